This design comes from an exercise in tuning for small area on the open sky130 flow, not from production work. Where RTL was checked, it was by simulation tests only, not by an equivalence proof against the original. The runs stand in the order in which they began. Some may have run side by side, so a run need not build on the results above it, and the first need not be the original design. The series may have gaps, and a smaller design here may also do less where the tests do not look. For runs 3 to 11, 18 to 21, 31, 32, 41, 49, 52, 59, 61, 62 and 66, only the layout was checked, not whether the RTL still works. Power figures rest on the tool's default switching activity, not on a simulated workload.

==> flow/design.v <==
module spi_interface(
    output reg mosi,
    input miso,
    input clk,
    input rst,
    output reg              RX_valid,                
    output reg [7:0]        output_shift_register,   
    input               TX_valid,                    
    input [7:0]         input_shift_register
);
reg [2:0] meta_data_count;
reg [5:0] prefix_count;
reg [7:0] data_count;
reg [7:0]    SPI_to_FIB_metadata;
reg [63:0]   SPI_to_FIB_prefix;
reg [255:0]  SPI_to_FIB_data;
reg isInterestPacket;
localparam HIGH = 1;
localparam LOW = 0;
reg [2:0] receiving_state;
reg [2:0] prefix_byte_count;
reg [4:0] data_byte_count;
localparam idle = 0, INTERFACE_to_SPI_meta_state = 1, INTERFACE_to_SPI_prefix_state = 2, INTERFACE_to_SPI_packet_state = 3, SPI_to_FIB_meta_state = 4, SPI_to_FIB_prefix_state = 5, SPI_to_FIB_data_state = 6;
always@(posedge clk, posedge rst) begin
    if (rst) begin
        RX_valid <= 0;
        receiving_state <= idle;
        SPI_to_FIB_metadata <= 8'd0;
        SPI_to_FIB_prefix <= 64'd0;
        SPI_to_FIB_data <= 255'd0;
        prefix_byte_count <= 0;
        data_byte_count <= 0;
        output_shift_register <= 0;
    end
    else begin
        case (receiving_state)
            idle: begin
                RX_valid <= 0;
                SPI_to_FIB_metadata <= 0;
                SPI_to_FIB_prefix <= 0;
                SPI_to_FIB_data <= 0;
                meta_data_count <= 7;
                prefix_count <= 63;
                data_count <= 255;
                prefix_byte_count <= 7;
                data_byte_count <= 31;
                if (!miso) begin
                    receiving_state <= INTERFACE_to_SPI_meta_state;
                end
            end 
            INTERFACE_to_SPI_meta_state: begin
                if (meta_data_count == 6) begin
                    if (miso) begin
                        isInterestPacket <= HIGH;
                    end
                    else begin
                        isInterestPacket <= LOW;
                    end
                    SPI_to_FIB_metadata[meta_data_count] <= miso;
                    meta_data_count <= meta_data_count - 1;
                end
                else if (meta_data_count > 0) begin
                    SPI_to_FIB_metadata[meta_data_count] <= miso;
                end
                else if (meta_data_count == 0) begin
                    SPI_to_FIB_metadata[meta_data_count] <= miso;
                    receiving_state <= INTERFACE_to_SPI_prefix_state;
                end
                meta_data_count <= meta_data_count - 1;
            end
            INTERFACE_to_SPI_prefix_state: begin
                if (prefix_count == 0) begin
                    if (isInterestPacket) begin
                        RX_valid <= HIGH;
                        receiving_state <= SPI_to_FIB_meta_state;
                    end
                    else begin
                        receiving_state <= INTERFACE_to_SPI_packet_state;
                    end    
                end
                SPI_to_FIB_prefix[prefix_count] <= miso; 
                prefix_count <= prefix_count - 1;
            end
            INTERFACE_to_SPI_packet_state: begin
                if (data_count == 0) begin
                    RX_valid <= HIGH;
                    receiving_state <= SPI_to_FIB_meta_state;
                end
                SPI_to_FIB_data[data_count] <= miso;
                data_count <= data_count - 1;
            end
            SPI_to_FIB_meta_state: begin
                output_shift_register <= SPI_to_FIB_metadata;
                receiving_state <= SPI_to_FIB_prefix_state;
            end
            SPI_to_FIB_prefix_state: begin
                if (prefix_byte_count == 0) begin
                    if (isInterestPacket) begin
                        receiving_state <= idle;
                    end
                    else begin
                        receiving_state <= SPI_to_FIB_data_state;
                    end
                end
                output_shift_register <= SPI_to_FIB_prefix[63:56];
				SPI_to_FIB_prefix <= SPI_to_FIB_prefix << 8;
                prefix_byte_count <= prefix_byte_count - 1;
            end
            SPI_to_FIB_data_state: begin
                if (data_byte_count == 0) begin
                    receiving_state <= idle;
                end
                output_shift_register <= SPI_to_FIB_data[255:248];
				SPI_to_FIB_data <= SPI_to_FIB_data << 8;
                data_byte_count <= data_byte_count - 1;
            end
            default: begin
                receiving_state <= idle;
            end
        endcase
    end
end
reg [2:0] meta_data_input_count;
reg [5:0] prefix_input_count;
reg [7:0] data_input_count;
reg transferring_data_packet;
reg [7:0]    FIB_to_SPI_metadata;
reg [63:0]   FIB_to_SPI_prefix;
reg [255:0]  FIB_to_SPI_data;
parameter FIB_to_SPI_meta_state = 1, FIB_to_SPI_prefix_state = 2, FIB_to_SPI_data_state = 3, SPI_to_INTERFACE_meta = 4, SPI_to_INTERFACE_prefix = 5, SPI_to_INTERFACE_data = 6;
reg [2:0] transmitting_state;
always@(posedge clk, posedge rst)
    if (rst) begin
        transmitting_state <= idle;
        meta_data_input_count <= 0;
        prefix_input_count <= 0;
        data_input_count <= 0;
        mosi <= HIGH;
        transferring_data_packet <= LOW;
        FIB_to_SPI_metadata <= 0;
        FIB_to_SPI_data <= 0;
        FIB_to_SPI_prefix <= 0;
    end
    else begin
        case (transmitting_state)
            idle: begin
				meta_data_input_count <= 1;
                prefix_input_count <= 8;
                data_input_count <= 32;
                transferring_data_packet <= LOW;  
                if (TX_valid) begin
                    mosi <= LOW;
                    transmitting_state <= FIB_to_SPI_meta_state;
                end
                else begin
                    mosi <= HIGH;
                end
            end
			FIB_to_SPI_meta_state: begin
				if(meta_data_input_count > 0) begin
				FIB_to_SPI_metadata <= input_shift_register;
				meta_data_input_count <= meta_data_input_count - 1;
				end
				if(meta_data_input_count == 1) begin
				transmitting_state <= FIB_to_SPI_prefix_state;
				meta_data_input_count <= 7;
				end
			end
			FIB_to_SPI_prefix_state: begin
				if(prefix_input_count > 0) begin
					FIB_to_SPI_prefix <= (FIB_to_SPI_prefix << 8) + input_shift_register;
					prefix_input_count <= prefix_input_count - 1;
				end
				if(prefix_input_count == 1) begin
					transmitting_state <= FIB_to_SPI_data_state;
                	prefix_input_count <= 63;
				end
			end
			FIB_to_SPI_data_state: begin
				if(data_input_count > 0) begin
					FIB_to_SPI_data <= (FIB_to_SPI_data << 8) + input_shift_register;	
					data_input_count <= data_input_count - 1;			
				end
				if(data_input_count == 1) begin
					transmitting_state <= SPI_to_INTERFACE_meta;
                 	data_input_count <= 255;
				end
			end 
            SPI_to_INTERFACE_meta: begin
                if (meta_data_input_count == 0) begin
                    transmitting_state <= SPI_to_INTERFACE_prefix;
                end 
                else if (meta_data_input_count == 6) begin
                    transferring_data_packet <= !FIB_to_SPI_metadata[meta_data_input_count];  
                end
                mosi <= FIB_to_SPI_metadata[meta_data_input_count];
                meta_data_input_count <= meta_data_input_count - 1;
            end
            SPI_to_INTERFACE_prefix: begin
                if (prefix_input_count == 0) begin
                    if (transferring_data_packet) begin
                        transmitting_state <= SPI_to_INTERFACE_data;
                    end
                    else begin
                        transmitting_state <= idle;
                    end
                end
                mosi <= FIB_to_SPI_prefix[prefix_input_count];
                prefix_input_count <= prefix_input_count - 1;
            end
            SPI_to_INTERFACE_data: begin
                if (data_input_count == 0) begin
                    transmitting_state <= idle;
                end
                mosi <= FIB_to_SPI_data[data_input_count];
                data_input_count <= data_input_count - 1;
            end
        endcase
    end
endmodule
==> flow/run.sh <==
#!/bin/bash
# synth_recipe.tcl (not shown) runs the flow's synth.tcl, then flattens the netlist and writes it again
# the make line also repeats each setting of config.mk as NAME=value (left out here)
make -C /OpenROAD-flow-scripts/flow DESIGN_CONFIG=/design/flow/config.mk WORK_HOME=/design/flow/orfs CLKGATE_MAP_FILE= SYNTH_SCRIPT=/design/flow/synth_recipe.tcl finish
==> flow/config.mk <==
export PLATFORM = sky130hd
export DESIGN_NAME = spi_interface
export DESIGN_NICKNAME = spi_interface
export VERILOG_FILES = /design/flow/design.v
export SDC_FILE = /design/flow/constraint.sdc
export NUM_CORES = 8
export LEC_CHECK = 0
export CAP_MARGIN = 20
export CORE_MARGIN = 2
export CORE_UTILIZATION = 40
export SLEW_MARGIN = 20
==> flow/constraint.sdc <==
create_clock -name core_clock -period 5.0 [get_ports {clk}]
set_input_delay 1.0000 -clock core_clock [delete_from_list [all_inputs] [get_ports {clk}]]
set_output_delay 1.0000 -clock core_clock [all_outputs]
set_load 0.01 [all_outputs]
==> impl_metrics.py, run 1 <==
metrics = {
    "floorplanning": {
        "start_util": 0.403,
        "pin_count": 22,
        "die-area_um2": 92800,
        "fp.dieW_um": 305,
        "die_h_um": 305,
        "rows": 110,
        "coreArea_um2": 89700,
    },
    "finish": {
        "nNetsFinal": 3245,
        "regArea_um2": 18000,
        "fill_cells": 8313,
        "final_cell_mix": "dfrtp_1 (694), nand2_1 (399), mux2_2 (341), a21oi_1 (240), o21ai_0 (202)",
        "final_common_cell": "dfrtp_1",
        "multiInputGateArea_um2": 17000,
        "drive_above_1_share": 0.208,
        "diodes": 0,
        "area_growth_pct": 11.7,
    },
    "synth": {
        "synth_cell_types": 85,
        "synth_flop_cell": "dfrtp_1",
        "synthAdderAreaFrac": 0.00962,
        "synth.cell_area_um2": 36100,
        "synth_nets": 3332,
        "yosysSeqAreaShare": 0.498,
        "synth-seq-cells": 716,
        "netlist_instances": 3293,
        "yosys-mux-area-fraction": 0.171,
        "synth_enable_flop_cells": 18,
        "avgSynthCellArea_um2": 11.0,
        "synth_top_family_by_area": "compound AO/OA/AOI/OAI gates",
        "async_reset_ff_frac": 0.975,
        "synth_xor_area_frac": 0.00315,
        "synth_compound_area_frac": 0.189,
        "yosys.area_share.simple": 0.0946,
        "yosysWarningCount": 1,
    },
    "worst_setup_path": {
        "path_cells": "inv_1, ha_1, nand2b_1, o31a_1, nor4_4, nand2_1, o21ai_0, a21oi_1, a221o_1",
        "reg2regPathDepth": 9,
        "cp_slowest_stage_delay_ns": 0.75,
        "cp_slowest_cell": "nand2_1",
        "path_max_fanout": 25,
        "cp.arrival_ns": 4.46,
        "start_kind": "flop",
        "cp-end-kind": "flop",
        "worstSetupPathType": "flop to flop",
        "cp_data_required_time_ns": 5.51,
    },
    "sta": {
        "skew_ns": 0.0477,
        "worst_pin_slew_ns": 1.12,
        "slew-limit-headroom": 0.247,
        "fin_crit_sh": 0.791,
        "tns_ns": 0,
        "rsz0062_at_grt": "no",
        "whs_ns": 0.474,
        "finalSetupViolations": 0,
        "maxSlewViolCount": 0,
        "post-route-min-period_ns": 3.95,
        "layout_setup_ws_ns": 1.05,
        "fmax_mhz": 253,
        "finalHoldViolations": 0,
    },
    "outcome": {
        "status": "complete, no violations",
    },
    "global_routing": {
        "grtUsageTotal": 0.204,
        "grt_remaining_overflow": 0,
        "grt_pass1_vias": 26344,
        "antenna_found_initial": 0,
        "grt_max_degree": 246,
        "grt_pass1_wl_mm": 155,
    },
    "detailed_routing": {
        "vias": 26908,
        "drt_pass1_iterations": 5,
        "drtAntennaViolNets": 0,
        "drt_iter0_markers": 2420,
        "drc_errors": 0,
        "vias_per_cell": 6.05,
        "wirelength_mm": 95.4,
        "routedWlPerCell_um": 21.4,
    },
    "clock_network": {
        "cts_hold_buf": 0,
        "cts_setup_buffers": 0,
        "cts.repair.resized": 0,
        "numCtsBuffers": 83,
        "clkSlewWorstSetupHoldPaths_ns": 0.06,
        "cts_tree": "done",
        "worstSkewPairLatency_ns": 0.66,
        "clk_path_buf_depth": 3,
        "cts-root-buf": "clkbuf_16",
        "cts.sinks": 716,
        "htreeDepth": 3,
    },
    "pwr": {
        "peakVddDrop_mv": 0.515,
        "p_leak_nw": 17.5,
        "power_density_nw_per_um2": 468,
    },
    "placed_design": {
        "dp.final_hpwl_mm": 57.8,
        "preCtsSetupSlack_ns": 1.13,
        "io_buffers": 21,
        "gp_congestion": 0.866,
    },
    "flow_run": {
        "cap_viol_max_count": 0,
    },
    "min_path": {
        "min_path_cells": 2,
        "hold_path.class": "flop to flop",
    },
}
synth_stat cells, types with 7 or more instances:
| master | instances | area share |
|---|---|---|
| buf_2 | 37 | 0.0051 |
| nor4_1 | 10 | 0.0017 |
| a2bb2oi_1 | 12 | 0.0029 |
| dfrtp_1 | 697 | 0.48 |
| a32o_1 | 15 | 0.0042 |
| mux2i_1 | 51 | 0.014 |
| nor3_2 | 9 | 0.0025 |
| and3_1 | 12 | 0.0021 |
| nand3_1 | 50 | 0.0069 |
| nand4_1 | 7 | 0.0012 |
| nor2_1 | 128 | 0.013 |
| o21ai_1 | 42 | 0.0058 |
| a31oi_1 | 17 | 0.0029 |
| nand2_1 | 400 | 0.042 |
| mux2_2 | 341 | 0.11 |
| o31ai_1 | 10 | 0.0021 |
| clkbuf_1 | 188 | 0.020 |
| o211ai_1 | 85 | 0.018 |
| a32oi_1 | 21 | 0.0051 |
| nor3_1 | 42 | 0.0058 |
| o21a_1 | 11 | 0.0023 |
| o22ai_1 | 23 | 0.0040 |
| inv_1 | 29 | 0.0030 |
| o21ai_0 | 202 | 0.028 |
| and2_1 | 19 | 0.0033 |
| a21oi_1 | 241 | 0.033 |
| mux4_2 | 81 | 0.050 |
| a221oi_1 | 19 | 0.0046 |
| buf_4 | 9 | 0.0019 |
| a22oi_1 | 125 | 0.026 |
| nor2b_1 | 15 | 0.0026 |
| a211oi_1 | 16 | 0.0033 |
| ha_1 | 27 | 0.0093 |
| buf_1 | 22 | 0.0023 |
| a221o_1 | 127 | 0.035 |
| nand2b_1 | 12 | 0.0021 |
| edfxtp_1 | 18 | 0.015 |
| xor2_1 | 7 | 0.0017 |
where the power goes:
part / total, mW / internal [mW] / switching, mW
logic: 5.09 / 2.12 / 2.96
clock network: 6.34 / 3.79 / 2.55
registers: 7.49 / 6.57 / 0.912
sequential cells by signal (all words and copies together), names as in the netlist, 3 cells and up:
name / count
SPI_to_FIB_metadata: 8
data_input_count: 8
SPI_to_FIB_data: 256
prefix_byte_count: 3
prefix_count: 6
receiving_state: 3
data_count: 8
SPI_to_FIB_prefix: 64
FIB_to_SPI_prefix: 64
transmitting_state: 3
output_shift_register: 8
meta_data_input_count: 3
meta_data_count: 3
prefix_input_count: 6
FIB_to_SPI_metadata: 8
data_byte_count: 5
FIB_to_SPI_data: 256
kinds of logic after synthesis:
group	Yosys count
buf+inv	296
mux	474
fa+ha+maj	28
compound gates	1015
simple gates	751
xor+xnor	13
flops	716
final timing paths:
| check | startpoint | to | slack, ns |
|---|---|---|---|
| max reg2reg | data_count[0] | SPI_to_FIB_data[133] | 1.05 |
| max in group asynchronous | rst | FIB_to_SPI_data[21] | 2.75 |
| max | data_count[0] | SPI_to_FIB_data[133] | 1.05 |
| min reg2reg | SPI_to_FIB_prefix[55] | SPI_to_FIB_prefix[63] | 0.47 |
| min in group asynchronous | rst | SPI_to_FIB_data[132] | 1.00 |
| min | SPI_to_FIB_prefix[55] | SPI_to_FIB_prefix[63] | 0.47 |
worst max-delay path: cells and delay by family (launching register included):
kind / cells / cell delay [ns]
fa+ha+maj: 1 / 0.24
simple gates: 3 / 1.56
flops: 1 / 0.53
compound gates: 4 / 1.25
buf+inv: 1 / 0.17
per-stage QoR:
stage	area (um^2)	power [mW]	instances	util
floorplan	36100	11.2	3293	-
global placement	37500	12.6	4296	0.418
detailed placement	37500	12.7	4296	0.418
CTS	40300	19.1	4449	0.449
global route	40400	19.9	4450	0.450
finish	40400	18.9	4450	0.450
metal layers:
layer	part of all wire	up-vias	GRT usage
met5	0	-	0
met4	0.027	0	0.0638
met3	0.050	173	0.0284
met2	0.45	777	0.305
met1	0.47	13695	0.306
li1	-	12263	-
area by class of cell:
class | count | area share
flip-flops and latches | 716 | 0.446
multi-input cells | 2281 | 0.421
clock buffers | 119 | 0.0608
well taps | 1176 | 0.0365
repair buffers | 90 | 0.0224
clock inverters | 34 | 0.00992
inverters | 34 | 0.00325
==> run 2, diff against run 1 <==
==> flow/design.v (replaced) <==
module spi_interface(
    output reg          mosi,
    input               miso,
    input               clk,
    input               rst,
    output reg          RX_valid,
    output reg [7:0]    output_shift_register,
    input               TX_valid,
    input [7:0]         input_shift_register
);
localparam IDLE = 2'd0, MOVE_IN = 2'd1, MOVE_OUT = 2'd2;
reg [1:0] r_st;
reg [2:0] r_bit;
reg [5:0] r_byte;
reg       r_int;
reg [6:0] r_des;                                
wire r_idle = (r_st == IDLE);
wire r_in   = (r_st == MOVE_IN);
wire r_out  = (r_st == MOVE_OUT);
wire r_lo   = (r_byte < 6'd9);                  
wire r_end  = (r_byte == 6'd40) | (r_int & (r_byte == 6'd8));
wire r_last = r_in & (r_bit == 3'd7) & r_end;
wire r_en_a = r_out | (r_in & (r_bit == 3'd7) & r_lo);
wire r_en_b = r_out | (r_in & (r_bit == 3'd7) & ~r_lo);
wire r_out_next = (r_out & ~r_end) | r_last;
reg  r_en_a_n, r_en_b_n;
always @(posedge clk or posedge rst) begin
    if (rst) begin
        r_en_a_n <= 1'b1;
        r_en_b_n <= 1'b1;
    end else begin
        r_en_a_n <= ~(r_out_next | (r_in & (r_bit == 3'd6) & r_lo));
        r_en_b_n <= ~(r_out_next | (r_in & (r_bit == 3'd6) & ~r_lo));
    end
end
always @(posedge clk)
    r_des <= {r_des[5:0], miso};
reg [71:0]  ra;
reg [255:0] rb;
wire [7:0] ra_in = r_out ? rb[7:0] : {r_des, miso};
wire [79:0]  ra_src = {ra_in, ra};
wire [263:0] rb_src = {r_des, miso, rb};
genvar i;
generate
    for (i = 0; i < 72; i = i + 1) begin : rag
        always @(posedge clk)
            ra[i] <= ~((ra_src[i+8] | r_en_a_n) & (ra[i] | r_en_a));
    end
    for (i = 0; i < 256; i = i + 1) begin : rbg
        always @(posedge clk)
            rb[i] <= ~((rb_src[i+8] | r_en_b_n) & (rb[i] | r_en_b));
    end
endgenerate
always @(posedge clk) begin
    if (r_in & (r_byte == 6'd0) & (r_bit == 3'd1))
        r_int <= miso;
end
always @(posedge clk or posedge rst) begin
    if (rst) begin
        r_st <= IDLE;
        RX_valid <= 1'b0;
        output_shift_register <= 8'd0;
    end else begin
        RX_valid <= r_last | r_out;
        if (r_out)
            output_shift_register <= ra[7:0] ^ {8{~r_byte[0]}};
        case (r_st)
            IDLE:     if (!miso) r_st <= MOVE_IN;
            MOVE_IN:  if (r_last) r_st <= MOVE_OUT;
            MOVE_OUT: if (r_end) r_st <= IDLE;
            default:  r_st <= IDLE;
        endcase
    end
end
always @(posedge clk) begin
    if (r_idle | r_last | (r_out & r_end)) begin
        r_bit <= 3'd0;
        r_byte <= 6'd0;
    end else if (r_in) begin
        r_bit <= r_bit + 3'd1;
        if (r_bit == 3'd7)
            r_byte <= r_byte + 6'd1;
    end else begin
        r_byte <= r_byte + 6'd1;
    end
end
reg [1:0] t_st;
reg [2:0] t_bit;
reg [5:0] t_byte;
reg       t_int;
wire t_idle = (t_st == IDLE);
wire t_in   = (t_st == MOVE_IN);
wire t_out  = (t_st == MOVE_OUT);
wire t_in_end = (t_byte == 6'd40);
wire t_end  = (t_bit == 3'd7) & ((t_byte == 6'd40) | (t_int & (t_byte == 6'd8)));
wire t_en = t_in | (t_out & (t_bit == 3'd7));
reg  t_en_n;
always @(posedge clk or posedge rst) begin
    if (rst)
        t_en_n <= 1'b1;
    else
        t_en_n <= ~((t_idle & TX_valid) | (t_in & ~t_in_end) | (t_out & (t_bit == 3'd6)));
end
reg [327:0] tl;
wire [335:0] tl_src = {input_shift_register, tl};
generate
    for (i = 0; i < 328; i = i + 1) begin : tg
        always @(posedge clk)
            tl[i] <= ~((tl_src[i+8] | t_en_n) & (tl[i] | t_en));
    end
endgenerate
wire t_bitval = tl[7 - t_bit] ^ ~(t_bit[0] ^ t_byte[0]);
always @(posedge clk) begin
    if (t_in & (t_byte == 6'd0))
        t_int <= input_shift_register[6];
end
always @(posedge clk or posedge rst) begin
    if (rst) begin
        t_st <= IDLE;
        mosi <= 1'b1;
    end else begin
        case (t_st)
            IDLE: begin
                mosi <= ~TX_valid;
                if (TX_valid) t_st <= MOVE_IN;
            end
            MOVE_IN: begin
                mosi <= 1'b0;
                if (t_in_end) t_st <= MOVE_OUT;
            end
            MOVE_OUT: begin
                mosi <= t_bitval;
                if (t_end) t_st <= IDLE;
            end
            default: begin
                mosi <= 1'b1;
                t_st <= IDLE;
            end
        endcase
    end
end
always @(posedge clk) begin
    if (t_idle | (t_in & t_in_end) | (t_out & t_end)) begin
        t_bit <= 3'd0;
        t_byte <= 6'd0;
    end else if (t_in) begin
        t_byte <= t_byte + 6'd1;
    end else begin
        t_bit <= t_bit + 3'd1;
        if (t_bit == 3'd7)
            t_byte <= t_byte + 6'd1;
    end
end
endmodule
==> impl_metrics.py, run 2 <==
metrics = {
    "outcome": {
        "status": "complete, no violations",
    },
    "global_routing": {
        "grt_util_met2": 0.183,
        "busiest_layer": "met2",
        "use_met3": 0.0282,
        "grt_pass1_wl_mm": 54.0,
        "grt_max_degree": 193,
        "grt_util_met1": 0.155,
    },
    "detailed_routing": {
        "wl_met3_mm": 1.00,
        "top_layer_used": "met4",
        "vias_per_cell": 5.26,
        "drt_pass1_iterations": 4,
        "drtAntennaViolNets": 0,
        "drt_iter0_markers": 753,
        "met1Wirelength_mm": 15.8,
        "vias": 12308,
    },
    "clock_network": {
        "clk_path_buf_depth": 3,
        "cts_setup_buffers": 0,
        "numCtsBuffers": 67,
        "cts_hold_buf": 0,
        "cts.sinks": 700,
        "htreeDepth": 3,
    },
    "worst_setup_path": {
        "cp-end-kind": "flop",
        "r2r_slack_ns": 1.90,
        "reg2regPathDepth": 7,
        "cp-endpoint": "rb[131]",
        "path_cells": "inv_1, ha_1, nand2b_1, a211oi_2, o21ai_4, buf_12, o22ai_1",
        "cp_data_required_time_ns": 5.42,
        "start_kind": "flop",
        "cp_top_family": "compound AO/OA/AOI/OAI gates",
        "path_buf_inv": 2,
        "rr_endpoint": "rb[131]",
        "worstSetupPathType": "flop to flop",
    },
    "floorplanning": {
        "rows": 82,
        "start_util": 0.404,
        "pin_count": 22,
        "die_h_um": 229,
    },
    "synth": {
        "yosys.area.top_type": "dfxtp_1",
        "synth.cell_area_um2": 20200,
        "synth_compound_area_frac": 0.218,
        "synth_enable_flop_cells": 2,
        "synthAdderAreaFrac": 0.00743,
        "yosys.area_share.simple": 0.0145,
        "synth_cell_types": 43,
        "synth_flop_cell": "dfxtp_1",
        "avgSynthCellArea_um2": 12.1,
        "synth_xor_area_frac": 0.00953,
        "synth_common_cells": "dfxtp_1 (681), o22ai_1 (656), clkbuf_1 (73)",
        "yosysSeqAreaShare": 0.699,
        "ys_top_cells_by_area": "dfxtp_1 (67%), o22ai_1 (20%), buf_6 (1.9%)",
        "synth.most_common_cell": "dfxtp_1",
        "synth_top_area_share": 0.674,
        "yosysWarningCount": 1,
    },
    "finish": {
        "nNetsFinal": 1639,
        "drive_above_1_share": 0.0828,
        "largest-register": "tl",
        "final_common_cell": "dfxtp_1",
        "area_growth_pct": 12.3,
        "diodes": 0,
    },
    "placed_design": {
        "io_buffers": 21,
    },
    "pwr": {
        "power_density_nw_per_um2": 761,
        "peakVddDrop_mv": 0.244,
        "p_clk_mw": 4.80,
        "p_leak_nw": 8.51,
        "power_frac_clock": 0.278,
        "internal_power_mw": 12.5,
        "p_switching_mw": 4.77,
    },
    "sta": {
        "post-route-min-period_ns": 3.10,
        "rsz0062_at_grt": "no",
        "skew_ns": 0.0192,
        "slew-limit-headroom": 0.329,
        "fmax_mhz": 323,
    },
}
## run 2: per-stage QoR
stage	cells	setup WS (ns)	area (um^2)	power [mW]	hold slack, ns
after floorplan	1665	3.20	20200	11.9	0.346
after global placement	2218	2.03	20600	12.3	0.359
after detailed placement	2218	1.93	20600	12.6	0.354
after CTS	2338	1.93	22700	17.5	0.364
after global routing	2338	1.63	22700	18.4	0.377
final	2338	1.90	22700	17.3	0.364
## run 2: how the worst min path moves through the flow
stage,end,depth (start not counted),start,slack (ns)
6_report,r_des[4],0,r_des[3],0.36
5_1_grt,r_des[3],0,r_des[2],0.38
4_1_cts,r_des[4],0,r_des[3],0.36
3_5_place_dp,r_des[4],0,r_des[3],0.35
3_3_place_gp,r_des[4],0,r_des[3],0.36
2_1_floorplan,r_des[1],0,r_des[0],0.35
## run 2: final cells by class
| class | count | area, um^2 | share of cell area |
|---|---|---|---|
| clock inverter | 22 | 183 | 0.00805 |
| multi-input combinational | 805 | 5190 | 0.229 |
| clock buffer | 98 | 1970 | 0.0866 |
| tap | 672 | 841 | 0.0370 |
| sequential | 700 | 14100 | 0.623 |
| timing repair buffer | 33 | 363 | 0.0160 |
| inverter | 8 | 30.0 | 0.00132 |
## run 2: kinds of logic (layout without fill, tap and decap cells)
kind of cell | after synthesis | count (layout)
AOI/OAI and AO/OA | 698 | 698
xor gates and xnor gates | 22 | 22
adders and majority gates | 12 | 12
buffers and inverters | 160 | 161
DFF | 700 | 700
muxes | 11 | 11
and+or+nand+nor | 62 | 62
==> run 3, diff against run 2 <==
==> flow/design.v (replaced) <==
module spi_interface(
    output reg          mosi,
    input               miso,
    input               clk,
    input               rst,
    output reg          RX_valid,
    output reg [7:0]    output_shift_register,
    input               TX_valid,
    input [7:0]         input_shift_register
);
genvar i;
reg       r_in, r_in_n;                         
reg       r_out;                                
reg [2:0] r_bit;
reg [5:0] r_byte;
reg       r_int;                                
wire r_end  = (r_byte == 6'd40) | (r_int & (r_byte == 6'd8));
wire r_last = r_in & (r_bit == 3'd7) & r_end;
wire r_in_next = r_in ? ~r_last : (~r_out & ~miso);
reg [327:0] rs;
wire [328:0] rs_ser  = {miso, rs};              
wire [335:0] rs_byte = {8'hff, rs};             
generate
    for (i = 0; i < 328; i = i + 1) begin : rsg
        always @(posedge clk)
            rs[i] <= ~((rs_ser[i+1] | r_in_n) & (rs_byte[i+8] | r_in));
    end
endgenerate
wire [7:0] r_tap;
generate
    for (i = 0; i < 8; i = i + 1) begin : rtap
        assign r_tap[7-i] = (r_int ? rs[256+i] : rs[i]) ^ r_byte[0] ^ (i % 2);
    end
endgenerate
always @(posedge clk) begin
    if (r_in & (r_byte == 6'd0) & (r_bit == 3'd1))
        r_int <= miso;
end
always @(posedge clk or posedge rst) begin
    if (rst) begin
        r_in <= 1'b0;
        r_in_n <= 1'b1;
        r_out <= 1'b0;
        RX_valid <= 1'b0;
        output_shift_register <= 8'd0;
    end else begin
        r_in <= r_in_next;
        r_in_n <= ~r_in_next;
        r_out <= r_last | (r_out & ~r_end);
        RX_valid <= r_last | r_out;
        if (r_out)
            output_shift_register <= r_tap;
    end
end
always @(posedge clk) begin
    if (~(r_in | r_out) | r_last | (r_out & r_end)) begin
        r_bit <= 3'd0;
        r_byte <= 6'd0;
    end else if (r_in) begin
        r_bit <= r_bit + 3'd1;
        if (r_bit == 3'd7)
            r_byte <= r_byte + 6'd1;
    end else begin
        r_byte <= r_byte + 6'd1;
    end
end
reg       t_in, t_in_n;                         
reg       t_out;                                
reg [2:0] t_bit;
reg [5:0] t_byte;
reg       t_int;                                
wire t_in_end = (t_byte == 6'd40);
wire t_end  = (t_bit == 3'd7) & ((t_byte == 6'd40) | (t_int & (t_byte == 6'd8)));
wire t_in_next = t_in ? ~t_in_end : (~t_out & TX_valid);
reg [327:0] ts;
wire [328:0] ts_ser  = {1'b1, ts};
wire [335:0] ts_byte;
generate
    for (i = 0; i < 8; i = i + 1) begin : tin
        assign ts_byte[328+i] = input_shift_register[7-i];
    end
endgenerate
assign ts_byte[327:0] = ts;
generate
    for (i = 0; i < 328; i = i + 1) begin : tsg
        always @(posedge clk)
            ts[i] <= ~((ts_ser[i+1] | t_in) & (ts_byte[i+8] | t_in_n));
    end
endgenerate
always @(posedge clk) begin
    if (t_in & (t_byte == 6'd0))
        t_int <= input_shift_register[6];
end
always @(posedge clk or posedge rst) begin
    if (rst) begin
        t_in <= 1'b0;
        t_in_n <= 1'b1;
        t_out <= 1'b0;
        mosi <= 1'b1;
    end else begin
        t_in <= t_in_next;
        t_in_n <= ~t_in_next;
        t_out <= (t_in & t_in_end) | (t_out & ~t_end);
        if (t_out)
            mosi <= ts[0] ^ ~(t_bit[0] ^ t_byte[0]);
        else
            mosi <= ~(t_in | TX_valid);
    end
end
always @(posedge clk) begin
    if (~(t_in | t_out) | (t_in & t_in_end) | (t_out & t_end)) begin
        t_bit <= 3'd0;
        t_byte <= 6'd0;
    end else if (t_in) begin
        t_byte <= t_byte + 6'd1;
    end else begin
        t_bit <= t_bit + 3'd1;
        if (t_bit == 3'd7)
            t_byte <= t_byte + 6'd1;
    end
end
endmodule
==> impl_metrics.py, run 3 <==
metrics = {
    "pwr": {
        "power_density_nw_per_um2": 825,
        "power_mw": 18.7,
        "peakVddDrop_mv": 0.393,
        "p_leak_nw": 8.59,
    },
    "finish": {
        "diodes": 0,
        "fin_area_um2": 22700,
        "nNetsFinal": 1610,
        "area_growth_pct": 15.5,
        "final_common_cell": "dfxtp_1",
        "drive_above_1_share": 0.0845,
    },
    "synth": {
        "synth_xor_area_frac": 0.00846,
        "synth_flop_cell": "dfxtp_1",
        "yosysSeqAreaShare": 0.709,
        "yosys.area_share.simple": 0.0151,
        "synth_common_cells": "dfxtp_1 (674), o22ai_1 (647), buf_2 (81)",
        "synth_nets": 1658,
        "yosys.area.top_type": "dfxtp_1",
        "synthAdderAreaFrac": 0.00572,
        "synth_compound_area_frac": 0.217,
        "ys_top_cells_by_area": "dfxtp_1 (69%), o22ai_1 (21%), buf_2 (2.1%)",
        "netlist_instances": 1637,
        "synth.cell_area_um2": 19700,
        "yosysWarningCount": 1,
        "synth_cell_types": 43,
        "synth_enable_flop_cells": 2,
        "synth.most_common_cell": "dfxtp_1",
        "avgSynthCellArea_um2": 12.0,
    },
    "detailed_routing": {
        "drtAntennaViolNets": 0,
        "top_layer_used": "met4",
        "drt_iter0_markers": 885,
        "wl_met3_um": 979,
        "vias_per_cell": 5.28,
        "vias": 12189,
        "met1Wirelength_mm": 17.6,
        "drt_pass1_iterations": 4,
    },
    "clock_network": {
        "cts_setup_buffers": 0,
        "numCtsBuffers": 70,
        "cts.sinks": 692,
        "clk_path_buf_depth": 3,
        "htreeDepth": 3,
        "cts_hold_buf": 0,
    },
    "worst_setup_path": {
        "cp-end-kind": "output pin",
        "path_cells": "clkdlybuf4s50_1",
        "worstSetupPathType": "flop to output pin",
        "cp.arrival_ns": 1.63,
        "path_buf_inv": 1,
        "start_kind": "flop",
        "reg2regPathDepth": 2,
        "cp_top_family": "buffers and inverters",
        "cp_data_required_time_ns": 4.00,
    },
    "floorplanning": {
        "coreArea_um2": 48700,
        "start_util": 0.404,
        "pin_count": 22,
        "rows": 81,
        "die_h_um": 226,
    },
    "global_routing": {
        "grt_pass1_wl_mm": 57.1,
        "grt_util_met1": 0.194,
        "antenna_found_initial": 0,
        "grt_util_met2": 0.190,
        "grt_max_degree": 191,
    },
    "placed_design": {
        "io_buffers": 21,
        "dpl_cell_area_um2": 20200,
    },
    "sta": {
        "rsz0062_at_grt": "no",
        "post-route-min-period_ns": 2.63,
        "worst_pin_slew_ns": 0.953,
        "whs_ns": 0.402,
        "slew-limit-headroom": 0.365,
        "fmax_mhz": 381,
        "skew_ns": 0.0246,
    },
    "outcome": {
        "status": "complete, no violations",
    },
    "min_path": {
        "min_path_cells": 1,
    },
}
## run 3: changes by cell type after synthesis, sizes merged, moves of 4 or more
cell	before	now
xor2	15	7
mux2	8	4
o21ai	18	7
nand2	21	9
nor2	21	34
dfxtp	681	674
clkbuf	73	55
mux2i	1	12
nand2b	5	1
xnor2	7	12
buf	79	97
o22ai	658	648
## run 3: worst paths after layout
check / from / end / slack [ns]
max: mosi / mosi / 2.37
min: rs[323] / rs[322] / 0.40
max reg2reg: t_in_n / ts[182] / 2.75
min reg2reg: rs[323] / rs[322] / 0.40
max in group asynchronous: rst / t_in / 3.53
min in group asynchronous: rst / output_shift_register[6] / 0.86
## run 3: worst reg2reg max path: stages (launching register included)
cell	delay [ns]
dfstp_4	1.20
buf_12	0.61
o22ai_1	0.28
## run 3: per-stage QoR
step	std cells	utilization	worst slack, ns
2_1_floorplan	1637	-	3.48
3_3_place_gp	2180	0.414	2.67
3_5_place_dp	2180	0.414	2.64
4_1_cts	2307	0.465	2.33
5_1_grt	2308	0.466	2.32
6_report	2308	0.466	2.37
## run 3: report_power, final
| group | internal [mW] | switching (mW) | total (mW) |
|---|---|---|---|
| sequential | 8.44 | 1.76 | 10.2 |
| clock | 3.31 | 2.15 | 5.46 |
| combinational | 1.70 | 1.37 | 3.07 |
## run 3: layout make-up
type | count | area [um^2] | share of cell area
Timing Repair Buffer | 32 | 375 | 0.0165
Sequential cell | 692 | 14000 | 0.615
Clock inverter | 27 | 452 | 0.0199
Tap cell | 664 | 831 | 0.0366
Clock buffer | 100 | 2050 | 0.0901
Multi-Input combinational cell | 785 | 5010 | 0.220
Inverter | 8 | 30.0 | 0.00132
==> run 4, diff against run 3 <==
--- a/flow/config.mk
+++ b/flow/config.mk
@@ -10,2 +10,5 @@
 export CORE_UTILIZATION = 40
+export CTS_BUF_LIST = sky130_fd_sc_hd__clkbuf_8
+export CTS_CLUSTER_DIAMETER = 60
+export CTS_CLUSTER_SIZE = 20
 export SLEW_MARGIN = 20
==> impl_metrics.py, run 4 <==
metrics = {
    "worst_setup_path": {
        "start_kind": "flop",
        "cp-endpoint": "mosi",
        "cp-end-kind": "output pin",
        "r2r_slack_ns": 2.74,
        "reg2regPathDepth": 2,
        "rr_endpoint": "ts[182]",
        "timing.rr.start": "t_in_n",
        "path_cells": "clkdlybuf4s50_1",
        "cp_top_family": "flip-flops",
        "cp_data_required_time_ns": 4.00,
        "cp.arrival_ns": 1.69,
        "path_buf_inv": 1,
        "worstSetupPathType": "flop to output pin",
    },
    "sta": {
        "fmax_mhz": 371,
        "post-route-min-period_ns": 2.69,
        "rsz0062_at_grt": "no",
        "slew-limit-headroom": 0.376,
        "skew_ns": 0.0389,
        "layout_setup_ws_ns": 2.31,
        "worst_pin_slew_ns": 0.936,
    },
    "detailed_routing": {
        "vias": 11950,
        "drt_iter0_markers": 829,
        "drt_pass1_iterations": 4,
        "vias_per_cell": 5.32,
        "drtAntennaViolNets": 0,
    },
    "outcome": {
        "status": "complete, no violations",
    },
    "pwr": {
        "power_leader": "sequential cells",
        "peakVddDrop_mv": 0.340,
        "combinationalPower_mw": 3.04,
        "swShare": 0.300,
        "internal_power_mw": 11.2,
        "power_frac_clock": 0.170,
        "power_density_nw_per_um2": 757,
        "p_leak_nw": 7.82,
        "combPwrFrac": 0.191,
        "p_clk_mw": 2.72,
    },
    "synth": {
        "synth_flop_cell": "dfxtp_1",
        "synth.most_common_cell": "dfxtp_1",
        "ys_top_cells_by_area": "dfxtp_1 (69%), o22ai_1 (21%), buf_2 (2.1%)",
        "synth_enable_flop_cells": 2,
        "synth.cell_area_um2": 19700,
        "yosysSeqAreaShare": 0.709,
        "synth_common_cells": "dfxtp_1 (674), o22ai_1 (647), buf_2 (81)",
        "yosys.area.top_type": "dfxtp_1",
        "synth_nets": 1658,
        "yosysWarningCount": 1,
        "synth_cell_types": 43,
        "netlist_instances": 1637,
    },
    "finish": {
        "drive_above_1_share": 0.0550,
        "final_common_cell": "dfxtp_1",
        "regArea_um2": 14000,
        "nNetsFinal": 1584,
        "multiInputGateArea_um2": 5010,
        "area_growth_pct": 7.05,
        "finish.utilization": 0.432,
    },
    "global_routing": {
        "grt_max_degree": 191,
        "antenna_found_initial": 1,
    },
    "floorplanning": {
        "rows": 81,
        "pin_count": 22,
        "start_util": 0.404,
        "coreArea_um2": 48700,
        "die_h_um": 226,
    },
    "clock_network": {
        "clk_path_buf_depth": 3,
        "cts.sinks": 692,
        "cts_hold_buf": 0,
        "cts_setup_buffers": 0,
        "numCtsBuffers": 44,
    },
    "placed_design": {
        "preCtsSetupSlack_ns": 2.64,
    },
    "min_path": {
        "min_path_cells": 1,
        "holdCritStartpoint": "rs[323]",
        "hold_end": "rs[322]",
    },
}
run 4: cell counts after synthesis:
Identical to the previous run, type by type.
run 4: through the flow:
stage | area, um^2 | power [mW] | std cells | hold slack (ns)
2_1_floorplan | 19700 | 12.4 | 1637 | 0.386
3_3_place_gp | 20200 | 13.2 | 2180 | 0.397
3_5_place_dp | 20200 | 13.4 | 2180 | 0.402
4_1_cts | 21000 | 16.1 | 2245 | 0.406
5_1_grt | 21100 | 17.0 | 2247 | 0.435
6_report | 21100 | 15.9 | 2247 | 0.404
run 4: layer usage:
metal / track usage / share of wire / up-vias
met5: 0 / 0 / -
met4: 0.0404 / 0.022 / 0
met3: 0.0243 / 0.025 / 50
met2: 0.185 / 0.43 / 84
met1: 0.192 / 0.53 / 5694
li1: - / - / 6122
run 4: area by class of cell:
type                            count  area share
Sequential cell                   692       0.663
Clock buffer                       49      0.0320
Inverter                            8     0.00143
Multi-Input combinational cell    785       0.238
Timing Repair Buffer               32      0.0175
Tap cell                          664      0.0394
Clock inverter                     16     0.00832
Antenna cell                        1    0.000119
run 4: cells by family after synthesis:
| family | count (synthesis) | share of synthesized area |
|---|---|---|
| adders and majority gates | 9 | 0.00572 |
| and+or+nand+nor | 62 | 0.0151 |
| DFF | 692 | 0.709 |
| buffers and inverters | 160 | 0.0361 |
| muxes | 16 | 0.00839 |
| xor gates and xnor gates | 19 | 0.00846 |
| AOI/OAI and AO/OA | 679 | 0.217 |
run 4: worst register-to-register path, stage by stage, from the launching register on:
cell	delay (ns)
dfstp_4	1.25
buf_12	0.55
o22ai_1	0.33
==> run 5, diff against run 4 <==
--- a/flow/config.mk
+++ b/flow/config.mk
@@ -10,5 +10,5 @@
 export CORE_UTILIZATION = 40
-export CTS_BUF_LIST = sky130_fd_sc_hd__clkbuf_8
-export CTS_CLUSTER_DIAMETER = 60
-export CTS_CLUSTER_SIZE = 20
+export CTS_BUF_LIST = sky130_fd_sc_hd__clkbuf_4
+export CTS_CLUSTER_DIAMETER = 40
+export CTS_CLUSTER_SIZE = 12
 export SLEW_MARGIN = 20
==> impl_metrics.py, run 5 <==
metrics = {
    "pwr": {
        "internal_power_mw": 11.6,
        "combPwrFrac": 0.184,
        "power_frac_clock": 0.202,
        "swShare": 0.301,
        "power_density_nw_per_um2": 773,
        "peakVddDrop_mv": 0.361,
        "p_leak_nw": 8.04,
    },
    "synth": {
        "netlist_instances": 1637,
        "yosys.area.top_type": "dfxtp_1",
        "synth_nets": 1658,
        "synth.most_common_cell": "dfxtp_1",
        "synth.cell_area_um2": 19700,
        "ys_top_cells_by_area": "dfxtp_1 (69%), o22ai_1 (21%), buf_2 (2.1%)",
        "yosysWarningCount": 1,
        "yosysSeqAreaShare": 0.709,
        "synth_common_cells": "dfxtp_1 (674), o22ai_1 (647), buf_2 (81)",
        "synth_enable_flop_cells": 2,
        "synth_flop_cell": "dfxtp_1",
        "synth_top_area_share": 0.686,
        "synth_cell_types": 43,
    },
    "sta": {
        "tns_ns": 0,
        "fmax_mhz": 350,
        "whs_ns": 0.411,
        "rsz0062_at_grt": "no",
        "worst_pin_slew_ns": 0.960,
        "slew-limit-headroom": 0.360,
        "layout_setup_ws_ns": 2.14,
        "post-route-min-period_ns": 2.86,
        "skew_ns": 0.0508,
    },
    "finish": {
        "area_growth_pct": 8.99,
        "drive_above_1_share": 0.0947,
        "regArea_um2": 14000,
        "biggestRegsByFlops": "rs x328, ts x328, output_shift_register x8",
        "multiInputGateArea_um2": 5010,
        "final_common_cell": "dfxtp_1",
        "nNetsFinal": 1622,
    },
    "worst_setup_path": {
        "path_buf_inv": 1,
        "cp_top_family": "flip-flops",
        "cp_slowest_stage_delay_ns": 0.53,
        "timing.rr.start": "t_in_n",
        "start_kind": "flop",
        "worstSetupPathType": "flop to output pin",
        "cp-end-kind": "output pin",
        "path_cells": "clkdlybuf4s50_1",
        "cp_data_required_time_ns": 4.00,
        "r2r_slack_ns": 2.68,
        "cp.arrival_ns": 1.86,
    },
    "detailed_routing": {
        "vias_per_cell": 5.28,
        "vias": 12257,
        "drt_iter0_markers": 849,
        "drt_pass1_iterations": 4,
        "drtAntennaViolNets": 0,
    },
    "floorplanning": {
        "coreArea_um2": 48700,
        "rows": 81,
        "start_util": 0.404,
        "pin_count": 22,
        "die_h_um": 226,
    },
    "clock_network": {
        "numCtsBuffers": 82,
        "htreeDepth": 3,
        "cts_setup_buffers": 0,
        "cts_hold_buf": 0,
        "worstSkewPairLatency_ns": 0.84,
        "cts.sinks": 692,
        "clk_path_buf_depth": 3,
        "cts-root-buf": "clkbuf_4",
    },
    "global_routing": {
        "grtUsageTotal": 0.133,
        "antenna_found_initial": 2,
        "grt_max_degree": 191,
    },
    "placed_design": {
        "preCtsSetupSlack_ns": 2.64,
    },
    "min_path": {
        "holdCritStartpoint": "rs[323]",
    },
    "outcome": {
        "status": "complete, no violations",
    },
}
## run 5: cell counts after synthesis
No cell type changed its count.
## run 5: layout make-up
class,count,share of cell area
Multi-Input combinational cell,785,0.234
Antenna cell,2,0.000233
Tap cell,664,0.0387
Clock buffer,93,0.0326
Clock inverter,47,0.0248
Inverter,8,0.00140
Timing Repair Buffer,32,0.0172
Sequential cell,692,0.652
## run 5: power by group through the flow
stage	Combinational [mW]	Sequential (mW)	Clock, mW
detailed placement	3.00	10.3	0
global placement	2.89	10.4	0
global route	3.45	10.6	3.70
CTS	3.03	10.2	3.47
floorplan	2.73	9.62	0
finish	3.04	10.2	3.34
## run 5: worst paths after layout
kind,endpoint,cells past startpoint
setup reg to reg,ts[182],2
hold reg to reg,rs[322],1
max in group asynchronous,t_in,2
setup / recovery,mosi,1
hold / removal,rs[322],1
min in group asynchronous,r_in,2
## run 5: kinds of logic after synthesis
logic type | Yosys count | share of synthesized area
compound gates | 679 | 0.217
xor+xnor | 19 | 0.00846
fa+ha+maj | 9 | 0.00572
buf+inv | 160 | 0.0361
flops | 692 | 0.709
mux | 16 | 0.00839
simple gates | 62 | 0.0151
## run 5: layer usage
layer / part of all wire / GRT usage
met1: 0.52 / 0.193
met3: 0.037 / 0.0308
met5: 0 / 0
met2: 0.42 / 0.187
met4: 0.022 / 0.0600
## run 5: stage by stage
step	total power [mW]	cells	utilization	area, um^2
after CTS	16.7	2320	0.439	21400
final	16.6	2323	0.440	21400
after detailed placement	13.4	2180	0.414	20200
after floorplan	12.4	1637	-	19700
after global placement	13.2	2180	0.414	20200
after global routing	17.7	2323	0.440	21400
==> run 6, diff against run 5 <==
--- a/flow/config.mk
+++ b/flow/config.mk
@@ -10,5 +10,3 @@
 export CORE_UTILIZATION = 40
-export CTS_BUF_LIST = sky130_fd_sc_hd__clkbuf_4
-export CTS_CLUSTER_DIAMETER = 40
-export CTS_CLUSTER_SIZE = 12
+export CTS_BUF_LIST = sky130_fd_sc_hd__clkbuf_4 sky130_fd_sc_hd__clkbuf_8
 export SLEW_MARGIN = 20
==> impl_metrics.py, run 6 <==
metrics = {
    "clock_network": {
        "cts.sinks": 692,
        "worstSkewPairLatency_ns": 0.70,
        "numCtsBuffers": 106,
        "cts.repair.resized": 0,
        "cts-root-buf": "clkbuf_8",
        "cts_setup_buffers": 0,
        "htreeDepth": 3,
        "clk_path_buf_depth": 3,
    },
    "finish": {
        "finish.utilization": 0.464,
        "final_common_cell": "dfxtp_1",
        "drive_above_1_share": 0.124,
        "area_growth_pct": 15.0,
        "nNetsFinal": 1646,
    },
    "outcome": {
        "status": "complete, no violations",
    },
    "detailed_routing": {
        "top_layer_used": "met4",
        "met2_length_mm": 14.7,
        "drt_iter0_markers": 812,
        "vias_per_cell": 5.22,
        "drt_pass1_iterations": 4,
        "met1Wirelength_mm": 17.8,
        "drtAntennaViolNets": 0,
    },
    "pwr": {
        "combinationalPower_mw": 3.06,
        "power_density_nw_per_um2": 813,
        "internal_power_mw": 13.2,
        "power_leader": "sequential cells",
        "power_frac_clock": 0.279,
        "peakVddDrop_mv": 0.451,
    },
    "sta": {
        "skew_ns": 0.0398,
        "fmax_mhz": 368,
        "rsz0062_at_grt": "no",
        "tns_ns": 0,
        "post-route-min-period_ns": 2.72,
        "slew-limit-headroom": 0.365,
        "worst_pin_slew_ns": 0.952,
    },
    "worst_setup_path": {
        "start_kind": "flop",
        "path_buf_inv": 1,
        "cp_data_required_time_ns": 4.00,
        "cp.arrival_ns": 1.72,
        "reg2regPathDepth": 2,
        "cp_top_family": "buffers and inverters",
        "r2r_slack_ns": 2.75,
        "worstSetupPathType": "flop to output pin",
        "crit_cells": 1,
        "path_cells": "clkdlybuf4s50_1",
        "cp_slowest_stage_delay_ns": 0.52,
        "timing.rr.start": "t_in_n",
    },
    "global_routing": {
        "busiest_layer": "met1",
        "antenna_found_initial": 1,
        "grt_pass1_vias": 11951,
        "use_met3": 0.0337,
        "grtUsageTotal": 0.135,
        "grt_util_met2": 0.190,
        "grt_max_degree": 191,
        "grt_util_met1": 0.194,
    },
    "synth": {
        "yosys.area.top_type": "dfxtp_1",
        "synth.most_common_cell": "dfxtp_1",
        "synth_top_area_share": 0.686,
        "synth_cell_types": 43,
        "synth_flop_cell": "dfxtp_1",
        "yosysWarningCount": 1,
        "synth_common_cells": "dfxtp_1 (674), o22ai_1 (647), buf_2 (81)",
        "synth_nets": 1658,
        "netlist_instances": 1637,
        "synth_enable_flop_cells": 2,
        "yosysSeqAreaShare": 0.709,
        "ys_top_cells_by_area": "dfxtp_1 (69%), o22ai_1 (21%), buf_2 (2.1%)",
    },
    "floorplanning": {
        "die_h_um": 226,
        "rows": 81,
        "pin_count": 22,
        "start_util": 0.404,
    },
    "min_path": {
        "min_path_cells": 1,
    },
}
-- run 6: worst min path at each step --
stage	start	endpoint	slack, ns
6_report	rs[323]	rs[322]	0.40
5_1_grt	rs[323]	rs[322]	0.42
4_1_cts	rs[323]	rs[322]	0.40
3_5_place_dp	rs[327]	rs[326]	0.40
3_3_place_gp	rs[323]	rs[322]	0.40
2_1_floorplan	rs[321]	rs[320]	0.39
-- run 6: layout make-up --
cell class                      instances  area, um^2
Fill cell                            4467       26100
Timing Repair Buffer                   32         375
Clock buffer                          163        2070
Inverter                                8        30.0
Clock inverter                         23         345
Sequential cell                       692       14000
Multi-Input combinational cell        785        5010
Tap cell                              664         831
Antenna cell                            1        2.50
-- run 6: cell families after synthesis --
| kind of cell | Yosys count | share of synthesized area |
|---|---|---|
| simple gates | 62 | 0.0151 |
| flops | 692 | 0.709 |
| mux | 16 | 0.00839 |
| buf+inv | 160 | 0.0361 |
| compound gates | 679 | 0.217 |
| fa+ha+maj | 9 | 0.00572 |
| xor+xnor | 19 | 0.00846 |
-- run 6: worst register-to-register path, delay by kind of cell, from the launching register on --
kind / cells / cell delay [ns]
flip-flops: 1 / 1.23
AO/OA/AOI/OAI: 1 / 0.26
buffers and inverters: 1 / 0.61
-- run 6: stage by stage --
step,power [mW],setup slack [ns],hold slack (ns),std cells,area [um^2]
after floorplan,12.4,3.48,0.386,1637,19700
after global placement,13.2,2.67,0.397,2180,20200
after detailed placement,13.4,2.64,0.402,2180,20200
after CTS,18.6,2.20,0.405,2366,22600
after global routing,19.6,2.20,0.421,2368,22600
final,18.4,2.28,0.399,2368,22600
==> run 7, diff against run 6 <==
--- a/flow/config.mk
+++ b/flow/config.mk
@@ -7,6 +7,8 @@
 export LEC_CHECK = 0
-export CAP_MARGIN = 20
+export CAP_MARGIN = 0
 export CORE_MARGIN = 2
 export CORE_UTILIZATION = 40
-export CTS_BUF_LIST = sky130_fd_sc_hd__clkbuf_4 sky130_fd_sc_hd__clkbuf_8
-export SLEW_MARGIN = 20
+export CTS_BUF_LIST = sky130_fd_sc_hd__clkbuf_8
+export CTS_CLUSTER_DIAMETER = 60
+export CTS_CLUSTER_SIZE = 20
+export SLEW_MARGIN = 0
==> impl_metrics.py, run 7 <==
metrics = {
    "clock_network": {
        "worstSkewPairLatency_ns": 0.64,
        "cts_setup_buffers": 0,
        "clk_path_buf_depth": 3,
        "cts.sinks": 692,
        "cts.repair.resized": 0,
        "htreeDepth": 2,
        "numCtsBuffers": 44,
        "cts-root-buf": "clkbuf_8",
    },
    "placed_design": {
        "gp_congestion": 0.693,
        "dp.cells": 2180,
        "preCtsSetupSlack_ns": 2.64,
        "dpl_cell_area_um2": 20200,
    },
    "pwr": {
        "power_mw": 15.9,
        "power_density_nw_per_um2": 757,
        "peakVddDrop_mv": 0.340,
        "power_frac_clock": 0.171,
        "internal_power_mw": 11.1,
    },
    "detailed_routing": {
        "drt_iter0_markers": 881,
        "wirelength_mm": 33.0,
        "routedWlPerCell_um": 14.7,
        "drtAntennaViolNets": 0,
        "drt_pass1_iterations": 4,
        "vias_per_cell": 5.32,
    },
    "synth": {
        "synth_common_cells": "dfxtp_1 (674), o22ai_1 (647), buf_2 (81)",
        "yosys-mux-area-fraction": 0.00839,
        "yosys.area_share.simple": 0.0151,
        "synth_flop_cell": "dfxtp_1",
        "yosysSeqAreaShare": 0.709,
        "synth_cell_types": 43,
        "synth_nets": 1658,
        "synth_top_area_share": 0.686,
        "synth.most_common_cell": "dfxtp_1",
        "ys_top_cells_by_area": "dfxtp_1 (69%), o22ai_1 (21%), buf_2 (2.1%)",
        "synth_compound_area_frac": 0.217,
        "yosys.area.top_type": "dfxtp_1",
        "synth_enable_flop_cells": 2,
        "synth_top_family_by_area": "compound AO/OA/AOI/OAI gates",
        "netlist_instances": 1637,
        "synth_xor_area_frac": 0.00846,
    },
    "worst_setup_path": {
        "cp.arrival_ns": 1.69,
        "cp_slowest_stage_delay_ns": 0.53,
        "path_cells": "clkdlybuf4s50_1",
        "worstSetupPathType": "flop to output pin",
        "path_buf_inv": 1,
        "start_kind": "flop",
        "cp_data_required_time_ns": 4.00,
        "cp_top_family": "flip-flops",
    },
    "global_routing": {
        "grt_pass1_vias": 11307,
        "grt_max_degree": 191,
        "antenna_found_initial": 1,
        "grtUsageTotal": 0.128,
    },
    "finish": {
        "final_common_cell": "dfxtp_1",
        "fin_area_um2": 21000,
        "finish.utilization": 0.432,
        "nNetsFinal": 1583,
        "instances_no_fill": 2246,
        "area_growth_pct": 6.94,
        "drive_above_1_share": 0.0544,
    },
    "sta": {
        "skew_ns": 0.0389,
        "tns_ns": 0,
        "rsz0062_at_grt": "no",
        "fmax_mhz": 371,
        "post-route-min-period_ns": 2.69,
        "worst_pin_slew_ns": 1.16,
        "layout_setup_ws_ns": 2.31,
    },
    "floorplanning": {
        "die_h_um": 226,
        "rows": 81,
        "die-area_um2": 51000,
        "pin_count": 22,
        "start_util": 0.404,
    },
    "outcome": {
        "status": "complete, no violations",
    },
}
## run 7: cell counts after synthesis
Identical to the previous run, type by type.
## run 7: worst paths after layout
| path | cells after the start | slack, ns | startpoint | to |
|---|---|---|---|---|
| max | 1 | 2.31 | mosi | mosi |
| max in group asynchronous | 2 | 3.61 | rst | t_in |
| min in group asynchronous | 2 | 0.79 | rst | output_shift_register[4] |
| min | 1 | 0.40 | rs[323] | rs[322] |
| max reg2reg | 2 | 2.62 | r_in_n | rs[44] |
| min reg2reg | 1 | 0.40 | rs[323] | rs[322] |
## run 7: kinds of logic (layout without fill, tap and decap cells)
logic type / Yosys count / after routing
flops: 692 / 692
compound gates: 679 / 679
buf+inv: 160 / 104
simple gates: 62 / 62
xor+xnor: 19 / 19
mux: 16 / 16
fa+ha+maj: 9 / 9
other cells: 0 / 1
## run 7: power groups by stage
stage | Sequential, mW | Clock [mW] | Combinational (mW)
after floorplan | 9.62 | 0 | 2.73
after global placement | 10.4 | 0 | 2.89
after detailed placement | 10.3 | 0 | 3.00
after CTS | 10.2 | 2.83 | 3.02
after global routing | 10.6 | 3.01 | 3.40
final | 10.2 | 2.72 | 2.99
## run 7: per-layer routing
layer | part of all wire | global-route usage | vias up
li1 | - | - | 6112
met1 | 0.53 | 0.192 | 5702
met2 | 0.42 | 0.185 | 97
met3 | 0.026 | 0.0243 | 47
met4 | 0.021 | 0.0404 | 0
met5 | 0 | 0 | -
## run 7: final cells by class
class | count | area [um^2]
multi-input combinational | 785 | 5010
antenna | 1 | 2.50
clock buffer | 49 | 674
fill | 4598 | 27700
clock inverter | 16 | 175
sequential | 692 | 14000
inverter | 8 | 30.0
tap | 664 | 831
timing repair buffer | 31 | 348
==> run 8, diff against run 7 <==
--- a/flow/config.mk
+++ b/flow/config.mk
@@ -7,5 +7,5 @@
 export LEC_CHECK = 0
-export CAP_MARGIN = 0
+export CAP_MARGIN = 20
 export CORE_MARGIN = 2
-export CORE_UTILIZATION = 40
+export CORE_UTILIZATION = 65
 export CTS_BUF_LIST = sky130_fd_sc_hd__clkbuf_8
@@ -13,2 +13,2 @@
 export CTS_CLUSTER_SIZE = 20
-export SLEW_MARGIN = 0
+export SLEW_MARGIN = 20
==> impl_metrics.py, run 8 <==
metrics = {
    "outcome": {
        "status": "complete, no violations",
    },
    "global_routing": {
        "busiest_layer": "met2",
        "grt_max_degree": 220,
        "grt_util_met1": 0.294,
        "grt_util_met2": 0.298,
        "use_met3": 0.0301,
        "antenna_found_initial": 0,
        "grt_pass1_vias": 10983,
        "grtUsageTotal": 0.195,
    },
    "sta": {
        "tns_ns": 0,
        "maxSlewViolCount": 0,
        "rsz0062_at_grt": "no",
        "fmax_mhz": 376,
        "post-route-min-period_ns": 2.66,
        "layout_setup_ws_ns": 2.34,
        "skew_ns": 0.0264,
        "worst_pin_slew_ns": 0.931,
    },
    "synth": {
        "yosys.area.top_type": "dfxtp_1",
        "yosysSeqAreaShare": 0.709,
        "netlist_instances": 1637,
        "synth_enable_flop_cells": 2,
        "ys_top_cells_by_area": "dfxtp_1 (69%), o22ai_1 (21%), buf_2 (2.1%)",
        "synth_common_cells": "dfxtp_1 (674), o22ai_1 (647), buf_2 (81)",
        "synth_nets": 1658,
        "synth_top_area_share": 0.686,
    },
    "detailed_routing": {
        "drt_pass1_iterations": 5,
        "met1Wirelength_mm": 16.4,
        "vias_per_cell": 6.11,
        "drt_iter0_markers": 743,
        "wirelength_mm": 31.8,
        "top_layer_used": "met4",
        "routedWlPerCell_um": 16.2,
    },
    "finish": {
        "nNetsFinal": 1579,
        "diodes": 0,
        "fill_cells": 2189,
        "final_common_cell": "dfxtp_1",
    },
    "placed_design": {
        "dp.final_hpwl_mm": 18.1,
        "gp_congestion": 0.711,
    },
    "worst_setup_path": {
        "crit_cells": 1,
        "cp_data_required_time_ns": 4.00,
        "cp_slowest_stage_delay_ns": 0.55,
        "worstSetupPathType": "flop to output pin",
        "timing.rr.start": "r_in_n",
        "path_buf_inv": 1,
        "cp_top_family": "flip-flops",
        "rr_endpoint": "rs[38]",
        "cp.arrival_ns": 1.66,
        "start_kind": "flop",
        "reg2regPathDepth": 2,
    },
    "min_path": {
        "holdCritStartpoint": "rs[324]",
        "hold_end": "rs[323]",
        "min_path_cells": 1,
    },
    "pwr": {
        "power_density_nw_per_um2": 761,
        "p_clk_mw": 2.38,
        "peakVddDrop_mv": 0.461,
        "seq_power_mw": 10.2,
        "combinationalPower_mw": 3.02,
        "power_leader": "sequential cells",
        "power_frac_clock": 0.152,
    },
    "clock_network": {
        "cts-root-buf": "clkbuf_8",
        "htreeDepth": 2,
        "cts.repair.resized": 0,
        "cts_setup_buffers": 0,
        "numCtsBuffers": 41,
        "cts.sinks": 692,
        "clk_path_buf_depth": 3,
    },
    "floorplanning": {
        "pin_count": 22,
        "die_h_um": 178,
        "rows": 63,
        "die-area_um2": 31700,
        "start_util": 0.662,
    },
}
run 8: cell types whose count changed in the layout (fill, tap and decap cells not counted):
| cell | change |
|---|---|
| clkbuf_8 | -5 |
| inv_6 | -3 |
| bufinv_16 | -2 |
| clkinv_4 | -2 |
| buf_12 | -1 |
| clkinv_2 | -1 |
| clkinv_8 | -1 |
| clkinvlp_4 | +1 |
| diode_2 | -1 |
| inv_1 | +1 |
run 8: how the worst max path moves through the flow:
| stage | startpoint | to |
|---|---|---|
| floorplan | mosi | mosi |
| global placement | r_in_n | rs[246] |
| detailed placement | r_in_n | rs[38] |
| CTS | mosi | mosi |
| global route | mosi | mosi |
| finish | mosi | mosi |
run 8: logic make-up after synthesis:
| kind of cell | synth area share |
|---|---|
| AOI/OAI and AO/OA | 0.217 |
| xor gates and xnor gates | 0.00846 |
| adders and majority gates | 0.00572 |
| buffers and inverters | 0.0361 |
| DFF | 0.709 |
| muxes | 0.00839 |
| and+or+nand+nor | 0.0151 |
run 8: per-stage QoR:
step | instance area (um^2) | std cells | util | total power, mW
2_1_floorplan | 19700 | 1637 | - | 12.4
3_3_place_gp | 19800 | 1905 | 0.667 | 13.2
3_5_place_dp | 19800 | 1905 | 0.667 | 13.3
4_1_cts | 20500 | 1958 | 0.690 | 15.7
5_1_grt | 20500 | 1958 | 0.690 | 16.6
6_report | 20500 | 1958 | 0.690 | 15.6
run 8: final cells by class:
type,count,area (um^2),share of cell area
sequential,692,14000,0.682
tap,390,488,0.0238
clock inverter,9,61.3,0.00299
inverter,8,30.0,0.00147
clock buffer,44,606,0.0296
multi-input combinational,785,5010,0.244
timing repair buffer,30,328,0.0160
==> run 9, diff against run 8 <==
--- a/flow/config.mk
+++ b/flow/config.mk
@@ -9,6 +9,6 @@
 export CORE_MARGIN = 2
-export CORE_UTILIZATION = 65
-export CTS_BUF_LIST = sky130_fd_sc_hd__clkbuf_8
+export CORE_UTILIZATION = 40
+export CTS_BUF_LIST = sky130_fd_sc_hd__clkbuf_16
 export CTS_CLUSTER_DIAMETER = 60
-export CTS_CLUSTER_SIZE = 20
+export CTS_CLUSTER_SIZE = 40
 export SLEW_MARGIN = 20
==> impl_metrics.py, run 9 <==
metrics = {
    "detailed_routing": {
        "drt_pass1_iterations": 5,
        "routedWlPerCell_um": 14.6,
        "wirelength_mm": 32.8,
        "drt_iter0_markers": 946,
        "vias_per_cell": 5.33,
    },
    "worst_setup_path": {
        "cp_data_required_time_ns": 4.00,
        "cp-endpoint": "mosi",
        "cp.arrival_ns": 1.60,
        "reg2regPathDepth": 2,
        "start_kind": "flop",
        "cp_slowest_stage_delay_ns": 0.52,
        "worstSetupPathType": "flop to output pin",
        "rr_endpoint": "ts[182]",
        "path_buf_inv": 1,
        "cp_top_family": "flip-flops",
        "timing.rr.start": "t_in_n",
        "crit_cells": 1,
        "critPathLaunch": "mosi",
    },
    "clock_network": {
        "cts.repair.resized": 0,
        "htreeDepth": 2,
        "clk_path_buf_depth": 3,
        "cts_setup_buffers": 0,
        "numCtsBuffers": 35,
        "cts.sinks": 692,
        "cts-root-buf": "clkbuf_16",
    },
    "sta": {
        "worst_pin_slew_ns": 0.944,
        "fmax_mhz": 385,
        "tns_ns": 0,
        "rsz0062_at_grt": "no",
        "maxSlewViolCount": 0,
        "skew_ns": 0.0542,
        "post-route-min-period_ns": 2.60,
    },
    "synth": {
        "synth_nets": 1658,
        "netlist_instances": 1637,
        "yosysSeqAreaShare": 0.709,
        "synth_top_area_share": 0.686,
        "yosys.area.top_type": "dfxtp_1",
        "ys_top_cells_by_area": "dfxtp_1 (69%), o22ai_1 (21%), buf_2 (2.1%)",
        "synth_common_cells": "dfxtp_1 (674), o22ai_1 (647), buf_2 (81)",
        "synth_enable_flop_cells": 2,
    },
    "finish": {
        "multiInputGateArea_um2": 5010,
        "multi_input_gates": 785,
        "fill_cells": 4546,
        "regArea_um2": 14000,
        "buffers_excl_clock": 32,
        "multi_input_area_share": 0.232,
        "clockBufferCount": 36,
        "diodes": 0,
        "nFlopsAndLatches": 692,
        "instances_no_fill": 2245,
        "sh_seq_area": 0.648,
        "inverters_excl_clock": 8,
        "finish.utilization": 0.442,
        "nNetsFinal": 1575,
        "clk_share": 0.0620,
    },
    "floorplanning": {
        "rows": 81,
        "n_tap_cell": 664,
        "start_util": 0.404,
        "pin_count": 22,
        "die-area_um2": 51000,
        "die_h_um": 226,
    },
    "placed_design": {
        "dp.cells": 2180,
        "dp.final_hpwl_mm": 18.4,
        "gp_congestion": 0.693,
    },
    "pwr": {
        "power_frac_clock": 0.212,
        "power_density_nw_per_um2": 779,
        "peakVddDrop_mv": 0.451,
    },
    "global_routing": {
        "grtUsageTotal": 0.128,
        "grt_pass1_vias": 11197,
        "antenna_found_initial": 0,
    },
    "outcome": {
        "status": "complete, no violations",
    },
}
run 9: cell counts after synthesis:
No cell type changed its count.
run 9: cell families after synthesis:
kind of cell / count (synthesis) / synth area share
adders and majority gates: 9 / 0.00572
AOI/OAI and AO/OA: 679 / 0.217
and+or+nand+nor: 62 / 0.0151
DFF: 692 / 0.709
xor gates and xnor gates: 19 / 0.00846
muxes: 16 / 0.00839
buffers and inverters: 160 / 0.0361
run 9: stage by stage:
stage / instance area (um^2) / hold WS [ns] / total power, mW / setup slack [ns]
after floorplan: 19700 / 0.386 / 12.4 / 3.48
after global placement: 20200 / 0.397 / 13.2 / 2.67
after detailed placement: 20200 / 0.402 / 13.4 / 2.64
after CTS: 21500 / 0.398 / 16.9 / 2.36
after global routing: 21600 / 0.411 / 17.9 / 2.34
final: 21600 / 0.391 / 16.8 / 2.40
run 9: power by group through the flow:
stage	clock, mW	combinational [mW]	sequential (mW)
2_1_floorplan	0	2.73	9.62
3_3_place_gp	0	2.89	10.4
3_5_place_dp	0	3.00	10.3
4_1_cts	3.67	3.02	10.2
5_1_grt	3.85	3.47	10.6
6_report	3.56	3.05	10.2
run 9: worst min path at each step:
stage               cells after the start       to  startpoint
floorplan                               1  rs[320]     rs[321]
global placement                        1  rs[322]     rs[323]
detailed placement                      1  rs[326]     rs[327]
CTS                                     1  rs[325]     rs[326]
global route                            1  rs[325]     rs[326]
finish                                  1  rs[325]     rs[326]
run 9: per-layer routing:
layer / global-route usage / vias to the layer above / wire length, um
met1: 0.192 / 5702 / 17100
met3: 0.0245 / 46 / 937
li1: - / 6127 / -
met2: 0.184 / 94 / 14100
met4: 0.0391 / 0 / 704
met5: 0 / - / 0
==> run 10, diff against run 9 <==
==> flow/flow/run.sh (new file) <==
#!/bin/bash
set -euo pipefail
export CTS_ARGS="-sink_clustering_enable -repair_clock_nets -sink_clustering_size 20 -sink_clustering_max_diameter 60 -buf_list sky130_fd_sc_hd__clkbuf_8 -dont_use_dummy_load"
bash standard.sh > standard.log 2>&1
==> flow/standard.sh (new file) <==
#!/bin/bash
# synth_recipe.tcl (not shown) runs the flow's synth.tcl, then flattens the netlist and writes it again
# the make line also repeats each setting of config.mk as NAME=value (left out here)
make -C /OpenROAD-flow-scripts/flow DESIGN_CONFIG=/design/flow/config.mk WORK_HOME=/design/flow/orfs CLKGATE_MAP_FILE= SYNTH_SCRIPT=/design/flow/synth_recipe.tcl "${@:-finish}"
--- a/flow/config.mk
+++ b/flow/config.mk
@@ -9,6 +9,6 @@
 export CORE_MARGIN = 2
-export CORE_UTILIZATION = 40
-export CTS_BUF_LIST = sky130_fd_sc_hd__clkbuf_16
+export CORE_UTILIZATION = 65
+export CTS_BUF_LIST = sky130_fd_sc_hd__clkbuf_8
 export CTS_CLUSTER_DIAMETER = 60
-export CTS_CLUSTER_SIZE = 40
+export CTS_CLUSTER_SIZE = 20
 export SLEW_MARGIN = 20
removed: flow/run.sh
==> impl_metrics.py, run 10 <==
metrics = {
    "outcome": {
        "status": "complete, no violations",
    },
    "global_routing": {
        "grtUsageTotal": 0.195,
        "grt_pass1_vias": 10978,
        "antenna_found_initial": 0,
    },
    "synth": {
        "netlist_instances": 1637,
        "synth_cell_types": 43,
        "synth_common_cells": "dfxtp_1 (674), o22ai_1 (647), buf_2 (81)",
        "yosysSeqAreaShare": 0.709,
        "yosys.area.top_type": "dfxtp_1",
        "synth_nets": 1658,
        "ys_top_cells_by_area": "dfxtp_1 (69%), o22ai_1 (21%), buf_2 (2.1%)",
        "synth_top_area_share": 0.686,
        "synth_enable_flop_cells": 2,
    },
    "detailed_routing": {
        "drt_pass1_iterations": 5,
        "routedWlPerCell_um": 16.4,
        "vias_per_cell": 6.13,
        "vias": 11931,
        "drtAntennaViolNets": 0,
        "wirelength_mm": 31.8,
        "drt_iter0_markers": 678,
    },
    "floorplanning": {
        "fp.dieW_um": 178,
        "die-area_um2": 31700,
        "start_util": 0.662,
        "pin_count": 22,
        "rows": 63,
        "die_h_um": 178,
    },
    "placed_design": {
        "preCtsSetupSlack_ns": 2.82,
        "gp_congestion": 0.711,
        "dp.cells": 1905,
        "dpl_cell_area_um2": 19800,
        "dp.final_hpwl_mm": 18.1,
    },
    "pwr": {
        "power_frac_clock": 0.146,
        "pwr-share-seq": 0.659,
        "peakVddDrop_mv": 0.461,
        "p_switching_mw": 4.61,
        "power_mw": 15.5,
        "power_density_nw_per_um2": 758,
    },
    "sta": {
        "finalHoldViolations": 0,
        "layout_setup_ws_ns": 2.36,
        "rsz0062_at_grt": "no",
        "skew_ns": 0.0449,
        "maxSlewViolCount": 0,
        "slew-limit-headroom": 0.360,
        "whs_ns": 0.390,
        "post-route-min-period_ns": 2.64,
        "worst_pin_slew_ns": 0.960,
        "fmax_mhz": 378,
        "tns_ns": 0,
    },
    "worst_setup_path": {
        "cp_top_family": "flip-flops",
        "path_buf_inv": 1,
        "cp-end-kind": "output pin",
        "cp.arrival_ns": 1.64,
        "worstSetupPathType": "flop to output pin",
        "cp_slowest_stage_delay_ns": 0.55,
        "cp_data_required_time_ns": 4.00,
        "start_kind": "flop",
    },
    "clock_network": {
        "cts_setup_buffers": 0,
        "worstSkewPairLatency_ns": 0.58,
        "clk_path_buf_depth": 3,
        "cts.repair.resized": 0,
        "numCtsBuffers": 41,
        "cts.sinks": 692,
        "cts-root-buf": "clkbuf_8",
        "htreeDepth": 2,
    },
    "finish": {
        "nNetsFinal": 1579,
        "diodes": 0,
        "biggestRegsByFlops": "rs x328, ts x328, output_shift_register x8",
        "fin_area_um2": 20400,
        "finish.utilization": 0.686,
        "instances_no_fill": 1946,
    },
    "min_path": {
        "hold_path.class": "flop to flop",
    },
}
## run 10: cell families after synthesis
group	share of synthesized area
AOI/OAI and AO/OA	0.217
xor gates and xnor gates	0.00846
adders and majority gates	0.00572
buffers and inverters	0.0361
DFF	0.709
muxes	0.00839
and+or+nand+nor	0.0151
## run 10: worst register-to-register path: stages (launching register included)
cell and delay (ns):
dfstp_4 1.13, buf_4 0.69, o22ai_1 0.25
## run 10: worst paths after layout
| path | slack (ns) | endpoint | from | depth (start not counted) |
|---|---|---|---|---|
| worst min-delay path | 0.39 | rs[326] | rs[327] | 1 |
| worst min register to register | 0.39 | rs[326] | rs[327] | 1 |
| max in group asynchronous | 3.65 | t_in | rst | 2 |
| worst max-delay path | 2.36 | mosi | mosi | 1 |
| worst max register to register | 2.74 | rs[38] | r_in_n | 2 |
| min in group asynchronous | 0.82 | output_shift_register[2] | rst | 2 |
## run 10: area by class of cell
class / instances / area, um^2
clock buffer: 41 / 564
fill: 2202 / 9330
multi-input combinational: 785 / 5010
timing repair buffer: 30 / 328
sequential: 692 / 14000
inverter: 8 / 30.0
tap: 390 / 488
## run 10: per-layer routing
layer,GRT usage,vias to the layer above,part of all wire
li1,-,6097,-
met3,0.0322,43,0.026
met2,0.299,89,0.45
met5,0,-,0
met4,0.0423,0,0.014
met1,0.292,5702,0.51
## run 10: power by group through the flow
stage | clock network [mW] | registers (mW) | logic, mW
after floorplan | 0 | 9.62 | 2.73
after global placement | 0 | 10.3 | 2.90
after detailed placement | 0 | 10.3 | 3.03
after CTS | 2.33 | 10.2 | 3.05
after global routing | 2.53 | 10.5 | 3.41
final | 2.25 | 10.2 | 3.02
==> run 11, diff against run 10 <==
==> flow/flow/run.sh (replaced) <==
#!/bin/bash
set -euo pipefail
export CTS_ARGS="-sink_clustering_enable -repair_clock_nets -sink_clustering_size 20 -sink_clustering_max_diameter 60 -buf_list sky130_fd_sc_hd__clkbuf_8 -dont_use_dummy_load -tree_buf sky130_fd_sc_hd__clkbuf_4 -root_buf sky130_fd_sc_hd__clkbuf_8"
bash standard.sh > standard.log 2>&1
==> impl_metrics.py, run 11 <==
metrics = {
    "worst_setup_path": {
        "worstSetupPathType": "flop to output pin",
        "cp.arrival_ns": 1.64,
        "cp_top_family": "flip-flops",
        "critPathLaunch": "mosi",
        "cp-end-kind": "output pin",
        "start_kind": "flop",
        "path_cells": "clkdlybuf4s50_1",
        "crit_cells": 1,
        "timing.rr.start": "r_in_n",
        "cp_slowest_stage_delay_ns": 0.55,
        "reg2regPathDepth": 2,
    },
    "synth": {
        "synthAdderAreaFrac": 0.00572,
        "synth_top_area_share": 0.686,
        "netlist_instances": 1637,
        "synth_xor_area_frac": 0.00846,
        "yosys.area.top_type": "dfxtp_1",
        "yosysSeqAreaShare": 0.709,
        "yosys-mux-area-fraction": 0.00839,
        "synth_common_cells": "dfxtp_1 (674), o22ai_1 (647), buf_2 (81)",
        "synth_compound_area_frac": 0.217,
        "synth_enable_flop_cells": 2,
        "synth_cell_types": 43,
        "synth_top_family_by_area": "compound AO/OA/AOI/OAI gates",
        "ys_top_cells_by_area": "dfxtp_1 (69%), o22ai_1 (21%), buf_2 (2.1%)",
        "yosys.area_share.simple": 0.0151,
    },
    "sta": {
        "slew-limit-headroom": 0.360,
        "worst_pin_slew_ns": 0.960,
        "whs_ns": 0.390,
        "finalHoldViolations": 0,
        "fmax_mhz": 378,
        "maxSlewViolCount": 0,
        "rsz0062_at_grt": "no",
        "tns_ns": 0,
        "skew_ns": 0.0449,
        "post-route-min-period_ns": 2.64,
        "layout_setup_ws_ns": 2.36,
    },
    "placed_design": {
        "dp.final_hpwl_mm": 18.1,
        "preCtsSetupSlack_ns": 2.82,
    },
    "clock_network": {
        "cts.sinks": 692,
        "clk_path_buf_depth": 3,
        "cts-root-buf": "clkbuf_8",
        "cts.repair.resized": 0,
        "htreeDepth": 2,
        "numCtsBuffers": 41,
        "cts_setup_buffers": 0,
    },
    "global_routing": {
        "grtUsageTotal": 0.195,
        "grt_util_met2": 0.299,
        "grt_util_met1": 0.292,
        "antenna_found_initial": 0,
        "use_met3": 0.0322,
        "grt_pass1_vias": 10978,
        "busiest_layer": "met2",
    },
    "outcome": {
        "status": "complete, no violations",
    },
    "detailed_routing": {
        "wirelength_mm": 31.8,
        "routedWlPerCell_um": 16.4,
        "drt_pass1_iterations": 5,
        "drtAntennaViolNets": 0,
        "vias": 11931,
    },
    "floorplanning": {
        "fp.dieW_um": 178,
        "die_h_um": 178,
        "rows": 63,
        "pin_count": 22,
        "die-area_um2": 31700,
        "start_util": 0.662,
    },
    "pwr": {
        "peakVddDrop_mv": 0.461,
        "power_mw": 15.5,
    },
    "finish": {
        "area_growth_pct": 3.64,
        "nNetsFinal": 1579,
    },
    "min_path": {
        "hold_path.class": "flop to flop",
        "min_path_cells": 1,
        "holdCritStartpoint": "rs[327]",
    },
}
[run 11: cell counts after synthesis]
Identical to the previous run, type by type.
[run 11: area by class of cell]
type / count / area [um^2]
Multi-Input combinational cell: 785 / 5010
Timing Repair Buffer: 30 / 328
Tap cell: 390 / 488
Fill cell: 2202 / 9330
Sequential cell: 692 / 14000
Clock buffer: 41 / 564
Inverter: 8 / 30.0
[run 11: path summary, 6_finish.rpt]
path,slack (ns),endpoint
setup reg to reg,2.74,rs[38]
setup / recovery,2.36,mosi
hold / removal,0.39,rs[326]
max in group asynchronous,3.65,t_in
min in group asynchronous,0.82,output_shift_register[2]
hold reg to reg,0.39,rs[326]
[run 11: stage by stage]
step | std cells | util | instance area (um^2)
6_report | 1946 | 0.686 | 20400
5_1_grt | 1946 | 0.686 | 20400
4_1_cts | 1946 | 0.686 | 20400
3_5_place_dp | 1905 | 0.667 | 19800
3_3_place_gp | 1905 | 0.667 | 19800
2_1_floorplan | 1637 | - | 19700
[run 11: per-layer routing]
layer / vias up / wire, um
li1: 6097 / -
met1: 5702 / 16300
met2: 89 / 14300
met3: 43 / 824
met4: 0 / 445
met5: - / 0
[run 11: cell families after synthesis]
| group | after synthesis |
|---|---|
| AND/OR/NAND/NOR | 62 |
| multiplexers | 16 |
| adder cells (fa/ha/maj) | 9 |
| flip-flops | 692 |
| XOR/XNOR | 19 |
| buffers and inverters | 160 |
| AO/OA/AOI/OAI | 679 |
[run 11: where the power goes]
| group | switching, mW | internal (mW) |
|---|---|---|
| logic | 1.34 | 1.69 |
| clock network | 1.50 | 0.745 |
| registers | 1.77 | 8.42 |
==> run 12, diff against run 11 <==
==> flow/design.v (replaced) <==
module spi_interface(
    output reg          mosi,
    input               miso,
    input               clk,
    input               rst,
    output reg          RX_valid,
    output reg [7:0]    output_shift_register,
    input               TX_valid,
    input [7:0]         input_shift_register
);
genvar j, p;
reg       r_in;                                 
reg       r_out;                                
reg [2:0] r_bit;
reg [3:0] r_q;                                  
reg [1:0] r_m;
reg       r_int;                                
reg [6:0] r_des;                                
wire r_k8   = (r_q == 4'd2) & (r_m == 2'd2);
wire r_k40  = (r_q == 4'd13) & (r_m == 2'd1);
wire r_end  = r_k40 | (r_int & r_k8);
wire r_last = r_in & (r_bit == 3'd7) & r_end;
wire r_lo   = (r_q < 4'd7);                     
wire r_ins  = r_in & (r_bit == 3'd7);
wire [7:0] r_byte = {r_des, miso};              
reg [20:0] ra [0:7];
reg [20:0] rb [0:7];
wire [7:0] r_tap;
generate
    for (j = 0; j < 8; j = j + 1) begin : rl
        always @(posedge clk) begin
            ra[j] <= {(r_ins & r_lo)  ? r_byte[7-j] : ra[j][0], ra[j][20:1]};
            rb[j] <= {(r_ins & ~r_lo) ? r_byte[7-j] : rb[j][0], rb[j][20:1]};
        end
        reg t;
        always @(*) begin
            if (r_lo) begin
                if (r_int)
                    case (r_m)
                        2'd0: t = ra[j][19];
                        2'd1: t = ra[j][5];
                        default: t = ra[j][12];
                    endcase
                else
                    case (r_m)
                        2'd0: t = ra[j][15];
                        2'd1: t = ra[j][1];
                        default: t = ra[j][8];
                    endcase
            end else begin
                case (r_m)
                    2'd0: t = rb[j][15];
                    2'd1: t = rb[j][1];
                    default: t = rb[j][8];
                endcase
            end
        end
        assign r_tap[7-j] = t;
    end
endgenerate
always @(posedge clk)
    r_des <= {r_des[5:0], miso};
always @(posedge clk) begin
    if (r_in & (r_q == 4'd0) & (r_m == 2'd0) & (r_bit == 3'd1))
        r_int <= miso;
end
always @(posedge clk or posedge rst) begin
    if (rst) begin
        r_in <= 1'b0;
        r_out <= 1'b0;
        RX_valid <= 1'b0;
        output_shift_register <= 8'd0;
    end else begin
        r_in <= r_in ? ~r_last : (~r_out & ~miso);
        r_out <= r_last | (r_out & ~r_end);
        RX_valid <= r_last | r_out;
        if (r_out)
            output_shift_register <= r_tap;
    end
end
wire r_inc = r_out | r_ins;
always @(posedge clk) begin
    if (~(r_in | r_out) | r_last | (r_out & r_end)) begin
        r_bit <= 3'd0;
        r_q <= 4'd0;
        r_m <= 2'd0;
    end else begin
        if (r_in)
            r_bit <= r_bit + 3'd1;
        if (r_inc) begin
            if (r_m == 2'd2) begin
                r_m <= 2'd0;
                r_q <= r_q + 4'd1;
            end else begin
                r_m <= r_m + 2'd1;
            end
        end
    end
end
reg       t_in;                                 
reg       t_out;                                
reg [2:0] t_bit;
reg [2:0] t_q;                                  
reg [2:0] t_m;
reg       t_int;                                
wire t_k8   = (t_q == 3'd1) & (t_m == 3'd2);
wire t_k40  = (t_q == 3'd6) & (t_m == 3'd4);
wire t_end  = (t_bit == 3'd7) & (t_k40 | (t_int & t_k8));
reg [41:0] tr [0:7];
reg t_tap;
generate
    for (j = 0; j < 8; j = j + 1) begin : tl
        always @(posedge clk)
            tr[j] <= {t_in ? input_shift_register[7-j] : tr[j][0], tr[j][41:1]};
    end
endgenerate
integer jj, mm;
always @(*) begin
    t_tap = 1'b0;
    for (jj = 0; jj < 8; jj = jj + 1)
        for (mm = 0; mm < 6; mm = mm + 1)
            if (t_bit == jj && t_m == mm)
                t_tap = tr[jj][(1 - jj - 7 * mm + 84) % 42];
end
always @(posedge clk) begin
    if (t_in & (t_q == 3'd0) & (t_m == 3'd0))
        t_int <= input_shift_register[6];
end
always @(posedge clk or posedge rst) begin
    if (rst) begin
        t_in <= 1'b0;
        t_out <= 1'b0;
        mosi <= 1'b1;
    end else begin
        t_in <= t_in ? ~t_k40 : (~t_out & TX_valid);
        t_out <= (t_in & t_k40) | (t_out & ~t_end);
        if (t_out)
            mosi <= t_tap;
        else
            mosi <= ~(t_in | TX_valid);
    end
end
wire t_inc = t_in | (t_bit == 3'd7);
always @(posedge clk) begin
    if (~(t_in | t_out) | (t_in & t_k40) | (t_out & t_end)) begin
        t_bit <= 3'd0;
        t_q <= 3'd0;
        t_m <= 3'd0;
    end else begin
        if (t_out)
            t_bit <= t_bit + 3'd1;
        if (t_inc) begin
            if (t_m == 3'd5) begin
                t_m <= 3'd0;
                t_q <= t_q + 3'd1;
            end else begin
                t_m <= t_m + 3'd1;
            end
        end
    end
end
endmodule
==> flow/run.sh (new file) <==
#!/bin/bash
# synth_recipe.tcl (not shown) runs the flow's synth.tcl, then flattens the netlist and writes it again
# the make line also repeats each setting of config.mk as NAME=value (left out here)
make -C /OpenROAD-flow-scripts/flow DESIGN_CONFIG=/design/flow/config.mk WORK_HOME=/design/flow/orfs CLKGATE_MAP_FILE= SYNTH_SCRIPT=/design/flow/synth_recipe.tcl finish
--- a/flow/config.mk
+++ b/flow/config.mk
@@ -9,6 +9,3 @@
 export CORE_MARGIN = 2
-export CORE_UTILIZATION = 65
-export CTS_BUF_LIST = sky130_fd_sc_hd__clkbuf_8
-export CTS_CLUSTER_DIAMETER = 60
-export CTS_CLUSTER_SIZE = 20
+export CORE_UTILIZATION = 40
 export SLEW_MARGIN = 20
removed: flow/flow/run.sh
removed: flow/standard.sh
==> impl_metrics.py, run 12 <==
metrics = {
    "outcome": {
        "status": "complete, no violations",
    },
    "synth": {
        "yosysSeqAreaShare": 0.845,
        "netlist_instances": 1088,
        "ys_top_cells_by_area": "dfxtp_1 (82%), dfrtp_1 (1.9%), mux2_2 (1.7%)",
        "synth_common_cells": "dfxtp_1 (697), nor2_1 (62), a21oi_1 (49)",
        "synth_cell_types": 71,
        "synth_enable_flop_cells": 2,
        "synth_top_area_share": 0.820,
        "yosys.area.top_type": "dfxtp_1",
    },
    "detailed_routing": {
        "wl_met3_mm": 1.09,
        "wirelength_mm": 25.2,
        "routedWlPerCell_um": 14.5,
        "drtAntennaViolNets": 0,
        "met1Wirelength_mm": 12.6,
        "top_layer_used": "met4",
        "drt_pass1_iterations": 4,
        "met2_length_mm": 10.8,
    },
    "finish": {
        "instances_no_fill": 1740,
        "fill_cells": 3623,
        "multiInputGateArea_um2": 2410,
        "nNetsFinal": 1181,
        "fin_area_um2": 19900,
        "regArea_um2": 14400,
        "area_growth_pct": 17.1,
    },
    "floorplanning": {
        "rows": 75,
        "die-area_um2": 44200,
        "die_h_um": 210,
        "pin_count": 22,
        "fp.dieW_um": 210,
        "start_util": 0.405,
    },
    "sta": {
        "tns_ns": 0,
        "rsz0062_at_grt": "no",
        "finalSetupViolations": 0,
        "worst_pin_slew_ns": 0.910,
        "maxSlewViolCount": 0,
        "skew_ns": 0.0217,
        "fmax_mhz": 318,
        "slew-limit-headroom": 0.393,
        "post-route-min-period_ns": 3.15,
    },
    "worst_setup_path": {
        "r2r_slack_ns": 1.85,
        "start_kind": "flop",
        "worstSetupPathType": "flop to flop",
        "path_cells": "and2_1, ha_1, or2_2, a2111oi_1, a211oi_1, o211ai_2, a21oi_1, o21ai_1, a211o_1",
        "rr_endpoint": "mosi",
        "cp.arrival_ns": 3.66,
        "cp-end-kind": "flop",
        "timing.rr.start": "t_m[1]",
        "cp_slowest_stage_delay_ns": 0.92,
        "reg2regPathDepth": 9,
        "critPathLaunch": "t_m[1]",
        "cp-endpoint": "mosi",
    },
    "global_routing": {
        "grt_util_met2": 0.180,
        "grtUsageTotal": 0.117,
        "use_met3": 0.0298,
        "grt_pass1_vias": 7588,
        "busiest_layer": "met2",
        "antenna_found_initial": 0,
        "grt_util_met1": 0.160,
    },
    "clock_network": {
        "clk_path_buf_depth": 3,
        "cts.repair.resized": 0,
        "cts_setup_buffers": 0,
        "cts-root-buf": "clkbuf_16",
        "numCtsBuffers": 61,
        "htreeDepth": 2,
        "worstSkewPairLatency_ns": 0.60,
    },
    "min_path": {
        "hold_path.class": "flop to flop",
        "hold_end": "tr[4][13]",
        "min_path_cells": 0,
        "holdCritStartpoint": "tr[4][14]",
    },
    "pwr": {
        "peakVddDrop_mv": 0.319,
    },
    "placed_design": {
        "dp.cells": 1627,
    },
}
[run 12: cell count changes after synthesis, moves of 23 or more]
cell,change
buf_2,-73
nor2_1,+28
o22ai_1,-644
dfxtp_1,+23
clkbuf_1,-44
a21oi_1,+38
[run 12: where the power goes]
| group | internal [mW] | leakage, nW | switching [mW] |
|---|---|---|---|
| Sequential | 6.31 | 5.94 | 0.259 |
| Combinational | 0.255 | 1.14 | 0.225 |
| Clock | 2.84 | 1.04 | 1.97 |
[run 12: per-stage QoR]
step                       util  setup WS [ns]  power (mW)  hold slack, ns
after CTS                 0.475           1.93        12.0           0.313
after global placement    0.424           2.02        7.16           0.310
final                     0.475           1.85        11.9           0.311
after detailed placement  0.424           1.94        7.18           0.312
after floorplan               -           2.68        6.93           0.310
after global routing      0.475           1.71        12.4           0.323
[run 12: final cells by class]
type / instances / area share
multi-input combinational: 328 / 0.121
clock inverter: 23 / 0.0160
sequential: 713 / 0.721
timing repair buffer: 28 / 0.0132
inverter: 19 / 0.00358
clock buffer: 90 / 0.0912
tap: 539 / 0.0338
[run 12: cells by family after synthesis]
group | count (synthesis) | share of synthesized area
xor gates and xnor gates | 8 | 0.00412
DFF | 713 | 0.845
AOI/OAI and AO/OA | 110 | 0.0428
muxes | 56 | 0.0410
and+or+nand+nor | 136 | 0.0408
buffers and inverters | 47 | 0.0134
adders and majority gates | 18 | 0.0132
[run 12: critical path: cells and delay by family (launching register included)]
kind | cells | cell delay (ns)
DFF | 1 | 0.92
AOI/OAI and AO/OA | 6 | 1.04
adders and majority gates | 1 | 0.62
and+or+nand+nor | 2 | 0.48
==> run 13, diff against run 12 <==
--- a/flow/config.mk
+++ b/flow/config.mk
@@ -9,3 +9,6 @@
 export CORE_MARGIN = 2
-export CORE_UTILIZATION = 40
+export CORE_UTILIZATION = 65
+export CTS_BUF_LIST = sky130_fd_sc_hd__clkbuf_8
+export CTS_CLUSTER_DIAMETER = 60
+export CTS_CLUSTER_SIZE = 20
 export SLEW_MARGIN = 20
==> impl_metrics.py, run 13 <==
metrics = {
    "pwr": {
        "seq_power_mw": 6.55,
        "pwr-share-seq": 0.684,
        "combinationalPower_mw": 0.485,
        "internal_power_mw": 7.52,
        "swShare": 0.215,
        "power_mw": 9.59,
        "combPwrFrac": 0.051,
        "p_switching_mw": 2.07,
        "p_clk_mw": 2.55,
        "power_leader": "sequential cells",
        "power_frac_clock": 0.266,
        "peakVddDrop_mv": 0.398,
    },
    "sta": {
        "skew_ns": 0.0228,
        "fmax_mhz": 323,
        "slew-limit-headroom": 0.357,
        "finalSetupViolations": 0,
        "post-route-min-period_ns": 3.09,
        "maxSlewViolCount": 0,
        "worst_pin_slew_ns": 0.961,
        "whs_ns": 0.315,
        "rsz0062_at_grt": "no",
    },
    "outcome": {
        "status": "complete, no violations",
    },
    "floorplanning": {
        "die-area_um2": 27500,
        "die_h_um": 166,
        "start_util": 0.658,
        "pin_count": 22,
        "fp.dieW_um": 166,
    },
    "worst_setup_path": {
        "worstSetupPathType": "flop to flop",
        "reg2regPathDepth": 9,
        "start_kind": "flop",
        "cp-end-kind": "flop",
        "timing.rr.start": "t_m[1]",
        "cp.arrival_ns": 3.58,
        "r2r_slack_ns": 1.91,
    },
    "synth": {
        "synth_nets": 1118,
        "synth_cell_types": 71,
        "synth_enable_flop_cells": 2,
        "ys_top_cells_by_area": "dfxtp_1 (82%), dfrtp_1 (1.9%), mux2_2 (1.7%)",
        "netlist_instances": 1088,
        "yosysSeqAreaShare": 0.845,
        "yosys.area.top_type": "dfxtp_1",
        "synth_top_area_share": 0.820,
    },
    "clock_network": {
        "htreeDepth": 2,
        "cts.repair.resized": 0,
        "clk_path_buf_depth": 3,
        "worstSkewPairLatency_ns": 0.58,
        "cts_setup_buffers": 0,
        "cts.sinks": 713,
        "cts_tree": "done",
        "numCtsBuffers": 44,
    },
    "detailed_routing": {
        "routedWlPerCell_um": 16.3,
        "drtAntennaViolNets": 0,
        "met1Wirelength_mm": 11.7,
        "met2_length_mm": 10.7,
        "wirelength_mm": 24.0,
        "wl_met3_um": 805,
        "drt_pass1_iterations": 5,
    },
    "global_routing": {
        "busiest_layer": "met2",
        "antenna_found_initial": 0,
        "grt_max_degree": 35,
        "grt_util_met1": 0.252,
        "use_met3": 0.0296,
        "grtUsageTotal": 0.178,
    },
    "finish": {
        "fin_area_um2": 18300,
        "area_growth_pct": 7.47,
    },
    "min_path": {
        "hold_path.class": "flop to flop",
        "holdCritStartpoint": "tr[7][12]",
        "min_path_cells": 0,
        "hold_end": "tr[7][11]",
    },
    "placed_design": {
        "preCtsSetupSlack_ns": 1.76,
    },
    "flow_run": {
        "cap_viol_max_count": 0,
    },
}
[run 13: area by class of cell]
type / instances / area [um^2]
fillers: 1717 / 7560
repair buffers: 26 / 248
inverters: 19 / 71.3
clock inverters: 10 / 140
multi-input cells: 328 / 2410
clock buffers: 45 / 619
flip-flops and latches: 713 / 14400
well taps: 335 / 419
[run 13: how the worst max path moves through the flow]
stage | from | endpoint | slack, ns | cells after the start
after global placement | t_m[0] | mosi | 1.80 | 9
after floorplan | t_m[0] | mosi | 2.68 | 12
after CTS | t_m[0] | mosi | 1.70 | 9
after global routing | t_m[1] | mosi | 1.59 | 9
after detailed placement | t_m[0] | mosi | 1.76 | 9
final | t_m[1] | mosi | 1.91 | 9
[run 13: per-stage QoR]
step | instances | util
after floorplan | 1088 | -
after global placement | 1421 | 0.678
after detailed placement | 1421 | 0.678
after CTS | 1476 | 0.707
after global routing | 1476 | 0.707
final | 1476 | 0.707
[run 13: kinds of logic after synthesis]
| family | after synthesis | share of synthesized area |
|---|---|---|
| XOR/XNOR | 8 | 0.00412 |
| AO/OA/AOI/OAI | 110 | 0.0428 |
| multiplexers | 56 | 0.0410 |
| adder cells (fa/ha/maj) | 18 | 0.0132 |
| AND/OR/NAND/NOR | 136 | 0.0408 |
| buffers and inverters | 47 | 0.0134 |
| flip-flops | 713 | 0.845 |
[run 13: critical path: stages, from the launching register on]
cell and delay, ns:
dfxtp_1 0.92, and2_1 0.23, ha_1 0.60, or2_2 0.24, a2111oi_1 0.05, a211oi_1 0.35, o211ai_2 0.12, a21oi_1 0.14
o21ai_1 0.09, a211o_1 0.26
==> run 14, diff against run 13 <==
==> flow/flow/run.sh (new file) <==
#!/bin/bash
# The standard layout, with our own clock tree synthesis options.
set -euo pipefail
export CTS_ARGS="-sink_clustering_enable -repair_clock_nets -sink_clustering_size 20 -sink_clustering_max_diameter 60 -buf_list sky130_fd_sc_hd__clkbuf_8 -dont_use_dummy_load"

bash standard.sh > standard.log 2>&1
==> flow/standard.sh (new file) <==
#!/bin/bash
# synth_recipe.tcl (not shown) runs the flow's synth.tcl, then flattens the netlist and writes it again
# the make line also repeats each setting of config.mk as NAME=value (left out here)
make -C /OpenROAD-flow-scripts/flow DESIGN_CONFIG=/design/flow/config.mk WORK_HOME=/design/flow/orfs CLKGATE_MAP_FILE= SYNTH_SCRIPT=/design/flow/synth_recipe.tcl "${@:-finish}"
--- a/flow/config.mk
+++ b/flow/config.mk
@@ -10,5 +10,2 @@
 export CORE_UTILIZATION = 65
-export CTS_BUF_LIST = sky130_fd_sc_hd__clkbuf_8
-export CTS_CLUSTER_DIAMETER = 60
-export CTS_CLUSTER_SIZE = 20
 export SLEW_MARGIN = 20
removed: flow/run.sh
==> impl_metrics.py, run 14 <==
metrics = {
    "worst_setup_path": {
        "cp_slowest_stage_delay_ns": 0.91,
        "cp-end-kind": "flop",
        "cp_top_family": "compound AO/OA/AOI/OAI gates",
        "cp.arrival_ns": 3.57,
        "rr_endpoint": "mosi",
        "crit_cells": 9,
        "worstSetupPathType": "flop to flop",
        "timing.rr.start": "t_m[1]",
        "cp_slowest_cell": "dfxtp_1",
        "path_cells": "and2_1, ha_1, or2_2, a2111oi_1, a211oi_1, o211ai_2, a21oi_1, o21ai_1, a211o_1",
        "start_kind": "flop",
        "reg2regPathDepth": 9,
        "cp-endpoint": "mosi",
        "r2r_slack_ns": 1.87,
        "path_buf_inv": 0,
        "critPathLaunch": "t_m[1]",
    },
    "detailed_routing": {
        "drtAntennaViolNets": 0,
        "drc_errors": 0,
        "drt_pass1_iterations": 5,
        "wirelength_mm": 24.0,
        "routedWlPerCell_um": 16.4,
    },
    "sta": {
        "post-route-min-period_ns": 3.13,
        "rsz0062_at_grt": "no",
        "fmax_mhz": 319,
        "skew_ns": 0.0676,
        "worst_pin_slew_ns": 0.965,
        "fin_crit_sh": 0.626,
        "slew-limit-headroom": 0.354,
        "maxSlewViolCount": 0,
        "finalSetupViolations": 0,
    },
    "global_routing": {
        "grtUsageTotal": 0.178,
        "grt_pass1_wl_mm": 38.4,
        "antenna_found_initial": 0,
        "grt_max_degree": 35,
    },
    "synth": {
        "yosysSeqAreaShare": 0.845,
        "ys_top_cells_by_area": "dfxtp_1 (82%), dfrtp_1 (1.9%), mux2_2 (1.7%)",
        "netlist_instances": 1088,
        "synth.cell_area_um2": 17000,
        "synth_nets": 1118,
        "synth_cell_types": 71,
        "synth-seq-cells": 713,
        "synth_top_area_share": 0.820,
        "yosysWarningCount": 4,
        "yosys.area.top_type": "dfxtp_1",
        "synth_enable_flop_cells": 2,
    },
    "outcome": {
        "status": "complete, no violations",
    },
    "floorplanning": {
        "die-area_um2": 27500,
        "pin_count": 22,
        "die_h_um": 166,
        "fp.dieW_um": 166,
        "start_util": 0.658,
    },
    "flow_run": {
        "cap_viol_max_count": 0,
    },
    "finish": {
        "area_growth_pct": 6.57,
        "final_cell_mix": "dfxtp_1 (696), nor2_1 (62), a21oi_1 (49), clkbuf_8 (44), mux2_2 (25)",
        "largest-register": "tr",
        "biggestRegsByFlops": "tr x336, ra x168, rb x168",
        "finish.utilization": 0.702,
    },
    "min_path": {
        "holdCritStartpoint": "tr[7][12]",
        "hold_path.class": "flop to flop",
        "min_path_cells": 0,
        "hold_end": "tr[7][11]",
    },
    "clock_network": {
        "cts_tree": "done",
        "htreeDepth": 2,
        "cts_setup_buffers": 0,
        "cts.repair.resized": 0,
        "worstSkewPairLatency_ns": 0.58,
        "clk_path_buf_depth": 3,
        "numCtsBuffers": 44,
        "cts.sinks": 713,
    },
    "pwr": {
        "power_mw": 9.33,
        "peakVddDrop_mv": 0.398,
    },
}
run 14: layout make-up:
| class | instances | area [um^2] |
|---|---|---|
| sequential | 713 | 14400 |
| fill | 1742 | 7710 |
| tap | 335 | 419 |
| multi-input combinational | 328 | 2410 |
| inverter | 19 | 71.3 |
| timing repair buffer | 26 | 248 |
| clock buffer | 44 | 606 |
run 14: per-layer routing:
layer  up-vias  GRT usage  wire length (um)
met1      3424      0.252             11700
li1       3620          -                 -
met3        56     0.0298               879
met5         -          0                 0
met2       157      0.278             10700
met4         0     0.0730               759
run 14: cell families after synthesis:
kind of cell,after synthesis,synth area share
AOI/OAI and AO/OA,110,0.0428
xor gates and xnor gates,8,0.00412
adders and majority gates,18,0.0132
buffers and inverters,47,0.0134
DFF,713,0.845
muxes,56,0.0410
and+or+nand+nor,136,0.0408
run 14: power breakdown:
group | internal (mW) | switching [mW] | leakage (nW) | total [mW]
Clock | 0.796 | 1.50 | 0.316 | 2.29
Sequential | 6.31 | 0.249 | 5.94 | 6.55
Combinational | 0.255 | 0.230 | 1.13 | 0.485
Total | 7.36 | 1.97 | 7.39 | 9.33
run 14: through the flow:
| step | instances | hold WS, ns | worst slack (ns) | area, um^2 |
|---|---|---|---|---|
| after floorplan | 1088 | 0.310 | 2.68 | 17000 |
| after global placement | 1421 | 0.309 | 1.80 | 17500 |
| after detailed placement | 1421 | 0.312 | 1.76 | 17500 |
| after CTS | 1465 | 0.251 | 1.66 | 18100 |
| after global routing | 1465 | 0.249 | 1.56 | 18100 |
| final | 1465 | 0.250 | 1.87 | 18100 |
==> run 15, diff against run 14 <==
--- a/flow/flow/run.sh
+++ b/flow/flow/run.sh
@@ -4,3 +4,3 @@
 export CTS_ARGS="-sink_clustering_enable -repair_clock_nets -sink_clustering_size 20 -sink_clustering_max_diameter 60 -buf_list sky130_fd_sc_hd__clkbuf_8 -dont_use_dummy_load"
-
+export BUFFER_PORTS_ARGS="-buffer_cell sky130_fd_sc_hd__buf_1"
 bash standard.sh > standard.log 2>&1
==> impl_metrics.py, run 15 <==
metrics = {
    "finish": {
        "area_growth_pct": 5.75,
        "final_cell_mix": "dfxtp_1 (697), nor2_1 (62), a21oi_1 (49), clkbuf_8 (43), mux2_2 (25)",
        "fill_cells": 1777,
        "biggestRegsByFlops": "tr x336, ra x168, rb x168",
        "largest-register": "tr",
    },
    "global_routing": {
        "antenna_found_initial": 0,
        "grt_pass1_wl_mm": 38.3,
        "grt_util_met1": 0.252,
        "grt_util_met2": 0.274,
        "grtUsageTotal": 0.177,
        "busiest_layer": "met2",
        "use_met3": 0.0293,
    },
    "worst_setup_path": {
        "worstSetupPathType": "flop to flop",
        "r2r_slack_ns": 2.01,
        "cp_slowest_cell": "dfxtp_1",
        "start_kind": "flop",
        "timing.rr.start": "t_m[1]",
        "reg2regPathDepth": 9,
        "cp-endpoint": "mosi",
        "cp_slowest_stage_delay_ns": 0.88,
        "rr_endpoint": "mosi",
        "cp.arrival_ns": 3.50,
    },
    "synth": {
        "synth_nets": 1118,
        "netlist_instances": 1088,
        "synth_top_area_share": 0.820,
        "ys_top_cells_by_area": "dfxtp_1 (82%), dfrtp_1 (1.9%), mux2_2 (1.7%)",
        "synth_cell_types": 71,
        "synth_enable_flop_cells": 2,
        "yosysSeqAreaShare": 0.845,
        "synth-seq-cells": 713,
        "yosysWarningCount": 4,
        "yosys.area.top_type": "dfxtp_1",
    },
    "detailed_routing": {
        "top_layer_used": "met4",
        "drt_pass1_iterations": 4,
        "drtAntennaViolNets": 0,
        "met2_length_mm": 10.2,
        "drc_errors": 0,
        "vias_per_cell": 4.88,
        "routedWlPerCell_um": 16.2,
        "met1Wirelength_mm": 11.9,
        "wl_met3_um": 858,
        "wirelength_mm": 23.8,
    },
    "sta": {
        "layout_setup_ws_ns": 2.01,
        "skew_ns": 0.0627,
        "rsz0062_at_grt": "no",
        "maxSlewViolCount": 0,
        "fin_crit_sh": 0.598,
        "finalSetupViolations": 0,
        "fmax_mhz": 334,
    },
    "placed_design": {
        "preCtsSetupSlack_ns": 1.98,
    },
    "clock_network": {
        "numCtsBuffers": 43,
        "worstSkewPairLatency_ns": 0.58,
        "htreeDepth": 2,
        "cts_tree": "done",
        "clk_path_buf_depth": 3,
        "cts.repair.resized": 0,
        "cts.sinks": 713,
    },
    "floorplanning": {
        "die-area_um2": 27500,
        "fp.dieW_um": 166,
        "die_h_um": 166,
        "start_util": 0.658,
    },
    "min_path": {
        "min_path_cells": 0,
        "holdCritStartpoint": "tr[4][20]",
        "hold_path.class": "flop to flop",
    },
    "pwr": {
        "pwr-share-seq": 0.705,
        "internal_power_mw": 7.30,
        "p_leak_nw": 7.33,
        "peakVddDrop_mv": 0.443,
        "power_frac_clock": 0.245,
        "p_switching_mw": 1.97,
    },
    "outcome": {
        "status": "complete, no violations",
    },
}
[run 15: cell counts after synthesis]
No cell type changed its count.
[run 15: logic make-up after synthesis]
group	synth area share
AND/OR/NAND/NOR	0.0408
adder cells (fa/ha/maj)	0.0132
multiplexers	0.0410
XOR/XNOR	0.00412
flip-flops	0.845
AO/OA/AOI/OAI	0.0428
buffers and inverters	0.0134
[run 15: stage by stage]
stage          hold WS (ns)  instance area [um^2]  total power, mW   util  cells
2_1_floorplan         0.310                 17000             6.93      -   1088
3_3_place_gp          0.310                 17400             7.11  0.673   1422
3_5_place_dp          0.312                 17400             7.14  0.673   1422
4_1_cts               0.252                 18000             9.38  0.696   1465
5_1_grt               0.250                 18000             9.68  0.696   1465
6_report              0.248                 18000             9.27  0.696   1465
[run 15: area by class of cell]
type | count | area (um^2) | share of cell area
clock buffer | 43 | 592 | 0.0329
inverter | 19 | 71.3 | 0.00397
tap | 335 | 419 | 0.0233
timing repair buffer | 27 | 124 | 0.00689
multi-input combinational | 328 | 2410 | 0.134
sequential | 713 | 14400 | 0.799
[run 15: worst max-delay path: cells and delay by family, from the launching register on]
family	cells	cell delay, ns
simple gates	2	0.47
fa+ha+maj	1	0.61
compound gates	6	1.01
flops	1	0.88
[run 15: power by group through the flow]
stage	logic [mW]	registers [mW]	clock network, mW
3_3_place_gp	0.467	6.65	0
3_5_place_dp	0.475	6.67	0
2_1_floorplan	0.358	6.57	0
4_1_cts	0.477	6.55	2.35
6_report	0.467	6.53	2.27
5_1_grt	0.530	6.61	2.55
==> run 16, diff against run 15 <==
==> flow/flow/run.sh (replaced) <==
#!/bin/bash
# The standard layout, with our own clock tree synthesis options.
set -euo pipefail
export CTS_ARGS="-sink_clustering_enable -repair_clock_nets -sink_clustering_size 40 -sink_clustering_max_diameter 60 -buf_list sky130_fd_sc_hd__clkbuf_16 -dont_use_dummy_load"
export BUFFER_PORTS_ARGS="-buffer_cell sky130_fd_sc_hd__buf_1"
bash standard.sh > standard.log 2>&1
==> impl_metrics.py, run 16 <==
metrics = {
    "global_routing": {
        "grt_pass1_wl_mm": 38.7,
        "grtUsageTotal": 0.178,
        "antenna_found_initial": 0,
    },
    "finish": {
        "area_growth_pct": 6.83,
        "fill_cells": 1746,
        "fin_area_um2": 18200,
        "largest-register": "tr",
        "biggestRegsByFlops": "tr x336, ra x168, rb x168",
    },
    "sta": {
        "whs_ns": 0.253,
        "rsz0062_at_grt": "no",
        "finalSetupViolations": 0,
        "fin_crit_sh": 0.607,
        "layout_setup_ws_ns": 1.97,
        "fmax_mhz": 330,
        "maxSlewViolCount": 0,
        "post-route-min-period_ns": 3.03,
    },
    "pwr": {
        "power_frac_clock": 0.272,
        "p_switching_mw": 2.00,
        "seq_power_mw": 6.54,
        "combinationalPower_mw": 0.467,
        "pwr-share-seq": 0.679,
        "p_clk_mw": 2.62,
        "internal_power_mw": 7.63,
        "peakVddDrop_mv": 0.534,
        "power_leader": "sequential cells",
        "power_mw": 9.63,
        "p_leak_nw": 7.40,
    },
    "synth": {
        "synth_nets": 1118,
        "ys_top_cells_by_area": "dfxtp_1 (82%), dfrtp_1 (1.9%), mux2_2 (1.7%)",
        "synth_top_area_share": 0.820,
        "synth_compound_area_frac": 0.0428,
        "synthAdderAreaFrac": 0.0132,
        "synth_xor_area_frac": 0.00412,
        "yosys.area_share.simple": 0.0408,
        "synth_enable_flop_cells": 2,
        "yosys-mux-area-fraction": 0.0410,
        "yosys.area.top_type": "dfxtp_1",
        "synth_top_family_by_area": "compound AO/OA/AOI/OAI gates",
        "netlist_instances": 1088,
        "yosysWarningCount": 4,
        "synth-seq-cells": 713,
        "synth_cell_types": 71,
        "async_reset_ff_frac": 0.0196,
    },
    "min_path": {
        "holdCritStartpoint": "tr[1][25]",
        "min_path_cells": 0,
        "hold_path.class": "flop to flop",
    },
    "detailed_routing": {
        "drc_errors": 0,
        "drtAntennaViolNets": 0,
        "wirelength_mm": 24.0,
        "routedWlPerCell_um": 16.5,
        "vias_per_cell": 4.90,
    },
    "placed_design": {
        "dpl_cell_area_um2": 17400,
        "preCtsSetupSlack_ns": 1.98,
    },
    "clock_network": {
        "worstSkewPairLatency_ns": 0.60,
        "cts_tree": "done",
        "clk_path_buf_depth": 3,
        "htreeDepth": 1,
        "numCtsBuffers": 31,
        "cts.sinks": 713,
    },
    "floorplanning": {
        "die_h_um": 166,
        "fp.dieW_um": 166,
        "die-area_um2": 27500,
        "start_util": 0.658,
        "pin_count": 22,
    },
    "worst_setup_path": {
        "r2r_slack_ns": 1.97,
        "cp.arrival_ns": 3.52,
        "worstSetupPathType": "flop to flop",
        "rr_endpoint": "mosi",
        "timing.rr.start": "t_m[1]",
        "start_kind": "flop",
    },
    "outcome": {
        "status": "complete, no violations",
    },
}
-- run 16: layout make-up --
class	count	area (um^2)	share of cell area
Clock buffer	31	776	0.0427
Inverter	19	71.3	0.00393
Multi-Input combinational cell	328	2410	0.133
Sequential cell	713	14400	0.791
Tap cell	335	419	0.0231
Timing Repair Buffer	27	124	0.00682
-- run 16: stage by stage --
stage	utilization	cells
2_1_floorplan	-	1088
3_3_place_gp	0.673	1422
3_5_place_dp	0.673	1422
4_1_cts	0.703	1453
5_1_grt	0.703	1453
6_report	0.703	1453
-- run 16: layer usage --
metal / global-route usage / wire length, um / part of all wire / up-vias
li1: - / - / - / 3622
met1: 0.259 / 12000 / 0.50 / 3341
met2: 0.279 / 10500 / 0.44 / 103
met3: 0.0257 / 735 / 0.031 / 53
met4: 0.0624 / 793 / 0.033 / 0
met5: 0 / 0 / 0 / -
-- run 16: worst max-delay path by stage --
stage / start / end / cells past startpoint
2_1_floorplan: t_m[0] / mosi / 12
3_3_place_gp: t_m[1] / mosi / 9
3_5_place_dp: t_m[1] / mosi / 9
4_1_cts: t_m[1] / mosi / 9
5_1_grt: t_m[1] / mosi / 9
6_report: t_m[1] / mosi / 9
-- run 16: cell families after synthesis --
family | after synthesis
AND/OR/NAND/NOR | 136
buffers and inverters | 47
adder cells (fa/ha/maj) | 18
XOR/XNOR | 8
AO/OA/AOI/OAI | 110
flip-flops | 713
multiplexers | 56
-- run 16: worst max-delay path, cell delays in order, from the launching register on --
cell       delay, ns
dfxtp_1         0.89
and2_1          0.23
ha_1            0.60
or2_2           0.24
a2111oi_1       0.05
a211oi_1        0.33
o211ai_2        0.13
a21oi_1         0.15
o21ai_1         0.09
a211o_1         0.27
==> run 17, diff against run 16 <==
==> flow/flow/run.sh (replaced) <==
#!/bin/bash
# The standard layout, with our own clock tree synthesis options.
set -euo pipefail
export CTS_ARGS="-sink_clustering_enable -repair_clock_nets -sink_clustering_size 20 -sink_clustering_max_diameter 60 -buf_list sky130_fd_sc_hd__clkbuf_8 -dont_use_dummy_load"
export BUFFER_PORTS_ARGS="-buffer_cell sky130_fd_sc_hd__buf_1"
bash standard.sh > standard.log 2>&1
--- a/flow/config.mk
+++ b/flow/config.mk
@@ -9,3 +9,4 @@
 export CORE_MARGIN = 2
-export CORE_UTILIZATION = 65
+export CORE_UTILIZATION = 80
+export PLACE_DENSITY = 0.85
 export SLEW_MARGIN = 20
==> impl_metrics.py, run 17 <==
metrics = {
    "sta": {
        "fin_crit_sh": 0.642,
        "whs_ns": 0.314,
        "rsz0062_at_grt": "no",
        "finalSetupViolations": 0,
        "maxSlewViolCount": 0,
        "layout_setup_ws_ns": 1.79,
        "post-route-min-period_ns": 3.21,
        "fmax_mhz": 311,
    },
    "global_routing": {
        "grtUsageTotal": 0.298,
        "grt_pass1_wl_mm": 48.9,
        "antenna_found_initial": 0,
    },
    "synth": {
        "yosysWarningCount": 4,
        "async_reset_ff_frac": 0.0196,
        "ys_top_cells_by_area": "dfxtp_1 (82%), dfrtp_1 (1.9%), mux2_2 (1.7%)",
        "synth_enable_flop_cells": 2,
        "synth-seq-cells": 713,
        "synth_common_cells": "dfxtp_1 (697), nor2_1 (62), a21oi_1 (49)",
        "yosys.area.top_type": "dfxtp_1",
        "synth_flop_cell": "dfxtp_1",
        "synth_nets": 1118,
        "synth_cell_types": 71,
        "netlist_instances": 1088,
        "synth_top_area_share": 0.820,
        "yosysSeqAreaShare": 0.845,
    },
    "placed_design": {
        "io_buffers": 21,
        "preCtsSetupSlack_ns": 1.88,
        "dpl_cell_area_um2": 17300,
    },
    "finish": {
        "fin_area_um2": 17900,
        "final_cell_mix": "dfxtp_1 (696), nor2_1 (62), a21oi_1 (49), clkbuf_8 (41), mux2_2 (25)",
        "largest-register": "tr",
        "biggestRegsByFlops": "tr x336, ra x168, rb x168",
        "diodes": 0,
        "area_growth_pct": 5.11,
        "drive_above_1_share": 0.0852,
        "fill_cells": 870,
    },
    "pwr": {
        "p_switching_mw": 2.20,
        "power_frac_clock": 0.240,
        "internal_power_mw": 7.29,
        "peakVddDrop_mv": 0.379,
        "p_leak_nw": 7.31,
        "pwr-share-seq": 0.701,
    },
    "floorplanning": {
        "die_h_um": 150,
        "start_util": 0.812,
        "pin_count": 22,
        "die-area_um2": 22400,
        "fp.dieW_um": 150,
    },
    "worst_setup_path": {
        "worstSetupPathType": "flop to flop",
        "cp-end-kind": "flop",
        "critPathLaunch": "t_m[2]",
        "rr_endpoint": "mosi",
        "start_kind": "flop",
        "cp.arrival_ns": 3.74,
        "cp-endpoint": "mosi",
        "r2r_slack_ns": 1.79,
        "timing.rr.start": "t_m[2]",
    },
    "detailed_routing": {
        "vias_per_cell": 5.64,
        "drtAntennaViolNets": 0,
        "routedWlPerCell_um": 22.8,
        "wirelength_mm": 31.9,
        "drt_pass1_iterations": 5,
    },
    "clock_network": {
        "numCtsBuffers": 41,
        "clk_path_buf_depth": 3,
        "cts_hold_buf": 0,
        "cts_tree": "done",
        "cts.sinks": 713,
        "htreeDepth": 2,
        "worstSkewPairLatency_ns": 0.59,
    },
    "outcome": {
        "status": "complete, no violations",
    },
    "flow_run": {
        "cap_viol_max_count": 0,
    },
    "min_path": {
        "min_path_cells": 0,
        "hold_path.class": "flop to flop",
    },
}
## run 17: cell counts after synthesis
Identical to the previous run, type by type.
## run 17: final cells by class
class | count | area, um^2 | share of cell area
Tap cell | 275 | 344 | 0.0192
Inverter | 19 | 71.3 | 0.00399
Sequential cell | 713 | 14400 | 0.804
Clock buffer | 41 | 564 | 0.0316
Timing Repair Buffer | 26 | 116 | 0.00651
Multi-Input combinational cell | 328 | 2410 | 0.135
## run 17: logic make-up after synthesis
kind of cell,share of synthesized area
xor+xnor,0.00412
flops,0.845
fa+ha+maj,0.0132
mux,0.0410
compound gates,0.0428
buf+inv,0.0134
simple gates,0.0408
## run 17: metrics by stage
stage	power (mW)	std cells	utilization
finish	9.49	1402	0.853
global route	9.76	1402	0.853
CTS	9.50	1402	0.853
detailed placement	7.24	1361	0.826
global placement	7.10	1361	0.826
floorplan	6.93	1088	-
## run 17: power groups by stage
stage,combinational [mW],clock (mW),sequential [mW]
floorplan,0.358,0,6.57
global placement,0.443,0,6.66
detailed placement,0.509,0,6.73
CTS,0.550,2.31,6.64
global route,0.578,2.50,6.69
finish,0.556,2.28,6.65
## run 17: metal layers
layer / track usage / part of all wire / vias up
li1: - / - / 3619
met1: 0.363 / 0.39 / 3811
met2: 0.504 / 0.49 / 341
met3: 0.0497 / 0.052 / 132
met4: 0.172 / 0.060 / 0
met5: 0 / 0 / -
## run 17: critical path, stage by stage, from the launching register on
cell       delay [ns]
dfxtp_1          0.88
inv_1            0.28
ha_1             0.53
or2_2            0.40
a2111oi_1        0.33
a211oi_1         0.16
o211ai_2         0.18
a21oi_1          0.11
o21ai_1          0.15
a211o_1          0.15
==> run 18, diff against run 17 <==
--- a/flow/design.v
+++ b/flow/design.v
@@ -104,6 +104,5 @@
 reg [2:0] t_m;
-reg       t_int;                                
 wire t_k8   = (t_q == 3'd1) & (t_m == 3'd2);
 wire t_k40  = (t_q == 3'd6) & (t_m == 3'd4);
-wire t_end  = (t_bit == 3'd7) & (t_k40 | (t_int & t_k8));
+wire t_end  = (t_bit == 3'd7) & (t_k40 | (tr[1][14] & t_k8));
 reg [41:0] tr [0:7];
@@ -123,6 +122,2 @@
                 t_tap = tr[jj][(1 - jj - 7 * mm + 84) % 42];
-end
-always @(posedge clk) begin
-    if (t_in & (t_q == 3'd0) & (t_m == 3'd0))
-        t_int <= input_shift_register[6];
 end
--- a/flow/config.mk
+++ b/flow/config.mk
@@ -9,4 +9,3 @@
 export CORE_MARGIN = 2
-export CORE_UTILIZATION = 80
-export PLACE_DENSITY = 0.85
+export CORE_UTILIZATION = 65
 export SLEW_MARGIN = 20
==> impl_metrics.py, run 18 <==
metrics = {
    "outcome": {
        "status": "complete, no violations",
    },
    "placed_design": {
        "dpl_cell_area_um2": 17300,
        "gp_congestion": 0.874,
        "io_buffers": 21,
    },
    "synth": {
        "synth_nets": 1109,
        "synth_common_cells": "dfxtp_1 (697), nor2_1 (65), a21oi_1 (42)",
        "synth-seq-cells": 712,
        "yosysSeqAreaShare": 0.850,
        "synth_cell_types": 64,
        "synth_enable_flop_cells": 1,
        "synth_top_area_share": 0.827,
        "ys_top_cells_by_area": "dfxtp_1 (83%), dfrtp_1 (1.9%), mux2_2 (1.8%)",
        "yosys.area.top_type": "dfxtp_1",
        "async_reset_ff_frac": 0.0197,
        "yosysWarningCount": 4,
        "synth_flop_cell": "dfxtp_1",
    },
    "clock_network": {
        "clkSlewWorstSetupHoldPaths_ns": 0.11,
        "cts.sinks": 712,
        "cts_tree": "done",
        "cts_hold_buf": 0,
        "htreeDepth": 2,
        "numCtsBuffers": 43,
        "cts-root-buf": "clkbuf_8",
        "clk_path_buf_depth": 3,
        "worstSkewPairLatency_ns": 0.58,
    },
    "pwr": {
        "power_mw": 9.20,
        "peakVddDrop_mv": 0.372,
        "p_leak_nw": 7.27,
    },
    "sta": {
        "maxSlewViolCount": 0,
        "finalSetupViolations": 0,
        "post-route-min-period_ns": 2.82,
        "fmax_mhz": 355,
        "fin_crit_sh": 0.564,
        "rsz0062_at_grt": "no",
    },
    "global_routing": {
        "antenna_found_initial": 0,
        "grt_pass1_wl_mm": 36.9,
        "grtUsageTotal": 0.179,
    },
    "finish": {
        "fill_cells": 1711,
        "area_growth_pct": 5.91,
        "biggestRegsByFlops": "tr x336, ra x168, rb x168",
        "regArea_um2": 14300,
        "fin_area_um2": 17900,
        "multiInputGateArea_um2": 2340,
        "largest-register": "tr",
        "final_cell_mix": "dfxtp_1 (697), nor2_1 (65), clkbuf_8 (43), a21oi_1 (42), mux2_2 (27)",
        "diodes": 0,
        "largest_reg_flops": 336,
        "drive_above_1_share": 0.0818,
    },
    "worst_setup_path": {
        "rr_endpoint": "mosi",
        "timing.rr.start": "t_m[2]",
        "r2r_slack_ns": 2.18,
        "cp.arrival_ns": 3.33,
        "critPathLaunch": "t_m[2]",
        "start_kind": "flop",
        "cp-end-kind": "flop",
        "worstSetupPathType": "flop to flop",
        "cp-endpoint": "mosi",
    },
    "detailed_routing": {
        "drtAntennaViolNets": 0,
        "vias_per_cell": 4.88,
        "drt_pass1_iterations": 4,
        "wirelength_mm": 23.5,
        "routedWlPerCell_um": 16.1,
    },
    "min_path": {
        "min_path_cells": 0,
        "hold_end": "tr[5][34]",
        "hold_path.class": "flop to flop",
    },
    "floorplanning": {
        "start_util": 0.666,
        "die_h_um": 165,
        "die-area_um2": 27200,
        "fp.dieW_um": 165,
        "pin_count": 22,
    },
    "flow_run": {
        "cap_viol_max_count": 0,
    },
}
-- run 18: critical path, cell delays in order (launching register included) --
cell and delay, ns:
dfxtp_1 0.79, inv_1 0.16, ha_1 0.42, inv_1 0.28, o211ai_1 0.13, o311a_1 0.35
a31oi_1 0.21, nor3_1 0.09, nor3b_1 0.19, a22o_1 0.16
-- run 18: final cells by class --
class	instances	area share
multi-input combinational	327	0.131
sequential	712	0.803
inverter	16	0.00336
tap	330	0.0231
clock buffer	43	0.0331
timing repair buffer	27	0.00694
-- run 18: kinds of logic after synthesis --
group,Yosys count,synth area share
flip-flops,712,0.850
buffers and inverters,41,0.0114
adder cells (fa/ha/maj),17,0.0126
multiplexers,58,0.0424
XOR/XNOR,8,0.00416
AO/OA/AOI/OAI,109,0.0424
AND/OR/NAND/NOR,135,0.0370
-- run 18: report_power, final --
part	leakage [nW]	total (mW)	internal, mW	switching [mW]
clock network	0.309	2.27	0.779	1.50
logic	1.04	0.441	0.216	0.225
registers	5.92	6.49	6.26	0.230
-- run 18: stage by stage --
step                      worst slack [ns]  instances
after detailed placement              2.22       1412
after floorplan                       2.80       1080
after global routing                  1.97       1455
final                                 2.18       1455
after global placement                2.31       1412
after CTS                             2.23       1455
-- run 18: per-layer routing --
layer	wire length (um)	GRT usage	part of all wire
met1	11800	0.254	0.50
met2	9990	0.273	0.43
met3	843	0.0332	0.036
met4	816	0.0751	0.035
met5	0	0	0
==> run 19, diff against run 18 <==
--- a/flow/config.mk
+++ b/flow/config.mk
@@ -9,3 +9,4 @@
 export CORE_MARGIN = 2
-export CORE_UTILIZATION = 65
+export CORE_UTILIZATION = 80
+export PLACE_DENSITY = 0.85
 export SLEW_MARGIN = 20
==> impl_metrics.py, run 19 <==
metrics = {
    "outcome": {
        "status": "complete, no violations",
    },
    "finish": {
        "regArea_um2": 14300,
        "multiInputGateArea_um2": 2340,
        "diodes": 0,
        "fin_area_um2": 17800,
        "drive_above_1_share": 0.0801,
        "largest_reg_flops": 336,
        "final_cell_mix": "dfxtp_1 (697), nor2_1 (65), a21oi_1 (42), clkbuf_8 (41), mux2_2 (27)",
        "largest-register": "tr",
        "area_growth_pct": 5.34,
        "biggestRegsByFlops": "tr x336, ra x168, rb x168",
        "fill_cells": 838,
    },
    "pwr": {
        "combPwrFrac": 0.056,
        "power_leader": "sequential cells",
        "power_mw": 9.40,
        "power_frac_clock": 0.244,
        "p_leak_nw": 7.26,
        "internal_power_mw": 7.23,
        "p_clk_mw": 2.30,
        "seq_power_mw": 6.58,
        "swShare": 0.231,
        "combinationalPower_mw": 0.526,
    },
    "worst_setup_path": {
        "cp_slowest_stage_delay_ns": 0.80,
        "path_buf_inv": 2,
        "cp_common_cell": "inv_1",
        "cp-end-kind": "flop",
        "start_kind": "flop",
        "path_cells": "inv_1, ha_1, inv_1, o211ai_1, o311a_1, a31oi_1, nor3_1, nor3b_1, a22o_1",
        "cp.arrival_ns": 3.35,
        "worstSetupPathType": "flop to flop",
    },
    "clock_network": {
        "worstSkewPairLatency_ns": 0.60,
        "clk_path_buf_depth": 3,
        "htreeDepth": 2,
        "cts-root-buf": "clkbuf_8",
        "cts_hold_buf": 0,
        "cts.sinks": 712,
        "cts_tree": "done",
        "clkSlewWorstSetupHoldPaths_ns": 0.12,
    },
    "synth": {
        "synth_top_area_share": 0.827,
        "synth_enable_flop_cells": 1,
        "synth-seq-cells": 712,
        "synth_nets": 1109,
        "yosysWarningCount": 4,
        "yosysSeqAreaShare": 0.850,
        "yosys.area.top_type": "dfxtp_1",
        "async_reset_ff_frac": 0.0197,
    },
    "placed_design": {
        "gp_congestion": 0.885,
        "preCtsSetupSlack_ns": 2.26,
        "dpl_cell_area_um2": 17200,
        "io_buffers": 21,
    },
    "sta": {
        "fin_crit_sh": 0.569,
        "finalSetupViolations": 0,
        "rsz0062_at_grt": "no",
        "layout_setup_ws_ns": 2.16,
        "fmax_mhz": 352,
        "maxSlewViolCount": 0,
    },
    "floorplanning": {
        "die-area_um2": 22300,
        "start_util": 0.810,
        "pin_count": 22,
    },
    "detailed_routing": {
        "met2_length_mm": 15.6,
        "wl_met3_mm": 1.60,
        "met1Wirelength_mm": 12.4,
        "drtAntennaViolNets": 0,
        "routedWlPerCell_um": 22.2,
        "drt_pass1_iterations": 5,
        "wirelength_mm": 31.0,
        "vias_per_cell": 5.59,
    },
    "global_routing": {
        "antenna_found_initial": 0,
        "grt_pass1_wl_mm": 47.7,
    },
    "min_path": {
        "hold_path.class": "flop to flop",
    },
    "flow_run": {
        "cap_viol_max_count": 0,
    },
}
-- run 19: cell counts after synthesis --
No cell type changed its count.
-- run 19: per-layer routing --
metal,track usage,vias to the layer above
met1,0.356,3783
met3,0.0514,115
met4,0.143,0
met2,0.502,314
met5,0,-
li1,-,3605
-- run 19: cells by family (layout without fill, tap and decap cells) --
logic type | after synthesis | count (layout) | synth area share
xor gates and xnor gates | 8 | 8 | 0.00416
muxes | 58 | 58 | 0.0424
and+or+nand+nor | 135 | 135 | 0.0370
adders and majority gates | 17 | 17 | 0.0126
buffers and inverters | 41 | 84 | 0.0114
AOI/OAI and AO/OA | 109 | 109 | 0.0424
DFF | 712 | 712 | 0.850
-- run 19: cell type report --
cell class	instances	area share
clock buffer	41	0.0318
sequential	712	0.807
multi-input combinational	327	0.132
timing repair buffer	27	0.00697
inverter	16	0.00338
tap	275	0.0194
-- run 19: stage by stage --
stage	std cells	utilization
2_1_floorplan	1080	-
3_3_place_gp	1357	0.826
3_5_place_dp	1357	0.826
4_1_cts	1398	0.853
5_1_grt	1398	0.853
6_report	1398	0.853
-- run 19: worst paths after layout --
check / startpoint / end / slack [ns] / cells past startpoint
min reg2reg: tr[4][29] / tr[4][28] / 0.30 / 0
min: tr[4][29] / tr[4][28] / 0.30 / 0
min in group asynchronous: rst / output_shift_register[4] / 0.50 / 2
max reg2reg: t_m[2] / mosi / 2.16 / 9
max: t_m[2] / mosi / 2.16 / 9
max in group asynchronous: rst / t_out / 3.98 / 2
==> run 20, diff against run 19 <==
==> flow/flow/run.sh (replaced) <==
#!/bin/bash
# The standard layout, with our own clock tree synthesis options.
set -euo pipefail
export CTS_ARGS="-sink_clustering_enable -repair_clock_nets -sink_clustering_size 35 -sink_clustering_max_diameter 60 -buf_list sky130_fd_sc_hd__buf_12 -dont_use_dummy_load"
export BUFFER_PORTS_ARGS="-buffer_cell sky130_fd_sc_hd__buf_1"
bash standard.sh > standard.log 2>&1
--- a/flow/config.mk
+++ b/flow/config.mk
@@ -9,4 +9,3 @@
 export CORE_MARGIN = 2
-export CORE_UTILIZATION = 80
-export PLACE_DENSITY = 0.85
+export CORE_UTILIZATION = 65
 export SLEW_MARGIN = 20
==> impl_metrics.py, run 20 <==
metrics = {
    "outcome": {
        "status": "complete, no violations",
    },
    "placed_design": {
        "io_buffers": 21,
        "dpl_cell_area_um2": 17300,
        "preCtsSetupSlack_ns": 2.22,
        "gp_congestion": 0.874,
        "dp.cells": 1412,
    },
    "sta": {
        "fin_crit_sh": 0.569,
        "maxSlewViolCount": 0,
        "fmax_mhz": 352,
        "tns_ns": 0,
        "rsz0062_at_grt": "no",
        "finalSetupViolations": 0,
        "layout_setup_ws_ns": 2.16,
    },
    "pwr": {
        "power_frac_clock": 0.280,
        "pwr-share-seq": 0.674,
        "internal_power_mw": 7.61,
        "combPwrFrac": 0.046,
        "swShare": 0.211,
        "power_mw": 9.64,
    },
    "detailed_routing": {
        "drtAntennaViolNets": 0,
        "vias_per_cell": 4.91,
        "wirelength_mm": 23.8,
        "routedWlPerCell_um": 16.4,
    },
    "finish": {
        "largest-register": "tr",
        "diodes": 0,
        "drive_above_1_share": 0.0760,
        "instances_no_fill": 1448,
        "finish.utilization": 0.710,
        "fill_cells": 1684,
        "final_cell_mix": "dfxtp_1 (697), nor2_1 (65), a21oi_1 (42), buf_12 (36), mux2_2 (27)",
        "largest_reg_flops": 336,
        "biggestRegsByFlops": "tr x336, ra x168, rb x168",
        "multiInputGateArea_um2": 2340,
        "area_growth_pct": 6.68,
        "fin_area_um2": 18000,
        "regArea_um2": 14300,
    },
    "clock_network": {
        "clk_path_buf_depth": 3,
        "cts_tree": "done",
        "worstSkewPairLatency_ns": 0.49,
        "cts-root-buf": "buf_12",
        "cts.sinks": 712,
        "cts_hold_buf": 0,
        "htreeDepth": 2,
        "clkSlewWorstSetupHoldPaths_ns": 0.10,
    },
    "synth": {
        "synth_nets": 1109,
        "synth-seq-cells": 712,
        "yosys.area.top_type": "dfxtp_1",
        "yosysSeqAreaShare": 0.850,
        "synth_enable_flop_cells": 1,
        "yosysWarningCount": 4,
        "synth_top_area_share": 0.827,
        "async_reset_ff_frac": 0.0197,
    },
    "min_path": {
        "holdCritStartpoint": "tr[5][15]",
        "min_path_cells": 0,
        "hold_path.class": "flop to flop",
        "hold_end": "tr[5][14]",
    },
    "worst_setup_path": {
        "cp_slowest_stage_delay_ns": 0.79,
        "cp-end-kind": "flop",
        "path_buf_inv": 2,
        "cp_common_cell": "inv_1",
        "start_kind": "flop",
        "r2r_slack_ns": 2.16,
        "worstSetupPathType": "flop to flop",
        "path_cells": "inv_1, ha_1, inv_1, o211ai_1, o311a_1, a31oi_1, nor3_1, nor3b_1, a22o_1",
        "reg2regPathDepth": 9,
        "cp.arrival_ns": 3.23,
    },
    "floorplanning": {
        "die-area_um2": 27200,
        "start_util": 0.666,
        "pin_count": 22,
    },
    "global_routing": {
        "antenna_found_initial": 0,
        "grt_pass1_wl_mm": 37.1,
    },
}
-- run 20: power by group through the flow --
stage	clock network, mW	registers (mW)	logic (mW)
6_report	2.70	6.50	0.440
2_1_floorplan	0	6.52	0.352
4_1_cts	2.79	6.51	0.449
3_5_place_dp	0	6.62	0.446
3_3_place_gp	0	6.61	0.438
5_1_grt	2.97	6.56	0.495
-- run 20: per-layer routing --
layer,vias to the layer above,global-route usage,routed length [um]
met5,-,0,0
met4,0,0.0672,733
met3,52,0.0312,771
met2,107,0.283,10500
met1,3346,0.253,11800
li1,3611,-,-
-- run 20: worst max path at each step --
stage | from | end | slack, ns | cells after the start
after floorplan | t_m[2] | mosi | 2.80 | 12
after global placement | t_m[2] | mosi | 2.31 | 9
after detailed placement | t_m[2] | mosi | 2.22 | 9
after CTS | t_m[2] | mosi | 2.21 | 9
after global routing | t_m[2] | mosi | 1.96 | 9
final | t_m[2] | mosi | 2.16 | 9
-- run 20: cell type report --
| type | instances | area share |
|---|---|---|
| sequential | 712 | 0.797 |
| clock buffer | 36 | 0.0401 |
| tap | 330 | 0.0230 |
| timing repair buffer | 27 | 0.00689 |
| multi-input combinational | 327 | 0.130 |
| inverter | 16 | 0.00334 |
-- run 20: logic make-up (layout without fill, tap and decap cells) --
logic type,count (synthesis),count (layout),synth area share
AND/OR/NAND/NOR,135,135,0.0370
AO/OA/AOI/OAI,109,109,0.0424
XOR/XNOR,8,8,0.00416
buffers and inverters,41,79,0.0114
multiplexers,58,58,0.0424
adder cells (fa/ha/maj),17,17,0.0126
flip-flops,712,712,0.850
==> run 21, diff against run 20 <==
==> flow/flow/run.sh (replaced) <==
#!/bin/bash
# The standard layout, with our own clock tree synthesis options.
set -euo pipefail
export CTS_ARGS="-sink_clustering_enable -repair_clock_nets -sink_clustering_size 25 -sink_clustering_max_diameter 60 -buf_list sky130_fd_sc_hd__buf_8 -dont_use_dummy_load"
export BUFFER_PORTS_ARGS="-buffer_cell sky130_fd_sc_hd__buf_1"
bash standard.sh > standard.log 2>&1
==> impl_metrics.py, run 21 <==
metrics = {
    "finish": {
        "clk_share": 0.0304,
        "finish.utilization": 0.703,
        "sh_seq_area": 0.805,
        "largest_class": "flip-flops and latches",
        "multi_input_area_share": 0.131,
        "regArea_um2": 14300,
        "final_cell_mix": "dfxtp_1 (697), nor2_1 (65), a21oi_1 (42), buf_8 (36), mux2_2 (27)",
        "diodes": 0,
        "area_growth_pct": 5.61,
        "clockBufferCount": 36,
        "biggestRegsByFlops": "tr x336, ra x168, rb x168",
        "multiInputGateArea_um2": 2340,
        "drive_above_1_share": 0.0760,
        "nFlopsAndLatches": 712,
        "fill_cells": 1717,
        "final-nonclk-buf-share": 0.00696,
        "largest-register": "tr",
        "buffers_excl_clock": 27,
        "inverters_excl_clock": 16,
        "largest_reg_flops": 336,
        "fin_area_um2": 17800,
        "instances_no_fill": 1448,
    },
    "synth": {
        "synth_top_area_share": 0.827,
        "synth_enable_flop_cells": 1,
        "yosys.area.top_type": "dfxtp_1",
        "yosysWarningCount": 4,
        "synth_nets": 1109,
        "synth-seq-cells": 712,
    },
    "floorplanning": {
        "pin_count": 22,
        "start_util": 0.666,
        "n_tap_cell": 330,
        "die-area_um2": 27200,
    },
    "worst_setup_path": {
        "cp.arrival_ns": 3.23,
        "cp_data_required_time_ns": 5.44,
        "worstSetupPathType": "flop to flop",
        "start_kind": "flop",
        "cp-end-kind": "flop",
    },
    "clock_network": {
        "cts-root-buf": "buf_8",
        "cts.sinks": 712,
        "htreeDepth": 2,
        "cts_tree": "done",
        "clkSlewWorstSetupHoldPaths_ns": 0.12,
        "clk_path_buf_depth": 3,
        "worstSkewPairLatency_ns": 0.51,
        "cts_hold_buf": 0,
    },
    "sta": {
        "fin_crit_sh": 0.558,
        "worst_pin_slew_ns": 0.935,
        "post-route-min-period_ns": 2.79,
        "maxSlewViolCount": 0,
        "tns_ns": 0,
        "rsz0062_at_grt": "no",
        "finalSetupViolations": 0,
        "fmax_mhz": 358,
    },
    "global_routing": {
        "antenna_found_initial": 0,
        "grt_util_met1": 0.252,
        "grt_pass1_vias": 6869,
        "grt_pass1_wl_mm": 36.4,
        "busiest_layer": "met2",
        "grt_util_met2": 0.269,
    },
    "detailed_routing": {
        "drtAntennaViolNets": 0,
        "routedWlPerCell_um": 16.2,
        "vias_per_cell": 4.88,
        "wirelength_mm": 23.5,
    },
    "min_path": {
        "hold_path.class": "flop to flop",
    },
    "placed_design": {
        "dp.cells": 1412,
        "io_buffers": 21,
        "dpl_cell_area_um2": 17300,
        "gp_congestion": 0.874,
    },
    "outcome": {
        "status": "complete, no violations",
    },
    "flow_run": {
        "cap_viol_max_count": 0,
    },
    "pwr": {
        "p_leak_nw": 7.23,
    },
}
==> run 21: per-layer routing <==
metal / part of all wire / up-vias
met1: 0.51 / 3311
met3: 0.036 / 48
met4: 0.030 / 0
met5: 0 / -
li1: - / 3602
met2: 0.43 / 103
==> run 21: stage by stage <==
step,power [mW],setup WS [ns]
finish,9.26,2.21
global route,9.62,2.01
CTS,9.34,2.25
detailed placement,7.07,2.22
global placement,7.05,2.31
floorplan,6.87,2.80
==> run 21: cell families after synthesis <==
kind of cell               share of synthesized area
and+or+nand+nor                               0.0370
DFF                                            0.850
xor gates and xnor gates                     0.00416
buffers and inverters                         0.0114
muxes                                         0.0424
adders and majority gates                     0.0126
AOI/OAI and AO/OA                             0.0424
==> run 21: worst max-delay path, stage by stage, from the launching register on <==
cell and delay (ns):
dfxtp_1 0.81, inv_1 0.16, ha_1 0.43, inv_1 0.28
o211ai_1 0.13, o311a_1 0.35, a31oi_1 0.20, nor3_1 0.09
nor3b_1 0.19, a22o_1 0.16
==> run 21: worst paths after layout <==
| path | start | end | slack (ns) | cells after the start |
|---|---|---|---|---|
| setup / recovery | t_m[2] | mosi | 2.21 | 9 |
| hold / removal | tr[5][27] | tr[5][26] | 0.27 | 0 |
| setup reg to reg | t_m[2] | mosi | 2.21 | 9 |
| hold reg to reg | tr[5][27] | tr[5][26] | 0.27 | 0 |
| max in group asynchronous | rst | t_in | 3.87 | 2 |
| min in group asynchronous | rst | r_in | 0.60 | 2 |
==> run 21: where the power goes <==
| part | switching (mW) | leakage, nW | internal, mW |
|---|---|---|---|
| combinational | 0.225 | 1.04 | 0.216 |
| sequential | 0.232 | 5.92 | 6.26 |
| clock | 1.54 | 0.267 | 0.788 |
==> run 22, diff against run 21 <==
--- a/flow/design.v
+++ b/flow/design.v
@@ -24,2 +24,6 @@
 wire r_ins  = r_in & (r_bit == 3'd7);
+wire r_ins_a   = r_ins & r_lo & ~r_int;
+wire r_ins_b   = r_ins & ~r_lo;
+wire r_ins_int = r_ins & r_int;
+wire r_use_a   = r_lo & ~r_int;                 
 wire [7:0] r_byte = {r_des, miso};              
@@ -31,4 +35,5 @@
         always @(posedge clk) begin
-            ra[j] <= {(r_ins & r_lo)  ? r_byte[7-j] : ra[j][0], ra[j][20:1]};
-            rb[j] <= {(r_ins & ~r_lo) ? r_byte[7-j] : rb[j][0], rb[j][20:1]};
+            ra[j] <= {r_ins_a ? r_byte[7-j] : ra[j][0], ra[j][20:1]};
+            rb[j] <= {r_ins_b ? r_byte[7-j] : rb[j][0], rb[j][20:18],
+                      r_ins_int ? r_byte[7-j] : rb[j][17], rb[j][16:1]};
         end
@@ -36,22 +41,7 @@
         always @(*) begin
-            if (r_lo) begin
-                if (r_int)
-                    case (r_m)
-                        2'd0: t = ra[j][19];
-                        2'd1: t = ra[j][5];
-                        default: t = ra[j][12];
-                    endcase
-                else
-                    case (r_m)
-                        2'd0: t = ra[j][15];
-                        2'd1: t = ra[j][1];
-                        default: t = ra[j][8];
-                    endcase
-            end else begin
-                case (r_m)
-                    2'd0: t = rb[j][15];
-                    2'd1: t = rb[j][1];
-                    default: t = rb[j][8];
-                endcase
-            end
+            case (r_m)
+                2'd0: t = r_use_a ? ra[j][15] : rb[j][15];
+                2'd1: t = r_use_a ? ra[j][1]  : rb[j][1];
+                default: t = r_use_a ? ra[j][8] : rb[j][8];
+            endcase
         end
@@ -102,16 +92,18 @@
 reg [2:0] t_bit;
-reg [2:0] t_q;                                  
-reg [2:0] t_m;
-wire t_k8   = (t_q == 3'd1) & (t_m == 3'd2);
-wire t_k40  = (t_q == 3'd6) & (t_m == 3'd4);
-wire t_end  = (t_bit == 3'd7) & (t_k40 | (tr[1][14] & t_k8));
+reg [3:0] t_q;                                  
+reg [1:0] t_m;
+wire t_k8   = (t_q == 4'd2) & (t_m == 2'd2);
+wire t_k40  = (t_q == 4'd13) & (t_m == 2'd1);
 reg [41:0] tr [0:7];
-reg t_tap;
 generate
     for (j = 0; j < 8; j = j + 1) begin : tl
+        wire d = input_shift_register[7-j];
         always @(posedge clk)
-            tr[j] <= {t_in ? input_shift_register[7-j] : tr[j][0], tr[j][41:1]};
+            tr[j] <= {(t_in & (t_m == 2'd2)) ? d : tr[j][0], tr[j][41:36],
+                      (t_in & (t_m == 2'd1)) ? d : tr[j][35], tr[j][34:29],
+                      (t_in & (t_m == 2'd0)) ? d : tr[j][28], tr[j][27:1]};
     end
 endgenerate
-integer jj, mm;
+reg t_tap;
+integer jj;
 always @(*) begin
@@ -119,6 +111,6 @@
     for (jj = 0; jj < 8; jj = jj + 1)
-        for (mm = 0; mm < 6; mm = mm + 1)
-            if (t_bit == jj && t_m == mm)
-                t_tap = tr[jj][(1 - jj - 7 * mm + 84) % 42];
+        if (t_bit == jj)
+            t_tap = t_q[0] ? tr[jj][8 - jj] : tr[jj][29 - jj];
 end
+wire t_end  = (t_bit == 3'd7) & (t_k40 | (tr[1][0] & t_k8));
 always @(posedge clk or posedge rst) begin
@@ -141,4 +133,4 @@
         t_bit <= 3'd0;
-        t_q <= 3'd0;
-        t_m <= 3'd0;
+        t_q <= 4'd0;
+        t_m <= 2'd0;
     end else begin
@@ -147,7 +139,7 @@
         if (t_inc) begin
-            if (t_m == 3'd5) begin
-                t_m <= 3'd0;
-                t_q <= t_q + 3'd1;
+            if (t_m == 2'd2) begin
+                t_m <= 2'd0;
+                t_q <= t_q + 4'd1;
             end else begin
-                t_m <= t_m + 3'd1;
+                t_m <= t_m + 2'd1;
             end
==> flow/flow/run.sh (replaced) <==
#!/bin/bash
# The standard layout, with our own clock tree synthesis options.
set -euo pipefail
export CTS_ARGS="-sink_clustering_enable -repair_clock_nets -sink_clustering_size 20 -sink_clustering_max_diameter 60 -buf_list sky130_fd_sc_hd__clkbuf_8 -dont_use_dummy_load"
export BUFFER_PORTS_ARGS="-buffer_cell sky130_fd_sc_hd__buf_1"
bash standard.sh > standard.log 2>&1
==> impl_metrics.py, run 22 <==
metrics = {
    "outcome": {
        "status": "complete, no violations",
    },
    "synth": {
        "synth_xor_area_frac": 0.00427,
        "yosys-mux-area-fraction": 0.0622,
        "yosys.area_share.simple": 0.0238,
        "yosys.area.top_type": "dfxtp_1",
        "synth_enable_flop_cells": 1,
        "yosysWarningCount": 4,
        "synth-seq-cells": 712,
        "synth_top_family_by_area": "multiplexers",
        "synth_cell_types": 48,
        "synth_compound_area_frac": 0.0150,
        "synth_nets": 987,
        "synth_top_area_share": 0.851,
    },
    "clock_network": {
        "cts-root-buf": "clkbuf_8",
        "cts_tree": "done",
        "numCtsBuffers": 41,
        "cts_hold_buf": 0,
        "cts.sinks": 712,
        "clk_path_buf_depth": 3,
        "htreeDepth": 2,
        "worstSkewPairLatency_ns": 0.56,
        "clkSlewWorstSetupHoldPaths_ns": 0.11,
    },
    "global_routing": {
        "antenna_found_initial": 0,
        "grt_pass1_vias": 6503,
        "busiest_layer": "met2",
        "use_met3": 0.0334,
        "grt_pass1_wl_mm": 33.8,
        "grt_util_met2": 0.251,
    },
    "pwr": {
        "power_frac_clock": 0.245,
        "internal_power_mw": 7.20,
        "pwr-share-seq": 0.719,
        "p_leak_nw": 7.14,
        "peakVddDrop_mv": 0.359,
        "swShare": 0.208,
    },
    "floorplanning": {
        "start_util": 0.657,
        "fp.dieW_um": 163,
        "die-area_um2": 26500,
        "pin_count": 22,
    },
    "finish": {
        "fin_area_um2": 17400,
        "largest_reg_flops": 336,
        "drive_above_1_share": 0.107,
        "largest-register": "tr",
        "area_growth_pct": 5.96,
        "final_cell_mix": "dfxtp_1 (697), mux2_2 (58), clkbuf_8 (41), nor2_1 (31), buf_1 (21)",
        "diodes": 0,
        "biggestRegsByFlops": "tr x336, ra x168, rb x168",
    },
    "sta": {
        "layout_setup_ws_ns": 2.55,
        "maxSlewViolCount": 0,
        "post-route-min-period_ns": 2.45,
        "slew-limit-headroom": 0.395,
        "tns_ns": 0,
        "worst_pin_slew_ns": 0.903,
        "rsz0062_at_grt": "no",
        "finalHoldViolations": 0,
        "finalSetupViolations": 0,
        "fin_crit_sh": 0.489,
    },
    "worst_setup_path": {
        "worstSetupPathType": "flop to flop",
        "start_kind": "flop",
        "cp_data_required_time_ns": 5.43,
        "cp-end-kind": "flop",
        "cp.arrival_ns": 2.88,
    },
    "placed_design": {
        "gp_congestion": 0.791,
        "preCtsSetupSlack_ns": 2.25,
        "io_buffers": 21,
        "dpl_cell_area_um2": 16800,
    },
    "flow_run": {
        "cap_viol_max_count": 0,
    },
    "detailed_routing": {
        "routedWlPerCell_um": 15.6,
        "wirelength_mm": 20.9,
        "drtAntennaViolNets": 0,
        "vias_per_cell": 4.77,
    },
    "min_path": {
        "hold_path.class": "flop to flop",
    },
}
-- run 22: area by class of cell --
class / count / area (um^2)
clock buffers: 41 / 564
fillers: 1680 / 7590
inverters: 12 / 45.0
multi-input cells: 219 / 1930
flip-flops and latches: 712 / 14300
well taps: 330 / 413
repair buffers: 22 / 90.1
-- run 22: per-layer routing --
metal,share of wire,wire length (um)
met1,0.49,10300
met2,0.44,9190
met3,0.038,801
met4,0.030,626
met5,0,0
-- run 22: stage by stage --
stage	total power, mW	hold WS, ns	cells	util
after global placement	6.96	0.310	1294	0.673
after global routing	9.47	0.319	1336	0.696
after floorplan	6.81	0.310	959	-
after detailed placement	6.99	0.312	1294	0.673
after CTS	9.19	0.316	1335	0.695
final	9.09	0.321	1336	0.696
-- run 22: final timing paths --
kind                       startpoint                    endpoint  slack, ns  cells after the start
setup reg to reg               r_q[0]                   ra[0][20]       2.55                      5
max in group asynchronous         rst  asynchronous set/reset pin       3.92                      2
setup / recovery               r_q[0]                   ra[0][20]       2.55                      5
hold / removal               rb[5][9]                    rb[5][8]       0.32                      0
min in group asynchronous         rst                       t_out       0.56                      2
hold reg to reg              rb[5][9]                    rb[5][8]       0.32                      0
-- run 22: critical path: stages, from the launching register on --
cell      delay, ns
dfxtp_1        0.39
ha_1           0.28
a211oi_4       0.51
buf_6          0.26
and3_1         0.48
mux2_2         0.39
-- run 22: power groups by stage --
stage,registers (mW),logic [mW],clock network [mW]
global route,6.60,0.363,2.50
detailed placement,6.66,0.327,0
CTS,6.55,0.330,2.32
global placement,6.65,0.308,0
floorplan,6.53,0.275,0
finish,6.53,0.327,2.23
==> run 23, diff against run 22 <==
==> flow/flow/run.sh (replaced) <==
#!/bin/bash
# The standard layout, with our own clock tree synthesis options.
set -euo pipefail
export CTS_ARGS="-sink_clustering_enable -repair_clock_nets -sink_clustering_size 22 -sink_clustering_max_diameter 50 -buf_list sky130_fd_sc_hd__clkbuf_8 -dont_use_dummy_load"
export BUFFER_PORTS_ARGS="-buffer_cell sky130_fd_sc_hd__buf_1"
bash standard.sh > standard.log 2>&1
==> impl_metrics.py, run 23 <==
metrics = {
    "finish": {
        "fin_area_um2": 17400,
        "largest_reg_flops": 336,
        "area_growth_pct": 6.04,
        "final_cell_mix": "dfxtp_1 (697), mux2_2 (58), clkbuf_8 (42), nor2_1 (31), buf_1 (21)",
        "instances_no_fill": 1337,
        "finish.utilization": 0.696,
        "drive_above_1_share": 0.108,
        "biggestRegsByFlops": "tr x336, ra x168, rb x168",
        "diodes": 0,
    },
    "worst_setup_path": {
        "path_cells": "ha_1, a211oi_4, buf_6, mux4_1, mux2i_1, a21oi_1",
        "reg2regPathDepth": 6,
        "cp.arrival_ns": 2.82,
        "path_buf_inv": 1,
        "cp_top_family": "multiplexers",
        "cp_data_required_time_ns": 5.41,
        "worstSetupPathType": "flop to flop",
        "cp-end-kind": "flop",
        "cp_slowest_cell": "mux4_1",
        "critPathLaunch": "r_q[0]",
        "cp_slowest_stage_delay_ns": 0.57,
    },
    "sta": {
        "worst_pin_slew_ns": 0.915,
        "finalHoldViolations": 0,
        "slew-limit-headroom": 0.386,
        "finalSetupViolations": 0,
        "post-route-min-period_ns": 2.41,
        "maxSlewViolCount": 0,
        "fin_crit_sh": 0.482,
        "rsz0062_at_grt": "no",
        "whs_ns": 0.285,
        "tns_ns": 0,
    },
    "min_path": {
        "hold_path.class": "flop to flop",
        "holdCritStartpoint": "rb[5][9]",
        "min_path_cells": 0,
    },
    "clock_network": {
        "cts-root-buf": "clkbuf_8",
        "cts_tree": "done",
        "clkSlewWorstSetupHoldPaths_ns": 0.12,
        "cts.sinks": 712,
        "worstSkewPairLatency_ns": 0.58,
        "numCtsBuffers": 42,
        "cts_hold_buf": 0,
    },
    "placed_design": {
        "gp_congestion": 0.791,
        "dpl_cell_area_um2": 16800,
        "dp.cells": 1294,
        "io_buffers": 21,
    },
    "pwr": {
        "power_frac_clock": 0.246,
        "internal_power_mw": 7.22,
        "p_leak_nw": 7.15,
        "power_leader": "sequential cells",
        "p_clk_mw": 2.24,
        "swShare": 0.207,
        "pwr-share-seq": 0.718,
        "peakVddDrop_mv": 0.362,
    },
    "global_routing": {
        "antenna_found_initial": 0,
        "grt_pass1_vias": 6450,
    },
    "synth": {
        "synth_cell_types": 48,
        "synth_top_family_by_area": "multiplexers",
        "synth_nets": 987,
        "synth_compound_area_frac": 0.0150,
        "synth-seq-cells": 712,
        "yosys-mux-area-fraction": 0.0622,
        "synth_enable_flop_cells": 1,
        "yosysWarningCount": 4,
    },
    "outcome": {
        "status": "complete, no violations",
    },
    "detailed_routing": {
        "top_layer_used": "met4",
        "routedWlPerCell_um": 15.5,
        "met2_length_mm": 9.06,
        "wl_met3_um": 908,
        "drtAntennaViolNets": 0,
        "met1Wirelength_mm": 10.2,
    },
    "floorplanning": {
        "fp.dieW_um": 163,
        "pin_count": 22,
    },
}
[run 23: changes by cell type in the layout (fill, tap and decap cells not counted)]
cell | previous run | this run
clkbuf_8 | 41 | 42
[run 23: layer usage]
layer,vias to the layer above,GRT usage
met5,-,0
met2,113,0.247
met1,3018,0.232
met3,52,0.0339
met4,0,0.0628
li1,3170,-
[run 23: layout make-up]
type	instances	area, um^2	share of cell area
clock buffers	42	578	0.0332
inverters	12	45.0	0.00259
flip-flops and latches	712	14300	0.824
multi-input cells	219	1930	0.111
repair buffers	22	90.1	0.00518
well taps	330	413	0.0237
[run 23: cell families (layout without fill, tap and decap cells)]
| group | after synthesis | in the layout |
|---|---|---|
| buffers and inverters | 28 | 76 |
| xor gates and xnor gates | 8 | 8 |
| AOI/OAI and AO/OA | 36 | 36 |
| adders and majority gates | 16 | 16 |
| muxes | 82 | 82 |
| DFF | 712 | 712 |
| and+or+nand+nor | 77 | 77 |
[run 23: path summary, 6_finish.rpt]
kind	endpoint	slack (ns)
max	output_shift_register[6]	2.59
min	rb[5][8]	0.28
max reg2reg	output_shift_register[6]	2.59
min reg2reg	rb[5][8]	0.28
max in group asynchronous	r_in	3.90
min in group asynchronous	output_shift_register[3]	0.54
[run 23: worst register-to-register path, stage by stage, from the launching register on]
cell and delay, ns:
dfxtp_1 0.39, ha_1 0.29, a211oi_4 0.51, buf_6 0.25
mux4_1 0.58, mux2i_1 0.17, a21oi_1 0.09
==> run 24, diff against run 23 <==
==> flow/flow/run.sh (replaced) <==
#!/bin/bash
# The standard layout, with our own clock tree synthesis options.
set -euo pipefail
export CTS_ARGS="-sink_clustering_enable -repair_clock_nets -sink_clustering_size 18 -sink_clustering_max_diameter 50 -buf_list sky130_fd_sc_hd__buf_6 -dont_use_dummy_load"
export BUFFER_PORTS_ARGS="-buffer_cell sky130_fd_sc_hd__buf_1"
bash standard.sh > standard.log 2>&1
==> impl_metrics.py, run 24 <==
metrics = {
    "global_routing": {
        "grt_util_met2": 0.249,
        "grt_util_met1": 0.233,
        "antenna_found_initial": 0,
        "use_met3": 0.0318,
        "grt_pass1_vias": 6560,
        "busiest_layer": "met2",
    },
    "pwr": {
        "internal_power_mw": 7.17,
        "power_frac_clock": 0.246,
        "peakVddDrop_mv": 0.297,
        "pwr-share-seq": 0.718,
        "p_leak_nw": 7.13,
        "swShare": 0.211,
    },
    "worst_setup_path": {
        "cp-endpoint": "ra[0][20]",
        "rr_endpoint": "ra[0][20]",
        "cp-end-kind": "flop",
        "r2r_slack_ns": 2.53,
        "critPathLaunch": "r_q[0]",
        "worstSetupPathType": "flop to flop",
        "cp.arrival_ns": 2.83,
        "reg2regPathDepth": 5,
    },
    "finish": {
        "fin_area_um2": 17300,
        "area_growth_pct": 5.68,
        "final-nonclk-buf-share": 0.00520,
        "clk_share": 0.0299,
        "multiInputGateArea_um2": 1930,
        "multi_input_area_share": 0.111,
        "regArea_um2": 14300,
        "final_cell_mix": "dfxtp_1 (697), mux2_2 (58), buf_6 (47), nor2_1 (31), buf_1 (21)",
        "clockBufferCount": 46,
        "largest_class": "flip-flops and latches",
        "buffers_excl_clock": 22,
        "sh_seq_area": 0.827,
        "diodes": 0,
        "biggestRegsByFlops": "tr x336, ra x168, rb x168",
        "drive_above_1_share": 0.112,
        "nFlopsAndLatches": 712,
    },
    "synth": {
        "synth_enable_flop_cells": 1,
        "synth_common_cells": "dfxtp_1 (697), mux2_2 (58), nor2_1 (31)",
        "yosysWarningCount": 4,
        "synth-seq-cells": 712,
        "synth_cell_types": 48,
        "avgSynthCellArea_um2": 17.1,
        "synth_nets": 987,
    },
    "detailed_routing": {
        "met2_length_mm": 9.09,
        "drtAntennaViolNets": 0,
        "routedWlPerCell_um": 15.5,
        "wl_met3_um": 775,
        "top_layer_used": "met4",
    },
    "floorplanning": {
        "fp.dieW_um": 163,
        "pin_count": 22,
        "n_tap_cell": 330,
    },
    "sta": {
        "rsz0062_at_grt": "no",
        "maxSlewViolCount": 0,
        "worst_pin_slew_ns": 0.918,
        "fin_crit_sh": 0.494,
        "slew-limit-headroom": 0.385,
        "tns_ns": 0,
        "finalHoldViolations": 0,
        "finalSetupViolations": 0,
        "post-route-min-period_ns": 2.47,
    },
    "outcome": {
        "status": "complete, no violations",
    },
    "placed_design": {
        "io_buffers": 21,
        "gp_congestion": 0.791,
        "dpl_cell_area_um2": 16800,
    },
    "clock_network": {
        "numCtsBuffers": 46,
        "worstSkewPairLatency_ns": 0.54,
        "clk_path_buf_depth": 3,
        "cts-root-buf": "buf_6",
        "cts_hold_buf": 0,
        "cts.sinks": 712,
        "cts_tree": "done",
    },
}
==> run 24: stage by stage <==
stage,setup WS [ns],util,total power [mW],std cells,hold WS [ns]
after CTS,2.18,0.694,9.20,1340,0.280
after detailed placement,2.25,0.673,6.99,1294,0.312
after global routing,2.41,0.694,9.48,1341,0.270
final,2.53,0.694,9.09,1341,0.275
after floorplan,2.96,-,6.81,959,0.310
after global placement,2.37,0.673,6.96,1294,0.310
==> run 24: kinds of logic after synthesis <==
group	share of synthesized area
xor+xnor	0.00427
simple gates	0.0238
fa+ha+maj	0.0122
compound gates	0.0150
flops	0.874
mux	0.0622
buf+inv	0.00824
==> run 24: power by group through the flow <==
| stage | Sequential, mW | Clock, mW | Combinational (mW) |
|---|---|---|---|
| after global placement | 6.65 | 0 | 0.308 |
| after detailed placement | 6.66 | 0 | 0.327 |
| after CTS | 6.55 | 2.32 | 0.331 |
| final | 6.53 | 2.23 | 0.328 |
| after global routing | 6.60 | 2.52 | 0.364 |
| after floorplan | 6.53 | 0 | 0.275 |
==> run 24: worst max-delay path: stages (launching register included) <==
cell and delay (ns):
dfxtp_1 0.38, ha_1 0.28, a211oi_4 0.51, buf_6 0.26, and3_1 0.48, mux2_2 0.39
==> run 24: worst min-delay path by stage <==
stage / to / cells after the start / from / slack [ns]
detailed placement: ra[6][3] / 0 / ra[6][4] / 0.31
floorplan: ra[0][10] / 0 / ra[0][11] / 0.31
CTS: tr[3][39] / 0 / tr[3][40] / 0.28
global route: tr[3][39] / 0 / tr[3][40] / 0.27
global placement: tr[0][33] / 0 / tr[0][34] / 0.31
finish: tr[3][39] / 0 / tr[3][40] / 0.27
==> run 25, diff against run 24 <==
==> flow/flow/run.sh (replaced) <==
#!/bin/bash
# The standard layout, with our own clock tree synthesis options.
set -euo pipefail
export CTS_ARGS="-sink_clustering_enable -repair_clock_nets -sink_clustering_size 22 -sink_clustering_max_diameter 60 -buf_list sky130_fd_sc_hd__buf_8 -dont_use_dummy_load"
export BUFFER_PORTS_ARGS="-buffer_cell sky130_fd_sc_hd__buf_1"
bash standard.sh > standard.log 2>&1
==> impl_metrics.py, run 25 <==
metrics = {
    "outcome": {
        "status": "complete, no violations",
    },
    "worst_setup_path": {
        "cp_slowest_stage_delay_ns": 0.50,
        "cp.arrival_ns": 2.83,
        "r2r_slack_ns": 2.57,
        "worstSetupPathType": "flop to flop",
        "cp_slowest_cell": "a211oi_4",
        "cp-end-kind": "flop",
        "path_buf_inv": 1,
        "cp_top_family": "compound AO/OA/AOI/OAI gates",
    },
    "sta": {
        "layout_setup_ws_ns": 2.57,
        "slew-limit-headroom": 0.388,
        "finalHoldViolations": 0,
        "worst_pin_slew_ns": 0.912,
        "rsz0062_at_grt": "no",
        "post-route-min-period_ns": 2.43,
        "maxSlewViolCount": 0,
        "tns_ns": 0,
        "whs_ns": 0.272,
        "fin_crit_sh": 0.485,
    },
    "synth": {
        "synth_common_cells": "dfxtp_1 (697), mux2_2 (58), nor2_1 (31)",
        "synth_enable_flop_cells": 1,
        "yosysWarningCount": 4,
        "synth_nets": 987,
        "avgSynthCellArea_um2": 17.1,
        "synth_cell_types": 48,
        "synth-seq-cells": 712,
    },
    "finish": {
        "largest_reg_flops": 336,
        "final_cell_mix": "dfxtp_1 (697), mux2_2 (58), buf_8 (39), nor2_1 (31), buf_1 (21)",
        "clockBufferCount": 39,
        "drive_above_1_share": 0.106,
        "finish.utilization": 0.697,
        "largest_class": "flip-flops and latches",
        "multiInputGateArea_um2": 1930,
        "instances_no_fill": 1334,
        "fin_area_um2": 17400,
        "regArea_um2": 14300,
        "biggestRegsByFlops": "tr x336, ra x168, rb x168",
        "clk_share": 0.0337,
        "area_growth_pct": 6.09,
        "nNetsFinal": 1034,
        "multi_input_area_share": 0.111,
        "final-nonclk-buf-share": 0.00518,
        "buffers_excl_clock": 22,
    },
    "pwr": {
        "internal_power_mw": 7.31,
        "power_frac_clock": 0.259,
        "swShare": 0.211,
        "p_leak_nw": 7.14,
        "peakVddDrop_mv": 0.345,
        "power_mw": 9.26,
        "pwr-share-seq": 0.705,
    },
    "global_routing": {
        "antenna_found_initial": 0,
        "grt_pass1_vias": 6483,
    },
    "floorplanning": {
        "pin_count": 22,
        "die-area_um2": 26500,
        "n_tap_cell": 330,
        "fp.dieW_um": 163,
    },
    "placed_design": {
        "dp.cells": 1294,
        "preCtsSetupSlack_ns": 2.25,
        "dpl_cell_area_um2": 16800,
        "gp_congestion": 0.791,
    },
    "clock_network": {
        "cts-root-buf": "buf_8",
        "numCtsBuffers": 39,
        "clkSlewWorstSetupHoldPaths_ns": 0.11,
        "clk_path_buf_depth": 3,
        "worstSkewPairLatency_ns": 0.50,
        "cts.sinks": 712,
        "cts_tree": "done",
        "cts_hold_buf": 0,
    },
    "detailed_routing": {
        "drt_pass1_iterations": 4,
        "drtAntennaViolNets": 0,
        "routedWlPerCell_um": 15.5,
    },
}
-- run 25: cell count changes in the layout (fill, tap and decap cells not counted) --
cell	delta
buf_6	-46
buf_8	+39
-- run 25: final timing paths --
path                            startpoint                         end  cells after the start
worst min register to register   tr[6][16]                   tr[6][15]                      0
max in group asynchronous              rst  asynchronous set/reset pin                      2
worst max register to register      r_q[0]                   ra[1][20]                      5
worst min-delay path             tr[6][16]                   tr[6][15]                      0
min in group asynchronous              rst                        t_in                      2
worst max-delay path                r_q[0]                   ra[1][20]                      5
-- run 25: layer usage --
| metal | share of wire | GRT usage | vias up |
|---|---|---|---|
| met5 | 0 | 0 | - |
| met2 | 0.44 | 0.250 | 104 |
| met1 | 0.49 | 0.232 | 3032 |
| li1 | - | - | 3168 |
| met4 | 0.027 | 0.0591 | 0 |
| met3 | 0.040 | 0.0331 | 50 |
-- run 25: cells by family (layout without fill, tap and decap cells) --
group / after synthesis / after routing / synth area share
flip-flops: 712 / 712 / 0.874
multiplexers: 82 / 82 / 0.0622
AND/OR/NAND/NOR: 77 / 77 / 0.0238
AO/OA/AOI/OAI: 36 / 36 / 0.0150
buffers and inverters: 28 / 73 / 0.00824
adder cells (fa/ha/maj): 16 / 16 / 0.0122
XOR/XNOR: 8 / 8 / 0.00427
-- run 25: power by group through the flow --
stage                     Combinational [mW]  Clock [mW]  Sequential [mW]
final                                  0.327        2.40             6.53
after global routing                   0.363        2.68             6.60
after floorplan                        0.275           0             6.53
after CTS                              0.330        2.50             6.55
after global placement                 0.308           0             6.65
after detailed placement               0.327           0             6.66
==> run 26, diff against run 25 <==
==> flow/flow/run.sh (replaced) <==
#!/bin/bash
# The standard layout, with our own clock tree synthesis options.
set -euo pipefail
export CTS_ARGS="-sink_clustering_enable -repair_clock_nets -sink_clustering_size 30 -sink_clustering_max_diameter 60 -buf_list sky130_fd_sc_hd__buf_12 -dont_use_dummy_load"
export BUFFER_PORTS_ARGS="-buffer_cell sky130_fd_sc_hd__buf_1"
bash standard.sh > standard.log 2>&1
==> impl_metrics.py, run 26 <==
metrics = {
    "synth": {
        "synth_enable_flop_cells": 1,
        "synth_cell_types": 48,
        "async_reset_ff_frac": 0.0197,
        "synth_nets": 987,
        "synth_common_cells": "dfxtp_1 (697), mux2_2 (58), nor2_1 (31)",
        "avgSynthCellArea_um2": 17.1,
        "synth.cell_area_um2": 16400,
        "yosysWarningCount": 4,
        "synth_top_area_share": 0.851,
        "synth-seq-cells": 712,
        "yosysSeqAreaShare": 0.874,
    },
    "clock_network": {
        "clkSlewWorstSetupHoldPaths_ns": 0.11,
        "cts-root-buf": "buf_12",
        "cts.sinks": 712,
        "cts_tree": "done",
        "htreeDepth": 2,
        "worstSkewPairLatency_ns": 0.48,
        "cts_hold_buf": 0,
        "clk_path_buf_depth": 3,
        "numCtsBuffers": 35,
    },
    "floorplanning": {
        "die-area_um2": 26500,
        "die_h_um": 163,
        "fp.dieW_um": 163,
        "pin_count": 22,
    },
    "detailed_routing": {
        "drt_iter0_markers": 405,
        "drt_pass1_iterations": 6,
        "routedWlPerCell_um": 15.7,
        "drtAntennaViolNets": 0,
    },
    "pwr": {
        "p_leak_nw": 7.18,
        "power_mw": 9.54,
        "peakVddDrop_mv": 0.349,
    },
    "finish": {
        "instances_no_fill": 1330,
        "final_cell_mix": "dfxtp_1 (697), mux2_2 (58), buf_12 (35), nor2_1 (31), buf_1 (21)",
        "nNetsFinal": 1030,
        "drive_above_1_share": 0.102,
        "regArea_um2": 14300,
        "multiInputGateArea_um2": 1930,
        "largest_reg_flops": 336,
        "biggestRegsByFlops": "tr x336, ra x168, rb x168",
        "finish.utilization": 0.701,
        "area_growth_pct": 6.79,
        "fin_area_um2": 17500,
    },
    "placed_design": {
        "gp_congestion": 0.791,
        "dpl_cell_area_um2": 16800,
        "dp.cells": 1294,
        "preCtsSetupSlack_ns": 2.25,
    },
    "worst_setup_path": {
        "path_max_fanout": 11,
        "cp_slowest_stage_delay_ns": 0.51,
        "cp.arrival_ns": 2.80,
        "worstSetupPathType": "flop to flop",
        "cp-end-kind": "flop",
        "cp_slowest_cell": "a211oi_4",
        "start_kind": "flop",
    },
    "sta": {
        "slew-limit-headroom": 0.365,
        "rsz0062_at_grt": "no",
        "maxSlewViolCount": 0,
        "post-route-min-period_ns": 2.47,
        "worst_pin_slew_ns": 0.947,
        "finalHoldViolations": 0,
        "fin_crit_sh": 0.493,
        "layout_setup_ws_ns": 2.53,
        "fmax_mhz": 405,
        "finalSetupViolations": 0,
        "tns_ns": 0,
        "whs_ns": 0.259,
    },
    "outcome": {
        "status": "complete, no violations",
    },
    "global_routing": {
        "grt_pass1_vias": 6451,
        "antenna_found_initial": 0,
        "grt_remaining_overflow": 0,
    },
    "flow_run": {
        "cap_viol_max_count": 0,
    },
    "min_path": {
        "hold_path.class": "flop to flop",
    },
}
[run 26: path summary, 6_finish.rpt]
check	from	to	slack, ns	cells past startpoint
max in group asynchronous	rst	r_in	3.82	2
setup reg to reg	r_q[0]	ra[0][20]	2.53	5
min in group asynchronous	rst	t_in	0.63	2
setup / recovery	r_q[0]	ra[0][20]	2.53	5
hold reg to reg	tr[6][33]	tr[6][32]	0.26	0
hold / removal	tr[6][33]	tr[6][32]	0.26	0
[run 26: final cells by class]
class | instances | area share
Tap cell | 330 | 0.0236
Clock buffer | 35 | 0.0400
Timing Repair Buffer | 22 | 0.00515
Sequential cell | 712 | 0.819
Multi-Input combinational cell | 219 | 0.110
Inverter | 12 | 0.00257
[run 26: where the power goes]
part | switching (mW) | internal, mW | total [mW] | leakage (nW)
sequential | 0.255 | 6.28 | 6.54 | 5.89
combinational | 0.149 | 0.179 | 0.328 | 0.961
clock | 1.58 | 1.10 | 2.67 | 0.329
[run 26: per-layer routing]
metal | track usage | wire length, um
met3 | 0.0306 | 677
met4 | 0.0583 | 552
met5 | 0 | 0
met2 | 0.251 | 9240
met1 | 0.235 | 10400
[run 26: critical path, delay by kind of cell, from the launching register on]
family | cells | cell delay (ns)
compound gates | 1 | 0.51
fa+ha+maj | 1 | 0.28
buf+inv | 1 | 0.25
flops | 1 | 0.39
mux | 1 | 0.39
simple gates | 1 | 0.49
[run 26: logic make-up after synthesis]
kind of cell,count (synthesis),synth area share
buf+inv,28,0.00824
fa+ha+maj,16,0.0122
compound gates,36,0.0150
flops,712,0.874
mux,82,0.0622
xor+xnor,8,0.00427
simple gates,77,0.0238
==> run 27, diff against run 26 <==
==> flow/flow/run.sh (replaced) <==
#!/bin/bash
# The standard layout, with our own clock tree synthesis options.
set -euo pipefail
export CTS_ARGS="-sink_clustering_enable -repair_clock_nets -sink_clustering_size 18 -sink_clustering_max_diameter 50 -buf_list sky130_fd_sc_hd__buf_6 -dont_use_dummy_load"
export BUFFER_PORTS_ARGS="-buffer_cell sky130_fd_sc_hd__buf_1"
bash standard.sh > standard.log 2>&1
--- a/flow/config.mk
+++ b/flow/config.mk
@@ -9,3 +9,3 @@
 export CORE_MARGIN = 2
-export CORE_UTILIZATION = 65
+export CORE_UTILIZATION = 70
 export SLEW_MARGIN = 20
==> impl_metrics.py, run 27 <==
metrics = {
    "flow_run": {
        "cap_viol_max_count": 0,
    },
    "detailed_routing": {
        "top_layer_used": "met4",
        "drtAntennaViolNets": 0,
        "met1Wirelength_mm": 10.2,
        "met2_length_mm": 9.13,
        "routedWlPerCell_um": 15.6,
        "drt_pass1_iterations": 4,
        "wl_met3_um": 833,
    },
    "outcome": {
        "status": "complete, no violations",
    },
    "clock_network": {
        "htreeDepth": 2,
        "cts_tree": "done",
        "clkSlewWorstSetupHoldPaths_ns": 0.11,
        "cts_hold_buf": 0,
        "worstSkewPairLatency_ns": 0.53,
        "numCtsBuffers": 46,
        "cts.sinks": 712,
    },
    "finish": {
        "multiInputGateArea_um2": 1930,
        "largest_reg_flops": 336,
        "final_cell_mix": "dfxtp_1 (697), mux2_2 (58), buf_6 (47), nor2_1 (31), buf_1 (21)",
        "nNetsFinal": 1041,
        "regArea_um2": 14300,
        "area_growth_pct": 5.59,
        "instances_no_fill": 1330,
    },
    "sta": {
        "post-route-min-period_ns": 2.48,
        "finalSetupViolations": 0,
        "finalHoldViolations": 0,
        "worst_pin_slew_ns": 0.908,
        "slew-limit-headroom": 0.392,
        "layout_setup_ws_ns": 2.52,
        "tns_ns": 0,
        "rsz0062_at_grt": "no",
        "maxSlewViolCount": 0,
        "whs_ns": 0.301,
        "fmax_mhz": 403,
    },
    "worst_setup_path": {
        "cp-end-kind": "flop",
        "critPathLaunch": "r_q[0]",
        "rr_endpoint": "output_shift_register[0]",
        "r2r_slack_ns": 2.52,
        "cp-endpoint": "output_shift_register[0]",
        "cp_slowest_cell": "a211oi_4",
        "reg2regPathDepth": 6,
        "cp.arrival_ns": 2.84,
        "worstSetupPathType": "flop to flop",
        "start_kind": "flop",
        "timing.rr.start": "r_q[0]",
        "path_max_fanout": 10,
    },
    "floorplanning": {
        "die-area_um2": 24700,
        "die_h_um": 157,
        "pin_count": 22,
    },
    "synth": {
        "async_reset_ff_frac": 0.0197,
        "synth.cell_area_um2": 16400,
        "avgSynthCellArea_um2": 17.1,
        "yosysSeqAreaShare": 0.874,
        "synth_top_area_share": 0.851,
        "synth_common_cells": "dfxtp_1 (697), mux2_2 (58), nor2_1 (31)",
        "synth_nets": 987,
        "yosysWarningCount": 4,
        "synth_enable_flop_cells": 1,
        "synth_cell_types": 48,
    },
    "min_path": {
        "holdCritStartpoint": "ra[0][5]",
        "min_path_cells": 0,
        "hold_path.class": "flop to flop",
        "hold_end": "ra[0][4]",
    },
    "placed_design": {
        "preCtsSetupSlack_ns": 2.28,
        "dpl_cell_area_um2": 16800,
        "dp.cells": 1283,
        "dp.final_hpwl_mm": 12.5,
    },
    "pwr": {
        "p_leak_nw": 7.13,
        "power_mw": 9.10,
    },
    "global_routing": {
        "antenna_found_initial": 0,
        "grt_remaining_overflow": 0,
    },
}
-- run 27: layout make-up --
| type | count | share of cell area |
|---|---|---|
| multi-input combinational | 219 | 0.111 |
| tap | 319 | 0.0231 |
| timing repair buffer | 22 | 0.00520 |
| sequential | 712 | 0.828 |
| clock buffer | 46 | 0.0299 |
| inverter | 12 | 0.00260 |
-- run 27: power by group --
group	internal [mW]	switching [mW]	leakage, nW
clock	0.715	1.52	0.278
combinational	0.181	0.153	0.961
sequential	6.28	0.254	5.89
total	7.17	1.92	7.13
-- run 27: kinds of logic (layout without fill, tap and decap cells) --
| group | count (synthesis) | after routing | synth area share |
|---|---|---|---|
| buf+inv | 28 | 80 | 0.00824 |
| simple gates | 77 | 77 | 0.0238 |
| compound gates | 36 | 36 | 0.0150 |
| xor+xnor | 8 | 8 | 0.00427 |
| flops | 712 | 712 | 0.874 |
| fa+ha+maj | 16 | 16 | 0.0122 |
| mux | 82 | 82 | 0.0622 |
-- run 27: worst max-delay path: cells and delay by family (launching register included) --
kind	cells	cell delay, ns
AOI/OAI and AO/OA	2	0.69
muxes	2	0.71
adders and majority gates	1	0.29
buffers and inverters	1	0.25
DFF	1	0.39
-- run 27: metal layers --
| metal | global-route usage | vias up |
|---|---|---|
| met5 | 0 | - |
| met4 | 0.0693 | 0 |
| met3 | 0.0383 | 48 |
| met2 | 0.269 | 112 |
| met1 | 0.245 | 3027 |
| li1 | - | 3189 |
==> run 28, diff against run 27 <==
==> flow/flow/run.sh (replaced) <==
#!/bin/bash
# The standard layout, with our own clock tree synthesis options.
set -euo pipefail
export CTS_ARGS="-sink_clustering_enable -repair_clock_nets -sink_clustering_size 16 -sink_clustering_max_diameter 40 -buf_list sky130_fd_sc_hd__buf_6 -dont_use_dummy_load"
export BUFFER_PORTS_ARGS="-buffer_cell sky130_fd_sc_hd__buf_1"
bash standard.sh > standard.log 2>&1
--- a/flow/config.mk
+++ b/flow/config.mk
@@ -9,3 +9,3 @@
 export CORE_MARGIN = 2
-export CORE_UTILIZATION = 70
+export CORE_UTILIZATION = 65
 export SLEW_MARGIN = 20
==> impl_metrics.py, run 28 <==
metrics = {
    "outcome": {
        "status": "complete, no violations",
    },
    "worst_setup_path": {
        "start_kind": "flop",
        "cp_slowest_cell": "a211oi_4",
        "reg2regPathDepth": 5,
        "timing.rr.start": "r_q[0]",
        "rr_endpoint": "ra[0][20]",
        "cp_top_family": "compound AO/OA/AOI/OAI gates",
        "cp-end-kind": "flop",
        "path_buf_inv": 1,
        "path_max_fanout": 11,
        "critPathLaunch": "r_q[0]",
        "r2r_slack_ns": 2.61,
        "worstSetupPathType": "flop to flop",
        "path_cells": "ha_1, a211oi_4, buf_6, and3_1, mux2_2",
    },
    "sta": {
        "finalSetupViolations": 0,
        "tns_ns": 0,
        "finalHoldViolations": 0,
        "skew_ns": 0.0343,
        "fmax_mhz": 419,
        "worst_pin_slew_ns": 0.928,
        "rsz0062_at_grt": "no",
        "whs_ns": 0.306,
        "maxSlewViolCount": 0,
        "slew-limit-headroom": 0.378,
        "post-route-min-period_ns": 2.39,
    },
    "synth": {
        "synth_xor_area_frac": 0.00427,
        "synth_common_cells": "dfxtp_1 (697), mux2_2 (58), nor2_1 (31)",
        "avgSynthCellArea_um2": 17.1,
        "yosysWarningCount": 4,
        "synth_top_family_by_area": "multiplexers",
        "async_reset_ff_frac": 0.0197,
        "yosys-mux-area-fraction": 0.0622,
        "yosys.area_share.simple": 0.0238,
        "synth_cell_types": 48,
        "yosysSeqAreaShare": 0.874,
        "synthAdderAreaFrac": 0.0122,
        "synth_nets": 987,
        "synth_compound_area_frac": 0.0150,
        "synth_enable_flop_cells": 1,
    },
    "placed_design": {
        "io_buffers": 21,
        "dp.final_hpwl_mm": 12.2,
    },
    "min_path": {
        "holdCritStartpoint": "rb[4][18]",
        "hold_end": "rb[4][17]",
        "hold_path.class": "flop to flop",
        "min_path_cells": 0,
    },
    "pwr": {
        "p_leak_nw": 7.17,
    },
    "detailed_routing": {
        "vias": 6444,
        "routedWlPerCell_um": 15.5,
        "drt_pass1_iterations": 4,
        "drtAntennaViolNets": 0,
    },
    "finish": {
        "area_growth_pct": 6.16,
        "final_cell_mix": "dfxtp_1 (697), mux2_2 (58), buf_6 (54), nor2_1 (31), buf_1 (21)",
        "regArea_um2": 14300,
        "multiInputGateArea_um2": 1930,
        "nNetsFinal": 1048,
        "largest_reg_flops": 336,
    },
    "clock_network": {
        "cts_tree": "done",
        "clkSlewWorstSetupHoldPaths_ns": 0.10,
        "htreeDepth": 2,
        "worstSkewPairLatency_ns": 0.55,
        "cts_hold_buf": 0,
        "cts.sinks": 712,
        "numCtsBuffers": 53,
    },
    "flow_run": {
        "cap_viol_max_count": 0,
    },
    "floorplanning": {
        "die-area_um2": 26500,
        "rows": 58,
        "pin_count": 22,
        "die_h_um": 163,
    },
    "global_routing": {
        "grt_remaining_overflow": 0,
        "antenna_found_initial": 0,
        "grt_pass1_vias": 6635,
    },
}
==> run 28: cell counts after synthesis <==
Identical to the previous run, type by type.
==> run 28: cell families after synthesis <==
kind of cell / after synthesis
xor+xnor: 8
compound gates: 36
simple gates: 77
fa+ha+maj: 16
mux: 82
buf+inv: 28
flops: 712
==> run 28: how the worst max path moves through the flow <==
stage,slack [ns],to,cells after the start
after detailed placement,2.25,ra[1][20],4
after floorplan,2.96,output_shift_register[7],6
after global placement,2.37,ra[0][20],4
after global routing,2.49,ra[0][20],5
final,2.61,ra[0][20],5
after CTS,2.25,ra[0][20],4
==> run 28: cell type report <==
cell class                      instances  share of cell area
Sequential cell                       712               0.824
Multi-Input combinational cell        219               0.111
Clock buffer                           53              0.0343
Tap cell                              330              0.0237
Timing Repair Buffer                   22             0.00518
Inverter                               12             0.00259
==> run 28: per-layer routing <==
layer / vias to the layer above / GRT usage / share of wire / wire length (um)
met1: 3058 / 0.232 / 0.49 / 10300
met2: 117 / 0.252 / 0.44 / 9100
li1: 3206 / - / - / -
met5: - / 0 / 0 / 0
met3: 63 / 0.0359 / 0.040 / 838
met4: 0 / 0.0660 / 0.032 / 668
==> run 28: where the power goes <==
group          total [mW]  internal, mW  switching, mW
logic               0.326         0.179          0.147
clock network        2.37         0.816           1.55
registers            6.54          6.28          0.255
total                9.23          7.28           1.95
==> run 28: metrics by stage <==
stage	util	instance area [um^2]	cells	total power [mW]	setup WS [ns]
floorplan	-	16400	959	6.81	2.96
global placement	0.673	16800	1294	6.96	2.37
detailed placement	0.673	16800	1294	6.99	2.25
CTS	0.697	17400	1347	9.34	2.25
global route	0.697	17400	1348	9.62	2.49
finish	0.697	17400	1348	9.23	2.61
==> run 29, diff against run 28 <==
==> flow/flow/run.sh (replaced) <==
#!/bin/bash
# The standard layout, with our own clock tree synthesis options.
set -euo pipefail
export CTS_ARGS="-sink_clustering_enable -repair_clock_nets -sink_clustering_size 18 -sink_clustering_max_diameter 50 -buf_list sky130_fd_sc_hd__buf_6 -dont_use_dummy_load"
export BUFFER_PORTS_ARGS="-buffer_cell sky130_fd_sc_hd__buf_1"
bash standard.sh > standard.log 2>&1
--- a/flow/config.mk
+++ b/flow/config.mk
@@ -10,2 +10,4 @@
 export CORE_UTILIZATION = 65
+export GPL_ROUTABILITY_DRIVEN = 0
+export GPL_TIMING_DRIVEN = 0
 export SLEW_MARGIN = 20
==> impl_metrics.py, run 29 <==
metrics = {
    "worst_setup_path": {
        "path_max_fanout": 10,
        "start_kind": "flop",
        "critPathLaunch": "r_q[0]",
        "cp-endpoint": "ra[3][20]",
        "reg2regPathDepth": 6,
        "crit_cells": 6,
        "timing.rr.start": "r_q[0]",
        "path_cells": "ha_1, a211oi_4, buf_6, and3_1, buf_4, mux2_2",
        "path_buf_inv": 2,
        "cp_top_family": "compound AO/OA/AOI/OAI gates",
        "cp_slowest_cell": "a211oi_4",
        "cp-end-kind": "flop",
        "worstSetupPathType": "flop to flop",
    },
    "finish": {
        "regArea_um2": 14300,
        "final_cell_mix": "dfxtp_1 (697), mux2_2 (58), buf_6 (49), nor2_1 (31), buf_1 (22)",
        "fin_area_um2": 17400,
        "instances_no_fill": 1356,
        "area_growth_pct": 6.16,
        "multiInputGateArea_um2": 1930,
        "largest_reg_flops": 336,
        "finish.utilization": 0.697,
        "nNetsFinal": 1056,
    },
    "detailed_routing": {
        "drt_pass1_iterations": 4,
        "vias": 6423,
        "routedWlPerCell_um": 15.5,
        "drt_iter0_markers": 422,
    },
    "clock_network": {
        "cts_tree": "done",
        "clkSlewWorstSetupHoldPaths_ns": 0.11,
        "htreeDepth": 2,
        "numCtsBuffers": 46,
        "cts.sinks": 712,
        "worstSkewPairLatency_ns": 0.52,
        "cts_hold_buf": 0,
    },
    "min_path": {
        "holdCritStartpoint": "rb[0][14]",
        "min_path_cells": 0,
        "hold_end": "rb[0][13]",
    },
    "placed_design": {
        "dp.cells": 1310,
        "io_buffers": 21,
        "dp.final_hpwl_mm": 12.4,
        "dpl_cell_area_um2": 16900,
        "preCtsSetupSlack_ns": 2.41,
    },
    "pwr": {
        "swShare": 0.212,
        "power_frac_clock": 0.246,
        "pwr-share-seq": 0.710,
        "p_leak_nw": 7.16,
        "combPwrFrac": 0.044,
        "internal_power_mw": 7.18,
    },
    "synth": {
        "synth_cell_types": 48,
        "avgSynthCellArea_um2": 17.1,
        "yosysSeqAreaShare": 0.874,
        "synth_common_cells": "dfxtp_1 (697), mux2_2 (58), nor2_1 (31)",
        "async_reset_ff_frac": 0.0197,
        "synth_enable_flop_cells": 1,
    },
    "sta": {
        "rsz0062_at_grt": "no",
        "slew-limit-headroom": 0.277,
        "fmax_mhz": 394,
        "finalSetupViolations": 0,
        "whs_ns": 0.312,
        "post-route-min-period_ns": 2.54,
        "finalHoldViolations": 0,
        "layout_setup_ws_ns": 2.46,
        "maxSlewViolCount": 0,
        "tns_ns": 0,
    },
    "outcome": {
        "status": "complete, no violations",
    },
    "global_routing": {
        "grt_remaining_overflow": 0,
        "grt_pass1_vias": 6764,
        "grt_pass1_wl_mm": 34.1,
        "antenna_found_initial": 0,
    },
    "floorplanning": {
        "pin_count": 22,
        "die-area_um2": 26500,
    },
    "flow_run": {
        "cap_viol_max_count": 0,
    },
}
[run 29: routing by layer]
layer	routed length (um)	vias to the layer above	part of all wire	global-route usage
met2	9520	126	0.45	0.265
met3	941	48	0.045	0.0313
met5	0	-	0	0
met4	629	0	0.030	0.0688
li1	-	3221	-	-
met1	9940	3028	0.47	0.224
[run 29: cell type report]
cell class	instances	area share
multi-input cells	219	0.111
flip-flops and latches	712	0.824
plain buffers	16	0.00518
clock buffers	46	0.0298
repair buffers	21	0.00453
inverters	12	0.00259
well taps	330	0.0237
[run 29: kinds of logic (layout without fill, tap and decap cells)]
| kind of cell | count (synthesis) | after routing | synth area share |
|---|---|---|---|
| AO/OA/AOI/OAI | 36 | 36 | 0.0150 |
| XOR/XNOR | 8 | 8 | 0.00427 |
| adder cells (fa/ha/maj) | 16 | 16 | 0.0122 |
| buffers and inverters | 28 | 95 | 0.00824 |
| flip-flops | 712 | 712 | 0.874 |
| multiplexers | 82 | 82 | 0.0622 |
| AND/OR/NAND/NOR | 77 | 77 | 0.0238 |
[run 29: worst register-to-register path: stages, from the launching register on]
cell and delay, ns:
dfxtp_1 0.38, ha_1 0.28, a211oi_4 0.70, buf_6 0.30, and3_1 0.19, buf_4 0.20
mux2_2 0.37
[run 29: power by group through the flow]
| stage | registers [mW] | logic, mW | clock network, mW |
|---|---|---|---|
| after floorplan | 6.53 | 0.275 | 0 |
| after global placement | 6.58 | 0.382 | 0 |
| after detailed placement | 6.61 | 0.403 | 0 |
| final | 6.47 | 0.400 | 2.24 |
| after global routing | 6.54 | 0.440 | 2.54 |
| after CTS | 6.49 | 0.406 | 2.32 |
==> run 30, diff against run 29 <==
--- a/flow/config.mk
+++ b/flow/config.mk
@@ -9,5 +9,4 @@
 export CORE_MARGIN = 2
-export CORE_UTILIZATION = 65
-export GPL_ROUTABILITY_DRIVEN = 0
-export GPL_TIMING_DRIVEN = 0
+export CORE_UTILIZATION = 75
+export PLACE_DENSITY = 0.8
 export SLEW_MARGIN = 20
==> impl_metrics.py, run 30 <==
metrics = {
    "clock_network": {
        "cts_hold_buf": 0,
        "worstSkewPairLatency_ns": 0.54,
        "clkSlewWorstSetupHoldPaths_ns": 0.11,
        "numCtsBuffers": 45,
        "htreeDepth": 2,
        "cts.sinks": 712,
        "cts_tree": "done",
    },
    "worst_setup_path": {
        "path_buf_inv": 1,
        "path_max_fanout": 11,
        "timing.rr.start": "r_q[0]",
        "path_cells": "ha_1, a211oi_4, buf_6, mux4_1, mux2i_1, a21oi_1",
        "cp_top_family": "multiplexers",
        "cp-end-kind": "flop",
        "start_kind": "flop",
        "critPathLaunch": "r_q[0]",
        "worstSetupPathType": "flop to flop",
        "cp_slowest_cell": "mux4_1",
    },
    "detailed_routing": {
        "wl_met3_um": 767,
        "drtAntennaViolNets": 0,
        "routedWlPerCell_um": 16.3,
        "met2_length_mm": 9.25,
        "drt_iter0_markers": 242,
        "top_layer_used": "met4",
        "vias": 6356,
        "met1Wirelength_mm": 10.5,
    },
    "pwr": {
        "pwr-share-seq": 0.720,
        "p_leak_nw": 7.12,
        "internal_power_mw": 7.16,
        "swShare": 0.211,
        "power_frac_clock": 0.244,
        "peakVddDrop_mv": 0.361,
    },
    "placed_design": {
        "dp.final_hpwl_mm": 12.8,
        "dp.cells": 1244,
        "io_buffers": 21,
        "preCtsSetupSlack_ns": 2.35,
        "dpl_cell_area_um2": 16700,
    },
    "sta": {
        "slew-limit-headroom": 0.385,
        "maxSlewViolCount": 0,
        "tns_ns": 0,
        "fmax_mhz": 436,
        "layout_setup_ws_ns": 2.70,
        "post-route-min-period_ns": 2.30,
        "finalHoldViolations": 0,
        "rsz0062_at_grt": "no",
        "finalSetupViolations": 0,
    },
    "finish": {
        "largest_reg_flops": 336,
        "instances_no_fill": 1290,
        "area_growth_pct": 5.23,
        "nNetsFinal": 1040,
        "final_cell_mix": "dfxtp_1 (697), mux2_2 (58), buf_6 (46), nor2_1 (31), buf_1 (21)",
        "regArea_um2": 14300,
        "fin_area_um2": 17300,
        "multiInputGateArea_um2": 1930,
    },
    "global_routing": {
        "grt_pass1_wl_mm": 33.9,
        "grt_util_met1": 0.273,
        "busiest_layer": "met2",
        "grt_pass1_vias": 6617,
        "use_met3": 0.0351,
        "grt_remaining_overflow": 0,
        "antenna_found_initial": 0,
    },
    "synth": {
        "ys_top_cells_by_area": "dfxtp_1 (85%), mux2_2 (4.0%), dfrtp_1 (2.0%)",
        "avgSynthCellArea_um2": 17.1,
        "synth_common_cells": "dfxtp_1 (697), mux2_2 (58), nor2_1 (31)",
        "synth_enable_flop_cells": 1,
        "yosysSeqAreaShare": 0.874,
        "async_reset_ff_frac": 0.0197,
    },
    "flow_run": {
        "cap_viol_max_count": 0,
    },
    "outcome": {
        "status": "complete, no violations",
    },
    "min_path": {
        "holdCritStartpoint": "rb[5][3]",
    },
    "floorplanning": {
        "pin_count": 22,
        "die-area_um2": 23100,
    },
}
run 30: cell counts after synthesis:
Identical to the previous run, type by type.
run 30: kinds of logic after synthesis:
group                      share of synthesized area
DFF                                            0.874
muxes                                         0.0622
and+or+nand+nor                               0.0238
AOI/OAI and AO/OA                             0.0150
buffers and inverters                        0.00824
adders and majority gates                     0.0122
xor gates and xnor gates                     0.00427
run 30: final cells by class:
cell class | instances | share of cell area
Multi-Input combinational cell | 219 | 0.112
Timing Repair Buffer | 22 | 0.00522
Inverter | 12 | 0.00261
Clock buffer | 45 | 0.0294
Tap cell | 280 | 0.0203
Sequential cell | 712 | 0.831
run 30: path summary, 6_finish.rpt:
path | end | slack, ns | depth (start not counted)
max in group asynchronous | asynchronous set/reset pin | 3.87 | 2
worst max-delay path | output_shift_register[6] | 2.70 | 6
min in group asynchronous | t_out | 0.58 | 2
worst max register to register | output_shift_register[6] | 2.70 | 6
worst min-delay path | rb[5][2] | 0.30 | 0
worst min register to register | rb[5][2] | 0.30 | 0
run 30: stage by stage:
step,hold slack (ns),util
detailed placement,0.312,0.774
CTS,0.299,0.797
floorplan,0.310,-
global placement,0.310,0.774
finish,0.301,0.798
global route,0.302,0.798
run 30: power by group through the flow:
| stage | registers, mW | clock network (mW) | logic [mW] |
|---|---|---|---|
| final | 6.54 | 2.21 | 0.326 |
| after global routing | 6.60 | 2.45 | 0.364 |
| after CTS | 6.55 | 2.26 | 0.328 |
| after detailed placement | 6.67 | 0 | 0.326 |
| after global placement | 6.64 | 0 | 0.310 |
| after floorplan | 6.53 | 0 | 0.275 |
==> run 31, diff against run 30 <==
--- a/flow/design.v
+++ b/flow/design.v
@@ -17,3 +17,2 @@
 reg       r_int;                                
-reg [6:0] r_des;                                
 wire r_k8   = (r_q == 4'd2) & (r_m == 2'd2);
@@ -24,7 +23,2 @@
 wire r_ins  = r_in & (r_bit == 3'd7);
-wire r_ins_a   = r_ins & r_lo & ~r_int;
-wire r_ins_b   = r_ins & ~r_lo;
-wire r_ins_int = r_ins & r_int;
-wire r_use_a   = r_lo & ~r_int;                 
-wire [7:0] r_byte = {r_des, miso};              
 reg [20:0] ra [0:7];
@@ -34,6 +28,6 @@
     for (j = 0; j < 8; j = j + 1) begin : rl
+        wire ins = r_in & (r_bit == j);
         always @(posedge clk) begin
-            ra[j] <= {r_ins_a ? r_byte[7-j] : ra[j][0], ra[j][20:1]};
-            rb[j] <= {r_ins_b ? r_byte[7-j] : rb[j][0], rb[j][20:18],
-                      r_ins_int ? r_byte[7-j] : rb[j][17], rb[j][16:1]};
+            ra[j] <= {(ins & r_lo)  ? miso : ra[j][0], ra[j][20:1]};
+            rb[j] <= {(ins & ~r_lo) ? miso : rb[j][0], rb[j][20:1]};
         end
@@ -41,7 +35,22 @@
         always @(*) begin
-            case (r_m)
-                2'd0: t = r_use_a ? ra[j][15] : rb[j][15];
-                2'd1: t = r_use_a ? ra[j][1]  : rb[j][1];
-                default: t = r_use_a ? ra[j][8] : rb[j][8];
-            endcase
+            if (r_lo) begin
+                if (r_int)
+                    case (r_m)
+                        2'd0: t = ra[j][(j + 12) % 21];
+                        2'd1: t = ra[j][(j + 19) % 21];
+                        default: t = ra[j][(j + 26) % 21];
+                    endcase
+                else
+                    case (r_m)
+                        2'd0: t = ra[j][(j + 8) % 21];
+                        2'd1: t = ra[j][(j + 15) % 21];
+                        default: t = ra[j][(j + 22) % 21];
+                    endcase
+            end else begin
+                case (r_m)
+                    2'd0: t = rb[j][(j + 8) % 21];
+                    2'd1: t = rb[j][(j + 15) % 21];
+                    default: t = rb[j][(j + 22) % 21];
+                endcase
+            end
         end
@@ -50,4 +59,2 @@
 endgenerate
-always @(posedge clk)
-    r_des <= {r_des[5:0], miso};
 always @(posedge clk) begin
@@ -92,18 +99,16 @@
 reg [2:0] t_bit;
-reg [3:0] t_q;                                  
-reg [1:0] t_m;
-wire t_k8   = (t_q == 4'd2) & (t_m == 2'd2);
-wire t_k40  = (t_q == 4'd13) & (t_m == 2'd1);
+reg [2:0] t_q;                                  
+reg [2:0] t_m;
+wire t_k8   = (t_q == 3'd1) & (t_m == 3'd2);
+wire t_k40  = (t_q == 3'd6) & (t_m == 3'd4);
+wire t_end  = (t_bit == 3'd7) & (t_k40 | (tr[1][14] & t_k8));
 reg [41:0] tr [0:7];
+reg t_tap;
 generate
     for (j = 0; j < 8; j = j + 1) begin : tl
-        wire d = input_shift_register[7-j];
         always @(posedge clk)
-            tr[j] <= {(t_in & (t_m == 2'd2)) ? d : tr[j][0], tr[j][41:36],
-                      (t_in & (t_m == 2'd1)) ? d : tr[j][35], tr[j][34:29],
-                      (t_in & (t_m == 2'd0)) ? d : tr[j][28], tr[j][27:1]};
+            tr[j] <= {t_in ? input_shift_register[7-j] : tr[j][0], tr[j][41:1]};
     end
 endgenerate
-reg t_tap;
-integer jj;
+integer jj, mm;
 always @(*) begin
@@ -111,6 +116,6 @@
     for (jj = 0; jj < 8; jj = jj + 1)
-        if (t_bit == jj)
-            t_tap = t_q[0] ? tr[jj][8 - jj] : tr[jj][29 - jj];
+        for (mm = 0; mm < 6; mm = mm + 1)
+            if (t_bit == jj && t_m == mm)
+                t_tap = tr[jj][(1 - jj - 7 * mm + 84) % 42];
 end
-wire t_end  = (t_bit == 3'd7) & (t_k40 | (tr[1][0] & t_k8));
 always @(posedge clk or posedge rst) begin
@@ -133,4 +138,4 @@
         t_bit <= 3'd0;
-        t_q <= 4'd0;
-        t_m <= 2'd0;
+        t_q <= 3'd0;
+        t_m <= 3'd0;
     end else begin
@@ -139,7 +144,7 @@
         if (t_inc) begin
-            if (t_m == 2'd2) begin
-                t_m <= 2'd0;
-                t_q <= t_q + 4'd1;
+            if (t_m == 3'd5) begin
+                t_m <= 3'd0;
+                t_q <= t_q + 3'd1;
             end else begin
-                t_m <= t_m + 2'd1;
+                t_m <= t_m + 3'd1;
             end
--- a/flow/config.mk
+++ b/flow/config.mk
@@ -7,2 +7,3 @@
 export LEC_CHECK = 0
+export ABC_AREA = 1
 export CAP_MARGIN = 20
==> impl_metrics.py, run 31 <==
metrics = {
    "floorplanning": {
        "die-area_um2": 23600,
        "pin_count": 22,
    },
    "synth": {
        "synth_nets": 1280,
        "yosysSeqAreaShare": 0.846,
        "synth_compound_area_frac": 0.0400,
        "synth_xor_area_frac": 0.00157,
        "synthAdderAreaFrac": 0.0149,
        "ys_top_cells_by_area": "dfxtp_1 (82%), nand2_1 (4.1%), dfrtp_1 (1.9%)",
        "async_reset_ff_frac": 0.0199,
        "synth_common_cells": "dfxtp_1 (690), nand2_1 (183), nor2_1 (77)",
        "synth_top_family_by_area": "simple AND/OR/NAND/NOR gates",
        "avgSynthCellArea_um2": 13.4,
        "yosys.area_share.simple": 0.0772,
        "synth_enable_flop_cells": 1,
    },
    "clock_network": {
        "cts_tree": "done",
        "numCtsBuffers": 46,
        "cts.sinks": 705,
        "worstSkewPairLatency_ns": 0.53,
        "cts_hold_buf": 0,
        "cts_setup_buffers": 0,
    },
    "finish": {
        "final_cell_mix": "dfxtp_1 (690), nand2_1 (183), nor2_1 (75), a21oi_1 (57), inv_1 (53)",
        "regArea_um2": 14200,
        "largest_reg_flops": 336,
        "area_growth_pct": 5.30,
        "finish.utilization": 0.807,
        "multiInputGateArea_um2": 2260,
    },
    "worst_setup_path": {
        "cp_slowest_cell": "dfxtp_1",
        "timing.rr.start": "t_m[1]",
        "path_max_fanout": 9,
        "r2r_slack_ns": 1.11,
        "path_buf_inv": 2,
        "start_kind": "flop",
        "cp-endpoint": "mosi",
        "reg2regPathDepth": 56,
        "cp-end-kind": "flop",
        "rr_endpoint": "mosi",
        "crit_cells": 56,
        "worstSetupPathType": "flop to flop",
    },
    "flow_run": {
        "cap_viol_max_count": 0,
    },
    "global_routing": {
        "grt_pass1_vias": 8206,
        "busiest_layer": "met2",
        "grt_remaining_overflow": 0,
        "grt_pass1_wl_mm": 43.1,
        "grt_util_met1": 0.348,
        "antenna_found_initial": 0,
    },
    "pwr": {
        "seq_power_mw": 6.09,
        "peakVddDrop_mv": 0.349,
        "pwr-share-seq": 0.673,
        "combinationalPower_mw": 0.723,
        "internal_power_mw": 6.89,
        "swShare": 0.239,
        "power_leader": "sequential cells",
        "p_leak_nw": 7.49,
    },
    "detailed_routing": {
        "wl_met3_mm": 1.19,
        "drtAntennaViolNets": 0,
        "drt_iter0_markers": 688,
        "routedWlPerCell_um": 17.7,
        "met2_length_mm": 12.7,
        "vias": 8235,
        "top_layer_used": "met4",
    },
    "sta": {
        "finalSetupViolations": 0,
        "finalHoldViolations": 0,
        "fmax_mhz": 257,
        "layout_setup_ws_ns": 1.11,
        "slew-limit-headroom": 0.288,
        "post-route-min-period_ns": 3.89,
        "tns_ns": 0,
    },
    "outcome": {
        "status": "complete, no violations",
    },
    "placed_design": {
        "io_buffers": 21,
        "preCtsSetupSlack_ns": 1.21,
        "dp.final_hpwl_mm": 17.5,
    },
}
==> run 31: cell count changes after synthesis, moves of 8 or more <==
cell / previous run / this run
nor2_1: 31 / 77
a21oi_1: 16 / 57
a221oi_1: 0 / 9
nand3_1: 3 / 37
inv_1: 12 / 54
a211o_1: 0 / 8
a31oi_1: 1 / 19
mux2i_1: 16 / 0
inv_2: 0 / 10
nand2_1: 7 / 183
mux2_2: 58 / 1
clkbuf_1: 8 / 20
==> run 31: worst min path at each step <==
stage	cells past startpoint	from	endpoint	slack, ns
final	0	tr[6][6]	tr[6][5]	0.25
after global routing	0	rb[5][12]	rb[5][11]	0.26
after detailed placement	0	ra[5][11]	ra[5][10]	0.31
after floorplan	0	ra[0][11]	ra[0][10]	0.31
after global placement	0	tr[4][23]	tr[4][22]	0.31
after CTS	0	tr[6][6]	tr[6][5]	0.26
==> run 31: stage by stage <==
| stage | hold slack, ns | instances | area, um^2 |
|---|---|---|---|
| after global placement | 0.310 | 1530 | 17200 |
| after detailed placement | 0.312 | 1530 | 17200 |
| final | 0.253 | 1576 | 17700 |
| after floorplan | 0.310 | 1248 | 16800 |
| after global routing | 0.255 | 1576 | 17700 |
| after CTS | 0.259 | 1576 | 17700 |
==> run 31: area by class of cell <==
| type | count | area share |
|---|---|---|
| Tap cell | 280 | 0.0198 |
| Inverter | 64 | 0.0136 |
| Clock buffer | 46 | 0.0293 |
| Timing Repair Buffer | 25 | 0.00616 |
| Multi-Input combinational cell | 456 | 0.128 |
| Sequential cell | 705 | 0.803 |
==> run 32, diff against run 31 <==
--- a/flow/design.v
+++ b/flow/design.v
@@ -17,2 +17,3 @@
 reg       r_int;                                
+reg [6:0] r_des;                                
 wire r_k8   = (r_q == 4'd2) & (r_m == 2'd2);
@@ -23,2 +24,3 @@
 wire r_ins  = r_in & (r_bit == 3'd7);
+wire [7:0] r_byte = {r_des, miso};              
 reg [20:0] ra [0:7];
@@ -28,6 +30,5 @@
     for (j = 0; j < 8; j = j + 1) begin : rl
-        wire ins = r_in & (r_bit == j);
         always @(posedge clk) begin
-            ra[j] <= {(ins & r_lo)  ? miso : ra[j][0], ra[j][20:1]};
-            rb[j] <= {(ins & ~r_lo) ? miso : rb[j][0], rb[j][20:1]};
+            ra[j] <= {(r_ins & r_lo)  ? r_byte[7-j] : ra[j][0], ra[j][20:1]};
+            rb[j] <= {(r_ins & ~r_lo) ? r_byte[7-j] : rb[j][0], rb[j][20:1]};
         end
@@ -38,5 +39,5 @@
                     case (r_m)
-                        2'd0: t = ra[j][(j + 12) % 21];
-                        2'd1: t = ra[j][(j + 19) % 21];
-                        default: t = ra[j][(j + 26) % 21];
+                        2'd0: t = ra[j][19];
+                        2'd1: t = ra[j][5];
+                        default: t = ra[j][12];
                     endcase
@@ -44,5 +45,5 @@
                     case (r_m)
-                        2'd0: t = ra[j][(j + 8) % 21];
-                        2'd1: t = ra[j][(j + 15) % 21];
-                        default: t = ra[j][(j + 22) % 21];
+                        2'd0: t = ra[j][15];
+                        2'd1: t = ra[j][1];
+                        default: t = ra[j][8];
                     endcase
@@ -50,5 +51,5 @@
                 case (r_m)
-                    2'd0: t = rb[j][(j + 8) % 21];
-                    2'd1: t = rb[j][(j + 15) % 21];
-                    default: t = rb[j][(j + 22) % 21];
+                    2'd0: t = rb[j][15];
+                    2'd1: t = rb[j][1];
+                    default: t = rb[j][8];
                 endcase
@@ -59,2 +60,4 @@
 endgenerate
+always @(posedge clk)
+    r_des <= {r_des[5:0], miso};
 always @(posedge clk) begin
==> impl_metrics.py, run 32 <==
metrics = {
    "floorplanning": {
        "pin_count": 22,
        "n_tap_cell": 280,
        "die-area_um2": 23700,
    },
    "finish": {
        "area_growth_pct": 5.45,
        "largest_reg_flops": 336,
        "regArea_um2": 14300,
        "fin_area_um2": 17800,
        "clk_share": 0.0298,
        "inverters_excl_clock": 70,
        "multi_input_gates": 454,
        "multiInputGateArea_um2": 2180,
        "largest_class": "flip-flops and latches",
        "final-nonclk-buf-share": 0.00613,
        "finish.utilization": 0.809,
        "nFlopsAndLatches": 712,
        "clockBufferCount": 47,
        "buffers_excl_clock": 25,
        "largest-register": "tr",
        "final_cell_mix": "dfxtp_1 (697), nand2_1 (223), nor2_1 (73), inv_1 (63), buf_6 (47)",
    },
    "pwr": {
        "seq_power_mw": 6.17,
        "internal_power_mw": 6.98,
        "swShare": 0.240,
        "combinationalPower_mw": 0.727,
        "power_leader": "sequential cells",
    },
    "flow_run": {
        "cap_viol_max_count": 0,
    },
    "clock_network": {
        "cts_tree": "done",
        "clk_path_buf_depth": 3,
        "worstSkewPairLatency_ns": 0.54,
        "cts_setup_buffers": 0,
        "numCtsBuffers": 47,
        "cts_hold_buf": 0,
    },
    "worst_setup_path": {
        "timing.rr.start": "t_m[1]",
        "path_buf_inv": 3,
        "cp-end-kind": "flop",
        "cp_slowest_cell": "dfxtp_1",
        "cp.arrival_ns": 4.36,
        "r2r_slack_ns": 1.08,
        "rr_endpoint": "mosi",
        "path_max_fanout": 9,
        "reg2regPathDepth": 58,
    },
    "sta": {
        "finalHoldViolations": 0,
        "tns_ns": 0,
        "layout_setup_ws_ns": 1.08,
        "whs_ns": 0.288,
        "post-route-min-period_ns": 3.92,
        "slew-limit-headroom": 0.409,
        "fmax_mhz": 255,
        "finalSetupViolations": 0,
        "worst_pin_slew_ns": 0.886,
    },
    "min_path": {
        "min_path_cells": 0,
        "hold_end": "tr[0][13]",
        "holdCritStartpoint": "tr[0][14]",
    },
    "placed_design": {
        "dpl_cell_area_um2": 17200,
        "dp.cells": 1541,
        "preCtsSetupSlack_ns": 1.13,
    },
    "detailed_routing": {
        "drtAntennaViolNets": 0,
        "vias": 8064,
        "drt_iter0_markers": 489,
        "routedWlPerCell_um": 16.9,
    },
    "global_routing": {
        "grt_pass1_wl_mm": 42.2,
        "antenna_found_initial": 0,
        "grt_remaining_overflow": 0,
        "grt_pass1_vias": 8314,
    },
    "synth": {
        "synth.most_common_cell": "dfxtp_1",
        "async_reset_ff_frac": 0.0197,
        "avgSynthCellArea_um2": 13.4,
        "synth_nets": 1284,
        "synth_enable_flop_cells": 1,
        "yosysSeqAreaShare": 0.851,
        "ys_top_cells_by_area": "dfxtp_1 (83%), nand2_1 (5.0%), dfrtp_1 (1.9%)",
    },
    "outcome": {
        "status": "complete, no violations",
    },
}
[run 32: cell count changes in the layout (fill, tap and decap cells not counted), sizes merged, moves of 5 or more]
| cell | previous run | this run |
|---|---|---|
| nand2 | 184 | 223 |
| o211ai | 0 | 8 |
| a31o | 0 | 12 |
| nand3 | 37 | 27 |
| dfxtp | 690 | 697 |
| a31oi | 19 | 8 |
| a211o | 8 | 0 |
| a21oi | 57 | 22 |
| nand4 | 4 | 9 |
| a221oi | 9 | 0 |
| o21ai | 11 | 23 |
[run 32: kinds of logic (layout without fill, tap and decap cells)]
kind of cell | count (synthesis) | in the layout | synth area share
AOI/OAI and AO/OA | 83 | 83 | 0.0304
xor gates and xnor gates | 4 | 4 | 0.00208
adders and majority gates | 17 | 17 | 0.0126
buffers and inverters | 89 | 142 | 0.0200
DFF | 712 | 712 | 0.851
muxes | 1 | 1 | 0.000668
and+or+nand+nor | 349 | 349 | 0.0835
[run 32: layer usage]
layer	share of wire	up-vias	GRT usage
li1	-	4009	-
met1	0.45	3821	0.300
met2	0.48	161	0.396
met3	0.033	73	0.0375
met4	0.034	0	0.0912
met5	0	-	0
[run 32: worst max path at each step]
stage | from | slack, ns | depth (start not counted) | endpoint
after floorplan | t_m[1] | 1.75 | 59 | mosi
after global placement | t_m[1] | 1.20 | 58 | mosi
after detailed placement | t_m[1] | 1.13 | 58 | mosi
after CTS | t_m[1] | 1.11 | 58 | mosi
after global routing | t_m[1] | 0.55 | 58 | mosi
final | t_m[1] | 1.08 | 58 | mosi
==> run 33, diff against run 32 <==
==> flow/design.v: back to that of run 22 <==
==> impl_metrics.py, run 33 <==
metrics = {
    "outcome": {
        "status": "complete, no violations",
    },
    "synth": {
        "synth_top_area_share": 0.856,
        "ys_top_cells_by_area": "dfxtp_1 (86%), nand2_1 (2.1%), dfrtp_1 (2.0%)",
        "synth.most_common_cell": "dfxtp_1",
        "synth_nets": 1131,
        "synth_cell_types": 39,
        "avgSynthCellArea_um2": 14.8,
        "synth_enable_flop_cells": 1,
        "async_reset_ff_frac": 0.0197,
    },
    "floorplanning": {
        "pin_count": 22,
        "rows": 53,
        "die-area_um2": 22900,
    },
    "worst_setup_path": {
        "rr_endpoint": "ra[5][20]",
        "r2r_slack_ns": 3.06,
        "cp_top_family": "flip-flops",
        "cp.arrival_ns": 1.18,
        "timing.rr.start": "r_q[0]",
        "reg2regPathDepth": 7,
        "path_buf_inv": 1,
        "critPathLaunch": "mosi",
        "cp_slowest_cell": "dfstp_2",
        "path_max_fanout": 1,
        "cp-end-kind": "output pin",
        "start_kind": "flop",
    },
    "clock_network": {
        "cts_setup_buffers": 0,
        "cts_tree": "done",
        "cts_hold_buf": 0,
        "cts-root-buf": "buf_6",
        "worstSkewPairLatency_ns": 0.52,
        "numCtsBuffers": 45,
        "clk_path_buf_depth": 3,
    },
    "detailed_routing": {
        "wirelength_mm": 21.7,
        "wl_met3_um": 927,
        "met1Wirelength_mm": 10.6,
        "vias": 7028,
        "top_layer_used": "met4",
        "drtAntennaViolNets": 0,
        "routedWlPerCell_um": 15.2,
        "drt_iter0_markers": 379,
        "met2_length_mm": 9.77,
    },
    "sta": {
        "finalSetupViolations": 0,
        "whs_ns": 0.293,
        "slew-limit-headroom": 0.471,
        "finalHoldViolations": 0,
        "fmax_mhz": 459,
        "post-route-min-period_ns": 2.18,
        "worst_pin_slew_ns": 0.793,
        "fin_crit_sh": 0.436,
        "tns_ns": 0,
    },
    "pwr": {
        "internal_power_mw": 7.81,
        "power_frac_clock": 0.220,
        "swShare": 0.218,
    },
    "finish": {
        "largest_reg_flops": 336,
        "regArea_um2": 14300,
        "area_growth_pct": 5.21,
        "largest-register": "tr",
        "multiInputGateArea_um2": 1680,
        "finish.utilization": 0.810,
        "final_cell_mix": "dfxtp_1 (697), nand2_1 (90), nor2_1 (64), o21ai_0 (64), inv_1 (46)",
        "biggestRegsByFlops": "tr x336, ra x168, rb x168",
    },
    "global_routing": {
        "busiest_layer": "met2",
        "use_met3": 0.0419,
        "grt_util_met1": 0.279,
        "grt_util_met2": 0.307,
        "grt_remaining_overflow": 0,
        "grt_pass1_vias": 7005,
        "antenna_found_initial": 2,
    },
    "min_path": {
        "hold_end": "rb[7][13]",
        "min_path_cells": 0,
        "holdCritStartpoint": "rb[7][14]",
    },
    "flow_run": {
        "cap_viol_max_count": 0,
    },
}
[run 33: logic make-up after synthesis]
group / after synthesis / share of synthesized area
adder cells (fa/ha/maj): 16 / 0.0123
buffers and inverters: 65 / 0.0171
AO/OA/AOI/OAI: 123 / 0.0426
AND/OR/NAND/NOR: 182 / 0.0455
flip-flops: 712 / 0.880
XOR/XNOR: 5 / 0.00269
[run 33: final cells by class]
cell class              count  share of cell area
flip-flops and latches    712               0.836
multi-input cells         326              0.0980
clock buffers              45              0.0296
well taps                 275              0.0201
inverters                  51              0.0114
repair buffers             21             0.00460
diodes                      1            0.000146
[run 33: per-stage QoR]
step | worst slack (ns) | area, um^2 | instances
finish | 2.82 | 17100 | 1431
global route | 2.75 | 17100 | 1430
CTS | 2.77 | 17100 | 1430
detailed placement | 3.12 | 16600 | 1385
global placement | 3.25 | 16600 | 1385
floorplan | 3.46 | 16300 | 1103
[run 33: worst max-delay path by stage]
stage	endpoint	depth (start not counted)
after floorplan	r_q[3]	10
after global placement	ra[1][20]	7
after detailed placement	ra[1][20]	7
after CTS	mosi	1
after global routing	mosi	1
final	mosi	1
[run 33: power by group through the flow]
stage | sequential (mW) | combinational (mW) | clock [mW]
3_3_place_gp | 7.45 | 0.373 | 0
4_1_cts | 7.42 | 0.397 | 2.28
2_1_floorplan | 7.31 | 0.298 | 0
3_5_place_dp | 7.53 | 0.391 | 0
6_report | 7.40 | 0.394 | 2.20
5_1_grt | 7.52 | 0.467 | 2.46
==> run 34, diff against run 33 <==
==> flow/flow/run.sh (replaced) <==
#!/bin/bash
# The standard layout, with our own clock tree synthesis options.
set -euo pipefail
export CTS_ARGS="-sink_clustering_enable -repair_clock_nets -sink_clustering_size 20 -sink_clustering_max_diameter 40 -buf_list sky130_fd_sc_hd__buf_6 -dont_use_dummy_load"
export BUFFER_PORTS_ARGS="-buffer_cell sky130_fd_sc_hd__buf_1"
bash standard.sh > standard.log 2>&1
==> impl_metrics.py, run 34 <==
metrics = {
    "clock_network": {
        "cts_hold_buf": 0,
        "worstSkewPairLatency_ns": 0.54,
        "cts-root-buf": "buf_6",
    },
    "synth": {
        "async_reset_ff_frac": 0.0197,
        "ys_top_cells_by_area": "dfxtp_1 (86%), nand2_1 (2.1%), dfrtp_1 (2.0%)",
        "synth.most_common_cell": "dfxtp_1",
        "yosys.area_share.simple": 0.0455,
        "synth.cell_area_um2": 16300,
        "synth_xor_area_frac": 0.00269,
        "synth_top_area_share": 0.856,
        "yosys-mux-area-fraction": 0,
        "synth_nets": 1131,
        "synth_cell_types": 39,
        "synth_top_family_by_area": "simple AND/OR/NAND/NOR gates",
        "synth_enable_flop_cells": 1,
        "avgSynthCellArea_um2": 14.8,
    },
    "global_routing": {
        "grt_util_met1": 0.277,
        "antenna_found_initial": 1,
        "use_met3": 0.0431,
        "busiest_layer": "met2",
        "grt_remaining_overflow": 0,
        "grt_pass1_vias": 7022,
    },
    "detailed_routing": {
        "wirelength_mm": 21.9,
        "vias": 7068,
        "top_layer_used": "met4",
        "routedWlPerCell_um": 15.3,
        "drt_iter0_markers": 345,
        "wl_met3_um": 970,
        "drtAntennaViolNets": 0,
        "met1Wirelength_mm": 10.5,
        "met2_length_mm": 9.98,
    },
    "outcome": {
        "status": "complete, no violations",
    },
    "worst_setup_path": {
        "cp-endpoint": "mosi",
        "rr_endpoint": "ra[5][20]",
        "cp_top_family": "flip-flops",
        "cp-end-kind": "output pin",
        "critPathLaunch": "mosi",
        "path_max_fanout": 1,
        "start_kind": "flop",
        "timing.rr.start": "r_q[0]",
        "path_buf_inv": 1,
        "crit_cells": 1,
        "cp.arrival_ns": 1.21,
        "reg2regPathDepth": 7,
        "r2r_slack_ns": 3.05,
    },
    "finish": {
        "regArea_um2": 14300,
        "largest-register": "tr",
        "instances_no_fill": 1435,
        "largest_reg_flops": 336,
        "biggestRegsByFlops": "tr x336, ra x168, rb x168",
        "multiInputGateArea_um2": 1680,
        "finish.utilization": 0.812,
        "final_cell_mix": "dfxtp_1 (697), nand2_1 (90), nor2_1 (64), o21ai_0 (64), buf_6 (48)",
        "area_growth_pct": 5.43,
    },
    "sta": {
        "slew-limit-headroom": 0.470,
        "worst_pin_slew_ns": 0.794,
        "finalSetupViolations": 0,
        "tns_ns": 0,
        "fin_crit_sh": 0.441,
        "post-route-min-period_ns": 2.21,
        "whs_ns": 0.294,
        "rsz0062_at_grt": "no",
    },
    "floorplanning": {
        "die-area_um2": 22900,
        "coreArea_um2": 21200,
        "rows": 53,
        "pin_count": 22,
    },
    "pwr": {
        "swShare": 0.218,
        "power_frac_clock": 0.225,
    },
    "placed_design": {
        "gp_congestion": 0.767,
        "dp.cells": 1385,
    },
    "flow_run": {
        "cap_viol_max_count": 0,
    },
}
==> run 34: cell type report <==
type                       count  area share
antenna                        2    0.000291
timing repair buffer          21     0.00459
sequential                   712       0.834
inverter                      51      0.0114
clock buffer                  48      0.0315
multi-input combinational    326      0.0978
tap                          275      0.0200
==> run 34: worst min-delay path by stage <==
stage / start / endpoint / slack [ns] / depth (start not counted)
2_1_floorplan: ra[0][11] / ra[0][10] / 0.31 / 0
3_3_place_gp: tr[2][23] / tr[2][22] / 0.31 / 0
3_5_place_dp: ra[0][10] / ra[0][9] / 0.31 / 0
4_1_cts: ra[3][20] / ra[3][19] / 0.30 / 0
5_1_grt: tr[0][31] / tr[0][30] / 0.29 / 0
6_report: ra[3][20] / ra[3][19] / 0.29 / 0
==> run 34: cell families (layout without fill, tap and decap cells) <==
family          Yosys count  after routing
flops                   712            712
xor+xnor                  5              5
compound gates          123            123
simple gates            182            182
other cells               0              2
fa+ha+maj                16             16
buf+inv                  65            120
==> run 34: metrics by stage <==
| step | area (um^2) | worst slack (ns) | power, mW |
|---|---|---|---|
| 2_1_floorplan | 16300 | 3.46 | 7.61 |
| 3_3_place_gp | 16600 | 3.25 | 7.82 |
| 6_report | 17200 | 2.79 | 10.1 |
| 3_5_place_dp | 16600 | 3.12 | 7.92 |
| 5_1_grt | 17200 | 2.73 | 10.5 |
| 4_1_cts | 17200 | 2.76 | 10.1 |
==> run 34: power groups by stage <==
stage	clock network (mW)	registers (mW)	logic, mW
floorplan	0	7.31	0.298
finish	2.26	7.40	0.392
detailed placement	0	7.53	0.391
global placement	0	7.45	0.373
CTS	2.33	7.42	0.395
global route	2.52	7.52	0.465
==> run 35, diff against run 34 <==
==> flow/flow/run.sh (replaced) <==
#!/bin/bash
# The standard layout, with our own clock tree synthesis options.
set -euo pipefail
export CTS_ARGS="-sink_clustering_enable -repair_clock_nets -sink_clustering_size 22 -sink_clustering_max_diameter 40 -buf_list sky130_fd_sc_hd__clkbuf_8 -dont_use_dummy_load"
export BUFFER_PORTS_ARGS="-buffer_cell sky130_fd_sc_hd__buf_1"
bash standard.sh > standard.log 2>&1
==> impl_metrics.py, run 35 <==
metrics = {
    "clock_network": {
        "worstSkewPairLatency_ns": 0.60,
        "cts-root-buf": "clkbuf_8",
        "cts_hold_buf": 0,
    },
    "worst_setup_path": {
        "critPathLaunch": "mosi",
        "path_max_fanout": 1,
        "r2r_slack_ns": 3.04,
        "start_kind": "flop",
        "cp-end-kind": "output pin",
        "cp.arrival_ns": 1.22,
        "timing.rr.start": "r_q[1]",
        "cp_top_family": "flip-flops",
        "path_buf_inv": 1,
    },
    "finish": {
        "clk_share": 0.0382,
        "final-nonclk-buf-share": 0.00456,
        "area_growth_pct": 6.20,
        "clockBufferCount": 48,
        "largest_reg_flops": 336,
        "finish.utilization": 0.818,
        "buffers_excl_clock": 21,
        "multi_input_area_share": 0.0971,
        "final_cell_mix": "dfxtp_1 (697), nand2_1 (90), nor2_1 (64), o21ai_0 (64), clkbuf_8 (48)",
        "regArea_um2": 14300,
        "inverters_excl_clock": 51,
        "largest-register": "tr",
        "multi_input_gates": 326,
        "biggestRegsByFlops": "tr x336, ra x168, rb x168",
        "nFlopsAndLatches": 712,
        "multiInputGateArea_um2": 1680,
        "drive_above_1_share": 0.0579,
        "nNetsFinal": 1188,
        "diodes": 4,
    },
    "sta": {
        "finalSetupViolations": 0,
        "post-route-min-period_ns": 2.22,
        "fin_crit_sh": 0.444,
        "layout_setup_ws_ns": 2.78,
        "worst_pin_slew_ns": 0.787,
        "tns_ns": 0,
        "slew-limit-headroom": 0.475,
    },
    "synth": {
        "synth_cell_types": 39,
        "netlist_instances": 1103,
        "synth_top_area_share": 0.856,
        "synth.most_common_cell": "dfxtp_1",
        "synth.cell_area_um2": 16300,
        "ys_top_cells_by_area": "dfxtp_1 (86%), nand2_1 (2.1%), dfrtp_1 (2.0%)",
        "async_reset_ff_frac": 0.0197,
    },
    "floorplanning": {
        "die-area_um2": 22900,
        "coreArea_um2": 21200,
        "rows": 53,
        "n_tap_cell": 275,
        "die_h_um": 151,
    },
    "pwr": {
        "power_density_nw_per_um2": 588,
        "power_mw": 10.2,
    },
    "detailed_routing": {
        "wirelength_mm": 22.4,
        "vias": 7118,
        "top_layer_used": "met4",
        "routedWlPerCell_um": 15.6,
        "wl_met3_um": 947,
        "drtAntennaViolNets": 0,
        "met2_length_mm": 10.1,
        "drt_iter0_markers": 358,
        "met1Wirelength_mm": 10.7,
    },
    "global_routing": {
        "grt_pass1_vias": 7069,
        "grt_max_degree": 26,
        "grt_remaining_overflow": 0,
        "antenna_found_initial": 1,
    },
    "outcome": {
        "status": "complete, no violations",
    },
    "placed_design": {
        "preCtsSetupSlack_ns": 3.12,
        "gp_congestion": 0.767,
        "io_buffers": 21,
    },
    "flow_run": {
        "cap_viol_max_count": 0,
    },
    "min_path": {
        "holdCritStartpoint": "tr[1][6]",
    },
}
run 35: cell counts after synthesis:
Identical to the previous run, type by type.
run 35: power by group:
part | total [mW] | leakage, nW | switching (mW) | internal [mW]
registers | 7.41 | 5.96 | 0.421 | 6.98
clock network | 2.38 | 0.345 | 1.52 | 0.864
logic | 0.393 | 0.906 | 0.265 | 0.127
run 35: final timing paths:
check                                                 to  depth (start not counted)
worst max-delay path                                mosi                          1
max in group asynchronous       output_shift_register[6]                          2
worst min register to register                  tr[1][5]                          0
worst max register to register                 ra[5][20]                          7
worst min-delay path                            tr[1][5]                          0
min in group asynchronous       output_shift_register[3]                          2
run 35: metal layers:
| layer | track usage | vias up |
|---|---|---|
| met5 | 0 | - |
| met2 | 0.321 | 153 |
| met1 | 0.282 | 3351 |
| li1 | - | 3559 |
| met4 | 0.0790 | 0 |
| met3 | 0.0386 | 55 |
run 35: logic make-up after synthesis:
logic type,Yosys count,share of synthesized area
xor+xnor,5,0.00269
buf+inv,65,0.0171
flops,712,0.880
simple gates,182,0.0455
fa+ha+maj,16,0.0123
compound gates,123,0.0426
run 35: per-stage QoR:
step | hold WS, ns | std cells | area (um^2)
after global placement | 0.310 | 1385 | 16600
final | 0.258 | 1437 | 17300
after global routing | 0.250 | 1433 | 17300
after floorplan | 0.310 | 1103 | 16300
after detailed placement | 0.312 | 1385 | 16600
after CTS | 0.249 | 1433 | 17300
==> run 36, diff against run 35 <==
==> flow/flow/run.sh (replaced) <==
#!/bin/bash
# The standard layout, with our own clock tree synthesis options.
set -euo pipefail
export CTS_ARGS="-sink_clustering_enable -repair_clock_nets -sink_clustering_size 19 -sink_clustering_max_diameter 50 -buf_list sky130_fd_sc_hd__buf_6 -dont_use_dummy_load"
export BUFFER_PORTS_ARGS="-buffer_cell sky130_fd_sc_hd__buf_1"
bash standard.sh > standard.log 2>&1
==> impl_metrics.py, run 36 <==
metrics = {
    "outcome": {
        "status": "complete, no violations",
    },
    "worst_setup_path": {
        "r2r_slack_ns": 3.07,
        "timing.rr.start": "r_q[0]",
        "cp-end-kind": "output pin",
        "start_kind": "flop",
        "path_buf_inv": 1,
        "reg2regPathDepth": 7,
        "rr_endpoint": "ra[5][20]",
        "cp.arrival_ns": 1.21,
        "cp_top_family": "flip-flops",
        "path_max_fanout": 1,
    },
    "floorplanning": {
        "pin_count": 22,
        "die_h_um": 151,
        "coreArea_um2": 21200,
        "rows": 53,
        "die-area_um2": 22900,
    },
    "detailed_routing": {
        "vias": 6984,
        "drt_iter0_markers": 362,
        "wirelength_mm": 21.7,
        "routedWlPerCell_um": 15.2,
        "drtAntennaViolNets": 0,
        "vias_per_cell": 4.89,
    },
    "finish": {
        "largest_reg_flops": 336,
        "final_cell_mix": "dfxtp_1 (697), nand2_1 (90), nor2_1 (64), o21ai_0 (64), inv_1 (46)",
        "drive_above_1_share": 0.0538,
        "fin_area_um2": 17100,
        "area_growth_pct": 5.05,
        "largest-register": "tr",
        "diodes": 0,
        "finish.utilization": 0.809,
        "nNetsFinal": 1183,
        "instances_no_fill": 1428,
        "final_common_cell": "dfxtp_1",
        "biggestRegsByFlops": "tr x336, ra x168, rb x168",
    },
    "flow_run": {
        "cap_viol_max_count": 0,
    },
    "global_routing": {
        "grt_pass1_vias": 6949,
        "grt_max_degree": 26,
        "grt_remaining_overflow": 0,
        "antenna_found_initial": 1,
    },
    "synth": {
        "synth_top_area_share": 0.856,
        "synth.cell_area_um2": 16300,
        "async_reset_ff_frac": 0.0197,
        "synth.most_common_cell": "dfxtp_1",
        "netlist_instances": 1103,
        "synth_cell_types": 39,
        "ys_top_cells_by_area": "dfxtp_1 (86%), nand2_1 (2.1%), dfrtp_1 (2.0%)",
        "synth_enable_flop_cells": 1,
    },
    "placed_design": {
        "preCtsSetupSlack_ns": 3.12,
        "gp_congestion": 0.767,
        "dp.cells": 1385,
        "dpl_cell_area_um2": 16600,
        "io_buffers": 21,
    },
    "min_path": {
        "min_path_cells": 0,
        "holdCritStartpoint": "tr[0][25]",
        "hold_end": "tr[0][24]",
    },
    "sta": {
        "post-route-min-period_ns": 2.21,
        "layout_setup_ws_ns": 2.79,
        "skew_ns": 0.0338,
        "finalSetupViolations": 0,
        "fin_crit_sh": 0.442,
        "slew-limit-headroom": 0.469,
        "whs_ns": 0.305,
        "worst_pin_slew_ns": 0.796,
        "tns_ns": 0,
    },
    "clock_network": {
        "cts_hold_buf": 0,
        "numCtsBuffers": 43,
        "worstSkewPairLatency_ns": 0.51,
        "cts-root-buf": "buf_6",
    },
    "pwr": {
        "power_density_nw_per_um2": 582,
        "power_mw": 9.96,
        "peakVddDrop_mv": 0.421,
    },
}
[run 36: cell count changes in the layout (fill, tap and decap cells not counted)]
| cell | change |
|---|---|
| diode_2 | -4 |
| clkbuf_8 | -48 |
| buf_6 | +43 |
[run 36: cells by family after synthesis]
family	synth area share
compound gates	0.0426
xor+xnor	0.00269
fa+ha+maj	0.0123
buf+inv	0.0171
flops	0.880
simple gates	0.0455
[run 36: worst max path at each step]
stage | start | endpoint | cells after the start
global placement | r_q[0] | ra[1][20] | 7
global route | mosi | mosi | 1
detailed placement | r_q[0] | ra[1][20] | 7
floorplan | r_bit[0] | r_q[3] | 10
finish | mosi | mosi | 1
CTS | mosi | mosi | 1
[run 36: final cells by class]
type	count	area [um^2]	share of cell area
Clock buffer	43	484	0.0283
Tap cell	275	344	0.0201
Timing Repair Buffer	21	78.8	0.00460
Sequential cell	712	14300	0.837
Multi-Input combinational cell	326	1680	0.0982
Inverter	51	195	0.0114
[run 36: layer usage]
| metal | up-vias | global-route usage | part of all wire |
|---|---|---|---|
| li1 | 3546 | - | - |
| met1 | 3259 | 0.279 | 0.49 |
| met2 | 130 | 0.307 | 0.45 |
| met3 | 49 | 0.0392 | 0.044 |
| met4 | 0 | 0.0738 | 0.024 |
| met5 | - | 0 | 0 |
[run 36: power by group]
part           switching [mW]  internal, mW
Sequential              0.413          6.98
Clock                    1.50         0.671
Combinational           0.266         0.127
==> run 37, diff against run 36 <==
==> flow/flow/run.sh (replaced) <==
#!/bin/bash
# The standard layout, with our own clock tree synthesis options.
set -euo pipefail
export CTS_ARGS="-sink_clustering_enable -repair_clock_nets -sink_clustering_size 12 -sink_clustering_max_diameter 40 -buf_list sky130_fd_sc_hd__buf_4 -dont_use_dummy_load"
export BUFFER_PORTS_ARGS="-buffer_cell sky130_fd_sc_hd__buf_1"
bash standard.sh > standard.log 2>&1
==> impl_metrics.py, run 37 <==
metrics = {
    "finish": {
        "area_growth_pct": 5.34,
        "final_cell_mix": "dfxtp_1 (697), nand2_1 (90), buf_4 (70), nor2_1 (64), o21ai_0 (64)",
        "largest_reg_flops": 336,
        "final_common_cell": "dfxtp_1",
        "biggestRegsByFlops": "tr x336, ra x168, rb x168",
        "instances_no_fill": 1457,
        "drive_above_1_share": 0.0754,
        "finish.utilization": 0.811,
        "nNetsFinal": 1210,
        "largest-register": "tr",
        "fin_area_um2": 17200,
    },
    "placed_design": {
        "io_buffers": 21,
        "dpl_cell_area_um2": 16600,
        "preCtsSetupSlack_ns": 3.12,
        "dp.cells": 1385,
        "gp_congestion": 0.767,
    },
    "pwr": {
        "p_leak_nw": 7.20,
        "power_density_nw_per_um2": 584,
        "peakVddDrop_mv": 0.417,
        "power_mw": 10.0,
    },
    "outcome": {
        "status": "complete, no violations",
    },
    "synth": {
        "synth_enable_flop_cells": 1,
        "synth.cell_area_um2": 16300,
        "async_reset_ff_frac": 0.0197,
        "yosys.area.top_type": "dfxtp_1",
        "synth_top_area_share": 0.856,
        "ys_top_cells_by_area": "dfxtp_1 (86%), nand2_1 (2.1%), dfrtp_1 (2.0%)",
        "netlist_instances": 1103,
        "synth_cell_types": 39,
        "synth.most_common_cell": "dfxtp_1",
    },
    "floorplanning": {
        "rows": 53,
        "coreArea_um2": 21200,
        "pin_count": 22,
        "die-area_um2": 22900,
        "die_h_um": 151,
    },
    "worst_setup_path": {
        "start_kind": "flop",
        "path_max_fanout": 1,
        "cp_top_family": "flip-flops",
        "cp-end-kind": "output pin",
        "path_buf_inv": 1,
    },
    "clock_network": {
        "numCtsBuffers": 70,
        "worstSkewPairLatency_ns": 0.60,
        "cts-root-buf": "buf_4",
        "cts_hold_buf": 0,
    },
    "sta": {
        "slew-limit-headroom": 0.473,
        "fin_crit_sh": 0.449,
        "tns_ns": 0,
        "maxSlewViolCount": 0,
        "finalSetupViolations": 0,
        "whs_ns": 0.282,
        "worst_pin_slew_ns": 0.789,
        "post-route-min-period_ns": 2.25,
        "layout_setup_ws_ns": 2.75,
        "skew_ns": 0.0615,
    },
    "detailed_routing": {
        "wirelength_mm": 22.1,
        "drt_pass1_iterations": 4,
        "top_layer_used": "met4",
        "drtAntennaViolNets": 0,
        "drt_iter0_markers": 394,
        "wl_met3_um": 968,
        "met1Wirelength_mm": 10.6,
        "met2_length_mm": 10.0,
        "routedWlPerCell_um": 15.2,
        "vias": 7154,
        "vias_per_cell": 4.91,
    },
    "global_routing": {
        "grt_remaining_overflow": 0,
        "antenna_found_initial": 2,
        "grt_pass1_wl_mm": 35.2,
        "grt_pass1_vias": 7205,
        "grt_max_degree": 26,
    },
    "flow_run": {
        "cap_viol_max_count": 0,
    },
}
[run 37: cell types whose count changed in the layout (fill, tap and decap cells not counted), sizes merged]
cell   before  now
diode       0    2
buf        64   91
[run 37: area by class of cell]
class	instances	area [um^2]	area share
antenna	2	5.00	0.000292
clock buffer	70	526	0.0306
inverter	51	195	0.0114
multi-input combinational	326	1680	0.0979
sequential	712	14300	0.835
tap	275	344	0.0200
timing repair buffer	21	78.8	0.00459
[run 37: path summary, 6_finish.rpt]
check | startpoint | end | slack [ns] | depth (start not counted)
max | mosi | mosi | 2.75 | 1
min | tr[1][17] | tr[1][16] | 0.28 | 0
max reg2reg | r_q[0] | ra[1][20] | 3.05 | 7
min reg2reg | tr[1][17] | tr[1][16] | 0.28 | 0
max in group asynchronous | rst | t_out | 3.90 | 2
min in group asynchronous | rst | output_shift_register[5] | 0.56 | 2
[run 37: where the power goes]
part | leakage, nW | internal [mW] | switching [mW]
logic | 0.906 | 0.127 | 0.265
registers | 5.96 | 6.98 | 0.413
clock network | 0.336 | 0.715 | 1.51
total | 7.20 | 7.83 | 2.19
[run 37: layer usage]
metal	vias up	global-route usage
met4	0	0.0850
met1	3370	0.278
met5	-	0
met3	52	0.0554
li1	3589	-
met2	143	0.313
[run 37: kinds of logic (layout without fill, tap and decap cells)]
logic type / after synthesis / count (layout) / share of synthesized area
other: 0 / 2 / 0
AOI/OAI and AO/OA: 123 / 123 / 0.0426
and+or+nand+nor: 182 / 182 / 0.0455
xor gates and xnor gates: 5 / 5 / 0.00269
adders and majority gates: 16 / 16 / 0.0123
DFF: 712 / 712 / 0.880
buffers and inverters: 65 / 142 / 0.0171
==> run 38, diff against run 37 <==
==> flow/flow/run.sh (replaced) <==
#!/bin/bash
# The standard layout, with our own clock tree synthesis options.
set -euo pipefail
export CTS_ARGS="-sink_clustering_enable -repair_clock_nets -sink_clustering_size 18 -sink_clustering_max_diameter 50 -buf_list sky130_fd_sc_hd__buf_6 -dont_use_dummy_load -root_buf sky130_fd_sc_hd__buf_8"
export BUFFER_PORTS_ARGS="-buffer_cell sky130_fd_sc_hd__buf_1"
bash standard.sh > standard.log 2>&1
==> impl_metrics.py, run 38 <==
metrics = {
    "outcome": {
        "status": "complete, no violations",
    },
    "sta": {
        "skew_ns": 0.0323,
        "maxSlewViolCount": 0,
        "slew-limit-headroom": 0.476,
        "post-route-min-period_ns": 2.16,
        "finalSetupViolations": 0,
        "fin_crit_sh": 0.433,
        "layout_setup_ws_ns": 2.84,
        "tns_ns": 0,
        "worst_pin_slew_ns": 0.785,
        "whs_ns": 0.305,
    },
    "finish": {
        "biggestRegsByFlops": "tr x336, ra x168, rb x168",
        "largest-register": "tr",
        "drive_above_1_share": 0.0554,
        "fin_area_um2": 17200,
        "final_common_cell": "dfxtp_1",
        "final_cell_mix": "dfxtp_1 (697), nand2_1 (90), nor2_1 (64), o21ai_0 (64), inv_1 (46)",
        "instances_no_fill": 1431,
        "largest_reg_flops": 336,
        "multiInputGateArea_um2": 1680,
        "finish.utilization": 0.811,
        "nNetsFinal": 1185,
        "regArea_um2": 14300,
    },
    "detailed_routing": {
        "routedWlPerCell_um": 15.4,
        "vias": 7058,
        "wirelength_mm": 22.0,
        "drt_iter0_markers": 364,
        "drt_pass1_iterations": 5,
        "vias_per_cell": 4.93,
        "drtAntennaViolNets": 0,
    },
    "floorplanning": {
        "coreArea_um2": 21200,
        "die_h_um": 151,
        "die-area_um2": 22900,
        "rows": 53,
        "pin_count": 22,
    },
    "clock_network": {
        "cts-root-buf": "buf_8",
        "cts_hold_buf": 0,
        "numCtsBuffers": 45,
        "cts.sinks": 712,
        "worstSkewPairLatency_ns": 0.50,
        "htreeDepth": 2,
    },
    "global_routing": {
        "grt_max_degree": 26,
        "grt_pass1_wl_mm": 35.1,
        "antenna_found_initial": 2,
        "grt_pass1_vias": 7115,
        "grt_remaining_overflow": 0,
    },
    "synth": {
        "yosys.area.top_type": "dfxtp_1",
        "synth.most_common_cell": "dfxtp_1",
        "synth_enable_flop_cells": 1,
        "synth-seq-cells": 712,
        "synth_cell_types": 39,
        "async_reset_ff_frac": 0.0197,
        "synth.cell_area_um2": 16300,
        "ys_top_cells_by_area": "dfxtp_1 (86%), nand2_1 (2.1%), dfrtp_1 (2.0%)",
        "netlist_instances": 1103,
        "synth_top_area_share": 0.856,
    },
    "placed_design": {
        "preCtsSetupSlack_ns": 3.12,
        "dpl_cell_area_um2": 16600,
        "dp.cells": 1385,
        "gp_congestion": 0.767,
        "io_buffers": 21,
    },
    "pwr": {
        "power_density_nw_per_um2": 586,
        "power_mw": 10.1,
        "peakVddDrop_mv": 0.452,
    },
    "worst_setup_path": {
        "path_max_fanout": 1,
        "cp_slowest_stage_delay_ns": 0.54,
        "path_buf_inv": 1,
        "cp-end-kind": "output pin",
        "cp_top_family": "flip-flops",
        "cp_slowest_cell": "dfstp_2",
        "start_kind": "flop",
    },
}
==> run 38: per-layer routing <==
layer	vias to the layer above	GRT usage	routed length [um]
met5	-	0	0
met4	0	0.0738	510
met3	45	0.0440	941
met2	126	0.317	9980
met1	3336	0.278	10600
li1	3551	-	-
==> run 38: logic make-up (layout without fill, tap and decap cells) <==
group                      count (synthesis)  after routing  synth area share
DFF                                      712            712             0.880
and+or+nand+nor                          182            182            0.0455
other                                      0              1                 0
xor gates and xnor gates                   5              5           0.00269
AOI/OAI and AO/OA                        123            123            0.0426
buffers and inverters                     65            117            0.0171
adders and majority gates                 16             16            0.0123
==> run 38: worst register-to-register path, stage by stage, from the launching register on <==
cell	delay, ns
dfxtp_1	0.36
ha_1	0.26
a21oi_4	0.20
nand2_4	0.20
inv_4	0.29
nand2_2	0.26
nand2_1	0.14
o21ai_0	0.09
==> run 38: final cells by class <==
cell class              instances  share of cell area
diodes                          1            0.000146
clock buffers                  45              0.0306
inverters                      51              0.0114
multi-input cells             326              0.0979
flip-flops and latches        712               0.835
well taps                     275              0.0200
repair buffers                 21             0.00459
==> run 38: path summary, 6_finish.rpt <==
path                       slack, ns      start  cells past startpoint         to
max in group asynchronous       3.84        rst                      2      t_out
setup / recovery                2.84       mosi                      1       mosi
hold / removal                  0.30  rb[7][14]                      0  rb[7][13]
min in group asynchronous       0.66        rst                      2       r_in
setup reg to reg                3.09     r_q[0]                      7  ra[5][20]
hold reg to reg                 0.30  rb[7][14]                      0  rb[7][13]
==> run 38: report_power, final <==
group,switching [mW],internal [mW]
clock network,1.52,0.734
logic,0.272,0.129
registers,0.419,6.98
total,2.21,7.85
==> run 39, diff against run 38 <==
==> flow/flow/run.sh (replaced) <==
#!/bin/bash
# The standard layout, with our own clock tree synthesis options.
set -euo pipefail
export CTS_ARGS="-sink_clustering_enable -repair_clock_nets -sink_clustering_size 14 -sink_clustering_max_diameter 30 -buf_list sky130_fd_sc_hd__buf_4 -dont_use_dummy_load"
export BUFFER_PORTS_ARGS="-buffer_cell sky130_fd_sc_hd__buf_1"
bash standard.sh > standard.log 2>&1
==> impl_metrics.py, run 39 <==
metrics = {
    "sta": {
        "maxSlewViolCount": 0,
        "tns_ns": 0,
        "layout_setup_ws_ns": 2.75,
        "finalSetupViolations": 0,
        "worst_pin_slew_ns": 0.777,
        "whs_ns": 0.269,
        "fin_crit_sh": 0.449,
        "slew-limit-headroom": 0.482,
    },
    "finish": {
        "finish.utilization": 0.813,
        "drive_above_1_share": 0.0785,
        "instances_no_fill": 1460,
        "largest_reg_flops": 336,
        "fin_area_um2": 17200,
        "biggestRegsByFlops": "tr x336, ra x168, rb x168",
        "final_common_cell": "dfxtp_1",
        "nNetsFinal": 1214,
    },
    "worst_setup_path": {
        "critPathLaunch": "mosi",
        "cp-end-kind": "output pin",
        "start_kind": "flop",
        "cp_slowest_cell": "dfstp_2",
        "path_max_fanout": 1,
        "cp_slowest_stage_delay_ns": 0.54,
        "timing.rr.start": "r_q[0]",
    },
    "pwr": {
        "internal_power_mw": 7.87,
        "p_switching_mw": 2.19,
        "power_mw": 10.1,
        "power_frac_clock": 0.225,
        "combPwrFrac": 0.039,
        "pwr-share-seq": 0.736,
        "power_density_nw_per_um2": 585,
    },
    "synth": {
        "synth.cell_area_um2": 16300,
        "netlist_instances": 1103,
        "synth_enable_flop_cells": 1,
        "synth-seq-cells": 712,
        "yosys.area.top_type": "dfxtp_1",
        "ys_top_cells_by_area": "dfxtp_1 (86%), nand2_1 (2.1%), dfrtp_1 (2.0%)",
        "synth_cell_types": 39,
    },
    "placed_design": {
        "gp_congestion": 0.767,
        "dp.cells": 1385,
        "preCtsSetupSlack_ns": 3.12,
        "dpl_cell_area_um2": 16600,
    },
    "detailed_routing": {
        "wl_met3_mm": 1.08,
        "drt_pass1_iterations": 5,
        "met2_length_mm": 9.93,
        "routedWlPerCell_um": 15.1,
        "vias": 7129,
        "drtAntennaViolNets": 0,
        "met1Wirelength_mm": 10.5,
        "vias_per_cell": 4.88,
        "top_layer_used": "met4",
    },
    "global_routing": {
        "grt_util_met2": 0.309,
        "grt_pass1_vias": 7235,
        "busiest_layer": "met2",
        "grt_max_degree": 26,
        "grt_remaining_overflow": 0,
        "grt_util_met1": 0.274,
        "grt_pass1_wl_mm": 34.8,
        "use_met3": 0.0593,
    },
    "min_path": {
        "holdCritStartpoint": "ra[0][5]",
    },
    "floorplanning": {
        "pin_count": 22,
        "die_h_um": 151,
        "die-area_um2": 22900,
        "rows": 53,
        "coreArea_um2": 21200,
    },
    "clock_network": {
        "cts.sinks": 712,
        "worstSkewPairLatency_ns": 0.62,
        "numCtsBuffers": 74,
        "htreeDepth": 3,
        "cts-root-buf": "buf_4",
        "cts_hold_buf": 0,
    },
    "outcome": {
        "status": "complete, no violations",
    },
}
==> run 39: worst paths after layout <==
path                                            endpoint  slack [ns]  cells past startpoint
worst max-delay path                                mosi        2.75                      1
worst min-delay path                            ra[0][4]        0.27                      0
worst max register to register                 ra[5][20]        3.06                      7
worst min register to register                  ra[0][4]        0.27                      0
max in group asynchronous       output_shift_register[6]        3.93                      2
min in group asynchronous       output_shift_register[4]        0.54                      2
==> run 39: power groups by stage <==
stage / logic (mW) / registers [mW] / clock network, mW
after floorplan: 0.298 / 7.31 / 0
final: 0.394 / 7.40 / 2.27
after detailed placement: 0.391 / 7.53 / 0
after CTS: 0.397 / 7.42 / 2.34
after global routing: 0.467 / 7.52 / 2.54
after global placement: 0.373 / 7.45 / 0
==> run 39: logic make-up (layout without fill, tap and decap cells) <==
kind of cell / Yosys count / in the layout / synth area share
AO/OA/AOI/OAI: 123 / 123 / 0.0426
XOR/XNOR: 5 / 5 / 0.00269
flip-flops: 712 / 712 / 0.880
buffers and inverters: 65 / 146 / 0.0171
other: 0 / 1 / 0
AND/OR/NAND/NOR: 182 / 182 / 0.0455
adder cells (fa/ha/maj): 16 / 16 / 0.0123
==> run 39: layout make-up <==
| type | count | area, um^2 | area share |
|---|---|---|---|
| multi-input combinational | 326 | 1680 | 0.0977 |
| tap | 275 | 344 | 0.0200 |
| timing repair buffer | 21 | 78.8 | 0.00459 |
| inverter | 51 | 195 | 0.0114 |
| clock buffer | 74 | 556 | 0.0323 |
| sequential | 712 | 14300 | 0.834 |
| antenna | 1 | 2.50 | 0.000146 |
==> run 40, diff against run 39 <==
==> flow/flow/run.sh (replaced) <==
#!/bin/bash
# The standard layout, with our own clock tree synthesis options.
set -euo pipefail
export CTS_ARGS="-sink_clustering_enable -repair_clock_nets -sink_clustering_size 13 -sink_clustering_max_diameter 40 -buf_list sky130_fd_sc_hd__buf_4 -dont_use_dummy_load"
export BUFFER_PORTS_ARGS="-buffer_cell sky130_fd_sc_hd__buf_1"
bash standard.sh > standard.log 2>&1
==> impl_metrics.py, run 40 <==
metrics = {
    "outcome": {
        "status": "complete, no violations",
    },
    "global_routing": {
        "grt_pass1_wl_mm": 34.6,
        "busiest_layer": "met2",
        "grtUsageTotal": 0.199,
        "use_met3": 0.0452,
        "grt_util_met2": 0.309,
        "grt_util_met1": 0.276,
        "grt_remaining_overflow": 0,
        "grt_max_degree": 26,
        "grt_pass1_vias": 7167,
    },
    "clock_network": {
        "clkSlewWorstSetupHoldPaths_ns": 0.11,
        "cts-root-buf": "buf_4",
        "numCtsBuffers": 61,
        "htreeDepth": 2,
        "cts_hold_buf": 0,
        "cts.sinks": 712,
        "worstSkewPairLatency_ns": 0.63,
    },
    "synth": {
        "netlist_instances": 1103,
        "ys_top_cells_by_area": "dfxtp_1 (86%), nand2_1 (2.1%), dfrtp_1 (2.0%)",
        "synth_cell_types": 39,
        "synth-seq-cells": 712,
        "synth_enable_flop_cells": 1,
        "yosys.area.top_type": "dfxtp_1",
    },
    "detailed_routing": {
        "met2_length_mm": 9.89,
        "vias": 7129,
        "drt_pass1_iterations": 4,
        "met1Wirelength_mm": 10.6,
        "routedWlPerCell_um": 15.1,
        "top_layer_used": "met4",
        "wl_met3_um": 942,
        "vias_per_cell": 4.91,
        "wirelength_mm": 21.9,
        "drtAntennaViolNets": 0,
    },
    "worst_setup_path": {
        "reg2regPathDepth": 7,
        "start_kind": "flop",
        "cp_slowest_stage_delay_ns": 0.55,
        "cp_slowest_cell": "dfstp_2",
        "rr_endpoint": "ra[1][20]",
        "path_max_fanout": 1,
        "r2r_slack_ns": 3.09,
    },
    "finish": {
        "final_common_cell": "dfxtp_1",
        "drive_above_1_share": 0.0683,
        "biggestRegsByFlops": "tr x336, ra x168, rb x168",
        "nNetsFinal": 1201,
        "largest_reg_flops": 336,
    },
    "sta": {
        "whs_ns": 0.287,
        "maxSlewViolCount": 0,
        "slew-limit-headroom": 0.473,
        "finalSetupViolations": 0,
        "fin_crit_sh": 0.459,
        "layout_setup_ws_ns": 2.70,
        "worst_pin_slew_ns": 0.790,
        "tns_ns": 0,
    },
    "pwr": {
        "internal_power_mw": 7.73,
        "combPwrFrac": 0.040,
        "power_frac_clock": 0.212,
        "p_clk_mw": 2.10,
        "power_density_nw_per_um2": 578,
        "power_leader": "sequential cells",
        "seq_power_mw": 7.40,
        "p_switching_mw": 2.16,
        "pwr-share-seq": 0.748,
    },
    "min_path": {
        "holdCritStartpoint": "rb[7][14]",
        "hold_end": "rb[7][13]",
        "min_path_cells": 0,
    },
    "floorplanning": {
        "pin_count": 22,
        "die-area_um2": 22900,
        "die_h_um": 151,
        "rows": 53,
    },
    "placed_design": {
        "gp_congestion": 0.767,
        "preCtsSetupSlack_ns": 3.12,
    },
}
-- run 40: cell counts after synthesis --
No cell type changed its count.
-- run 40: logic make-up after synthesis --
| group | count (synthesis) | share of synthesized area |
|---|---|---|
| adder cells (fa/ha/maj) | 16 | 0.0123 |
| buffers and inverters | 65 | 0.0171 |
| AO/OA/AOI/OAI | 123 | 0.0426 |
| AND/OR/NAND/NOR | 182 | 0.0455 |
| XOR/XNOR | 5 | 0.00269 |
| flip-flops | 712 | 0.880 |
-- run 40: layout make-up --
| class | count | area (um^2) |
|---|---|---|
| timing repair buffer | 21 | 78.8 |
| fill | 1122 | 4050 |
| tap | 275 | 344 |
| multi-input combinational | 326 | 1680 |
| inverter | 51 | 195 |
| clock buffer | 61 | 458 |
| antenna | 5 | 12.5 |
| sequential | 712 | 14300 |
-- run 40: worst max path at each step --
stage,from,endpoint,slack [ns],cells past startpoint
floorplan,r_bit[0],r_q[3],3.46,10
global placement,r_q[0],ra[1][20],3.25,7
detailed placement,r_q[0],ra[1][20],3.12,7
CTS,mosi,mosi,2.64,1
global route,mosi,mosi,2.61,1
finish,mosi,mosi,2.70,1
-- run 40: through the flow --
step | instances | utilization | power [mW] | area (um^2)
4_1_cts | 1446 | 0.808 | 9.98 | 17100
6_report | 1451 | 0.809 | 9.89 | 17100
5_1_grt | 1447 | 0.808 | 10.3 | 17100
3_5_place_dp | 1385 | 0.786 | 7.92 | 16600
2_1_floorplan | 1103 | - | 7.61 | 16300
3_3_place_gp | 1385 | 0.786 | 7.82 | 16600
==> run 41, diff against run 40 <==
--- a/flow/design.v
+++ b/flow/design.v
@@ -22,11 +22,6 @@
 wire r_last = r_in & (r_bit == 3'd7) & r_end;
-wire r_lo   = (r_q < 4'd7);                     
 wire r_ins  = r_in & (r_bit == 3'd7);
-wire r_ins_a   = r_ins & r_lo & ~r_int;
-wire r_ins_b   = r_ins & ~r_lo;
-wire r_ins_int = r_ins & r_int;
-wire r_use_a   = r_lo & ~r_int;                 
+wire r_odd  = r_q[0] ^ r_m[0];                  
 wire [7:0] r_byte = {r_des, miso};              
-reg [20:0] ra [0:7];
-reg [20:0] rb [0:7];
+reg [41:0] rr [0:7];
 wire [7:0] r_tap;
@@ -34,7 +29,5 @@
     for (j = 0; j < 8; j = j + 1) begin : rl
-        always @(posedge clk) begin
-            ra[j] <= {r_ins_a ? r_byte[7-j] : ra[j][0], ra[j][20:1]};
-            rb[j] <= {r_ins_b ? r_byte[7-j] : rb[j][0], rb[j][20:18],
-                      r_ins_int ? r_byte[7-j] : rb[j][17], rb[j][16:1]};
-        end
+        always @(posedge clk)
+            rr[j] <= {(r_ins & ~r_odd) ? r_byte[7-j] : rr[j][0], rr[j][41:22],
+                      (r_ins &  r_odd) ? r_byte[7-j] : rr[j][21], rr[j][20:1]};
         reg t;
@@ -42,5 +35,5 @@
             case (r_m)
-                2'd0: t = r_use_a ? ra[j][15] : rb[j][15];
-                2'd1: t = r_use_a ? ra[j][1]  : rb[j][1];
-                default: t = r_use_a ? ra[j][8] : rb[j][8];
+                2'd0: t = r_int ? rr[j][19] : rr[j][15];
+                2'd1: t = r_int ? rr[j][5]  : rr[j][1];
+                default: t = r_int ? rr[j][33] : rr[j][29];
             endcase
==> impl_metrics.py, run 41 <==
metrics = {
    "outcome": {
        "status": "complete, no violations",
    },
    "detailed_routing": {
        "routedWlPerCell_um": 14.9,
        "vias_per_cell": 4.81,
        "drtAntennaViolNets": 0,
        "wirelength_mm": 21.4,
        "drt_pass1_iterations": 5,
    },
    "global_routing": {
        "grtUsageTotal": 0.199,
        "grt_pass1_wl_mm": 34.7,
        "grt_pass1_vias": 7225,
        "grt_max_degree": 23,
    },
    "floorplanning": {
        "rows": 53,
        "die_h_um": 151,
        "pin_count": 22,
    },
    "worst_setup_path": {
        "cp_slowest_stage_delay_ns": 0.55,
        "reg2regPathDepth": 4,
        "path_max_fanout": 1,
        "crit_cells": 1,
        "start_kind": "flop",
        "cp_slowest_cell": "dfstp_2",
        "worstSetupPathType": "flop to output pin",
    },
    "clock_network": {
        "cts-root-buf": "buf_4",
        "clk_path_buf_depth": 3,
        "numCtsBuffers": 66,
        "cts.sinks": 712,
        "htreeDepth": 3,
        "clkSlewWorstSetupHoldPaths_ns": 0.11,
        "cts_hold_buf": 0,
        "worstSkewPairLatency_ns": 0.58,
    },
    "sta": {
        "finalSetupViolations": 0,
        "layout_setup_ws_ns": 2.74,
        "tns_ns": 0,
        "fin_crit_sh": 0.452,
        "whs_ns": 0.277,
        "slew-limit-headroom": 0.513,
        "worst_pin_slew_ns": 0.730,
    },
    "finish": {
        "finish.utilization": 0.807,
        "final_cell_mix": "dfxtp_1 (697), nand2_1 (92), buf_4 (66), nor2_1 (62), inv_1 (51)",
        "fill_cells": 1192,
        "instances_no_fill": 1436,
        "biggestRegsByFlops": "rr x336, tr x336, output_shift_register x8",
        "fin_area_um2": 17100,
        "final_common_cell": "dfxtp_1",
        "multiInputGateArea_um2": 1610,
        "drive_above_1_share": 0.0716,
    },
    "pwr": {
        "internal_power_mw": 7.79,
        "power_frac_clock": 0.218,
        "power_mw": 9.97,
        "p_leak_nw": 7.19,
        "p_switching_mw": 2.17,
        "pwr-share-seq": 0.741,
        "seq_power_mw": 7.38,
        "p_clk_mw": 2.18,
        "combPwrFrac": 0.041,
        "power_leader": "sequential cells",
        "swShare": 0.218,
        "power_density_nw_per_um2": 584,
    },
    "placed_design": {
        "dpl_cell_area_um2": 16600,
        "gp_congestion": 0.841,
        "dp.cells": 1369,
        "preCtsSetupSlack_ns": 3.05,
    },
    "synth": {
        "synth_enable_flop_cells": 1,
        "avgSynthCellArea_um2": 14.9,
        "netlist_instances": 1089,
        "synth-seq-cells": 712,
        "synth_top_area_share": 0.860,
        "synth_cell_types": 38,
        "ys_top_cells_by_area": "dfxtp_1 (86%), nand2_1 (2.1%), dfrtp_1 (2.0%)",
        "synth.most_common_cell": "dfxtp_1",
        "yosys.area.top_type": "dfxtp_1",
        "synth_common_cells": "dfxtp_1 (697), nand2_1 (92), nor2_1 (62)",
    },
    "min_path": {
        "min_path_cells": 0,
    },
}
run 41: cell types whose count changed after synthesis, sizes merged, moves of 4 or more:
cell / before / now
a21oi: 25 / 16
a22oi: 1 / 9
inv: 50 / 54
o211ai: 0 / 4
o21ai: 78 / 58
o22ai: 9 / 4
run 41: worst reg2reg max path: stages, from the launching register on:
cell and delay (ns):
edfxtp_1 0.81, inv_1 0.47, o21ai_0 0.27, o211ai_1 0.14, o22a_1 0.21
run 41: logic make-up after synthesis:
group	after synthesis	share of synthesized area
XOR/XNOR	8	0.00432
adder cells (fa/ha/maj)	16	0.0123
AO/OA/AOI/OAI	100	0.0364
buffers and inverters	71	0.0176
flip-flops	712	0.883
AND/OR/NAND/NOR	180	0.0448
multiplexers	2	0.00131
run 41: final cells by class:
class,count,area share
Multi-Input combinational cell,306,0.0943
Timing Repair Buffer,21,0.00462
Inverter,55,0.0121
Clock buffer,66,0.0290
Sequential cell,712,0.840
Tap cell,275,0.0202
Antenna cell,1,0.000147
run 41: path summary, 6_finish.rpt:
| check | startpoint | end | slack, ns |
|---|---|---|---|
| setup reg to reg | r_int | output_shift_register[5] | 2.98 |
| min in group asynchronous | rst | output_shift_register[7] | 0.51 |
| setup / recovery | mosi | mosi | 2.74 |
| max in group asynchronous | rst | output_shift_register[3] | 4.00 |
| hold / removal | rr[6][20] | rr[6][19] | 0.28 |
| hold reg to reg | rr[6][20] | rr[6][19] | 0.28 |
run 41: metal layers:
layer	up-vias	track usage	share of wire
li1	3508	-	-
met1	3201	0.263	0.48
met2	137	0.320	0.45
met3	57	0.0440	0.037
met4	0	0.0855	0.031
met5	-	0	0
==> run 42, diff against run 41 <==
--- a/flow/design.v
+++ b/flow/design.v
@@ -17,3 +17,2 @@
 reg       r_int;                                
-reg [6:0] r_des;                                
 wire r_k8   = (r_q == 4'd2) & (r_m == 2'd2);
@@ -22,5 +21,3 @@
 wire r_last = r_in & (r_bit == 3'd7) & r_end;
-wire r_ins  = r_in & (r_bit == 3'd7);
 wire r_odd  = r_q[0] ^ r_m[0];                  
-wire [7:0] r_byte = {r_des, miso};              
 reg [41:0] rr [0:7];
@@ -29,5 +26,6 @@
     for (j = 0; j < 8; j = j + 1) begin : rl
+        wire here = r_in & (r_bit == j);
         always @(posedge clk)
-            rr[j] <= {(r_ins & ~r_odd) ? r_byte[7-j] : rr[j][0], rr[j][41:22],
-                      (r_ins &  r_odd) ? r_byte[7-j] : rr[j][21], rr[j][20:1]};
+            rr[j] <= {(here & ~r_odd) ? miso : rr[j][0], rr[j][41:22],
+                      (here &  r_odd) ? miso : rr[j][21], rr[j][20:1]};
         reg t;
@@ -35,5 +33,5 @@
             case (r_m)
-                2'd0: t = r_int ? rr[j][19] : rr[j][15];
-                2'd1: t = r_int ? rr[j][5]  : rr[j][1];
-                default: t = r_int ? rr[j][33] : rr[j][29];
+                2'd0: t = r_int ? rr[j][(12 + j) % 42] : rr[j][(8 + j) % 42];
+                2'd1: t = r_int ? rr[j][(40 + j) % 42] : rr[j][(36 + j) % 42];
+                default: t = r_int ? rr[j][(26 + j) % 42] : rr[j][(22 + j) % 42];
             endcase
@@ -43,4 +41,2 @@
 endgenerate
-always @(posedge clk)
-    r_des <= {r_des[5:0], miso};
 always @(posedge clk) begin
@@ -63,3 +59,3 @@
 end
-wire r_inc = r_out | r_ins;
+wire r_inc = r_out | (r_in & (r_bit == 3'd7));
 always @(posedge clk) begin
==> impl_metrics.py, run 42 <==
metrics = {
    "pwr": {
        "power_frac_clock": 0.214,
        "p_switching_mw": 2.15,
        "pwr-share-seq": 0.747,
        "power_density_nw_per_um2": 578,
        "p_clk_mw": 2.10,
        "internal_power_mw": 7.67,
        "p_leak_nw": 7.13,
        "seq_power_mw": 7.34,
        "power_mw": 9.82,
        "combPwrFrac": 0.039,
        "power_leader": "sequential cells",
        "swShare": 0.219,
    },
    "floorplanning": {
        "rows": 53,
        "die_h_um": 151,
        "pin_count": 22,
    },
    "worst_setup_path": {
        "cp-end-kind": "output pin",
        "cp_slowest_cell": "dfstp_2",
        "path_max_fanout": 1,
        "cp_data_required_time_ns": 4.00,
        "start_kind": "flop",
        "cp_slowest_stage_delay_ns": 0.53,
        "worstSetupPathType": "flop to output pin",
    },
    "outcome": {
        "status": "complete, no violations",
    },
    "finish": {
        "instances_no_fill": 1430,
        "biggestRegsByFlops": "rr x336, tr x336, output_shift_register x8",
        "fin_area_um2": 17000,
        "final_common_cell": "dfxtp_1",
        "drive_above_1_share": 0.0685,
        "finish.utilization": 0.805,
        "final_cell_mix": "dfxtp_1 (690), nand2_1 (84), buf_4 (61), nor2_1 (59), inv_1 (45)",
        "fill_cells": 1151,
    },
    "detailed_routing": {
        "routedWlPerCell_um": 15.4,
        "vias_per_cell": 4.93,
        "wirelength_mm": 22.1,
    },
    "sta": {
        "finalHoldViolations": 0,
        "whs_ns": 0.310,
        "fin_crit_sh": 0.461,
        "tns_ns": 0,
        "layout_setup_ws_ns": 2.70,
        "worst_pin_slew_ns": 0.772,
        "slew-limit-headroom": 0.485,
        "finalSetupViolations": 0,
    },
    "clock_network": {
        "cts.repair.resized": 0,
        "htreeDepth": 2,
        "cts.sinks": 705,
        "worstSkewPairLatency_ns": 0.64,
        "numCtsBuffers": 61,
        "clkSlewWorstSetupHoldPaths_ns": 0.11,
        "cts_tree": "done",
        "clk_path_buf_depth": 3,
        "cts_hold_buf": 0,
        "cts-root-buf": "buf_4",
    },
    "synth": {
        "synth-seq-cells": 705,
        "avgSynthCellArea_um2": 14.9,
        "yosys.area.top_type": "dfxtp_1",
        "synth_cell_types": 35,
        "synth.most_common_cell": "dfxtp_1",
        "synth_enable_flop_cells": 1,
        "synth_common_cells": "dfxtp_1 (690), nand2_1 (84), nor2_1 (59)",
        "ys_top_cells_by_area": "dfxtp_1 (85%), dfrtp_1 (2.0%), nand2_1 (1.9%)",
        "netlist_instances": 1088,
        "synth_top_area_share": 0.853,
    },
    "placed_design": {
        "dp.cells": 1368,
        "gp_congestion": 0.809,
        "preCtsSetupSlack_ns": 3.08,
        "dp.final_hpwl_mm": 13.9,
        "dpl_cell_area_um2": 16500,
    },
    "global_routing": {
        "grtUsageTotal": 0.202,
        "grt_pass1_vias": 6990,
        "grt_pass1_wl_mm": 34.8,
        "grt_max_degree": 20,
    },
}
[run 42: changes by cell type after synthesis, moves of 6 or more]
cell,delta
dfxtp_1,-7
o21ai_1,-15
inv_1,-6
a31oi_1,+13
a21oi_1,+17
nand2_1,-8
[run 42: final timing paths]
kind	endpoint	slack (ns)	cells after the start	startpoint
worst max-delay path	mosi	2.70	1	mosi
worst min-delay path	tr[1][16]	0.31	0	tr[1][17]
worst min register to register	tr[1][16]	0.31	0	tr[1][17]
max in group asynchronous	output_shift_register[4]	4.17	2	rst
min in group asynchronous	RX_valid	0.41	2	rst
worst max register to register	t_q[1]	3.02	7	t_q[0]
[run 42: final cells by class]
type                    instances  area, um^2  area share
flip-flops and latches        705       14200       0.836
multi-input cells             316        1710       0.101
clock buffers                  61         458      0.0270
well taps                     275         344      0.0203
inverters                      51         191      0.0113
repair buffers                 21        78.8     0.00464
diodes                          1        2.50    0.000147
[run 42: cells by family (layout without fill, tap and decap cells)]
family	after synthesis	count (layout)	share of synthesized area
buffers and inverters	67	133	0.0178
adders and majority gates	19	19	0.0147
AOI/OAI and AO/OA	120	120	0.0445
other	0	1	0
xor gates and xnor gates	4	4	0.00216
and+or+nand+nor	173	173	0.0445
DFF	705	705	0.876
[run 42: per-layer routing]
layer / vias up / wire (um) / global-route usage / share of wire
met5: - / 0 / 0 / 0
met4: 0 / 556 / 0.0813 / 0.025
met3: 53 / 1110 / 0.0473 / 0.050
met2: 150 / 9830 / 0.311 / 0.44
met1: 3314 / 10600 / 0.282 / 0.48
li1: 3540 / - / - / -
==> run 43, diff against run 42 <==
==> flow/flow/run.sh (replaced) <==
#!/bin/bash
# The standard layout, with our own clock tree synthesis options.
set -euo pipefail
export CTS_ARGS="-sink_clustering_enable -repair_clock_nets -sink_clustering_size 12 -sink_clustering_max_diameter 35 -buf_list sky130_fd_sc_hd__buf_4 -dont_use_dummy_load"
export BUFFER_PORTS_ARGS="-buffer_cell sky130_fd_sc_hd__buf_1"
bash standard.sh > standard.log 2>&1
==> impl_metrics.py, run 43 <==
metrics = {
    "sta": {
        "finalHoldViolations": 0,
        "tns_ns": 0,
        "finalSetupViolations": 0,
        "whs_ns": 0.290,
        "worst_pin_slew_ns": 0.805,
        "rsz0062_at_grt": "no",
        "slew-limit-headroom": 0.463,
        "fin_crit_sh": 0.450,
    },
    "synth": {
        "yosys-mux-area-fraction": 0,
        "yosysWarningCount": 3,
        "netlist_instances": 1088,
        "yosys.area_share.simple": 0.0445,
        "avgSynthCellArea_um2": 14.9,
        "synth_top_family_by_area": "compound AO/OA/AOI/OAI gates",
        "synth-seq-cells": 705,
        "synth_top_area_share": 0.853,
        "synthAdderAreaFrac": 0.0147,
        "synth_enable_flop_cells": 1,
        "ys_top_cells_by_area": "dfxtp_1 (85%), dfrtp_1 (2.0%), nand2_1 (1.9%)",
        "synth_cell_types": 35,
        "async_reset_ff_frac": 0.0199,
        "synth.most_common_cell": "dfxtp_1",
        "yosys.area.top_type": "dfxtp_1",
        "synth_common_cells": "dfxtp_1 (690), nand2_1 (84), nor2_1 (59)",
        "synth_xor_area_frac": 0.00216,
    },
    "clock_network": {
        "numCtsBuffers": 70,
        "clk_path_buf_depth": 3,
        "htreeDepth": 3,
        "cts_hold_buf": 0,
        "cts.repair.resized": 0,
        "cts.sinks": 705,
        "worstSkewPairLatency_ns": 0.59,
        "clkSlewWorstSetupHoldPaths_ns": 0.11,
        "cts_tree": "done",
        "cts-root-buf": "buf_4",
    },
    "pwr": {
        "p_leak_nw": 7.17,
        "power_mw": 9.96,
        "power_density_nw_per_um2": 584,
    },
    "outcome": {
        "status": "complete, no violations",
    },
    "worst_setup_path": {
        "timing.rr.start": "t_q[0]",
        "rr_endpoint": "t_q[1]",
        "cp_data_required_time_ns": 4.00,
        "path_max_fanout": 1,
        "cp_slowest_stage_delay_ns": 0.53,
        "reg2regPathDepth": 7,
        "worstSetupPathType": "flop to output pin",
        "cp-end-kind": "output pin",
        "r2r_slack_ns": 2.98,
        "path_cells": "buf_1",
        "cp_slowest_cell": "dfstp_2",
        "start_kind": "flop",
    },
    "finish": {
        "biggestRegsByFlops": "rr x336, tr x336, output_shift_register x8",
        "nNetsFinal": 1196,
        "final_common_cell": "dfxtp_1",
        "final_cell_mix": "dfxtp_1 (690), nand2_1 (84), buf_4 (70), nor2_1 (59), inv_1 (45)",
    },
    "detailed_routing": {
        "drt_iter0_markers": 318,
        "wirelength_mm": 22.5,
        "routedWlPerCell_um": 15.7,
        "vias_per_cell": 4.94,
    },
    "min_path": {
        "min_path_cells": 0,
        "hold_end": "rr[6][16]",
        "holdCritStartpoint": "rr[6][17]",
    },
    "global_routing": {
        "grt_remaining_overflow": 0,
        "grt_pass1_vias": 7150,
        "grt_pass1_wl_mm": 35.6,
        "grtUsageTotal": 0.208,
        "grt_max_degree": 20,
    },
    "floorplanning": {
        "rows": 53,
        "pin_count": 22,
    },
    "placed_design": {
        "gp_congestion": 0.809,
        "dp.final_hpwl_mm": 13.9,
    },
}
## run 43: cell counts after synthesis
Identical to the previous run, type by type.
## run 43: per-layer routing
| layer | part of all wire | vias to the layer above | GRT usage |
|---|---|---|---|
| met5 | 0.00058 | - | 0 |
| met4 | 0.036 | 2 | 0.0958 |
| met3 | 0.044 | 77 | 0.0569 |
| met2 | 0.44 | 146 | 0.317 |
| met1 | 0.48 | 3329 | 0.284 |
| li1 | - | 3561 | - |
## run 43: how the worst max path moves through the flow
stage           endpoint  depth (start not counted)
5_1_grt             mosi                          1
2_1_floorplan  rr[0][20]                          3
3_3_place_gp    t_bit[0]                          7
6_report            mosi                          1
3_5_place_dp      t_q[1]                          7
4_1_cts             mosi                          1
## run 43: metrics by stage
| stage | std cells | area [um^2] | setup WS (ns) | utilization |
|---|---|---|---|---|
| 2_1_floorplan | 1088 | 16200 | 3.37 | - |
| 3_3_place_gp | 1368 | 16500 | 3.12 | 0.784 |
| 3_5_place_dp | 1368 | 16500 | 3.08 | 0.784 |
| 4_1_cts | 1438 | 17000 | 2.68 | 0.808 |
| 5_1_grt | 1439 | 17100 | 2.66 | 0.809 |
| 6_report | 1439 | 17100 | 2.75 | 0.809 |
## run 43: cell type report
class | instances | area (um^2)
antenna | 1 | 2.50
clock buffer | 70 | 526
fill | 1137 | 4040
inverter | 51 | 191
multi-input combinational | 316 | 1710
sequential | 705 | 14200
tap | 275 | 344
timing repair buffer | 21 | 78.8
## run 43: power by group
group          leakage [nW]  total, mW  internal [mW]  switching (mW)
clock network         0.336       2.23          0.715            1.51
logic                 0.916      0.392          0.127           0.266
registers              5.92       7.34           6.93           0.414
total                  7.17       9.96           7.77            2.19
==> run 44, diff against run 43 <==
==> flow/flow/run.sh (replaced) <==
#!/bin/bash
# The standard layout, with our own clock tree synthesis options.
set -euo pipefail
export CTS_ARGS="-sink_clustering_enable -repair_clock_nets -sink_clustering_size 13 -sink_clustering_max_diameter 40 -buf_list sky130_fd_sc_hd__clkbuf_4 -dont_use_dummy_load"
export BUFFER_PORTS_ARGS="-buffer_cell sky130_fd_sc_hd__buf_1"
bash standard.sh > standard.log 2>&1
==> impl_metrics.py, run 44 <==
metrics = {
    "clock_network": {
        "htreeDepth": 2,
        "cts_hold_buf": 0,
        "numCtsBuffers": 61,
        "cts.sinks": 705,
        "clk_path_buf_depth": 3,
        "cts.repair.resized": 0,
        "cts-root-buf": "clkbuf_4",
        "clkSlewWorstSetupHoldPaths_ns": 0.12,
        "worstSkewPairLatency_ns": 0.74,
        "cts_tree": "done",
    },
    "finish": {
        "fill_cells": 1151,
        "biggestRegsByFlops": "rr x336, tr x336, output_shift_register x8",
        "regArea_um2": 14200,
        "final_cell_mix": "dfxtp_1 (690), nand2_1 (84), clkbuf_4 (61), nor2_1 (59), inv_1 (45)",
        "instances_no_fill": 1430,
        "nNetsFinal": 1187,
        "final_common_cell": "dfxtp_1",
        "fin_area_um2": 17000,
        "multiInputGateArea_um2": 1710,
    },
    "detailed_routing": {
        "routedWlPerCell_um": 15.4,
        "vias_per_cell": 4.94,
        "drt_iter0_markers": 372,
        "wirelength_mm": 22.0,
    },
    "synth": {
        "ys_top_cells_by_area": "dfxtp_1 (85%), dfrtp_1 (2.0%), nand2_1 (1.9%)",
        "synth_common_cells": "dfxtp_1 (690), nand2_1 (84), nor2_1 (59)",
        "synth_top_area_share": 0.853,
        "avgSynthCellArea_um2": 14.9,
        "netlist_instances": 1088,
        "async_reset_ff_frac": 0.0199,
        "synth_enable_flop_cells": 1,
        "yosysWarningCount": 3,
        "synth_cell_types": 35,
        "synth-seq-cells": 705,
        "yosys.area.top_type": "dfxtp_1",
    },
    "pwr": {
        "p_leak_nw": 7.11,
        "power_frac_clock": 0.208,
        "power_leader": "sequential cells",
        "combPwrFrac": 0.040,
        "p_switching_mw": 2.14,
        "p_clk_mw": 2.03,
        "swShare": 0.219,
        "pwr-share-seq": 0.752,
        "combinationalPower_mw": 0.386,
        "seq_power_mw": 7.33,
        "internal_power_mw": 7.61,
    },
    "sta": {
        "layout_setup_ws_ns": 2.59,
        "worst_pin_slew_ns": 0.777,
        "slew-limit-headroom": 0.481,
        "fin_crit_sh": 0.482,
        "tns_ns": 0,
        "finalSetupViolations": 0,
        "finalHoldViolations": 0,
    },
    "worst_setup_path": {
        "worstSetupPathType": "flop to output pin",
        "start_kind": "flop",
        "path_cells": "buf_1",
        "cp-end-kind": "output pin",
        "cp_slowest_cell": "dfstp_2",
        "cp_slowest_stage_delay_ns": 0.53,
        "cp_data_required_time_ns": 4.00,
    },
    "placed_design": {
        "preCtsSetupSlack_ns": 3.08,
        "dpl_cell_area_um2": 16500,
        "dp.final_hpwl_mm": 13.9,
        "dp.cells": 1368,
    },
    "global_routing": {
        "grt_max_degree": 20,
        "grt_pass1_vias": 7009,
        "grtUsageTotal": 0.202,
        "grt_pass1_wl_mm": 34.9,
        "grt_remaining_overflow": 0,
    },
    "floorplanning": {
        "pin_count": 22,
        "rows": 53,
    },
    "outcome": {
        "status": "complete, no violations",
    },
}
-- run 44: cell counts after synthesis --
No cell type changed its count.
-- run 44: layout make-up --
class | count | area share
multi-input combinational | 316 | 0.101
inverter | 51 | 0.0113
clock buffer | 61 | 0.0270
timing repair buffer | 21 | 0.00464
sequential | 705 | 0.836
tap | 275 | 0.0203
antenna | 1 | 0.000147
-- run 44: path summary, 6_finish.rpt --
kind | slack [ns] | depth (start not counted) | from | endpoint
worst max-delay path | 2.59 | 1 | mosi | mosi
worst min-delay path | 0.31 | 2 | rst | t_out
worst max register to register | 3.03 | 7 | t_q[0] | t_q[1]
worst min register to register | 0.31 | 0 | tr[1][17] | tr[1][16]
max in group asynchronous | 4.26 | 2 | rst | output_shift_register[4]
min in group core_clock | 0.31 | 0 | tr[1][17] | tr[1][16]
-- run 44: metal layers --
layer,vias up,global-route usage,share of wire
met3,57,0.0473,0.051
met2,145,0.310,0.44
met5,-,0,0
met1,3297,0.283,0.48
li1,3566,-,-
met4,0,0.0827,0.027
-- run 44: kinds of logic after synthesis --
kind of cell	Yosys count	share of synthesized area
xor+xnor	4	0.00216
buf+inv	67	0.0178
flops	705	0.876
fa+ha+maj	19	0.0147
simple gates	173	0.0445
compound gates	120	0.0445
-- run 44: stage by stage --
stage / power, mW / utilization / hold slack [ns]
finish: 9.75 / 0.805 / 0.308
global route: 10.2 / 0.805 / 0.308
CTS: 9.85 / 0.805 / 0.290
detailed placement: 7.86 / 0.784 / 0.312
global placement: 7.76 / 0.784 / 0.310
floorplan: 7.55 / - / 0.310
==> run 45, diff against run 44 <==
==> flow/flow/run.sh (replaced) <==
#!/bin/bash
# The standard layout, with our own clock tree synthesis options.
set -euo pipefail
export CTS_ARGS="-sink_clustering_enable -repair_clock_nets -sink_clustering_size 13 -sink_clustering_max_diameter 40 -buf_list sky130_fd_sc_hd__buf_4 -dont_use_dummy_load"
export BUFFER_PORTS_ARGS="-buffer_cell sky130_fd_sc_hd__buf_1"
bash standard.sh > standard.log 2>&1
--- a/flow/config.mk
+++ b/flow/config.mk
@@ -10,4 +10,4 @@
 export CORE_MARGIN = 2
-export CORE_UTILIZATION = 75
-export PLACE_DENSITY = 0.8
+export CORE_UTILIZATION = 85
+export PLACE_DENSITY = 0.9
 export SLEW_MARGIN = 20
==> impl_metrics.py, run 45 <==
metrics = {
    "outcome": {
        "status": "aborted with a tool error",
        "lastStage": "detailed placement (3_5_place_dp)",
        "tool.error": "[ERROR DPL-0033] detailed placement checks failed during check placement.",
    },
    "placed_design": {
        "dp.final_hpwl_mm": 22.4,
        "gp_congestion": 0.860,
        "io_buffers": 21,
    },
    "synth": {
        "yosys.area.top_type": "dfxtp_1",
        "synth_top_area_share": 0.853,
        "synth.most_common_cell": "dfxtp_1",
        "synth_cell_types": 35,
        "yosysWarningCount": 3,
        "ys_top_cells_by_area": "dfxtp_1 (85%), dfrtp_1 (2.0%), nand2_1 (1.9%)",
        "synth_common_cells": "dfxtp_1 (690), nand2_1 (84), nor2_1 (59)",
        "yosysSeqAreaShare": 0.876,
        "avgSynthCellArea_um2": 14.9,
        "synth_nets": 1119,
        "synth_enable_flop_cells": 1,
        "synth_flop_cell": "dfxtp_1",
        "netlist_instances": 1088,
        "synth.cell_area_um2": 16200,
        "synth-seq-cells": 705,
        "async_reset_ff_frac": 0.0199,
    },
    "floorplanning": {
        "rows": 50,
        "die_h_um": 142,
        "start_util": 0.866,
        "fp.dieW_um": 142,
        "pin_count": 22,
    },
}
-- run 45: cell counts after synthesis --
Identical to the previous run, type by type.
-- run 45: worst max-delay path by stage --
stage          cells past startpoint   endpoint  slack, ns  startpoint
2_1_floorplan                      3  rr[0][20]       3.37        miso
3_3_place_gp                       7     t_m[0]       3.16      t_q[0]
-- run 45: cell families after synthesis --
| logic type | count (synthesis) | synth area share |
|---|---|---|
| adders and majority gates | 19 | 0.0147 |
| AOI/OAI and AO/OA | 120 | 0.0445 |
| buffers and inverters | 67 | 0.0178 |
| DFF | 705 | 0.876 |
| and+or+nand+nor | 173 | 0.0445 |
| xor gates and xnor gates | 4 | 0.00216 |
-- run 45: power by group through the flow --
stage	logic, mW	registers (mW)	clock network, mW
floorplan	0.293	7.25	0
global placement	0.364	7.39	0
==> run 46, diff against run 45 <==
==> flow/flow/run.sh (replaced) <==
#!/bin/bash
# The standard layout, with our own clock tree synthesis options.
set -euo pipefail
export CTS_ARGS="-sink_clustering_enable -repair_clock_nets -sink_clustering_size 18 -sink_clustering_max_diameter 50 -buf_list sky130_fd_sc_hd__buf_6 -dont_use_dummy_load"
export BUFFER_PORTS_ARGS="-buffer_cell sky130_fd_sc_hd__buf_1"
bash standard.sh > standard.log 2>&1
--- a/flow/config.mk
+++ b/flow/config.mk
@@ -10,4 +10,4 @@
 export CORE_MARGIN = 2
-export CORE_UTILIZATION = 85
-export PLACE_DENSITY = 0.9
+export CORE_UTILIZATION = 75
+export PLACE_DENSITY = 0.8
 export SLEW_MARGIN = 20
==> impl_metrics.py, run 46 <==
metrics = {
    "synth": {
        "synth_enable_flop_cells": 1,
        "synth.cell_area_um2": 16200,
        "synth_nets": 1119,
        "ys_top_cells_by_area": "dfxtp_1 (85%), dfrtp_1 (2.0%), nand2_1 (1.9%)",
        "yosys.area.top_type": "dfxtp_1",
        "yosysSeqAreaShare": 0.876,
        "synth_cell_types": 35,
        "async_reset_ff_frac": 0.0199,
        "synth_top_area_share": 0.853,
        "synth_flop_cell": "dfxtp_1",
        "synth.most_common_cell": "dfxtp_1",
        "yosysWarningCount": 3,
        "avgSynthCellArea_um2": 14.9,
        "synth-seq-cells": 705,
        "synth_common_cells": "dfxtp_1 (690), nand2_1 (84), nor2_1 (59)",
        "netlist_instances": 1088,
    },
    "finish": {
        "area_growth_pct": 5.14,
        "biggestRegsByFlops": "rr x336, tr x336, output_shift_register x8",
        "fin_area_um2": 17000,
        "finish.utilization": 0.808,
        "diodes": 0,
        "drive_above_1_share": 0.0554,
        "fill_cells": 1128,
    },
    "clock_network": {
        "cts_tree": "done",
        "cts.repair.resized": 0,
        "cts.sinks": 705,
        "worstSkewPairLatency_ns": 0.53,
        "clk_path_buf_depth": 3,
        "cts_setup_buffers": 0,
        "cts-root-buf": "buf_6",
    },
    "worst_setup_path": {
        "critPathLaunch": "mosi",
        "cp_slowest_stage_delay_ns": 0.53,
        "rr_endpoint": "t_q[1]",
        "timing.rr.start": "t_q[0]",
        "crit_cells": 1,
        "start_kind": "flop",
        "cp_slowest_cell": "dfstp_2",
        "cp-endpoint": "mosi",
        "r2r_slack_ns": 2.96,
        "reg2regPathDepth": 7,
    },
    "floorplanning": {
        "fp.dieW_um": 151,
        "start_util": 0.768,
        "rows": 53,
        "pin_count": 22,
        "die_h_um": 151,
    },
    "sta": {
        "tns_ns": 0,
        "finalHoldViolations": 0,
        "rsz0062_at_grt": "no",
        "fmax_mhz": 457,
        "worst_pin_slew_ns": 0.809,
    },
    "placed_design": {
        "io_buffers": 21,
        "dpl_cell_area_um2": 16500,
        "dp.final_hpwl_mm": 13.9,
        "gp_congestion": 0.809,
    },
    "pwr": {
        "p_clk_mw": 2.20,
        "power_frac_clock": 0.221,
        "swShare": 0.220,
        "power_density_nw_per_um2": 583,
        "seq_power_mw": 7.34,
    },
    "detailed_routing": {
        "drt_iter0_markers": 292,
        "routedWlPerCell_um": 15.7,
        "wirelength_mm": 22.2,
        "drtAntennaViolNets": 0,
        "drc_errors": 0,
    },
    "flow_run": {
        "cap_viol_max_count": 0,
    },
    "global_routing": {
        "grtUsageTotal": 0.203,
        "grt_remaining_overflow": 0,
        "grt_max_degree": 20,
        "antenna_found_initial": 1,
        "grt_pass1_wl_mm": 34.9,
    },
    "outcome": {
        "status": "complete, no violations",
    },
}
## run 46: worst min path at each step
stage	cells past startpoint	startpoint	to	slack [ns]
3_3_place_gp	0	rr[4][31]	rr[4][30]	0.31
2_1_floorplan	0	rr[0][1]	rr[0][0]	0.31
3_5_place_dp	0	rr[0][39]	rr[0][38]	0.31
4_1_cts	0	rr[0][4]	rr[0][3]	0.30
6_report	0	rr[0][4]	rr[0][3]	0.30
5_1_grt	0	rr[0][4]	rr[0][3]	0.30
## run 46: per-layer routing
| layer | GRT usage | vias to the layer above | part of all wire |
|---|---|---|---|
| met5 | 0 | - | 0 |
| met4 | 0.0780 | 0 | 0.027 |
| met3 | 0.0413 | 52 | 0.044 |
| met2 | 0.315 | 135 | 0.45 |
| met1 | 0.286 | 3280 | 0.48 |
| li1 | - | 3530 | - |
## run 46: stage by stage
stage,power [mW],hold slack [ns],instances
floorplan,7.55,0.310,1088
global placement,7.76,0.310,1368
detailed placement,7.86,0.312,1368
CTS,10.0,0.299,1413
global route,10.4,0.301,1413
finish,9.94,0.300,1413
## run 46: layout make-up
| type | instances | area, um^2 | share of cell area |
|---|---|---|---|
| flip-flops and latches | 705 | 14200 | 0.834 |
| multi-input cells | 316 | 1710 | 0.101 |
| clock buffers | 45 | 507 | 0.0298 |
| well taps | 275 | 344 | 0.0202 |
| inverters | 51 | 191 | 0.0112 |
| repair buffers | 21 | 78.8 | 0.00463 |
## run 46: cell families after synthesis
| logic type | synth area share |
|---|---|
| adder cells (fa/ha/maj) | 0.0147 |
| XOR/XNOR | 0.00216 |
| AND/OR/NAND/NOR | 0.0445 |
| AO/OA/AOI/OAI | 0.0445 |
| buffers and inverters | 0.0178 |
| flip-flops | 0.876 |
==> run 47, diff against run 46 <==
--- a/flow/design.v
+++ b/flow/design.v
@@ -11,5 +11,19 @@
 genvar j, p;
+function is_jc8;
+    input [3:0] c;
+    input integer n;
+    case (n)
+        0: is_jc8 = ~c[0] & ~c[3];
+        1: is_jc8 =  c[0] & ~c[1];
+        2: is_jc8 =  c[1] & ~c[2];
+        3: is_jc8 =  c[2] & ~c[3];
+        4: is_jc8 =  c[3] &  c[0];
+        5: is_jc8 = ~c[0] &  c[1];
+        6: is_jc8 = ~c[1] &  c[2];
+        default: is_jc8 = ~c[2] & c[3];
+    endcase
+endfunction
 reg       r_in;                                 
 reg       r_out;                                
-reg [2:0] r_bit;
+reg [3:0] r_bit;                                
 reg [3:0] r_q;                                  
@@ -20,3 +34,3 @@
 wire r_end  = r_k40 | (r_int & r_k8);
-wire r_last = r_in & (r_bit == 3'd7) & r_end;
+wire r_last = r_in & is_jc8(r_bit, 7) & r_end;
 wire r_odd  = r_q[0] ^ r_m[0];                  
@@ -26,3 +40,3 @@
     for (j = 0; j < 8; j = j + 1) begin : rl
-        wire here = r_in & (r_bit == j);
+        wire here = r_in & is_jc8(r_bit, j);
         always @(posedge clk)
@@ -42,3 +56,3 @@
 always @(posedge clk) begin
-    if (r_in & (r_q == 4'd0) & (r_m == 2'd0) & (r_bit == 3'd1))
+    if (r_in & (r_q == 4'd0) & (r_m == 2'd0) & is_jc8(r_bit, 1))
         r_int <= miso;
@@ -59,6 +73,6 @@
 end
-wire r_inc = r_out | (r_in & (r_bit == 3'd7));
+wire r_inc = r_out | (r_in & is_jc8(r_bit, 7));
 always @(posedge clk) begin
     if (~(r_in | r_out) | r_last | (r_out & r_end)) begin
-        r_bit <= 3'd0;
+        r_bit <= 4'd0;
         r_q <= 4'd0;
@@ -67,3 +81,3 @@
         if (r_in)
-            r_bit <= r_bit + 3'd1;
+            r_bit <= {r_bit[2:0], ~r_bit[3]};
         if (r_inc) begin
==> flow/flow/run.sh (replaced) <==
#!/bin/bash
# The standard layout, with our own clock tree synthesis options.
set -euo pipefail
export CTS_ARGS="-sink_clustering_enable -repair_clock_nets -sink_clustering_size 13 -sink_clustering_max_diameter 40 -buf_list sky130_fd_sc_hd__buf_4 -dont_use_dummy_load"
export BUFFER_PORTS_ARGS="-buffer_cell sky130_fd_sc_hd__buf_1"
bash standard.sh > standard.log 2>&1
==> impl_metrics.py, run 47 <==
metrics = {
    "synth": {
        "synth.cell_area_um2": 16100,
        "synth_enable_flop_cells": 1,
        "synth_nets": 1100,
        "synth_top_area_share": 0.859,
        "async_reset_ff_frac": 0.0198,
        "yosysWarningCount": 3,
        "yosys.area.top_type": "dfxtp_1",
        "synth_cell_types": 37,
        "synth_flop_cell": "dfxtp_1",
        "synth-seq-cells": 706,
        "yosysSeqAreaShare": 0.883,
        "synth.most_common_cell": "dfxtp_1",
        "ys_top_cells_by_area": "dfxtp_1 (86%), dfrtp_1 (2.0%), nand2_1 (1.8%)",
        "synth_common_cells": "dfxtp_1 (691), nand2_1 (79), nor2_1 (61)",
        "avgSynthCellArea_um2": 15.0,
    },
    "detailed_routing": {
        "drt_iter0_markers": 347,
        "wirelength_mm": 21.7,
        "routedWlPerCell_um": 15.3,
        "drtAntennaViolNets": 0,
        "drc_errors": 0,
        "drt_pass1_iterations": 6,
        "vias": 7025,
    },
    "worst_setup_path": {
        "rr_endpoint": "r_q[2]",
        "timing.rr.start": "r_m[1]",
        "path_cells": "buf_1",
        "r2r_slack_ns": 2.86,
        "critPathLaunch": "mosi",
        "cp_slowest_stage_delay_ns": 0.55,
        "crit_cells": 1,
        "start_kind": "flop",
        "reg2regPathDepth": 6,
        "cp_slowest_cell": "dfstp_2",
        "cp-endpoint": "mosi",
    },
    "global_routing": {
        "grt_pass1_wl_mm": 35.1,
        "grt_max_degree": 21,
        "grt_remaining_overflow": 0,
        "antenna_found_initial": 1,
    },
    "floorplanning": {
        "fp.dieW_um": 151,
        "rows": 53,
        "die_h_um": 151,
    },
    "clock_network": {
        "cts_tree": "done",
        "cts_setup_buffers": 0,
        "worstSkewPairLatency_ns": 0.63,
        "cts.repair.resized": 0,
        "cts.sinks": 706,
        "clk_path_buf_depth": 3,
        "cts-root-buf": "buf_4",
    },
    "sta": {
        "fmax_mhz": 431,
        "worst_pin_slew_ns": 0.854,
        "tns_ns": 0,
        "whs_ns": 0.290,
        "finalHoldViolations": 0,
        "rsz0062_at_grt": "no",
        "post-route-min-period_ns": 2.32,
    },
    "min_path": {
        "hold_path.class": "flop to flop",
        "holdCritStartpoint": "rr[4][22]",
    },
    "pwr": {
        "power_density_nw_per_um2": 580,
        "power_frac_clock": 0.212,
        "swShare": 0.217,
        "power_mw": 9.82,
    },
    "placed_design": {
        "dpl_cell_area_um2": 16500,
        "io_buffers": 21,
        "dp.cells": 1356,
    },
    "outcome": {
        "status": "complete, no violations",
    },
    "finish": {
        "instances_no_fill": 1419,
        "drive_above_1_share": 0.0648,
        "finish.utilization": 0.805,
        "fin_area_um2": 16900,
        "biggestRegsByFlops": "rr x336, tr x336, output_shift_register x8",
        "fill_cells": 1099,
    },
    "flow_run": {
        "cap_viol_max_count": 0,
    },
}
-- run 47: power groups by stage --
stage	logic, mW	registers, mW	clock network (mW)
2_1_floorplan	0.339	7.26	0
5_1_grt	0.476	7.45	2.37
3_5_place_dp	0.410	7.46	0
6_report	0.409	7.33	2.08
3_3_place_gp	0.397	7.40	0
4_1_cts	0.416	7.36	2.15
-- run 47: cells by family after synthesis --
group,count (synthesis),share of synthesized area
AOI/OAI and AO/OA,121,0.0454
xor gates and xnor gates,6,0.00373
buffers and inverters,63,0.0152
muxes,2,0.00132
adders and majority gates,13,0.0101
DFF,706,0.883
and+or+nand+nor,164,0.0411
-- run 47: area by class of cell --
cell class / instances / area, um^2 / share of cell area
multi-input combinational: 306 / 1640 / 0.0969
antenna: 2 / 5.00 / 0.000296
inverter: 48 / 180 / 0.0106
timing repair buffer: 21 / 78.8 / 0.00466
clock buffer: 61 / 458 / 0.0271
sequential: 706 / 14200 / 0.840
tap: 275 / 344 / 0.0203
-- run 47: per-layer routing --
metal  up-vias  part of all wire  GRT usage  routed length, um
li1       3514                 -          -                  -
met1      3303              0.47      0.278              10200
met2       157              0.47      0.321              10200
met3        51             0.040     0.0430                864
met4         0             0.023     0.0769                507
met5         -                 0          0                  0
-- run 47: worst min path at each step --
stage / end / slack [ns] / depth (start not counted)
after global routing: rr[4][21] / 0.27 / 0
after CTS: rr[4][21] / 0.28 / 0
final: rr[4][21] / 0.29 / 0
after global placement: rr[6][33] / 0.31 / 0
after detailed placement: tr[3][11] / 0.31 / 0
after floorplan: rr[0][0] / 0.31 / 0
==> run 48, diff against run 47 <==
==> flow/flow/run.sh (replaced) <==
#!/bin/bash
# The standard layout, with our own clock tree synthesis options.
set -euo pipefail
export CTS_ARGS="-sink_clustering_enable -repair_clock_nets -sink_clustering_size 18 -sink_clustering_max_diameter 50 -buf_list sky130_fd_sc_hd__buf_6 -dont_use_dummy_load"
export BUFFER_PORTS_ARGS="-buffer_cell sky130_fd_sc_hd__buf_1"
bash standard.sh > standard.log 2>&1
==> impl_metrics.py, run 48 <==
metrics = {
    "global_routing": {
        "use_met3": 0.0373,
        "grt_max_degree": 21,
        "busiest_layer": "met2",
        "grt_util_met2": 0.326,
        "antenna_found_initial": 1,
        "grt_remaining_overflow": 0,
        "grt_pass1_wl_mm": 34.9,
    },
    "synth": {
        "synth_top_family_by_area": "compound AO/OA/AOI/OAI gates",
        "synth-seq-cells": 706,
        "synth_enable_flop_cells": 1,
        "synth_flop_cell": "dfxtp_1",
        "synth_compound_area_frac": 0.0454,
        "avgSynthCellArea_um2": 15.0,
        "yosysSeqAreaShare": 0.883,
        "synthAdderAreaFrac": 0.0101,
        "synth_nets": 1100,
        "ys_top_cells_by_area": "dfxtp_1 (86%), dfrtp_1 (2.0%), nand2_1 (1.8%)",
        "yosys.area_share.simple": 0.0411,
        "async_reset_ff_frac": 0.0198,
        "synth_top_area_share": 0.859,
        "synth_xor_area_frac": 0.00373,
        "synth.most_common_cell": "dfxtp_1",
        "synth_common_cells": "dfxtp_1 (691), nand2_1 (79), nor2_1 (61)",
        "yosysWarningCount": 3,
        "synth_cell_types": 37,
        "synth.cell_area_um2": 16100,
        "yosys.area.top_type": "dfxtp_1",
    },
    "finish": {
        "finish.utilization": 0.807,
        "fill_cells": 1072,
        "drive_above_1_share": 0.0515,
        "diodes": 0,
        "biggestRegsByFlops": "rr x336, tr x336, output_shift_register x8",
    },
    "clock_network": {
        "cts.sinks": 706,
        "worstSkewPairLatency_ns": 0.52,
        "cts_setup_buffers": 0,
        "cts_tree": "done",
        "clk_path_buf_depth": 3,
        "cts-root-buf": "buf_6",
        "cts.repair.resized": 0,
    },
    "detailed_routing": {
        "drt_pass1_iterations": 5,
        "wirelength_mm": 22.0,
        "met2_length_mm": 10.2,
        "drt_iter0_markers": 351,
        "routedWlPerCell_um": 15.7,
        "met1Wirelength_mm": 10.2,
        "vias": 6992,
        "drtAntennaViolNets": 0,
        "wl_met3_mm": 1.08,
    },
    "worst_setup_path": {
        "path_cells": "buf_1",
        "r2r_slack_ns": 2.87,
        "reg2regPathDepth": 6,
        "rr_endpoint": "output_shift_register[1]",
        "start_kind": "flop",
        "cp_slowest_cell": "dfstp_2",
        "crit_cells": 1,
        "path_buf_inv": 1,
        "cp-endpoint": "mosi",
        "cp_slowest_stage_delay_ns": 0.55,
    },
    "min_path": {
        "hold_path.class": "flop to flop",
    },
    "outcome": {
        "status": "complete, no violations",
    },
    "sta": {
        "tns_ns": 0,
        "finalHoldViolations": 0,
        "worst_pin_slew_ns": 0.878,
        "post-route-min-period_ns": 2.19,
        "fmax_mhz": 456,
    },
    "floorplanning": {
        "rows": 53,
        "die_h_um": 151,
        "fp.dieW_um": 151,
    },
    "flow_run": {
        "cap_viol_max_count": 0,
    },
    "pwr": {
        "peakVddDrop_mv": 0.537,
    },
    "placed_design": {
        "io_buffers": 21,
    },
}
-- run 48: through the flow --
step	cells	instance area, um^2	total power, mW	hold WS, ns	setup slack [ns]
detailed placement	1356	16500	7.87	0.312	2.85
finish	1401	17000	9.94	0.294	2.81
global route	1401	17000	10.4	0.294	2.70
CTS	1401	17000	10.0	0.298	2.76
global placement	1356	16500	7.79	0.310	2.99
floorplan	1075	16100	7.59	0.310	3.41
-- run 48: report_power, final --
group,total (mW),internal [mW],switching [mW]
clock network,2.19,0.700,1.49
registers,7.34,6.93,0.408
logic,0.418,0.141,0.277
-- run 48: cell type report --
cell class | instances | area (um^2) | share of cell area
repair buffers | 21 | 78.8 | 0.00465
flip-flops and latches | 706 | 14200 | 0.838
clock buffers | 45 | 507 | 0.0299
well taps | 275 | 344 | 0.0203
inverters | 48 | 180 | 0.0106
multi-input cells | 306 | 1640 | 0.0966
-- run 48: cells by family (layout without fill, tap and decap cells) --
kind of cell | after synthesis | after routing
xor gates and xnor gates | 6 | 6
adders and majority gates | 13 | 13
AOI/OAI and AO/OA | 121 | 121
and+or+nand+nor | 164 | 164
buffers and inverters | 63 | 114
muxes | 2 | 2
DFF | 706 | 706
-- run 48: worst min-delay path by stage --
stage	from	slack [ns]	end	cells past startpoint
after floorplan	rr[0][1]	0.31	rr[0][0]	0
after global placement	rr[6][34]	0.31	rr[6][33]	0
after detailed placement	tr[3][12]	0.31	tr[3][11]	0
after CTS	rr[5][35]	0.30	rr[5][34]	0
after global routing	tr[1][15]	0.29	tr[1][14]	0
final	tr[1][15]	0.29	tr[1][14]	0
==> run 49, diff against run 48 <==
--- a/flow/design.v
+++ b/flow/design.v
@@ -26,4 +26,4 @@
 reg       r_in;                                 
-reg       r_out;                                
 reg [3:0] r_bit;                                
+wire      r_out = RX_valid & r_bit[0];
 reg [3:0] r_q;                                  
@@ -62,3 +62,2 @@
         r_in <= 1'b0;
-        r_out <= 1'b0;
         RX_valid <= 1'b0;
@@ -67,3 +66,2 @@
         r_in <= r_in ? ~r_last : (~r_out & ~miso);
-        r_out <= r_last | (r_out & ~r_end);
         RX_valid <= r_last | r_out;
@@ -75,4 +73,7 @@
 always @(posedge clk) begin
+    if (r_in)
+        r_bit <= r_last ? 4'b0001 : {r_bit[2:0], ~r_bit[3]};
+    else if (~r_out | r_end)
+        r_bit <= 4'b0000;
     if (~(r_in | r_out) | r_last | (r_out & r_end)) begin
-        r_bit <= 4'd0;
         r_q <= 4'd0;
@@ -80,4 +81,2 @@
     end else begin
-        if (r_in)
-            r_bit <= {r_bit[2:0], ~r_bit[3]};
         if (r_inc) begin
@@ -94,3 +93,3 @@
 reg       t_out;                                
-reg [2:0] t_bit;
+reg [3:0] t_bit;                                
 reg [3:0] t_q;                                  
@@ -114,6 +113,6 @@
     for (jj = 0; jj < 8; jj = jj + 1)
-        if (t_bit == jj)
+        if (is_jc8(t_bit, jj))
             t_tap = t_q[0] ? tr[jj][8 - jj] : tr[jj][29 - jj];
 end
-wire t_end  = (t_bit == 3'd7) & (t_k40 | (tr[1][0] & t_k8));
+wire t_end  = is_jc8(t_bit, 7) & (t_k40 | (tr[1][0] & t_k8));
 always @(posedge clk or posedge rst) begin
@@ -132,6 +131,6 @@
 end
-wire t_inc = t_in | (t_bit == 3'd7);
+wire t_inc = t_in | is_jc8(t_bit, 7);
 always @(posedge clk) begin
     if (~(t_in | t_out) | (t_in & t_k40) | (t_out & t_end)) begin
-        t_bit <= 3'd0;
+        t_bit <= 4'd0;
         t_q <= 4'd0;
@@ -140,3 +139,3 @@
         if (t_out)
-            t_bit <= t_bit + 3'd1;
+            t_bit <= {t_bit[2:0], ~t_bit[3]};
         if (t_inc) begin
==> flow/flow/run.sh (replaced) <==
#!/bin/bash
# The standard layout, with our own clock tree synthesis options.
set -euo pipefail
export CTS_ARGS="-sink_clustering_enable -repair_clock_nets -dont_use_dummy_load -sink_clustering_size 13 -sink_clustering_max_diameter 35 -buf_list sky130_fd_sc_hd__buf_4"
export BUFFER_PORTS_ARGS="-buffer_cell sky130_fd_sc_hd__buf_1"
bash standard.sh > standard.log 2>&1
==> impl_metrics.py, run 49 <==
metrics = {
    "detailed_routing": {
        "wl_met3_um": 892,
        "drt_pass1_iterations": 5,
        "wirelength_mm": 21.7,
        "routedWlPerCell_um": 15.1,
        "vias": 7075,
        "met2_length_mm": 9.58,
        "drtAntennaViolNets": 0,
        "met1Wirelength_mm": 10.7,
        "drt_iter0_markers": 444,
    },
    "finish": {
        "fin_area_um2": 16900,
        "finish.utilization": 0.806,
        "biggestRegsByFlops": "rr x336, tr x336, output_shift_register x8",
        "drive_above_1_share": 0.0714,
        "instances_no_fill": 1438,
        "fill_cells": 1109,
    },
    "clock_network": {
        "cts.sinks": 706,
        "cts_setup_buffers": 0,
        "clkSlewWorstSetupHoldPaths_ns": 0.12,
        "cts.repair.resized": 0,
        "clk_path_buf_depth": 3,
        "cts-root-buf": "buf_4",
        "cts_tree": "done",
        "worstSkewPairLatency_ns": 0.59,
    },
    "global_routing": {
        "grt_remaining_overflow": 0,
        "busiest_layer": "met2",
        "grt_pass1_wl_mm": 34.1,
        "antenna_found_initial": 2,
        "use_met3": 0.0512,
        "grt_util_met2": 0.299,
        "grt_max_degree": 28,
    },
    "sta": {
        "whs_ns": 0.282,
        "worst_pin_slew_ns": 0.882,
        "tns_ns": 0,
        "finalHoldViolations": 0,
        "skew_ns": 0.0521,
        "fmax_mhz": 441,
        "layout_setup_ws_ns": 2.73,
    },
    "synth": {
        "synth_top_family_by_area": "simple AND/OR/NAND/NOR gates",
        "synth.most_common_cell": "dfxtp_1",
        "async_reset_ff_frac": 0.0184,
        "yosys.area_share.simple": 0.0479,
        "yosysWarningCount": 3,
        "synth_xor_area_frac": 0.00373,
        "synth_enable_flop_cells": 5,
        "synth_compound_area_frac": 0.0402,
        "synth_cell_types": 38,
        "synth.cell_area_um2": 16100,
        "synth_nets": 1108,
        "ys_top_cells_by_area": "dfxtp_1 (86%), nor2_1 (1.9%), dfrtp_1 (1.9%)",
        "synth-seq-cells": 706,
        "synth_flop_cell": "dfxtp_1",
        "yosys.area.top_type": "dfxtp_1",
        "yosysSeqAreaShare": 0.885,
        "synth_top_area_share": 0.856,
    },
    "placed_design": {
        "dpl_cell_area_um2": 16400,
        "io_buffers": 21,
        "preCtsSetupSlack_ns": 2.81,
    },
    "min_path": {
        "hold_path.class": "flop to flop",
    },
    "worst_setup_path": {
        "cp_slowest_stage_delay_ns": 0.95,
        "start_kind": "flop",
        "path_buf_inv": 1,
        "cp_slowest_cell": "edfxtp_1",
        "path_cells": "inv_1, nor2_1, nor2_1, o21ai_0, o21ai_0, o22a_1",
    },
    "pwr": {
        "peakVddDrop_mv": 0.414,
        "power_mw": 9.96,
    },
    "flow_run": {
        "cap_viol_max_count": 0,
    },
    "floorplanning": {
        "coreArea_um2": 21000,
        "rows": 53,
        "fp.dieW_um": 151,
        "die_h_um": 151,
    },
    "outcome": {
        "status": "complete, no violations",
    },
}
## run 49: cell count changes after synthesis, moves of 7 or more
cell,change
nor2_1,+22
o21ai_0,+17
a22oi_1,-13
a21oi_1,-7
## run 49: kinds of logic after synthesis
| logic type | after synthesis |
|---|---|
| AOI/OAI and AO/OA | 114 |
| xor gates and xnor gates | 6 |
| adders and majority gates | 7 |
| buffers and inverters | 65 |
| DFF | 706 |
| and+or+nand+nor | 191 |
## run 49: worst paths after layout
check | startpoint | end | slack, ns | cells after the start
max in group asynchronous | rst | output_shift_register[6] | 4.04 | 2
hold reg to reg | tr[2][38] | tr[2][37] | 0.28 | 0
setup reg to reg | r_int | output_shift_register[7] | 2.73 | 6
min in group asynchronous | rst | output_shift_register[4] | 0.48 | 2
setup / recovery | r_int | output_shift_register[7] | 2.73 | 6
hold / removal | tr[2][38] | tr[2][37] | 0.28 | 0
## run 49: worst reg2reg max path: stages, from the launching register on
cell	delay [ns]
edfxtp_1	0.95
inv_1	0.59
nor2_1	0.22
nor2_1	0.05
o21ai_0	0.07
o21ai_0	0.11
o22a_1	0.16
## run 49: cell type report
cell class | count | area (um^2) | share of cell area
well taps | 275 | 344 | 0.0203
flip-flops and latches | 706 | 14200 | 0.842
repair buffers | 22 | 86.3 | 0.00510
diodes | 1 | 2.50 | 0.000148
clock buffers | 66 | 495 | 0.0293
multi-input cells | 318 | 1570 | 0.0924
inverters | 50 | 190 | 0.0112
## run 49: power breakdown
group / total (mW) / switching (mW) / internal (mW)
Sequential: 7.36 / 0.410 / 6.95
Clock: 2.17 / 1.49 / 0.676
Combinational: 0.432 / 0.283 / 0.148
==> run 50, diff against run 49 <==
--- a/flow/design.v
+++ b/flow/design.v
@@ -93,3 +93,3 @@
 reg       t_out;                                
-reg [3:0] t_bit;                                
+reg [2:0] t_bit;
 reg [3:0] t_q;                                  
@@ -113,6 +113,6 @@
     for (jj = 0; jj < 8; jj = jj + 1)
-        if (is_jc8(t_bit, jj))
+        if (t_bit == jj)
             t_tap = t_q[0] ? tr[jj][8 - jj] : tr[jj][29 - jj];
 end
-wire t_end  = is_jc8(t_bit, 7) & (t_k40 | (tr[1][0] & t_k8));
+wire t_end  = (t_bit == 3'd7) & (t_k40 | (tr[1][0] & t_k8));
 always @(posedge clk or posedge rst) begin
@@ -131,6 +131,6 @@
 end
-wire t_inc = t_in | is_jc8(t_bit, 7);
+wire t_inc = t_in | (t_bit == 3'd7);
 always @(posedge clk) begin
     if (~(t_in | t_out) | (t_in & t_k40) | (t_out & t_end)) begin
-        t_bit <= 4'd0;
+        t_bit <= 3'd0;
         t_q <= 4'd0;
@@ -139,3 +139,3 @@
         if (t_out)
-            t_bit <= {t_bit[2:0], ~t_bit[3]};
+            t_bit <= t_bit + 3'd1;
         if (t_inc) begin
==> impl_metrics.py, run 50 <==
metrics = {
    "flow_run": {
        "cap_viol_max_count": 0,
    },
    "sta": {
        "worst_pin_slew_ns": 0.722,
        "rsz0062_at_grt": "no",
        "layout_setup_ws_ns": 2.65,
        "fmax_mhz": 426,
        "whs_ns": 0.308,
        "tns_ns": 0,
        "skew_ns": 0.0374,
        "finalHoldViolations": 0,
    },
    "outcome": {
        "status": "complete, no violations",
    },
    "synth": {
        "yosysSeqAreaShare": 0.885,
        "synth.most_common_cell": "dfxtp_1",
        "synth-seq-cells": 705,
        "synth_top_area_share": 0.855,
        "synth_enable_flop_cells": 5,
        "synth_flop_cell": "dfxtp_1",
        "synth.cell_area_um2": 16100,
        "synth_cell_types": 38,
        "async_reset_ff_frac": 0.0184,
        "ys_top_cells_by_area": "dfxtp_1 (86%), dfrtp_1 (1.9%), nand2_1 (1.7%)",
        "yosysWarningCount": 3,
        "yosys.area.top_type": "dfxtp_1",
        "synth_common_cells": "dfxtp_1 (687), nand2_1 (74), nor2_1 (69)",
    },
    "detailed_routing": {
        "drt_pass1_iterations": 5,
        "wirelength_mm": 22.3,
        "drt_iter0_markers": 408,
        "routedWlPerCell_um": 15.7,
        "vias": 7028,
    },
    "min_path": {
        "hold_path.class": "flop to flop",
    },
    "finish": {
        "nNetsFinal": 1170,
        "instances_no_fill": 1421,
        "biggestRegsByFlops": "rr x336, tr x336, output_shift_register x8",
        "finish.utilization": 0.805,
        "final_common_cell": "dfxtp_1",
        "fill_cells": 1116,
        "multiInputGateArea_um2": 1620,
        "regArea_um2": 14200,
        "fin_area_um2": 16900,
        "drive_above_1_share": 0.0674,
    },
    "pwr": {
        "power_mw": 11.8,
        "pwr-share-seq": 0.748,
        "power_frac_clock": 0.177,
        "internal_power_mw": 8.90,
        "peakVddDrop_mv": 0.453,
        "combPwrFrac": 0.074,
        "p_switching_mw": 2.86,
    },
    "worst_setup_path": {
        "cp_slowest_cell": "dfstp_2",
        "cp_slowest_stage_delay_ns": 0.55,
        "start_kind": "flop",
        "path_max_fanout": 1,
        "path_cells": "buf_1",
    },
    "clock_network": {
        "clk_path_buf_depth": 3,
        "cts_tree": "done",
        "cts.repair.resized": 0,
        "cts.sinks": 705,
        "clkSlewWorstSetupHoldPaths_ns": 0.12,
        "worstSkewPairLatency_ns": 0.63,
        "cts-root-buf": "buf_4",
        "htreeDepth": 2,
        "cts_setup_buffers": 0,
    },
    "global_routing": {
        "antenna_found_initial": 3,
        "grt_remaining_overflow": 0,
        "grt_max_degree": 23,
        "grt_pass1_wl_mm": 35.8,
    },
    "floorplanning": {
        "die_h_um": 150,
        "fp.dieW_um": 150,
        "rows": 53,
        "coreArea_um2": 21000,
    },
    "placed_design": {
        "io_buffers": 21,
        "dpl_cell_area_um2": 16500,
        "preCtsSetupSlack_ns": 3.10,
    },
}
[run 50: final cells by class]
type | count | area share
flip-flops and latches | 705 | 0.841
inverters | 46 | 0.0103
multi-input cells | 309 | 0.0956
clock buffers | 61 | 0.0271
repair buffers | 22 | 0.00510
diodes | 3 | 0.000444
well taps | 275 | 0.0203
[run 50: cells by family after synthesis]
kind of cell               share of synthesized area
adders and majority gates                     0.0101
DFF                                            0.885
and+or+nand+nor                               0.0433
xor gates and xnor gates                     0.00319
AOI/OAI and AO/OA                             0.0440
buffers and inverters                         0.0146
[run 50: worst paths after layout]
check / cells past startpoint / end / slack, ns / startpoint
worst max-delay path: 1 / mosi / 2.65 / mosi
worst min register to register: 0 / rr[6][30] / 0.31 / rr[6][31]
min in group asynchronous: 2 / t_out / 0.47 / rst
worst max register to register: 4 / output_shift_register[3] / 3.04 / r_int
max in group asynchronous: 2 / output_shift_register[1] / 4.04 / rst
worst min-delay path: 0 / rr[6][30] / 0.31 / rr[6][31]
[run 50: power by group through the flow]
| stage | clock network [mW] | logic (mW) | registers [mW] |
|---|---|---|---|
| floorplan | 0 | 0.676 | 8.50 |
| global placement | 0 | 0.816 | 8.81 |
| detailed placement | 0 | 0.864 | 8.92 |
| CTS | 2.16 | 0.871 | 8.84 |
| global route | 2.36 | 1.00 | 9.02 |
| finish | 2.08 | 0.874 | 8.80 |
[run 50: routing by layer]
metal	share of wire	wire length (um)	global-route usage	up-vias
met5	0	0	0	-
met4	0.027	613	0.0802	0
met3	0.047	1050	0.0461	52
met2	0.46	10300	0.339	159
met1	0.46	10300	0.272	3292
li1	-	-	-	3525
==> run 51, diff against run 50 <==
--- a/flow/design.v
+++ b/flow/design.v
@@ -37,3 +37,7 @@
 reg [41:0] rr [0:7];
-wire [7:0] r_tap;
+wire miso_n = ~miso;
+wire [7:0] r_next;                              
+wire [5:0] r_sel = {6{r_out}} & {r_int & (r_m == 2'd2), ~r_int & (r_m == 2'd2),
+                                 r_int & (r_m == 2'd1), ~r_int & (r_m == 2'd1),
+                                 r_int & (r_m == 2'd0), ~r_int & (r_m == 2'd0)};
 generate
@@ -41,14 +45,13 @@
         wire here = r_in & is_jc8(r_bit, j);
+        wire in_even, in_odd;                   
+        spi_interface_ins ins_even (.dn(miso_n), .sn(~(here & ~r_odd)), .fb(rr[j][0]),  .y(in_even));
+        spi_interface_ins ins_odd  (.dn(miso_n), .sn(~(here &  r_odd)), .fb(rr[j][21]), .y(in_odd));
         always @(posedge clk)
-            rr[j] <= {(here & ~r_odd) ? miso : rr[j][0], rr[j][41:22],
-                      (here &  r_odd) ? miso : rr[j][21], rr[j][20:1]};
-        reg t;
-        always @(*) begin
-            case (r_m)
-                2'd0: t = r_int ? rr[j][(12 + j) % 42] : rr[j][(8 + j) % 42];
-                2'd1: t = r_int ? rr[j][(40 + j) % 42] : rr[j][(36 + j) % 42];
-                default: t = r_int ? rr[j][(26 + j) % 42] : rr[j][(22 + j) % 42];
-            endcase
-        end
-        assign r_tap[7-j] = t;
+            rr[j] <= {in_even, rr[j][41:22], in_odd, rr[j][20:1]};
+        spi_interface_pick7 pick (
+            .t({rr[j][(26 + j) % 42], rr[j][(22 + j) % 42],
+                rr[j][(40 + j) % 42], rr[j][(36 + j) % 42],
+                rr[j][(12 + j) % 42], rr[j][(8 + j) % 42]}),
+            .s(r_sel), .q(output_shift_register[7-j]), .h(~r_out),
+            .y(r_next[7-j]));
     end
@@ -67,4 +70,3 @@
         RX_valid <= r_last | r_out;
-        if (r_out)
-            output_shift_register <= r_tap;
+        output_shift_register <= r_next;
     end
@@ -73,6 +75,4 @@
 always @(posedge clk) begin
-    if (r_in)
-        r_bit <= r_last ? 4'b0001 : {r_bit[2:0], ~r_bit[3]};
-    else if (~r_out | r_end)
-        r_bit <= 4'b0000;
+    r_bit[3:1] <= (r_in & ~r_last) ? r_bit[2:0] : 3'b000;
+    r_bit[0]   <= r_in ? (r_last | ~r_bit[3]) : (r_out & ~r_end);
     if (~(r_in | r_out) | r_last | (r_out & r_end)) begin
@@ -99,19 +99,30 @@
 reg [41:0] tr [0:7];
+wire [2:0] t_sn = ~({3{t_in}} & {t_m == 2'd2, t_m == 2'd1, t_m == 2'd0});
 generate
     for (j = 0; j < 8; j = j + 1) begin : tl
-        wire d = input_shift_register[7-j];
+        wire dn = ~input_shift_register[7-j];
+        wire in2, in1, in0;                     
+        spi_interface_ins ins2 (.dn(dn), .sn(t_sn[2]), .fb(tr[j][0]),  .y(in2));
+        spi_interface_ins ins1 (.dn(dn), .sn(t_sn[1]), .fb(tr[j][35]), .y(in1));
+        spi_interface_ins ins0 (.dn(dn), .sn(t_sn[0]), .fb(tr[j][28]), .y(in0));
         always @(posedge clk)
-            tr[j] <= {(t_in & (t_m == 2'd2)) ? d : tr[j][0], tr[j][41:36],
-                      (t_in & (t_m == 2'd1)) ? d : tr[j][35], tr[j][34:29],
-                      (t_in & (t_m == 2'd0)) ? d : tr[j][28], tr[j][27:1]};
+            tr[j] <= {in2, tr[j][41:36], in1, tr[j][34:29], in0, tr[j][27:1]};
     end
 endgenerate
-reg t_tap;
-integer jj;
-always @(*) begin
-    t_tap = 1'b0;
-    for (jj = 0; jj < 8; jj = jj + 1)
-        if (t_bit == jj)
-            t_tap = t_q[0] ? tr[jj][8 - jj] : tr[jj][29 - jj];
-end
+wire [15:0] t_taps;
+generate
+    for (j = 0; j < 8; j = j + 1) begin : ttap
+        assign t_taps[2*j]   = tr[j][29 - j];
+        assign t_taps[2*j+1] = tr[j][8 - j];
+    end
+endgenerate
+wire [3:0] t_sel = {t_bit, t_q[0]};
+wire [3:0] t_m4;
+wire t_tap;
+generate
+    for (j = 0; j < 4; j = j + 1) begin : tm
+        spi_interface_mux4 m (.a(t_taps[4*j +: 4]), .s(t_sel[1:0]), .y(t_m4[j]));
+    end
+endgenerate
+spi_interface_mux4 tm4 (.a(t_m4), .s(t_sel[3:2]), .y(t_tap));
 wire t_end  = (t_bit == 3'd7) & (t_k40 | (tr[1][0] & t_k8));
@@ -151 +162,33 @@
 endmodule
+module spi_interface_ins(
+    input  dn,
+    input  sn,
+    input  fb,
+    output y
+);
+wire b;
+spi_interface_nand2 g0 (.a(sn), .b(fb), .y(b));
+spi_interface_o21ai g1 (.a1(dn), .a2(sn), .b1(b), .y(y));
+endmodule
+module spi_interface_nand2(input a, b, output y);
+assign y = ~(a & b);
+endmodule
+module spi_interface_o21ai(input a1, a2, b1, output y);
+assign y = ~((a1 | a2) & b1);
+endmodule
+module spi_interface_mux4(
+    input [3:0] a,
+    input [1:0] s,
+    output      y
+);
+assign y = a[s];
+endmodule
+module spi_interface_pick7(
+    input [5:0] t,
+    input [5:0] s,
+    input       q,
+    input       h,
+    output      y
+);
+assign y = (|(t & s)) | (q & h);
+endmodule
--- a/flow/config.mk
+++ b/flow/config.mk
@@ -7,3 +7,3 @@
 export LEC_CHECK = 0
-export ABC_AREA = 1
+export ABC_AREA = 0
 export CAP_MARGIN = 20
@@ -13 +13,2 @@
 export SLEW_MARGIN = 20
+export SYNTH_HIERARCHICAL = 1
==> impl_metrics.py, run 51 <==
metrics = {
    "global_routing": {
        "antenna_found_initial": 1,
        "grt_remaining_overflow": 0,
        "grt_pass1_wl_mm": 35.2,
        "grt_max_degree": 18,
    },
    "synth": {
        "yosys-mux-area-fraction": 0.00902,
        "ys_top_cells_by_area": "dfxtp_1 (88%), dfrtp_1 (1.9%), nand2_1 (1.5%)",
        "yosysWarningCount": 11,
        "synth.most_common_cell": "dfxtp_1",
        "synth_flop_cell": "dfxtp_1",
        "synth_compound_area_frac": 0.0362,
        "synth_common_cells": "dfxtp_1 (691), nand2_1 (63), o21ai_1 (40)",
        "synth_cell_types": 48,
        "synth_top_family_by_area": "simple AND/OR/NAND/NOR gates",
        "synthAdderAreaFrac": 0.00712,
        "yosysSeqAreaShare": 0.898,
        "synth.cell_area_um2": 15800,
        "synth_top_area_share": 0.875,
        "synth_enable_flop_cells": 1,
        "yosys.area.top_type": "dfxtp_1",
        "synth-seq-cells": 705,
        "synth_xor_area_frac": 0.00499,
        "yosys.area_share.simple": 0.0383,
    },
    "placed_design": {
        "preCtsSetupSlack_ns": 2.94,
        "dp.final_hpwl_mm": 13.7,
        "io_buffers": 21,
    },
    "clock_network": {
        "cts.repair.resized": 0,
        "clkSlewWorstSetupHoldPaths_ns": 0.10,
        "cts.sinks": 705,
        "htreeDepth": 3,
        "cts_tree": "done",
        "cts-root-buf": "buf_4",
        "worstSkewPairLatency_ns": 0.60,
        "clk_path_buf_depth": 3,
    },
    "worst_setup_path": {
        "crit_cells": 1,
        "reg2regPathDepth": 5,
        "cp_data_required_time_ns": 4.00,
        "r2r_slack_ns": 2.94,
        "cp_slowest_stage_delay_ns": 0.56,
        "path_max_fanout": 1,
        "path_cells": "buf_1",
        "start_kind": "flop",
        "cp_slowest_cell": "dfstp_2",
    },
    "sta": {
        "rsz0062_at_grt": "no",
        "finalHoldViolations": 0,
        "layout_setup_ws_ns": 2.73,
        "skew_ns": 0.0460,
        "tns_ns": 0,
        "worst_pin_slew_ns": 1.09,
        "fmax_mhz": 440,
    },
    "finish": {
        "regArea_um2": 14200,
        "drive_above_1_share": 0.0795,
        "final_common_cell": "dfxtp_1",
        "multiInputGateArea_um2": 1520,
        "fill_cells": 1127,
        "biggestRegsByFlops": "rr x336, tr x336, output_shift_register x8",
        "nNetsFinal": 1080,
        "finish.utilization": 0.803,
    },
    "min_path": {
        "hold_path.class": "flop to flop",
        "min_path_cells": 0,
    },
    "floorplanning": {
        "rows": 53,
        "fp.dieW_um": 149,
        "die_h_um": 149,
        "coreArea_um2": 20800,
    },
    "detailed_routing": {
        "wirelength_mm": 22.4,
        "drt_pass1_iterations": 5,
        "drt_iter0_markers": 426,
        "vias": 6641,
        "routedWlPerCell_um": 16.8,
    },
    "flow_run": {
        "cap_viol_max_count": 0,
    },
    "outcome": {
        "status": "complete, no violations",
    },
    "pwr": {
        "power_mw": 9.34,
    },
}
==> run 51: stage by stage <==
stage	hold slack, ns	std cells	instance area, um^2
floorplan	0.310	973	15800
global placement	0.310	1266	16200
detailed placement	0.312	1266	16200
CTS	0.281	1332	16700
global route	0.279	1333	16700
finish	0.279	1333	16700
==> run 51: logic make-up after synthesis <==
family | Yosys count
flip-flops | 705
XOR/XNOR | 9
AND/OR/NAND/NOR | 131
multiplexers | 8
adder cells (fa/ha/maj) | 9
AO/OA/AOI/OAI | 86
buffers and inverters | 25
==> run 51: per-layer routing <==
metal	vias up	global-route usage	wire [um]
met5	-	0	0
met4	0	0.0986	681
met3	57	0.0453	936
met2	165	0.331	10600
met1	3136	0.284	10200
li1	3283	-	-
==> run 51: cell type report <==
cell class | count | area share
clock buffers | 66 | 0.0296
repair buffers | 23 | 0.00561
diodes | 1 | 0.000150
inverters | 20 | 0.00464
flip-flops and latches | 705 | 0.849
multi-input cells | 243 | 0.0907
well taps | 275 | 0.0206
==> run 51: path summary, 6_finish.rpt <==
| check | endpoint | start |
|---|---|---|
| min | tr[7][29] | tr[7][30] |
| max | mosi | mosi |
| max reg2reg | output_shift_register[3] | r_bit[0] |
| min in group asynchronous | r_in | rst |
| max in group asynchronous | mosi | rst |
| min reg2reg | tr[7][29] | tr[7][30] |
==> run 51: power breakdown <==
part,internal [mW],leakage [nW],switching (mW),total [mW]
sequential,6.50,5.87,0.343,6.85
combinational,0.109,0.699,0.199,0.307
clock,0.676,0.317,1.51,2.18
total,7.29,6.88,2.05,9.34
==> run 52, diff against run 51 <==
--- a/flow/design.v
+++ b/flow/design.v
@@ -75,4 +75,6 @@
 always @(posedge clk) begin
-    r_bit[3:1] <= (r_in & ~r_last) ? r_bit[2:0] : 3'b000;
-    r_bit[0]   <= r_in ? (r_last | ~r_bit[3]) : (r_out & ~r_end);
+    if (r_in)
+        r_bit <= r_last ? 4'b0001 : {r_bit[2:0], ~r_bit[3]};
+    else if (~r_out | r_end)
+        r_bit <= 4'b0000;
     if (~(r_in | r_out) | r_last | (r_out & r_end)) begin
@@ -111,18 +113,10 @@
 endgenerate
-wire [15:0] t_taps;
-generate
-    for (j = 0; j < 8; j = j + 1) begin : ttap
-        assign t_taps[2*j]   = tr[j][29 - j];
-        assign t_taps[2*j+1] = tr[j][8 - j];
-    end
-endgenerate
-wire [3:0] t_sel = {t_bit, t_q[0]};
-wire [3:0] t_m4;
-wire t_tap;
-generate
-    for (j = 0; j < 4; j = j + 1) begin : tm
-        spi_interface_mux4 m (.a(t_taps[4*j +: 4]), .s(t_sel[1:0]), .y(t_m4[j]));
-    end
-endgenerate
-spi_interface_mux4 tm4 (.a(t_m4), .s(t_sel[3:2]), .y(t_tap));
+reg t_tap;
+integer jj;
+always @(*) begin
+    t_tap = 1'b0;
+    for (jj = 0; jj < 8; jj = jj + 1)
+        if (t_bit == jj)
+            t_tap = t_q[0] ? tr[jj][8 - jj] : tr[jj][29 - jj];
+end
 wire t_end  = (t_bit == 3'd7) & (t_k40 | (tr[1][0] & t_k8));
@@ -178,9 +172,2 @@
 endmodule
-module spi_interface_mux4(
-    input [3:0] a,
-    input [1:0] s,
-    output      y
-);
-assign y = a[s];
-endmodule
 module spi_interface_pick7(
==> impl_metrics.py, run 52 <==
metrics = {
    "outcome": {
        "status": "complete, no violations",
    },
    "finish": {
        "final_common_cell": "dfxtp_1",
        "regArea_um2": 14200,
        "fill_cells": 1117,
        "nNetsFinal": 1108,
        "biggestRegsByFlops": "rr x336, tr x336, output_shift_register x8",
        "finish.utilization": 0.805,
        "multiInputGateArea_um2": 1610,
        "drive_above_1_share": 0.0759,
        "fin_area_um2": 16900,
    },
    "detailed_routing": {
        "vias": 6793,
        "drt_iter0_markers": 391,
        "routedWlPerCell_um": 16.8,
    },
    "sta": {
        "skew_ns": 0.0542,
        "rsz0062_at_grt": "no",
        "worst_pin_slew_ns": 1.02,
        "fmax_mhz": 420,
        "layout_setup_ws_ns": 2.62,
    },
    "pwr": {
        "pwr-share-seq": 0.734,
        "internal_power_mw": 7.23,
        "p_clk_mw": 2.17,
        "combPwrFrac": 0.032,
        "combinationalPower_mw": 0.294,
        "power_mw": 9.25,
        "p_switching_mw": 2.02,
        "power_frac_clock": 0.234,
        "swShare": 0.219,
    },
    "clock_network": {
        "cts-root-buf": "buf_4",
        "worstSkewPairLatency_ns": 0.59,
        "cts_tree": "done",
        "cts.repair.resized": 0,
        "clk_path_buf_depth": 3,
        "htreeDepth": 3,
        "clkSlewWorstSetupHoldPaths_ns": 0.10,
        "cts.sinks": 705,
    },
    "global_routing": {
        "use_met3": 0.0549,
        "grt_util_met1": 0.295,
        "busiest_layer": "met2",
        "antenna_found_initial": 1,
        "grt_util_met2": 0.340,
        "grt_max_degree": 23,
        "grt_pass1_wl_mm": 36.6,
    },
    "min_path": {
        "holdCritStartpoint": "rr[5][40]",
        "min_path_cells": 0,
        "hold_path.class": "flop to flop",
    },
    "placed_design": {
        "io_buffers": 21,
        "dpl_cell_area_um2": 16300,
        "preCtsSetupSlack_ns": 2.24,
    },
    "synth": {
        "synth_enable_flop_cells": 5,
        "synth_flop_cell": "dfxtp_1",
        "yosysWarningCount": 11,
        "synth.cell_area_um2": 16000,
        "ys_top_cells_by_area": "dfxtp_1 (86%), dfrtp_1 (1.9%), nand2_1 (1.5%)",
        "yosysSeqAreaShare": 0.891,
        "synth_cell_types": 49,
        "synth.most_common_cell": "dfxtp_1",
        "synth_common_cells": "dfxtp_1 (687), nand2_1 (63), o21ai_1 (40)",
        "yosys.area.top_type": "dfxtp_1",
    },
    "worst_setup_path": {
        "reg2regPathDepth": 4,
        "r2r_slack_ns": 2.62,
        "cp_data_required_time_ns": 5.47,
        "path_cells": "nand2_1, nor3_1, a22oi_1, nand3_1",
        "cp_slowest_cell": "nor3_1",
        "rr_endpoint": "output_shift_register[1]",
        "path_max_fanout": 22,
        "timing.rr.start": "r_bit[0]",
    },
    "floorplanning": {
        "rows": 53,
        "die_h_um": 150,
        "fp.dieW_um": 150,
        "coreArea_um2": 21000,
    },
    "flow_run": {
        "cap_viol_max_count": 0,
    },
}
## run 52: cell count changes after synthesis, moves of 3 or more
cell / change
inv_1: +5
mux2_2: +3
dfxtp_1: -4
nor2_1: -6
clkbuf_1: +3
mux4_2: -5
ha_1: +4
nor3_1: +12
a21oi_1: +5
edfxtp_1: +4
mux2i_1: +3
and3_1: -3
## run 52: logic make-up (layout without fill, tap and decap cells)
logic type,after synthesis,in the layout,synth area share
flip-flops,705,705,0.891
AND/OR/NAND/NOR,137,137,0.0400
AO/OA/AOI/OAI,93,93,0.0382
buffers and inverters,33,114,0.00885
adder cells (fa/ha/maj),13,13,0.0102
multiplexers,10,10,0.00682
XOR/XNOR,9,9,0.00494
other,0,1,0
## run 52: final cells by class
class | count | share of cell area
flip-flops and latches | 705 | 0.844
well taps | 275 | 0.0204
repair buffers | 24 | 0.00556
multi-input cells | 262 | 0.0955
diodes | 1 | 0.000148
clock buffers | 66 | 0.0294
inverters | 24 | 0.00534
## run 52: worst max-delay path by stage
stage | from | end | slack, ns | cells after the start
6_report | r_bit[0] | output_shift_register[1] | 2.62 | 4
4_1_cts | r_bit[0] | output_shift_register[2] | 2.31 | 4
3_3_place_gp | r_bit[0] | output_shift_register[4] | 2.72 | 4
5_1_grt | r_bit[0] | output_shift_register[5] | 2.41 | 4
2_1_floorplan | r_bit[0] | output_shift_register[0] | 3.15 | 5
3_5_place_dp | r_bit[0] | output_shift_register[2] | 2.24 | 4
## run 52: per-layer routing
| metal | routed length [um] | up-vias |
|---|---|---|
| met5 | 0 | - |
| met4 | 743 | 0 |
| met3 | 1160 | 68 |
| met2 | 10500 | 175 |
| met1 | 10400 | 3166 |
| li1 | - | 3384 |
==> run 53, diff against run 52 <==
--- a/flow/design.v
+++ b/flow/design.v
@@ -75,6 +75,4 @@
 always @(posedge clk) begin
-    if (r_in)
-        r_bit <= r_last ? 4'b0001 : {r_bit[2:0], ~r_bit[3]};
-    else if (~r_out | r_end)
-        r_bit <= 4'b0000;
+    r_bit[3:1] <= (r_in & ~r_last) ? r_bit[2:0] : 3'b000;
+    r_bit[0]   <= r_in ? (r_last | ~r_bit[3]) : (r_out & ~r_end);
     if (~(r_in | r_out) | r_last | (r_out & r_end)) begin
@@ -104,3 +102,3 @@
     for (j = 0; j < 8; j = j + 1) begin : tl
-        wire dn = ~input_shift_register[7-j];
+        wire dn = input_shift_register[7-j];   
         wire in2, in1, in0;                     
@@ -113,11 +111,19 @@
 endgenerate
-reg t_tap;
-integer jj;
-always @(*) begin
-    t_tap = 1'b0;
-    for (jj = 0; jj < 8; jj = jj + 1)
-        if (t_bit == jj)
-            t_tap = t_q[0] ? tr[jj][8 - jj] : tr[jj][29 - jj];
-end
-wire t_end  = (t_bit == 3'd7) & (t_k40 | (tr[1][0] & t_k8));
+wire [15:0] t_taps;
+generate
+    for (j = 0; j < 8; j = j + 1) begin : ttap
+        assign t_taps[2*j]   = tr[j][29 - j];
+        assign t_taps[2*j+1] = tr[j][8 - j];
+    end
+endgenerate
+wire [3:0] t_sel = {t_bit, t_q[0]};
+wire [3:0] t_m4;
+wire t_tap;
+generate
+    for (j = 0; j < 4; j = j + 1) begin : tm
+        spi_interface_mux4 m (.a(t_taps[4*j +: 4]), .s(t_sel[1:0]), .y(t_m4[j]));
+    end
+endgenerate
+spi_interface_mux4 tm4 (.a(t_m4), .s(t_sel[3:2]), .y(t_tap));
+wire t_end  = (t_bit == 3'd7) & (t_k40 | (~tr[1][0] & t_k8));
 always @(posedge clk or posedge rst) begin
@@ -131,3 +137,3 @@
         if (t_out)
-            mosi <= t_tap;
+            mosi <= ~t_tap;
         else
@@ -172,2 +178,9 @@
 endmodule
+module spi_interface_mux4(
+    input [3:0] a,
+    input [1:0] s,
+    output      y
+);
+assign y = a[s];
+endmodule
 module spi_interface_pick7(
==> impl_metrics.py, run 53 <==
metrics = {
    "outcome": {
        "status": "complete, no violations",
    },
    "synth": {
        "yosysWarningCount": 11,
        "synth_compound_area_frac": 0.0353,
        "yosys.area.top_type": "dfxtp_1",
        "synth_xor_area_frac": 0.00500,
        "synth_enable_flop_cells": 1,
        "synth_cell_types": 47,
        "yosys.area_share.simple": 0.0385,
        "synth_common_cells": "dfxtp_1 (691), nand2_1 (62), o21ai_1 (40)",
        "ys_top_cells_by_area": "dfxtp_1 (88%), dfrtp_1 (1.9%), nand2_1 (1.5%)",
        "synth_flop_cell": "dfxtp_1",
        "yosys-mux-area-fraction": 0.00905,
        "synth_top_area_share": 0.877,
        "synthAdderAreaFrac": 0.00714,
        "synth.cell_area_um2": 15800,
    },
    "finish": {
        "nNetsFinal": 1072,
        "biggestRegsByFlops": "rr x336, tr x336, output_shift_register x8",
        "nFlopsAndLatches": 705,
        "fin_area_um2": 16700,
        "clockBufferCount": 66,
        "finish.utilization": 0.801,
        "final_cell_mix": "dfxtp_1 (691), buf_4 (68), nand2_1 (62), o21ai_1 (40), nor2_1 (25)",
        "multi_input_gates": 242,
        "final_common_cell": "dfxtp_1",
        "regArea_um2": 14200,
        "multi_input_area_share": 0.0898,
        "final-nonclk-buf-share": 0.00563,
        "inverters_excl_clock": 13,
        "diodes": 1,
    },
    "pwr": {
        "combPwrFrac": 0.053,
        "power_mw": 11.2,
        "power_frac_clock": 0.193,
        "p_switching_mw": 2.57,
        "internal_power_mw": 8.61,
        "swShare": 0.230,
        "power_density_nw_per_um2": 671,
    },
    "clock_network": {
        "worstSkewPairLatency_ns": 0.61,
        "cts.repair.resized": 0,
        "clk_path_buf_depth": 3,
        "htreeDepth": 3,
        "cts-root-buf": "buf_4",
        "cts_tree": "done",
        "clkSlewWorstSetupHoldPaths_ns": 0.11,
        "cts.sinks": 705,
    },
    "sta": {
        "post-route-min-period_ns": 2.29,
        "fin_crit_sh": 0.459,
        "fmax_mhz": 436,
        "rsz0062_at_grt": "no",
        "layout_setup_ws_ns": 2.71,
        "worst_pin_slew_ns": 1.03,
        "skew_ns": 0.0437,
    },
    "floorplanning": {
        "die-area_um2": 22200,
        "coreArea_um2": 20800,
        "n_tap_cell": 275,
        "die_h_um": 149,
        "fp.dieW_um": 149,
        "rows": 53,
        "start_util": 0.757,
    },
    "worst_setup_path": {
        "worstSetupPathType": "flop to output pin",
        "cp_slowest_cell": "dfstp_2",
        "path_max_fanout": 1,
        "path_cells": "buf_1",
        "cp_data_required_time_ns": 4.00,
    },
    "placed_design": {
        "gp_congestion": 0.885,
        "preCtsSetupSlack_ns": 3.01,
    },
    "detailed_routing": {
        "routedWlPerCell_um": 16.9,
        "drt_iter0_markers": 514,
        "vias": 6596,
    },
    "global_routing": {
        "grt_max_degree": 18,
    },
    "min_path": {
        "hold_path.class": "flop to flop",
    },
    "flow_run": {
        "cap_viol_max_count": 0,
    },
}
-- run 53: changes by cell type after synthesis, moves of 4 or more --
cell	before	now
nor3_1	15	4
edfxtp_1	5	1
ha_1	13	9
a21oi_1	9	5
dfxtp_1	687	691
mux4_2	0	5
nor2_1	20	25
inv_1	24	12
-- run 53: worst register-to-register path, delay by kind of cell (launching register included) --
family	cells	cell delay, ns
AND/OR/NAND/NOR	3	1.20
buffers and inverters	1	0.09
AO/OA/AOI/OAI	1	0.23
flip-flops	1	0.44
-- run 53: path summary, 6_finish.rpt --
check	startpoint	end	slack, ns	depth (start not counted)
max in group asynchronous	rst	r_in	4.12	2
hold / removal	tr[5][29]	tr[5][28]	0.30	0
hold reg to reg	tr[5][29]	tr[5][28]	0.30	0
setup / recovery	mosi	mosi	2.71	1
min in group asynchronous	rst	output_shift_register[5]	0.48	2
setup reg to reg	r_bit[0]	output_shift_register[4]	2.98	5
-- run 53: routing by layer --
layer | up-vias | global-route usage | share of wire
met4 | 0 | 0.0871 | 0.028
met2 | 145 | 0.343 | 0.48
li1 | 3271 | - | -
met1 | 3127 | 0.285 | 0.45
met5 | - | 0 | 0
met3 | 53 | 0.0483 | 0.038
-- run 53: power by group through the flow --
| stage | clock (mW) | combinational (mW) | sequential [mW] |
|---|---|---|---|
| after detailed placement | 0 | 0.594 | 8.55 |
| after global routing | 2.45 | 0.670 | 8.62 |
| after CTS | 2.24 | 0.599 | 8.46 |
| final | 2.16 | 0.597 | 8.43 |
| after global placement | 0 | 0.563 | 8.43 |
| after floorplan | 0 | 0.462 | 8.17 |
==> run 54, diff against run 53 <==
--- a/flow/flow/run.sh
+++ b/flow/flow/run.sh
@@ -1,3 +1,2 @@
 #!/bin/bash
-# The standard layout, with our own clock tree synthesis options.
 set -euo pipefail
@@ -5,2 +4,3 @@
 export BUFFER_PORTS_ARGS="-buffer_cell sky130_fd_sc_hd__buf_1"
+export PRE_FLOORPLAN_TCL=$(pwd)/flow/restructure.tcl
 bash standard.sh > standard.log 2>&1
==> flow/flow/restructure.tcl (new file) <==
# Before floorplanning: resynthesise the logic between flip-flops for area
# with OpenROAD's restructure (ABC). Flip-flops and ports are not touched.
set_dont_use $::env(DONT_USE_CELLS)
report_design_area
file mkdir $::env(OBJECTS_DIR)/restructure
restructure -target area -liberty_file [lindex $::env(LIB_FILES) 0] \
  -tielo_port [join $::env(TIELO_CELL_AND_PORT) /] \
  -tiehi_port [join $::env(TIEHI_CELL_AND_PORT) /] \
  -work_dir $::env(OBJECTS_DIR)/restructure
report_design_area
==> impl_metrics.py, run 54 <==
metrics = {
    "outcome": {
        "status": "aborted with a tool error",
        "lastStage": "floorplan (2_1_floorplan)",
        "tool.error": "[ERROR EST-0104] inconsistent parasitics state",
    },
    "synth": {
        "netlist_instances": 927,
        "yosysWarningCount": 11,
        "synth.cell_area_um2": 15600,
        "avgSynthCellArea_um2": 16.8,
    },
    "floorplanning": {
        "start_util": 0.767,
        "rows": 52,
        "fp.dieW_um": 148,
        "die_h_um": 148,
    },
}
==> run 55, diff against run 54 <==
--- a/flow/flow/run.sh
+++ b/flow/flow/run.sh
@@ -4,3 +4,6 @@
 export BUFFER_PORTS_ARGS="-buffer_cell sky130_fd_sc_hd__buf_1"
-export PRE_FLOORPLAN_TCL=$(pwd)/flow/restructure.tcl
+bash standard.sh synth > synth.log 2>&1
+RESTRUCTURE_RESULTS=orfs/results/sky130hd/spi_interface/base \
+RESTRUCTURE_DONT_USE="sky130_fd_sc_hd__probe_p_8 sky130_fd_sc_hd__probec_p_8 sky130_fd_sc_hd__lpflow_*" \
+  openroad -no_init -exit flow/restructure.tcl > restructure.log 2>&1
 bash standard.sh > standard.log 2>&1
==> flow/flow/restructure.tcl (replaced) <==
# Resynthesise the logic between flip-flops of the synthesised design for
# area with OpenROAD's restructure (ABC), in place in 1_synth.odb. Flip-flops
# and ports are not touched.
set plat $::env(FLOW_HOME)/platforms/sky130hd
set res $::env(RESTRUCTURE_RESULTS)
read_db $res/1_synth.odb
read_liberty $plat/lib/sky130_fd_sc_hd__tt_025C_1v80.lib
read_sdc $res/1_synth.sdc
set_dont_use $::env(RESTRUCTURE_DONT_USE)
report_design_area
file mkdir restructure
restructure -target area -liberty_file $plat/lib/sky130_fd_sc_hd__tt_025C_1v80.lib \
  -tielo_port sky130_fd_sc_hd__conb_1/LO -tiehi_port sky130_fd_sc_hd__conb_1/HI \
  -work_dir restructure
report_design_area
write_db $res/1_synth.odb
==> impl_metrics.py, run 55 <==
metrics = {
    "sta": {
        "rsz0062_at_grt": "no",
        "fmax_mhz": 376,
        "skew_ns": 0.0433,
        "tns_ns": 0,
        "maxSlewViolCount": 0,
        "layout_setup_ws_ns": 2.34,
        "finalHoldViolations": 0,
        "finalSetupViolations": 0,
        "post-route-min-period_ns": 2.66,
    },
    "detailed_routing": {
        "drtAntennaViolNets": 0,
        "top_layer_used": "met4",
        "met1Wirelength_mm": 10.3,
        "met2_length_mm": 9.88,
        "drt_pass1_iterations": 6,
        "vias_per_cell": 5.18,
        "drt_iter0_markers": 461,
        "routedWlPerCell_um": 17.3,
        "wirelength_mm": 22.1,
    },
    "clock_network": {
        "cts_setup_buffers": 0,
        "numCtsBuffers": 61,
        "cts-root-buf": "buf_4",
        "clk_path_buf_depth": 3,
        "cts.sinks": 705,
        "clkSlewWorstSetupHoldPaths_ns": 0.12,
        "cts.repair.resized": 0,
    },
    "min_path": {
        "hold_end": "tr[0][9]",
        "min_path_cells": 0,
        "hold_path.class": "flop to flop",
        "holdCritStartpoint": "tr[0][10]",
    },
    "global_routing": {
        "busiest_layer": "met2",
        "grt_util_met1": 0.296,
        "antenna_found_initial": 0,
        "grtUsageTotal": 0.209,
        "grt_pass1_wl_mm": 34.7,
        "grt_remaining_overflow": 0,
        "grt_util_met2": 0.327,
    },
    "placed_design": {
        "dpl_cell_area_um2": 16000,
        "preCtsSetupSlack_ns": 2.39,
        "gp_congestion": 0.917,
        "dp.final_hpwl_mm": 14.3,
        "io_buffers": 21,
        "dp.cells": 1222,
    },
    "pwr": {
        "p_leak_nw": 6.68,
        "power_density_nw_per_um2": 558,
    },
    "finish": {
        "diodes": 0,
        "fill_cells": 1031,
        "final_cell_mix": "dfxtp_1 (691), buf_4 (65), nor2_1 (32), clkinv_1 (29), o2bb2ai_1 (24)",
        "final_common_cell": "dfxtp_1",
        "biggestRegsByFlops": "rr x336, tr x336, output_shift_register x8",
    },
    "worst_setup_path": {
        "timing.rr.start": "r_m[0]",
        "rr_endpoint": "rr[4][20]",
        "cp_data_required_time_ns": 5.50,
        "cp_slowest_cell": "o22ai_1",
        "r2r_slack_ns": 2.34,
        "cp_common_cell": "clkinv_1",
        "path_cells": "clkinv_1, o22ai_1, clkinv_1, nor2_1, mux2_1",
        "start_kind": "flop",
        "cp_slowest_stage_delay_ns": 0.68,
        "cp-end-kind": "flop",
    },
    "floorplanning": {
        "die_h_um": 148,
        "pin_count": 22,
        "fp.dieW_um": 148,
        "rows": 52,
        "start_util": 0.767,
    },
    "synth": {
        "avgSynthCellArea_um2": 16.8,
        "netlist_instances": 927,
        "synth_nets": 939,
        "synth.cell_area_um2": 15600,
        "yosysWarningCount": 11,
    },
    "flow_run": {
        "cap_viol_max_count": 0,
    },
    "outcome": {
        "status": "complete, no violations",
    },
}
-- run 55: power breakdown --
part / total (mW) / leakage [nW] / switching, mW / internal (mW)
Sequential: 6.78 / 5.91 / 0.323 / 6.46
Clock: 2.09 / 0.293 / 1.47 / 0.621
Combinational: 0.329 / 0.477 / 0.209 / 0.120
-- run 55: area by class of cell --
cell class | instances | area [um^2] | share of cell area
well taps | 270 | 338 | 0.0205
flip-flops and latches | 705 | 14200 | 0.861
repair buffers | 25 | 109 | 0.00660
clock buffers | 61 | 458 | 0.0278
multi-input cells | 193 | 1280 | 0.0776
inverters | 29 | 109 | 0.00660
-- run 55: worst max path at each step --
stage                     cells after the start   start         to  slack, ns
after floorplan                               5  r_m[0]  rr[2][20]       3.14
after global placement                        5  r_m[0]  rr[6][20]       2.58
after detailed placement                      5  r_m[0]  rr[4][20]       2.39
after CTS                                     5  r_m[0]  rr[4][20]       2.36
after global routing                          5  r_m[0]  rr[4][20]       2.25
final                                         5  r_m[0]  rr[4][20]       2.34
-- run 55: worst max-delay path: cells and delay by family (launching register included) --
| kind | cells | cell delay, ns |
|---|---|---|
| muxes | 1 | 0.36 |
| buffers and inverters | 2 | 0.69 |
| and+or+nand+nor | 1 | 0.27 |
| AOI/OAI and AO/OA | 1 | 0.68 |
| DFF | 1 | 0.54 |
-- run 55: metrics by stage --
| stage | power [mW] | hold slack (ns) | utilization |
|---|---|---|---|
| finish | 9.21 | 0.299 | 0.812 |
| global route | 9.57 | 0.304 | 0.812 |
| CTS | 9.25 | 0.280 | 0.812 |
| detailed placement | 7.23 | 0.312 | 0.789 |
| global placement | 7.14 | 0.310 | 0.789 |
| floorplan | 6.97 | 0.310 | - |
==> run 56, diff against run 55 <==
--- a/flow/config.mk
+++ b/flow/config.mk
@@ -7,3 +7,3 @@
 export LEC_CHECK = 0
-export ABC_AREA = 0
+export ABC_AREA = 1
 export CAP_MARGIN = 20
==> impl_metrics.py, run 56 <==
metrics = {
    "floorplanning": {
        "die-area_um2": 21900,
        "pin_count": 22,
        "rows": 52,
        "coreArea_um2": 20300,
        "die_h_um": 148,
        "fp.dieW_um": 148,
        "start_util": 0.767,
    },
    "placed_design": {
        "preCtsSetupSlack_ns": 2.56,
        "gp_congestion": 0.867,
        "dp.final_hpwl_mm": 13.2,
        "dpl_cell_area_um2": 16000,
        "io_buffers": 21,
    },
    "worst_setup_path": {
        "cp.arrival_ns": 3.03,
        "crit_cells": 8,
        "critPathLaunch": "RX_valid",
        "path_buf_inv": 2,
        "cp_slowest_cell": "nand2_1",
        "cp-end-kind": "flop",
        "cp_data_required_time_ns": 5.52,
        "path_cells": "nand2_1, clkinv_1, nor2_1, nor2_1, clkinv_1, nor4_1, o21ai_0, a21oi_1",
        "reg2regPathDepth": 8,
        "rr_endpoint": "r_q[3]",
        "path_max_fanout": 16,
        "cp_top_family": "simple AND/OR/NAND/NOR gates",
        "cp-endpoint": "r_q[3]",
        "timing.rr.start": "RX_valid",
        "start_kind": "flop",
        "r2r_slack_ns": 2.49,
        "cp_slowest_stage_delay_ns": 0.48,
        "worstSetupPathType": "flop to flop",
    },
    "finish": {
        "area_growth_pct": 6.05,
        "drive_above_1_share": 0.0725,
        "fill_cells": 1044,
        "nNetsFinal": 1021,
        "fin_area_um2": 16500,
        "final_cell_mix": "dfxtp_1 (691), buf_4 (66), nor2_1 (32), clkinv_1 (27), o2bb2ai_1 (24)",
        "biggestRegsByFlops": "rr x336, tr x336, output_shift_register x8",
        "final_common_cell": "dfxtp_1",
        "finish.utilization": 0.813,
        "diodes": 0,
    },
    "global_routing": {
        "grt_pass1_wl_mm": 34.1,
        "antenna_found_initial": 0,
        "grt_pass1_vias": 6618,
        "grt_remaining_overflow": 0,
        "grt_max_degree": 19,
        "grtUsageTotal": 0.206,
    },
    "sta": {
        "maxSlewViolCount": 0,
        "fmax_mhz": 398,
        "tns_ns": 0,
        "fin_crit_sh": 0.503,
        "rsz0062_at_grt": "no",
        "worst_pin_slew_ns": 1.02,
        "post-route-min-period_ns": 2.51,
        "finalHoldViolations": 0,
        "slew-limit-headroom": 0.313,
        "finalSetupViolations": 0,
        "layout_setup_ws_ns": 2.49,
        "whs_ns": 0.289,
        "skew_ns": 0.0442,
    },
    "detailed_routing": {
        "wl_met3_um": 939,
        "top_layer_used": "met4",
        "met1Wirelength_mm": 10.6,
        "vias_per_cell": 5.01,
        "vias": 6401,
        "met2_length_mm": 9.60,
        "wirelength_mm": 21.8,
        "drt_pass1_iterations": 5,
        "drt_iter0_markers": 344,
        "drc_errors": 0,
        "routedWlPerCell_um": 17.0,
        "drtAntennaViolNets": 0,
    },
    "clock_network": {
        "clkSlewWorstSetupHoldPaths_ns": 0.11,
        "cts.repair.resized": 0,
        "clk_path_buf_depth": 3,
        "cts-root-buf": "buf_4",
        "cts_tree": "done",
        "htreeDepth": 3,
        "worstSkewPairLatency_ns": 0.60,
        "numCtsBuffers": 66,
        "cts.sinks": 705,
        "cts_hold_buf": 0,
        "cts_setup_buffers": 0,
    },
    "pwr": {
        "peakVddDrop_mv": 0.426,
        "p_leak_nw": 6.66,
        "power_density_nw_per_um2": 684,
    },
    "flow_run": {
        "cap_viol_max_count": 0,
    },
    "outcome": {
        "status": "complete, no violations",
    },
    "synth": {
        "netlist_instances": 920,
        "avgSynthCellArea_um2": 16.9,
        "yosysWarningCount": 11,
        "synth.cell_area_um2": 15600,
        "synth_nets": 932,
    },
    "min_path": {
        "hold_path.class": "flop to flop",
    },
}
run 56: cell count changes in the layout (fill, tap and decap cells not counted), moves of 3 or more:
cell      change
nor4_1        -4
nor3_1        -3
nand2_1       -3
nor3_2        +5
o22ai_1      -12
o221ai_1      +6
run 56: how the worst min path moves through the flow:
stage | start | to | cells past startpoint
2_1_floorplan | rr[0][1] | rr[0][0] | 0
3_3_place_gp | rr[7][27] | rr[7][26] | 0
3_5_place_dp | tr[5][22] | tr[5][21] | 0
4_1_cts | tr[1][3] | tr[1][2] | 0
5_1_grt | tr[1][38] | tr[1][37] | 0
6_report | tr[1][3] | tr[1][2] | 0
run 56: layout make-up:
cell class | instances | area (um^2) | area share
flip-flops and latches | 705 | 14200 | 0.859
multi-input cells | 188 | 1310 | 0.0793
clock buffers | 66 | 495 | 0.0300
well taps | 270 | 338 | 0.0205
inverters | 27 | 101 | 0.00614
repair buffers | 21 | 78.8 | 0.00477
run 56: metrics by stage:
step                      total power, mW  instances
after global placement               9.08       1211
after CTS                            11.4       1277
final                                11.3       1277
after floorplan                      8.70        920
after global routing                 11.8       1277
after detailed placement             9.23       1211
run 56: report_power, final:
group,total (mW),switching [mW],internal [mW]
sequential,8.41,0.715,7.70
clock,2.17,1.49,0.676
combinational,0.710,0.433,0.276
run 56: routing by layer:
metal  GRT usage  up-vias
met3      0.0561       56
met2       0.307      141
met1       0.292     2983
met4      0.0886        0
li1            -     3221
met5           0        -
==> run 57, diff against run 56 <==
--- a/flow/flow/run.sh
+++ b/flow/flow/run.sh
@@ -4,5 +4,6 @@
 export BUFFER_PORTS_ARGS="-buffer_cell sky130_fd_sc_hd__buf_1"
+dont_use="sky130_fd_sc_hd__probe_p_8 sky130_fd_sc_hd__probec_p_8 sky130_fd_sc_hd__lpflow_*"
 bash standard.sh synth > synth.log 2>&1
-RESTRUCTURE_RESULTS=orfs/results/sky130hd/spi_interface/base \
-RESTRUCTURE_DONT_USE="sky130_fd_sc_hd__probe_p_8 sky130_fd_sc_hd__probec_p_8 sky130_fd_sc_hd__lpflow_*" \
+python3 flow/filter_lib.py $FLOW_HOME/platforms/sky130hd/lib/sky130_fd_sc_hd__tt_025C_1v80.lib restructure.lib "$dont_use"
+RESTRUCTURE_RESULTS=orfs/results/sky130hd/spi_interface/base RESTRUCTURE_LIB=restructure.lib RESTRUCTURE_DONT_USE="$dont_use" \
   openroad -no_init -exit flow/restructure.tcl > restructure.log 2>&1
==> flow/flow/filter_lib.py (new file) <==
# Write a copy of a liberty file without the cells the platform marks
# don't-use, for restructure (which reads the liberty file directly).
import re, sys, fnmatch
src, dst = sys.argv[1], sys.argv[2]
pats = sys.argv[3].split()
text = open(src).read()
out = []
pos = 0
for m in re.finditer(r'\n\s*cell\s*\(\s*"?([\w$]+)"?\s*\)\s*\{', text):
    name = m.group(1)
    if not any(fnmatch.fnmatch(name, p) for p in pats):
        continue
    # find the matching closing brace of this cell group
    depth = 0
    i = m.end() - 1
    while True:
        c = text[i]
        if c == '{':
            depth += 1
        elif c == '}':
            depth -= 1
            if depth == 0:
                break
        i += 1
    out.append(text[pos:m.start()])
    pos = i + 1
out.append(text[pos:])
open(dst, 'w').write(''.join(out))
--- a/flow/flow/restructure.tcl
+++ b/flow/flow/restructure.tcl
@@ -11,3 +11,5 @@
 file mkdir restructure
-restructure -target area -liberty_file $plat/lib/sky130_fd_sc_hd__tt_025C_1v80.lib \
+# restructure reads the liberty file itself: give it one without the
+# don't-use cells
+restructure -target area -liberty_file $::env(RESTRUCTURE_LIB) \
   -tielo_port sky130_fd_sc_hd__conb_1/LO -tiehi_port sky130_fd_sc_hd__conb_1/HI \
--- a/flow/config.mk
+++ b/flow/config.mk
@@ -7,3 +7,3 @@
 export LEC_CHECK = 0
-export ABC_AREA = 1
+export ABC_AREA = 0
 export CAP_MARGIN = 20
==> impl_metrics.py, run 57 <==
metrics = {
    "floorplanning": {
        "die_h_um": 148,
        "pin_count": 22,
        "fp.dieW_um": 148,
        "die-area_um2": 21900,
        "start_util": 0.767,
        "coreArea_um2": 20300,
        "rows": 52,
    },
    "clock_network": {
        "clkSlewWorstSetupHoldPaths_ns": 0.12,
        "numCtsBuffers": 61,
        "cts-root-buf": "buf_4",
        "htreeDepth": 2,
        "cts_tree": "done",
        "cts.sinks": 705,
        "cts_hold_buf": 0,
        "cts_setup_buffers": 0,
        "cts.repair.resized": 0,
        "worstSkewPairLatency_ns": 0.62,
        "clk_path_buf_depth": 3,
    },
    "worst_setup_path": {
        "cp.arrival_ns": 3.16,
        "r2r_slack_ns": 2.34,
        "worstSetupPathType": "flop to flop",
        "start_kind": "flop",
        "timing.rr.start": "r_m[0]",
        "critPathLaunch": "r_m[0]",
        "reg2regPathDepth": 5,
        "path_max_fanout": 10,
        "rr_endpoint": "rr[4][20]",
        "cp_data_required_time_ns": 5.50,
        "cp-end-kind": "flop",
    },
    "synth": {
        "synth.cell_area_um2": 15600,
        "netlist_instances": 927,
        "synth_nets": 939,
        "avgSynthCellArea_um2": 16.8,
        "yosysWarningCount": 11,
    },
    "global_routing": {
        "grt_remaining_overflow": 0,
        "grt_pass1_wl_mm": 34.7,
        "antenna_found_initial": 0,
        "grt_max_degree": 19,
        "grtUsageTotal": 0.209,
        "grt_pass1_vias": 6660,
    },
    "min_path": {
        "holdCritStartpoint": "tr[0][10]",
        "hold_path.class": "flop to flop",
        "hold_end": "tr[0][9]",
        "min_path_cells": 0,
    },
    "sta": {
        "tns_ns": 0,
        "rsz0062_at_grt": "no",
        "worst_pin_slew_ns": 1.04,
        "slew-limit-headroom": 0.302,
        "whs_ns": 0.299,
        "fmax_mhz": 376,
        "post-route-min-period_ns": 2.66,
        "fin_crit_sh": 0.532,
        "maxSlewViolCount": 0,
        "finalSetupViolations": 0,
        "skew_ns": 0.0433,
        "layout_setup_ws_ns": 2.34,
        "finalHoldViolations": 0,
    },
    "finish": {
        "final_cell_mix": "dfxtp_1 (691), buf_4 (65), nor2_1 (32), clkinv_1 (29), o2bb2ai_1 (24)",
        "drive_above_1_share": 0.0661,
        "fill_cells": 1031,
        "final_common_cell": "dfxtp_1",
        "finish.utilization": 0.812,
        "diodes": 0,
        "biggestRegsByFlops": "rr x336, tr x336, output_shift_register x8",
        "area_growth_pct": 5.84,
        "nNetsFinal": 1027,
    },
    "placed_design": {
        "dp.final_hpwl_mm": 14.3,
        "gp_congestion": 0.917,
        "io_buffers": 21,
        "preCtsSetupSlack_ns": 2.39,
    },
    "pwr": {
        "power_density_nw_per_um2": 558,
        "p_leak_nw": 6.68,
        "peakVddDrop_mv": 0.365,
    },
    "detailed_routing": {
        "drtAntennaViolNets": 0,
        "drc_errors": 0,
        "drt_iter0_markers": 461,
        "wirelength_mm": 22.1,
        "vias_per_cell": 5.18,
        "vias": 6646,
        "routedWlPerCell_um": 17.3,
        "drt_pass1_iterations": 6,
    },
    "flow_run": {
        "cap_viol_max_count": 0,
    },
    "outcome": {
        "status": "complete, no violations",
    },
}
run 57: cell count changes in the layout (fill, tap and decap cells not counted), sizes merged, moves of 3 or more:
cell,before,now
nand2,7,10
nor4,2,6
o221ai,6,0
o22ai,3,15
run 57: worst max-delay path: stages (launching register included):
cell      delay, ns
dfxtp_1        0.54
clkinv_1       0.16
o22ai_1        0.68
clkinv_1       0.53
nor2_1         0.27
mux2_1         0.36
run 57: report_power, final:
part / switching [mW] / internal [mW]
combinational: 0.209 / 0.120
clock: 1.47 / 0.621
sequential: 0.323 / 6.46
run 57: layout make-up:
class | instances | area (um^2) | area share
repair buffers | 25 | 109 | 0.00660
multi-input cells | 193 | 1280 | 0.0776
clock buffers | 61 | 458 | 0.0278
flip-flops and latches | 705 | 14200 | 0.861
inverters | 29 | 109 | 0.00660
well taps | 270 | 338 | 0.0205
run 57: worst max path at each step:
stage | endpoint | cells past startpoint
detailed placement | rr[4][20] | 5
CTS | rr[4][20] | 5
global placement | rr[6][20] | 5
finish | rr[4][20] | 5
global route | rr[4][20] | 5
floorplan | rr[2][20] | 5
run 57: per-stage QoR:
| stage | instance area [um^2] | std cells | power, mW |
|---|---|---|---|
| finish | 16500 | 1283 | 9.21 |
| global route | 16500 | 1283 | 9.57 |
| CTS | 16500 | 1283 | 9.25 |
| detailed placement | 16000 | 1222 | 7.23 |
| global placement | 16000 | 1222 | 7.14 |
| floorplan | 15600 | 927 | 6.97 |
run 57: metal layers:
metal,routed length [um],part of all wire,vias to the layer above,global-route usage
li1,-,-,3222,-
met1,10300,0.47,3136,0.296
met2,9880,0.45,234,0.327
met3,1370,0.062,54,0.0488
met4,576,0.026,0,0.0676
met5,0,0,-,0
==> run 58, diff against run 57 <==
--- a/flow/design.v
+++ b/flow/design.v
@@ -102,3 +102,3 @@
     for (j = 0; j < 8; j = j + 1) begin : tl
-        wire dn = input_shift_register[7-j];   
+        wire dn = ~input_shift_register[7-j];
         wire in2, in1, in0;                     
@@ -127,3 +127,3 @@
 spi_interface_mux4 tm4 (.a(t_m4), .s(t_sel[3:2]), .y(t_tap));
-wire t_end  = (t_bit == 3'd7) & (t_k40 | (~tr[1][0] & t_k8));
+wire t_end  = (t_bit == 3'd7) & (t_k40 | (tr[1][0] & t_k8));
 always @(posedge clk or posedge rst) begin
@@ -137,3 +137,3 @@
         if (t_out)
-            mosi <= ~t_tap;
+            mosi <= t_tap;
         else
==> impl_metrics.py, run 58 <==
metrics = {
    "finish": {
        "drive_above_1_share": 0.0682,
        "nNetsFinal": 1040,
        "biggestRegsByFlops": "rr x336, tr x336, output_shift_register x8",
        "fill_cells": 1022,
        "area_growth_pct": 6.00,
        "final_common_cell": "dfxtp_1",
        "final_cell_mix": "dfxtp_1 (691), buf_4 (69), clkinv_1 (41), nor2_1 (30), o2bb2ai_1 (23)",
    },
    "clock_network": {
        "worstSkewPairLatency_ns": 0.61,
        "cts_setup_buffers": 0,
        "cts.repair.resized": 0,
        "clk_path_buf_depth": 3,
        "htreeDepth": 3,
        "cts_hold_buf": 0,
        "numCtsBuffers": 66,
        "cts-root-buf": "buf_4",
        "clkSlewWorstSetupHoldPaths_ns": 0.11,
        "cts_tree": "done",
        "cts.sinks": 705,
    },
    "sta": {
        "layout_setup_ws_ns": 2.42,
        "maxSlewViolCount": 0,
        "worst_pin_slew_ns": 1.14,
        "slew-limit-headroom": 0.236,
        "tns_ns": 0,
        "finalSetupViolations": 0,
        "fin_crit_sh": 0.515,
        "post-route-min-period_ns": 2.58,
        "rsz0062_at_grt": "no",
        "fmax_mhz": 388,
        "finalHoldViolations": 0,
        "skew_ns": 0.0533,
    },
    "global_routing": {
        "busiest_layer": "met2",
        "grt_pass1_vias": 6969,
        "grt_util_met1": 0.281,
        "grt_remaining_overflow": 0,
        "grt_max_degree": 19,
        "grt_util_met2": 0.338,
        "antenna_found_initial": 2,
        "grt_pass1_wl_mm": 35.5,
        "use_met3": 0.0494,
        "grtUsageTotal": 0.214,
    },
    "worst_setup_path": {
        "cp_data_required_time_ns": 5.50,
        "cp.arrival_ns": 3.07,
        "cp-end-kind": "flop",
        "path_max_fanout": 18,
        "start_kind": "flop",
        "worstSetupPathType": "flop to flop",
    },
    "pwr": {
        "seq_power_mw": 6.78,
        "power_frac_clock": 0.233,
        "power_density_nw_per_um2": 560,
        "power_leader": "sequential cells",
        "swShare": 0.217,
        "combPwrFrac": 0.036,
        "internal_power_mw": 7.26,
        "peakVddDrop_mv": 0.335,
        "p_clk_mw": 2.16,
        "combinationalPower_mw": 0.329,
        "p_switching_mw": 2.01,
        "p_leak_nw": 6.74,
        "pwr-share-seq": 0.731,
    },
    "floorplanning": {
        "rows": 52,
        "die-area_um2": 22000,
        "start_util": 0.767,
        "die_h_um": 148,
        "coreArea_um2": 20400,
        "fp.dieW_um": 148,
        "pin_count": 22,
    },
    "synth": {
        "avgSynthCellArea_um2": 16.7,
        "synth.cell_area_um2": 15600,
        "netlist_instances": 936,
        "synth_nets": 948,
        "yosysWarningCount": 11,
    },
    "detailed_routing": {
        "drtAntennaViolNets": 0,
        "wirelength_mm": 22.2,
        "top_layer_used": "met4",
        "met2_length_mm": 10.3,
        "vias": 6622,
        "wl_met3_mm": 1.14,
        "routedWlPerCell_um": 17.1,
        "vias_per_cell": 5.11,
        "drt_iter0_markers": 457,
        "drt_pass1_iterations": 5,
        "met1Wirelength_mm": 9.91,
        "drc_errors": 0,
    },
    "min_path": {
        "hold_path.class": "flop to flop",
    },
    "outcome": {
        "status": "complete, no violations",
    },
    "flow_run": {
        "cap_viol_max_count": 0,
    },
    "placed_design": {
        "preCtsSetupSlack_ns": 2.58,
        "io_buffers": 21,
        "dp.final_hpwl_mm": 14.2,
        "gp_congestion": 0.846,
    },
}
==> run 58: path summary, 6_finish.rpt <==
| check | cells after the start | slack [ns] | from | end |
|---|---|---|---|---|
| setup / recovery | 7 | 2.42 | r_bit[0] | r_q[0] |
| setup reg to reg | 7 | 2.42 | r_bit[0] | r_q[0] |
| min in group asynchronous | 2 | 0.35 | rst | output_shift_register[4] |
| max in group asynchronous | 2 | 4.29 | rst | RX_valid |
| hold reg to reg | 0 | 0.29 | tr[1][1] | tr[1][0] |
| hold / removal | 0 | 0.29 | tr[1][1] | tr[1][0] |
==> run 58: critical path, stage by stage (launching register included) <==
cell	delay (ns)
dfxtp_1	0.37
nand2_1	0.44
clkinv_1	0.18
nor2_1	0.27
clkinv_1	0.19
a22oi_1	0.55
o21ai_0	0.29
a21oi_1	0.20
==> run 58: area by class of cell <==
cell class                      instances  area, um^2  share of cell area
Sequential cell                       705       14200               0.857
Multi-Input combinational cell        190        1270              0.0770
Clock buffer                           66         495              0.0299
Tap cell                              270         338              0.0204
Inverter                               41         154             0.00930
Timing Repair Buffer                   24         101             0.00612
Antenna cell                            1        2.50            0.000151
==> run 58: stage by stage <==
stage               instances  total power [mW]  hold WS (ns)  area (um^2)   util
finish                   1297              9.28         0.288        16600  0.813
floorplan                 936              6.98         0.310        15600      -
CTS                      1296              9.35         0.293        16600  0.813
global route             1297              9.65         0.293        16600  0.813
detailed placement       1230              7.23         0.312        16100  0.789
global placement         1230              7.16         0.310        16100  0.789
==> run 59, diff against run 58 <==
--- a/flow/design.v
+++ b/flow/design.v
@@ -37,3 +37,2 @@
 reg [41:0] rr [0:7];
-wire miso_n = ~miso;
 wire [7:0] r_next;                              
@@ -45,7 +44,5 @@
         wire here = r_in & is_jc8(r_bit, j);
-        wire in_even, in_odd;                   
-        spi_interface_ins ins_even (.dn(miso_n), .sn(~(here & ~r_odd)), .fb(rr[j][0]),  .y(in_even));
-        spi_interface_ins ins_odd  (.dn(miso_n), .sn(~(here &  r_odd)), .fb(rr[j][21]), .y(in_odd));
         always @(posedge clk)
-            rr[j] <= {in_even, rr[j][41:22], in_odd, rr[j][20:1]};
+            rr[j] <= {(here & ~r_odd) ? miso : rr[j][0], rr[j][41:22],
+                      (here &  r_odd) ? miso : rr[j][21], rr[j][20:1]};
         spi_interface_pick7 pick (
@@ -75,4 +72,6 @@
 always @(posedge clk) begin
-    r_bit[3:1] <= (r_in & ~r_last) ? r_bit[2:0] : 3'b000;
-    r_bit[0]   <= r_in ? (r_last | ~r_bit[3]) : (r_out & ~r_end);
+    if (r_in)
+        r_bit <= r_last ? 4'b0001 : {r_bit[2:0], ~r_bit[3]};
+    else if (~r_out | r_end)
+        r_bit <= 4'b0000;
     if (~(r_in | r_out) | r_last | (r_out & r_end)) begin
@@ -99,30 +98,19 @@
 reg [41:0] tr [0:7];
-wire [2:0] t_sn = ~({3{t_in}} & {t_m == 2'd2, t_m == 2'd1, t_m == 2'd0});
 generate
     for (j = 0; j < 8; j = j + 1) begin : tl
-        wire dn = ~input_shift_register[7-j];
-        wire in2, in1, in0;                     
-        spi_interface_ins ins2 (.dn(dn), .sn(t_sn[2]), .fb(tr[j][0]),  .y(in2));
-        spi_interface_ins ins1 (.dn(dn), .sn(t_sn[1]), .fb(tr[j][35]), .y(in1));
-        spi_interface_ins ins0 (.dn(dn), .sn(t_sn[0]), .fb(tr[j][28]), .y(in0));
+        wire d = input_shift_register[7-j];
         always @(posedge clk)
-            tr[j] <= {in2, tr[j][41:36], in1, tr[j][34:29], in0, tr[j][27:1]};
+            tr[j] <= {(t_in & (t_m == 2'd2)) ? d : tr[j][0], tr[j][41:36],
+                      (t_in & (t_m == 2'd1)) ? d : tr[j][35], tr[j][34:29],
+                      (t_in & (t_m == 2'd0)) ? d : tr[j][28], tr[j][27:1]};
     end
 endgenerate
-wire [15:0] t_taps;
-generate
-    for (j = 0; j < 8; j = j + 1) begin : ttap
-        assign t_taps[2*j]   = tr[j][29 - j];
-        assign t_taps[2*j+1] = tr[j][8 - j];
-    end
-endgenerate
-wire [3:0] t_sel = {t_bit, t_q[0]};
-wire [3:0] t_m4;
-wire t_tap;
-generate
-    for (j = 0; j < 4; j = j + 1) begin : tm
-        spi_interface_mux4 m (.a(t_taps[4*j +: 4]), .s(t_sel[1:0]), .y(t_m4[j]));
-    end
-endgenerate
-spi_interface_mux4 tm4 (.a(t_m4), .s(t_sel[3:2]), .y(t_tap));
+reg t_tap;
+integer jj;
+always @(*) begin
+    t_tap = 1'b0;
+    for (jj = 0; jj < 8; jj = jj + 1)
+        if (t_bit == jj)
+            t_tap = t_q[0] ? tr[jj][8 - jj] : tr[jj][29 - jj];
+end
 wire t_end  = (t_bit == 3'd7) & (t_k40 | (tr[1][0] & t_k8));
@@ -162,25 +150,2 @@
 endmodule
-module spi_interface_ins(
-    input  dn,
-    input  sn,
-    input  fb,
-    output y
-);
-wire b;
-spi_interface_nand2 g0 (.a(sn), .b(fb), .y(b));
-spi_interface_o21ai g1 (.a1(dn), .a2(sn), .b1(b), .y(y));
-endmodule
-module spi_interface_nand2(input a, b, output y);
-assign y = ~(a & b);
-endmodule
-module spi_interface_o21ai(input a1, a2, b1, output y);
-assign y = ~((a1 | a2) & b1);
-endmodule
-module spi_interface_mux4(
-    input [3:0] a,
-    input [1:0] s,
-    output      y
-);
-assign y = a[s];
-endmodule
 module spi_interface_pick7(
==> impl_metrics.py, run 59 <==
metrics = {
    "sta": {
        "post-route-min-period_ns": 2.92,
        "fin_crit_sh": 0.584,
        "worst_pin_slew_ns": 0.917,
        "maxSlewViolCount": 0,
        "whs_ns": 0.270,
        "rsz0062_at_grt": "no",
        "tns_ns": 0,
        "slew-limit-headroom": 0.386,
        "skew_ns": 0.0652,
        "finalSetupViolations": 0,
        "finalHoldViolations": 0,
        "fmax_mhz": 343,
        "layout_setup_ws_ns": 2.08,
    },
    "clock_network": {
        "clkSlewWorstSetupHoldPaths_ns": 0.11,
        "cts-root-buf": "buf_4",
        "cts_hold_buf": 0,
        "numCtsBuffers": 66,
        "cts.sinks": 705,
        "clk_path_buf_depth": 3,
        "worstSkewPairLatency_ns": 0.58,
        "cts.repair.resized": 0,
        "cts_setup_buffers": 0,
        "htreeDepth": 3,
        "cts_tree": "done",
    },
    "placed_design": {
        "dp.final_hpwl_mm": 14.9,
        "preCtsSetupSlack_ns": 2.11,
        "io_buffers": 21,
        "dpl_cell_area_um2": 16200,
        "dp.cells": 1233,
        "gp_congestion": 0.820,
    },
    "pwr": {
        "power_mw": 11.7,
        "combPwrFrac": 0.068,
        "internal_power_mw": 8.89,
        "power_density_nw_per_um2": 701,
        "peakVddDrop_mv": 0.435,
        "pwr-share-seq": 0.746,
        "p_switching_mw": 2.79,
        "power_frac_clock": 0.186,
        "p_leak_nw": 6.73,
        "swShare": 0.239,
    },
    "outcome": {
        "status": "complete, no violations",
    },
    "worst_setup_path": {
        "path_max_fanout": 17,
        "cp-end-kind": "flop",
        "reg2regPathDepth": 7,
        "worstSetupPathType": "flop to flop",
        "cp_data_required_time_ns": 5.53,
        "cp.arrival_ns": 3.45,
        "start_kind": "flop",
    },
    "finish": {
        "area_growth_pct": 6.10,
        "biggestRegsByFlops": "rr x336, tr x336, output_shift_register x8",
        "finish.utilization": 0.818,
        "fin_area_um2": 16700,
        "nNetsFinal": 1043,
        "final_cell_mix": "dfxtp_1 (687), buf_4 (68), clkinv_1 (43), nor2_1 (32), o2bb2ai_1 (24)",
        "final_common_cell": "dfxtp_1",
        "instances_no_fill": 1301,
        "drive_above_1_share": 0.0719,
    },
    "detailed_routing": {
        "drtAntennaViolNets": 0,
        "vias_per_cell": 5.20,
        "vias": 6764,
        "drt_iter0_markers": 367,
        "routedWlPerCell_um": 17.8,
        "drc_errors": 0,
        "wirelength_mm": 23.2,
        "drt_pass1_iterations": 5,
    },
    "global_routing": {
        "antenna_found_initial": 5,
        "grt_remaining_overflow": 0,
        "grtUsageTotal": 0.220,
        "grt_pass1_wl_mm": 36.3,
        "grt_max_degree": 19,
        "grt_pass1_vias": 6933,
    },
    "min_path": {
        "hold_path.class": "flop to flop",
        "min_path_cells": 0,
    },
    "floorplanning": {
        "start_util": 0.771,
        "coreArea_um2": 20400,
        "rows": 52,
        "die-area_um2": 22100,
        "pin_count": 22,
        "die_h_um": 149,
        "fp.dieW_um": 149,
    },
    "synth": {
        "synth.cell_area_um2": 15700,
        "synth_nets": 952,
        "netlist_instances": 940,
        "avgSynthCellArea_um2": 16.7,
        "yosysWarningCount": 9,
    },
    "flow_run": {
        "cap_viol_max_count": 0,
    },
}
==> run 59: routing by layer <==
layer / vias to the layer above / share of wire / track usage
met1: 3205 / 0.44 / 0.290
met4: 0 / 0.031 / 0.0910
met3: 61 / 0.057 / 0.0595
met5: - / 0 / 0
met2: 220 / 0.48 / 0.350
li1: 3278 / - / -
==> run 59: final timing paths <==
check	startpoint	to	slack, ns
worst max-delay path	r_bit[0]	r_q[3]	2.08
worst min-delay path	tr[0][22]	tr[0][21]	0.27
worst max register to register	r_bit[0]	r_q[3]	2.08
worst min register to register	tr[0][22]	tr[0][21]	0.27
max in group asynchronous	rst	t_out	4.19
min in group asynchronous	rst	output_shift_register[6]	0.38
==> run 59: cell type report <==
class	instances	area (um^2)
Clock buffer	66	495
Timing Repair Buffer	23	93.8
Sequential cell	705	14200
Tap cell	270	338
Inverter	43	161
Antenna cell	2	5.00
Fill cell	1016	3700
Multi-Input combinational cell	192	1340
==> run 59: power by group through the flow <==
stage          Combinational, mW  Sequential (mW)  Clock, mW
6_report                   0.791             8.71       2.17
5_1_grt                    0.883             8.91       2.44
4_1_cts                    0.791             8.75       2.24
2_1_floorplan              0.575             8.42          0
3_5_place_dp               0.781             8.84          0
3_3_place_gp               0.731             8.69          0
==> run 59: worst max-delay path, cell delays in order (launching register included) <==
cell	delay [ns]
edfxtp_1	0.45
nand2_1	0.61
clkinv_1	0.30
nor2_1	0.35
clkinv_1	0.21
a22oi_1	0.57
o21ai_0	0.24
a21oi_1	0.16
==> run 60, diff against run 59 <==
--- a/flow/design.v
+++ b/flow/design.v
@@ -26,4 +26,4 @@
 reg       r_in;                                 
+reg       r_out;                                
 reg [3:0] r_bit;                                
-wire      r_out = RX_valid & r_bit[0];
 reg [3:0] r_q;                                  
@@ -37,6 +37,3 @@
 reg [41:0] rr [0:7];
-wire [7:0] r_next;                              
-wire [5:0] r_sel = {6{r_out}} & {r_int & (r_m == 2'd2), ~r_int & (r_m == 2'd2),
-                                 r_int & (r_m == 2'd1), ~r_int & (r_m == 2'd1),
-                                 r_int & (r_m == 2'd0), ~r_int & (r_m == 2'd0)};
+wire [7:0] r_tap;
 generate
@@ -47,8 +44,11 @@
                       (here &  r_odd) ? miso : rr[j][21], rr[j][20:1]};
-        spi_interface_pick7 pick (
-            .t({rr[j][(26 + j) % 42], rr[j][(22 + j) % 42],
-                rr[j][(40 + j) % 42], rr[j][(36 + j) % 42],
-                rr[j][(12 + j) % 42], rr[j][(8 + j) % 42]}),
-            .s(r_sel), .q(output_shift_register[7-j]), .h(~r_out),
-            .y(r_next[7-j]));
+        reg t;
+        always @(*) begin
+            case (r_m)
+                2'd0: t = r_int ? rr[j][(12 + j) % 42] : rr[j][(8 + j) % 42];
+                2'd1: t = r_int ? rr[j][(40 + j) % 42] : rr[j][(36 + j) % 42];
+                default: t = r_int ? rr[j][(26 + j) % 42] : rr[j][(22 + j) % 42];
+            endcase
+        end
+        assign r_tap[7-j] = t;
     end
@@ -62,2 +62,3 @@
         r_in <= 1'b0;
+        r_out <= 1'b0;
         RX_valid <= 1'b0;
@@ -66,4 +67,6 @@
         r_in <= r_in ? ~r_last : (~r_out & ~miso);
+        r_out <= r_last | (r_out & ~r_end);
         RX_valid <= r_last | r_out;
-        output_shift_register <= r_next;
+        if (r_out)
+            output_shift_register <= r_tap;
     end
@@ -72,7 +75,4 @@
 always @(posedge clk) begin
-    if (r_in)
-        r_bit <= r_last ? 4'b0001 : {r_bit[2:0], ~r_bit[3]};
-    else if (~r_out | r_end)
-        r_bit <= 4'b0000;
     if (~(r_in | r_out) | r_last | (r_out & r_end)) begin
+        r_bit <= 4'd0;
         r_q <= 4'd0;
@@ -80,2 +80,4 @@
     end else begin
+        if (r_in)
+            r_bit <= {r_bit[2:0], ~r_bit[3]};
         if (r_inc) begin
@@ -150,10 +152 @@
 endmodule
-module spi_interface_pick7(
-    input [5:0] t,
-    input [5:0] s,
-    input       q,
-    input       h,
-    output      y
-);
-assign y = (|(t & s)) | (q & h);
-endmodule
==> impl_metrics.py, run 60 <==
metrics = {
    "outcome": {
        "status": "complete, no violations",
    },
    "sta": {
        "post-route-min-period_ns": 3.58,
        "maxSlewViolCount": 0,
        "fin_crit_sh": 0.716,
        "layout_setup_ws_ns": 1.42,
        "finalHoldViolations": 0,
        "finalSetupViolations": 0,
        "rsz0062_at_grt": "no",
        "worst_pin_slew_ns": 0.826,
        "slew-limit-headroom": 0.449,
        "tns_ns": 0,
        "fmax_mhz": 279,
        "skew_ns": 0.0180,
    },
    "worst_setup_path": {
        "cp-end-kind": "flop",
        "path_cells": "clkinv_1, o22ai_1, clkinv_1, nor2_1, mux2_1",
        "path_max_fanout": 18,
        "timing.rr.start": "r_m[0]",
        "worstSetupPathType": "flop to flop",
        "start_kind": "flop",
        "reg2regPathDepth": 5,
        "cp.arrival_ns": 4.11,
        "cp_slowest_stage_delay_ns": 0.84,
        "path_buf_inv": 2,
        "cp_top_family": "buffers and inverters",
        "crit_cells": 5,
        "cp_slowest_cell": "o22ai_1",
        "critPathLaunch": "r_m[0]",
        "cp_common_cell": "clkinv_1",
        "cp_data_required_time_ns": 5.53,
    },
    "clock_network": {
        "cts-root-buf": "buf_4",
        "cts_hold_buf": 0,
        "cts.repair.resized": 0,
        "htreeDepth": 2,
        "worstSkewPairLatency_ns": 0.63,
        "clk_path_buf_depth": 3,
        "clkSlewWorstSetupHoldPaths_ns": 0.11,
        "numCtsBuffers": 61,
        "cts.sinks": 706,
        "cts_setup_buffers": 0,
        "cts_tree": "done",
    },
    "floorplanning": {
        "pin_count": 22,
        "fp.dieW_um": 149,
        "rows": 53,
        "start_util": 0.757,
        "coreArea_um2": 20800,
        "die-area_um2": 22200,
        "die_h_um": 149,
    },
    "synth": {
        "yosysWarningCount": 9,
        "netlist_instances": 951,
        "synth.cell_area_um2": 15800,
        "avgSynthCellArea_um2": 16.6,
        "synth_nets": 963,
    },
    "finish": {
        "final_common_cell": "dfxtp_1",
        "drive_above_1_share": 0.0600,
        "biggestRegsByFlops": "rr x336, tr x336, output_shift_register x8",
        "nNetsFinal": 1047,
        "area_growth_pct": 5.60,
        "final_cell_mix": "dfxtp_1 (691), buf_4 (61), clkinv_1 (43), nor2_1 (33), o2bb2ai_1 (25)",
        "fill_cells": 1077,
    },
    "min_path": {
        "holdCritStartpoint": "rr[5][37]",
        "hold_path.class": "flop to flop",
        "min_path_cells": 0,
    },
    "global_routing": {
        "grtUsageTotal": 0.204,
        "grt_remaining_overflow": 0,
        "grt_max_degree": 19,
        "grt_pass1_vias": 6657,
        "grt_pass1_wl_mm": 34.7,
        "antenna_found_initial": 1,
    },
    "detailed_routing": {
        "drtAntennaViolNets": 0,
        "drc_errors": 0,
        "routedWlPerCell_um": 16.8,
        "drt_iter0_markers": 497,
        "wirelength_mm": 22.0,
        "vias_per_cell": 5.18,
        "vias": 6786,
        "drt_pass1_iterations": 5,
    },
    "pwr": {
        "peakVddDrop_mv": 0.451,
        "power_mw": 11.9,
        "power_density_nw_per_um2": 716,
        "p_leak_nw": 6.71,
    },
    "placed_design": {
        "io_buffers": 21,
        "dp.final_hpwl_mm": 13.6,
        "gp_congestion": 0.840,
        "preCtsSetupSlack_ns": 1.55,
    },
    "flow_run": {
        "cap_viol_max_count": 0,
    },
}
run 60: power breakdown:
part / total (mW) / internal [mW] / switching (mW)
clock: 2.10 / 0.619 / 1.48
sequential: 8.91 / 8.03 / 0.885
combinational: 0.918 / 0.367 / 0.551
total: 11.9 / 9.01 / 2.92
run 60: metrics by stage:
step | cell area (um^2) | instances | hold slack [ns] | util
after floorplan | 15800 | 951 | 0.310 | -
after global placement | 16200 | 1247 | 0.310 | 0.778
after detailed placement | 16200 | 1247 | 0.312 | 0.778
after CTS | 16600 | 1308 | 0.305 | 0.800
after global routing | 16700 | 1309 | 0.310 | 0.800
final | 16700 | 1309 | 0.314 | 0.800
run 60: final timing paths:
kind / endpoint / slack (ns)
max: rr[7][41] / 1.42
min: rr[5][36] / 0.31
max reg2reg: rr[7][41] / 1.42
min reg2reg: rr[5][36] / 0.31
max in group asynchronous: mosi / 4.30
min in group asynchronous: output_shift_register[6] / 0.34
run 60: per-layer routing:
layer  up-vias  global-route usage  routed length (um)
li1       3312                   -                   -
met1      3206               0.287               10200
met2       204               0.316                9970
met3        64              0.0422                1090
met4         0              0.0857                 745
met5         -                   0                   0
run 60: final cells by class:
cell class                      count  area [um^2]  area share
Antenna cell                        1         2.50    0.000150
Clock buffer                       61          458      0.0275
Inverter                           43          161     0.00969
Multi-Input combinational cell    202         1390      0.0836
Sequential cell                   706        14200       0.854
Tap cell                          275          344      0.0207
Timing Repair Buffer               21         78.8     0.00473
==> run 61, diff against run 60 <==
--- a/flow/design.v
+++ b/flow/design.v
@@ -26,4 +26,4 @@
 reg       r_in;                                 
-reg       r_out;                                
 reg [3:0] r_bit;                                
+wire      r_out = RX_valid & r_bit[0];
 reg [3:0] r_q;                                  
@@ -37,3 +37,7 @@
 reg [41:0] rr [0:7];
-wire [7:0] r_tap;
+wire miso_n = ~miso;
+wire [7:0] r_next;                              
+wire [5:0] r_sel = {6{r_out}} & {r_int & (r_m == 2'd2), ~r_int & (r_m == 2'd2),
+                                 r_int & (r_m == 2'd1), ~r_int & (r_m == 2'd1),
+                                 r_int & (r_m == 2'd0), ~r_int & (r_m == 2'd0)};
 generate
@@ -41,14 +45,12 @@
         wire here = r_in & is_jc8(r_bit, j);
+        wire in_even = (here & ~r_odd) ? miso : rr[j][0];    
+        wire in_odd  = (here &  r_odd) ? miso : rr[j][21];   
         always @(posedge clk)
-            rr[j] <= {(here & ~r_odd) ? miso : rr[j][0], rr[j][41:22],
-                      (here &  r_odd) ? miso : rr[j][21], rr[j][20:1]};
-        reg t;
-        always @(*) begin
-            case (r_m)
-                2'd0: t = r_int ? rr[j][(12 + j) % 42] : rr[j][(8 + j) % 42];
-                2'd1: t = r_int ? rr[j][(40 + j) % 42] : rr[j][(36 + j) % 42];
-                default: t = r_int ? rr[j][(26 + j) % 42] : rr[j][(22 + j) % 42];
-            endcase
-        end
-        assign r_tap[7-j] = t;
+            rr[j] <= {in_even, rr[j][41:22], in_odd, rr[j][20:1]};
+        spi_interface_pick7 pick (
+            .t({rr[j][(26 + j) % 42], rr[j][(22 + j) % 42],
+                rr[j][(40 + j) % 42], rr[j][(36 + j) % 42],
+                rr[j][(12 + j) % 42], rr[j][(8 + j) % 42]}),
+            .s(r_sel), .q(output_shift_register[7-j]), .h(~r_out),
+            .y(r_next[7-j]));
     end
@@ -62,3 +64,2 @@
         r_in <= 1'b0;
-        r_out <= 1'b0;
         RX_valid <= 1'b0;
@@ -67,6 +68,4 @@
         r_in <= r_in ? ~r_last : (~r_out & ~miso);
-        r_out <= r_last | (r_out & ~r_end);
         RX_valid <= r_last | r_out;
-        if (r_out)
-            output_shift_register <= r_tap;
+        output_shift_register <= r_next;
     end
@@ -75,4 +74,5 @@
 always @(posedge clk) begin
+    r_bit[3:1] <= (r_in & ~r_last) ? r_bit[2:0] : 3'b000;
+    r_bit[0]   <= r_in ? (r_last | ~r_bit[3]) : (r_out & ~r_end);
     if (~(r_in | r_out) | r_last | (r_out & r_end)) begin
-        r_bit <= 4'd0;
         r_q <= 4'd0;
@@ -80,4 +80,2 @@
     end else begin
-        if (r_in)
-            r_bit <= {r_bit[2:0], ~r_bit[3]};
         if (r_inc) begin
@@ -100,20 +98,31 @@
 reg [41:0] tr [0:7];
+wire [2:0] t_sn = ~({3{t_in}} & {t_m == 2'd2, t_m == 2'd1, t_m == 2'd0});
 generate
     for (j = 0; j < 8; j = j + 1) begin : tl
-        wire d = input_shift_register[7-j];
+        wire dn = input_shift_register[7-j];   
+        wire in2, in1, in0;                     
+        spi_interface_ins ins2 (.dn(dn), .sn(t_sn[2]), .fb(tr[j][0]),  .y(in2));
+        spi_interface_ins ins1 (.dn(dn), .sn(t_sn[1]), .fb(tr[j][35]), .y(in1));
+        spi_interface_ins ins0 (.dn(dn), .sn(t_sn[0]), .fb(tr[j][28]), .y(in0));
         always @(posedge clk)
-            tr[j] <= {(t_in & (t_m == 2'd2)) ? d : tr[j][0], tr[j][41:36],
-                      (t_in & (t_m == 2'd1)) ? d : tr[j][35], tr[j][34:29],
-                      (t_in & (t_m == 2'd0)) ? d : tr[j][28], tr[j][27:1]};
+            tr[j] <= {in2, tr[j][41:36], in1, tr[j][34:29], in0, tr[j][27:1]};
     end
 endgenerate
-reg t_tap;
-integer jj;
-always @(*) begin
-    t_tap = 1'b0;
-    for (jj = 0; jj < 8; jj = jj + 1)
-        if (t_bit == jj)
-            t_tap = t_q[0] ? tr[jj][8 - jj] : tr[jj][29 - jj];
-end
-wire t_end  = (t_bit == 3'd7) & (t_k40 | (tr[1][0] & t_k8));
+wire [15:0] t_taps;
+generate
+    for (j = 0; j < 8; j = j + 1) begin : ttap
+        assign t_taps[2*j]   = tr[j][29 - j];
+        assign t_taps[2*j+1] = tr[j][8 - j];
+    end
+endgenerate
+wire [3:0] t_sel = {t_bit, t_q[0]};
+wire [3:0] t_m4;
+wire t_tap;
+generate
+    for (j = 0; j < 4; j = j + 1) begin : tm
+        spi_interface_mux4 m (.a(t_taps[4*j +: 4]), .s(t_sel[1:0]), .y(t_m4[j]));
+    end
+endgenerate
+spi_interface_mux4 tm4 (.a(t_m4), .s(t_sel[3:2]), .y(t_tap));
+wire t_end  = (t_bit == 3'd7) & (t_k40 | (~tr[1][0] & t_k8));
 always @(posedge clk or posedge rst) begin
@@ -127,3 +136,3 @@
         if (t_out)
-            mosi <= t_tap;
+            mosi <= ~t_tap;
         else
@@ -152 +161,33 @@
 endmodule
+module spi_interface_ins(
+    input  dn,
+    input  sn,
+    input  fb,
+    output y
+);
+wire b;
+spi_interface_nand2 g0 (.a(sn), .b(fb), .y(b));
+spi_interface_o21ai g1 (.a1(dn), .a2(sn), .b1(b), .y(y));
+endmodule
+module spi_interface_nand2(input a, b, output y);
+assign y = ~(a & b);
+endmodule
+module spi_interface_o21ai(input a1, a2, b1, output y);
+assign y = ~((a1 | a2) & b1);
+endmodule
+module spi_interface_mux4(
+    input [3:0] a,
+    input [1:0] s,
+    output      y
+);
+assign y = a[s];
+endmodule
+module spi_interface_pick7(
+    input [5:0] t,
+    input [5:0] s,
+    input       q,
+    input       h,
+    output      y
+);
+assign y = (|(t & s)) | (q & h);
+endmodule
==> impl_metrics.py, run 61 <==
metrics = {
    "finish": {
        "biggestRegsByFlops": "rr x336, tr x336, output_shift_register x8",
        "nNetsFinal": 1028,
        "fill_cells": 1052,
        "drive_above_1_share": 0.0730,
        "area_growth_pct": 6.16,
        "multiInputGateArea_um2": 1300,
        "final_cell_mix": "dfxtp_1 (691), buf_4 (68), nor2_1 (33), clkinv_1 (28), o2bb2ai_1 (24)",
        "regArea_um2": 14200,
        "final_common_cell": "dfxtp_1",
    },
    "placed_design": {
        "io_buffers": 21,
        "preCtsSetupSlack_ns": 2.54,
        "gp_congestion": 0.862,
        "dp.final_hpwl_mm": 13.7,
    },
    "detailed_routing": {
        "drtAntennaViolNets": 0,
        "drt_pass1_iterations": 4,
        "wirelength_mm": 22.1,
        "drt_iter0_markers": 398,
        "drc_errors": 0,
        "vias": 6602,
        "routedWlPerCell_um": 17.2,
        "vias_per_cell": 5.13,
    },
    "sta": {
        "slew-limit-headroom": 0.420,
        "finalHoldViolations": 0,
        "fin_crit_sh": 0.522,
        "finalSetupViolations": 0,
        "layout_setup_ws_ns": 2.39,
        "worst_pin_slew_ns": 0.865,
        "skew_ns": 0.0596,
        "maxSlewViolCount": 0,
        "fmax_mhz": 383,
        "post-route-min-period_ns": 2.61,
        "rsz0062_at_grt": "no",
        "tns_ns": 0,
    },
    "outcome": {
        "status": "complete, no violations",
    },
    "clock_network": {
        "numCtsBuffers": 66,
        "clk_path_buf_depth": 3,
        "worstSkewPairLatency_ns": 0.60,
        "clkSlewWorstSetupHoldPaths_ns": 0.11,
        "cts-root-buf": "buf_4",
        "cts.repair.resized": 0,
        "htreeDepth": 3,
        "cts_setup_buffers": 0,
        "cts_hold_buf": 0,
        "cts_tree": "done",
        "cts.sinks": 705,
    },
    "worst_setup_path": {
        "cp-end-kind": "flop",
        "cp_slowest_stage_delay_ns": 0.58,
        "start_kind": "flop",
        "cp_data_required_time_ns": 5.48,
        "cp_slowest_cell": "nand2_1",
        "cp_common_cell": "clkinv_1",
        "path_cells": "nand2_1, clkinv_1, nor2_1, clkinv_1, a22oi_1, o21ai_0, a21oi_1",
        "path_max_fanout": 17,
        "cp.arrival_ns": 3.09,
        "worstSetupPathType": "flop to flop",
        "cp_top_family": "simple AND/OR/NAND/NOR gates",
        "path_buf_inv": 2,
    },
    "global_routing": {
        "grt_pass1_wl_mm": 35.3,
        "grtUsageTotal": 0.212,
        "grt_max_degree": 19,
        "grt_remaining_overflow": 0,
        "grt_pass1_vias": 6894,
        "antenna_found_initial": 2,
    },
    "floorplanning": {
        "coreArea_um2": 20300,
        "fp.dieW_um": 148,
        "die-area_um2": 21900,
        "rows": 52,
        "start_util": 0.767,
        "pin_count": 22,
        "die_h_um": 148,
    },
    "min_path": {
        "hold_path.class": "flop to flop",
    },
    "pwr": {
        "p_leak_nw": 6.69,
        "peakVddDrop_mv": 0.387,
        "power_mw": 11.2,
        "power_density_nw_per_um2": 678,
    },
    "synth": {
        "netlist_instances": 925,
        "synth.cell_area_um2": 15600,
        "yosysWarningCount": 11,
        "synth_nets": 937,
        "avgSynthCellArea_um2": 16.8,
    },
    "flow_run": {
        "cap_viol_max_count": 0,
    },
}
run 61: final timing paths:
check                           from                       end  slack (ns)  cells after the start
max                         RX_valid                    r_q[3]        2.39                      7
min                        rr[3][28]                 rr[3][27]        0.30                      0
max reg2reg                 RX_valid                    r_q[3]        2.39                      7
max in group asynchronous        rst                  RX_valid        4.23                      2
min in group asynchronous        rst  output_shift_register[5]        0.38                      2
min reg2reg                rr[3][28]                 rr[3][27]        0.30                      0
run 61: report_power, final:
group	switching, mW	total [mW]	internal (mW)
clock	1.50	2.17	0.676
combinational	0.431	0.689	0.258
sequential	0.708	8.35	7.64
run 61: routing by layer:
layer / wire (um) / GRT usage
met1: 10100 / 0.277
met4: 694 / 0.0971
met5: 0 / 0
met3: 1080 / 0.0558
met2: 10200 / 0.337
run 61: area by class of cell:
| class | instances | area share |
|---|---|---|
| antenna | 2 | 0.000303 |
| inverter | 28 | 0.00636 |
| sequential | 705 | 0.859 |
| tap | 270 | 0.0204 |
| multi-input combinational | 192 | 0.0787 |
| clock buffer | 66 | 0.0300 |
| timing repair buffer | 23 | 0.00568 |
run 61: through the flow:
| stage | cells | hold slack (ns) | util | cell area (um^2) |
|---|---|---|---|---|
| after floorplan | 925 | 0.310 | - | 15600 |
| after global placement | 1218 | 0.310 | 0.788 | 16000 |
| final | 1286 | 0.305 | 0.814 | 16500 |
| after detailed placement | 1218 | 0.312 | 0.790 | 16000 |
| after CTS | 1284 | 0.307 | 0.814 | 16500 |
| after global routing | 1285 | 0.290 | 0.814 | 16500 |
==> run 62, diff against run 61 <==
--- a/flow/design.v
+++ b/flow/design.v
@@ -45,12 +45,11 @@
         wire here = r_in & is_jc8(r_bit, j);
-        wire in_even = (here & ~r_odd) ? miso : rr[j][0];    
-        wire in_odd  = (here &  r_odd) ? miso : rr[j][21];   
+        wire in_even, in_odd;                   
+        spi_interface_ins ins_even (.dn(miso_n), .sn(~(here & ~r_odd)), .fb(rr[j][0]),  .y(in_even));
+        spi_interface_ins ins_odd  (.dn(miso_n), .sn(~(here &  r_odd)), .fb(rr[j][21]), .y(in_odd));
         always @(posedge clk)
             rr[j] <= {in_even, rr[j][41:22], in_odd, rr[j][20:1]};
-        spi_interface_pick7 pick (
-            .t({rr[j][(26 + j) % 42], rr[j][(22 + j) % 42],
+        assign r_next[7-j] = (|({rr[j][(26 + j) % 42], rr[j][(22 + j) % 42],
                 rr[j][(40 + j) % 42], rr[j][(36 + j) % 42],
-                rr[j][(12 + j) % 42], rr[j][(8 + j) % 42]}),
-            .s(r_sel), .q(output_shift_register[7-j]), .h(~r_out),
-            .y(r_next[7-j]));
+                rr[j][(12 + j) % 42], rr[j][(8 + j) % 42]} & r_sel))
+                | (output_shift_register[7-j] & ~r_out);
     end
==> impl_metrics.py, run 62 <==
metrics = {
    "clock_network": {
        "cts_hold_buf": 0,
        "cts.sinks": 705,
        "cts_setup_buffers": 0,
        "cts.repair.resized": 0,
        "numCtsBuffers": 61,
        "htreeDepth": 2,
        "clkSlewWorstSetupHoldPaths_ns": 0.11,
        "cts_tree": "done",
        "clk_path_buf_depth": 3,
    },
    "worst_setup_path": {
        "reg2regPathDepth": 9,
        "cp_data_required_time_ns": 5.54,
        "start_kind": "flop",
        "cp-endpoint": "t_q[3]",
        "cp_slowest_cell": "dfxtp_1",
        "r2r_slack_ns": 2.27,
        "worstSetupPathType": "flop to flop",
        "path_max_fanout": 12,
        "cp-end-kind": "flop",
        "cp.arrival_ns": 3.27,
    },
    "finish": {
        "finish.utilization": 0.813,
        "fin_area_um2": 16600,
        "diodes": 0,
        "drive_above_1_share": 0.0609,
        "final_common_cell": "dfxtp_1",
        "instances_no_fill": 1288,
        "area_growth_pct": 5.58,
        "nNetsFinal": 1032,
        "fill_cells": 1051,
    },
    "outcome": {
        "status": "complete, no violations",
    },
    "floorplanning": {
        "die_h_um": 149,
        "die-area_um2": 22100,
        "coreArea_um2": 20400,
        "fp.dieW_um": 149,
        "start_util": 0.770,
    },
    "sta": {
        "fmax_mhz": 366,
        "finalHoldViolations": 0,
        "skew_ns": 0.0293,
        "slew-limit-headroom": 0.436,
        "fin_crit_sh": 0.546,
        "worst_pin_slew_ns": 0.846,
        "post-route-min-period_ns": 2.73,
        "finalSetupViolations": 0,
    },
    "detailed_routing": {
        "drtAntennaViolNets": 0,
        "vias_per_cell": 5.17,
        "drc_errors": 0,
        "vias": 6654,
        "drt_pass1_iterations": 5,
        "drt_iter0_markers": 408,
    },
    "pwr": {
        "combPwrFrac": 0.041,
        "power_frac_clock": 0.212,
        "p_switching_mw": 2.20,
        "power_density_nw_per_um2": 598,
        "internal_power_mw": 7.69,
        "pwr-share-seq": 0.747,
        "p_leak_nw": 6.66,
        "peakVddDrop_mv": 0.443,
    },
    "placed_design": {
        "dpl_cell_area_um2": 16100,
        "gp_congestion": 0.846,
        "dp.cells": 1227,
        "io_buffers": 21,
        "preCtsSetupSlack_ns": 2.39,
    },
    "synth": {
        "yosysWarningCount": 11,
        "synth_nets": 948,
        "avgSynthCellArea_um2": 16.8,
        "netlist_instances": 936,
        "synth.cell_area_um2": 15700,
    },
    "global_routing": {
        "grt_pass1_wl_mm": 36.1,
        "grt_max_degree": 23,
        "grt_pass1_vias": 6888,
    },
    "flow_run": {
        "cap_viol_max_count": 0,
    },
    "min_path": {
        "hold_path.class": "flop to flop",
    },
}
## run 62: power groups by stage
stage	Clock (mW)	Combinational, mW	Sequential, mW
after floorplan	0	0.276	7.26
after global routing	2.37	0.448	7.50
after global placement	0	0.353	7.41
after CTS	2.15	0.405	7.41
final	2.10	0.407	7.39
after detailed placement	0	0.400	7.49
## run 62: worst min-delay path by stage
stage / end / slack (ns)
2_1_floorplan: rr[0][0] / 0.31
3_3_place_gp: rr[3][23] / 0.31
3_5_place_dp: tr[4][29] / 0.31
4_1_cts: tr[4][35] / 0.31
5_1_grt: tr[4][35] / 0.32
6_report: tr[4][35] / 0.30
## run 62: area by class of cell
class | instances | area (um^2) | share of cell area
Inverter | 29 | 109 | 0.00657
Timing Repair Buffer | 21 | 78.8 | 0.00476
Multi-Input combinational cell | 202 | 1390 | 0.0838
Sequential cell | 705 | 14200 | 0.857
Clock buffer | 61 | 458 | 0.0277
Tap cell | 270 | 338 | 0.0204
## run 62: per-layer routing
layer | share of wire | global-route usage | vias up
met5 | 0 | 0 | -
met4 | 0.032 | 0.0871 | 0
met3 | 0.049 | 0.0472 | 78
met2 | 0.47 | 0.347 | 217
met1 | 0.45 | 0.288 | 3108
li1 | - | - | 3251
## run 62: stage by stage
stage	total power, mW	hold slack (ns)
global placement	7.76	0.310
finish	9.90	0.300
detailed placement	7.89	0.312
floorplan	7.54	0.310
CTS	9.97	0.308
global route	10.3	0.316
## run 62: critical path: cells and delay by family, from the launching register on
family | cells | cell delay, ns
AND/OR/NAND/NOR | 7 | 1.53
flip-flops | 1 | 0.54
buffers and inverters | 1 | 0.41
AO/OA/AOI/OAI | 1 | 0.17
==> run 63, diff against run 62 <==
--- a/flow/design.v
+++ b/flow/design.v
@@ -28,10 +28,11 @@
 wire      r_out = RX_valid & r_bit[0];
-reg [3:0] r_q;                                  
+reg       r_p;
 reg [1:0] r_m;
+reg [2:0] r_q;
 reg       r_int;                                
-wire r_k8   = (r_q == 4'd2) & (r_m == 2'd2);
-wire r_k40  = (r_q == 4'd13) & (r_m == 2'd1);
+wire r_k8   = (r_q == 3'd1) & ~r_p & (r_m == 2'd2);
+wire r_k40  = (r_q == 3'd6) & ~r_p & (r_m == 2'd1);
 wire r_end  = r_k40 | (r_int & r_k8);
 wire r_last = r_in & is_jc8(r_bit, 7) & r_end;
-wire r_odd  = r_q[0] ^ r_m[0];                  
+wire r_odd  = r_p;                              
 reg [41:0] rr [0:7];
@@ -50,6 +51,8 @@
             rr[j] <= {in_even, rr[j][41:22], in_odd, rr[j][20:1]};
-        assign r_next[7-j] = (|({rr[j][(26 + j) % 42], rr[j][(22 + j) % 42],
+        spi_interface_pick7 pick (
+            .t({rr[j][(26 + j) % 42], rr[j][(22 + j) % 42],
                 rr[j][(40 + j) % 42], rr[j][(36 + j) % 42],
-                rr[j][(12 + j) % 42], rr[j][(8 + j) % 42]} & r_sel))
-                | (output_shift_register[7-j] & ~r_out);
+                rr[j][(12 + j) % 42], rr[j][(8 + j) % 42]}),
+            .s(r_sel), .q(output_shift_register[7-j]), .h(~r_out),
+            .y(r_next[7-j]));
     end
@@ -57,3 +60,3 @@
 always @(posedge clk) begin
-    if (r_in & (r_q == 4'd0) & (r_m == 2'd0) & is_jc8(r_bit, 1))
+    if (r_in & (r_q == 3'd0) & ~r_p & (r_m == 2'd0) & is_jc8(r_bit, 1))
         r_int <= miso;
@@ -76,13 +79,10 @@
     if (~(r_in | r_out) | r_last | (r_out & r_end)) begin
-        r_q <= 4'd0;
+        r_p <= 1'b0;
         r_m <= 2'd0;
-    end else begin
-        if (r_inc) begin
-            if (r_m == 2'd2) begin
-                r_m <= 2'd0;
-                r_q <= r_q + 4'd1;
-            end else begin
-                r_m <= r_m + 2'd1;
-            end
-        end
+        r_q <= 3'd0;
+    end else if (r_inc) begin
+        r_p <= ~r_p;
+        r_m <= (r_m == 2'd2) ? 2'd0 : r_m + 2'd1;
+        if (r_p & (r_m == 2'd2))
+            r_q <= r_q + 3'd1;
     end
==> impl_metrics.py, run 63 <==
metrics = {
    "placed_design": {
        "dpl_cell_area_um2": 15900,
        "io_buffers": 21,
        "preCtsSetupSlack_ns": 2.62,
        "gp_congestion": 0.811,
    },
    "pwr": {
        "power_mw": 11.3,
        "combinationalPower_mw": 0.660,
        "combPwrFrac": 0.058,
        "p_switching_mw": 2.66,
        "p_leak_nw": 6.59,
        "power_density_nw_per_um2": 687,
        "power_frac_clock": 0.192,
        "internal_power_mw": 8.64,
        "peakVddDrop_mv": 0.388,
        "p_clk_mw": 2.17,
    },
    "sta": {
        "slew-limit-headroom": 0.221,
        "finalSetupViolations": 0,
        "post-route-min-period_ns": 2.48,
        "whs_ns": 0.299,
        "finalHoldViolations": 0,
        "fmax_mhz": 403,
        "worst_pin_slew_ns": 1.16,
        "fin_crit_sh": 0.496,
    },
    "worst_setup_path": {
        "path_max_fanout": 12,
        "cp_top_family": "simple AND/OR/NAND/NOR gates",
        "start_kind": "flop",
        "cp.arrival_ns": 2.96,
        "cp_slowest_cell": "dfxtp_1",
        "cp-end-kind": "flop",
        "cp_slowest_stage_delay_ns": 0.53,
        "r2r_slack_ns": 2.52,
        "reg2regPathDepth": 9,
        "worstSetupPathType": "flop to flop",
        "path_buf_inv": 1,
    },
    "detailed_routing": {
        "vias_per_cell": 5.14,
        "drtAntennaViolNets": 0,
        "drt_pass1_iterations": 6,
        "drc_errors": 0,
        "drt_iter0_markers": 407,
        "vias": 6548,
    },
    "global_routing": {
        "grt_pass1_vias": 6684,
        "grt_max_degree": 18,
        "grt_pass1_wl_mm": 34.5,
    },
    "clock_network": {
        "htreeDepth": 3,
        "cts.sinks": 705,
        "numCtsBuffers": 66,
        "cts.repair.resized": 0,
        "clkSlewWorstSetupHoldPaths_ns": 0.11,
        "clk_path_buf_depth": 3,
        "cts_setup_buffers": 0,
        "cts_tree": "done",
        "cts_hold_buf": 0,
    },
    "floorplanning": {
        "start_util": 0.764,
        "die-area_um2": 21900,
        "fp.dieW_um": 148,
        "die_h_um": 148,
        "coreArea_um2": 20300,
    },
    "synth": {
        "avgSynthCellArea_um2": 16.9,
        "synth_nets": 928,
        "netlist_instances": 916,
        "synth.cell_area_um2": 15500,
        "yosysWarningCount": 11,
    },
    "finish": {
        "instances_no_fill": 1273,
        "fin_area_um2": 16400,
        "drive_above_1_share": 0.0698,
        "fill_cells": 1059,
        "final_common_cell": "dfxtp_1",
        "area_growth_pct": 5.97,
    },
    "min_path": {
        "hold_path.class": "flop to flop",
        "hold_end": "rr[6][38]",
    },
    "outcome": {
        "status": "complete, no violations",
    },
    "flow_run": {
        "cap_viol_max_count": 0,
    },
}
[run 63: worst register-to-register path, stage by stage (launching register included)]
cell	delay, ns
dfxtp_1	0.53
clkinv_1	0.37
nor3_1	0.33
nor2_1	0.14
nor3_1	0.25
nand2_1	0.14
nor2_1	0.19
and2_0	0.22
nor2_1	0.05
a211oi_1	0.15
[run 63: worst max path at each step]
stage / to / slack, ns / start / cells past startpoint
2_1_floorplan: t_q[3] / 3.10 / t_bit[0] / 9
6_report: t_q[3] / 2.52 / t_bit[0] / 9
4_1_cts: output_shift_register[3] / 2.57 / r_bit[0] / 4
3_5_place_dp: output_shift_register[3] / 2.62 / r_bit[0] / 4
3_3_place_gp: output_shift_register[2] / 2.78 / r_bit[0] / 4
5_1_grt: t_q[3] / 2.28 / t_bit[0] / 9
[run 63: area by class of cell]
| class | instances | area (um^2) | share of cell area |
|---|---|---|---|
| flip-flops and latches | 705 | 14200 | 0.863 |
| multi-input cells | 186 | 1250 | 0.0759 |
| clock buffers | 66 | 495 | 0.0301 |
| well taps | 270 | 338 | 0.0205 |
| inverters | 25 | 93.8 | 0.00571 |
| repair buffers | 21 | 78.8 | 0.00479 |
[run 63: per-layer routing]
layer | vias up | global-route usage | part of all wire
met5 | - | 0 | 0
met2 | 184 | 0.313 | 0.45
met4 | 0 | 0.0943 | 0.027
li1 | 3234 | - | -
met3 | 60 | 0.0494 | 0.051
met1 | 3070 | 0.289 | 0.47
==> run 64, diff against run 63 <==
--- a/flow/design.v
+++ b/flow/design.v
@@ -31,5 +31,6 @@
 reg [2:0] r_q;
+wire r_m0 = ~r_m[1] & ~r_m[0], r_m1 = r_m[0], r_m2 = r_m[1];    
 reg       r_int;                                
-wire r_k8   = (r_q == 3'd1) & ~r_p & (r_m == 2'd2);
-wire r_k40  = (r_q == 3'd6) & ~r_p & (r_m == 2'd1);
+wire r_k8   = (r_q == 3'd1) & ~r_p & r_m2;
+wire r_k40  = r_q[2] & r_q[1] & ~r_p & r_m1;
 wire r_end  = r_k40 | (r_int & r_k8);
@@ -40,5 +41,5 @@
 wire [7:0] r_next;                              
-wire [5:0] r_sel = {6{r_out}} & {r_int & (r_m == 2'd2), ~r_int & (r_m == 2'd2),
-                                 r_int & (r_m == 2'd1), ~r_int & (r_m == 2'd1),
-                                 r_int & (r_m == 2'd0), ~r_int & (r_m == 2'd0)};
+wire [5:0] r_sel = {6{r_out}} & {r_int & r_m2, ~r_int & r_m2,
+                                 r_int & r_m1, ~r_int & r_m1,
+                                 r_int & r_m0, ~r_int & r_m0};
 generate
@@ -60,3 +61,3 @@
 always @(posedge clk) begin
-    if (r_in & (r_q == 3'd0) & ~r_p & (r_m == 2'd0) & is_jc8(r_bit, 1))
+    if (r_in & (r_q == 3'd0) & ~r_p & r_m0 & is_jc8(r_bit, 1))
         r_int <= miso;
@@ -84,4 +85,4 @@
         r_p <= ~r_p;
-        r_m <= (r_m == 2'd2) ? 2'd0 : r_m + 2'd1;
-        if (r_p & (r_m == 2'd2))
+        r_m <= {r_m[0], r_m0};
+        if (r_p & r_m2)
             r_q <= r_q + 3'd1;
@@ -93,7 +94,8 @@
 reg [3:0] t_q;                                  
-reg [1:0] t_m;
-wire t_k8   = (t_q == 4'd2) & (t_m == 2'd2);
-wire t_k40  = (t_q == 4'd13) & (t_m == 2'd1);
+reg [1:0] t_m;                                  
+wire t_m0 = ~t_m[1] & ~t_m[0], t_m1 = t_m[0], t_m2 = t_m[1];
+wire t_k8   = (t_q == 4'd2) & t_m2;
+wire t_k40  = t_q[3] & t_q[2] & t_q[0] & t_m1;
 reg [41:0] tr [0:7];
-wire [2:0] t_sn = ~({3{t_in}} & {t_m == 2'd2, t_m == 2'd1, t_m == 2'd0});
+wire [2:0] t_sn = ~({3{t_in}} & {t_m2, t_m1, t_m0});
 generate
@@ -150,8 +152,5 @@
         if (t_inc) begin
-            if (t_m == 2'd2) begin
-                t_m <= 2'd0;
+            t_m <= {t_m[0], t_m0};
+            if (t_m2)
                 t_q <= t_q + 4'd1;
-            end else begin
-                t_m <= t_m + 2'd1;
-            end
         end
==> impl_metrics.py, run 64 <==
metrics = {
    "outcome": {
        "status": "complete, no violations",
    },
    "clock_network": {
        "clkSlewWorstSetupHoldPaths_ns": 0.11,
        "cts.sinks": 705,
        "cts-root-buf": "buf_4",
        "numCtsBuffers": 61,
        "worstSkewPairLatency_ns": 0.63,
        "cts_hold_buf": 0,
        "cts.repair.resized": 0,
        "clk_path_buf_depth": 3,
        "cts_tree": "done",
        "cts_setup_buffers": 0,
        "htreeDepth": 2,
    },
    "finish": {
        "multiInputGateArea_um2": 1210,
        "diodes": 0,
        "nNetsFinal": 1007,
        "fill_cells": 1017,
        "final_cell_mix": "dfxtp_1 (691), buf_4 (61), o2bb2ai_1 (39), clkinv_1 (29), buf_1 (21)",
        "final_common_cell": "dfxtp_1",
        "area_growth_pct": 5.84,
        "regArea_um2": 14200,
        "biggestRegsByFlops": "rr x336, tr x336, output_shift_register x8",
        "drive_above_1_share": 0.0685,
    },
    "flow_run": {
        "cap_viol_max_count": 0,
    },
    "sta": {
        "finalSetupViolations": 0,
        "fmax_mhz": 363,
        "fin_crit_sh": 0.551,
        "post-route-min-period_ns": 2.76,
        "slew-limit-headroom": 0.323,
        "maxSlewViolCount": 0,
        "tns_ns": 0,
        "rsz0062_at_grt": "no",
        "skew_ns": 0.0520,
        "finalHoldViolations": 0,
        "worst_pin_slew_ns": 1.00,
    },
    "worst_setup_path": {
        "critPathLaunch": "t_bit[0]",
        "path_max_fanout": 11,
        "cp_common_cell": "o21ai_0",
        "cp.arrival_ns": 3.19,
        "cp_top_family": "compound AO/OA/AOI/OAI gates",
        "path_buf_inv": 1,
        "start_kind": "flop",
        "path_cells": "clkinv_1, nor3_1, o21ai_0, o21ai_0, a211oi_1",
        "cp_data_required_time_ns": 5.43,
        "cp_slowest_stage_delay_ns": 0.83,
        "cp-end-kind": "flop",
        "timing.rr.start": "t_bit[0]",
        "cp_slowest_cell": "o21ai_0",
        "worstSetupPathType": "flop to flop",
    },
    "synth": {
        "synth.cell_area_um2": 15500,
        "netlist_instances": 911,
        "avgSynthCellArea_um2": 17.0,
        "yosysWarningCount": 11,
        "synth_nets": 923,
    },
    "detailed_routing": {
        "vias_per_cell": 5.20,
        "drt_iter0_markers": 539,
        "routedWlPerCell_um": 17.2,
        "drt_pass1_iterations": 5,
        "vias": 6567,
        "drtAntennaViolNets": 0,
        "drc_errors": 0,
        "wirelength_mm": 21.8,
    },
    "pwr": {
        "p_leak_nw": 6.56,
        "power_density_nw_per_um2": 705,
        "peakVddDrop_mv": 0.417,
        "power_mw": 11.6,
    },
    "global_routing": {
        "grt_pass1_wl_mm": 34.4,
        "grtUsageTotal": 0.207,
        "grt_pass1_vias": 6751,
        "grt_remaining_overflow": 0,
        "antenna_found_initial": 2,
        "grt_max_degree": 19,
    },
    "floorplanning": {
        "die-area_um2": 21800,
        "fp.dieW_um": 148,
        "pin_count": 22,
        "die_h_um": 148,
        "coreArea_um2": 20200,
        "start_util": 0.765,
        "rows": 52,
    },
    "min_path": {
        "hold_path.class": "flop to flop",
        "holdCritStartpoint": "tr[7][24]",
    },
    "placed_design": {
        "io_buffers": 21,
        "dp.final_hpwl_mm": 13.9,
        "gp_congestion": 0.796,
    },
}
==> run 64: cell types whose count changed in the layout (fill, tap and decap cells not counted), sizes merged, moves of 3 or more <==
cell,delta
o21ai,-3
o22ai,+12
a221oi,-8
clkinv,+4
a21oi,+3
or3,-7
nand2,-3
buf,-5
o221a,+3
nand4,+5
==> run 64: worst paths after layout <==
kind | cells after the start | to | slack [ns]
max | 5 | t_q[3] | 2.24
min | 0 | tr[7][23] | 0.29
max reg2reg | 5 | t_q[3] | 2.24
min reg2reg | 0 | tr[7][23] | 0.29
max in group asynchronous | 2 | mosi | 4.25
min in group asynchronous | 2 | t_in | 0.34
==> run 64: stage by stage <==
step                      area (um^2)  instances  setup slack (ns)  hold slack [ns]   util
final                           16400       1263              2.24            0.293  0.810
after global routing            16400       1263              2.01            0.301  0.810
after CTS                       16400       1263              2.36            0.295  0.810
after detailed placement        15900       1202              2.39            0.312  0.787
after global placement          15900       1202              2.42            0.310  0.786
after floorplan                 15500        911              2.98            0.310      -
==> run 64: area by class of cell <==
type	instances	area share
multi-input cells	177	0.0741
repair buffers	21	0.00481
inverters	29	0.00664
clock buffers	61	0.0279
well taps	270	0.0206
flip-flops and latches	705	0.866
==> run 64: metal layers <==
metal / vias to the layer above / share of wire / GRT usage
met5: - / 0 / 0
met4: 0 / 0.038 / 0.0923
met3: 83 / 0.061 / 0.0491
met2: 236 / 0.46 / 0.328
met1: 3046 / 0.45 / 0.277
li1: 3202 / - / -
==> run 64: power by group <==
group	switching [mW]	total, mW	internal [mW]
sequential	0.803	8.70	7.90
clock	1.47	2.09	0.619
combinational	0.474	0.772	0.299
total	2.74	11.6	8.82
==> run 65, diff against run 64 <==
--- a/flow/design.v
+++ b/flow/design.v
@@ -79,3 +79,3 @@
     r_bit[0]   <= r_in ? (r_last | ~r_bit[3]) : (r_out & ~r_end);
-    if (~(r_in | r_out) | r_last | (r_out & r_end)) begin
+    if (~(r_in | r_out) | r_last) begin
         r_p <= 1'b0;
@@ -144,3 +144,3 @@
 always @(posedge clk) begin
-    if (~(t_in | t_out) | (t_in & t_k40) | (t_out & t_end)) begin
+    if (~(t_in | t_out) | (t_in & t_k40)) begin
         t_bit <= 3'd0;
==> impl_metrics.py, run 65 <==
metrics = {
    "clock_network": {
        "cts_tree": "done",
        "clkSlewWorstSetupHoldPaths_ns": 0.11,
        "htreeDepth": 3,
        "cts.repair.resized": 0,
        "clk_path_buf_depth": 3,
        "cts_hold_buf": 0,
        "cts-root-buf": "buf_4",
        "cts_setup_buffers": 0,
        "worstSkewPairLatency_ns": 0.60,
        "cts.sinks": 705,
        "numCtsBuffers": 66,
    },
    "sta": {
        "finalSetupViolations": 0,
        "post-route-min-period_ns": 2.36,
        "rsz0062_at_grt": "no",
        "fin_crit_sh": 0.472,
        "tns_ns": 0,
        "slew-limit-headroom": 0.364,
        "fmax_mhz": 424,
        "maxSlewViolCount": 0,
        "finalHoldViolations": 0,
        "worst_pin_slew_ns": 0.944,
        "skew_ns": 0.0586,
    },
    "worst_setup_path": {
        "path_max_fanout": 8,
        "reg2regPathDepth": 7,
        "cp_data_required_time_ns": 5.46,
        "r2r_slack_ns": 2.64,
        "timing.rr.start": "t_q[0]",
        "cp.arrival_ns": 2.82,
        "worstSetupPathType": "flop to flop",
        "rr_endpoint": "t_m[0]",
        "start_kind": "flop",
        "cp-end-kind": "flop",
    },
    "finish": {
        "regArea_um2": 14200,
        "fill_cells": 1050,
        "nNetsFinal": 1011,
        "final_cell_mix": "dfxtp_1 (691), buf_4 (66), o2bb2ai_1 (38), clkinv_1 (29), buf_1 (21)",
        "final_common_cell": "dfxtp_1",
        "drive_above_1_share": 0.0732,
        "instances_no_fill": 1268,
        "multiInputGateArea_um2": 1220,
        "area_growth_pct": 6.10,
        "biggestRegsByFlops": "rr x336, tr x336, output_shift_register x8",
    },
    "floorplanning": {
        "fp.dieW_um": 148,
        "pin_count": 22,
        "die_h_um": 148,
        "die-area_um2": 21800,
        "rows": 52,
        "coreArea_um2": 20200,
        "start_util": 0.765,
    },
    "global_routing": {
        "grt_max_degree": 20,
        "grt_remaining_overflow": 0,
        "grtUsageTotal": 0.202,
        "grt_pass1_vias": 6481,
        "grt_pass1_wl_mm": 33.3,
        "antenna_found_initial": 1,
    },
    "placed_design": {
        "dp.final_hpwl_mm": 13.0,
        "dp.cells": 1201,
        "gp_congestion": 0.880,
        "io_buffers": 21,
    },
    "min_path": {
        "hold_end": "tr[5][15]",
        "min_path_cells": 0,
        "hold_path.class": "flop to flop",
        "holdCritStartpoint": "tr[5][16]",
    },
    "detailed_routing": {
        "vias_per_cell": 5.07,
        "drt_iter0_markers": 303,
        "drc_errors": 0,
        "drtAntennaViolNets": 0,
        "vias": 6431,
        "routedWlPerCell_um": 16.5,
        "drt_pass1_iterations": 5,
        "wirelength_mm": 20.9,
    },
    "outcome": {
        "status": "complete, no violations",
    },
    "synth": {
        "yosysWarningCount": 11,
        "synth_nets": 922,
        "synth.cell_area_um2": 15500,
        "netlist_instances": 910,
        "avgSynthCellArea_um2": 17.0,
    },
    "pwr": {
        "peakVddDrop_mv": 0.456,
        "power_density_nw_per_um2": 609,
        "p_leak_nw": 6.58,
    },
    "flow_run": {
        "cap_viol_max_count": 0,
    },
}
run 65: stage by stage:
step,hold WS (ns),util,worst slack [ns],instance area [um^2],power (mW)
global placement,0.310,0.786,2.61,15900,7.89
detailed placement,0.312,0.787,2.38,15900,8.00
finish,0.289,0.812,2.64,16400,10.0
global route,0.293,0.812,2.34,16400,10.5
CTS,0.284,0.811,2.28,16400,10.1
floorplan,0.310,-,3.29,15500,7.66
run 65: cell type report:
class | count | area share
Sequential cell | 705 | 0.864
Multi-Input combinational cell | 176 | 0.0742
Clock buffer | 66 | 0.0302
Tap cell | 270 | 0.0206
Inverter | 29 | 0.00662
Timing Repair Buffer | 21 | 0.00480
Antenna cell | 1 | 0.000152
run 65: per-layer routing:
metal,up-vias,track usage,share of wire
li1,3200,-,-
met1,3046,0.293,0.49
met2,141,0.300,0.44
met3,44,0.0463,0.042
met4,0,0.0827,0.024
met5,-,0,0
run 65: worst max-delay path, cell delays in order (launching register included):
cell and delay, ns:
dfxtp_1 0.43, clkinv_1 0.23, nor4b_1 0.61, nand2_1 0.18, o21ai_0 0.40, clkinv_1 0.20
o21ai_0 0.13, a21oi_1 0.06
run 65: worst max-delay path by stage:
stage              from                        to
2_1_floorplan    t_q[0]                    t_m[0]
3_3_place_gp   r_bit[0]  output_shift_register[1]
3_5_place_dp   r_bit[0]  output_shift_register[5]
4_1_cts        r_bit[0]  output_shift_register[5]
5_1_grt        r_bit[0]                    r_q[2]
6_report         t_q[0]                    t_m[0]
run 65: power breakdown:
group / switching, mW / leakage (nW) / internal [mW]
combinational: 0.255 / 0.353 / 0.165
clock: 1.47 / 0.317 / 0.676
sequential: 0.447 / 5.91 / 7.00
total: 2.18 / 6.58 / 7.84
==> run 66, diff against run 65 <==
--- a/flow/design.v
+++ b/flow/design.v
@@ -31,6 +31,7 @@
 reg [2:0] r_q;
+wire r_q0 = ~r_q[2] & ~r_q[1], r_q1 = ~r_q[2] & ~r_q[0], r_q6 = ~r_q[1] & ~r_q[0];
 wire r_m0 = ~r_m[1] & ~r_m[0], r_m1 = r_m[0], r_m2 = r_m[1];    
 reg       r_int;                                
-wire r_k8   = (r_q == 3'd1) & ~r_p & r_m2;
-wire r_k40  = r_q[2] & r_q[1] & ~r_p & r_m1;
+wire r_k8   = r_q1 & ~r_p & r_m2;
+wire r_k40  = r_q6 & ~r_p & r_m1;
 wire r_end  = r_k40 | (r_int & r_k8);
@@ -61,3 +62,3 @@
 always @(posedge clk) begin
-    if (r_in & (r_q == 3'd0) & ~r_p & r_m0 & is_jc8(r_bit, 1))
+    if (r_in & r_q0 & ~r_p & r_m0 & is_jc8(r_bit, 1))
         r_int <= miso;
@@ -82,3 +83,3 @@
         r_m <= 2'd0;
-        r_q <= 3'd0;
+        r_q <= 3'b001;
     end else if (r_inc) begin
@@ -87,3 +88,3 @@
         if (r_p & r_m2)
-            r_q <= r_q + 3'd1;
+            r_q <= {r_q[1:0], r_q[2] ^ r_q[1]};
     end
@@ -93,7 +94,9 @@
 reg [2:0] t_bit;
-reg [3:0] t_q;                                  
+reg       t_u;
+reg [2:0] t_q;
 reg [1:0] t_m;                                  
 wire t_m0 = ~t_m[1] & ~t_m[0], t_m1 = t_m[0], t_m2 = t_m[1];
-wire t_k8   = (t_q == 4'd2) & t_m2;
-wire t_k40  = t_q[3] & t_q[2] & t_q[0] & t_m1;
+wire t_q1 = ~t_q[2] & ~t_q[0], t_q6 = ~t_q[1] & ~t_q[0];
+wire t_k8   = t_q1 & ~t_u & t_m2;
+wire t_k40  = t_q6 & t_u & t_m1;
 reg [41:0] tr [0:7];
@@ -118,3 +121,3 @@
 endgenerate
-wire [3:0] t_sel = {t_bit, t_q[0]};
+wire [3:0] t_sel = {t_bit, t_u};
 wire [3:0] t_m4;
@@ -146,3 +149,4 @@
         t_bit <= 3'd0;
-        t_q <= 4'd0;
+        t_u <= 1'b0;
+        t_q <= 3'b001;
         t_m <= 2'd0;
@@ -154,3 +158,5 @@
             if (t_m2)
-                t_q <= t_q + 4'd1;
+                t_u <= ~t_u;
+            if (t_m2 & t_u)
+                t_q <= {t_q[1:0], t_q[2] ^ t_q[1]};
         end
==> impl_metrics.py, run 66 <==
metrics = {
    "outcome": {
        "status": "complete, no violations",
    },
    "placed_design": {
        "gp_congestion": 0.830,
        "dp.final_hpwl_mm": 14.0,
        "io_buffers": 21,
    },
    "pwr": {
        "p_switching_mw": 2.64,
        "combinationalPower_mw": 0.728,
        "power_density_nw_per_um2": 667,
        "combPwrFrac": 0.066,
        "power_mw": 11.0,
        "power_frac_clock": 0.200,
        "pwr-share-seq": 0.733,
        "swShare": 0.241,
        "peakVddDrop_mv": 0.431,
        "internal_power_mw": 8.32,
        "p_leak_nw": 6.58,
        "seq_power_mw": 8.04,
        "power_leader": "sequential cells",
        "p_clk_mw": 2.19,
    },
    "worst_setup_path": {
        "timing.rr.start": "r_in",
        "path_max_fanout": 9,
        "worstSetupPathType": "flop to flop",
        "start_kind": "flop",
        "reg2regPathDepth": 7,
        "cp_data_required_time_ns": 5.44,
        "cp-end-kind": "flop",
        "r2r_slack_ns": 2.47,
        "rr_endpoint": "r_q[2]",
        "cp.arrival_ns": 2.97,
    },
    "global_routing": {
        "grt_remaining_overflow": 0,
        "grt_pass1_wl_mm": 37.1,
        "grt_pass1_vias": 7027,
        "grtUsageTotal": 0.224,
        "grt_max_degree": 17,
        "antenna_found_initial": 1,
    },
    "sta": {
        "slew-limit-headroom": 0.309,
        "skew_ns": 0.0406,
        "tns_ns": 0,
        "worst_pin_slew_ns": 1.03,
        "fmax_mhz": 395,
        "post-route-min-period_ns": 2.53,
        "rsz0062_at_grt": "no",
        "maxSlewViolCount": 0,
        "fin_crit_sh": 0.506,
        "finalSetupViolations": 0,
        "finalHoldViolations": 0,
    },
    "min_path": {
        "holdCritStartpoint": "tr[6][27]",
        "min_path_cells": 0,
        "hold_path.class": "flop to flop",
        "hold_end": "tr[6][26]",
    },
    "finish": {
        "final_cell_mix": "dfxtp_1 (691), buf_4 (66), o2bb2ai_1 (38), clkinv_1 (30), buf_1 (21)",
        "finish.utilization": 0.812,
        "biggestRegsByFlops": "rr x336, tr x336, output_shift_register x8",
        "nNetsFinal": 1001,
        "final_common_cell": "dfxtp_1",
        "area_growth_pct": 6.10,
        "drive_above_1_share": 0.0740,
    },
    "floorplanning": {
        "die-area_um2": 21800,
        "rows": 52,
        "fp.dieW_um": 148,
        "pin_count": 22,
        "die_h_um": 148,
        "coreArea_um2": 20200,
        "start_util": 0.765,
    },
    "detailed_routing": {
        "drc_errors": 0,
        "met2_length_mm": 11.5,
        "drtAntennaViolNets": 0,
        "wirelength_mm": 23.8,
        "drt_pass1_iterations": 5,
        "drt_iter0_markers": 406,
        "wl_met3_um": 988,
        "vias_per_cell": 5.18,
        "vias": 6515,
        "met1Wirelength_mm": 10.4,
        "routedWlPerCell_um": 18.9,
        "top_layer_used": "met4",
    },
    "clock_network": {
        "cts-root-buf": "buf_4",
        "htreeDepth": 3,
        "cts_tree": "done",
        "cts_setup_buffers": 0,
        "cts.sinks": 705,
        "worstSkewPairLatency_ns": 0.59,
        "clkSlewWorstSetupHoldPaths_ns": 0.11,
        "cts.repair.resized": 0,
        "clk_path_buf_depth": 3,
        "cts_hold_buf": 0,
        "numCtsBuffers": 66,
    },
    "synth": {
        "avgSynthCellArea_um2": 17.2,
        "netlist_instances": 900,
        "synth_nets": 912,
        "yosysWarningCount": 11,
        "synth.cell_area_um2": 15500,
    },
    "flow_run": {
        "cap_viol_max_count": 0,
    },
}
-- run 66: metal layers --
layer  track usage  vias to the layer above
met5             0                        -
met4         0.101                        0
met3        0.0460                       66
met2         0.365                      181
met1         0.294                     3079
li1              -                     3189
-- run 66: metrics by stage --
| stage | instances | cell area (um^2) | hold slack (ns) | setup WS (ns) |
|---|---|---|---|---|
| after floorplan | 900 | 15500 | 0.310 | 3.04 |
| after global placement | 1191 | 15900 | 0.310 | 2.34 |
| after detailed placement | 1191 | 15900 | 0.312 | 2.58 |
| after CTS | 1257 | 16400 | 0.302 | 2.57 |
| after global routing | 1258 | 16400 | 0.301 | 2.16 |
| final | 1258 | 16400 | 0.303 | 2.47 |
-- run 66: critical path: stages (launching register included) --
cell and delay (ns):
dfrtp_1 0.46, clkinv_1 0.24, nor3_1 0.31, clkinv_1 0.20, nor4_1 0.43, or2_0 0.27, o21ai_0 0.27, o221a_1 0.22
-- run 66: layout make-up --
| type | instances | area (um^2) |
|---|---|---|
| Antenna cell | 1 | 2.50 |
| Inverter | 30 | 113 |
| Tap cell | 270 | 338 |
| Timing Repair Buffer | 21 | 78.8 |
| Fill cell | 995 | 3800 |
| Sequential cell | 705 | 14200 |
| Multi-Input combinational cell | 165 | 1210 |
| Clock buffer | 66 | 495 |
-- run 66: how the worst max path moves through the flow --
stage	start	to	slack (ns)
after CTS	r_in	r_q[2]	2.57
after floorplan	r_in	r_q[1]	3.04
after global placement	r_bit[0]	output_shift_register[5]	2.34
after detailed placement	r_in	r_m[1]	2.58
after global routing	r_in	r_m[1]	2.16
final	r_in	r_q[2]	2.47
==> run 67, diff against run 66 <==
--- a/flow/design.v
+++ b/flow/design.v
@@ -94,9 +94,7 @@
 reg [2:0] t_bit;
-reg       t_u;
-reg [2:0] t_q;
+reg [3:0] t_q;                                  
 reg [1:0] t_m;                                  
 wire t_m0 = ~t_m[1] & ~t_m[0], t_m1 = t_m[0], t_m2 = t_m[1];
-wire t_q1 = ~t_q[2] & ~t_q[0], t_q6 = ~t_q[1] & ~t_q[0];
-wire t_k8   = t_q1 & ~t_u & t_m2;
-wire t_k40  = t_q6 & t_u & t_m1;
+wire t_k8   = (t_q == 4'd2) & t_m2;
+wire t_k40  = t_q[3] & t_q[2] & t_q[0] & t_m1;
 reg [41:0] tr [0:7];
@@ -121,3 +119,3 @@
 endgenerate
-wire [3:0] t_sel = {t_bit, t_u};
+wire [3:0] t_sel = {t_bit, t_q[0]};
 wire [3:0] t_m4;
@@ -149,4 +147,3 @@
         t_bit <= 3'd0;
-        t_u <= 1'b0;
-        t_q <= 3'b001;
+        t_q <= 4'd0;
         t_m <= 2'd0;
@@ -158,5 +155,3 @@
             if (t_m2)
-                t_u <= ~t_u;
-            if (t_m2 & t_u)
-                t_q <= {t_q[1:0], t_q[2] ^ t_q[1]};
+                t_q <= t_q + 4'd1;
         end
==> impl_metrics.py, run 67 <==
metrics = {
    "sta": {
        "rsz0062_at_grt": "no",
        "whs_ns": 0.312,
        "fin_crit_sh": 0.511,
        "fmax_mhz": 392,
        "finalSetupViolations": 0,
        "slew-limit-headroom": 0.347,
        "tns_ns": 0,
        "maxSlewViolCount": 0,
        "post-route-min-period_ns": 2.55,
        "finalHoldViolations": 0,
        "worst_pin_slew_ns": 0.975,
        "skew_ns": 0.0446,
    },
    "detailed_routing": {
        "wirelength_mm": 22.4,
        "drt_iter0_markers": 326,
        "drc_errors": 0,
        "routedWlPerCell_um": 17.8,
        "drtAntennaViolNets": 0,
        "drt_pass1_iterations": 5,
        "vias_per_cell": 5.15,
        "vias": 6456,
    },
    "placed_design": {
        "io_buffers": 21,
        "dpl_cell_area_um2": 15900,
        "dp.cells": 1192,
        "gp_congestion": 0.824,
        "dp.final_hpwl_mm": 13.8,
    },
    "synth": {
        "synth_nets": 911,
        "yosysWarningCount": 11,
        "netlist_instances": 899,
        "synth.cell_area_um2": 15500,
        "avgSynthCellArea_um2": 17.2,
    },
    "flow_run": {
        "cap_viol_max_count": 0,
    },
    "clock_network": {
        "cts.repair.resized": 0,
        "htreeDepth": 2,
        "cts.sinks": 705,
        "clkSlewWorstSetupHoldPaths_ns": 0.11,
        "numCtsBuffers": 61,
        "worstSkewPairLatency_ns": 0.62,
        "cts_setup_buffers": 0,
        "cts_tree": "done",
        "clk_path_buf_depth": 3,
        "cts-root-buf": "buf_4",
        "cts_hold_buf": 0,
    },
    "finish": {
        "finish.utilization": 0.810,
        "instances_no_fill": 1254,
        "drive_above_1_share": 0.0712,
        "final_cell_mix": "dfxtp_1 (691), buf_4 (63), o2bb2ai_1 (38), clkinv_1 (27), buf_1 (21)",
        "nNetsFinal": 997,
        "area_growth_pct": 5.96,
        "biggestRegsByFlops": "rr x336, tr x336, output_shift_register x8",
        "final_common_cell": "dfxtp_1",
        "fin_area_um2": 16400,
        "fill_cells": 1038,
    },
    "global_routing": {
        "grt_remaining_overflow": 0,
        "antenna_found_initial": 3,
        "grt_pass1_wl_mm": 36.0,
        "grtUsageTotal": 0.215,
        "grt_pass1_vias": 6848,
        "grt_max_degree": 17,
    },
    "worst_setup_path": {
        "start_kind": "flop",
        "critPathLaunch": "r_in",
        "cp_data_required_time_ns": 5.46,
        "cp.arrival_ns": 3.02,
        "worstSetupPathType": "flop to flop",
        "timing.rr.start": "r_in",
        "path_max_fanout": 9,
        "cp-end-kind": "flop",
    },
    "pwr": {
        "power_density_nw_per_um2": 672,
        "peakVddDrop_mv": 0.471,
        "p_leak_nw": 6.58,
    },
    "floorplanning": {
        "rows": 52,
        "fp.dieW_um": 148,
        "pin_count": 22,
        "start_util": 0.765,
        "die_h_um": 148,
        "coreArea_um2": 20200,
        "die-area_um2": 21800,
    },
    "min_path": {
        "holdCritStartpoint": "rr[7][2]",
        "hold_path.class": "flop to flop",
    },
    "outcome": {
        "status": "complete, no violations",
    },
}
## run 67: final timing paths
kind / endpoint / slack, ns / cells past startpoint
setup / recovery: r_q[2] / 2.45 / 7
hold / removal: rr[7][1] / 0.31 / 0
setup reg to reg: r_q[2] / 2.45 / 7
hold reg to reg: rr[7][1] / 0.31 / 0
max in group asynchronous: output_shift_register[7] / 4.20 / 2
min in group asynchronous: t_out / 0.40 / 2
## run 67: final cells by class
cell class	instances	area (um^2)	area share
timing repair buffer	23	93.8	0.00572
clock buffer	61	458	0.0279
sequential	705	14200	0.865
antenna	1	2.50	0.000153
tap	270	338	0.0206
inverter	27	101	0.00618
multi-input combinational	167	1210	0.0740
## run 67: stage by stage
stage / total power, mW / setup WS [ns]
floorplan: 8.48 / 3.04
global placement: 8.88 / 2.21
detailed placement: 9.03 / 2.52
CTS: 11.1 / 2.46
global route: 11.5 / 2.11
finish: 11.0 / 2.45
## run 67: power breakdown
part,leakage [nW],internal [mW],switching (mW)
registers,5.93,7.50,0.698
logic,0.358,0.282,0.449
clock network,0.293,0.619,1.47
total,6.58,8.40,2.62
## run 67: layer usage
layer  share of wire  GRT usage  vias up
li1                -          -     3169
met1            0.45      0.293     3073
met2            0.48      0.353      175
met3           0.043     0.0407       39
met4           0.020     0.0760        0
met5               0          0        -
## run 67: critical path, cell delays in order, from the launching register on
cell      delay [ns]
dfrtp_1         0.46
clkinv_1        0.23
nor3_1          0.28
clkinv_1        0.20
nor4_1          0.40
or2_0           0.27
o21ai_0         0.32
o221a_1         0.24
==> run 68, diff against run 67 <==
--- a/flow/design.v
+++ b/flow/design.v
@@ -31,7 +31,6 @@
 reg [2:0] r_q;
-wire r_q0 = ~r_q[2] & ~r_q[1], r_q1 = ~r_q[2] & ~r_q[0], r_q6 = ~r_q[1] & ~r_q[0];
 wire r_m0 = ~r_m[1] & ~r_m[0], r_m1 = r_m[0], r_m2 = r_m[1];    
 reg       r_int;                                
-wire r_k8   = r_q1 & ~r_p & r_m2;
-wire r_k40  = r_q6 & ~r_p & r_m1;
+wire r_k8   = (r_q == 3'd1) & ~r_p & r_m2;
+wire r_k40  = r_q[2] & r_q[1] & ~r_p & r_m1;
 wire r_end  = r_k40 | (r_int & r_k8);
@@ -62,3 +61,3 @@
 always @(posedge clk) begin
-    if (r_in & r_q0 & ~r_p & r_m0 & is_jc8(r_bit, 1))
+    if (r_in & (r_q == 3'd0) & ~r_p & r_m0 & is_jc8(r_bit, 1))
         r_int <= miso;
@@ -83,3 +82,3 @@
         r_m <= 2'd0;
-        r_q <= 3'b001;
+        r_q <= 3'd0;
     end else if (r_inc) begin
@@ -88,3 +87,3 @@
         if (r_p & r_m2)
-            r_q <= {r_q[1:0], r_q[2] ^ r_q[1]};
+            r_q <= r_q + 3'd1;
     end
--- a/flow/flow/run.sh
+++ b/flow/flow/run.sh
@@ -2,3 +2,3 @@
 set -euo pipefail
-export CTS_ARGS="-sink_clustering_enable -repair_clock_nets -dont_use_dummy_load -sink_clustering_size 13 -sink_clustering_max_diameter 35 -buf_list sky130_fd_sc_hd__buf_4"
+export CTS_ARGS="-sink_clustering_enable -repair_clock_nets -dont_use_dummy_load -sink_clustering_size 16 -sink_clustering_max_diameter 35 -buf_list {sky130_fd_sc_hd__buf_4 sky130_fd_sc_hd__buf_6}"
 export BUFFER_PORTS_ARGS="-buffer_cell sky130_fd_sc_hd__buf_1"
==> impl_metrics.py, run 68 <==
metrics = {
    "outcome": {
        "status": "complete, no violations",
    },
    "pwr": {
        "power_density_nw_per_um2": 623,
        "internal_power_mw": 8.03,
        "p_switching_mw": 2.28,
        "peakVddDrop_mv": 0.420,
        "swShare": 0.221,
        "power_frac_clock": 0.235,
        "p_leak_nw": 6.60,
        "combPwrFrac": 0.041,
        "pwr-share-seq": 0.725,
    },
    "floorplanning": {
        "fp.dieW_um": 148,
        "coreArea_um2": 20200,
        "start_util": 0.765,
        "pin_count": 22,
        "die_h_um": 148,
        "rows": 52,
        "die-area_um2": 21800,
    },
    "global_routing": {
        "grt_max_degree": 20,
        "grt_pass1_wl_mm": 35.3,
        "grt_pass1_vias": 6696,
        "grt_remaining_overflow": 0,
        "grtUsageTotal": 0.216,
        "antenna_found_initial": 0,
    },
    "clock_network": {
        "htreeDepth": 2,
        "numCtsBuffers": 56,
        "cts.sinks": 705,
        "clk_path_buf_depth": 3,
        "cts-root-buf": "buf_6",
        "cts.repair.resized": 0,
        "clkSlewWorstSetupHoldPaths_ns": 0.10,
        "cts_hold_buf": 0,
        "cts_tree": "done",
        "cts_setup_buffers": 0,
        "worstSkewPairLatency_ns": 0.56,
    },
    "worst_setup_path": {
        "cp_data_required_time_ns": 5.40,
        "path_max_fanout": 8,
        "cp-end-kind": "flop",
        "worstSetupPathType": "flop to flop",
        "cp.arrival_ns": 2.79,
        "start_kind": "flop",
    },
    "placed_design": {
        "dp.final_hpwl_mm": 13.0,
        "io_buffers": 21,
        "gp_congestion": 0.880,
        "preCtsSetupSlack_ns": 2.38,
        "dp.cells": 1201,
    },
    "synth": {
        "netlist_instances": 910,
        "synth_nets": 922,
        "avgSynthCellArea_um2": 17.0,
        "yosysWarningCount": 11,
        "synth.cell_area_um2": 15500,
    },
    "sta": {
        "whs_ns": 0.290,
        "worst_pin_slew_ns": 0.946,
        "fin_crit_sh": 0.477,
        "skew_ns": 0.0383,
        "layout_setup_ws_ns": 2.61,
        "post-route-min-period_ns": 2.39,
        "finalSetupViolations": 0,
        "maxSlewViolCount": 0,
        "fmax_mhz": 419,
        "slew-limit-headroom": 0.363,
        "tns_ns": 0,
        "finalHoldViolations": 0,
        "rsz0062_at_grt": "no",
    },
    "finish": {
        "nNetsFinal": 1001,
        "regArea_um2": 14200,
        "biggestRegsByFlops": "rr x336, tr x336, output_shift_register x8",
        "instances_no_fill": 1257,
        "drive_above_1_share": 0.0638,
        "area_growth_pct": 6.96,
        "final_cell_mix": "dfxtp_1 (691), buf_6 (56), o2bb2ai_1 (38), clkinv_1 (29), buf_1 (21)",
        "multiInputGateArea_um2": 1220,
        "diodes": 0,
        "fill_cells": 970,
        "final_common_cell": "dfxtp_1",
    },
    "detailed_routing": {
        "drc_errors": 0,
        "drt_iter0_markers": 271,
        "drt_pass1_iterations": 5,
        "vias": 6433,
        "wirelength_mm": 22.5,
        "vias_per_cell": 5.12,
        "drtAntennaViolNets": 0,
        "routedWlPerCell_um": 17.9,
    },
    "flow_run": {
        "cap_viol_max_count": 0,
    },
    "min_path": {
        "hold_path.class": "flop to flop",
    },
}
## run 68: power groups by stage
stage	Sequential, mW	Clock [mW]	Combinational (mW)
global route	7.59	2.69	0.474
floorplan	7.35	0	0.305
detailed placement	7.57	0	0.422
CTS	7.49	2.50	0.425
global placement	7.50	0	0.397
finish	7.47	2.42	0.422
## run 68: per-stage QoR
step	power, mW	instance area (um^2)	utilization
floorplan	7.66	15500	-
global placement	7.89	15900	0.786
detailed placement	8.00	15900	0.787
CTS	10.4	16600	0.818
global route	10.8	16600	0.819
finish	10.3	16600	0.819
## run 68: layer usage
metal,part of all wire,track usage
met1,0.46,0.298
met2,0.46,0.337
met3,0.054,0.0525
met4,0.027,0.0841
met5,0,0
## run 68: final cells by class
type,instances,area share
Clock buffer,56,0.0381
Inverter,29,0.00657
Multi-Input combinational cell,176,0.0736
Sequential cell,705,0.857
Tap cell,270,0.0204
Timing Repair Buffer,21,0.00476
## run 68: worst max-delay path, stage by stage, from the launching register on
cell and delay (ns):
dfxtp_1 0.43, clkinv_1 0.24, nor4b_1 0.61, nand2_1 0.18, o21ai_0 0.40, clkinv_1 0.20
o21ai_0 0.13, a21oi_1 0.06
## run 68: worst paths after layout
path	endpoint	depth (start not counted)	start	slack, ns
max in group asynchronous	mosi	2	rst	4.21
max reg2reg	t_m[0]	7	t_q[0]	2.61
max	t_m[0]	7	t_q[0]	2.61
min in group asynchronous	RX_valid	2	rst	0.41
min	rr[6][28]	0	rr[6][29]	0.29
min reg2reg	rr[6][28]	0	rr[6][29]	0.29
==> run 69, diff against run 68 <==
--- a/flow/flow/run.sh
+++ b/flow/flow/run.sh
@@ -2,3 +2,3 @@
 set -euo pipefail
-export CTS_ARGS="-sink_clustering_enable -repair_clock_nets -dont_use_dummy_load -sink_clustering_size 16 -sink_clustering_max_diameter 35 -buf_list {sky130_fd_sc_hd__buf_4 sky130_fd_sc_hd__buf_6}"
+export CTS_ARGS="-sink_clustering_enable -repair_clock_nets -dont_use_dummy_load -sink_clustering_size 18 -sink_clustering_max_diameter 40 -buf_list {sky130_fd_sc_hd__buf_4 sky130_fd_sc_hd__buf_6}"
 export BUFFER_PORTS_ARGS="-buffer_cell sky130_fd_sc_hd__buf_1"
==> impl_metrics.py, run 69 <==
metrics = {
    "outcome": {
        "status": "complete, no violations",
    },
    "finish": {
        "biggestRegsByFlops": "rr x336, tr x336, output_shift_register x8",
        "area_growth_pct": 6.30,
        "diodes": 0,
        "final_cell_mix": "dfxtp_1 (691), buf_6 (47), o2bb2ai_1 (38), clkinv_1 (29), buf_1 (21)",
        "drive_above_1_share": 0.0552,
        "fin_area_um2": 16500,
        "final_common_cell": "dfxtp_1",
        "nNetsFinal": 992,
        "finish.utilization": 0.814,
    },
    "clock_network": {
        "cts_hold_buf": 0,
        "cts.sinks": 705,
        "numCtsBuffers": 47,
        "cts_tree": "done",
        "htreeDepth": 2,
        "cts-root-buf": "buf_6",
        "worstSkewPairLatency_ns": 0.52,
        "cts_setup_buffers": 0,
        "cts.repair.resized": 0,
        "clk_path_buf_depth": 3,
        "clkSlewWorstSetupHoldPaths_ns": 0.11,
    },
    "sta": {
        "fin_crit_sh": 0.479,
        "slew-limit-headroom": 0.358,
        "tns_ns": 0,
        "maxSlewViolCount": 0,
        "worst_pin_slew_ns": 0.952,
        "finalSetupViolations": 0,
        "rsz0062_at_grt": "no",
        "fmax_mhz": 418,
        "post-route-min-period_ns": 2.39,
        "finalHoldViolations": 0,
        "skew_ns": 0.0452,
    },
    "global_routing": {
        "grt_pass1_wl_mm": 33.8,
        "grt_max_degree": 20,
        "grt_remaining_overflow": 0,
        "grt_pass1_vias": 6368,
        "grtUsageTotal": 0.204,
        "antenna_found_initial": 1,
    },
    "floorplanning": {
        "start_util": 0.765,
        "rows": 52,
        "fp.dieW_um": 148,
        "pin_count": 22,
        "die-area_um2": 21800,
        "die_h_um": 148,
        "coreArea_um2": 20200,
    },
    "placed_design": {
        "gp_congestion": 0.880,
        "dp.final_hpwl_mm": 13.0,
        "io_buffers": 21,
        "dpl_cell_area_um2": 15900,
    },
    "worst_setup_path": {
        "path_max_fanout": 8,
        "start_kind": "flop",
        "path_cells": "clkinv_1, nor4b_1, nand2_1, o21ai_0, clkinv_1, o21ai_0, a21oi_1",
        "cp_slowest_cell": "nor4b_1",
        "cp_data_required_time_ns": 5.40,
        "cp_slowest_stage_delay_ns": 0.63,
        "cp-end-kind": "flop",
        "path_buf_inv": 2,
        "worstSetupPathType": "flop to flop",
        "cp.arrival_ns": 2.80,
        "cp_top_family": "simple AND/OR/NAND/NOR gates",
    },
    "flow_run": {
        "cap_viol_max_count": 0,
    },
    "synth": {
        "synth_nets": 922,
        "avgSynthCellArea_um2": 17.0,
        "netlist_instances": 910,
        "synth.cell_area_um2": 15500,
        "yosysWarningCount": 11,
    },
    "pwr": {
        "p_leak_nw": 6.54,
        "peakVddDrop_mv": 0.458,
        "power_density_nw_per_um2": 614,
    },
    "detailed_routing": {
        "drc_errors": 0,
        "drtAntennaViolNets": 0,
        "vias_per_cell": 5.11,
        "routedWlPerCell_um": 17.1,
        "drt_pass1_iterations": 5,
        "wirelength_mm": 21.4,
        "vias": 6373,
        "drt_iter0_markers": 359,
    },
    "min_path": {
        "hold_path.class": "flop to flop",
    },
}
-- run 69: routing by layer --
layer / wire (um) / global-route usage
met4: 483 / 0.0649
met2: 9450 / 0.310
met3: 988 / 0.0410
met5: 13 / 0
met1: 10400 / 0.302
-- run 69: worst paths after layout --
check / from / end / slack (ns) / cells past startpoint
max: t_q[0] / t_m[0] / 2.61 / 7
max in group asynchronous: rst / mosi / 4.18 / 2
min in group asynchronous: rst / output_shift_register[1] / 0.44 / 2
max reg2reg: t_q[0] / t_m[0] / 2.61 / 7
min reg2reg: rr[3][41] / rr[3][40] / 0.30 / 0
min: rr[3][41] / rr[3][40] / 0.30 / 0
-- run 69: cell type report --
class / instances / area, um^2
multi-input cells: 176 / 1220
flip-flops and latches: 705 / 14200
inverters: 29 / 109
well taps: 270 / 338
fillers: 1008 / 3770
clock buffers: 47 / 529
repair buffers: 21 / 78.8
-- run 69: where the power goes --
part | internal [mW] | leakage [nW] | switching [mW]
combinational | 0.165 | 0.353 | 0.262
clock | 0.730 | 0.284 | 1.50
sequential | 7.00 | 5.91 | 0.451
total | 7.90 | 6.54 | 2.22
-- run 69: per-stage QoR --
stage          instances  hold slack (ns)  power [mW]  worst slack [ns]
6_report            1248            0.301        10.1              2.61
3_5_place_dp        1201            0.312        8.00              2.38
4_1_cts             1248            0.303        10.2              2.29
5_1_grt             1248            0.306        10.6              2.35
3_3_place_gp        1201            0.310        7.89              2.61
2_1_floorplan        910            0.310        7.66              3.29
==> run 70, diff against run 69 <==
--- a/flow/flow/run.sh
+++ b/flow/flow/run.sh
@@ -2,3 +2,3 @@
 set -euo pipefail
-export CTS_ARGS="-sink_clustering_enable -repair_clock_nets -dont_use_dummy_load -sink_clustering_size 18 -sink_clustering_max_diameter 40 -buf_list {sky130_fd_sc_hd__buf_4 sky130_fd_sc_hd__buf_6}"
+export CTS_ARGS="-sink_clustering_enable -repair_clock_nets -dont_use_dummy_load -sink_clustering_size 18 -sink_clustering_max_diameter 40 -buf_list sky130_fd_sc_hd__buf_4 -sink_clustering_buffer sky130_fd_sc_hd__buf_6"
 export BUFFER_PORTS_ARGS="-buffer_cell sky130_fd_sc_hd__buf_1"
==> impl_metrics.py, run 70 <==
metrics = {
    "placed_design": {
        "dp.final_hpwl_mm": 13.0,
        "io_buffers": 21,
        "gp_congestion": 0.880,
    },
    "pwr": {
        "combinationalPower_mw": 0.434,
        "combPwrFrac": 0.043,
        "power_mw": 10.1,
        "power_density_nw_per_um2": 613,
        "internal_power_mw": 7.86,
        "p_leak_nw": 6.54,
        "pwr-share-seq": 0.739,
        "power_frac_clock": 0.218,
        "power_leader": "sequential cells",
        "swShare": 0.221,
        "seq_power_mw": 7.45,
        "peakVddDrop_mv": 0.457,
        "p_switching_mw": 2.23,
        "p_clk_mw": 2.20,
    },
    "floorplanning": {
        "coreArea_um2": 20200,
        "die_h_um": 148,
        "die-area_um2": 21800,
        "fp.dieW_um": 148,
        "n_tap_cell": 270,
        "rows": 52,
        "start_util": 0.765,
        "pin_count": 22,
    },
    "global_routing": {
        "grt_pass1_vias": 6371,
        "grtUsageTotal": 0.204,
        "grt_max_degree": 20,
        "grt_remaining_overflow": 0,
        "antenna_found_initial": 2,
        "grt_pass1_wl_mm": 33.8,
    },
    "detailed_routing": {
        "vias": 6403,
        "drt_pass1_iterations": 5,
        "drt_iter0_markers": 382,
        "routedWlPerCell_um": 17.3,
        "drc_errors": 0,
        "drtAntennaViolNets": 0,
        "vias_per_cell": 5.13,
        "wirelength_mm": 21.6,
    },
    "clock_network": {
        "clkSlewWorstSetupHoldPaths_ns": 0.12,
        "cts_hold_buf": 0,
        "cts_tree": "done",
        "cts.sinks": 705,
        "clk_path_buf_depth": 3,
        "numCtsBuffers": 47,
        "cts_setup_buffers": 0,
        "worstSkewPairLatency_ns": 0.63,
        "htreeDepth": 2,
        "cts.repair.resized": 0,
        "cts-root-buf": "buf_4",
    },
    "sta": {
        "finalHoldViolations": 0,
        "maxSlewViolCount": 0,
        "fmax_mhz": 414,
        "finalSetupViolations": 0,
        "skew_ns": 0.0678,
        "rsz0062_at_grt": "no",
        "slew-limit-headroom": 0.363,
        "fin_crit_sh": 0.483,
        "worst_pin_slew_ns": 0.946,
        "post-route-min-period_ns": 2.41,
        "tns_ns": 0,
    },
    "synth": {
        "synth_nets": 922,
        "synth.cell_area_um2": 15500,
        "netlist_instances": 910,
        "yosysWarningCount": 11,
        "avgSynthCellArea_um2": 17.0,
    },
    "finish": {
        "multiInputGateArea_um2": 1220,
        "inverters_excl_clock": 29,
        "nFlopsAndLatches": 705,
        "largest_class": "flip-flops and latches",
        "final_cell_mix": "dfxtp_1 (691), buf_6 (42), o2bb2ai_1 (38), clkinv_1 (29), buf_1 (21)",
        "fill_cells": 1008,
        "sh_seq_area": 0.863,
        "final-nonclk-buf-share": 0.00479,
        "final_common_cell": "dfxtp_1",
        "biggestRegsByFlops": "rr x336, tr x336, output_shift_register x8",
        "clockBufferCount": 47,
        "diodes": 1,
        "buffers_excl_clock": 21,
        "area_growth_pct": 6.20,
        "clk_share": 0.0310,
        "multi_input_area_share": 0.0741,
        "multi_input_gates": 176,
        "drive_above_1_share": 0.0552,
        "nNetsFinal": 992,
        "regArea_um2": 14200,
    },
    "worst_setup_path": {
        "path_max_fanout": 8,
        "cp_data_required_time_ns": 5.50,
        "cp.arrival_ns": 2.91,
        "cp-end-kind": "flop",
        "start_kind": "flop",
        "worstSetupPathType": "flop to flop",
        "r2r_slack_ns": 2.59,
    },
    "outcome": {
        "status": "complete, no violations",
    },
    "flow_run": {
        "cap_viol_max_count": 0,
    },
    "min_path": {
        "hold_path.class": "flop to flop",
    },
}
[run 70: changes by cell type in the layout (fill, tap and decap cells not counted), sizes merged]
cell and delta:
diode +1
[run 70: routing by layer]
metal / wire length [um] / global-route usage / vias up / share of wire
li1: - / - / 3172 / -
met5: 16 / 0 / - / 0.00074
met2: 9510 / 0.310 / 152 / 0.44
met3: 1060 / 0.0414 / 54 / 0.049
met4: 529 / 0.0688 / 2 / 0.025
met1: 10500 / 0.302 / 3023 / 0.48
[run 70: worst paths after layout]
kind / start / to / cells after the start
max: t_q[0] / t_m[0] / 7
min: rr[3][41] / rr[3][40] / 0
max reg2reg: t_q[0] / t_m[0] / 7
min reg2reg: rr[3][41] / rr[3][40] / 0
max in group asynchronous: rst / mosi / 2
min in group asynchronous: rst / output_shift_register[1] / 2
[run 70: worst max-delay path: stages, from the launching register on]
cell,delay [ns]
dfxtp_1,0.44
clkinv_1,0.24
nor4b_1,0.64
nand2_1,0.18
o21ai_0,0.40
clkinv_1,0.21
o21ai_0,0.13
a21oi_1,0.06
[run 70: metrics by stage]
step / hold WS [ns] / util / setup WS (ns) / cell area (um^2) / cells
after floorplan: 0.310 / - / 3.29 / 15500 / 910
after global placement: 0.310 / 0.786 / 2.61 / 15900 / 1201
after detailed placement: 0.312 / 0.787 / 2.38 / 15900 / 1201
after CTS: 0.295 / 0.812 / 2.28 / 16400 / 1248
after global routing: 0.299 / 0.813 / 2.35 / 16400 / 1249
final: 0.275 / 0.813 / 2.59 / 16400 / 1249

[re-timing with driven ports]
The flow's constraints put no driver on any port. The routed layouts listed below were extracted and timed again, unchanged, in two steps.
Step 1, drivers: a clkbuf_16 drives clk and a buf_2 each remaining input, both assumed.
Step 2 also shifts input and output timing later by t, the mid clock arrival at the registers, as if the neighbouring blocks saw the same clock.
a / b / c = ideal ports / drivers / drivers and shift; a / b = the first two.
run | t (ns) | setup WS [ns] | worst setup path after step 2 | worst register clock-pin slew, ns
run 1 | 0.708 | 1.046 / 1.046 / 1.046 | register to register | 0.06 / 0.06
run 2 | 0.627 | 1.900 / 1.900 / 1.900 | register to register | 0.06 / 0.06
run 3 | 0.643 | 2.373 / 2.322 / 2.752 | register to register | 0.06 / 0.06
run 4 | 0.673 | 2.307 / 2.259 / 2.743 | register to register | 0.12 / 0.12
run 5 | 0.860 | 2.140 / 2.091 / 2.678 | register to register | 0.12 / 0.12
run 6 | 0.725 | 2.285 / 2.238 / 2.752 | register to register | 0.07 / 0.07
run 7 | 0.673 | 2.306 / 2.259 / 2.616 | register to register | 0.12 / 0.12
run 8 | 0.613 | 2.342 / 2.294 / 2.773 | register to register | 0.12 / 0.12
run 9 | 0.629 | 2.401 / 2.348 / 2.755 | register to register | 0.12 / 0.12
run 10 | 0.607 | 2.357 / 2.308 / 2.745 | register to register | 0.12 / 0.12
run 11 | 0.607 | 2.357 / 2.308 / 2.745 | register to register | 0.12 / 0.12
run 12 | 0.637 | 1.853 / 1.853 / 1.853 | register to register | 0.07 / 0.07
run 13 | 0.609 | 1.906 / 1.906 / 1.906 | register to register | 0.12 / 0.12
run 14 | 0.591 | 1.868 / 1.868 / 1.868 | register to register | 0.11 / 0.11
run 15 | 0.593 | 2.009 / 2.009 / 2.009 | register to register | 0.11 / 0.11
run 16 | 0.619 | 1.967 / 1.967 / 1.967 | register to register | 0.13 / 0.13
run 17 | 0.611 | 1.789 / 1.789 / 1.789 | register to register | 0.12 / 0.12
run 18 | 0.593 | 2.181 / 2.181 / 2.181 | register to register | 0.11 / 0.11
run 19 | 0.629 | 2.156 / 2.156 / 2.156 | register to register | 0.12 / 0.12
run 20 | 0.506 | 2.156 / 2.156 / 2.156 | register to register | 0.12 / 0.12
run 21 | 0.521 | 2.210 / 2.210 / 2.210 | register to register | 0.12 / 0.12
run 22 | 0.595 | 2.553 / 2.553 / 2.553 | register to register | 0.12 / 0.12
run 23 | 0.601 | 2.590 / 2.590 / 2.590 | register to register | 0.12 / 0.12
run 24 | 0.544 | 2.529 / 2.529 / 2.529 | register to register | 0.12 / 0.12
run 25 | 0.526 | 2.573 / 2.573 / 2.573 | register to register | 0.11 / 0.11
run 26 | 0.499 | 2.534 / 2.534 / 2.534 | register to register | 0.11 / 0.11
run 27 | 0.541 | 2.519 / 2.519 / 2.519 | register to register | 0.11 / 0.11
run 28 | 0.567 | 2.611 / 2.611 / 2.611 | register to register | 0.10 / 0.10
run 29 | 0.554 | 2.464 / 2.464 / 2.464 | register to register | 0.12 / 0.12
run 30 | 0.556 | 2.705 / 2.699 / 2.705 | register to register | 0.11 / 0.11
run 31 | 0.543 | 1.113 / 1.113 / 1.113 | register to register | 0.12 / 0.12
run 32 | 0.554 | 1.075 / 1.075 / 1.075 | register to register | 0.12 / 0.12
run 33 | 0.547 | 2.821 / 2.778 / 3.060 | register to register | 0.12 / 0.12
run 34 | 0.556 | 2.793 / 2.749 / 3.045 | register to register | 0.12 / 0.12
run 35 | 0.603 | 2.781 / 2.739 / 3.040 | register to register | 0.12 / 0.12
run 36 | 0.540 | 2.788 / 2.743 / 3.067 | register to register | 0.12 / 0.12
run 37 | 0.615 | 2.753 / 2.710 / 3.047 | register to register | 0.11 / 0.11
run 38 | 0.528 | 2.837 / 2.791 / 3.085 | register to register | 0.12 / 0.12
run 39 | 0.625 | 2.754 / 2.711 / 3.061 | register to register | 0.12 / 0.12
run 40 | 0.644 | 2.704 / 2.661 / 3.093 | register to register | 0.12 / 0.12
run 41 | 0.605 | 2.738 / 2.696 / 2.979 | register to register | 0.12 / 0.12
run 42 | 0.666 | 2.696 / 2.654 / 3.024 | register to register | 0.12 / 0.12
run 43 | 0.611 | 2.750 / 2.706 / 2.975 | register to register | 0.11 / 0.11
run 44 | 0.762 | 2.590 / 2.548 / 3.025 | register to register | 0.12 / 0.12
run 46 | 0.550 | 2.810 / 2.766 / 2.960 | register to register | 0.12 / 0.12
run 47 | 0.649 | 2.681 / 2.638 / 2.859 | register to register | 0.12 / 0.12
run 48 | 0.544 | 2.809 / 2.764 / 2.868 | register to register | 0.12 / 0.12
run 49 | 0.603 | 2.733 / 2.704 / 2.733 | register to register | 0.12 / 0.12
run 50 | 0.654 | 2.654 / 2.610 / 3.043 | register to register | 0.12 / 0.12
run 51 | 0.617 | 2.725 / 2.685 / 2.940 | register to register | 0.12 / 0.12
run 52 | 0.601 | 2.618 / 2.618 / 2.618 | register to register | 0.11 / 0.11
run 53 | 0.619 | 2.706 / 2.666 / 2.984 | register to register | 0.11 / 0.11
run 55 | 0.633 | 2.339 / 2.339 / 2.339 | register to register | 0.12 / 0.12
run 56 | 0.620 | 2.487 / 2.487 / 2.487 | register to register | 0.12 / 0.12
run 57 | 0.633 | 2.339 / 2.339 / 2.339 | register to register | 0.12 / 0.12
run 58 | 0.621 | 2.423 / 2.423 / 2.423 | register to register | 0.11 / 0.11
run 59 | 0.597 | 2.080 / 2.080 / 2.080 | register to register | 0.12 / 0.12
run 60 | 0.655 | 1.418 / 1.418 / 1.418 | register to register | 0.11 / 0.11
run 61 | 0.617 | 2.388 / 2.388 / 2.388 | register to register | 0.11 / 0.11
run 62 | 0.649 | 2.269 / 2.269 / 2.269 | register to register | 0.12 / 0.12
run 63 | 0.611 | 2.519 / 2.519 / 2.519 | register to register | 0.12 / 0.12
run 64 | 0.649 | 2.243 / 2.243 / 2.243 | register to register | 0.12 / 0.12
run 65 | 0.611 | 2.641 / 2.641 / 2.641 | register to register | 0.11 / 0.11
run 66 | 0.611 | 2.471 / 2.471 / 2.471 | register to register | 0.12 / 0.12
run 67 | 0.639 | 2.446 / 2.446 / 2.446 | register to register | 0.12 / 0.12
run 68 | 0.580 | 2.614 / 2.614 / 2.614 | register to register | 0.10 / 0.10
run 69 | 0.541 | 2.607 / 2.607 / 2.607 | register to register | 0.11 / 0.11
run 70 | 0.645 | 2.587 / 2.587 / 2.587 | register to register | 0.12 / 0.12
After both steps setup and hold are still met in every run listed.
